Context: an optimization exercise on an open-source flow, tuned for small area, a short achievable clock period and few clock cycles per item. The choices shown serve that exercise and are no tape-out recipe. At most, simulation tests tie the RTL to the original design; equivalence was not proved. The runs stand in the order in which they began. Some may have run side by side, so a run need not build on the results above it, and the first need not be the original design. The series may have gaps, and a smaller design here may also do less where the tests do not look. Only the layout flow was run in runs 4 to 17, 32 and 33; the RTL was not checked for function there. Power and IR drop assume default switching activity.

==> design/flow/design.v <==
`timescale 1ns / 1ps
module CORDIC #(
    parameter iterations = 16
    )(
    input clk,
    input rst,
    input input_ready,
    input [15:0] angle,  
    output reg output_ready,
    output reg signed [15:0] cosine_out,  
    output reg signed [15:0] sine_out
    );
    wire [15:0] SCALE_FACTOR_LUT [7:0];
    wire [15:0] ANGLE_LUT [15:0]; 
        localparam [1:0] START  = 2'b00,
                         CORDIC = 2'b01;
    reg [1:0] STATE;  
    reg signed [15:0] calc_angle;
    reg [15:0] angle_in;
    integer loop_num;
    assign ANGLE_LUT[0] = 16'd11520;  
    assign ANGLE_LUT[1] = 'd6801;  
    assign ANGLE_LUT[2] = 'd3593;   
    assign ANGLE_LUT[3] = 'd1824;   
    assign ANGLE_LUT[4] = 'd915;   
    assign ANGLE_LUT[5] = 'd458;    
    assign ANGLE_LUT[6] = 'd205;    
    assign ANGLE_LUT[7] = 'd115;    
    assign ANGLE_LUT[8] = 'd57;    
    assign ANGLE_LUT[9] = 'd29;     
    assign ANGLE_LUT[10] = 'd14;    
    assign ANGLE_LUT[11] = 'd7;    
    assign ANGLE_LUT[12] = 'd4;     
    assign ANGLE_LUT[13] = 'd2;     
    assign ANGLE_LUT[14] = 'd1;     
    assign ANGLE_LUT[15] = 'd1;
    assign SCALE_FACTOR_LUT[0] = 16'd23170;  
    assign SCALE_FACTOR_LUT[1] = 16'd20724;
    assign SCALE_FACTOR_LUT[2] = 16'd20105;
    assign SCALE_FACTOR_LUT[3] = 16'd19950;
    assign SCALE_FACTOR_LUT[4] = 16'd19911;
    assign SCALE_FACTOR_LUT[5] = 16'd19901;
    assign SCALE_FACTOR_LUT[6] = 16'd19899;
    assign SCALE_FACTOR_LUT[7] = 16'd19898;
    always @(posedge clk) begin
        if (rst) begin
            loop_num <= 'd0;
            output_ready <= 1'b0;
            STATE <= START;
        end else begin
            case (STATE)
                START: begin
                    if (input_ready) begin
                        if (iterations >= 'd8) begin
                            cosine_out <= SCALE_FACTOR_LUT[7];
                        end else begin
                            cosine_out <= SCALE_FACTOR_LUT[iterations - 1];
                        end
                        loop_num <= 'd0;
                        sine_out <= 'd0;
                        calc_angle <= 'd0;
                        output_ready <= 1'b0;
                        if (angle < 'd46080) begin
                            angle_in <= angle; 
                        end else begin
                            angle_in <= 'd46080;
                        end
                        STATE <= CORDIC;
                    end
                end
                CORDIC: begin
                    if ((loop_num >= iterations) || (loop_num >= 'd16)) begin
                        output_ready <= 1'b1;
                        STATE <= START;
                    end else begin
                        if ($signed({calc_angle[15], calc_angle}) <= $signed({1'b0, angle_in})) begin
                            cosine_out <= cosine_out - (sine_out >>> loop_num);
                            sine_out <= sine_out + (cosine_out >>> loop_num);
                            calc_angle <= calc_angle + ANGLE_LUT[loop_num];
                        end else begin
                            cosine_out <= cosine_out + (sine_out >>> loop_num);
                            sine_out <= sine_out - (cosine_out >>> loop_num);
                            calc_angle <= calc_angle - ANGLE_LUT[loop_num];
                        end
                    end
                    loop_num <= loop_num + 'd1;
                end
                default: begin
                    STATE <= START;
                end
            endcase
        end
    end
endmodule
==> design/flow/run.sh <==
#!/bin/bash
# synth_recipe.tcl (not shown) runs the flow's synth.tcl, then flattens the netlist and writes it again
# the make line also repeats each setting of config.mk as NAME=value (left out here)
make -C /OpenROAD-flow-scripts/flow DESIGN_CONFIG=/design/flow/config.mk WORK_HOME=/design/flow/orfs CLKGATE_MAP_FILE= SYNTH_SCRIPT=/design/flow/synth_recipe.tcl finish
==> design/flow/config.mk <==
export PLATFORM = sky130hd
export DESIGN_NAME = CORDIC
export DESIGN_NICKNAME = CORDIC
export VERILOG_FILES = /design/flow/design.v
export SDC_FILE = /design/flow/constraint.sdc
export NUM_CORES = 4
export LEC_CHECK = 0
export CAP_MARGIN = 20
export CORE_MARGIN = 2
export CORE_UTILIZATION = 40
export SLEW_MARGIN = 20
==> design/flow/constraint.sdc <==
create_clock -name core_clock -period 10.0 [get_ports {clk}]
set_input_delay 2.0000 -clock core_clock [delete_from_list [all_inputs] [get_ports {clk}]]
set_output_delay 2.0000 -clock core_clock [all_outputs]
set_load 0.01 [all_outputs]
==> flow_metrics.py, run 1 <==
metrics = {
    "route": {
        "drc": 0,
        "wl_per_cell_um": 18.7,
        "drt-pass1-iter-count": 5,
        "drt-total-wl_um": 27400,
        "drtIter0Drc": 766,
        "vias": 8561,
        "via_per_inst": 5.83,
        "ant_nets": 0,
    },
    "synthesis": {
        "syn-num-nets": 1227,
        "synth_seq_cells": 98,
        "avgSynthCellArea_um2": 8.48,
        "synthArstFlopShare_pct": 0,
        "muxShareOfSynthArea_pct": 8.86,
        "synth_edf_count": 64,
        "synth_cell_types": 82,
        "yosys_warnings": 1,
        "synth_top_family_by_area": "simple AND/OR/NAND/NOR gates",
        "syn_area_um2": 9610,
        "yosys.area_share.simple_pct": 21.8,
        "yosysSeqAreaShare_pct": 27.1,
        "synth-adder-area-share_pct": 10.0,
        "synthFlopType": "edfxtp_1",
        "synth-xor-area-share_pct": 7.38,
        "syn_inst": 1133,
        "synth_compound_area_share_pct": 20.0,
    },
    "min_path": {
        "holdPathEnd": "loop_num[0]",
        "whs_path_depth": 2,
        "hp-class": "flop to flop",
        "hp-start": "loop_num[0]",
    },
    "setup_path": {
        "cp-end-kind": "flop",
        "r2r_cells": 19,
        "path_class": "flop to flop",
        "cp_max_fo": 22,
        "worstPathRequired_ns": 10.14,
        "r2r-start": "loop_num[16]",
        "cp-start-kind": "flop",
        "ff2ff_setup_slack_ns": 4.24,
        "timing.rr.end": "sine_out[14]",
        "arrival_ns": 5.90,
    },
    "grt": {
        "grt_start_max_net_pins": 53,
        "grt_pass1_vias": 8110,
        "track_usage_pct": 21.6,
        "grt_pass1_wl_um": 44500,
        "grt_overflow": 0,
        "antenna_found_initial": 0,
    },
    "place": {
        "port_buffers": 51,
        "dp_hpwl_um": 19800,
        "gp_congestion": 0.976,
        "placed_area_um2": 10400,
    },
    "cells_and_area": {
        "fin_nets": 1239,
        "antenna_cells": 0,
        "final_layout_size_suffix_gt1_share_pct": 8.78,
        "final_cell_area_um2": 10700,
        "n_fill_cell": 2358,
        "area_growth_pct": 11.2,
    },
    "power": {
        "ir_drop_mv": 0.0764,
        "powerDensity_nw_per_um2": 142,
        "leakage_nw": 4.10,
    },
    "cts": {
        "clk_pin_slew_ns": 0.08,
        "cts_hold_buffers": 0,
        "clock_path_buffers": 2,
        "cts_made_buffers": 9,
        "htreeDepth": 3,
        "cts_resized": 0,
        "post-cts-setup-buffers": 0,
        "root_buffer": "clkbuf_16",
        "cts_tree": "done",
        "worstSkewPairLatency_ns": 0.37,
        "cts.sinks": 98,
    },
    "floorplan": {
        "core-area_um2": 23500,
        "rows": 56,
        "start_util_pct": 40.8,
        "io_pins": 52,
        "fp.dieH_um": 159,
        "die-area_um2": 25300,
        "die_w_um": 159,
    },
    "timing": {
        "tightest_slew_ns": 0.962,
        "skew_ns": 0.0143,
        "min_period_ns": 5.76,
        "rsz0062_at_grt": "false",
        "finalSetupViolations": 0,
        "fin_crit_sh_pct": 57.6,
        "fmax_mhz": 174,
        "setup_tns_ns": 0,
        "slew_headroom_pct": 35.6,
        "hold_viol": 0,
        "slew_violations": 0,
    },
    "job": {
        "cap_viol_max_count": 0,
    },
    "outcome": {
        "status": "complete, no violations",
    },
}
==> critical path: stages, from the launching register on <==
cell and delay (ns):
dfxtp_1 0.35, nor3_1 0.42, nand3_2 0.54, nor2_2 0.64, a21boi_0 0.36, o211a_1 0.38, ha_1 0.32, nor2_1 0.10
a21oi_1 0.08, fa_1 0.46, a21o_1 0.18, a21oi_1 0.22, o21bai_1 0.09, a21oi_1 0.22, o21bai_1 0.12, a41o_1 0.27
o41a_1 0.35, a31oi_1 0.21, xnor2_1 0.08, and2_1 0.15
==> power by group <==
group / internal, mW / total, mW / leakage [nW] / switching, mW
registers: 0.469 / 0.503 / 0.877 / 0.0339
logic: 0.286 / 0.645 / 3.08 / 0.359
clock network: 0.177 / 0.365 / 0.143 / 0.188
total: 0.932 / 1.51 / 4.10 / 0.581
==> registers in the layout, summed over array words and instances (netlist names) <==
signal / count
STATE: 1
angle_in: 16
calc_angle: 16
cosine_out: 16
loop_num: 32
output_ready: 1
sine_out: 16
==> routing by layer <==
layer	global-route usage [%]	vias up	wire (um)
met2	33.5	268	12200
li1	-	4190	-
met3	2.63	39	1450
met5	0	-	0
met4	7.15	0	616
met1	31.4	4064	13100
==> synth_stat cells, types with 3 or more instances <==
master | n | area (um^2)
a211o_1 | 3 | 26.3
a211oi_1 | 7 | 52.6
a21boi_0 | 3 | 22.5
a21o_1 | 14 | 105
a21oi_1 | 93 | 465
a221oi_1 | 3 | 26.3
a22oi_1 | 5 | 37.5
a31oi_1 | 16 | 100
a32oi_1 | 3 | 26.3
a41oi_1 | 4 | 35.0
and2_1 | 27 | 169
and3_1 | 14 | 87.6
buf_1 | 8 | 30.0
buf_2 | 17 | 85.1
clkbuf_1 | 39 | 146
dfxtp_1 | 34 | 681
edfxtp_1 | 64 | 1920
fa_1 | 3 | 60.1
ha_1 | 72 | 901
inv_1 | 48 | 180
mux2_2 | 14 | 158
mux2i_1 | 40 | 400
mux4_2 | 13 | 293
nand2_1 | 94 | 353
nand2b_1 | 12 | 75.1
nand3_1 | 48 | 240
nand4_1 | 11 | 68.8
nor2_1 | 107 | 402
nor2b_1 | 6 | 37.5
nor3_1 | 25 | 125
nor4_1 | 9 | 56.3
nor4_4 | 5 | 106
o211ai_1 | 21 | 158
o21a_1 | 11 | 82.6
o21ai_0 | 46 | 230
o21bai_1 | 10 | 75.1
o221ai_1 | 4 | 35.0
o22ai_1 | 4 | 25.0
o31ai_1 | 9 | 67.6
o32ai_1 | 3 | 26.3
or2_2 | 13 | 81.3
or3_1 | 17 | 106
xnor2_1 | 45 | 394
xor2_1 | 36 | 315
==> cells by family after synthesis <==
kind of cell | after synthesis
AO/OA/AOI/OAI | 291
XOR/XNOR | 81
adder cells (fa/ha/maj) | 75
buffers and inverters | 116
flip-flops | 98
multiplexers | 67
AND/OR/NAND/NOR | 405
==> metrics by stage <==
stage	std cells	power [mW]	hold WS (ns)	util, %	setup slack, ns
detailed placement	1453	1.15	0.476	44.1	4.34
global route	1469	1.62	0.533	45.4	3.76
CTS	1469	1.52	0.503	45.4	4.31
global placement	1453	1.15	0.461	44.1	4.40
finish	1469	1.51	0.496	45.4	4.24
floorplan	1133	0.986	0.475	-	4.77
==> worst max-delay path by stage <==
stage | from | endpoint | cells after the start
6_report | loop_num[16] | sine_out[14] | 19
5_1_grt | loop_num[16] | sine_out[14] | 19
4_1_cts | loop_num[11] | sine_out[14] | 19
3_5_place_dp | loop_num[16] | sine_out[14] | 19
3_3_place_gp | loop_num[2] | sine_out[14] | 19
2_1_floorplan | rst | calc_angle[0] | 3
==> placed cells by master, fill, tap and decap left out, drive strengths merged, types with 12 or more instances in the layout <==
cell type / instances
nor4: 16
nand2: 95
clkdlybuf4s50: 51
inv: 52
o211ai: 21
or2: 13
nand3: 49
xor2: 36
mux2i: 40
and3: 14
mux2: 14
o21ai: 47
xnor2: 45
dfxtp: 34
and2: 27
nor2: 108
a21oi: 94
nor3: 26
nand2b: 12
a31oi: 16
mux4: 13
ha: 72
edfxtp: 64
nand4: 12
buf: 16
a21o: 14
or3: 17
==> final cells by class <==
cell class,instances,area (um^2),share of cell area [%]
Clock buffer,9,225,2.11
Clock inverter,7,72.6,0.679
Inverter,50,188,1.76
Multi-Input combinational cell,919,6560,61.4
Sequential cell,98,2610,24.4
Tap cell,319,399,3.74
Timing Repair Buffer,67,631,5.90
Testbench counts, summed over its fixed seeds: cycles 43,200, items 2,400.
==> run 2: changes to the inputs <==
==> design/flow/design.v (replaced) <==
module CORDIC (
    input clk,
    input rst,
    input input_ready,
    input [15:0] angle,
    output reg output_ready,
    output reg signed [15:0] cosine_out,
    output reg signed [15:0] sine_out
);
    reg               busy;
    reg        [3:0]  cnt;    
    reg signed [13:0] r;      
    wire        big  = (angle >= 16'd25546);
    wire        d1   = (angle >= 16'd11520);
    wire [15:0] r2a  = angle - 16'd18321;    
    wire [15:0] r2b  = angle - 16'd4719;     
    wire [13:0] r2   = big ? 14'sd7225 : d1 ? r2a[13:0] : r2b[13:0];
    wire [12:0] t =
        (cnt == 4'd2) ? 13'd3593 :
        (cnt == 4'd3) ? 13'd1824 :
        (cnt == 4'd4) ? 13'd915 :
        (cnt == 4'd5) ? 13'd458 :
        (cnt == 4'd6) ? 13'd205 :
        (cnt == 4'd7) ? 13'd115 :
        (cnt == 4'd8) ? 13'd57 :
        (cnt == 4'd9) ? 13'd29 :
        (cnt == 4'd10) ? 13'd14 :
        (cnt == 4'd11) ? 13'd7 :
        (cnt == 4'd12) ? 13'd4 :
        (cnt == 4'd13) ? 13'd2 :
        (cnt == 4'd14) ? 13'd1 :
                        13'd1;
    wire               up = ~r[13];    
    wire signed [15:0] ss = sine_out >>> cnt;
    wire signed [15:0] cs = cosine_out >>> cnt;
    always @(posedge clk) begin
        if (rst) begin
            busy <= 1'b0;
            output_ready <= 1'b0;
        end else if (input_ready) begin
            busy <= 1'b1;
            output_ready <= 1'b0;
        end else if (busy && cnt == 4'd15) begin
            busy <= 1'b0;
            output_ready <= 1'b1;
        end
        if (input_ready) begin
            cnt <= 4'd2;
            cosine_out <= d1 ? 16'sd9949 : 16'sd29847;
            sine_out <= d1 ? 16'sd29847 : 16'sd9949;
            r <= r2;
        end else if (busy) begin
            cnt <= cnt + 4'd1;
            cosine_out <= up ? cosine_out - ss : cosine_out + ss;
            sine_out <= up ? sine_out + cs : sine_out - cs;
            r <= up ? r - $signed({1'b0, t}) : r + $signed({1'b0, t});
        end
    end
endmodule
==> run 2 against run 1 <==
  * Highest routed layer unchanged
  * Sequential cell count fell by 46
  * Clock skew fell by 0.0046 ns
  * Critical endpoint is now cosine_out[15]
  * Non-clock buffer count fell by 10
  * Clock-buffer cell count fell by 3
  * Die area fell by 29%
  * Still clean on timing, DRC and antenna
  * Core utilization rose by 0.30 points
  * Critical path type unchanged
  * Hold slack improved by 0.073 ns
==> flow_metrics.py, run 2 <==
metrics = {
    "timing": {
        "rsz0062_at_grt": "false",
        "fin_crit_sh_pct": 55.4,
        "slew_violations": 0,
        "tightest_slew_ns": 0.958,
        "min_period_ns": 5.54,
        "finalSetupViolations": 0,
        "skew_ns": 0.00966,
        "hold_viol": 0,
        "setup_tns_ns": 0,
        "slew_headroom_pct": 36.1,
        "fmax_mhz": 181,
    },
    "setup_path": {
        "cp-end-kind": "flop",
        "ff2ff_setup_slack_ns": 4.46,
        "cp_max_fo": 35,
        "path_class": "flop to flop",
        "r2r_cells": 15,
        "arrival_ns": 5.60,
        "cp-start-kind": "flop",
        "worstPathRequired_ns": 10.07,
    },
    "synthesis": {
        "synthFlopType": "edfxtp_1",
        "syn_inst": 752,
        "syn_area_um2": 6710,
        "yosys_warnings": 1,
        "synth.area.top_cells": "edfxtp_1 (21%), ha_1 (11%), mux4_2 (6.0%), xnor2_1 (6.0%), mux4_1 (5.9%)",
        "synth_top_area_cell": "edfxtp_1",
        "syn-num-nets": 835,
        "yosysSeqAreaShare_pct": 22.4,
        "synth_cell_types": 70,
        "synth_seq_cells": 52,
        "netlist_top_cells_count": "nor2_1 (78), a21oi_1 (67), nand2_1 (66), ha_1 (60)",
        "synthArstFlopShare_pct": 0,
        "avgSynthCellArea_um2": 8.92,
        "synth_edf_count": 46,
        "yosysTopAreaCellShare_pct": 20.6,
        "yosysMostFrequentCell": "nor2_1",
    },
    "floorplan": {
        "io_pins": 52,
        "core-area_um2": 16500,
        "start_util_pct": 40.8,
        "die_w_um": 134,
        "rows": 47,
        "die-area_um2": 17800,
        "fp.dieH_um": 134,
    },
    "cells_and_area": {
        "final_cell_area_um2": 7520,
        "layout_common_cells": "nor2_1 (78), a21oi_1 (67), nand2_1 (66)",
        "fin_cells": 1000,
        "final_layout_size_suffix_gt1_share_pct": 6.67,
        "antenna_cells": 0,
        "fin_nets": 862,
        "final_common_cell": "nor2_1",
        "area_growth_pct": 12.0,
        "reg_top3": "cosine_out x16, sine_out x16, r x14",
    },
    "route": {
        "drt-pass1-iter-count": 5,
        "vias": 5941,
        "drt-total-wl_um": 18300,
        "wl_per_cell_um": 18.3,
        "drc": 0,
        "drtIter0Drc": 470,
        "via_per_inst": 5.94,
        "ant_nets": 0,
    },
    "cts": {
        "cts_made_buffers": 5,
        "post-cts-setup-buffers": 0,
        "clock_path_buffers": 2,
        "worstSkewPairLatency_ns": 0.31,
        "cts.sinks": 52,
        "clk_pin_slew_ns": 0.08,
        "cts_tree": "done",
        "root_buffer": "clkbuf_16",
        "cts_hold_buffers": 0,
        "htreeDepth": 2,
        "cts_resized": 0,
    },
    "grt": {
        "grt_start_max_net_pins": 45,
        "grt_pass1_wl_um": 29900,
        "grt_pass1_vias": 5870,
        "track_usage_pct": 20.8,
        "antenna_found_initial": 0,
        "grt_overflow": 0,
    },
    "min_path": {
        "whs_path_depth": 2,
        "hp-class": "flop to flop",
    },
    "job": {
        "cap_viol_max_count": 0,
    },
    "place": {
        "place_inst": 992,
        "dp_hpwl_um": 13800,
        "gp_congestion": 0.932,
        "placed_area_um2": 7350,
        "port_buffers": 51,
    },
    "outcome": {
        "status": "complete, no violations",
    },
}
-- run 2: final cells by class --
type                    count  area, um^2
fillers                  1601        8950
multi-input cells         634        4910
flip-flops and latches     52        1500
repair buffers             57         556
well taps                 220         275
clock buffers               6         129
inverters                  29         109
clock inverters             2        35.0
-- run 2: path summary, 6_finish.rpt --
path                     start              to
hold reg to reg   output_ready    output_ready
hold / removal    output_ready    output_ready
setup reg to reg        cnt[0]  cosine_out[15]
setup / recovery        cnt[0]  cosine_out[15]
-- run 2: cells by family after synthesis --
logic type | after synthesis | synth area share, %
compound gates | 214 | 20.4
xor+xnor | 78 | 10.4
fa+ha+maj | 64 | 12.4
buf+inv | 66 | 4.42
flops | 52 | 22.4
mux | 46 | 14.0
simple gates | 232 | 16.1
-- run 2: metrics by stage --
| step | hold slack, ns | util [%] | setup slack (ns) |
|---|---|---|---|
| 2_1_floorplan | 0.558 | - | 5.26 |
| 3_3_place_gp | 0.533 | 44.7 | 4.62 |
| 3_5_place_dp | 0.547 | 44.7 | 4.42 |
| 4_1_cts | 0.563 | 45.7 | 4.46 |
| 5_1_grt | 0.617 | 45.7 | 4.01 |
| 6_report | 0.569 | 45.7 | 4.46 |
-- run 2: critical path, cell delays in order (launching register included) --
cell and delay [ns]:
dfxtp_2 0.96, mux4_2 0.62, mux2_2 0.30, a222oi_1 0.60
ha_1 0.35, nand2_1 0.08, o21ai_0 0.17, ha_1 0.35
a211o_1 0.30, a21oi_1 0.18, o21ai_0 0.20, a2111oi_0 0.43
a211oi_1 0.14, a31oi_1 0.24, nor2_1 0.05, mux2_1 0.29
-- run 2: layer usage --
layer	vias to the layer above	GRT usage, %	share of wire [%]
met2	184	34.4	46
met1	2847	27.7	46
met4	0	7.27	2.6
met5	-	0	0
met3	36	3.35	5.4
li1	2874	-	-
Testbench counts for the RTL of run 2, summed over its fixed seeds: cycles 36,000, items 2,400.
Power of run 2 is not shown: the default activity estimate is doubtful for this run.
==> run 3: changes to the inputs <==
==> design/flow/design.v (replaced) <==
module CORDIC (
    input clk,
    input rst,
    input input_ready,
    input [15:0] angle,
    output reg output_ready,
    output reg signed [15:0] cosine_out,
    output reg signed [15:0] sine_out
);
    reg               busy;
    reg        [3:0]  cnt;    
    reg               up;     
    reg signed [15:0] r;      
    wire [15:0] a_c = (angle >= 16'd25546) ? 16'd25546 : angle;
    reg signed [15:0] k;
    always @* begin
        k = 16'sd0;
        if (cnt == 4'd1) k = up ? -16'sd18321 : -16'sd4719;
        if (cnt == 4'd2) k = up ? -16'sd3593 : 16'sd3593;
        if (cnt == 4'd3) k = up ? -16'sd1824 : 16'sd1824;
        if (cnt == 4'd4) k = up ? -16'sd915 : 16'sd915;
        if (cnt == 4'd5) k = up ? -16'sd458 : 16'sd458;
        if (cnt == 4'd6) k = up ? -16'sd205 : 16'sd205;
        if (cnt == 4'd7) k = up ? -16'sd115 : 16'sd115;
        if (cnt == 4'd8) k = up ? -16'sd57 : 16'sd57;
        if (cnt == 4'd9) k = up ? -16'sd29 : 16'sd29;
        if (cnt == 4'd10) k = up ? -16'sd14 : 16'sd14;
        if (cnt == 4'd11) k = up ? -16'sd7 : 16'sd7;
        if (cnt == 4'd12) k = up ? -16'sd4 : 16'sd4;
        if (cnt == 4'd13) k = up ? -16'sd2 : 16'sd2;
        if (cnt == 4'd14 || cnt == 4'd15) k = up ? -16'sd1 : 16'sd1;
    end
    wire signed [15:0] r_n = r + k;
    wire signed [15:0] ss = sine_out >>> cnt;
    wire signed [15:0] cs = cosine_out >>> cnt;
    wire signed [15:0] c_n = cosine_out + (ss ^ {16{up}}) + {15'd0, up};
    wire signed [15:0] s_n = sine_out + (cs ^ {16{~up}}) + {15'd0, ~up};
    always @(posedge clk) begin
        if (rst) begin
            busy <= 1'b0;
            output_ready <= 1'b0;
        end else if (input_ready) begin
            busy <= 1'b1;
            output_ready <= 1'b0;
        end else if (busy && cnt == 4'd15) begin
            busy <= 1'b0;
            output_ready <= 1'b1;
        end
        if (input_ready) begin
            cnt <= 4'd1;
            cosine_out <= 16'sd19898;    
            sine_out <= 16'sd19898;
            r <= a_c;
            up <= (angle >= 16'd11520);
        end else if (busy) begin
            cnt <= cnt + 4'd1;
            cosine_out <= c_n;
            sine_out <= s_n;
            r <= r_n;
            up <= ~r_n[15];
        end
    end
endmodule
--- a/design/flow/config.mk
+++ b/design/flow/config.mk
@@ -6,4 +6,5 @@
 export NUM_CORES = 4
 export LEC_CHECK = 0
+export ABC_AREA = 1
 export CAP_MARGIN = 20
 export CORE_MARGIN = 2
==> run 3 against run 2 <==
  * Clock-buffer cell count is 1 lower
  * Final area is 5.5% lower
  * Clock skew is 0.0028 ns lower
  * First-iteration DRC count is 16% higher
  * Hold slack worse by 0.042 ns
  * Core utilization is 0.74 points higher
  * Synthesized area is 6.1% lower
  * Synthesized cell count is 35% higher
  * Sequential share of layout area is 2.1 points lower
  * Critical path depth is 7 higher
  * Sequential cell count is 3 higher
==> flow_metrics.py, run 3 <==
metrics = {
    "outcome": {
        "status": "complete, no violations",
    },
    "cts": {
        "cts_resized": 0,
        "clk_pin_slew_ns": 0.09,
        "cts.sinks": 55,
        "clock_path_buffers": 2,
        "cts_hold_buffers": 0,
        "root_buffer": "clkbuf_16",
        "cts_tree": "done",
        "cts_made_buffers": 5,
        "htreeDepth": 2,
        "post-cts-setup-buffers": 0,
        "worstSkewPairLatency_ns": 0.31,
    },
    "setup_path": {
        "worstPathRequired_ns": 10.08,
        "max_stage_delay_ns": 1.03,
        "critical_path_buf_inv_count": 1,
        "cp_max_fo": 34,
        "cp-end-kind": "flop",
        "cp-start-kind": "flop",
        "path_class": "flop to flop",
        "r2r_cells": 22,
        "path_cells": "inv_1, ha_1, o21ai_1, nor2_1, a211oi_1, nor3_1, o21ai_0, nand3_1, a21oi_1, a21oi_1, ha_1, nand3_1, nand2_1, a21boi_0, o21ai_0, a31oi_1, o21bai_1, nand2_1, nand2_1, nand2_1, nand3_1, nand2_1",
        "cpLargestDelayFamily": "compound AO/OA/AOI/OAI gates",
        "cp_common_cell": "nand2_1",
        "arrival_ns": 5.59,
        "crit_cells": 22,
        "crit_path_top_delay_cell": "dfxtp_1",
    },
    "power": {
        "leakage_nw": 3.35,
        "ir_drop_mv": 0.209,
        "p_total_mw": 2.46,
        "powerDensity_nw_per_um2": 346,
        "swShare_pct": 53.8,
        "p_sw_mw": 1.32,
        "pwr-share-clk_pct": 7.9,
        "combPwrFrac_pct": 75.3,
        "internal_power_mw": 1.14,
        "p_seq_share_pct": 16.8,
    },
    "cells_and_area": {
        "final_layout_size_suffix_gt1_share_pct": 4.21,
        "reg_top3": "cosine_out x16, r x16, sine_out x16",
        "fin_cells": 1256,
        "antenna_cells": 0,
        "fin_nets": 1114,
        "final_common_cell": "nand2_1",
        "area_growth_pct": 12.7,
        "fin_util_pct": 46.4,
        "final_cell_area_um2": 7110,
        "n_fill_cell": 1690,
        "layout_common_cells": "nand2_1 (261), a21oi_1 (100), o21ai_0 (92)",
    },
    "synthesis": {
        "synth_cell_types": 46,
        "synth.area.top_cells": "nand2_1 (16%), dfxtp_1 (12%), ha_1 (9.5%), edfxtp_1 (8.1%), a21oi_1 (7.9%)",
        "syn_area_um2": 6300,
        "syn_inst": 1015,
        "synthFlopType": "dfxtp_1",
        "yosysTopAreaCellShare_pct": 15.5,
        "synth_edf_count": 17,
        "synthArstFlopShare_pct": 0,
        "netlist_top_cells_count": "nand2_1 (261), a21oi_1 (100), o21ai_0 (92), nor2_1 (88), inv_1 (83)",
        "yosys_warnings": 1,
        "synth_seq_cells": 55,
        "syn-num-nets": 1085,
        "yosysSeqAreaShare_pct": 20.2,
        "yosysMostFrequentCell": "nand2_1",
        "avgSynthCellArea_um2": 6.21,
        "synth_top_area_cell": "nand2_1",
    },
    "place": {
        "dp_hpwl_um": 14600,
        "placed_area_um2": 6960,
        "port_buffers": 51,
        "gp_congestion": 0.964,
        "place_ws_ns": 4.61,
        "place_inst": 1248,
    },
    "grt": {
        "grt_start_max_net_pins": 36,
        "antenna_found_initial": 0,
        "grt_pass1_vias": 6258,
        "grt_overflow": 0,
        "grt_pass1_wl_um": 31700,
        "track_usage_pct": 23.7,
    },
    "floorplan": {
        "rows": 45,
        "start_util_pct": 41.2,
        "core-area_um2": 15300,
        "die_w_um": 130,
        "fp.dieH_um": 130,
        "io_pins": 52,
        "die-area_um2": 16800,
    },
    "timing": {
        "setup_ws_ns": 4.49,
        "skew_ns": 0.00681,
        "fin_crit_sh_pct": 55.1,
        "fmax_mhz": 181,
        "finalSetupViolations": 0,
        "slew_violations": 0,
        "setup_tns_ns": 0,
        "min_period_ns": 5.51,
        "tightest_slew_ns": 1.06,
        "slew_headroom_pct": 29.3,
        "rsz0062_at_grt": "false",
        "holdWs_ns": 0.526,
        "hold_viol": 0,
    },
    "route": {
        "drc": 0,
        "vias": 6900,
        "drt-total-wl_um": 19500,
        "drtIter0Drc": 547,
        "ant_nets": 0,
        "via_per_inst": 5.49,
        "drt-pass1-iter-count": 5,
        "wl_per_cell_um": 15.5,
    },
    "min_path": {
        "hp-class": "flop to flop",
        "whs_path_depth": 2,
    },
    "job": {
        "cap_viol_max_count": 0,
    },
}
[run 3: logic make-up after synthesis]
kind of cell / after synthesis / synth area share [%]
AO/OA/AOI/OAI: 265 / 23.6
XOR/XNOR: 40 / 5.56
adder cells (fa/ha/maj): 51 / 10.5
buffers and inverters: 125 / 8.04
flip-flops: 55 / 20.2
multiplexers: 2 / 0.318
AND/OR/NAND/NOR: 477 / 31.9
[run 3: tightest hold or removal path, cell delays in order (launching register included)]
cell and delay, ns:
dfxtp_1 0.32, a21oi_1 0.12, nor3_1 0.05
[run 3: area by class of cell]
type | count | area [um^2] | area share (%)
repair buffers | 58 | 563 | 7.92
clock inverters | 3 | 22.5 | 0.317
well taps | 211 | 264 | 3.72
clock buffers | 5 | 125 | 1.76
multi-input cells | 835 | 4530 | 63.7
inverters | 89 | 334 | 4.70
flip-flops and latches | 55 | 1270 | 17.9
[run 3: path summary, 6_finish.rpt]
| path | startpoint | endpoint | slack (ns) |
|---|---|---|---|
| max reg2reg | cnt[1] | r[13] | 4.49 |
| max | cnt[1] | r[13] | 4.49 |
| min | output_ready | output_ready | 0.53 |
| min reg2reg | output_ready | output_ready | 0.53 |
[run 3: power groups by stage]
stage | clock (mW) | combinational, mW | sequential [mW]
floorplan | 0 | 1.39 | 0.401
global placement | 0 | 1.82 | 0.416
detailed placement | 0 | 1.82 | 0.414
CTS | 0.199 | 1.83 | 0.411
global route | 0.207 | 2.12 | 0.422
finish | 0.194 | 1.85 | 0.412
[run 3: layer usage]
metal | global-route usage (%) | wire length [um]
met1 | 36.4 | 10200
met2 | 34.8 | 7940
met3 | 3.30 | 1060
met4 | 5.19 | 245
met5 | 0 | 0
Testbench counts for the RTL of run 3, summed over its fixed seeds: cycles 38,400, items 2,400.
==> run 4: changes to the inputs <==
--- a/design/flow/design.v
+++ b/design/flow/design.v
@@ -13,9 +13,12 @@
     reg signed [15:0] r;      
     wire [15:0] a_c = (angle >= 16'd25546) ? 16'd25546 : angle;
+    wire d1 = (angle >= 16'd11520);
+    wire d2 = d1 ? (angle >= 16'd18321) : (angle >= 16'd4719);
+    wire d1_held = ~cosine_out[14];
     reg signed [15:0] k;
     always @* begin
         k = 16'sd0;
-        if (cnt == 4'd1) k = up ? -16'sd18321 : -16'sd4719;
-        if (cnt == 4'd2) k = up ? -16'sd3593 : 16'sd3593;
+        if (cnt == 4'd2) k = d1_held ? (up ? -16'sd21914 : -16'sd14728)
+                                     : (up ? -16'sd8312 : -16'sd1126);
         if (cnt == 4'd3) k = up ? -16'sd1824 : 16'sd1824;
         if (cnt == 4'd4) k = up ? -16'sd915 : 16'sd915;
@@ -48,9 +51,9 @@
         end
         if (input_ready) begin
-            cnt <= 4'd1;
-            cosine_out <= 16'sd19898;    
-            sine_out <= 16'sd19898;
+            cnt <= 4'd2;
+            cosine_out <= d1 ? 16'sd9949 : 16'sd29847;    
+            sine_out <= d1 ? 16'sd29847 : 16'sd9949;
             r <= a_c;
-            up <= (angle >= 16'd11520);
+            up <= d2;
         end else if (busy) begin
             cnt <= cnt + 4'd1;
--- a/design/flow/config.mk
+++ b/design/flow/config.mk
@@ -10,3 +10,4 @@
 export CORE_MARGIN = 2
 export CORE_UTILIZATION = 40
+export SETUP_SLACK_MARGIN = 5
 export SLEW_MARGIN = 20
==> run 4 against run 3 <==
  * Synthesized area is 3.5% higher
  * Clock skew increased by 0.0073 ns
  * Die area grew 3.4%
  * Synthesized cell count fell by 3.5%
  * Final area increased by 3.6%
  * Core utilization shrank 0.20 points
  * First-iteration DRC count decreased by 19%
  * Routed wire length increased by 6.0%
  * Setup slack better by 1.1 ns
  * Critical path depth is 2 lower
==> flow_metrics.py, run 4 <==
metrics = {
    "grt": {
        "use_met1_pct": 35.3,
        "grt_pass1_wl_um": 33000,
        "grt_start_max_net_pins": 38,
        "grt_overflow": 0,
        "grt-busiest-layer": "met2",
        "antenna_found_initial": 1,
        "met2_usage_pct": 35.7,
        "track_usage_pct": 23.6,
        "use_met3_pct": 3.77,
        "grt_pass1_vias": 6297,
    },
    "place": {
        "gp_congestion": 0.949,
        "dp_hpwl_um": 15500,
        "port_buffers": 51,
        "placed_area_um2": 7200,
        "place_inst": 1220,
    },
    "synthesis": {
        "yosysSeqAreaShare_pct": 24.4,
        "synth_seq_cells": 55,
        "netlist_top_cells_count": "nand2_1 (270), nand3_1 (104), inv_1 (87), a21oi_1 (84), o21ai_0 (69)",
        "synthFlopType": "edfxtp_1",
        "yosysTopAreaCellShare_pct": 22.5,
        "synthArstFlopShare_pct": 0,
        "yosys_warnings": 1,
        "syn_area_um2": 6530,
        "synth_edf_count": 49,
        "synth_top_area_cell": "edfxtp_1",
        "synth.area.top_cells": "edfxtp_1 (23%), nand2_1 (16%), ha_1 (11%), nand3_1 (8.0%), a21oi_1 (6.4%)",
        "yosysMostFrequentCell": "nand2_1",
        "avgSynthCellArea_um2": 6.67,
        "syn_inst": 979,
        "synth_cell_types": 44,
        "syn-num-nets": 1056,
    },
    "setup_path": {
        "path_class": "flop to flop",
        "cpLargestDelayFamily": "compound AO/OA/AOI/OAI gates",
        "cp-start-kind": "flop",
        "worstPathRequired_ns": 10.04,
        "crit_path_top_delay_cell": "nor2_2",
        "cp-end-kind": "flop",
        "path_cells": "nor2_2, inv_1, nor2_1, inv_1, o21ai_0, a21oi_1, a21oi_1, o21ai_0, a21boi_0, ha_1, a21oi_1, o21ai_0, nand2_1, o2111ai_1, nand2_1, inv_1, o21ai_0, nand3_1, nand3_1, o21ai_0",
        "arrival_ns": 4.45,
        "critical_path_buf_inv_count": 3,
        "cp_max_fo": 15,
        "cp_common_cell": "o21ai_0",
        "max_stage_delay_ns": 0.60,
    },
    "floorplan": {
        "die_w_um": 132,
        "die-area_um2": 17400,
        "start_util_pct": 40.9,
        "rows": 46,
        "core-area_um2": 15900,
        "io_pins": 52,
        "fp.dieH_um": 132,
    },
    "cts": {
        "root_buffer": "clkbuf_16",
        "clock_path_buffers": 2,
        "cts.sinks": 55,
        "worstSkewPairLatency_ns": 0.32,
        "cts_hold_buffers": 0,
        "cts_tree": "done",
        "htreeDepth": 2,
        "clk_pin_slew_ns": 0.09,
        "cts_made_buffers": 5,
    },
    "timing": {
        "setup_tns_ns": 0,
        "rsz0062_at_grt": "false",
        "slew_violations": 0,
        "hold_viol": 0,
        "skew_ns": 0.0141,
        "fmax_mhz": 227,
        "holdWs_ns": 0.540,
        "fin_crit_sh_pct": 44.1,
        "min_period_ns": 4.41,
        "slew_headroom_pct": 46.7,
        "finalSetupViolations": 0,
        "tightest_slew_ns": 0.798,
    },
    "route": {
        "vias": 6768,
        "drc": 0,
        "drt-total-wl_um": 20600,
        "ant_nets": 0,
        "via_per_inst": 5.51,
        "wl_per_cell_um": 16.8,
        "drtIter0Drc": 443,
        "drt-pass1-iter-count": 6,
    },
    "job": {
        "cap_viol_max_count": 0,
    },
    "outcome": {
        "status": "complete, no violations",
    },
    "cells_and_area": {
        "fin_nets": 1089,
        "layout_common_cells": "nand2_1 (269), nand3_1 (104), inv_1 (86)",
        "final_layout_size_suffix_gt1_share_pct": 3.26,
        "fin_cells": 1229,
        "antenna_cells": 0,
        "area_growth_pct": 12.8,
        "final_cell_area_um2": 7360,
        "final_common_cell": "nand2_1",
        "reg_top3": "cosine_out x16, r x16, sine_out x16",
    },
    "min_path": {
        "hp-class": "flop to flop",
    },
}
run 4: kinds of logic after synthesis:
logic type               share of synthesized area, %
AND/OR/NAND/NOR                                  30.2
AO/OA/AOI/OAI                                    19.7
buffers and inverters                            7.55
adder cells (fa/ha/maj)                          11.5
flip-flops                                       24.4
XOR/XNOR                                         6.31
multiplexers                                    0.460
run 4: layout make-up:
cell class                      instances  area, um^2
Fill cell                            1729        8580
Multi-Input combinational cell        801        4440
Sequential cell                        55        1600
Timing Repair Buffer                   57         556
Inverter                               91         345
Tap cell                              216         270
Clock buffer                            5         125
Clock inverter                          3        23.8
Timing Repair inverter                  1        5.00
run 4: through the flow:
stage / util (%) / setup WS, ns
finish: 46.2 / 5.59
detailed placement: 45.2 / 4.87
CTS: 46.1 / 5.40
global route: 46.2 / 5.09
floorplan: - / 5.96
global placement: 45.2 / 4.93
run 4: per-layer routing:
metal	wire [um]	part of all wire (%)
met5	0	0
met3	1290	6.2
met2	8730	42
met1	10300	50
met4	278	1.3
run 4: worst paths after layout:
path / from / endpoint / slack [ns] / depth (start not counted)
setup / recovery: cnt[2] / r[14] / 5.59 / 20
hold reg to reg: output_ready / output_ready / 0.54 / 2
setup reg to reg: cnt[2] / r[14] / 5.59 / 20
hold / removal: output_ready / output_ready / 0.54 / 2
run 4: timing repair:
action                     4_1_cts  5_1_grt
gates cloned                     0        1
buffers inserted                 0        0
setup endpoints to repair        7        5
resized for setup                1        2
run 4: worst reg2reg max path: cells and delay by family, from the launching register on:
kind / cells / cell delay [ns]
AOI/OAI and AO/OA: 10 / 1.56
and+or+nand+nor: 6 / 1.26
adders and majority gates: 1 / 0.29
buffers and inverters: 3 / 0.51
DFF: 1 / 0.52
Power of run 4 is not shown: the default activity estimate is doubtful for this run.
==> run 5: changes to the inputs <==
==> design/flow/flow/run.sh (new file) <==
#!/bin/bash
set -euo pipefail
bash standard.sh SETUP_SLACK_MARGIN=6 finish > make_finish.log 2>&1
==> design/flow/standard.sh (new file) <==
#!/bin/bash
# synth_recipe.tcl (not shown) runs the flow's synth.tcl, then flattens the netlist and writes it again
# the make line also repeats each setting of config.mk as NAME=value (left out here)
make -C /OpenROAD-flow-scripts/flow DESIGN_CONFIG=/design/flow/config.mk WORK_HOME=/design/flow/orfs CLKGATE_MAP_FILE= SYNTH_SCRIPT=/design/flow/synth_recipe.tcl "${@:-finish}"
--- a/design/flow/config.mk
+++ b/design/flow/config.mk
@@ -10,4 +10,3 @@
 export CORE_MARGIN = 2
 export CORE_UTILIZATION = 40
-export SETUP_SLACK_MARGIN = 5
 export SLEW_MARGIN = 20
removed: design/flow/run.sh
==> run 5 against run 4 <==
  * Highest routed layer unchanged
  * Via count up 2.5%
  * Fmax up 15%
  * Setup slack better by 0.56 ns
  * Still clean
  * Clock skew down 0.0065 ns
  * Routed wire length up 3.1%
  * Hold slack worse by 0.0098 ns
  * Sequential share of layout area down 0.72 points
==> flow_metrics.py, run 5 <==
metrics = {
    "synthesis": {
        "syn_inst": 979,
        "synth_top_area_cell": "edfxtp_1",
        "yosys_warnings": 1,
        "syn-num-nets": 1056,
        "synth_compound_area_share_pct": 19.7,
        "synth-xor-area-share_pct": 6.31,
        "yosys.area_share.simple_pct": 30.2,
        "synth_cell_types": 44,
        "syn_area_um2": 6530,
        "synth_top_family_by_area": "simple AND/OR/NAND/NOR gates",
        "yosysMostFrequentCell": "nand2_1",
        "yosysTopAreaCellShare_pct": 22.5,
        "netlist_top_cells_count": "nand2_1 (270), nand3_1 (104), inv_1 (87), a21oi_1 (84), o21ai_0 (69)",
        "avgSynthCellArea_um2": 6.67,
        "synth-adder-area-share_pct": 11.5,
        "muxShareOfSynthArea_pct": 0.460,
        "synthArstFlopShare_pct": 0,
        "synth.area.top_cells": "edfxtp_1 (23%), nand2_1 (16%), ha_1 (11%), nand3_1 (8.0%), a21oi_1 (6.4%)",
        "synth_seq_cells": 55,
        "yosysSeqAreaShare_pct": 24.4,
        "synthFlopType": "edfxtp_1",
        "synth_edf_count": 49,
    },
    "route": {
        "ant_nets": 0,
        "wl_per_cell_um": 17.1,
        "vias": 6938,
        "drt-pass1-iter-count": 5,
        "drt-total-wl_um": 21300,
        "drtIter0Drc": 546,
        "drc": 0,
        "via_per_inst": 5.56,
    },
    "cells_and_area": {
        "reg_top3": "cosine_out x16, r x16, sine_out x16",
        "fin_nets": 1107,
        "final_layout_size_suffix_gt1_share_pct": 6.21,
        "layout_common_cells": "nand2_1 (266), nand3_1 (104), inv_1 (85)",
        "n_fill_cell": 1667,
        "fin_util_pct": 48.0,
        "area_growth_pct": 17.4,
        "final_common_cell": "nand2_1",
        "fin_cells": 1247,
        "antenna_cells": 0,
    },
    "job": {
        "cap_viol_max_count": 0,
    },
    "timing": {
        "min_period_ns": 3.85,
        "skew_ns": 0.00764,
        "slew_headroom_pct": 59.5,
        "tightest_slew_ns": 0.604,
        "setup_tns_ns": 0,
        "fmax_mhz": 260,
        "slew_violations": 0,
        "hold_viol": 0,
        "fin_crit_sh_pct": 38.5,
        "rsz0062_at_grt": "true",
        "finalSetupViolations": 0,
        "holdWs_ns": 0.530,
    },
    "setup_path": {
        "path_class": "primary input to flop",
        "crit_end": "r[15]",
        "r2r_cells": 20,
        "cp-end-kind": "flop",
        "arrival_ns": 3.83,
        "cp_max_fo": 37,
        "crit_start": "input_ready",
        "timing.rr.end": "r[14]",
        "ff2ff_setup_slack_ns": 6.29,
        "r2r-start": "cnt[0]",
        "worstPathRequired_ns": 9.98,
        "cp-start-kind": "primary input",
    },
    "grt": {
        "antenna_found_initial": 1,
        "grt_overflow": 0,
        "grt_start_max_net_pins": 38,
        "grt_pass1_vias": 6244,
        "track_usage_pct": 23.6,
        "grt_pass1_wl_um": 33200,
    },
    "cts": {
        "cts_made_buffers": 5,
        "root_buffer": "clkbuf_16",
        "cts.sinks": 55,
        "clock_path_buffers": 2,
        "clk_pin_slew_ns": 0.08,
        "worstSkewPairLatency_ns": 0.32,
        "cts_hold_buffers": 0,
        "htreeDepth": 2,
        "cts_tree": "done",
    },
    "floorplan": {
        "start_util_pct": 40.9,
        "die-area_um2": 17400,
        "io_pins": 52,
        "core-area_um2": 15900,
        "rows": 46,
        "die_w_um": 132,
        "fp.dieH_um": 132,
    },
    "place": {
        "dp_hpwl_um": 15600,
        "port_buffers": 51,
        "gp_congestion": 0.945,
        "place_inst": 1220,
    },
    "outcome": {
        "status": "complete, no violations",
    },
    "min_path": {
        "hp-class": "flop to flop",
    },
}
run 5: what timing repair did:
action | in CTS | in global routing
setup endpoints to repair | 90 | 15
cloned | 1 | 3
gates resized for setup | 9 | 39
buffers inserted | 1 | 14
pin swaps | 0 | 2
run 5: metrics by stage:
stage,setup WS (ns),instance area [um^2]
2_1_floorplan,6.16,6530
3_3_place_gp,4.91,7200
3_5_place_dp,4.85,7200
4_1_cts,5.99,7390
5_1_grt,5.95,7660
6_report,6.15,7660
run 5: worst min-delay path by stage:
stage | slack [ns] | from | cells after the start | to
after global routing | 0.58 | output_ready | 2 | output_ready
after detailed placement | 0.52 | output_ready | 2 | output_ready
after CTS | 0.54 | output_ready | 2 | output_ready
after floorplan | 0.49 | busy | 1 | cnt[1]
final | 0.53 | output_ready | 2 | output_ready
after global placement | 0.52 | output_ready | 2 | output_ready
run 5: cell families after synthesis:
| kind of cell | count (synthesis) |
|---|---|
| flops | 55 |
| simple gates | 471 |
| fa+ha+maj | 58 |
| xor+xnor | 47 |
| compound gates | 222 |
| buf+inv | 123 |
| mux | 3 |
run 5: area by class of cell:
| cell class | instances | area [um^2] | share of cell area [%] |
|---|---|---|---|
| clock buffers | 5 | 125 | 1.63 |
| clock inverters | 3 | 17.5 | 0.229 |
| inverters | 91 | 362 | 4.72 |
| multi-input cells | 801 | 4510 | 58.9 |
| flip-flops and latches | 55 | 1600 | 20.9 |
| well taps | 216 | 270 | 3.53 |
| repair buffers | 74 | 759 | 9.92 |
| repair inverters | 2 | 10.0 | 0.131 |
run 5: critical path, stage by stage:
cell and delay, ns:
clkdlybuf4s50_1 0.45, buf_4 0.36, inv_4 0.30, nand2_8 0.28, buf_4 0.38
run 5: metal layers:
layer  share of wire [%]  global-route usage [%]  wire (um)  up-vias
met3                 6.8                    3.96       1440       17
met2                  42                    35.3       8980      219
met1                  50                    35.7      10600     3227
met5                   0                       0          0        -
met4                 1.3                    4.95        284        0
li1                    -                       -          -     3475
Power of run 5 is not shown: the default activity estimate is doubtful for this run.
==> run 6: changes to the inputs <==
==> design/flow/flow/run.sh (replaced) <==
#!/bin/bash
set -euo pipefail
bash standard.sh SETUP_SLACK_MARGIN=7 finish > make_finish.log 2>&1
==> run 6 against run 5 <==
  * Core utilization grew 21 points
  * Global-route usage grew 5.8 points
  * Sequential cell count is the same
  * Clock skew grew 0.0056 ns
  * Final area grew 43%
  * Still clean on timing, DRC and antenna
  * Critical endpoint is now up
  * Critical path type is now flop to flop
  * Routed wire length grew 35%
  * Die area is the same
==> flow_metrics.py, run 6 <==
metrics = {
    "outcome": {
        "status": "complete, no violations",
    },
    "synthesis": {
        "synth-adder-area-share_pct": 11.5,
        "synth_top_family_by_area": "simple AND/OR/NAND/NOR gates",
        "syn_area_um2": 6530,
        "synth_edf_count": 49,
        "netlist_top_cells_count": "nand2_1 (270), nand3_1 (104), inv_1 (87), a21oi_1 (84), o21ai_0 (69)",
        "syn_inst": 979,
        "yosysMostFrequentCell": "nand2_1",
        "avgSynthCellArea_um2": 6.67,
        "yosys.area_share.simple_pct": 30.2,
        "yosys_warnings": 1,
        "synthArstFlopShare_pct": 0,
        "yosysTopAreaCellShare_pct": 22.5,
        "synthFlopType": "edfxtp_1",
        "synth_compound_area_share_pct": 19.7,
        "synth_top_area_cell": "edfxtp_1",
        "syn-num-nets": 1056,
        "yosysSeqAreaShare_pct": 24.4,
        "synth_cell_types": 44,
        "synth-xor-area-share_pct": 6.31,
        "synth_seq_cells": 55,
        "synth.area.top_cells": "edfxtp_1 (23%), nand2_1 (16%), ha_1 (11%), nand3_1 (8.0%), a21oi_1 (6.4%)",
        "muxShareOfSynthArea_pct": 0.460,
    },
    "cells_and_area": {
        "final_cell_area_um2": 11000,
        "reg_top3": "cosine_out x16, r x16, sine_out x16",
        "antenna_cells": 0,
        "n_fill_cell": 1211,
        "multi_input_area_um2": 6160,
        "area_growth_pct": 68.1,
        "final_layout_size_suffix_gt1_share_pct": 44.6,
        "regArea_um2": 1610,
        "layout_common_cells": "nand2_1 (199), buf_4 (140), nand3_1 (79)",
        "final_common_cell": "nand2_1",
        "fin_nets": 1286,
    },
    "cts": {
        "htreeDepth": 2,
        "cts_made_buffers": 5,
        "clk_pin_slew_ns": 0.08,
        "cts_hold_buffers": 0,
        "cts.sinks": 55,
        "clock_path_buffers": 2,
        "worstSkewPairLatency_ns": 0.32,
        "cts_tree": "done",
        "root_buffer": "clkbuf_16",
    },
    "setup_path": {
        "cp-end-kind": "flop",
        "cp_max_fo": 5,
        "worstPathRequired_ns": 10.08,
        "ff2ff_setup_slack_ns": 6.55,
        "cp-start-kind": "flop",
        "path_class": "flop to flop",
        "arrival_ns": 3.52,
    },
    "min_path": {
        "hp-class": "flop to flop",
    },
    "route": {
        "drt-pass1-iter-count": 6,
        "wl_met2_um": 12900,
        "drt-total-wl_um": 28800,
        "wl_per_cell_um": 20.2,
        "drc": 0,
        "route.met3.wl_um": 2810,
        "drtIter0Drc": 873,
        "ant_nets": 0,
        "met1_length_um": 11700,
        "via_per_inst": 5.94,
        "vias": 8475,
        "maxUsedRoutingLayer": "met4",
    },
    "job": {
        "cap_viol_max_count": 0,
    },
    "place": {
        "dp_hpwl_um": 15700,
        "port_buffers": 51,
        "placed_area_um2": 7400,
        "gp_congestion": 1.00,
        "place_ws_ns": 5.64,
    },
    "timing": {
        "rsz0062_at_grt": "true",
        "fin_crit_sh_pct": 34.5,
        "setup_tns_ns": 0,
        "min_period_ns": 3.45,
        "finalSetupViolations": 0,
        "slew_headroom_pct": 66.6,
        "slew_violations": 0,
        "hold_viol": 0,
        "setup_ws_ns": 6.55,
        "tightest_slew_ns": 0.496,
        "fmax_mhz": 290,
        "skew_ns": 0.0132,
    },
    "floorplan": {
        "die_w_um": 132,
        "io_pins": 52,
        "die-area_um2": 17400,
        "core-area_um2": 15900,
        "fp.dieH_um": 132,
        "start_util_pct": 40.9,
        "rows": 46,
    },
    "grt": {
        "antenna_found_initial": 0,
        "grt_overflow": 0,
        "grt_start_max_net_pins": 30,
        "grt_pass1_vias": 7601,
        "track_usage_pct": 29.4,
        "grt_pass1_wl_um": 40700,
    },
}
[run 6: cell count changes in the layout (fill, tap and decap cells not counted), sizes merged]
cell / before / now
bufinv: 0 / 1
dlygate4sd2: 0 / 3
nand2: 273 / 276
clkinv: 2 / 3
buf: 21 / 209
bufbuf: 0 / 3
clkinvlp: 3 / 2
clkdlybuf4s15: 0 / 20
clkdlybuf4s50: 51 / 2
clkbuf: 7 / 17
[run 6: path summary, 6_finish.rpt]
kind / start / end / cells after the start
min: output_ready / output_ready / 2
max reg2reg: cnt[0] / up / 21
min reg2reg: output_ready / output_ready / 2
max: cnt[0] / up / 21
[run 6: critical path, cell delays in order (launching register included)]
cell	delay, ns
dfxtp_4	0.37
buf_4	0.16
ha_4	0.19
inv_6	0.09
nand2_8	0.06
o21ai_4	0.14
nand3b_1	0.18
buf_4	0.21
nand2_4	0.08
nand2_4	0.10
inv_2	0.08
nand2_2	0.06
a41oi_2	0.23
ha_4	0.25
nand2_1	0.07
nor2_1	0.05
inv_1	0.12
a21oi_2	0.07
a2111oi_4	0.31
nand3_1	0.18
nand3_1	0.11
nand3_1	0.07
[run 6: cell type report]
type | count | area share (%)
Timing Repair inverter | 4 | 0.479
Clock inverter | 2 | 0.114
Multi-Input combinational cell | 804 | 56.1
Sequential cell | 55 | 14.6
Inverter | 91 | 4.15
Clock buffer | 6 | 1.17
Tap cell | 216 | 2.46
Timing Repair Buffer | 248 | 20.8
[run 6: layer usage]
metal  global-route usage, %  up-vias
li1                        -     3849
met1                    40.2     3969
met2                    44.3      536
met3                    7.15      121
met4                    12.4        0
met5                       0        -
[run 6: cell families (layout without fill, tap and decap cells)]
kind of cell             Yosys count  in the layout
XOR/XNOR                          47             47
buffers and inverters            123            351
multiplexers                       3              3
AO/OA/AOI/OAI                    222            222
AND/OR/NAND/NOR                  471            474
adder cells (fa/ha/maj)           58             58
flip-flops                        55             55
[run 6: repair_timing]
item	in CTS	in global routing
resized for setup	370	232
endpoints found under the setup margin	133	77
pin swaps	116	83
setup buffers	139	50
gates cloned	11	1
[run 6: stage by stage]
step,hold slack (ns),util [%],cells
after floorplan,0.489,-,979
after global placement,0.497,46.4,1217
after detailed placement,0.498,46.4,1217
after CTS,0.510,61.0,1375
after global routing,0.546,68.8,1426
final,0.512,68.8,1426
Power of run 6 is not shown: the default activity estimate is doubtful for this run.
==> run 7: changes to the inputs <==
==> design/flow/design.v (replaced) <==
module CORDIC (
    input clk,
    input rst,
    input input_ready,
    input [15:0] angle,
    output reg output_ready,
    output reg signed [15:0] cosine_out,
    output reg signed [15:0] sine_out
);
    reg               busy;
    reg        [3:0]  cnt;    
    reg               d1;     
    reg               up;     
    reg signed [16:0] r;      
    wire in_d1 = (angle >= 16'd11520);
    wire in_d2 = in_d1 ? (angle >= 16'd18321) : (angle >= 16'd4719);
    reg signed [16:0] k;
    always @* begin
        k = 17'sd0;
        if (cnt == 4'd2) k = d1 ? (up ? -17'sd21914 : -17'sd14728)
                                : (up ? -17'sd8312 : -17'sd1126);
        if (cnt == 4'd3) k = up ? -17'sd1824 : 17'sd1824;
        if (cnt == 4'd4) k = up ? -17'sd915 : 17'sd915;
        if (cnt == 4'd5) k = up ? -17'sd458 : 17'sd458;
        if (cnt == 4'd6) k = up ? -17'sd205 : 17'sd205;
        if (cnt == 4'd7) k = up ? -17'sd115 : 17'sd115;
        if (cnt == 4'd8) k = up ? -17'sd57 : 17'sd57;
        if (cnt == 4'd9) k = up ? -17'sd29 : 17'sd29;
        if (cnt == 4'd10) k = up ? -17'sd14 : 17'sd14;
        if (cnt == 4'd11) k = up ? -17'sd7 : 17'sd7;
        if (cnt == 4'd12) k = up ? -17'sd4 : 17'sd4;
        if (cnt == 4'd13) k = up ? -17'sd2 : 17'sd2;
        if (cnt == 4'd14 || cnt == 4'd15) k = up ? -17'sd1 : 17'sd1;
    end
    wire signed [16:0] r_n = r + k;
    wire signed [15:0] c3 = d1 ? (up ? 16'sd2488 : 16'sd17410)
                               : (up ? 16'sd27360 : 16'sd32334);
    wire signed [15:0] s3 = d1 ? (up ? 16'sd32334 : 16'sd27360)
                               : (up ? 16'sd17410 : 16'sd2488);
    wire signed [15:0] ss = sine_out >>> cnt;
    wire signed [15:0] cs = cosine_out >>> cnt;
    wire signed [15:0] c_n = cosine_out + (ss ^ {16{up}}) + {15'd0, up};
    wire signed [15:0] s_n = sine_out + (cs ^ {16{~up}}) + {15'd0, ~up};
    always @(posedge clk) begin
        if (rst) begin
            busy <= 1'b0;
            output_ready <= 1'b0;
        end else if (busy) begin
            if (cnt == 4'd15) begin
                busy <= 1'b0;
                output_ready <= 1'b1;
            end
        end else if (input_ready) begin
            busy <= 1'b1;
            output_ready <= 1'b0;
        end
        if (busy) begin
            cnt <= cnt + 4'd1;
            r <= r_n;
            up <= ~r_n[16];
            cosine_out <= (cnt == 4'd2) ? c3 : c_n;
            sine_out <= (cnt == 4'd2) ? s3 : s_n;
        end else begin
            cnt <= 4'd2;
            r <= {1'b0, angle};
            d1 <= in_d1;
            up <= in_d2;
        end
    end
endmodule
==> design/flow/flow/run.sh (replaced) <==
#!/bin/bash
# Standard layout with extra make settings for timing repair.
set -euo pipefail
bash standard.sh SETUP_SLACK_MARGIN=6 finish > make_finish.log 2>&1
==> run 7 against run 6 <==
  * Die area grew 1.6%
  * Register-to-register slack lost 0.24 ns
  * Synthesized area grew 1.7%
  * Setup slack lost 0.24 ns
  * Sequential share of layout area grew 4.3 points
  * Final area shrank 29%
  * First-iteration DRC count shrank 39%
  * Critical path depth is the same
  * Fmax shrank 6.6%
  * Highest routed layer unchanged
  * Routed wire length shrank 27%
  * Critical endpoint is now r[9]
  * Global-route usage shrank 5.3 points
  * Still clean on timing, DRC and antenna
  * Synthesized cell count grew 2.7%
==> flow_metrics.py, run 7 <==
metrics = {
    "outcome": {
        "status": "complete, no violations",
    },
    "cts": {
        "worstSkewPairLatency_ns": 0.35,
        "cts_tree": "done",
        "clk_pin_slew_ns": 0.06,
        "root_buffer": "clkbuf_16",
        "cts_made_buffers": 9,
        "cts_hold_buffers": 0,
        "clock_path_buffers": 2,
        "cts.sinks": 57,
        "htreeDepth": 3,
    },
    "timing": {
        "fin_crit_sh_pct": 36.9,
        "fmax_mhz": 271,
        "skew_ns": 0.00925,
        "holdWs_ns": 0.500,
        "slew_headroom_pct": 47.3,
        "min_period_ns": 3.69,
        "setup_tns_ns": 0,
        "hold_viol": 0,
        "slew_violations": 0,
        "finalSetupViolations": 0,
        "tightest_slew_ns": 0.785,
        "rsz0062_at_grt": "true",
    },
    "route": {
        "drtIter0Drc": 536,
        "drt-pass1-iter-count": 7,
        "drt-total-wl_um": 20900,
        "vias": 6871,
        "via_per_inst": 5.40,
        "wl_per_cell_um": 16.4,
        "drc": 0,
        "ant_nets": 0,
    },
    "cells_and_area": {
        "fin_nets": 1123,
        "antenna_cells": 0,
        "layout_common_cells": "nand2_1 (270), nand3_1 (90), o21ai_0 (88)",
        "largest_register": "r",
        "final_layout_size_suffix_gt1_share_pct": 8.84,
        "largest_reg_flops": 17,
        "regArea_um2": 1480,
        "fin_util_pct": 47.5,
        "final_common_cell": "nand2_1",
        "area_growth_pct": 17.5,
        "multi_input_area_um2": 4670,
        "final_cell_area_um2": 7800,
        "n_fill_cell": 1701,
        "reg_top3": "r x17, cosine_out x16, sine_out x16",
    },
    "floorplan": {
        "fp.dieH_um": 133,
        "core-area_um2": 16400,
        "die_w_um": 133,
        "io_pins": 52,
        "rows": 47,
        "die-area_um2": 17600,
        "start_util_pct": 40.4,
    },
    "synthesis": {
        "yosysTopAreaCellShare_pct": 15.3,
        "syn_inst": 1005,
        "synth_cell_types": 52,
        "syn-num-nets": 1081,
        "synth.area.top_cells": "nand2_1 (15%), edfxtp_1 (15%), ha_1 (10%), dfxtp_1 (7.2%), nand3_1 (6.8%)",
        "synth_edf_count": 33,
        "yosysMostFrequentCell": "nand2_1",
        "yosysSeqAreaShare_pct": 22.2,
        "yosys_warnings": 1,
        "synth_seq_cells": 57,
        "synthFlopType": "edfxtp_1",
        "avgSynthCellArea_um2": 6.60,
        "synth_top_area_cell": "nand2_1",
        "synthArstFlopShare_pct": 0,
        "syn_area_um2": 6640,
        "netlist_top_cells_count": "nand2_1 (271), nand3_1 (90), o21ai_0 (90), inv_1 (82), a21oi_1 (70)",
    },
    "setup_path": {
        "path_class": "flop to flop",
        "crit_path_top_delay_cell": "dfxtp_2",
        "cp-end-kind": "flop",
        "cp_max_fo": 28,
        "path_cells": "buf_12, clkinv_8, ha_2, inv_4, nor2_4, buf_12, buf_4, o211ai_1, a31oi_1, o31ai_1, nand2_1, ha_1, a21oi_1, inv_1, a31oi_1, o21ai_0, a21o_1, nand2_1, nand3_1, nand3_1, o21ai_0",
        "arrival_ns": 3.90,
        "critical_path_buf_inv_count": 6,
        "worstPathRequired_ns": 10.21,
        "cpLargestDelayFamily": "compound AO/OA/AOI/OAI gates",
        "cp-start-kind": "flop",
        "max_stage_delay_ns": 0.40,
    },
    "grt": {
        "antenna_found_initial": 0,
        "grt_pass1_wl_um": 33600,
        "grt_start_max_net_pins": 50,
        "grt_overflow": 0,
        "grt_pass1_vias": 6471,
        "track_usage_pct": 24.1,
    },
    "power": {
        "leakage_nw": 3.65,
        "p_total_mw": 2.07,
        "powerDensity_nw_per_um2": 266,
        "ir_drop_mv": 0.110,
    },
    "place": {
        "placed_area_um2": 7280,
        "port_buffers": 51,
        "dp_hpwl_um": 15500,
        "gp_congestion": 0.949,
    },
    "job": {
        "cap_viol_max_count": 0,
    },
    "min_path": {
        "hp-class": "flop to flop",
    },
}
==> run 7: cell types whose count changed after synthesis, sizes merged, moves of 4 or more <==
cell and delta:
or2 +5, nor3 -9, o21ai +24, nand3 -12, inv +6, dfxtp +18
edfxtp -16, o21a -5, a21oi -14, nand2 +11, nor2 +4
==> run 7: final cells by class <==
class	instances	share of cell area, %
Multi-Input combinational cell	817	59.8
Sequential cell	57	19.0
Timing Repair Buffer	62	8.47
Inverter	99	5.34
Tap cell	220	3.53
Clock buffer	10	3.21
Clock inverter	6	0.498
Timing Repair inverter	1	0.112
==> run 7: kinds of logic after synthesis <==
| logic type | share of synthesized area [%] |
|---|---|
| AND/OR/NAND/NOR | 31.5 |
| buffers and inverters | 8.33 |
| multiplexers | 0.603 |
| adder cells (fa/ha/maj) | 11.1 |
| flip-flops | 22.2 |
| AO/OA/AOI/OAI | 19.6 |
| XOR/XNOR | 6.73 |
==> run 7: where the power goes <==
group	internal, mW	switching, mW	total (mW)
clock	0.183	0.131	0.313
sequential	0.327	0.0562	0.384
combinational	0.540	0.837	1.38
==> run 7: path summary, 6_finish.rpt <==
check             slack, ns         start            to  cells after the start
setup / recovery       6.31        cnt[0]          r[9]                     21
hold / removal         0.50  output_ready  output_ready                      2
setup reg to reg       6.31        cnt[0]          r[9]                     21
hold reg to reg        0.50  output_ready  output_ready                      2
==> run 7: per-layer routing <==
metal | GRT usage [%] | share of wire, % | vias to the layer above
li1 | - | - | 3510
met1 | 30.4 | 45 | 3143
met2 | 41.0 | 48 | 179
met3 | 3.41 | 4.5 | 39
met4 | 10.3 | 3.0 | 0
met5 | 0 | 0 | -
==> run 7: through the flow <==
| step | std cells | worst slack [ns] |
|---|---|---|
| after CTS | 1267 | 5.98 |
| after global routing | 1272 | 5.91 |
| after global placement | 1247 | 5.36 |
| after detailed placement | 1247 | 5.19 |
| after floorplan | 1005 | 6.56 |
| final | 1272 | 6.31 |
==> run 7: repair_timing <==
action                                  CTS  global route
resized for setup                        10            33
cloned                                    1             2
pin swaps                                 2             3
setup buffers                             3             3
endpoints found under the setup margin   13            12
==> run 7: worst register-to-register path: stages (launching register included) <==
cell,delay (ns)
dfxtp_2,0.40
buf_12,0.19
clkinv_8,0.13
ha_2,0.26
inv_4,0.11
nor2_4,0.06
buf_12,0.14
buf_4,0.16
o211ai_1,0.12
a31oi_1,0.14
o31ai_1,0.21
nand2_1,0.10
ha_1,0.36
a21oi_1,0.21
inv_1,0.06
a31oi_1,0.22
o21ai_0,0.17
a21o_1,0.19
nand2_1,0.07
nand3_1,0.08
nand3_1,0.08
o21ai_0,0.08
==> run 8: changes to the inputs <==
==> design/flow/flow/run.sh (replaced) <==
#!/bin/bash
# Standard layout with extra make settings for timing repair.
set -euo pipefail
bash standard.sh SETUP_SLACK_MARGIN=6 'BUFFER_PORTS_ARGS=-buffer_cell sky130_fd_sc_hd__buf_2' finish > make_finish.log 2>&1
==> run 8 against run 7 <==
  * First-iteration DRC count rose by 21%
  * Combinational power shrank 3%
  * Cell count barely moved
  * Synthesized cell count stayed put
  * Routed wire length fell by 1.0%
  * Non-clock buffer count decreased by 1
  * Core utilization fell by 1.7 points
  * Critical path type unchanged
==> flow_metrics.py, run 8 <==
metrics = {
    "cells_and_area": {
        "largest_reg_flops": 17,
        "area_growth_pct": 13.4,
        "largest_register": "r",
        "antenna_cells": 0,
        "reg_top3": "r x17, cosine_out x16, sine_out x16",
        "regArea_um2": 1480,
        "final_common_cell": "nand2_1",
        "layout_common_cells": "nand2_1 (270), nand3_1 (90), o21ai_0 (88)",
        "multi_input_area_um2": 4640,
        "n_fill_cell": 1725,
        "fin_nets": 1122,
        "final_layout_size_suffix_gt1_share_pct": 13.2,
        "fin_cells": 1271,
    },
    "power": {
        "internal_power_mw": 1.05,
        "pwr-share-clk_pct": 16.9,
        "swShare_pct": 49.3,
        "ir_drop_mv": 0.101,
        "combPwrFrac_pct": 64.6,
        "p_total_mw": 2.07,
        "p_sw_mw": 1.02,
        "powerDensity_nw_per_um2": 276,
        "p_seq_share_pct": 18.5,
        "leakage_nw": 3.66,
    },
    "min_path": {
        "hp-class": "flop to flop",
        "hp-start": "output_ready",
        "whs_path_depth": 2,
        "holdPathEnd": "output_ready",
    },
    "setup_path": {
        "cp_max_fo": 28,
        "ff2ff_setup_slack_ns": 6.25,
        "path_class": "flop to flop",
        "cp-end-kind": "flop",
        "timing.rr.end": "r[12]",
        "r2r-start": "cnt[0]",
        "r2r_cells": 27,
        "cp-start-kind": "flop",
        "worstPathRequired_ns": 10.20,
        "arrival_ns": 3.95,
    },
    "floorplan": {
        "die-area_um2": 17600,
        "fp.dieH_um": 133,
        "rows": 47,
        "io_pins": 52,
        "die_w_um": 133,
        "start_util_pct": 40.4,
        "core-area_um2": 16400,
    },
    "grt": {
        "antenna_found_initial": 0,
        "grt_overflow": 0,
        "use_met3_pct": 3.03,
        "track_usage_pct": 23.4,
        "grt-busiest-layer": "met2",
        "grt_pass1_wl_um": 32600,
        "met2_usage_pct": 38.8,
        "use_met1_pct": 30.6,
        "grt_pass1_vias": 6319,
        "grt_start_max_net_pins": 50,
    },
    "synthesis": {
        "synth_cell_types": 52,
        "syn_area_um2": 6640,
        "avgSynthCellArea_um2": 6.60,
        "yosysSeqAreaShare_pct": 22.2,
        "syn-num-nets": 1081,
        "synthFlopType": "edfxtp_1",
        "synth_seq_cells": 57,
        "synth_top_area_cell": "nand2_1",
        "yosys_warnings": 1,
        "syn_inst": 1005,
        "synthArstFlopShare_pct": 0,
        "netlist_top_cells_count": "nand2_1 (271), nand3_1 (90), o21ai_0 (90), inv_1 (82), a21oi_1 (70)",
        "yosysMostFrequentCell": "nand2_1",
        "synth.area.top_cells": "nand2_1 (15%), edfxtp_1 (15%), ha_1 (10%), dfxtp_1 (7.2%), nand3_1 (6.8%)",
        "yosysTopAreaCellShare_pct": 15.3,
        "synth_edf_count": 33,
    },
    "timing": {
        "hold_viol": 0,
        "setup_tns_ns": 0,
        "rsz0062_at_grt": "true",
        "slew_violations": 0,
        "finalSetupViolations": 0,
        "slew_headroom_pct": 49.6,
        "fmax_mhz": 267,
        "skew_ns": 0.00832,
        "fin_crit_sh_pct": 37.5,
        "tightest_slew_ns": 0.751,
        "min_period_ns": 3.75,
    },
    "route": {
        "drt-total-wl_um": 20700,
        "drc": 0,
        "vias": 6826,
        "ant_nets": 0,
        "drt-pass1-iter-count": 6,
        "wl_per_cell_um": 16.3,
        "via_per_inst": 5.37,
        "drtIter0Drc": 650,
    },
    "cts": {
        "worstSkewPairLatency_ns": 0.34,
        "clock_path_buffers": 2,
        "root_buffer": "clkbuf_16",
        "cts_tree": "done",
        "cts_made_buffers": 9,
        "cts_hold_buffers": 0,
        "cts.sinks": 57,
        "htreeDepth": 3,
        "clk_pin_slew_ns": 0.06,
    },
    "job": {
        "cap_viol_max_count": 0,
    },
    "place": {
        "gp_congestion": 0.912,
        "place_inst": 1247,
        "dp_hpwl_um": 15400,
        "port_buffers": 51,
    },
    "outcome": {
        "status": "complete, no violations",
    },
}
run 8: cell counts after synthesis:
No cell type changed its count.
run 8: power groups by stage:
| stage | clock, mW | sequential, mW | combinational [mW] |
|---|---|---|---|
| 4_1_cts | 0.354 | 0.385 | 1.31 |
| 3_3_place_gp | 0 | 0.389 | 1.29 |
| 5_1_grt | 0.363 | 0.391 | 1.51 |
| 2_1_floorplan | 0 | 0.385 | 0.983 |
| 6_report | 0.349 | 0.384 | 1.34 |
| 3_5_place_dp | 0 | 0.389 | 1.29 |
run 8: cell type report:
class / count / area share [%]
timing repair inverter: 1 / 0.116
sequential: 57 / 19.7
clock inverter: 5 / 0.765
timing repair buffer: 61 / 4.99
clock buffer: 11 / 3.66
tap: 220 / 3.66
inverter: 99 / 5.54
multi-input combinational: 817 / 61.6
run 8: kinds of logic (layout without fill, tap and decap cells):
group	after synthesis	after routing	share of synthesized area, %
multiplexers	4	4	0.603
flip-flops	57	57	22.2
AND/OR/NAND/NOR	476	477	31.5
XOR/XNOR	51	51	6.73
AO/OA/AOI/OAI	228	228	19.6
buffers and inverters	132	177	8.33
adder cells (fa/ha/maj)	57	57	11.1
run 8: critical path, stage by stage, from the launching register on:
cell      delay, ns
dfxtp_2        0.36
buf_12         0.17
clkinv_8       0.12
ha_1           0.20
inv_2          0.10
nor2_4         0.28
nand2_2        0.15
nor2_1         0.11
o21ai_1        0.11
a21boi_1       0.15
o22ai_1        0.08
nand2_1        0.06
o21ai_1        0.11
fa_1           0.42
inv_1          0.10
nand3_1        0.07
nand2_1        0.11
nand3_1        0.07
nand3b_1       0.17
nand2_1        0.07
nand2_1        0.13
a21oi_2        0.08
inv_1          0.06
nand2_1        0.06
nand2_1        0.06
nand2_1        0.05
nand3_1        0.06
o21ai_0        0.08
run 8: how the worst max path moves through the flow:
stage	start	to	slack [ns]
global route	cnt[0]	r[12]	5.92
global placement	cnt[3]	r[12]	5.46
CTS	up	r[12]	6.01
floorplan	up	r[12]	6.56
detailed placement	cnt[3]	r[12]	5.31
finish	cnt[0]	r[12]	6.25
run 8: timing repair:
action,4_1_cts,5_1_grt
resized for setup,10,24
setup endpoints to repair,13,12
gates cloned,1,2
buffers inserted,4,1
pin swaps,2,2
run 8: per-stage QoR:
step           hold WS [ns]  cell area, um^2  setup slack, ns  utilization (%)
4_1_cts               0.503             7420             6.01             45.2
3_5_place_dp          0.496             7030             5.31             42.8
6_report              0.496             7520             6.25             45.9
5_1_grt               0.522             7520             5.92             45.9
2_1_floorplan         0.511             6640             6.56                -
3_3_place_gp          0.502             7030             5.46             42.8
run 8: routing by layer:
metal / vias to the layer above / wire length, um
met5: - / 0
met1: 3083 / 9430
met3: 40 / 1000
met2: 195 / 9580
met4: 0 / 699
li1: 3508 / -
==> run 9: changes to the inputs <==
==> design/flow/design.v (replaced) <==
module CORDIC (
    input clk,
    input rst,
    input input_ready,
    input [15:0] angle,
    output reg output_ready,
    output reg signed [15:0] cosine_out,
    output reg signed [15:0] sine_out
);
    reg               busy;
    reg        [3:0]  m;      
    reg               d1;     
    reg               up;     
    reg signed [16:0] r;      
    wire in_d1 = (angle >= 16'd11520);
    wire in_d2 = in_d1 ? (angle >= 16'd18321) : (angle >= 16'd4719);
    reg signed [16:0] k;
    always @* begin
        k = 17'sd0;
        if (m == 4'd15) k = d1 ? (up ? -17'sd21914 : -17'sd14728)
                               : (up ? -17'sd8312 : -17'sd1126);
        if (m == 4'd0) k = up ? -17'sd1824 : 17'sd1824;
        if (m == 4'd1) k = up ? -17'sd915 : 17'sd915;
        if (m == 4'd2) k = up ? -17'sd458 : 17'sd458;
        if (m == 4'd3) k = up ? -17'sd205 : 17'sd205;
        if (m == 4'd4) k = up ? -17'sd115 : 17'sd115;
        if (m == 4'd5) k = up ? -17'sd57 : 17'sd57;
        if (m == 4'd6) k = up ? -17'sd29 : 17'sd29;
        if (m == 4'd7) k = up ? -17'sd14 : 17'sd14;
        if (m == 4'd8) k = up ? -17'sd7 : 17'sd7;
        if (m == 4'd9) k = up ? -17'sd4 : 17'sd4;
        if (m == 4'd10) k = up ? -17'sd2 : 17'sd2;
        if (m == 4'd11) k = up ? -17'sd1 : 17'sd1;
        if (m == 4'd12) k = up ? -17'sd1 : 17'sd1;
    end
    wire signed [16:0] r_n = r + k;
    wire signed [15:0] c3 = d1 ? (up ? 16'sd2488 : 16'sd17410)
                               : (up ? 16'sd27360 : 16'sd32334);
    wire signed [15:0] s3 = d1 ? (up ? 16'sd32334 : 16'sd27360)
                               : (up ? 16'sd17410 : 16'sd2488);
    wire signed [15:0] ss = busy ? (sine_out >>> 3) >>> m : 16'sd0;
    wire signed [15:0] cs = busy ? (cosine_out >>> 3) >>> m : 16'sd0;
    wire first = busy && (m == 4'd15);
    wire signed [15:0] c_n = cosine_out + (ss ^ {16{up}}) + {15'd0, up};
    wire signed [15:0] s_n = sine_out + (cs ^ {16{~up}}) + {15'd0, ~up};
    always @(posedge clk) begin
        if (rst) begin
            busy <= 1'b0;
            output_ready <= 1'b0;
        end else if (busy) begin
            if (m == 4'd12) begin
                busy <= 1'b0;
                output_ready <= 1'b1;
            end
        end else if (input_ready) begin
            busy <= 1'b1;
            output_ready <= 1'b0;
        end
        cosine_out <= first ? c3 : c_n;
        sine_out <= first ? s3 : s_n;
        if (busy) begin
            m <= m + 4'd1;
            r <= r_n;
            up <= ~r_n[16];
        end else begin
            m <= 4'd15;
            r <= {1'b0, angle};
            d1 <= in_d1;
            up <= in_d2;
        end
    end
endmodule
==> run 9 against run 8 <==
  * Still clean
  * Cell count down 3.1%
  * Core utilization increased by 1.3 points
  * Sequential power rose by 17%
  * Fmax grew 1.0%
==> flow_metrics.py, run 9 <==
metrics = {
    "timing": {
        "fin_crit_sh_pct": 37.1,
        "setup_tns_ns": 0,
        "hold_viol": 0,
        "finalSetupViolations": 0,
        "skew_ns": 0.00746,
        "slew_headroom_pct": 50.6,
        "min_period_ns": 3.71,
        "rsz0062_at_grt": "false",
        "setup_ws_ns": 6.29,
        "fmax_mhz": 270,
        "slew_violations": 0,
        "tightest_slew_ns": 0.736,
        "holdWs_ns": 0.468,
    },
    "floorplan": {
        "die-area_um2": 16400,
        "start_util_pct": 40.7,
        "die_w_um": 128,
        "fp.dieH_um": 128,
        "rows": 45,
        "core-area_um2": 15100,
        "io_pins": 52,
    },
    "cells_and_area": {
        "final_common_cell": "nand2_1",
        "final_layout_size_suffix_gt1_share_pct": 15.0,
        "antenna_cells": 0,
        "largest_reg_flops": 17,
        "n_fill_cell": 1583,
        "fin_util_pct": 47.2,
        "area_growth_pct": 16.1,
        "layout_common_cells": "nand2_1 (269), inv_1 (86), nand3_1 (81)",
        "fin_nets": 1115,
        "final_cell_area_um2": 7150,
        "fin_cells": 1231,
        "reg_top3": "r x17, cosine_out x16, sine_out x16",
        "largest_register": "r",
    },
    "grt": {
        "antenna_found_initial": 0,
        "grt_pass1_vias": 6148,
        "grt_pass1_wl_um": 30500,
        "grt_overflow": 0,
        "track_usage_pct": 23.3,
        "grt_start_max_net_pins": 41,
    },
    "synthesis": {
        "synth_top_family_by_area": "simple AND/OR/NAND/NOR gates",
        "synth_seq_cells": 57,
        "yosys.area_share.simple_pct": 33.1,
        "syn-num-nets": 1056,
        "synth-xor-area-share_pct": 5.55,
        "avgSynthCellArea_um2": 6.28,
        "netlist_top_cells_count": "nand2_1 (270), inv_1 (91), nand3_1 (81), a21oi_1 (77), o21ai_0 (77)",
        "yosysSeqAreaShare_pct": 18.7,
        "muxShareOfSynthArea_pct": 0.650,
        "yosysTopAreaCellShare_pct": 18.2,
        "synthArstFlopShare_pct": 0,
        "synth_compound_area_share_pct": 20.9,
        "yosysMostFrequentCell": "nand2_1",
        "syn_area_um2": 6160,
        "yosys_warnings": 1,
        "synthFlopType": "dfxtp_1",
        "syn_inst": 980,
        "synth_top_area_cell": "dfxtp_1",
        "synth_edf_count": 1,
        "synth.area.top_cells": "dfxtp_1 (18%), nand2_1 (16%), ha_1 (11%), nand3_1 (6.6%), a21oi_1 (6.3%)",
        "synth-adder-area-share_pct": 11.9,
        "synth_cell_types": 57,
    },
    "place": {
        "place_ws_ns": 5.36,
        "port_buffers": 51,
        "gp_congestion": 0.916,
        "placed_area_um2": 6550,
        "dp_hpwl_um": 14200,
        "place_inst": 1196,
    },
    "setup_path": {
        "r2r-start": "m[0]",
        "critical_path_buf_inv_count": 8,
        "max_stage_delay_ns": 0.38,
        "crit_path_top_delay_cell": "fa_1",
        "cp_max_fo": 14,
        "path_class": "flop to flop",
        "cp_common_cell": "nand2_1",
        "ff2ff_setup_slack_ns": 6.29,
        "timing.rr.end": "up",
        "cp-end-kind": "flop",
        "cp-start-kind": "flop",
        "cpLargestDelayFamily": "simple AND/OR/NAND/NOR gates",
        "r2r_cells": 27,
        "worstPathRequired_ns": 10.22,
        "arrival_ns": 3.93,
    },
    "outcome": {
        "status": "complete, no violations",
    },
    "route": {
        "via_per_inst": 5.46,
        "wl_per_cell_um": 15.5,
        "vias": 6720,
        "drc": 0,
        "drt-pass1-iter-count": 7,
        "drtIter0Drc": 552,
        "drt-total-wl_um": 19100,
        "ant_nets": 0,
    },
    "power": {
        "leakage_nw": 3.49,
        "powerDensity_nw_per_um2": 340,
        "p_total_mw": 2.43,
        "ir_drop_mv": 0.131,
    },
    "min_path": {
        "holdPathEnd": "sine_out[0]",
        "hp-class": "flop to flop",
        "whs_path_depth": 2,
        "hp-start": "sine_out[0]",
    },
    "cts": {
        "cts_hold_buffers": 0,
        "clk_pin_slew_ns": 0.05,
        "clock_path_buffers": 2,
        "cts_made_buffers": 9,
        "cts.sinks": 57,
        "root_buffer": "clkbuf_16",
        "worstSkewPairLatency_ns": 0.34,
        "cts_tree": "done",
        "htreeDepth": 3,
    },
    "job": {
        "cap_viol_max_count": 0,
    },
}
run 9: changes by cell type after synthesis, sizes merged, moves of 6 or more:
cell	change
xor2	-10
nand3	-8
dfxtp	+32
a21oi	+8
nand2	-6
o21ai	-13
edfxtp	-32
run 9: worst register-to-register path, delay by kind of cell (launching register included):
kind | cells | cell delay (ns)
AND/OR/NAND/NOR | 12 | 1.11
buffers and inverters | 8 | 0.81
AO/OA/AOI/OAI | 5 | 0.75
flip-flops | 1 | 0.35
adder cells (fa/ha/maj) | 2 | 0.56
run 9: cells by family after synthesis:
logic type,count (synthesis)
multiplexers,4
flip-flops,57
AND/OR/NAND/NOR,463
buffers and inverters,135
XOR/XNOR,39
AO/OA/AOI/OAI,225
adder cells (fa/ha/maj),57
run 9: timing repair:
item,in CTS,in global routing
cloned,1,1
endpoints found under the setup margin,12,9
resized for setup,11,34
buffers inserted,3,15
pin swaps,0,6
run 9: layout make-up:
| class | count | area, um^2 | share of cell area (%) |
|---|---|---|---|
| inverters | 105 | 429 | 6.00 |
| flip-flops and latches | 57 | 1160 | 16.2 |
| clock inverters | 5 | 32.5 | 0.455 |
| multi-input cells | 788 | 4540 | 63.5 |
| clock buffers | 10 | 239 | 3.34 |
| repair inverters | 1 | 5.00 | 0.0700 |
| well taps | 188 | 235 | 3.29 |
| repair buffers | 77 | 509 | 7.12 |
run 9: worst max-delay path by stage:
stage	from	to	slack, ns	depth (start not counted)
floorplan	up	r[14]	6.28	25
finish	m[0]	up	6.29	27
CTS	m[0]	r[13]	6.05	20
global placement	m[1]	r[13]	5.47	19
global route	m[1]	up	5.98	26
detailed placement	m[1]	r[13]	5.36	19
run 9: layer usage:
layer / up-vias / track usage, % / routed length, um
met1: 3037 / 32.2 / 9090
met5: - / 0 / 0
met4: 0 / 6.40 / 241
met2: 239 / 36.8 / 8490
li1: 3426 / - / -
met3: 18 / 5.13 / 1300
run 9: where the power goes:
group | switching (mW) | internal (mW)
clock network | 0.117 | 0.172
logic | 1.02 | 0.666
registers | 0.115 | 0.336
total | 1.25 | 1.17
==> run 10: changes to the inputs <==
--- a/design/flow/config.mk
+++ b/design/flow/config.mk
@@ -10,3 +10,4 @@
 export CORE_MARGIN = 2
 export CORE_UTILIZATION = 40
+export CTS_BUF_LIST = sky130_fd_sc_hd__clkbuf_2 sky130_fd_sc_hd__clkbuf_4 sky130_fd_sc_hd__clkbuf_8
 export SLEW_MARGIN = 20
==> run 10 against run 9 <==
  * Synthesized area unchanged
  * Routed wire length decreased by 0.54%
  * Fmax decreased by 0.42%
  * Largest power group unchanged
==> flow_metrics.py, run 10 <==
metrics = {
    "timing": {
        "slew_headroom_pct": 51.4,
        "setup_tns_ns": 0,
        "min_period_ns": 3.72,
        "slew_violations": 0,
        "rsz0062_at_grt": "false",
        "fmax_mhz": 269,
        "hold_viol": 0,
        "fin_crit_sh_pct": 37.2,
        "holdWs_ns": 0.471,
        "setup_ws_ns": 6.28,
        "finalSetupViolations": 0,
        "tightest_slew_ns": 0.724,
        "skew_ns": 0.0142,
    },
    "floorplan": {
        "io_pins": 52,
        "die-area_um2": 16400,
        "die_w_um": 128,
        "start_util_pct": 40.7,
        "rows": 45,
        "core-area_um2": 15100,
        "fp.dieH_um": 128,
    },
    "min_path": {
        "whs_path_depth": 2,
        "hp-class": "flop to flop",
    },
    "cells_and_area": {
        "reg_top3": "r x17, cosine_out x16, sine_out x16",
        "fin_nets": 1112,
        "multi_input_area_um2": 4540,
        "final_common_cell": "nand2_1",
        "regArea_um2": 1160,
        "largest_reg_flops": 17,
        "largest_register": "r",
        "area_growth_pct": 14.1,
        "fin_cells": 1228,
        "layout_common_cells": "nand2_1 (268), inv_1 (86), nand3_1 (81)",
        "final_layout_size_suffix_gt1_share_pct": 14.7,
        "final_cell_area_um2": 7020,
        "antenna_cells": 0,
        "n_fill_cell": 1592,
    },
    "setup_path": {
        "cp_max_fo": 16,
        "crit_start": "m[0]",
        "ff2ff_setup_slack_ns": 6.28,
        "r2r_cells": 27,
        "cp-start-kind": "flop",
        "timing.rr.end": "up",
        "crit_end": "up",
        "worstPathRequired_ns": 10.25,
        "r2r-start": "m[0]",
        "cp_common_cell": "nand2_1",
        "crit_cells": 27,
        "critical_path_buf_inv_count": 8,
        "arrival_ns": 3.97,
        "max_stage_delay_ns": 0.38,
        "path_class": "flop to flop",
        "cp-end-kind": "flop",
        "crit_path_top_delay_cell": "fa_1",
        "cpLargestDelayFamily": "simple AND/OR/NAND/NOR gates",
    },
    "cts": {
        "cts_made_buffers": 9,
        "root_buffer": "clkbuf_8",
        "cts_tree": "done",
        "cts.sinks": 57,
        "clock_path_buffers": 2,
        "worstSkewPairLatency_ns": 0.37,
        "cts_hold_buffers": 0,
        "htreeDepth": 3,
        "clk_pin_slew_ns": 0.07,
    },
    "synthesis": {
        "yosysTopAreaCellShare_pct": 18.2,
        "synth_cell_types": 57,
        "syn-num-nets": 1056,
        "yosysSeqAreaShare_pct": 18.7,
        "avgSynthCellArea_um2": 6.28,
        "netlist_top_cells_count": "nand2_1 (270), inv_1 (91), nand3_1 (81), a21oi_1 (77), o21ai_0 (77)",
        "synthFlopType": "dfxtp_1",
        "yosys_warnings": 1,
        "syn_area_um2": 6160,
        "syn_inst": 980,
        "synth.area.top_cells": "dfxtp_1 (18%), nand2_1 (16%), ha_1 (11%), nand3_1 (6.6%), a21oi_1 (6.3%)",
        "synth_top_area_cell": "dfxtp_1",
        "synth_edf_count": 1,
        "synthArstFlopShare_pct": 0,
        "yosysMostFrequentCell": "nand2_1",
        "synth_seq_cells": 57,
    },
    "route": {
        "wl_per_cell_um": 15.5,
        "drc": 0,
        "vias": 6747,
        "via_per_inst": 5.49,
        "drt-pass1-iter-count": 5,
        "drtIter0Drc": 531,
        "drt-total-wl_um": 19000,
        "ant_nets": 0,
    },
    "grt": {
        "grt_pass1_wl_um": 30600,
        "grt_pass1_vias": 6124,
        "track_usage_pct": 23.4,
        "antenna_found_initial": 0,
        "grt_start_max_net_pins": 41,
        "grt_overflow": 0,
    },
    "place": {
        "gp_congestion": 0.916,
        "dp_hpwl_um": 14200,
        "place_ws_ns": 5.36,
        "place_inst": 1196,
        "placed_area_um2": 6550,
        "port_buffers": 51,
    },
    "power": {
        "ir_drop_mv": 0.131,
        "powerDensity_nw_per_um2": 333,
        "leakage_nw": 3.43,
    },
    "job": {
        "cap_viol_max_count": 0,
    },
    "outcome": {
        "status": "complete, no violations",
    },
}
==> run 10: cell counts after synthesis <==
No cell type changed its count.
==> run 10: timing repair <==
action / CTS / global route
setup endpoints to repair: 12 / 9
pin swaps: 0 / 6
resized for setup: 11 / 34
setup buffers: 3 / 12
cloned: 1 / 1
==> run 10: worst min-delay path by stage <==
stage                        startpoint       endpoint  slack (ns)
after floorplan           cosine_out[0]  cosine_out[0]        0.49
after global placement      sine_out[0]    sine_out[0]        0.46
after CTS                   sine_out[0]    sine_out[0]        0.48
after global routing      cosine_out[0]  cosine_out[0]        0.51
final                       sine_out[0]    sine_out[0]        0.47
after detailed placement    sine_out[0]    sine_out[0]        0.47
==> run 10: cells by family after synthesis <==
logic type | after synthesis | synth area share [%]
XOR/XNOR | 39 | 5.55
buffers and inverters | 135 | 9.14
AO/OA/AOI/OAI | 225 | 20.9
AND/OR/NAND/NOR | 463 | 33.1
flip-flops | 57 | 18.7
multiplexers | 4 | 0.650
adder cells (fa/ha/maj) | 57 | 11.9
==> run 10: layout make-up <==
class | count | share of cell area, %
Clock inverter | 5 | 0.463
Clock buffer | 10 | 1.96
Multi-Input combinational cell | 788 | 64.7
Timing Repair inverter | 1 | 0.0713
Tap cell | 188 | 3.35
Timing Repair Buffer | 74 | 6.93
Sequential cell | 57 | 16.5
Inverter | 105 | 6.04
==> run 10: layer usage <==
layer | up-vias | share of wire (%) | wire length, um | GRT usage (%)
li1 | 3418 | - | - | -
met1 | 3064 | 49 | 9240 | 33.2
met2 | 239 | 44 | 8440 | 36.9
met3 | 26 | 5.2 | 991 | 2.80
met4 | 0 | 1.8 | 338 | 7.69
met5 | - | 0 | 0 | 0
==> run 10: through the flow <==
stage | power (mW) | utilization [%]
floorplan | 1.68 | -
global placement | 2.06 | 43.2
detailed placement | 2.06 | 43.2
CTS | 2.29 | 44.7
global route | 2.60 | 46.4
finish | 2.34 | 46.4
==> run 10: power breakdown <==
part / leakage, nW / switching, mW / internal, mW
clock: 0.0802 / 0.107 / 0.0942
sequential: 0.480 / 0.111 / 0.336
combinational: 2.87 / 1.02 / 0.664
total: 3.43 / 1.24 / 1.09
==> run 10: worst reg2reg max path: stages, from the launching register on <==
cell and delay (ns):
dfxtp_2 0.35, buf_12 0.16, clkinvlp_4 0.14, ha_4 0.18, inv_1 0.09, nor2_4 0.14
inv_2 0.08, nand2_1 0.09, o21ai_0 0.10, nand2_1 0.07, nand3_1 0.06, nand2_1 0.07
o211ai_1 0.11, a31oi_2 0.22, inv_1 0.08, fa_1 0.38, inv_1 0.09, nand3_1 0.09
nand2_2 0.10, a21oi_1 0.11, o21ai_2 0.21, buf_4 0.14, nand2_1 0.05, and2_1 0.18
inv_1 0.05, nand3_1 0.10, nand3_1 0.10, nand2_1 0.05
==> run 11: changes to the inputs <==
--- a/design/flow/config.mk
+++ b/design/flow/config.mk
@@ -9,5 +9,5 @@
 export CAP_MARGIN = 20
 export CORE_MARGIN = 2
-export CORE_UTILIZATION = 40
+export CORE_UTILIZATION = 65
 export CTS_BUF_LIST = sky130_fd_sc_hd__clkbuf_2 sky130_fd_sc_hd__clkbuf_4 sky130_fd_sc_hd__clkbuf_8
 export SLEW_MARGIN = 20
==> run 11 against run 10 <==
  * Sequential cell count is the same
  * Synthesized area is the same
  * Synthesized cell count is the same
  * Core utilization grew 28 points
==> flow_metrics.py, run 11 <==
metrics = {
    "route": {
        "drtIter0Drc": 500,
        "wl_per_cell_um": 16.2,
        "vias": 6895,
        "drc": 0,
        "via_per_inst": 6.04,
        "drt-total-wl_um": 18500,
        "drt-pass1-iter-count": 5,
        "ant_nets": 0,
    },
    "place": {
        "port_buffers": 51,
        "place_inst": 1116,
        "place_ws_ns": 5.16,
        "gp_congestion": 0.963,
        "dp_hpwl_um": 13100,
    },
    "timing": {
        "rsz0062_at_grt": "false",
        "hold_viol": 0,
        "slew_violations": 0,
        "setup_ws_ns": 6.18,
        "slew_headroom_pct": 55.2,
        "setup_tns_ns": 0,
        "tightest_slew_ns": 0.668,
        "fmax_mhz": 262,
        "fin_crit_sh_pct": 38.2,
        "skew_ns": 0.0119,
        "finalSetupViolations": 0,
        "min_period_ns": 3.82,
    },
    "synthesis": {
        "synthArstFlopShare_pct": 0,
        "syn-num-nets": 1056,
        "synth_cell_types": 57,
        "yosysSeqAreaShare_pct": 18.7,
        "yosysTopAreaCellShare_pct": 18.2,
        "synth.area.top_cells": "dfxtp_1 (18%), nand2_1 (16%), ha_1 (11%), nand3_1 (6.6%), a21oi_1 (6.3%)",
        "avgSynthCellArea_um2": 6.28,
        "synthFlopType": "dfxtp_1",
        "yosysMostFrequentCell": "nand2_1",
        "synth_edf_count": 1,
        "synth_top_area_cell": "dfxtp_1",
        "netlist_top_cells_count": "nand2_1 (270), inv_1 (91), nand3_1 (81), a21oi_1 (77), o21ai_0 (77)",
        "syn_inst": 980,
        "syn_area_um2": 6160,
        "synth_seq_cells": 57,
        "yosys_warnings": 1,
    },
    "power": {
        "powerDensity_nw_per_um2": 345,
        "leakage_nw": 3.40,
        "ir_drop_mv": 0.168,
        "p_total_mw": 2.36,
    },
    "min_path": {
        "hp-class": "flop to flop",
        "whs_path_depth": 2,
    },
    "cells_and_area": {
        "final_layout_size_suffix_gt1_share_pct": 13.5,
        "fin_cells": 1142,
        "layout_common_cells": "nand2_1 (269), inv_1 (89), nand3_1 (81)",
        "largest_register": "r",
        "reg_top3": "r x17, cosine_out x16, sine_out x16",
        "largest_reg_flops": 17,
        "final_common_cell": "nand2_1",
        "fin_nets": 1102,
        "antenna_cells": 0,
        "area_growth_pct": 11.3,
        "fin_util_pct": 74.5,
        "n_fill_cell": 804,
    },
    "grt": {
        "use_met1_pct": 42.4,
        "track_usage_pct": 34.7,
        "grt_pass1_vias": 6128,
        "grt_overflow": 0,
        "grt-busiest-layer": "met2",
        "grt_pass1_wl_um": 28400,
        "grt_start_max_net_pins": 40,
        "antenna_found_initial": 0,
        "met2_usage_pct": 60.4,
        "use_met3_pct": 3.52,
    },
    "setup_path": {
        "arrival_ns": 4.05,
        "cp_common_cell": "nand2_1",
        "r2r_cells": 25,
        "worstPathRequired_ns": 10.23,
        "path_class": "flop to flop",
        "cp-end-kind": "flop",
        "cp_max_fo": 18,
        "crit_path_top_delay_cell": "dfxtp_4",
        "max_stage_delay_ns": 0.39,
        "cp-start-kind": "flop",
    },
    "outcome": {
        "status": "complete, no violations",
    },
    "floorplan": {
        "die-area_um2": 10300,
        "die_w_um": 101,
        "fp.dieH_um": 101,
        "start_util_pct": 67.0,
        "core-area_um2": 9200,
        "rows": 35,
        "io_pins": 52,
    },
    "cts": {
        "cts_made_buffers": 9,
        "clock_path_buffers": 2,
        "cts_hold_buffers": 0,
        "worstSkewPairLatency_ns": 0.36,
        "root_buffer": "clkbuf_8",
        "cts.sinks": 57,
        "cts_tree": "done",
        "htreeDepth": 3,
        "clk_pin_slew_ns": 0.07,
    },
    "job": {
        "cap_viol_max_count": 0,
    },
}
==> run 11: cell types whose count changed in the layout (fill, tap and decap cells not counted), sizes merged <==
cell	previous run	this run
buf	73	62
clkinvlp	6	5
clkinv	5	6
clkbuf	11	13
==> run 11: worst paths after layout <==
check	startpoint	end	slack [ns]
worst max register to register	up	r[14]	6.18
worst min-delay path	output_ready	output_ready	0.48
worst min register to register	output_ready	output_ready	0.48
worst max-delay path	up	r[14]	6.18
==> run 11: final cells by class <==
| type | instances | area, um^2 | area share [%] |
|---|---|---|---|
| clock buffers | 11 | 151 | 2.21 |
| clock inverters | 5 | 30.0 | 0.438 |
| inverters | 105 | 424 | 6.19 |
| multi-input cells | 788 | 4490 | 65.6 |
| flip-flops and latches | 57 | 1170 | 17.0 |
| well taps | 111 | 139 | 2.03 |
| repair buffers | 64 | 440 | 6.43 |
| repair inverters | 1 | 5.00 | 0.0731 |
==> run 11: cell families (layout without fill, tap and decap cells) <==
family | count (synthesis) | count (layout) | synth area share [%]
adders and majority gates | 57 | 57 | 11.9
AOI/OAI and AO/OA | 225 | 225 | 20.9
buffers and inverters | 135 | 186 | 9.14
xor gates and xnor gates | 39 | 39 | 5.55
muxes | 4 | 4 | 0.650
and+or+nand+nor | 463 | 463 | 33.1
DFF | 57 | 57 | 18.7
==> run 11: timing repair <==
action                     4_1_cts  5_1_grt
setup buffers                    1        5
gates resized for setup         11       26
setup endpoints to repair       20        9
pin swaps                        1        3
cloned                           1        2
==> run 11: where the power goes <==
group | internal, mW | total [mW] | switching (mW) | leakage, nW
logic | 0.661 | 1.69 | 1.03 | 2.83
registers | 0.336 | 0.459 | 0.123 | 0.480
clock network | 0.102 | 0.212 | 0.110 | 0.0911
==> run 11: per-layer routing <==
layer | part of all wire (%) | wire length (um)
met1 | 41 | 7500
met2 | 47 | 8620
met3 | 7.6 | 1400
met4 | 5.2 | 970
met5 | 0 | 0
==> run 11: stage by stage <==
step | hold WS (ns) | cell area (um^2)
after global routing | 0.511 | 6850
after detailed placement | 0.472 | 6430
after global placement | 0.464 | 6430
after floorplan | 0.495 | 6160
final | 0.484 | 6850
after CTS | 0.488 | 6650
==> run 11: worst max-delay path: cells and delay by family, from the launching register on <==
family,cells,cell delay (ns)
buf+inv,5,0.65
fa+ha+maj,2,0.72
compound gates,8,1.08
simple gates,10,0.82
flops,1,0.39
==> run 12: changes to the inputs <==
--- a/design/flow/design.v
+++ b/design/flow/design.v
@@ -13,4 +13,31 @@
     reg               up;     
     reg signed [16:0] r;      
+    function [16:0] bk_add;
+        input [16:0] a, b;
+        input        cin;
+        input integer w;
+        reg [16:0] g, p, G, P, c;
+        integer i, d;
+        begin
+            g = a & b;
+            p = a ^ b;
+            G = g;
+            P = p;
+            for (d = 1; d < 17; d = d * 2)
+                for (i = 2 * d - 1; i < 17; i = i + 2 * d) begin
+                    G[i] = G[i] | (P[i] & G[i - d]);
+                    P[i] = P[i] & P[i - d];
+                end
+            for (d = 8; d >= 1; d = d / 2)
+                for (i = 3 * d - 1; i < 17; i = i + 2 * d) begin
+                    G[i] = G[i] | (P[i] & G[i - d]);
+                    P[i] = P[i] & P[i - d];
+                end
+            c[0] = cin;
+            for (i = 1; i < 17; i = i + 1)
+                c[i] = G[i - 1] | (P[i - 1] & cin);
+            bk_add = p ^ c;
+        end
+    endfunction
     wire in_d1 = (angle >= 16'd11520);
     wire in_d2 = in_d1 ? (angle >= 16'd18321) : (angle >= 16'd4719);
@@ -34,5 +61,5 @@
         if (m == 4'd12) k = up ? -17'sd1 : 17'sd1;
     end
-    wire signed [16:0] r_n = r + k;
+    wire signed [16:0] r_n = bk_add(r, k, 1'b0, 17);
     wire signed [15:0] c3 = d1 ? (up ? 16'sd2488 : 16'sd17410)
                                : (up ? 16'sd27360 : 16'sd32334);
@@ -42,6 +69,8 @@
     wire signed [15:0] cs = busy ? (cosine_out >>> 3) >>> m : 16'sd0;
     wire first = busy && (m == 4'd15);
-    wire signed [15:0] c_n = cosine_out + (ss ^ {16{up}}) + {15'd0, up};
-    wire signed [15:0] s_n = sine_out + (cs ^ {16{~up}}) + {15'd0, ~up};
+    wire [16:0] c_w = bk_add({1'b0, cosine_out}, {1'b0, ss ^ {16{up}}}, up, 16);
+    wire signed [15:0] c_n = c_w[15:0];
+    wire [16:0] s_w = bk_add({1'b0, sine_out}, {1'b0, cs ^ {16{~up}}}, ~up, 16);
+    wire signed [15:0] s_n = s_w[15:0];
     always @(posedge clk) begin
         if (rst) begin
--- a/design/flow/config.mk
+++ b/design/flow/config.mk
@@ -6,8 +6,8 @@
 export NUM_CORES = 4
 export LEC_CHECK = 0
-export ABC_AREA = 1
+export ABC_AREA = 0
 export CAP_MARGIN = 20
 export CORE_MARGIN = 2
-export CORE_UTILIZATION = 65
+export CORE_UTILIZATION = 40
 export CTS_BUF_LIST = sky130_fd_sc_hd__clkbuf_2 sky130_fd_sc_hd__clkbuf_4 sky130_fd_sc_hd__clkbuf_8
 export SLEW_MARGIN = 20
==> run 12 against run 11 <==
  * Still clean
  * Register-to-register slack worse by 0.16 ns
  * Sequential share of layout area down 0.57 points
  * Core utilization decreased by 26 points
  * Non-clock buffer count rose by 26
  * Hold slack worse by 0.0022 ns
  * Critical path type unchanged
  * Final area up 3.0%
  * Sequential cell count is the same
  * Via count is 15% lower
  * Critical endpoint is now sine_out[14]
  * Synthesized cell count fell by 24%
  * Clock-buffer cell count up 2
  * Fmax shrank 4.1%
  * Routed wire length down 2.5%
==> flow_metrics.py, run 12 <==
metrics = {
    "synthesis": {
        "synth.area.top_cells": "dfxtp_1 (19%), ha_1 (12%), xnor2_1 (7.2%), o21ai_0 (5.5%), a21oi_1 (5.2%)",
        "synthFlopType": "dfxtp_1",
        "yosysSeqAreaShare_pct": 19.6,
        "synth_edf_count": 1,
        "avgSynthCellArea_um2": 7.93,
        "synth_cell_types": 67,
        "synth_top_area_cell": "dfxtp_1",
        "yosysMostFrequentCell": "nand2_1",
        "syn_inst": 740,
        "yosysTopAreaCellShare_pct": 19.1,
        "yosys_warnings": 1,
        "synthArstFlopShare_pct": 0,
        "synth_seq_cells": 57,
        "syn-num-nets": 822,
        "netlist_top_cells_count": "nand2_1 (70), o21ai_0 (65), nor2_1 (64), a21oi_1 (61), dfxtp_1 (56)",
        "syn_area_um2": 5870,
    },
    "setup_path": {
        "r2r-start": "m[1]",
        "worstPathRequired_ns": 10.27,
        "path_class": "flop to flop",
        "ff2ff_setup_slack_ns": 6.01,
        "timing.rr.end": "sine_out[14]",
        "r2r_cells": 15,
        "arrival_ns": 4.26,
        "cp-end-kind": "flop",
        "cp-start-kind": "flop",
        "cp_max_fo": 7,
    },
    "cts": {
        "cts_hold_buffers": 0,
        "clock_path_buffers": 2,
        "cts_made_buffers": 9,
        "root_buffer": "clkbuf_8",
        "worstSkewPairLatency_ns": 0.38,
        "clk_pin_slew_ns": 0.08,
        "cts.sinks": 57,
        "cts_tree": "done",
        "htreeDepth": 3,
    },
    "grt": {
        "grt_start_max_net_pins": 70,
        "grt_pass1_vias": 5616,
        "track_usage_pct": 22.5,
        "antenna_found_initial": 0,
        "grt_overflow": 0,
        "grt_pass1_wl_um": 28400,
    },
    "route": {
        "via_per_inst": 5.95,
        "drt-pass1-iter-count": 6,
        "drtIter0Drc": 501,
        "wl_per_cell_um": 18.3,
        "drt-total-wl_um": 18000,
        "drc": 0,
        "ant_nets": 0,
        "vias": 5866,
    },
    "cells_and_area": {
        "layout_common_cells": "nand2_1 (67), o21ai_0 (62), nor2_1 (60)",
        "largest_register": "r",
        "largest_reg_flops": 17,
        "area_growth_pct": 20.3,
        "fin_nets": 879,
        "reg_top3": "r x17, cosine_out x16, sine_out x16",
        "final_layout_size_suffix_gt1_share_pct": 24.2,
        "multi_input_area_um2": 4680,
        "n_fill_cell": 1409,
        "regArea_um2": 1160,
        "antenna_cells": 0,
        "final_common_cell": "nand2_1",
    },
    "job": {
        "cap_viol_max_count": 0,
    },
    "min_path": {
        "holdPathEnd": "output_ready",
        "hp-class": "flop to flop",
        "whs_path_depth": 2,
        "hp-start": "output_ready",
    },
    "floorplan": {
        "fp.dieH_um": 125,
        "start_util_pct": 40.7,
        "core-area_um2": 14400,
        "die_w_um": 125,
        "io_pins": 52,
        "die-area_um2": 15700,
        "rows": 44,
    },
    "place": {
        "gp_congestion": 0.882,
        "dp_hpwl_um": 12800,
        "port_buffers": 51,
    },
    "timing": {
        "hold_viol": 0,
        "fmax_mhz": 251,
        "slew_violations": 0,
        "fin_crit_sh_pct": 39.9,
        "rsz0062_at_grt": "true",
        "tightest_slew_ns": 0.587,
        "min_period_ns": 3.99,
        "setup_tns_ns": 0,
        "skew_ns": 0.0104,
        "slew_headroom_pct": 60.8,
        "finalSetupViolations": 0,
    },
    "outcome": {
        "status": "complete, no violations",
    },
}
-- run 12: what timing repair did --
action	in CTS	in global routing
gates cloned	1	0
setup buffers	9	21
endpoints found under the setup margin	28	12
gates resized for setup	14	39
pin swaps	2	19
-- run 12: area by class of cell --
type	count	share of cell area (%)
Clock buffer	13	2.27
Clock inverter	3	0.567
Timing Repair Buffer	90	9.41
Sequential cell	57	16.5
Multi-Input combinational cell	613	66.4
Tap cell	184	3.26
Inverter	26	1.67
-- run 12: cell families after synthesis --
family                     count (synthesis)  share of synthesized area, %
AOI/OAI and AO/OA                        232                          25.2
xor gates and xnor gates                  54                          8.06
adders and majority gates                 63                          14.5
buffers and inverters                     70                          4.69
DFF                                       57                          19.6
muxes                                     48                          11.1
and+or+nand+nor                          216                          16.9
-- run 12: worst max path at each step --
stage                              end  cells past startpoint  startpoint  slack (ns)
after global placement           r[15]                     19          up        5.15
after global routing             r[15]                     17        m[2]        5.85
final                     sine_out[14]                     15        m[1]        6.01
after floorplan                  r[15]                     22        m[1]        6.01
after CTS                        r[13]                     19          up        6.00
after detailed placement         r[14]                     18          up        5.16
-- run 12: critical path, stage by stage, from the launching register on --
cell	delay, ns
dfxtp_4	0.41
buf_4	0.12
mux2_2	0.34
mux2i_1	0.32
o211ai_1	0.13
o211ai_1	0.12
buf_4	0.17
xnor2_2	0.07
ha_1	0.32
nor2b_4	0.14
o31a_1	0.35
o41a_4	0.49
a311oi_4	0.30
nor3_2	0.09
or3_1	0.31
a31o_1	0.20
-- run 12: routing by layer --
layer	part of all wire [%]	wire [um]	global-route usage (%)
met5	0	0	0
met4	2.3	411	8.30
met2	50	9090	39.4
met1	42	7560	27.5
met3	5.3	963	4.07
-- run 12: metrics by stage --
| stage | instances | setup slack (ns) | instance area [um^2] | utilization [%] | hold slack, ns |
|---|---|---|---|---|---|
| global placement | 939 | 5.15 | 6350 | 44.1 | 0.464 |
| finish | 986 | 6.01 | 7060 | 48.9 | 0.481 |
| detailed placement | 939 | 5.16 | 6350 | 44.1 | 0.477 |
| floorplan | 740 | 6.01 | 6040 | - | 0.492 |
| CTS | 965 | 6.00 | 6740 | 46.7 | 0.487 |
| global route | 986 | 5.85 | 7060 | 48.9 | 0.507 |
Power of run 12 is not shown: the default activity estimate is doubtful for this run.
==> run 13: changes to the inputs <==
--- a/design/flow/config.mk
+++ b/design/flow/config.mk
@@ -6,5 +6,5 @@
 export NUM_CORES = 4
 export LEC_CHECK = 0
-export ABC_AREA = 0
+export ABC_AREA = 1
 export CAP_MARGIN = 20
 export CORE_MARGIN = 2
==> run 13 against run 12 <==
  * Still clean
  * Sequential share of layout area up 0.60 points
  * Fmax up 5.7%
  * Critical path depth up 6
  * Routed wire length up 0.77%
  * Cell count up 20%
  * Final area down 3.1%
  * Die area up 2.1%
  * Global-route usage up 0.34 points
  * First-iteration DRC count up 17%
  * Critical path type unchanged
  * Largest cell class unchanged
  * Highest routed layer unchanged
==> flow_metrics.py, run 13 <==
metrics = {
    "cells_and_area": {
        "largest_register": "r",
        "reg_top3": "r x17, cosine_out x16, sine_out x16",
        "area_growth_pct": 14.0,
        "layout_common_cells": "nand2_1 (278), inv_1 (96), nand3_1 (79)",
        "largest_reg_flops": 17,
        "antenna_cells": 0,
        "final_common_cell": "nand2_1",
        "fin_nets": 1074,
        "final_cell_area_um2": 6840,
        "final_layout_size_suffix_gt1_share_pct": 14.3,
    },
    "cts": {
        "cts_hold_buffers": 0,
        "cts_made_buffers": 9,
        "clock_path_buffers": 2,
        "cts_tree": "done",
        "clk_pin_slew_ns": 0.07,
        "htreeDepth": 3,
        "root_buffer": "clkbuf_8",
        "worstSkewPairLatency_ns": 0.37,
        "cts.sinks": 57,
    },
    "setup_path": {
        "cp_common_cell": "nand2_1",
        "path_class": "flop to flop",
        "r2r-start": "m[0]",
        "path_cells": "buf_12, inv_4, ha_2, nand3_2, nand2_2, nor2_4, nand3_4, nor3_4, nand2_1, nand2_1, and3_1, o31ai_1, ha_1, nand2_1, nor3_2, a21oi_2, nor3_1, nor2_1, fa_1, xor2_1, o21ai_0",
        "cp_max_fo": 15,
        "worstPathRequired_ns": 10.24,
        "cp-start-kind": "flop",
        "ff2ff_setup_slack_ns": 6.23,
        "cp-end-kind": "flop",
        "max_stage_delay_ns": 0.40,
        "r2r_cells": 21,
        "timing.rr.end": "r[15]",
        "arrival_ns": 4.02,
        "crit_path_top_delay_cell": "dfxtp_4",
    },
    "floorplan": {
        "fp.dieH_um": 126,
        "die_w_um": 126,
        "die-area_um2": 16000,
        "start_util_pct": 41.1,
        "io_pins": 52,
        "rows": 44,
        "core-area_um2": 14600,
    },
    "route": {
        "drt-pass1-iter-count": 5,
        "wl_per_cell_um": 15.4,
        "vias": 6252,
        "drtIter0Drc": 586,
        "drt-total-wl_um": 18200,
        "drc": 0,
        "via_per_inst": 5.29,
        "ant_nets": 0,
    },
    "power": {
        "p_sw_mw": 1.09,
        "swShare_pct": 50.5,
        "powerDensity_nw_per_um2": 315,
        "p_seq_share_pct": 20.9,
        "ir_drop_mv": 0.109,
        "pwr-share-clk_pct": 11.5,
        "combPwrFrac_pct": 67.6,
        "internal_power_mw": 1.07,
        "leakage_nw": 3.56,
    },
    "grt": {
        "grt_start_max_net_pins": 47,
        "track_usage_pct": 22.8,
        "grt_pass1_wl_um": 29300,
        "grt_overflow": 0,
        "antenna_found_initial": 0,
        "grt_pass1_vias": 5820,
    },
    "timing": {
        "finalSetupViolations": 0,
        "slew_headroom_pct": 45.2,
        "fin_crit_sh_pct": 37.7,
        "slew_violations": 0,
        "hold_viol": 0,
        "holdWs_ns": 0.491,
        "skew_ns": 0.0108,
        "tightest_slew_ns": 0.821,
        "setup_tns_ns": 0,
        "min_period_ns": 3.77,
        "fmax_mhz": 265,
        "rsz0062_at_grt": "true",
    },
    "place": {
        "placed_area_um2": 6340,
        "dp_hpwl_um": 13200,
        "gp_congestion": 0.924,
        "port_buffers": 51,
    },
    "synthesis": {
        "synthFlopType": "dfxtp_1",
        "yosysTopAreaCellShare_pct": 18.7,
        "synth_edf_count": 1,
        "synthArstFlopShare_pct": 0,
        "yosys_warnings": 1,
        "netlist_top_cells_count": "nand2_1 (282), inv_1 (99), nand3_1 (80), o21ai_0 (80), dfxtp_1 (56)",
        "yosysSeqAreaShare_pct": 19.2,
        "synth.area.top_cells": "dfxtp_1 (19%), nand2_1 (18%), ha_1 (11%), nand3_1 (6.7%), o21ai_0 (6.7%)",
        "yosysMostFrequentCell": "nand2_1",
        "syn_area_um2": 6000,
        "synth_cell_types": 51,
        "synth_top_area_cell": "dfxtp_1",
        "syn_inst": 947,
        "syn-num-nets": 1029,
        "synth_seq_cells": 57,
        "avgSynthCellArea_um2": 6.33,
    },
    "min_path": {
        "hp-class": "flop to flop",
        "holdPathEnd": "output_ready",
        "whs_path_depth": 2,
        "hp-start": "output_ready",
    },
    "job": {
        "cap_viol_max_count": 0,
    },
    "outcome": {
        "status": "complete, no violations",
    },
}
-- run 13: cell types whose count changed after synthesis, sizes merged, moves of 17 or more --
| cell | before | now |
|---|---|---|
| a21oi | 61 | 41 |
| clkbuf | 29 | 12 |
| inv | 24 | 109 |
| nand2 | 70 | 288 |
| xor2 | 6 | 27 |
| xnor2 | 48 | 8 |
| mux2 | 18 | 0 |
| nand3 | 11 | 82 |
| o21ai | 66 | 86 |
-- run 13: cell families (layout without fill, tap and decap cells) --
group,count (synthesis),count (layout),share of synthesized area (%)
simple gates,463,463,33.5
compound gates,174,174,16.7
buf+inv,146,196,9.89
fa+ha+maj,63,63,14.1
flops,57,57,19.2
xor+xnor,35,35,5.11
mux,9,9,1.50
-- run 13: layer usage --
metal / part of all wire (%) / routed length, um / up-vias / global-route usage [%]
li1: - / - / 3220 / -
met1: 45 / 8140 / 2789 / 29.7
met2: 47 / 8500 / 204 / 38.3
met3: 5.7 / 1040 / 39 / 4.01
met4: 2.6 / 476 / 0 / 7.63
met5: 0 / 0 / - / 0
-- run 13: timing repair --
action,in CTS,in global routing
cloned,1,3
pin swaps,1,2
setup endpoints to repair,14,8
gates resized for setup,20,28
buffers inserted,5,5
-- run 13: worst max-delay path by stage --
stage | endpoint | start | slack, ns
after detailed placement | r[14] | m[1] | 5.21
after CTS | r[15] | m[3] | 6.02
final | r[15] | m[0] | 6.23
after global placement | r[14] | m[1] | 5.36
after floorplan | r[10] | up | 6.18
after global routing | r[15] | m[0] | 5.93
-- run 13: per-stage QoR --
stage / total power [mW] / worst slack (ns) / cells / utilization [%]
global route: 2.41 / 5.93 / 1181 / 46.9
finish: 2.16 / 6.23 / 1181 / 46.9
CTS: 2.13 / 6.02 / 1173 / 45.6
floorplan: 1.52 / 6.18 / 947 / -
detailed placement: 1.86 / 5.21 / 1151 / 43.5
global placement: 1.85 / 5.36 / 1151 / 43.5
-- run 13: cell type report --
| cell class | count | area (um^2) |
|---|---|---|
| Inverter | 110 | 443 |
| Clock buffer | 14 | 180 |
| Timing Repair inverter | 1 | 5.00 |
| Clock inverter | 2 | 35.0 |
| Sequential cell | 57 | 1170 |
| Fill cell | 1547 | 7750 |
| Tap cell | 184 | 230 |
| Timing Repair Buffer | 69 | 468 |
| Multi-Input combinational cell | 744 | 4310 |
-- run 13: power by group through the flow --
stage               combinational, mW  sequential (mW)  clock, mW
floorplan                        1.08            0.442          0
global placement                 1.39            0.455          0
detailed placement               1.40            0.457          0
CTS                              1.43            0.452      0.254
global route                     1.69            0.464      0.263
finish                           1.46            0.451      0.247
-- run 13: critical path: cells and delay by family, from the launching register on --
kind | cells | cell delay (ns)
buf+inv | 2 | 0.23
simple gates | 12 | 1.64
compound gates | 3 | 0.26
flops | 1 | 0.40
xor+xnor | 1 | 0.14
fa+ha+maj | 3 | 0.97
==> run 14: changes to the inputs <==
--- a/design/flow/design.v
+++ b/design/flow/design.v
@@ -13,4 +13,5 @@
     reg               up;     
     reg signed [16:0] r;      
+    reg               first;  
     function [16:0] bk_add;
         input [16:0] a, b;
@@ -42,24 +43,29 @@
     wire in_d1 = (angle >= 16'd11520);
     wire in_d2 = in_d1 ? (angle >= 16'd18321) : (angle >= 16'd4719);
-    reg signed [16:0] k;
+    wire [3:0] m_next = busy ? m + 4'd1 : 4'd0;
+    reg [10:0] t_next;
     always @* begin
-        k = 17'sd0;
-        if (m == 4'd15) k = d1 ? (up ? -17'sd21914 : -17'sd14728)
+        case (m_next)
+            4'd0: t_next = 11'd1824;
+            4'd1: t_next = 11'd915;
+            4'd2: t_next = 11'd458;
+            4'd3: t_next = 11'd205;
+            4'd4: t_next = 11'd115;
+            4'd5: t_next = 11'd57;
+            4'd6: t_next = 11'd29;
+            4'd7: t_next = 11'd14;
+            4'd8: t_next = 11'd7;
+            4'd9: t_next = 11'd4;
+            4'd10: t_next = 11'd2;
+            4'd11: t_next = 11'd1;
+            4'd12: t_next = 11'd1;
+            default: t_next = 11'd1;
+        endcase
+    end
+    reg [10:0] t;
+    wire signed [16:0] k0 = d1 ? (up ? -17'sd21914 : -17'sd14728)
                                : (up ? -17'sd8312 : -17'sd1126);
-        if (m == 4'd0) k = up ? -17'sd1824 : 17'sd1824;
-        if (m == 4'd1) k = up ? -17'sd915 : 17'sd915;
-        if (m == 4'd2) k = up ? -17'sd458 : 17'sd458;
-        if (m == 4'd3) k = up ? -17'sd205 : 17'sd205;
-        if (m == 4'd4) k = up ? -17'sd115 : 17'sd115;
-        if (m == 4'd5) k = up ? -17'sd57 : 17'sd57;
-        if (m == 4'd6) k = up ? -17'sd29 : 17'sd29;
-        if (m == 4'd7) k = up ? -17'sd14 : 17'sd14;
-        if (m == 4'd8) k = up ? -17'sd7 : 17'sd7;
-        if (m == 4'd9) k = up ? -17'sd4 : 17'sd4;
-        if (m == 4'd10) k = up ? -17'sd2 : 17'sd2;
-        if (m == 4'd11) k = up ? -17'sd1 : 17'sd1;
-        if (m == 4'd12) k = up ? -17'sd1 : 17'sd1;
-    end
-    wire signed [16:0] r_n = bk_add(r, k, 1'b0, 17);
+    wire [16:0] k = first ? k0 : ({17{up}} ^ {6'd0, t});
+    wire signed [16:0] r_n = bk_add(r, k, up & ~first, 17);
     wire signed [15:0] c3 = d1 ? (up ? 16'sd2488 : 16'sd17410)
                                : (up ? 16'sd27360 : 16'sd32334);
@@ -68,5 +74,4 @@
     wire signed [15:0] ss = busy ? (sine_out >>> 3) >>> m : 16'sd0;
     wire signed [15:0] cs = busy ? (cosine_out >>> 3) >>> m : 16'sd0;
-    wire first = busy && (m == 4'd15);
     wire [16:0] c_w = bk_add({1'b0, cosine_out}, {1'b0, ss ^ {16{up}}}, up, 16);
     wire signed [15:0] c_n = c_w[15:0];
@@ -88,4 +93,6 @@
         cosine_out <= first ? c3 : c_n;
         sine_out <= first ? s3 : s_n;
+        first <= ~busy;
+        t <= t_next;
         if (busy) begin
             m <= m + 4'd1;
==> run 14 against run 13 <==
  * Sequential power up 6.9%
  * Setup slack better by 0.23 ns
  * First-iteration DRC count shrank 30%
  * Die area fell by 0.59%
  * Final area is 4.4% lower
  * Clock-buffer cell count fell by 4
  * Register-to-register slack gained 0.23 ns
  * Cell count fell by 1.8%
  * Sequential share of layout area up 4.2 points
  * Sequential cell count increased by 12
  * Routed wire length down 7.7%
  * Combinational power down 21%
==> flow_metrics.py, run 14 <==
metrics = {
    "setup_path": {
        "critical_path_buf_inv_count": 2,
        "arrival_ns": 3.82,
        "cpLargestDelayFamily": "simple AND/OR/NAND/NOR gates",
        "timing.rr.end": "sine_out[11]",
        "worstPathRequired_ns": 10.28,
        "ff2ff_setup_slack_ns": 6.45,
        "crit_end": "sine_out[11]",
        "crit_start": "m[3]",
        "cp-end-kind": "flop",
        "cp-start-kind": "flop",
        "r2r_cells": 20,
        "cp_common_cell": "nand2_1",
        "r2r-start": "m[3]",
        "path_cells": "clkinvlp_4, o211ai_1, o211ai_1, xor2_1, ha_1, nand2_1, nand2_1, inv_1, nand2_2, nand2_1, nand2_1, nand2_1, nand2_2, nand2_1, nand2_1, nand2_1, nand2_1, nand2_1, nand3_1, nand2_1",
        "path_class": "flop to flop",
        "crit_cells": 20,
        "cp_max_fo": 20,
        "crit_path_top_delay_cell": "dfxtp_1",
        "max_stage_delay_ns": 0.81,
    },
    "synthesis": {
        "synth.area.top_cells": "dfxtp_1 (23%), nand2_1 (19%), ha_1 (12%), nand3_1 (6.6%), inv_1 (6.0%)",
        "yosysTopAreaCellShare_pct": 22.8,
        "synth_edf_count": 1,
        "synth_compound_area_share_pct": 14.5,
        "synth-adder-area-share_pct": 12.3,
        "syn_inst": 939,
        "yosys.area_share.simple_pct": 33.4,
        "synth_top_area_cell": "dfxtp_1",
        "synth_cell_types": 41,
        "synth_top_family_by_area": "simple AND/OR/NAND/NOR gates",
        "muxShareOfSynthArea_pct": 0,
        "yosysMostFrequentCell": "nand2_1",
        "syn-num-nets": 1016,
        "synth-xor-area-share_pct": 6.32,
        "syn_area_um2": 5960,
        "netlist_top_cells_count": "nand2_1 (300), inv_1 (96), nand3_1 (79), dfxtp_1 (68), o21ai_0 (64)",
        "yosys_warnings": 1,
        "yosysSeqAreaShare_pct": 23.3,
        "synthArstFlopShare_pct": 0,
        "synthFlopType": "dfxtp_1",
        "avgSynthCellArea_um2": 6.35,
        "synth_seq_cells": 69,
    },
    "cells_and_area": {
        "area_growth_pct": 9.72,
        "layout_common_cells": "nand2_1 (300), inv_1 (95), nand3_1 (79)",
        "final_layout_size_suffix_gt1_share_pct": 9.84,
        "fin_util_pct": 45.0,
        "final_common_cell": "nand2_1",
        "largest_register": "r",
        "largest_reg_flops": 17,
        "fin_nets": 1048,
        "antenna_cells": 0,
        "reg_top3": "r x17, cosine_out x16, sine_out x16",
    },
    "place": {
        "port_buffers": 51,
        "dp_hpwl_um": 12500,
        "gp_congestion": 0.894,
        "place_ws_ns": 6.38,
    },
    "grt": {
        "grt_pass1_vias": 5321,
        "antenna_found_initial": 0,
        "grt_overflow": 0,
        "grt_start_max_net_pins": 48,
        "grt_pass1_wl_um": 27300,
        "track_usage_pct": 21.5,
    },
    "power": {
        "powerDensity_nw_per_um2": 297,
        "ir_drop_mv": 0.103,
        "leakage_nw": 3.38,
    },
    "route": {
        "via_per_inst": 5.08,
        "vias": 5894,
        "wl_per_cell_um": 14.5,
        "drc": 0,
        "drt-total-wl_um": 16800,
        "ant_nets": 0,
        "drt-pass1-iter-count": 6,
        "drtIter0Drc": 408,
    },
    "cts": {
        "root_buffer": "clkbuf_8",
        "clk_pin_slew_ns": 0.09,
        "cts_made_buffers": 9,
        "clock_path_buffers": 2,
        "worstSkewPairLatency_ns": 0.39,
        "cts_hold_buffers": 0,
        "cts.sinks": 69,
        "htreeDepth": 3,
        "cts_tree": "done",
    },
    "outcome": {
        "status": "complete, no violations",
    },
    "timing": {
        "slew_headroom_pct": 38.8,
        "finalSetupViolations": 0,
        "fmax_mhz": 282,
        "min_period_ns": 3.55,
        "hold_viol": 0,
        "rsz0062_at_grt": "false",
        "setup_ws_ns": 6.45,
        "tightest_slew_ns": 0.917,
        "fin_crit_sh_pct": 35.5,
        "setup_tns_ns": 0,
        "slew_violations": 0,
        "skew_ns": 0.0164,
    },
    "floorplan": {
        "start_util_pct": 41.0,
        "io_pins": 52,
        "die_w_um": 126,
        "die-area_um2": 15900,
        "core-area_um2": 14500,
        "rows": 44,
        "fp.dieH_um": 126,
    },
    "job": {
        "cap_viol_max_count": 0,
    },
    "min_path": {
        "hp-class": "flop to flop",
    },
}
## run 14: cell count changes in the layout (fill, tap and decap cells not counted), moves of 7 or more
cell | previous run | this run
dfxtp_1 | 51 | 66
a21oi_1 | 38 | 52
fa_1 | 8 | 1
buf_4 | 13 | 5
mux2i_1 | 9 | 0
o21ai_0 | 77 | 64
nor2_1 | 50 | 57
nand2_1 | 278 | 300
## run 14: cells by family (layout without fill, tap and decap cells)
group,count (synthesis),count (layout)
AOI/OAI and AO/OA,158,158
DFF,69,69
adders and majority gates,58,58
xor gates and xnor gates,43,43
and+or+nand+nor,474,474
buffers and inverters,137,174
## run 14: layer usage
| metal | part of all wire, % | track usage [%] |
|---|---|---|
| met5 | 0 | 0 |
| met4 | 2.3 | 6.79 |
| met3 | 5.6 | 4.63 |
| met2 | 45 | 34.2 |
| met1 | 47 | 29.2 |
## run 14: through the flow
step / hold slack (ns) / power (mW) / cells / instance area [um^2]
2_1_floorplan: 0.481 / 1.35 / 939 / 5960
3_3_place_gp: 0.453 / 1.64 / 1143 / 6270
3_5_place_dp: 0.454 / 1.64 / 1143 / 6270
4_1_cts: 0.466 / 1.95 / 1159 / 6520
5_1_grt: 0.478 / 2.16 / 1160 / 6540
6_report: 0.461 / 1.94 / 1160 / 6540
## run 14: worst min-delay path, delay by kind of cell, from the launching register on
kind | cells | cell delay [ns]
simple gates | 1 | 0.06
flops | 1 | 0.31
compound gates | 1 | 0.05
## run 14: report_power, final
group | switching [mW] | internal [mW]
sequential | 0.115 | 0.366
combinational | 0.708 | 0.454
clock | 0.126 | 0.175
## run 14: how the worst min path moves through the flow
stage	from	endpoint	slack [ns]	depth (start not counted)
after floorplan	output_ready	output_ready	0.48	2
after global placement	output_ready	output_ready	0.45	2
after detailed placement	output_ready	output_ready	0.45	2
after CTS	output_ready	output_ready	0.47	2
after global routing	output_ready	output_ready	0.48	2
final	output_ready	output_ready	0.46	2
## run 14: area by class of cell
| class | count | area, um^2 |
|---|---|---|
| Fill cell | 1619 | 7990 |
| Sequential cell | 69 | 1390 |
| Tap cell | 184 | 230 |
| Multi-Input combinational cell | 733 | 3970 |
| Clock buffer | 10 | 138 |
| Inverter | 101 | 394 |
| Clock inverter | 6 | 116 |
| Timing Repair inverter | 1 | 7.51 |
| Timing Repair Buffer | 56 | 293 |
## run 14: what timing repair did
item                       in CTS  in global routing
setup endpoints to repair       0                  9
gates resized for setup         0                  5
hold endpoints to repair        0                  0
setup buffers                   0                  0
==> run 15: changes to the inputs <==
==> design/flow/flow/run.sh (replaced) <==
#!/bin/bash
# Standard layout with extra make settings for timing repair.
set -euo pipefail
bash standard.sh SETUP_SLACK_MARGIN=6.5 'BUFFER_PORTS_ARGS=-buffer_cell sky130_fd_sc_hd__buf_2' finish > make_finish.log 2>&1
==> run 15 against run 14 <==
  * Still clean
  * Register-to-register slack better by 0.39 ns
  * Core utilization grew 0.20 points
  * First-iteration DRC count grew 4.2%
  * Critical endpoint unchanged
  * Largest cell class unchanged
  * Highest routed layer unchanged
==> flow_metrics.py, run 15 <==
metrics = {
    "synthesis": {
        "netlist_top_cells_count": "nand2_1 (300), inv_1 (96), nand3_1 (79), dfxtp_1 (68), o21ai_0 (64)",
        "synthFlopType": "dfxtp_1",
        "synthArstFlopShare_pct": 0,
        "avgSynthCellArea_um2": 6.35,
        "synth.area.top_cells": "dfxtp_1 (23%), nand2_1 (19%), ha_1 (12%), nand3_1 (6.6%), inv_1 (6.0%)",
        "synth_top_family_by_area": "simple AND/OR/NAND/NOR gates",
        "synth-xor-area-share_pct": 6.32,
        "synth_edf_count": 1,
        "synth_compound_area_share_pct": 14.5,
        "synth_seq_cells": 69,
        "syn_area_um2": 5960,
        "yosysMostFrequentCell": "nand2_1",
        "synth_top_area_cell": "dfxtp_1",
        "yosysTopAreaCellShare_pct": 22.8,
        "muxShareOfSynthArea_pct": 0,
        "yosys.area_share.simple_pct": 33.4,
        "syn_inst": 939,
        "yosysSeqAreaShare_pct": 23.3,
        "synth-adder-area-share_pct": 12.3,
        "syn-num-nets": 1016,
        "yosys_warnings": 1,
        "synth_cell_types": 41,
    },
    "grt": {
        "track_usage_pct": 21.6,
        "grt_pass1_vias": 5330,
        "grt_overflow": 0,
        "grt_start_max_net_pins": 48,
        "antenna_found_initial": 0,
        "grt_pass1_wl_um": 27300,
    },
    "timing": {
        "finalSetupViolations": 0,
        "hold_viol": 0,
        "skew_ns": 0.0164,
        "slew_headroom_pct": 63.3,
        "tightest_slew_ns": 0.550,
        "min_period_ns": 3.15,
        "fmax_mhz": 317,
        "setup_tns_ns": 0,
        "rsz0062_at_grt": "false",
        "setup_ws_ns": 6.85,
        "slew_violations": 0,
        "fin_crit_sh_pct": 31.5,
    },
    "cts": {
        "root_buffer": "clkbuf_8",
        "cts_made_buffers": 9,
        "cts_hold_buffers": 0,
        "cts.sinks": 69,
        "htreeDepth": 3,
        "clock_path_buffers": 2,
        "cts_tree": "done",
        "clk_pin_slew_ns": 0.08,
        "worstSkewPairLatency_ns": 0.39,
    },
    "cells_and_area": {
        "fin_util_pct": 45.2,
        "fin_nets": 1049,
        "final_common_cell": "nand2_1",
        "final_layout_size_suffix_gt1_share_pct": 10.3,
        "area_growth_pct": 10.2,
        "largest_register": "r",
        "largest_reg_flops": 17,
        "reg_top3": "r x17, cosine_out x16, sine_out x16",
        "n_fill_cell": 1610,
        "antenna_cells": 0,
        "layout_common_cells": "nand2_1 (300), inv_1 (94), nand3_1 (79)",
    },
    "floorplan": {
        "core-area_um2": 14500,
        "die-area_um2": 15900,
        "die_w_um": 126,
        "start_util_pct": 41.0,
        "fp.dieH_um": 126,
        "io_pins": 52,
        "rows": 44,
    },
    "place": {
        "gp_congestion": 0.894,
        "port_buffers": 51,
        "dp_hpwl_um": 12500,
        "place_ws_ns": 6.38,
    },
    "setup_path": {
        "cp-start-kind": "flop",
        "max_stage_delay_ns": 0.34,
        "worstPathRequired_ns": 10.27,
        "cp_common_cell": "nand2_1",
        "cpLargestDelayFamily": "simple AND/OR/NAND/NOR gates",
        "cp-end-kind": "flop",
        "path_cells": "buf_8, inv_4, nand2_1, nand2_1, o21ai_1, o21ai_1, o211ai_1, xor2_1, ha_1, nand2_1, nand2_1, inv_1, nand2_2, nand2_1, nand2_1, nand2_1, nand2_2, nand2_1, nand2_1, nand2_1, nand3_1, nand3_1, nand2_1",
        "cp_max_fo": 35,
        "ff2ff_setup_slack_ns": 6.85,
        "crit_path_top_delay_cell": "dfxtp_1",
        "arrival_ns": 3.43,
        "critical_path_buf_inv_count": 3,
        "path_class": "flop to flop",
    },
    "route": {
        "drc": 0,
        "drt-pass1-iter-count": 6,
        "ant_nets": 0,
        "via_per_inst": 5.12,
        "vias": 5949,
        "wl_per_cell_um": 14.4,
        "drt-total-wl_um": 16700,
        "drtIter0Drc": 425,
    },
    "power": {
        "leakage_nw": 3.39,
        "powerDensity_nw_per_um2": 296,
        "pwr-share-clk_pct": 15.4,
        "p_sw_mw": 0.949,
        "ir_drop_mv": 0.103,
        "p_total_mw": 1.95,
        "internal_power_mw": 0.997,
        "combPwrFrac_pct": 59.8,
        "swShare_pct": 48.8,
        "p_seq_share_pct": 24.8,
    },
    "outcome": {
        "status": "complete, no violations",
    },
    "min_path": {
        "hp-class": "flop to flop",
    },
    "job": {
        "cap_viol_max_count": 0,
    },
}
==> run 15: cell counts after synthesis <==
Identical to the previous run, type by type.
==> run 15: power groups by stage <==
| stage | sequential (mW) | clock (mW) | combinational, mW |
|---|---|---|---|
| after global routing | 0.495 | 0.320 | 1.35 |
| after detailed placement | 0.489 | 0 | 1.15 |
| after CTS | 0.483 | 0.309 | 1.16 |
| after floorplan | 0.460 | 0 | 0.895 |
| final | 0.482 | 0.301 | 1.16 |
| after global placement | 0.489 | 0 | 1.15 |
==> run 15: cell type report <==
| class | instances | area [um^2] | area share [%] |
|---|---|---|---|
| Clock inverter | 6 | 116 | 1.77 |
| Clock buffer | 10 | 138 | 2.10 |
| Timing Repair inverter | 1 | 7.51 | 0.114 |
| Timing Repair Buffer | 57 | 308 | 4.69 |
| Inverter | 101 | 395 | 6.02 |
| Tap cell | 184 | 230 | 3.50 |
| Multi-Input combinational cell | 733 | 3980 | 60.5 |
| Sequential cell | 69 | 1400 | 21.3 |
==> run 15: cells by family (layout without fill, tap and decap cells) <==
logic type	Yosys count	after routing
adders and majority gates	58	58
xor gates and xnor gates	43	43
and+or+nand+nor	474	474
DFF	69	69
buffers and inverters	137	175
AOI/OAI and AO/OA	158	158
==> run 15: what timing repair did <==
action	CTS	global route
setup endpoints to repair	10	24
buffers inserted	0	1
pin swaps	0	1
resized for setup	5	8
cloned	1	0
==> run 15: worst min-delay path: cells and delay by family, from the launching register on <==
kind / cells / cell delay (ns)
compound gates: 1 / 0.05
simple gates: 1 / 0.06
flops: 1 / 0.31
==> run 15: per-stage QoR <==
step	area, um^2	hold slack [ns]	cells
after floorplan	5960	0.481	939
after global placement	6270	0.453	1143
after detailed placement	6270	0.454	1143
after CTS	6540	0.466	1160
after global routing	6570	0.478	1161
final	6570	0.461	1161
==> run 15: routing by layer <==
metal  track usage (%)  wire (um)  vias to the layer above  part of all wire (%)
met2              34.4       7510                      147                    45
met1              29.0       7990                     2650                    48
met4              6.79        361                        0                   2.2
li1                  -          -                     3129                     -
met3              4.97        843                       23                   5.0
met5                 0          0                        -                     0
==> run 15: path summary, 6_finish.rpt <==
| check | end | start | cells after the start |
|---|---|---|---|
| worst max register to register | sine_out[11] | m[0] | 23 |
| worst min-delay path | output_ready | output_ready | 2 |
| worst min register to register | output_ready | output_ready | 2 |
| worst max-delay path | sine_out[11] | m[0] | 23 |
==> run 16: changes to the inputs <==
==> design/flow/flow/run.sh (replaced) <==
#!/bin/bash
# Standard layout with extra make settings for timing repair.
set -euo pipefail
bash standard.sh SETUP_SLACK_MARGIN=7.5 'BUFFER_PORTS_ARGS=-buffer_cell sky130_fd_sc_hd__buf_2' finish > make_finish.log 2>&1
==> run 16 against run 15 <==
  * Core utilization increased by 13 points
  * Clock skew shrank 0.0092 ns
  * Die area is the same
  * Non-clock buffer count is 109 higher
  * Synthesized area unchanged
  * Largest power group unchanged
==> flow_metrics.py, run 16 <==
metrics = {
    "cells_and_area": {
        "largest_register": "r",
        "final_layout_size_suffix_gt1_share_pct": 35.2,
        "reg_top3": "r x17, cosine_out x16, sine_out x16",
        "layout_common_cells": "nand2_1 (239), buf_4 (98), inv_1 (82)",
        "area_growth_pct": 41.1,
        "largest_reg_flops": 17,
        "multi_input_area_um2": 4530,
        "antenna_cells": 0,
        "fin_nets": 1161,
        "regArea_um2": 1500,
        "final_common_cell": "nand2_1",
        "n_fill_cell": 1377,
        "final_cell_area_um2": 8410,
    },
    "grt": {
        "grt_start_max_net_pins": 48,
        "use_met3_pct": 4.84,
        "use_met1_pct": 32.9,
        "met2_usage_pct": 41.0,
        "track_usage_pct": 25.2,
        "grt_pass1_wl_um": 31800,
        "antenna_found_initial": 0,
        "grt-busiest-layer": "met2",
        "grt_pass1_vias": 6209,
        "grt_overflow": 0,
    },
    "setup_path": {
        "crit_start": "m[0]",
        "cp-end-kind": "flop",
        "worstPathRequired_ns": 10.25,
        "r2r_cells": 22,
        "cp-start-kind": "flop",
        "timing.rr.end": "cosine_out[11]",
        "ff2ff_setup_slack_ns": 7.02,
        "cp_max_fo": 4,
        "arrival_ns": 3.23,
        "path_class": "flop to flop",
        "r2r-start": "m[0]",
    },
    "job": {
        "cap_viol_max_count": 0,
    },
    "power": {
        "p_seq_share_pct": 18.0,
        "combPwrFrac_pct": 71.7,
        "pwr-share-clk_pct": 10.3,
        "leakage_nw": 4.18,
        "powerDensity_nw_per_um2": 311,
        "internal_power_mw": 1.40,
        "p_sw_mw": 1.21,
        "p_total_mw": 2.61,
        "swShare_pct": 46.3,
        "ir_drop_mv": 0.161,
    },
    "synthesis": {
        "synth_top_area_cell": "dfxtp_1",
        "syn_inst": 939,
        "synth.area.top_cells": "dfxtp_1 (23%), nand2_1 (19%), ha_1 (12%), nand3_1 (6.6%), inv_1 (6.0%)",
        "syn-num-nets": 1016,
        "synth_edf_count": 1,
        "yosysTopAreaCellShare_pct": 22.8,
        "avgSynthCellArea_um2": 6.35,
        "synth_cell_types": 41,
        "synthFlopType": "dfxtp_1",
        "synthArstFlopShare_pct": 0,
        "yosys_warnings": 1,
        "syn_area_um2": 5960,
        "yosysMostFrequentCell": "nand2_1",
        "synth_seq_cells": 69,
        "yosysSeqAreaShare_pct": 23.3,
        "netlist_top_cells_count": "nand2_1 (300), inv_1 (96), nand3_1 (79), dfxtp_1 (68), o21ai_0 (64)",
    },
    "route": {
        "vias": 6681,
        "ant_nets": 0,
        "drt-total-wl_um": 20600,
        "via_per_inst": 5.25,
        "drt-pass1-iter-count": 5,
        "drc": 0,
        "drtIter0Drc": 491,
        "wl_per_cell_um": 16.2,
    },
    "cts": {
        "cts_made_buffers": 9,
        "root_buffer": "clkbuf_8",
        "clock_path_buffers": 2,
        "cts.sinks": 69,
        "clk_pin_slew_ns": 0.08,
        "worstSkewPairLatency_ns": 0.38,
        "htreeDepth": 3,
        "cts_tree": "done",
    },
    "floorplan": {
        "core-area_um2": 14500,
        "die_w_um": 126,
        "fp.dieH_um": 126,
        "die-area_um2": 15900,
        "io_pins": 52,
        "start_util_pct": 41.0,
        "rows": 44,
    },
    "timing": {
        "tightest_slew_ns": 0.746,
        "hold_viol": 0,
        "min_period_ns": 2.98,
        "slew_headroom_pct": 50.0,
        "rsz0062_at_grt": "true",
        "skew_ns": 0.00722,
        "fin_crit_sh_pct": 29.8,
        "fmax_mhz": 336,
        "setup_ws_ns": 7.02,
        "setup_tns_ns": 0,
        "slew_violations": 0,
        "finalSetupViolations": 0,
        "holdWs_ns": 0.471,
    },
    "place": {
        "gp_congestion": 0.896,
        "placed_area_um2": 6300,
        "dp_hpwl_um": 12500,
        "place_ws_ns": 6.50,
        "port_buffers": 51,
    },
    "min_path": {
        "holdPathEnd": "output_ready",
        "hp-class": "flop to flop",
        "hp-start": "output_ready",
        "whs_path_depth": 2,
    },
    "outcome": {
        "status": "complete, no violations",
    },
}
[run 16: cell counts after synthesis]
No cell type changed its count.
[run 16: area by class of cell]
cell class / count / share of cell area [%]
multi-input combinational: 733 / 53.8
sequential: 69 / 17.8
timing repair buffer: 166 / 17.8
inverter: 101 / 4.92
tap: 184 / 2.74
clock buffer: 10 / 1.56
clock inverter: 6 / 1.04
timing repair inverter: 4 / 0.312
[run 16: cells by family after synthesis]
| kind of cell | count (synthesis) | share of synthesized area [%] |
|---|---|---|
| buffers and inverters | 137 | 10.1 |
| XOR/XNOR | 43 | 6.32 |
| AND/OR/NAND/NOR | 474 | 33.4 |
| AO/OA/AOI/OAI | 158 | 14.5 |
| flip-flops | 69 | 23.3 |
| adder cells (fa/ha/maj) | 58 | 12.3 |
[run 16: per-layer routing]
metal	vias to the layer above	share of wire, %
met3	44	6.5
met2	231	47
met5	-	0
met1	3045	43
met4	0	3.4
li1	3361	-
[run 16: stage by stage]
| stage | instances | utilization, % |
|---|---|---|
| 2_1_floorplan | 939 | - |
| 3_3_place_gp | 1142 | 43.3 |
| 3_5_place_dp | 1142 | 43.3 |
| 4_1_cts | 1255 | 55.0 |
| 5_1_grt | 1273 | 57.9 |
| 6_report | 1273 | 57.9 |
[run 16: worst max-delay path, stage by stage, from the launching register on]
cell	delay, ns
dfxtp_4	0.37
buf_8	0.14
buf_6	0.13
buf_4	0.13
nand2_4	0.06
nand2_4	0.08
o21ai_4	0.17
o21ai_2	0.08
o211ai_1	0.22
xor2_1	0.19
ha_1	0.30
nand2_2	0.10
nand2_1	0.05
nand2_1	0.06
nand2_1	0.07
nand2_2	0.09
nand3_4	0.09
nand2_1	0.11
nand2_1	0.10
nand2_1	0.08
nand3b_1	0.08
nand3_1	0.08
o21ai_1	0.05
[run 16: how the worst max path moves through the flow]
stage	endpoint	slack (ns)
6_report	cosine_out[11]	7.02
5_1_grt	sine_out[15]	6.84
4_1_cts	sine_out[13]	7.11
3_3_place_gp	sine_out[11]	6.52
2_1_floorplan	up	7.20
3_5_place_dp	cosine_out[11]	6.50
[run 16: power by group through the flow]
stage / clock [mW] / sequential [mW] / combinational (mW)
finish: 0.269 / 0.471 / 1.87
global route: 0.289 / 0.479 / 2.06
CTS: 0.275 / 0.469 / 1.63
detailed placement: 0 / 0.480 / 1.16
global placement: 0 / 0.481 / 1.16
floorplan: 0 / 0.460 / 0.907
[run 16: repair_timing]
item / in CTS / in global routing
setup buffers: 90 / 18
endpoints found under the setup margin: 81 / 75
gates resized for setup: 228 / 85
hold buffers: 0 / 0
gates cloned: 7 / 0
pin swaps: 61 / 64
==> run 17: changes to the inputs <==
==> design/flow/flow/run.sh (replaced) <==
#!/bin/bash
# Standard layout with extra make settings for timing repair.
set -euo pipefail
bash standard.sh SETUP_SLACK_MARGIN=7 'BUFFER_PORTS_ARGS=-buffer_cell sky130_fd_sc_hd__buf_2' finish > make_finish.log 2>&1
==> run 17 against run 16 <==
  * Still clean on timing, DRC and antenna
  * Synthesized area stayed put
  * Clock-buffer cell count stayed put
  * Sequential share of layout area is 2.0 points higher
  * Total power is 17% lower
  * Critical path type is now flop to output port
  * Critical endpoint is now cosine_out[7]
  * Largest cell class unchanged
==> flow_metrics.py, run 17 <==
metrics = {
    "outcome": {
        "status": "complete, no violations",
    },
    "cts": {
        "htreeDepth": 3,
        "clock_path_buffers": 2,
        "worstSkewPairLatency_ns": 0.39,
        "cts_hold_buffers": 0,
        "root_buffer": "clkbuf_8",
        "cts.sinks": 69,
        "clk_pin_slew_ns": 0.08,
        "cts_tree": "done",
        "cts_made_buffers": 9,
    },
    "timing": {
        "fin_crit_sh_pct": 29.9,
        "tightest_slew_ns": 0.620,
        "min_period_ns": 2.99,
        "hold_viol": 0,
        "setup_tns_ns": 0,
        "slew_headroom_pct": 58.4,
        "skew_ns": 0.0191,
        "slew_violations": 0,
        "finalSetupViolations": 0,
        "fmax_mhz": 334,
        "rsz0062_at_grt": "true",
        "setup_ws_ns": 7.01,
    },
    "power": {
        "powerDensity_nw_per_um2": 301,
        "ir_drop_mv": 0.103,
        "leakage_nw": 3.67,
    },
    "synthesis": {
        "synth_seq_cells": 69,
        "synth_edf_count": 1,
        "syn_area_um2": 5960,
        "yosys_warnings": 1,
        "synthFlopType": "dfxtp_1",
        "synth_top_area_cell": "dfxtp_1",
        "synth_cell_types": 41,
        "netlist_top_cells_count": "nand2_1 (300), inv_1 (96), nand3_1 (79), dfxtp_1 (68), o21ai_0 (64)",
        "synthArstFlopShare_pct": 0,
        "synth.area.top_cells": "dfxtp_1 (23%), nand2_1 (19%), ha_1 (12%), nand3_1 (6.6%), inv_1 (6.0%)",
        "yosysSeqAreaShare_pct": 23.3,
        "yosysMostFrequentCell": "nand2_1",
        "syn_inst": 939,
        "syn-num-nets": 1016,
        "avgSynthCellArea_um2": 6.35,
        "yosysTopAreaCellShare_pct": 22.8,
    },
    "cells_and_area": {
        "reg_top3": "r x17, cosine_out x16, sine_out x16",
        "layout_common_cells": "nand2_1 (263), inv_1 (91), nand3_1 (72)",
        "largest_reg_flops": 17,
        "final_common_cell": "nand2_1",
        "area_growth_pct": 21.8,
        "fin_nets": 1085,
        "antenna_cells": 0,
        "largest_register": "r",
        "final_layout_size_suffix_gt1_share_pct": 22.8,
        "fin_util_pct": 49.9,
    },
    "min_path": {
        "whs_path_depth": 2,
        "hp-class": "flop to flop",
    },
    "place": {
        "place_ws_ns": 6.38,
        "gp_congestion": 0.894,
        "dp_hpwl_um": 12500,
        "port_buffers": 51,
    },
    "route": {
        "vias": 6229,
        "drtIter0Drc": 466,
        "drt-pass1-iter-count": 8,
        "via_per_inst": 5.20,
        "wl_per_cell_um": 15.2,
        "drc": 0,
        "drt-total-wl_um": 18100,
        "ant_nets": 0,
    },
    "setup_path": {
        "critical_path_buf_inv_count": 1,
        "arrival_ns": 0.99,
        "cp-end-kind": "output port",
        "r2r-start": "m[0]",
        "timing.rr.end": "cosine_out[15]",
        "max_stage_delay_ns": 0.45,
        "cp-start-kind": "flop",
        "crit_end": "cosine_out[7]",
        "cpLargestDelayFamily": "flip-flops",
        "path_cells": "buf_2",
        "crit_start": "cosine_out[7]",
        "r2r_cells": 24,
        "crit_cells": 1,
        "ff2ff_setup_slack_ns": 7.11,
        "worstPathRequired_ns": 8.00,
        "path_class": "flop to output port",
        "crit_path_top_delay_cell": "dfxtp_1",
        "cp_max_fo": 4,
    },
    "floorplan": {
        "die-area_um2": 15900,
        "start_util_pct": 41.0,
        "die_w_um": 126,
        "rows": 44,
        "io_pins": 52,
        "fp.dieH_um": 126,
        "core-area_um2": 14500,
    },
    "grt": {
        "grt_pass1_wl_um": 27800,
        "grt_pass1_vias": 5366,
        "grt_start_max_net_pins": 48,
        "grt_overflow": 0,
        "track_usage_pct": 22.0,
        "antenna_found_initial": 0,
    },
    "job": {
        "cap_viol_max_count": 0,
    },
}
[run 17: worst reg2reg max path, cell delays in order, from the launching register on]
cell and delay [ns]:
dfxtp_4 0.39, buf_12 0.14, buf_16 0.13, nand2_4 0.05, o21ai_2 0.05, nand2_1 0.07, o21ai_1 0.07, o211ai_1 0.23
o211ai_1 0.14, xor2_1 0.18, ha_1 0.38, nand2_2 0.12, nand2_1 0.05, nand2_1 0.05, nand2_1 0.07, nand2_2 0.08
nand2_1 0.05, nand2_1 0.07, nand2_2 0.08, nand2_2 0.09, nand2_2 0.06, nand2_2 0.08, nand3_2 0.06, nand2_1 0.06
nor2_1 0.05
[run 17: cells by family (layout without fill, tap and decap cells)]
family | Yosys count | in the layout | share of synthesized area [%]
buffers and inverters | 137 | 211 | 10.1
DFF | 69 | 69 | 23.3
AOI/OAI and AO/OA | 158 | 158 | 14.5
and+or+nand+nor | 474 | 474 | 33.4
adders and majority gates | 58 | 58 | 12.3
xor gates and xnor gates | 43 | 43 | 6.32
[run 17: metrics by stage]
stage	instance area, um^2	hold WS [ns]	total power, mW	instances
after global placement	6270	0.453	1.64	1143
after floorplan	5960	0.481	1.35	939
after global routing	7260	0.478	2.40	1197
after CTS	6660	0.466	1.97	1164
final	7260	0.461	2.18	1197
after detailed placement	6270	0.454	1.64	1143
[run 17: worst min-delay path by stage]
stage | startpoint | end
final | output_ready | output_ready
after CTS | output_ready | output_ready
after global placement | output_ready | output_ready
after global routing | output_ready | output_ready
after detailed placement | output_ready | output_ready
after floorplan | output_ready | output_ready
[run 17: routing by layer]
metal	wire [um]	part of all wire [%]	vias to the layer above	GRT usage (%)
li1	-	-	3209	-
met1	8200	45	2801	29.6
met2	8490	47	203	35.2
met3	1210	6.7	16	4.80
met4	233	1.3	0	6.79
met5	0	0	-	0
[run 17: area by class of cell]
cell class                 count  area [um^2]
multi-input combinational    733         4230
timing repair inverter         2         12.5
inverter                     101          413
clock inverter                 6          116
sequential                    69         1440
fill                        1547         7280
clock buffer                  10          138
timing repair buffer          92          676
tap                          184          230
[run 17: where the power goes]
group | switching, mW | internal [mW] | total [mW]
combinational | 0.818 | 0.569 | 1.39
sequential | 0.116 | 0.378 | 0.494
clock | 0.127 | 0.175 | 0.301
[run 17: timing repair]
| action | CTS | global route |
|---|---|---|
| endpoints found under the setup margin | 58 | 37 |
| buffers inserted | 2 | 30 |
| endpoints found under the hold margin | 0 | 0 |
| pin swaps | 1 | 26 |
| gates cloned | 3 | 3 |
| gates resized for setup | 36 | 103 |
==> run 18: changes to the inputs <==
--- a/design/flow/design.v
+++ b/design/flow/design.v
@@ -91,7 +91,7 @@
             output_ready <= 1'b0;
         end
+        first <= ~rst && ~busy && input_ready;
         cosine_out <= first ? c3 : c_n;
         sine_out <= first ? s3 : s_n;
-        first <= ~busy;
         t <= t_next;
         if (busy) begin
==> design/flow/flow/run.sh (replaced) <==
#!/bin/bash
# Standard layout with extra make settings for timing repair.
set -euo pipefail
bash standard.sh SETUP_SLACK_MARGIN=6.5 'BUFFER_PORTS_ARGS=-buffer_cell sky130_fd_sc_hd__buf_2' finish > make_finish.log 2>&1
==> run 18 against run 17 <==
  * Still clean
  * Clock-buffer cell count did not move
  * Combinational power is 14% higher
  * Clock power fell by 26%
  * Sequential power increased by 6.1%
  * Routed wire length shrank 7.7%
  * Sequential cell count did not move
==> flow_metrics.py, run 18 <==
metrics = {
    "outcome": {
        "status": "complete, no violations",
    },
    "floorplan": {
        "rows": 44,
        "io_pins": 52,
        "fp.dieH_um": 126,
        "die_w_um": 126,
        "core-area_um2": 14500,
        "die-area_um2": 15800,
        "start_util_pct": 40.8,
    },
    "synthesis": {
        "yosys.area_share.simple_pct": 32.7,
        "syn-num-nets": 1007,
        "yosysSeqAreaShare_pct": 23.5,
        "synth.area.top_cells": "dfxtp_1 (23%), nand2_1 (19%), ha_1 (12%), inv_1 (6.1%), nand3_1 (6.0%)",
        "avgSynthCellArea_um2": 6.36,
        "yosysTopAreaCellShare_pct": 23.0,
        "syn_inst": 930,
        "synth_cell_types": 39,
        "synth_edf_count": 1,
        "synth-adder-area-share_pct": 12.4,
        "synth_seq_cells": 69,
        "yosys_warnings": 1,
        "synthFlopType": "dfxtp_1",
        "yosysMostFrequentCell": "nand2_1",
        "synth_top_family_by_area": "simple AND/OR/NAND/NOR gates",
        "synth-xor-area-share_pct": 6.52,
        "synth_compound_area_share_pct": 15.3,
        "syn_area_um2": 5910,
        "muxShareOfSynthArea_pct": 0.169,
        "netlist_top_cells_count": "nand2_1 (292), inv_1 (96), nand3_1 (71), dfxtp_1 (68), o21ai_0 (59)",
        "synthArstFlopShare_pct": 0,
        "synth_top_area_cell": "dfxtp_1",
    },
    "cells_and_area": {
        "final_layout_size_suffix_gt1_share_pct": 11.7,
        "area_growth_pct": 11.1,
        "largest_reg_flops": 17,
        "fin_nets": 1049,
        "layout_common_cells": "nand2_1 (292), inv_1 (93), nand3_1 (71)",
        "reg_top3": "r x17, cosine_out x16, sine_out x16",
        "n_fill_cell": 1571,
        "regArea_um2": 1400,
        "final_common_cell": "nand2_1",
        "largest_register": "r",
        "multi_input_area_um2": 3970,
        "antenna_cells": 0,
    },
    "timing": {
        "fin_crit_sh_pct": 32.1,
        "tightest_slew_ns": 0.743,
        "setup_tns_ns": 0,
        "finalSetupViolations": 0,
        "skew_ns": 0.0128,
        "slew_violations": 0,
        "min_period_ns": 3.21,
        "hold_viol": 0,
        "holdWs_ns": 0.476,
        "rsz0062_at_grt": "false",
        "fmax_mhz": 312,
        "slew_headroom_pct": 50.2,
    },
    "grt": {
        "grt_pass1_vias": 5284,
        "antenna_found_initial": 0,
        "grt_pass1_wl_um": 26500,
        "grt_start_max_net_pins": 44,
        "grt_overflow": 0,
        "track_usage_pct": 21.2,
    },
    "power": {
        "combPwrFrac_pct": 67.8,
        "ir_drop_mv": 0.179,
        "p_sw_mw": 1.19,
        "p_seq_share_pct": 22.5,
        "swShare_pct": 51.2,
        "pwr-share-clk_pct": 9.6,
        "internal_power_mw": 1.13,
        "leakage_nw": 3.40,
        "powerDensity_nw_per_um2": 354,
    },
    "route": {
        "ant_nets": 0,
        "drt-pass1-iter-count": 5,
        "wl_per_cell_um": 14.4,
        "drc": 0,
        "drt-total-wl_um": 16700,
        "drtIter0Drc": 397,
        "via_per_inst": 5.10,
        "vias": 5923,
    },
    "setup_path": {
        "cp_common_cell": "nand2_1",
        "worstPathRequired_ns": 10.29,
        "cp_max_fo": 26,
        "path_class": "flop to flop",
        "arrival_ns": 3.50,
        "max_stage_delay_ns": 0.42,
        "path_cells": "buf_4, clkinvlp_4, nor2_1, inv_1, o21ai_0, a21oi_1, ha_1, nand2_1, inv_1, a21oi_1, nand3_2, nand2_1, nand2_2, nand2_1, nand2_1, nand2_1, nand2_1, nand3_1, nand2_1",
        "cp-end-kind": "flop",
        "crit_path_top_delay_cell": "clkinvlp_4",
        "cp-start-kind": "flop",
    },
    "cts": {
        "clk_pin_slew_ns": 0.09,
        "cts.sinks": 69,
        "root_buffer": "clkbuf_8",
        "clock_path_buffers": 2,
        "cts_tree": "done",
        "worstSkewPairLatency_ns": 0.38,
        "cts_made_buffers": 9,
        "htreeDepth": 3,
    },
    "job": {
        "cap_viol_max_count": 0,
    },
    "place": {
        "dp_hpwl_um": 12300,
        "port_buffers": 51,
        "gp_congestion": 0.856,
    },
    "min_path": {
        "hp-class": "flop to flop",
    },
}
## run 18: changes by cell type after synthesis, moves of 3 or more
cell | before | now
o21ai_0 | 64 | 59
o21ai_1 | 13 | 16
buf_2 | 7 | 19
nand2_1 | 300 | 292
o21ai_2 | 0 | 3
buf_6 | 8 | 0
a21oi_1 | 52 | 55
nand3_1 | 79 | 71
buf_1 | 8 | 4
## run 18: worst paths after layout
check	start	endpoint	slack (ns)	cells past startpoint
setup / recovery	first	r[15]	6.79	19
hold / removal	output_ready	output_ready	0.48	2
setup reg to reg	first	r[15]	6.79	19
hold reg to reg	output_ready	output_ready	0.48	2
## run 18: power groups by stage
stage	sequential, mW	combinational [mW]	clock, mW
floorplan	0.509	1.22	0
global placement	0.534	1.54	0
detailed placement	0.533	1.55	0
CTS	0.528	1.56	0.231
global route	0.540	1.83	0.241
finish	0.524	1.58	0.224
## run 18: kinds of logic (layout without fill, tap and decap cells)
logic type      Yosys count  count (layout)
buf+inv                 137             184
compound gates          163             163
mux                       1               1
xor+xnor                 44              44
simple gates            458             458
flops                    69              69
fa+ha+maj                58              58
## run 18: critical path: cells and delay by family, from the launching register on
family                   cells  cell delay [ns]
adder cells (fa/ha/maj)      1             0.32
AO/OA/AOI/OAI                3             0.40
flip-flops                   1             0.31
buffers and inverters        4             0.99
AND/OR/NAND/NOR             11             1.07
## run 18: timing repair
action / in CTS / in global routing
pin swaps: 0 / 1
setup buffers: 0 / 11
resized for setup: 7 / 12
hold buffers: 0 / 0
cloned: 1 / 1
endpoints found under the setup margin: 25 / 28
endpoints found under the hold margin: 0 / 0
## run 18: area by class of cell
cell class                      instances  share of cell area [%]
Clock buffer                           10                    2.10
Clock inverter                          6                   0.724
Inverter                              101                    6.08
Multi-Input combinational cell        724                    60.5
Sequential cell                        69                    21.4
Tap cell                              184                    3.51
Timing Repair Buffer                   65                    5.54
Timing Repair inverter                  2                   0.191
## run 18: stage by stage
step	total power, mW	area [um^2]	setup slack [ns]	instances	utilization [%]
6_report	2.33	6570	6.79	1161	45.4
5_1_grt	2.62	6570	6.51	1161	45.4
4_1_cts	2.32	6450	6.52	1149	44.6
3_5_place_dp	2.09	6240	6.20	1132	43.1
3_3_place_gp	2.08	6240	6.21	1132	43.1
2_1_floorplan	1.73	5910	7.18	930	-
## run 18: per-layer routing
layer	wire length (um)	track usage (%)	part of all wire [%]	up-vias
met3	870	5.26	5.2	17
met2	7730	35.4	46	142
met1	7800	27.0	47	2628
met5	0	0	0	-
met4	343	6.08	2.0	0
li1	-	-	-	3136
Testbench counts for the RTL of run 18, summed over its fixed seeds: cycles 36,000, items 2,400.
==> run 19: changes to the inputs <==
--- a/design/flow/design.v
+++ b/design/flow/design.v
@@ -12,5 +12,6 @@
     reg               d1;     
     reg               up;     
-    reg signed [16:0] r;      
+    reg signed [12:0] r;      
+    reg               big;    
     reg               first;  
     function [16:0] bk_add;
@@ -64,8 +65,9 @@
     end
     reg [10:0] t;
-    wire signed [16:0] k0 = d1 ? (up ? -17'sd21914 : -17'sd14728)
-                               : (up ? -17'sd8312 : -17'sd1126);
-    wire [16:0] k = first ? k0 : ({17{up}} ^ {6'd0, t});
-    wire signed [16:0] r_n = bk_add(r, k, up & ~first, 17);
+    wire signed [12:0] k0 = d1 ? (up ? -13'sd21914 : -13'sd14728)
+                               : (up ? -13'sd8312 : -13'sd1126);
+    wire [12:0] k = first ? k0 : ({13{up}} ^ {2'd0, t});
+    wire [16:0] r_w = bk_add({4'd0, r}, {4'd0, k}, up & ~first, 13);
+    wire signed [12:0] r_n = r_w[12:0];
     wire signed [15:0] c3 = d1 ? (up ? 16'sd2488 : 16'sd17410)
                                : (up ? 16'sd27360 : 16'sd32334);
@@ -98,8 +100,9 @@
             m <= m + 4'd1;
             r <= r_n;
-            up <= ~r_n[16];
+            up <= ~r_n[12] | big;
         end else begin
             m <= 4'd15;
-            r <= {1'b0, angle};
+            r <= angle[12:0];
+            big <= (angle >= 16'd25546);
             d1 <= in_d1;
             up <= in_d2;
==> run 19 against run 18 <==
  * Still clean on timing, DRC and antenna
  * Synthesized area decreased by 2.2%
  * First-iteration DRC count decreased by 14%
  * Critical path depth decreased by 1
  * Sequential power decreased by 6.3%
==> flow_metrics.py, run 19 <==
metrics = {
    "power": {
        "leakage_nw": 3.34,
        "p_seq_share_pct": 24.6,
        "combPwrFrac_pct": 63.8,
        "p_total_mw": 1.99,
        "p_sw_mw": 0.990,
        "pwr-share-clk_pct": 11.6,
        "powerDensity_nw_per_um2": 313,
        "swShare_pct": 49.7,
        "internal_power_mw": 1.00,
        "ir_drop_mv": 0.104,
    },
    "route": {
        "maxUsedRoutingLayer": "met4",
        "route.met3.wl_um": 764,
        "met1_length_um": 7960,
        "wl_met2_um": 6870,
        "drt-total-wl_um": 15900,
        "drtIter0Drc": 342,
        "vias": 5585,
        "drt-pass1-iter-count": 6,
        "via_per_inst": 5.06,
        "wl_per_cell_um": 14.4,
        "ant_nets": 0,
        "drc": 0,
    },
    "floorplan": {
        "die_w_um": 124,
        "fp.dieH_um": 124,
        "core-area_um2": 14000,
        "die-area_um2": 15400,
        "io_pins": 52,
        "start_util_pct": 41.3,
        "rows": 43,
    },
    "cts": {
        "cts_made_buffers": 9,
        "cts_tree": "done",
        "clock_path_buffers": 2,
        "clk_pin_slew_ns": 0.08,
        "cts.sinks": 66,
        "root_buffer": "clkbuf_8",
        "worstSkewPairLatency_ns": 0.37,
        "htreeDepth": 3,
        "cts_hold_buffers": 0,
    },
    "cells_and_area": {
        "reg_top3": "cosine_out x16, sine_out x16, r x13",
        "fin_cells": 1104,
        "antenna_cells": 0,
        "fin_util_pct": 45.5,
        "fin_nets": 992,
        "layout_common_cells": "nand2_1 (262), inv_1 (91), o21ai_0 (67)",
        "multi_input_area_um2": 3850,
        "regArea_um2": 1350,
        "n_fill_cell": 1537,
        "final_layout_size_suffix_gt1_share_pct": 14.5,
        "area_growth_pct": 9.98,
        "final_common_cell": "nand2_1",
    },
    "synthesis": {
        "syn-num-nets": 953,
        "syn_area_um2": 5780,
        "synthFlopType": "dfxtp_1",
        "synthArstFlopShare_pct": 0,
        "yosys_warnings": 4,
        "syn_inst": 880,
        "synth_seq_cells": 66,
        "yosysTopAreaCellShare_pct": 22.2,
        "yosysMostFrequentCell": "nand2_1",
        "netlist_top_cells_count": "nand2_1 (262), inv_1 (92), o21ai_0 (67), dfxtp_1 (64), ha_1 (53)",
        "synth_cell_types": 49,
        "yosysSeqAreaShare_pct": 23.2,
        "avgSynthCellArea_um2": 6.57,
        "synth_edf_count": 2,
        "synth_top_area_cell": "dfxtp_1",
        "synth.area.top_cells": "dfxtp_1 (22%), nand2_1 (17%), ha_1 (11%), inv_1 (6.0%), o21ai_0 (5.8%)",
    },
    "setup_path": {
        "r2r-start": "up",
        "cp_max_fo": 32,
        "worstPathRequired_ns": 10.27,
        "ff2ff_setup_slack_ns": 6.82,
        "crit_start": "up",
        "timing.rr.end": "r[11]",
        "path_class": "flop to flop",
        "r2r_cells": 18,
        "arrival_ns": 3.45,
        "cp-end-kind": "flop",
        "cp-start-kind": "flop",
    },
    "min_path": {
        "hp-class": "flop to flop",
        "whs_path_depth": 2,
        "holdPathEnd": "output_ready",
        "hp-start": "output_ready",
    },
    "grt": {
        "grt_start_max_net_pins": 35,
        "antenna_found_initial": 0,
        "grt_pass1_wl_um": 26000,
        "track_usage_pct": 20.8,
        "grt_overflow": 0,
        "grt_pass1_vias": 5229,
    },
    "place": {
        "place_inst": 1080,
        "dp_hpwl_um": 11800,
        "port_buffers": 51,
        "gp_congestion": 0.869,
    },
    "timing": {
        "fin_crit_sh_pct": 31.8,
        "slew_violations": 0,
        "tightest_slew_ns": 0.668,
        "setup_tns_ns": 0,
        "skew_ns": 0.0138,
        "holdWs_ns": 0.464,
        "rsz0062_at_grt": "false",
        "slew_headroom_pct": 55.2,
        "finalSetupViolations": 0,
        "hold_viol": 0,
        "fmax_mhz": 314,
        "min_period_ns": 3.18,
    },
    "job": {
        "cap_viol_max_count": 0,
    },
    "outcome": {
        "status": "complete, no violations",
    },
}
[run 19: cell types whose count changed in the layout (fill, tap and decap cells not counted), moves of 5 or more]
cell and delta:
a21oi_1 -7, buf_4 -6, nand2_1 -30, nand3_1 -21, nand4_1 -5, nor2_1 -6
nor2_2 +5, o211ai_1 -12, o21ai_0 +8, o21ai_1 -7, o21ai_2 +8, o21bai_1 +5
[run 19: worst max-delay path by stage]
stage | endpoint | cells after the start
finish | r[11] | 18
global placement | cosine_out[15] | 22
floorplan | r[11] | 20
global route | r[11] | 19
CTS | cosine_out[11] | 20
detailed placement | cosine_out[11] | 20
[run 19: per-layer routing]
metal  up-vias  global-route usage, %
li1       2928                      -
met2       163                   33.2
met5         -                      0
met1      2473                   28.7
met3        21                   3.27
met4         0                   7.01
[run 19: worst max-delay path: stages (launching register included)]
cell	delay (ns)
dfxtp_1	0.33
buf_6	0.31
inv_6	0.20
ha_1	0.32
or2_2	0.40
o21ai_0	0.14
ha_1	0.31
nand2_1	0.08
nand2_1	0.08
nand2_1	0.06
nand2_1	0.09
nand2_1	0.11
nand3_1	0.15
nand2_1	0.12
nand2_1	0.05
nand2_1	0.09
nand3_1	0.08
nand3_1	0.09
nand2_1	0.05
[run 19: power by group through the flow]
stage | Clock, mW | Combinational (mW) | Sequential [mW]
2_1_floorplan | 0 | 0.971 | 0.481
3_3_place_gp | 0 | 1.25 | 0.496
5_1_grt | 0.252 | 1.47 | 0.507
6_report | 0.231 | 1.27 | 0.491
3_5_place_dp | 0 | 1.26 | 0.495
4_1_cts | 0.241 | 1.27 | 0.490
[run 19: area by class of cell]
type | instances | share of cell area (%)
Clock buffer | 9 | 1.95
Clock inverter | 7 | 1.08
Inverter | 101 | 6.18
Multi-Input combinational cell | 680 | 60.6
Sequential cell | 66 | 21.3
Tap cell | 180 | 3.54
Timing Repair Buffer | 60 | 5.33
Timing Repair inverter | 1 | 0.0787
[run 19: kinds of logic after synthesis]
logic type      Yosys count  share of synthesized area (%)
flops                    66                           23.2
buf+inv                 134                           10.2
xor+xnor                 46                           6.97
fa+ha+maj                54                           11.8
compound gates          169                           17.0
mux                       2                          0.346
simple gates            409                           30.5
[run 19: what timing repair did]
item	in CTS	in global routing
gates resized for setup	3	6
endpoints found under the setup margin	23	31
pin swaps	0	1
cloned	0	1
setup buffers	0	7
[run 19: per-stage QoR]
step / cell area, um^2 / worst slack (ns)
floorplan: 5780 / 7.17
global route: 6360 / 6.50
detailed placement: 6080 / 6.16
global placement: 6080 / 6.27
finish: 6360 / 6.82
CTS: 6270 / 6.56
Testbench counts for the RTL of run 19, summed over its fixed seeds: cycles 36,000, items 2,400.
==> run 20: changes to the inputs <==
--- a/design/flow/design.v
+++ b/design/flow/design.v
@@ -42,4 +42,16 @@
         end
     endfunction
+    function signed [15:0] sh;
+        input signed [15:0] x;
+        input [3:0] m;
+        reg signed [15:0] y;
+        begin
+            y = x >>> 3;
+            y = m[3] ? y >>> 8 : y;
+            y = m[2] ? y >>> 4 : y;
+            y = m[1] ? y >>> 2 : y;
+            sh = m[0] ? y >>> 1 : y;
+        end
+    endfunction
     wire in_d1 = (angle >= 16'd11520);
     wire in_d2 = in_d1 ? (angle >= 16'd18321) : (angle >= 16'd4719);
@@ -74,6 +86,6 @@
     wire signed [15:0] s3 = d1 ? (up ? 16'sd32334 : 16'sd27360)
                                : (up ? 16'sd17410 : 16'sd2488);
-    wire signed [15:0] ss = busy ? (sine_out >>> 3) >>> m : 16'sd0;
-    wire signed [15:0] cs = busy ? (cosine_out >>> 3) >>> m : 16'sd0;
+    wire signed [15:0] ss = busy ? sh(sine_out, m) : 16'sd0;
+    wire signed [15:0] cs = busy ? sh(cosine_out, m) : 16'sd0;
     wire [16:0] c_w = bk_add({1'b0, cosine_out}, {1'b0, ss ^ {16{up}}}, up, 16);
     wire signed [15:0] c_n = c_w[15:0];
==> run 20 against run 19 <==
  * Clock-buffer cell count grew 3
  * Fmax shrank 0.45%
  * Sequential cell count stayed put
  * Sequential power down 2%
  * Synthesized cell count increased by 1.0%
  * Critical path depth is 6 higher
  * Sequential share of layout area is 0.30 points higher
  * Die area shrank 2.7%
  * Highest routed layer unchanged
  * Setup slack worse by 0.014 ns
  * Clock skew grew 0.0024 ns
  * Critical endpoint is now sine_out[11]
  * Hold slack gained 0.0028 ns
==> flow_metrics.py, run 20 <==
metrics = {
    "cells_and_area": {
        "area_growth_pct": 11.9,
        "reg_top3": "cosine_out x16, sine_out x16, r x13",
        "final_common_cell": "nand2_1",
        "final_layout_size_suffix_gt1_share_pct": 11.9,
        "antenna_cells": 0,
        "fin_nets": 1004,
        "layout_common_cells": "nand2_1 (291), inv_1 (92), o21ai_0 (62)",
        "fin_cells": 1116,
        "n_fill_cell": 1502,
    },
    "cts": {
        "cts.sinks": 66,
        "cts_hold_buffers": 0,
        "root_buffer": "clkbuf_8",
        "clk_pin_slew_ns": 0.08,
        "cts_made_buffers": 9,
        "worstSkewPairLatency_ns": 0.38,
        "cts_tree": "done",
        "clock_path_buffers": 2,
        "htreeDepth": 3,
    },
    "synthesis": {
        "synth_seq_cells": 66,
        "syn_inst": 889,
        "yosysTopAreaCellShare_pct": 22.8,
        "synth_edf_count": 2,
        "synth.area.top_cells": "dfxtp_1 (23%), nand2_1 (20%), ha_1 (12%), inv_1 (6.3%), o21ai_0 (5.5%)",
        "yosys_warnings": 4,
        "yosysSeqAreaShare_pct": 23.9,
        "yosysMostFrequentCell": "nand2_1",
        "synthArstFlopShare_pct": 0,
        "syn_area_um2": 5620,
        "netlist_top_cells_count": "nand2_1 (292), inv_1 (95), dfxtp_1 (64), o21ai_0 (62), nand3_1 (56)",
        "synth_top_area_cell": "dfxtp_1",
        "synthFlopType": "dfxtp_1",
        "syn-num-nets": 962,
        "avgSynthCellArea_um2": 6.32,
        "synth_cell_types": 44,
    },
    "grt": {
        "grt_overflow": 0,
        "grt_pass1_wl_um": 25300,
        "use_met3_pct": 3.07,
        "met2_usage_pct": 36.3,
        "antenna_found_initial": 0,
        "grt_pass1_vias": 5206,
        "track_usage_pct": 21.8,
        "grt_start_max_net_pins": 33,
        "grt-busiest-layer": "met2",
        "use_met1_pct": 27.0,
    },
    "timing": {
        "finalSetupViolations": 0,
        "fin_crit_sh_pct": 32.0,
        "hold_viol": 0,
        "rsz0062_at_grt": "true",
        "setup_tns_ns": 0,
        "holdWs_ns": 0.467,
        "slew_violations": 0,
        "min_period_ns": 3.20,
        "fmax_mhz": 313,
        "slew_headroom_pct": 68.2,
        "setup_ws_ns": 6.80,
        "tightest_slew_ns": 0.476,
        "skew_ns": 0.0162,
    },
    "setup_path": {
        "cp-start-kind": "flop",
        "crit_path_top_delay_cell": "dfxtp_1",
        "cp_common_cell": "nand2_1",
        "max_stage_delay_ns": 0.56,
        "worstPathRequired_ns": 10.27,
        "cp-end-kind": "flop",
        "cp_max_fo": 7,
        "path_class": "flop to flop",
        "arrival_ns": 3.47,
        "path_cells": "nand2_2, inv_2, a21oi_1, nand2_1, o21ai_1, nand2_1, o21ai_2, or2_2, nand2_1, nand2_1, nand2_1, inv_1, ha_1, nand2_1, nor2_1, nand2_1, nand3_1, inv_1, o21bai_2, nand2_1, nand2_1, nand2_1, nand3_1, nand2_1",
        "r2r_cells": 24,
    },
    "place": {
        "place_inst": 1091,
        "dp_hpwl_um": 11500,
        "place_ws_ns": 5.67,
        "port_buffers": 51,
        "gp_congestion": 0.927,
    },
    "power": {
        "p_total_mw": 1.95,
        "powerDensity_nw_per_um2": 311,
        "leakage_nw": 3.34,
        "pwr-share-clk_pct": 12.7,
        "swShare_pct": 48.6,
        "combPwrFrac_pct": 62.8,
        "p_sw_mw": 0.950,
        "ir_drop_mv": 0.0840,
        "p_seq_share_pct": 24.5,
        "internal_power_mw": 1.00,
    },
    "route": {
        "drtIter0Drc": 301,
        "via_per_inst": 5.07,
        "drt-pass1-iter-count": 5,
        "vias": 5660,
        "drt-total-wl_um": 15500,
        "ant_nets": 0,
        "wl_per_cell_um": 13.9,
        "drc": 0,
    },
    "floorplan": {
        "io_pins": 52,
        "core-area_um2": 13800,
        "start_util_pct": 40.6,
        "fp.dieH_um": 123,
        "die_w_um": 123,
        "rows": 43,
        "die-area_um2": 15000,
    },
    "job": {
        "cap_viol_max_count": 0,
    },
    "outcome": {
        "status": "complete, no violations",
    },
    "min_path": {
        "hp-class": "flop to flop",
        "whs_path_depth": 2,
    },
}
run 20: worst max-delay path: cells and delay by family, from the launching register on:
| family | cells | cell delay [ns] |
|---|---|---|
| AND/OR/NAND/NOR | 16 | 1.65 |
| buffers and inverters | 3 | 0.22 |
| AO/OA/AOI/OAI | 4 | 0.35 |
| flip-flops | 1 | 0.56 |
| adder cells (fa/ha/maj) | 1 | 0.31 |
run 20: final cells by class:
class                           count  area (um^2)  area share (%)
Timing Repair inverter              2         12.5           0.199
Tap cell                          180          225            3.58
Timing Repair Buffer               60          329            5.23
Clock buffer                       12          159            2.53
Clock inverter                      4         50.0           0.796
Multi-Input combinational cell    691         3760            59.7
Inverter                          101          400            6.37
Sequential cell                    66         1360            21.5
run 20: stage by stage:
stage          util, %  area [um^2]
2_1_floorplan        -         5620
3_3_place_gp      43.1         5960
3_5_place_dp      43.1         5960
4_1_cts           44.9         6210
5_1_grt           45.5         6290
6_report          45.5         6290
run 20: logic make-up after synthesis:
group	count (synthesis)	synth area share, %
flip-flops	66	23.9
buffers and inverters	132	9.55
XOR/XNOR	43	6.70
AO/OA/AOI/OAI	159	15.9
adder cells (fa/ha/maj)	54	12.2
AND/OR/NAND/NOR	435	31.8
run 20: repair_timing:
item	CTS	global route
setup buffers	1	6
pin swaps	0	1
gates resized for setup	9	15
endpoints found under the setup margin	31	28
gates cloned	2	0
run 20: power groups by stage:
stage / Combinational, mW / Sequential, mW / Clock (mW)
6_report: 1.23 / 0.479 / 0.248
5_1_grt: 1.42 / 0.494 / 0.265
4_1_cts: 1.23 / 0.480 / 0.255
3_5_place_dp: 1.22 / 0.484 / 0
3_3_place_gp: 1.21 / 0.485 / 0
2_1_floorplan: 0.937 / 0.477 / 0
run 20: path summary, 6_finish.rpt:
check                 startpoint      endpoint  slack, ns
setup / recovery  cosine_out[15]  sine_out[11]       6.80
hold / removal      output_ready  output_ready       0.47
setup reg to reg  cosine_out[15]  sine_out[11]       6.80
hold reg to reg     output_ready  output_ready       0.47
run 20: metal layers:
layer  up-vias  share of wire [%]
met5         -                  0
met4         0                4.0
met3        33                4.2
met2       136                 46
met1      2524                 45
li1       2967                  -
Testbench counts for the RTL of run 20, summed over its fixed seeds: cycles 36,000, items 2,400.
==> run 21: changes to the inputs <==
--- a/design/flow/config.mk
+++ b/design/flow/config.mk
@@ -11,3 +11,4 @@
 export CORE_UTILIZATION = 40
 export CTS_BUF_LIST = sky130_fd_sc_hd__clkbuf_2 sky130_fd_sc_hd__clkbuf_4 sky130_fd_sc_hd__clkbuf_8
+export PLACE_DENSITY = 0.75
 export SLEW_MARGIN = 20
==> run 21 against run 20 <==
  * Non-clock buffer count is 3 higher
  * Largest cell class unchanged
  * Synthesized cell count unchanged
  * Highest routed layer unchanged
  * Largest power group unchanged
  * Still clean
  * Critical path type unchanged
  * Combinational power about the same
  * Hold slack got worse by 0.0094 ns
  * Clock-buffer cell count down 2
  * Total power fell by 0.90%
==> flow_metrics.py, run 21 <==
metrics = {
    "setup_path": {
        "cp_max_fo": 32,
        "r2r_cells": 18,
        "max_stage_delay_ns": 0.37,
        "path_class": "flop to flop",
        "cp_common_cell": "nand2_1",
        "r2r-start": "up",
        "arrival_ns": 3.51,
        "critical_path_buf_inv_count": 2,
        "crit_cells": 18,
        "cpLargestDelayFamily": "simple AND/OR/NAND/NOR gates",
        "timing.rr.end": "r[11]",
        "cp-start-kind": "flop",
        "path_cells": "buf_6, inv_4, ha_1, or2_2, o21ai_0, ha_1, nand2_1, nand2_1, nand2_1, nand2_1, nand2_1, nand3_1, nand2_1, nand2_1, nand2_1, nand3_1, nand3_1, nand2_1",
        "ff2ff_setup_slack_ns": 6.77,
        "worstPathRequired_ns": 10.28,
        "cp-end-kind": "flop",
        "crit_path_top_delay_cell": "or2_2",
    },
    "route": {
        "via_per_inst": 5.14,
        "drt-total-wl_um": 14800,
        "drc": 0,
        "vias": 5751,
        "drt-pass1-iter-count": 5,
        "drtIter0Drc": 426,
        "wl_per_cell_um": 13.2,
        "ant_nets": 0,
    },
    "timing": {
        "skew_ns": 0.0162,
        "setup_tns_ns": 0,
        "slew_violations": 0,
        "rsz0062_at_grt": "false",
        "hold_viol": 0,
        "slew_headroom_pct": 60.5,
        "finalSetupViolations": 0,
        "holdWs_ns": 0.457,
        "min_period_ns": 3.23,
        "setup_ws_ns": 6.77,
        "tightest_slew_ns": 0.591,
        "fin_crit_sh_pct": 32.3,
        "fmax_mhz": 309,
    },
    "grt": {
        "grt_start_max_net_pins": 33,
        "grt_overflow": 0,
        "use_met3_pct": 3.30,
        "grt_pass1_wl_um": 23700,
        "grt-busiest-layer": "met2",
        "met2_usage_pct": 34.3,
        "antenna_found_initial": 0,
        "track_usage_pct": 20.0,
        "grt_pass1_vias": 5060,
        "use_met1_pct": 25.2,
    },
    "synthesis": {
        "yosysTopAreaCellShare_pct": 22.8,
        "syn-num-nets": 962,
        "avgSynthCellArea_um2": 6.32,
        "yosysSeqAreaShare_pct": 23.9,
        "yosysMostFrequentCell": "nand2_1",
        "synth.area.top_cells": "dfxtp_1 (23%), nand2_1 (20%), ha_1 (12%), inv_1 (6.3%), o21ai_0 (5.5%)",
        "synth_edf_count": 2,
        "synth_top_area_cell": "dfxtp_1",
        "synthFlopType": "dfxtp_1",
        "synth_seq_cells": 66,
        "netlist_top_cells_count": "nand2_1 (292), inv_1 (95), dfxtp_1 (64), o21ai_0 (62), nand3_1 (56)",
        "synth_cell_types": 44,
        "syn_area_um2": 5620,
        "syn_inst": 889,
        "synthArstFlopShare_pct": 0,
        "yosys_warnings": 4,
    },
    "cells_and_area": {
        "reg_top3": "cosine_out x16, sine_out x16, r x13",
        "fin_util_pct": 45.5,
        "antenna_cells": 0,
        "final_cell_area_um2": 6290,
        "fin_nets": 1007,
        "final_common_cell": "nand2_1",
        "area_growth_pct": 11.8,
        "final_layout_size_suffix_gt1_share_pct": 12.2,
        "layout_common_cells": "nand2_1 (292), inv_1 (91), o21ai_0 (62)",
    },
    "power": {
        "swShare_pct": 49.7,
        "p_seq_share_pct": 24.9,
        "leakage_nw": 3.35,
        "combPwrFrac_pct": 63.6,
        "pwr-share-clk_pct": 11.5,
        "internal_power_mw": 0.973,
        "ir_drop_mv": 0.0884,
        "p_sw_mw": 0.964,
        "powerDensity_nw_per_um2": 308,
    },
    "min_path": {
        "whs_path_depth": 2,
        "hp-class": "flop to flop",
        "hp-start": "output_ready",
        "holdPathEnd": "output_ready",
    },
    "cts": {
        "cts_tree": "done",
        "cts_hold_buffers": 0,
        "htreeDepth": 3,
        "root_buffer": "clkbuf_8",
        "cts.sinks": 66,
        "clk_pin_slew_ns": 0.08,
        "worstSkewPairLatency_ns": 0.39,
        "clock_path_buffers": 2,
        "cts_made_buffers": 9,
    },
    "floorplan": {
        "die_w_um": 123,
        "rows": 43,
        "core-area_um2": 13800,
        "io_pins": 52,
        "start_util_pct": 40.6,
        "die-area_um2": 15000,
        "fp.dieH_um": 123,
    },
    "place": {
        "port_buffers": 51,
        "dp_hpwl_um": 11000,
        "place_ws_ns": 5.65,
        "placed_area_um2": 5960,
        "gp_congestion": 0.922,
    },
    "job": {
        "cap_viol_max_count": 0,
    },
    "outcome": {
        "status": "complete, no violations",
    },
}
run 21: cell counts after synthesis:
Identical to the previous run, type by type.
run 21: worst min-delay path: stages, from the launching register on:
cell and delay, ns:
dfxtp_1 0.31, nand2_1 0.06, a21oi_1 0.05
run 21: layout make-up:
| cell class | count | area (um^2) |
|---|---|---|
| repair inverters | 2 | 12.5 |
| clock inverters | 6 | 51.3 |
| fillers | 1411 | 7540 |
| repair buffers | 63 | 349 |
| inverters | 101 | 399 |
| clock buffers | 10 | 138 |
| multi-input cells | 691 | 3750 |
| flip-flops and latches | 66 | 1360 |
| well taps | 180 | 225 |
run 21: how the worst max path moves through the flow:
stage                         start              to  slack (ns)
after detailed placement       busy  cosine_out[15]        5.65
after global placement         busy  cosine_out[11]        5.88
after global routing           m[1]    sine_out[15]        6.52
after floorplan           angle[14]              up        7.17
after CTS                      m[2]  cosine_out[15]        6.49
final                            up           r[11]        6.77
run 21: metal layers:
metal  wire (um)  up-vias
met3         775       18
met4         246        0
li1            -     2975
met5           0        -
met2        7040      144
met1        6690     2614
run 21: power groups by stage:
stage	clock network (mW)	logic, mW	registers (mW)
2_1_floorplan	0	0.937	0.477
3_3_place_gp	0	1.19	0.485
3_5_place_dp	0	1.21	0.484
4_1_cts	0.225	1.22	0.479
5_1_grt	0.235	1.41	0.494
6_report	0.222	1.23	0.483
run 21: metrics by stage:
stage                     cells  power (mW)
after global placement     1091        1.67
after CTS                  1110        1.93
after detailed placement   1091        1.70
final                      1119        1.94
after floorplan             889        1.41
after global routing       1119        2.14
run 21: timing repair:
item	in CTS	in global routing
setup buffers	1	9
setup endpoints to repair	30	33
gates cloned	2	0
resized for setup	7	15
pin swaps	0	1
run 21: cells by family (layout without fill, tap and decap cells):
kind of cell / after synthesis / after routing / synth area share, %
xor+xnor: 43 / 43 / 6.70
fa+ha+maj: 54 / 54 / 12.2
simple gates: 435 / 435 / 31.8
compound gates: 159 / 159 / 15.9
flops: 66 / 66 / 23.9
buf+inv: 132 / 182 / 9.55
==> run 22: changes to the inputs <==
==> design/flow/flow/run.sh (replaced) <==
#!/bin/bash
# Standard layout with extra make settings for timing repair and the clock tree.
set -euo pipefail
bash standard.sh SETUP_SLACK_MARGIN=6.5 'BUFFER_PORTS_ARGS=-buffer_cell sky130_fd_sc_hd__buf_2' 'CTS_ARGS=-sink_clustering_enable -repair_clock_nets -dont_use_dummy_load -buf_list {sky130_fd_sc_hd__clkbuf_2 sky130_fd_sc_hd__clkbuf_4 sky130_fd_sc_hd__clkbuf_8}' finish > make_finish.log 2>&1
--- a/design/flow/config.mk
+++ b/design/flow/config.mk
@@ -10,5 +10,3 @@
 export CORE_MARGIN = 2
 export CORE_UTILIZATION = 40
-export CTS_BUF_LIST = sky130_fd_sc_hd__clkbuf_2 sky130_fd_sc_hd__clkbuf_4 sky130_fd_sc_hd__clkbuf_8
-export PLACE_DENSITY = 0.75
 export SLEW_MARGIN = 20
==> run 22 against run 21 <==
  * Critical endpoint is now sine_out[11]
  * Core utilization is 0.43 points lower
  * Critical path type unchanged
  * Die area unchanged
  * Global-route usage is 1.7 points higher
  * Sequential share of layout area increased by 0.19 points
  * Combinational power hardly changed
  * Clock power down 18%
==> flow_metrics.py, run 22 <==
metrics = {
    "power": {
        "ir_drop_mv": 0.0781,
        "leakage_nw": 3.32,
        "powerDensity_nw_per_um2": 304,
        "swShare_pct": 49.5,
        "pwr-share-clk_pct": 9.7,
        "internal_power_mw": 0.955,
        "p_sw_mw": 0.937,
        "p_total_mw": 1.89,
        "combPwrFrac_pct": 65.0,
        "p_seq_share_pct": 25.3,
    },
    "synthesis": {
        "yosys_warnings": 4,
        "synth.area.top_cells": "dfxtp_1 (23%), nand2_1 (20%), ha_1 (12%), inv_1 (6.3%), o21ai_0 (5.5%)",
        "syn_inst": 889,
        "synth_top_area_cell": "dfxtp_1",
        "synthFlopType": "dfxtp_1",
        "synth_edf_count": 2,
        "synthArstFlopShare_pct": 0,
        "syn-num-nets": 962,
        "syn_area_um2": 5620,
        "yosysTopAreaCellShare_pct": 22.8,
        "netlist_top_cells_count": "nand2_1 (292), inv_1 (95), dfxtp_1 (64), o21ai_0 (62), nand3_1 (56)",
        "yosysMostFrequentCell": "nand2_1",
        "avgSynthCellArea_um2": 6.32,
        "synth_cell_types": 44,
        "synth_seq_cells": 66,
        "yosysSeqAreaShare_pct": 23.9,
    },
    "cells_and_area": {
        "layout_common_cells": "nand2_1 (291), inv_1 (92), o21ai_0 (62)",
        "final_common_cell": "nand2_1",
        "reg_top3": "cosine_out x16, sine_out x16, r x13",
        "final_layout_size_suffix_gt1_share_pct": 11.5,
        "antenna_cells": 0,
        "fin_nets": 1007,
        "area_growth_pct": 10.8,
        "fin_cells": 1112,
        "n_fill_cell": 1506,
    },
    "floorplan": {
        "die-area_um2": 15000,
        "rows": 43,
        "core-area_um2": 13800,
        "io_pins": 52,
        "fp.dieH_um": 123,
        "start_util_pct": 40.6,
        "die_w_um": 123,
    },
    "timing": {
        "min_period_ns": 3.18,
        "slew_violations": 0,
        "slew_headroom_pct": 69.8,
        "finalSetupViolations": 0,
        "setup_ws_ns": 6.82,
        "hold_viol": 0,
        "setup_tns_ns": 0,
        "tightest_slew_ns": 0.452,
        "rsz0062_at_grt": "true",
        "fmax_mhz": 314,
        "fin_crit_sh_pct": 31.8,
        "skew_ns": 0.0208,
    },
    "min_path": {
        "hp-class": "flop to flop",
        "hp-start": "output_ready",
        "holdPathEnd": "output_ready",
        "whs_path_depth": 2,
    },
    "cts": {
        "root_buffer": "clkbuf_8",
        "worstSkewPairLatency_ns": 0.37,
        "cts_made_buffers": 9,
        "htreeDepth": 3,
        "clk_pin_slew_ns": 0.07,
        "clock_path_buffers": 2,
        "cts.sinks": 66,
        "cts_tree": "done",
    },
    "grt": {
        "grt_overflow": 0,
        "track_usage_pct": 21.8,
        "antenna_found_initial": 0,
        "grt_pass1_vias": 5204,
        "grt_pass1_wl_um": 25400,
        "grt_start_max_net_pins": 33,
    },
    "setup_path": {
        "cp-start-kind": "flop",
        "r2r-start": "cosine_out[15]",
        "cp_max_fo": 7,
        "timing.rr.end": "sine_out[11]",
        "cp-end-kind": "flop",
        "worstPathRequired_ns": 10.26,
        "r2r_cells": 24,
        "path_class": "flop to flop",
        "arrival_ns": 3.45,
        "ff2ff_setup_slack_ns": 6.82,
    },
    "job": {
        "cap_viol_max_count": 0,
    },
    "route": {
        "wl_per_cell_um": 14.0,
        "drtIter0Drc": 384,
        "drc": 0,
        "via_per_inst": 5.08,
        "ant_nets": 0,
        "drt-pass1-iter-count": 5,
        "drt-total-wl_um": 15600,
        "vias": 5653,
    },
    "place": {
        "port_buffers": 51,
        "place_inst": 1091,
        "place_ws_ns": 5.67,
        "gp_congestion": 0.927,
        "dp_hpwl_um": 11500,
    },
    "outcome": {
        "status": "complete, no violations",
    },
}
## run 22: cell counts after synthesis
No cell type changed its count.
## run 22: how the worst max path moves through the flow
stage | start | endpoint | slack, ns | cells after the start
floorplan | angle[14] | up | 7.17 | 9
global placement | busy | cosine_out[11] | 5.84 | 15
detailed placement | busy | sine_out[14] | 5.67 | 19
CTS | busy | cosine_out[11] | 6.54 | 15
global route | cosine_out[15] | sine_out[11] | 6.47 | 22
finish | cosine_out[15] | sine_out[11] | 6.82 | 24
## run 22: cell type report
cell class	count	area [um^2]	share of cell area [%]
Clock buffer	9	124	1.99
Tap cell	180	225	3.62
Sequential cell	66	1360	21.8
Timing Repair inverter	2	12.5	0.201
Multi-Input combinational cell	691	3760	60.3
Inverter	101	400	6.43
Timing Repair Buffer	63	352	5.65
## run 22: repair_timing
item                                    4_1_cts  5_1_grt
pin swaps                                     0        1
endpoints found under the setup margin       32       26
hold buffers                                  0        0
gates resized for setup                      10       14
buffers inserted                              1        9
cloned                                        2        0
## run 22: power groups by stage
| stage | clock, mW | sequential, mW | combinational [mW] |
|---|---|---|---|
| CTS | 0.188 | 0.480 | 1.22 |
| floorplan | 0 | 0.477 | 0.937 |
| global route | 0.199 | 0.494 | 1.42 |
| global placement | 0 | 0.485 | 1.21 |
| finish | 0.183 | 0.479 | 1.23 |
| detailed placement | 0 | 0.484 | 1.22 |
## run 22: stage by stage
stage / area [um^2] / util [%] / hold slack (ns)
global placement: 5960 / 43.1 / 0.454
CTS: 6120 / 44.3 / 0.470
global route: 6230 / 45.0 / 0.501
detailed placement: 5960 / 43.1 / 0.458
finish: 6230 / 45.0 / 0.465
floorplan: 5620 / - / 0.433
## run 22: per-layer routing
| layer | global-route usage [%] | vias to the layer above | share of wire [%] |
|---|---|---|---|
| li1 | - | 2961 | - |
| met1 | 27.4 | 2528 | 46 |
| met2 | 36.1 | 127 | 46 |
| met3 | 3.02 | 37 | 4.3 |
| met4 | 11.5 | 0 | 4.1 |
| met5 | 0 | - | 0 |
## run 22: cell families after synthesis
kind of cell,share of synthesized area (%)
AO/OA/AOI/OAI,15.9
adder cells (fa/ha/maj),12.2
AND/OR/NAND/NOR,31.8
buffers and inverters,9.55
flip-flops,23.9
XOR/XNOR,6.70
## run 22: worst max-delay path: stages, from the launching register on
cell      delay (ns)
dfxtp_1         0.55
nand2_2         0.16
inv_2           0.11
a21oi_1         0.07
nand2_1         0.09
o21ai_1         0.09
nand2_1         0.09
o21ai_2         0.07
or2_2           0.29
nand2_1         0.06
nand2_1         0.04
nand2_1         0.06
inv_1           0.04
ha_1            0.31
nand2_1         0.08
nor2_1          0.20
nand2_1         0.10
nand3_1         0.13
inv_1           0.07
o21bai_2        0.12
nand2_1         0.10
nand2_1         0.07
nand2_1         0.05
nand3_1         0.06
nand2_1         0.05
==> run 23: changes to the inputs <==
==> design/flow/flow/run.sh (replaced) <==
#!/bin/bash
# Standard layout with extra make settings for timing repair and the clock tree.
set -euo pipefail
bash standard.sh SETUP_SLACK_MARGIN=6.5 'BUFFER_PORTS_ARGS=-buffer_cell sky130_fd_sc_hd__buf_2' 'CTS_ARGS=-repair_clock_nets -dont_use_dummy_load -root_buf sky130_fd_sc_hd__clkbuf_16 -buf_list sky130_fd_sc_hd__clkbuf_16 -sink_clustering_enable -sink_clustering_size 100 -sink_clustering_max_diameter 500' finish > make_finish.log 2>&1
==> run 23 against run 22 <==
  * Clock skew down 0.0086 ns
  * Routed wire length decreased by 0.40%
  * Sequential power about the same
  * Hold slack lost 0.0025 ns
  * Clock-buffer cell count unchanged
  * Critical path type unchanged
  * Register-to-register slack better by 0.02 ns
  * Cell count down 0.27%
  * Non-clock buffer count is 3 lower
  * Clock power is 47% higher
  * Total power increased by 4.6%
==> flow_metrics.py, run 23 <==
metrics = {
    "grt": {
        "grt_pass1_vias": 5205,
        "track_usage_pct": 21.8,
        "grt_start_max_net_pins": 33,
        "grt_pass1_wl_um": 25400,
        "grt_overflow": 0,
        "antenna_found_initial": 0,
    },
    "place": {
        "dp_hpwl_um": 11500,
        "gp_congestion": 0.927,
        "port_buffers": 51,
    },
    "cts": {
        "worstSkewPairLatency_ns": 0.35,
        "clock_path_buffers": 2,
        "cts_hold_buffers": 0,
        "clk_pin_slew_ns": 0.05,
        "htreeDepth": 3,
        "cts_made_buffers": 9,
        "cts.sinks": 66,
        "cts_tree": "done",
        "root_buffer": "clkbuf_16",
    },
    "cells_and_area": {
        "fin_nets": 1004,
        "regArea_um2": 1360,
        "final_layout_size_suffix_gt1_share_pct": 11.3,
        "area_growth_pct": 12.2,
        "multi_input_area_um2": 3760,
        "reg_top3": "cosine_out x16, sine_out x16, r x13",
        "layout_common_cells": "nand2_1 (291), inv_1 (92), o21ai_0 (62)",
        "antenna_cells": 0,
        "n_fill_cell": 1493,
        "final_common_cell": "nand2_1",
    },
    "synthesis": {
        "synthArstFlopShare_pct": 0,
        "synth_seq_cells": 66,
        "synth_cell_types": 44,
        "syn-num-nets": 962,
        "syn_area_um2": 5620,
        "synth_top_area_cell": "dfxtp_1",
        "yosysSeqAreaShare_pct": 23.9,
        "avgSynthCellArea_um2": 6.32,
        "yosys_warnings": 4,
        "netlist_top_cells_count": "nand2_1 (292), inv_1 (95), dfxtp_1 (64), o21ai_0 (62), nand3_1 (56)",
        "yosysTopAreaCellShare_pct": 22.8,
        "synthFlopType": "dfxtp_1",
        "yosysMostFrequentCell": "nand2_1",
        "synth_edf_count": 2,
        "synth.area.top_cells": "dfxtp_1 (23%), nand2_1 (20%), ha_1 (12%), inv_1 (6.3%), o21ai_0 (5.5%)",
        "syn_inst": 889,
    },
    "timing": {
        "rsz0062_at_grt": "false",
        "min_period_ns": 3.16,
        "hold_viol": 0,
        "tightest_slew_ns": 0.463,
        "fmax_mhz": 317,
        "skew_ns": 0.0122,
        "slew_headroom_pct": 69.1,
        "holdWs_ns": 0.462,
        "finalSetupViolations": 0,
        "slew_violations": 0,
        "fin_crit_sh_pct": 31.6,
        "setup_tns_ns": 0,
    },
    "power": {
        "leakage_nw": 3.35,
        "powerDensity_nw_per_um2": 314,
        "ir_drop_mv": 0.0850,
    },
    "setup_path": {
        "cp-end-kind": "flop",
        "r2r-start": "up",
        "ff2ff_setup_slack_ns": 6.84,
        "path_class": "flop to flop",
        "r2r_cells": 18,
        "timing.rr.end": "r[11]",
        "cp_max_fo": 32,
        "arrival_ns": 3.39,
        "cp-start-kind": "flop",
        "worstPathRequired_ns": 10.23,
    },
    "route": {
        "wl_per_cell_um": 14.0,
        "drt-pass1-iter-count": 5,
        "drt-total-wl_um": 15500,
        "drc": 0,
        "drtIter0Drc": 287,
        "via_per_inst": 5.09,
        "vias": 5649,
        "ant_nets": 0,
    },
    "floorplan": {
        "io_pins": 52,
        "die_w_um": 123,
        "start_util_pct": 40.6,
        "core-area_um2": 13800,
        "die-area_um2": 15000,
        "rows": 43,
        "fp.dieH_um": 123,
    },
    "min_path": {
        "whs_path_depth": 2,
        "holdPathEnd": "output_ready",
        "hp-start": "output_ready",
        "hp-class": "flop to flop",
    },
    "job": {
        "cap_viol_max_count": 0,
    },
    "outcome": {
        "status": "complete, no violations",
    },
}
run 23: cell counts after synthesis:
No cell type changed its count.
run 23: logic make-up after synthesis:
logic type,Yosys count,synth area share (%)
flip-flops,66,23.9
AND/OR/NAND/NOR,435,31.8
buffers and inverters,132,9.55
XOR/XNOR,43,6.70
AO/OA/AOI/OAI,159,15.9
adder cells (fa/ha/maj),54,12.2
run 23: repair_timing:
action	CTS	global route
gates resized for setup	9	16
setup endpoints to repair	31	28
cloned	2	0
pin swaps	0	1
setup buffers	1	6
run 23: worst max path at each step:
stage	start	end	slack [ns]
6_report	up	r[11]	6.84
5_1_grt	m[3]	sine_out[11]	6.56
4_1_cts	m[3]	cosine_out[11]	6.51
3_5_place_dp	busy	sine_out[14]	5.67
3_3_place_gp	busy	cosine_out[11]	5.84
2_1_floorplan	angle[14]	up	7.17
run 23: worst max-delay path, stage by stage, from the launching register on:
cell      delay, ns
dfxtp_1        0.30
clkbuf_8       0.25
inv_6          0.28
ha_1           0.29
or2_2          0.41
o21ai_0        0.14
ha_1           0.30
nand2_1        0.08
nand2_1        0.06
nand2_1        0.06
nand2_1        0.09
nand2_1        0.10
nand3_1        0.17
nand2_1        0.12
nand2_1        0.05
nand2_1        0.10
nand3_1        0.08
nand3_1        0.10
nand2_1        0.05
run 23: metal layers:
layer	GRT usage (%)	wire (um)
met2	36.9	7280
met3	3.16	639
met5	0	0
met4	10.6	555
met1	27.1	7040
run 23: where the power goes:
part | switching (mW) | internal, mW
Sequential | 0.106 | 0.375
Clock | 0.112 | 0.157
Combinational | 0.729 | 0.500
Total | 0.946 | 1.03
run 23: area by class of cell:
cell class	count	area share (%)
Clock buffer	9	3.57
Tap cell	180	3.57
Timing Repair inverter	2	0.198
Timing Repair Buffer	60	5.22
Multi-Input combinational cell	691	59.6
Sequential cell	66	21.5
Inverter	101	6.35
run 23: per-stage QoR:
| stage | power [mW] | util [%] | cell area [um^2] | cells | setup WS [ns] |
|---|---|---|---|---|---|
| after floorplan | 1.41 | - | 5620 | 889 | 7.17 |
| after global placement | 1.69 | 43.1 | 5960 | 1091 | 5.84 |
| after detailed placement | 1.70 | 43.1 | 5960 | 1091 | 5.67 |
| after CTS | 1.98 | 45.0 | 6220 | 1103 | 6.51 |
| after global routing | 2.20 | 45.6 | 6310 | 1109 | 6.56 |
| final | 1.98 | 45.6 | 6310 | 1109 | 6.84 |
==> run 24: changes to the inputs <==
==> design/flow/design.v (replaced) <==
module CORDIC (
    input clk,
    input rst,
    input input_ready,
    input [15:0] angle,
    output reg output_ready,
    output reg signed [15:0] cosine_out,
    output reg signed [15:0] sine_out
);
    reg               busy;
    reg               first;  
    reg        [3:0]  m;      
    reg               up;     
    reg signed [12:0] r;      
    reg        [10:0] t;      
    reg               d1, d2;   
    reg               f1, f0;   
    function [16:0] bk_add;
        input [16:0] a, b;
        input        cin;
        reg [16:0] g, p, G, P, c;
        integer i, d;
        begin
            g = a & b;
            p = a ^ b;
            G = g;
            P = p;
            for (d = 1; d < 17; d = d * 2)
                for (i = 2 * d - 1; i < 17; i = i + 2 * d) begin
                    G[i] = G[i] | (P[i] & G[i - d]);
                    P[i] = P[i] & P[i - d];
                end
            for (d = 8; d >= 1; d = d / 2)
                for (i = 3 * d - 1; i < 17; i = i + 2 * d) begin
                    G[i] = G[i] | (P[i] & G[i - d]);
                    P[i] = P[i] & P[i - d];
                end
            c[0] = cin;
            for (i = 1; i < 17; i = i + 1)
                c[i] = G[i - 1] | (P[i - 1] & cin);
            bk_add = p ^ c;
        end
    endfunction
    function signed [15:0] sh;
        input signed [15:0] x;
        input [3:0] m;
        reg signed [15:0] y;
        begin
            y = x >>> 4;
            y = m[3] ? y >>> 8 : y;
            y = m[2] ? y >>> 4 : y;
            y = m[1] ? y >>> 2 : y;
            sh = m[0] ? y >>> 1 : y;
        end
    endfunction
    wire in_d1 = (angle >= 16'd11520);
    wire in_d2 = in_d1 ? (angle >= 16'd18321) : (angle >= 16'd4719);
    wire in_f1 = in_d1 ? (angle >= 16'd21914) : (angle >= 16'd8312);
    wire in_f0 = in_d1 ? (angle >= 16'd14728) : (angle >= 16'd1126);
    wire d3 = d2 ? f1 : f0;
    wire [3:0] m_next = busy ? m + 4'd1 : 4'd0;
    reg [10:0] t_next;
    always @* begin
        case (m_next)
            4'd0: t_next = 11'd915;
            4'd1: t_next = 11'd458;
            4'd2: t_next = 11'd205;
            4'd3: t_next = 11'd115;
            4'd4: t_next = 11'd57;
            4'd5: t_next = 11'd29;
            4'd6: t_next = 11'd14;
            4'd7: t_next = 11'd7;
            4'd8: t_next = 11'd4;
            4'd9: t_next = 11'd2;
            default: t_next = 11'd1;
        endcase
    end
    reg [12:0] z4;    
    always @* begin
        case ({d1, d2, d3})
            3'b111: z4 = 13'd7354;
            3'b110: z4 = 13'd3706;
            3'b101: z4 = 13'd168;
            3'b100: z4 = 13'd4712;
            3'b011: z4 = 13'd1944;
            3'b010: z4 = 13'sd6488;
            3'b001: z4 = 13'sd2950;
            default: z4 = 13'd7494;    
        endcase
    end
    wire [12:0] k = first ? ~z4 : ({13{up}} ^ {2'd0, t});
    wire [16:0] r_w = bk_add({4'd0, r}, {4'd0, k}, up | first);
    wire signed [12:0] r_n = r_w[12:0];
    reg signed [15:0] c4, s4;
    always @* begin
        case ({d1, d2, d3})
            3'b111: begin c4 = -16'sd1553; s4 = 16'sd32645; end
            3'b110: begin c4 = 16'sd6529;  s4 = 16'sd32023; end
            3'b101: begin c4 = 16'sd13990; s4 = 16'sd29536; end
            3'b100: begin c4 = 16'sd20830; s4 = 16'sd25184; end
            3'b011: begin c4 = 16'sd25184; s4 = 16'sd20830; end
            3'b010: begin c4 = 16'sd29536; s4 = 16'sd13990; end
            3'b001: begin c4 = 16'sd32023; s4 = 16'sd6529;  end
            default: begin c4 = 16'sd32645; s4 = -16'sd1553; end
        endcase
    end
    wire signed [15:0] ss = busy ? sh(sine_out, m) : 16'sd0;
    wire signed [15:0] cs = busy ? sh(cosine_out, m) : 16'sd0;
    wire [16:0] c_w = bk_add({1'b0, cosine_out}, {1'b0, ss ^ {16{up}}}, up);
    wire [16:0] s_w = bk_add({1'b0, sine_out}, {1'b0, cs ^ {16{~up}}}, ~up);
    always @(posedge clk) begin
        if (rst) begin
            busy <= 1'b0;
            output_ready <= 1'b0;
        end else if (busy) begin
            if (m == 4'd11) begin
                busy <= 1'b0;
                output_ready <= 1'b1;
            end
        end else if (input_ready) begin
            busy <= 1'b1;
            output_ready <= 1'b0;
        end
        first <= ~rst && ~busy && input_ready;
        cosine_out <= first ? c4 : c_w[15:0];
        sine_out <= first ? s4 : s_w[15:0];
        t <= t_next;
        up <= ~r_n[12];
        d1 <= in_d1;
        d2 <= in_d2;
        f1 <= in_f1;
        f0 <= in_f0;
        if (busy) begin
            m <= m + 4'd1;
            r <= r_n;
        end else begin
            m <= 4'd15;
            r <= (angle >= 16'd25546) ? 13'd1162 : angle[12:0];
        end
    end
endmodule
==> design/flow/flow/run.sh (replaced) <==
#!/bin/bash
# Standard layout with extra make settings for timing repair and the clock tree.
set -euo pipefail
bash standard.sh SETUP_SLACK_MARGIN=6.5 'BUFFER_PORTS_ARGS=-buffer_cell sky130_fd_sc_hd__buf_2' 'CTS_ARGS=-sink_clustering_enable -repair_clock_nets -dont_use_dummy_load -buf_list {sky130_fd_sc_hd__clkbuf_2 sky130_fd_sc_hd__clkbuf_4 sky130_fd_sc_hd__clkbuf_8}' finish > make_finish.log 2>&1
==> run 24 against run 23 <==
  * Critical path depth decreased by 3
  * Cell count rose by 4.3%
  * Clock skew up 0.0055 ns
  * Register-to-register slack got worse by 0.07 ns
  * Fmax decreased by 2.1%
  * Via count rose by 7.9%
  * Clock-buffer cell count is the same
  * Sequential share of layout area decreased by 0.87 points
  * Die area rose by 6.8%
==> flow_metrics.py, run 24 <==
metrics = {
    "timing": {
        "min_period_ns": 3.23,
        "slew_violations": 0,
        "slew_headroom_pct": 60.8,
        "fmax_mhz": 310,
        "fin_crit_sh_pct": 32.3,
        "tightest_slew_ns": 0.585,
        "hold_viol": 0,
        "skew_ns": 0.0177,
        "finalSetupViolations": 0,
        "setup_tns_ns": 0,
        "rsz0062_at_grt": "false",
    },
    "grt": {
        "grt_pass1_vias": 5606,
        "track_usage_pct": 22.7,
        "grt_start_max_net_pins": 37,
        "grt_pass1_wl_um": 28800,
        "antenna_found_initial": 0,
        "grt_overflow": 0,
    },
    "setup_path": {
        "worstPathRequired_ns": 10.25,
        "path_class": "flop to flop",
        "r2r_cells": 15,
        "cp-start-kind": "flop",
        "arrival_ns": 3.47,
        "cp_max_fo": 36,
        "cp-end-kind": "flop",
    },
    "floorplan": {
        "die_w_um": 127,
        "die-area_um2": 16000,
        "rows": 44,
        "fp.dieH_um": 127,
        "start_util_pct": 41.2,
        "io_pins": 52,
        "core-area_um2": 14600,
    },
    "route": {
        "ant_nets": 0,
        "drt-total-wl_um": 18100,
        "drtIter0Drc": 471,
        "wl_per_cell_um": 15.6,
        "via_per_inst": 5.27,
        "drt-pass1-iter-count": 5,
        "drc": 0,
        "vias": 6096,
    },
    "place": {
        "port_buffers": 51,
        "gp_congestion": 0.896,
        "placed_area_um2": 6330,
        "dp_hpwl_um": 13700,
        "place_inst": 1140,
    },
    "job": {
        "cap_viol_max_count": 0,
    },
    "cells_and_area": {
        "multi_input_area_um2": 4020,
        "layout_common_cells": "nand2_1 (255), inv_1 (113), nand3_1 (75)",
        "area_growth_pct": 8.97,
        "final_common_cell": "nand2_1",
        "regArea_um2": 1350,
        "fin_cells": 1157,
        "final_layout_size_suffix_gt1_share_pct": 12.9,
        "fin_nets": 1049,
        "n_fill_cell": 1550,
        "final_cell_area_um2": 6550,
        "antenna_cells": 0,
        "reg_top3": "cosine_out x16, sine_out x16, r x13",
    },
    "synthesis": {
        "yosysSeqAreaShare_pct": 22.3,
        "yosysMostFrequentCell": "nand2_1",
        "synth_edf_count": 0,
        "avgSynthCellArea_um2": 6.45,
        "synth_cell_types": 54,
        "netlist_top_cells_count": "nand2_1 (256), inv_1 (115), nand3_1 (75), dfxtp_1 (67), nor2_1 (66)",
        "synth_top_area_cell": "dfxtp_1",
        "syn_area_um2": 6010,
        "yosys_warnings": 1,
        "synth.area.top_cells": "dfxtp_1 (22%), nand2_1 (16%), ha_1 (11%), inv_1 (7.2%), nand3_1 (6.2%)",
        "synth_seq_cells": 67,
        "syn_inst": 933,
        "synthArstFlopShare_pct": 0,
        "synthFlopType": "dfxtp_1",
        "yosysTopAreaCellShare_pct": 22.3,
        "syn-num-nets": 1007,
    },
    "cts": {
        "worstSkewPairLatency_ns": 0.37,
        "clock_path_buffers": 2,
        "cts_hold_buffers": 0,
        "htreeDepth": 3,
        "root_buffer": "clkbuf_8",
        "cts_tree": "done",
        "cts.sinks": 67,
        "cts_made_buffers": 9,
        "clk_pin_slew_ns": 0.08,
    },
    "min_path": {
        "whs_path_depth": 2,
        "hp-class": "flop to flop",
    },
    "outcome": {
        "status": "complete, no violations",
    },
}
run 24: routing by layer:
metal | routed length (um) | up-vias | global-route usage, %
met5 | 0 | - | 0
met4 | 516 | 0 | 8.27
met3 | 1010 | 36 | 4.72
met2 | 8460 | 173 | 37.3
met1 | 8090 | 2754 | 29.5
li1 | - | 3133 | -
run 24: worst max-delay path, cell delays in order, from the launching register on:
cell,delay [ns]
dfxtp_1,0.31
buf_4,0.38
inv_1,0.33
or2_2,0.47
nand2_1,0.10
inv_1,0.04
ha_1,0.32
a21oi_1,0.09
o21ai_0,0.25
nand2_1,0.15
nand3_1,0.16
nand2_1,0.10
nand2_1,0.07
nand2_1,0.09
a21oi_1,0.16
a21oi_1,0.06
run 24: final timing paths:
path	start	end	slack, ns
setup / recovery	first	r[10]	6.77
hold / removal	output_ready	output_ready	0.50
setup reg to reg	first	r[10]	6.77
hold reg to reg	output_ready	output_ready	0.50
run 24: layout make-up:
class	instances	share of cell area, %
clock buffer	9	1.89
timing repair inverter	1	0.115
tap	184	3.51
inverter	123	7.28
multi-input combinational	712	61.3
sequential	67	20.6
timing repair buffer	61	5.23
run 24: what timing repair did:
action                                  in CTS  in global routing
endpoints found under the setup margin      26                 27
resized for setup                            6                  6
setup buffers                                2                  5
cloned                                       0                  1
pin swaps                                    0                  1
run 24: cells by family (layout without fill, tap and decap cells):
group	Yosys count	after routing	share of synthesized area, %
AND/OR/NAND/NOR	442	442	31.5
AO/OA/AOI/OAI	172	172	17.2
buffers and inverters	154	194	11.0
flip-flops	67	67	22.3
adder cells (fa/ha/maj)	55	55	11.6
XOR/XNOR	41	41	6.10
multiplexers	2	2	0.333
run 24: stage by stage:
| step | hold WS, ns | worst slack [ns] | utilization, % |
|---|---|---|---|
| final | 0.496 | 6.77 | 44.9 |
| after floorplan | 0.511 | 7.03 | - |
| after global routing | 0.524 | 6.51 | 44.9 |
| after detailed placement | 0.489 | 5.77 | 43.4 |
| after global placement | 0.493 | 5.85 | 43.4 |
| after CTS | 0.499 | 6.57 | 44.5 |
Testbench counts for the RTL of run 24, summed over its fixed seeds: cycles 33,600, items 2,400.
Power of run 24 is not shown: the default activity estimate is doubtful for this run.
==> run 25: changes to the inputs <==
==> design/flow/flow/run.sh (replaced) <==
#!/bin/bash
# Standard layout with extra make settings for timing repair and the clock tree.
set -euo pipefail
bash standard.sh SETUP_SLACK_MARGIN=7 'BUFFER_PORTS_ARGS=-buffer_cell sky130_fd_sc_hd__buf_2' 'CTS_ARGS=-sink_clustering_enable -repair_clock_nets -dont_use_dummy_load -buf_list {sky130_fd_sc_hd__clkbuf_2 sky130_fd_sc_hd__clkbuf_4 sky130_fd_sc_hd__clkbuf_8}' finish > make_finish.log 2>&1
==> run 25 against run 24 <==
  * Synthesized area unchanged
  * Die area unchanged
  * Critical path depth fell by 14
  * Fmax increased by 8.3%
  * Sequential share of layout area down 1.2 points
  * Critical path type is now flop to output port
  * Critical endpoint is now sine_out[11]
==> flow_metrics.py, run 25 <==
metrics = {
    "setup_path": {
        "r2r-start": "m[3]",
        "crit_path_top_delay_cell": "dfxtp_1",
        "cp_max_fo": 4,
        "critical_path_buf_inv_count": 1,
        "worstPathRequired_ns": 8.00,
        "cp-start-kind": "flop",
        "arrival_ns": 0.98,
        "crit_start": "sine_out[11]",
        "timing.rr.end": "sine_out[11]",
        "cp-end-kind": "output port",
        "path_cells": "buf_2",
        "crit_cells": 1,
        "crit_end": "sine_out[11]",
        "cpLargestDelayFamily": "flip-flops",
        "max_stage_delay_ns": 0.43,
        "ff2ff_setup_slack_ns": 7.08,
        "path_class": "flop to output port",
        "r2r_cells": 21,
    },
    "timing": {
        "fin_crit_sh_pct": 29.8,
        "min_period_ns": 2.98,
        "skew_ns": 0.0204,
        "slew_violations": 0,
        "hold_viol": 0,
        "rsz0062_at_grt": "true",
        "finalSetupViolations": 0,
        "fmax_mhz": 336,
        "setup_tns_ns": 0,
        "tightest_slew_ns": 0.605,
        "slew_headroom_pct": 59.3,
    },
    "synthesis": {
        "yosys.area_share.simple_pct": 31.5,
        "synthArstFlopShare_pct": 0,
        "synth_seq_cells": 67,
        "synth_edf_count": 0,
        "yosysSeqAreaShare_pct": 22.3,
        "synth_top_area_cell": "dfxtp_1",
        "synth_top_family_by_area": "simple AND/OR/NAND/NOR gates",
        "yosysTopAreaCellShare_pct": 22.3,
        "syn-num-nets": 1007,
        "syn_area_um2": 6010,
        "muxShareOfSynthArea_pct": 0.333,
        "synth-adder-area-share_pct": 11.6,
        "synth.area.top_cells": "dfxtp_1 (22%), nand2_1 (16%), ha_1 (11%), inv_1 (7.2%), nand3_1 (6.2%)",
        "avgSynthCellArea_um2": 6.45,
        "synth_cell_types": 54,
        "synth_compound_area_share_pct": 17.2,
        "synth-xor-area-share_pct": 6.10,
        "netlist_top_cells_count": "nand2_1 (256), inv_1 (115), nand3_1 (75), dfxtp_1 (67), nor2_1 (66)",
        "yosysMostFrequentCell": "nand2_1",
        "synthFlopType": "dfxtp_1",
        "yosys_warnings": 1,
        "syn_inst": 933,
    },
    "route": {
        "drtIter0Drc": 470,
        "drt-pass1-iter-count": 7,
        "drc": 0,
        "via_per_inst": 5.31,
        "ant_nets": 0,
        "wl_per_cell_um": 16.0,
        "drt-total-wl_um": 18900,
        "vias": 6272,
    },
    "min_path": {
        "hp-class": "flop to flop",
    },
    "floorplan": {
        "core-area_um2": 14600,
        "rows": 44,
        "start_util_pct": 41.2,
        "io_pins": 52,
        "die_w_um": 127,
        "die-area_um2": 16000,
        "fp.dieH_um": 127,
    },
    "cts": {
        "clock_path_buffers": 2,
        "cts_made_buffers": 9,
        "htreeDepth": 3,
        "clk_pin_slew_ns": 0.07,
        "cts_tree": "done",
        "root_buffer": "clkbuf_8",
        "worstSkewPairLatency_ns": 0.38,
        "cts.sinks": 67,
    },
    "cells_and_area": {
        "area_growth_pct": 17.7,
        "layout_common_cells": "nand2_1 (245), inv_1 (109), nand3_1 (70)",
        "reg_top3": "cosine_out x16, sine_out x16, r x13",
        "antenna_cells": 0,
        "fin_nets": 1073,
        "final_common_cell": "nand2_1",
        "n_fill_cell": 1506,
        "final_layout_size_suffix_gt1_share_pct": 21.5,
    },
    "place": {
        "gp_congestion": 0.896,
        "dp_hpwl_um": 13700,
        "port_buffers": 51,
    },
    "outcome": {
        "status": "complete, no violations",
    },
    "grt": {
        "grt_pass1_vias": 5689,
        "grt_start_max_net_pins": 37,
        "grt_overflow": 0,
        "track_usage_pct": 23.4,
        "grt_pass1_wl_um": 29500,
        "antenna_found_initial": 0,
    },
    "job": {
        "cap_viol_max_count": 0,
    },
}
run 25: cell counts after synthesis:
Identical to the previous run, type by type.
run 25: kinds of logic after synthesis:
kind of cell / after synthesis
xor+xnor: 41
fa+ha+maj: 55
buf+inv: 154
compound gates: 172
flops: 67
simple gates: 442
mux: 2
run 25: worst min-delay path by stage:
stage / startpoint / end / cells past startpoint
2_1_floorplan: output_ready / output_ready / 2
3_3_place_gp: output_ready / output_ready / 2
3_5_place_dp: output_ready / output_ready / 2
4_1_cts: output_ready / output_ready / 2
5_1_grt: output_ready / output_ready / 2
6_report: output_ready / output_ready / 2
run 25: repair_timing:
item	4_1_cts	5_1_grt
pin swaps	2	13
endpoints found under the setup margin	50	39
hold buffers	0	0
buffers inserted	16	14
resized for setup	26	77
cloned	1	1
run 25: through the flow:
step | hold slack (ns) | instances | worst slack, ns | util, % | area (um^2)
6_report | 0.496 | 1181 | 7.02 | 48.5 | 7080
5_1_grt | 0.523 | 1181 | 6.83 | 48.5 | 7080
4_1_cts | 0.499 | 1166 | 7.00 | 45.7 | 6660
3_5_place_dp | 0.489 | 1140 | 5.77 | 43.4 | 6330
3_3_place_gp | 0.493 | 1140 | 5.85 | 43.4 | 6330
2_1_floorplan | 0.511 | 933 | 7.03 | - | 6010
run 25: layout make-up:
type | instances | area, um^2 | area share [%]
Clock buffer | 9 | 124 | 1.75
Inverter | 123 | 489 | 6.91
Multi-Input combinational cell | 712 | 4280 | 60.5
Sequential cell | 67 | 1380 | 19.4
Tap cell | 184 | 230 | 3.25
Timing Repair Buffer | 85 | 571 | 8.06
Timing Repair inverter | 1 | 7.51 | 0.106
run 25: layer usage:
layer	GRT usage, %	wire length [um]	up-vias
li1	-	-	3188
met1	30.2	8450	2863
met2	38.4	8880	178
met3	4.89	977	43
met4	8.60	600	0
met5	0	0	-
Power of run 25 is not shown: the default activity estimate is doubtful for this run.
==> run 26: changes to the inputs <==
==> design/flow/flow/run.sh (replaced) <==
#!/bin/bash
# Standard layout with extra make settings for timing repair and the clock tree.
set -euo pipefail
bash standard.sh SETUP_SLACK_MARGIN=6.75 'BUFFER_PORTS_ARGS=-buffer_cell sky130_fd_sc_hd__buf_2' 'CTS_ARGS=-sink_clustering_enable -repair_clock_nets -dont_use_dummy_load -buf_list {sky130_fd_sc_hd__clkbuf_2 sky130_fd_sc_hd__clkbuf_4 sky130_fd_sc_hd__clkbuf_8}' finish > make_finish.log 2>&1
==> run 26 against run 25 <==
  * Clock-buffer cell count is the same
  * First-iteration DRC count shrank 8.3%
  * Critical path depth grew 14
  * Highest routed layer unchanged
==> flow_metrics.py, run 26 <==
metrics = {
    "route": {
        "via_per_inst": 5.24,
        "wl_per_cell_um": 15.8,
        "drtIter0Drc": 431,
        "drt-pass1-iter-count": 5,
        "ant_nets": 0,
        "drt-total-wl_um": 18500,
        "drc": 0,
        "vias": 6140,
    },
    "setup_path": {
        "r2r-start": "first",
        "arrival_ns": 3.29,
        "cpLargestDelayFamily": "simple AND/OR/NAND/NOR gates",
        "r2r_cells": 15,
        "crit_path_top_delay_cell": "or2_2",
        "cp-start-kind": "flop",
        "critical_path_buf_inv_count": 3,
        "cp_max_fo": 36,
        "cp-end-kind": "flop",
        "path_cells": "buf_6, clkinvlp_4, or2_2, nand2_1, inv_1, ha_1, a21oi_1, o21ai_0, nand2_1, nand3_1, nand2_1, nand2_1, nand2_1, a21oi_1, a21oi_1",
        "max_stage_delay_ns": 0.43,
        "worstPathRequired_ns": 10.25,
        "ff2ff_setup_slack_ns": 6.96,
        "path_class": "flop to flop",
        "timing.rr.end": "r[10]",
        "cp_common_cell": "nand2_1",
    },
    "cts": {
        "cts_made_buffers": 9,
        "cts_tree": "done",
        "root_buffer": "clkbuf_8",
        "htreeDepth": 3,
        "cts_hold_buffers": 0,
        "clock_path_buffers": 2,
        "clk_pin_slew_ns": 0.07,
        "cts.sinks": 67,
        "worstSkewPairLatency_ns": 0.37,
    },
    "synthesis": {
        "yosysTopAreaCellShare_pct": 22.3,
        "synth_edf_count": 0,
        "yosysMostFrequentCell": "nand2_1",
        "syn-num-nets": 1007,
        "avgSynthCellArea_um2": 6.45,
        "synthFlopType": "dfxtp_1",
        "yosys_warnings": 1,
        "synthArstFlopShare_pct": 0,
        "synth_cell_types": 54,
        "synth.area.top_cells": "dfxtp_1 (22%), nand2_1 (16%), ha_1 (11%), inv_1 (7.2%), nand3_1 (6.2%)",
        "syn_area_um2": 6010,
        "synth_top_area_cell": "dfxtp_1",
        "netlist_top_cells_count": "nand2_1 (256), inv_1 (115), nand3_1 (75), dfxtp_1 (67), nor2_1 (66)",
        "syn_inst": 933,
        "synth_seq_cells": 67,
        "yosysSeqAreaShare_pct": 22.3,
    },
    "timing": {
        "fin_crit_sh_pct": 30.4,
        "slew_violations": 0,
        "hold_viol": 0,
        "rsz0062_at_grt": "true",
        "slew_headroom_pct": 60.5,
        "finalSetupViolations": 0,
        "skew_ns": 0.0201,
        "fmax_mhz": 329,
        "setup_tns_ns": 0,
        "min_period_ns": 3.04,
        "holdWs_ns": 0.497,
        "tightest_slew_ns": 0.587,
    },
    "floorplan": {
        "die-area_um2": 16000,
        "io_pins": 52,
        "start_util_pct": 41.2,
        "core-area_um2": 14600,
        "rows": 44,
        "die_w_um": 127,
        "fp.dieH_um": 127,
    },
    "place": {
        "gp_congestion": 0.896,
        "place_inst": 1140,
        "port_buffers": 51,
        "dp_hpwl_um": 13700,
    },
    "grt": {
        "grt_pass1_wl_um": 29000,
        "grt_start_max_net_pins": 37,
        "track_usage_pct": 23.0,
        "grt_pass1_vias": 5624,
        "grt_overflow": 0,
        "antenna_found_initial": 0,
    },
    "min_path": {
        "hp-start": "output_ready",
        "holdPathEnd": "output_ready",
        "hp-class": "flop to flop",
        "whs_path_depth": 2,
    },
    "cells_and_area": {
        "fin_nets": 1064,
        "final_common_cell": "nand2_1",
        "reg_top3": "cosine_out x16, sine_out x16, r x13",
        "fin_cells": 1172,
        "layout_common_cells": "nand2_1 (255), inv_1 (111), nand3_1 (75)",
        "final_layout_size_suffix_gt1_share_pct": 15.3,
        "antenna_cells": 0,
        "area_growth_pct": 12.3,
    },
    "outcome": {
        "status": "complete, no violations",
    },
    "job": {
        "cap_viol_max_count": 0,
    },
}
==> run 26: cell counts after synthesis <==
No cell type changed its count.
==> run 26: cell type report <==
type                            instances  area [um^2]
Inverter                              123          484
Timing Repair inverter                  1         7.51
Clock buffer                            9          124
Sequential cell                        67         1360
Tap cell                              184          230
Timing Repair Buffer                   76          475
Multi-Input combinational cell        712         4070
Fill cell                            1533         7840
==> run 26: routing by layer <==
| layer | part of all wire [%] | up-vias | global-route usage, % |
|---|---|---|---|
| met4 | 3.0 | 0 | 8.21 |
| li1 | - | 3164 | - |
| met1 | 45 | 2763 | 29.6 |
| met5 | 0 | - | 0 |
| met3 | 5.9 | 38 | 4.89 |
| met2 | 47 | 175 | 37.9 |
==> run 26: worst max-delay path by stage <==
stage | start | to | slack [ns] | cells past startpoint
after floorplan | angle[4] | r[3] | 7.03 | 8
after global placement | busy | cosine_out[9] | 5.85 | 15
after detailed placement | busy | sine_out[11] | 5.77 | 18
after CTS | first | r[10] | 6.78 | 15
after global routing | m[3] | cosine_out[15] | 6.71 | 24
final | first | r[10] | 6.96 | 15
==> run 26: cells by family (layout without fill, tap and decap cells) <==
kind of cell,count (synthesis),in the layout,synth area share [%]
and+or+nand+nor,442,442,31.5
AOI/OAI and AO/OA,172,172,17.2
buffers and inverters,154,209,11.0
DFF,67,67,22.3
adders and majority gates,55,55,11.6
xor gates and xnor gates,41,41,6.10
muxes,2,2,0.333
==> run 26: worst min-delay path: cells and delay by family, from the launching register on <==
family           cells  cell delay [ns]
AO/OA/AOI/OAI        1             0.05
AND/OR/NAND/NOR      1             0.09
flip-flops           1             0.31
==> run 26: stage by stage <==
stage | area [um^2] | setup WS, ns | util [%]
2_1_floorplan | 6010 | 7.03 | -
3_3_place_gp | 6330 | 5.85 | 43.4
3_5_place_dp | 6330 | 5.77 | 43.4
4_1_cts | 6540 | 6.78 | 44.8
5_1_grt | 6750 | 6.71 | 46.3
6_report | 6750 | 6.96 | 46.3
==> run 26: repair_timing <==
item                                    in CTS  in global routing
hold endpoints to repair                     0                  0
pin swaps                                    1                  2
setup buffers                                6                 16
cloned                                       1                  0
endpoints found under the setup margin      32                 30
gates resized for setup                     11                 19
Power of run 26 is not shown: the default activity estimate is doubtful for this run.
==> run 27: changes to the inputs <==
==> design/flow/design.v: back to that of run 20 <==
==> run 27 against run 26 <==
  * Highest routed layer unchanged
  * Synthesized area fell by 6.5%
  * Hold slack got worse by 0.030 ns
  * Critical path type unchanged
  * Clock-buffer cell count is the same
  * Largest cell class unchanged
==> flow_metrics.py, run 27 <==
metrics = {
    "place": {
        "dp_hpwl_um": 11500,
        "gp_congestion": 0.927,
        "port_buffers": 51,
        "place_inst": 1091,
    },
    "setup_path": {
        "arrival_ns": 3.25,
        "r2r_cells": 24,
        "cp-end-kind": "flop",
        "path_class": "flop to flop",
        "worstPathRequired_ns": 10.27,
        "cp-start-kind": "flop",
        "cp_max_fo": 6,
    },
    "power": {
        "p_sw_mw": 0.947,
        "p_total_mw": 1.92,
        "pwr-share-clk_pct": 9.5,
        "p_seq_share_pct": 25.2,
        "powerDensity_nw_per_um2": 302,
        "ir_drop_mv": 0.0781,
        "internal_power_mw": 0.971,
        "combPwrFrac_pct": 65.3,
        "swShare_pct": 49.4,
        "leakage_nw": 3.37,
    },
    "floorplan": {
        "fp.dieH_um": 123,
        "start_util_pct": 40.6,
        "die-area_um2": 15000,
        "rows": 43,
        "core-area_um2": 13800,
        "io_pins": 52,
        "die_w_um": 123,
    },
    "route": {
        "ant_nets": 0,
        "drtIter0Drc": 419,
        "drc": 0,
        "vias": 5741,
        "via_per_inst": 5.13,
        "wl_per_cell_um": 14.4,
        "drt-total-wl_um": 16100,
        "drt-pass1-iter-count": 5,
    },
    "grt": {
        "grt_overflow": 0,
        "grt_start_max_net_pins": 33,
        "grt_pass1_wl_um": 25400,
        "grt_pass1_vias": 5213,
        "antenna_found_initial": 0,
        "track_usage_pct": 21.8,
    },
    "cells_and_area": {
        "final_common_cell": "nand2_1",
        "antenna_cells": 0,
        "final_layout_size_suffix_gt1_share_pct": 13.0,
        "fin_cells": 1120,
        "layout_common_cells": "nand2_1 (290), inv_1 (91), o21ai_0 (59)",
        "fin_nets": 1015,
        "reg_top3": "cosine_out x16, sine_out x16, r x13",
        "area_growth_pct": 13.1,
    },
    "synthesis": {
        "synthArstFlopShare_pct": 0,
        "netlist_top_cells_count": "nand2_1 (292), inv_1 (95), dfxtp_1 (64), o21ai_0 (62), nand3_1 (56)",
        "syn_inst": 889,
        "yosysSeqAreaShare_pct": 23.9,
        "yosys_warnings": 4,
        "synthFlopType": "dfxtp_1",
        "synth_seq_cells": 66,
        "avgSynthCellArea_um2": 6.32,
        "synth_cell_types": 44,
        "synth_edf_count": 2,
        "syn_area_um2": 5620,
        "synth_top_area_cell": "dfxtp_1",
        "yosysTopAreaCellShare_pct": 22.8,
        "yosysMostFrequentCell": "nand2_1",
        "syn-num-nets": 962,
        "synth.area.top_cells": "dfxtp_1 (23%), nand2_1 (20%), ha_1 (12%), inv_1 (6.3%), o21ai_0 (5.5%)",
    },
    "cts": {
        "cts_tree": "done",
        "cts_hold_buffers": 0,
        "cts.sinks": 66,
        "htreeDepth": 3,
        "root_buffer": "clkbuf_8",
        "worstSkewPairLatency_ns": 0.38,
        "clock_path_buffers": 2,
        "cts_made_buffers": 9,
        "clk_pin_slew_ns": 0.08,
    },
    "outcome": {
        "status": "complete, no violations",
    },
    "min_path": {
        "whs_path_depth": 2,
        "hp-class": "flop to flop",
    },
    "timing": {
        "min_period_ns": 2.98,
        "finalSetupViolations": 0,
        "tightest_slew_ns": 0.354,
        "fmax_mhz": 335,
        "slew_headroom_pct": 76.2,
        "setup_tns_ns": 0,
        "skew_ns": 0.0210,
        "hold_viol": 0,
        "fin_crit_sh_pct": 29.8,
        "slew_violations": 0,
        "rsz0062_at_grt": "true",
    },
    "job": {
        "cap_viol_max_count": 0,
    },
}
==> run 27: cell families (layout without fill, tap and decap cells) <==
family	count (synthesis)	in the layout	synth area share, %
AOI/OAI and AO/OA	159	159	15.9
xor gates and xnor gates	43	43	6.70
adders and majority gates	54	54	12.2
buffers and inverters	132	183	9.55
DFF	66	66	23.9
and+or+nand+nor	435	435	31.8
==> run 27: final cells by class <==
class	instances	area [um^2]
Tap cell	180	225
Timing Repair inverter	2	12.5
Multi-Input combinational cell	691	3770
Clock buffer	9	124
Sequential cell	66	1370
Inverter	101	417
Timing Repair Buffer	71	437
Fill cell	1491	7470
==> run 27: per-layer routing <==
layer	vias to the layer above	part of all wire (%)	track usage [%]
met2	137	46	36.3
met1	2582	46	27.3
met5	-	0	0
li1	2985	-	-
met4	0	4.0	11.4
met3	37	4.0	3.02
==> run 27: power groups by stage <==
stage	Clock, mW	Sequential, mW	Combinational, mW
4_1_cts	0.188	0.480	1.23
3_5_place_dp	0	0.484	1.22
6_report	0.183	0.483	1.25
2_1_floorplan	0	0.477	0.937
3_3_place_gp	0	0.485	1.21
5_1_grt	0.199	0.498	1.45
==> run 27: worst paths after layout <==
kind / endpoint / startpoint / slack, ns
setup / recovery: sine_out[15] / m[3] / 7.02
hold / removal: output_ready / output_ready / 0.47
setup reg to reg: sine_out[15] / m[3] / 7.02
hold reg to reg: output_ready / output_ready / 0.47
==> run 27: critical path: stages, from the launching register on <==
cell and delay [ns]:
dfxtp_4 0.44, nand2_2 0.12, inv_2 0.11, a21oi_1 0.07, nand2_1 0.08, o21ai_1 0.09
nand2_1 0.09, o21ai_2 0.07, or2_2 0.29, nand2_1 0.06, nand2_1 0.04, nand2_1 0.06
inv_1 0.04, ha_1 0.31, nand2_1 0.09, nor2_2 0.16, nand3_1 0.11, nand2_1 0.07
nor2_1 0.04, nand2_2 0.09, nand2_1 0.10, nand2_1 0.08, nand2_1 0.08, a21oi_1 0.13
nor2_1 0.05
==> run 27: metrics by stage <==
stage          util (%)  setup slack, ns  hold WS, ns  instance area (um^2)
2_1_floorplan         -             7.17        0.433                  5620
3_3_place_gp       43.1             5.84        0.454                  5960
3_5_place_dp       43.1             5.67        0.458                  5960
4_1_cts            44.6             6.77        0.470                  6160
5_1_grt            46.0             6.71        0.514                  6350
6_report           46.0             7.02        0.467                  6350
==> run 27: timing repair <==
action | CTS | global route
setup buffers | 3 | 14
hold endpoints to repair | 0 | 0
gates cloned | 2 | 1
endpoints found under the setup margin | 38 | 28
gates resized for setup | 16 | 29
pin swaps | 0 | 2
Testbench counts for the RTL of run 27, summed over its fixed seeds: cycles 36,000, items 2,400.
==> run 28: changes to the inputs <==
==> design/flow/flow/run.sh (replaced) <==
#!/bin/bash
# Standard layout with extra make settings for timing repair and the clock tree.
set -euo pipefail
bash standard.sh SETUP_SLACK_MARGIN=7 'BUFFER_PORTS_ARGS=-buffer_cell sky130_fd_sc_hd__buf_2' 'CTS_ARGS=-sink_clustering_enable -repair_clock_nets -dont_use_dummy_load -buf_list {sky130_fd_sc_hd__clkbuf_2 sky130_fd_sc_hd__clkbuf_4 sky130_fd_sc_hd__clkbuf_8}' finish > make_finish.log 2>&1
==> run 28 against run 27 <==
  * Setup slack worse by 0.036 ns
  * Clock-buffer cell count did not move
  * Total power grew 16%
  * Clock power is essentially flat
  * Combinational power is 23% higher
  * First-iteration DRC count is 10% lower
  * Clock skew down 0.0012 ns
  * Routed wire length grew 6.3%
==> flow_metrics.py, run 28 <==
metrics = {
    "cts": {
        "clock_path_buffers": 2,
        "htreeDepth": 3,
        "cts.sinks": 66,
        "worstSkewPairLatency_ns": 0.38,
        "root_buffer": "clkbuf_8",
        "cts_tree": "done",
        "cts_hold_buffers": 0,
        "cts_made_buffers": 9,
        "clk_pin_slew_ns": 0.07,
    },
    "place": {
        "dp_hpwl_um": 11500,
        "gp_congestion": 0.927,
        "port_buffers": 51,
    },
    "power": {
        "ir_drop_mv": 0.0865,
        "internal_power_mw": 1.12,
        "powerDensity_nw_per_um2": 313,
        "swShare_pct": 49.8,
        "pwr-share-clk_pct": 8.3,
        "combPwrFrac_pct": 69.2,
        "leakage_nw": 3.60,
        "p_total_mw": 2.22,
        "p_sw_mw": 1.11,
        "p_seq_share_pct": 22.5,
    },
    "cells_and_area": {
        "final_layout_size_suffix_gt1_share_pct": 24.9,
        "layout_common_cells": "nand2_1 (251), inv_1 (89), dfxtp_1 (56)",
        "fin_nets": 1039,
        "area_growth_pct": 26.3,
        "antenna_cells": 0,
        "regArea_um2": 1370,
        "reg_top3": "cosine_out x16, sine_out x16, r x13",
        "n_fill_cell": 1408,
        "final_common_cell": "nand2_1",
        "multi_input_area_um2": 4280,
    },
    "timing": {
        "hold_viol": 0,
        "slew_violations": 0,
        "fin_crit_sh_pct": 30.2,
        "slew_headroom_pct": 77.1,
        "rsz0062_at_grt": "true",
        "fmax_mhz": 331,
        "min_period_ns": 3.02,
        "skew_ns": 0.0198,
        "tightest_slew_ns": 0.342,
        "finalSetupViolations": 0,
        "setup_tns_ns": 0,
    },
    "synthesis": {
        "synth.area.top_cells": "dfxtp_1 (23%), nand2_1 (20%), ha_1 (12%), inv_1 (6.3%), o21ai_0 (5.5%)",
        "synth_top_area_cell": "dfxtp_1",
        "yosys_warnings": 4,
        "netlist_top_cells_count": "nand2_1 (292), inv_1 (95), dfxtp_1 (64), o21ai_0 (62), nand3_1 (56)",
        "yosysTopAreaCellShare_pct": 22.8,
        "synthArstFlopShare_pct": 0,
        "avgSynthCellArea_um2": 6.32,
        "syn_area_um2": 5620,
        "yosysMostFrequentCell": "nand2_1",
        "synth_cell_types": 44,
        "yosysSeqAreaShare_pct": 23.9,
        "synth_seq_cells": 66,
        "syn_inst": 889,
        "syn-num-nets": 962,
        "synthFlopType": "dfxtp_1",
        "synth_edf_count": 2,
    },
    "route": {
        "vias": 5949,
        "wl_per_cell_um": 15.0,
        "drt-pass1-iter-count": 5,
        "drtIter0Drc": 376,
        "via_per_inst": 5.20,
        "drc": 0,
        "drt-total-wl_um": 17100,
        "ant_nets": 0,
    },
    "job": {
        "cap_viol_max_count": 0,
    },
    "grt": {
        "track_usage_pct": 22.2,
        "grt_pass1_vias": 5238,
        "antenna_found_initial": 0,
        "grt_start_max_net_pins": 32,
        "grt_pass1_wl_um": 25800,
        "grt_overflow": 0,
    },
    "setup_path": {
        "cp_max_fo": 3,
        "cpLargestDelayFamily": "flip-flops",
        "worstPathRequired_ns": 8.00,
        "arrival_ns": 1.02,
        "cp-start-kind": "flop",
        "critical_path_buf_inv_count": 1,
        "crit_path_top_delay_cell": "dfxtp_1",
        "cp-end-kind": "output port",
        "path_cells": "buf_2",
        "ff2ff_setup_slack_ns": 7.07,
        "path_class": "flop to output port",
        "max_stage_delay_ns": 0.47,
    },
    "min_path": {
        "hp-class": "flop to flop",
    },
    "floorplan": {
        "io_pins": 52,
        "die-area_um2": 15000,
        "die_w_um": 123,
        "core-area_um2": 13800,
        "fp.dieH_um": 123,
        "start_util_pct": 40.6,
        "rows": 43,
    },
    "outcome": {
        "status": "complete, no violations",
    },
}
run 28: stage by stage:
step / area (um^2) / hold slack [ns] / worst slack [ns] / util (%) / instances
CTS: 6310 / 0.470 / 7.01 / 45.7 / 1114
global route: 7100 / 0.497 / 6.84 / 51.3 / 1144
finish: 7100 / 0.466 / 6.98 / 51.3 / 1144
global placement: 5960 / 0.454 / 5.84 / 43.1 / 1091
detailed placement: 5960 / 0.458 / 5.67 / 43.1 / 1091
floorplan: 5620 / 0.433 / 7.17 / - / 889
run 28: what timing repair did:
| item | in CTS | in global routing |
|---|---|---|
| endpoints found under the setup margin | 52 | 30 |
| pin swaps | 1 | 42 |
| gates resized for setup | 35 | 147 |
| gates cloned | 3 | 2 |
| endpoints found under the hold margin | 0 | 0 |
| buffers inserted | 11 | 28 |
run 28: cells by family (layout without fill, tap and decap cells):
logic type | Yosys count | after routing | share of synthesized area, %
AOI/OAI and AO/OA | 159 | 159 | 15.9
xor gates and xnor gates | 43 | 43 | 6.70
adders and majority gates | 54 | 54 | 12.2
DFF | 66 | 66 | 23.9
and+or+nand+nor | 435 | 435 | 31.8
buffers and inverters | 132 | 207 | 9.55
run 28: path summary, 6_finish.rpt:
| path | start | endpoint | depth (start not counted) |
|---|---|---|---|
| worst max-delay path | sine_out[7] | sine_out[7] | 1 |
| worst min-delay path | output_ready | output_ready | 2 |
| worst max register to register | m[3] | cosine_out[15] | 21 |
| worst min register to register | output_ready | output_ready | 2 |
run 28: power groups by stage:
stage	Combinational [mW]	Sequential (mW)	Clock (mW)
6_report	1.54	0.500	0.183
5_1_grt	1.73	0.515	0.199
4_1_cts	1.24	0.485	0.188
3_5_place_dp	1.22	0.484	0
3_3_place_gp	1.21	0.485	0
2_1_floorplan	0.937	0.477	0
run 28: metal layers:
metal	GRT usage, %	routed length, um	up-vias
met1	27.7	7520	2719
met3	3.39	714	43
met2	36.8	8180	151
met5	0	0	-
li1	-	-	3036
met4	12.0	710	0
run 28: final cells by class:
cell class                 instances  share of cell area [%]
clock buffer                       9                    1.74
inverter                         101                    6.19
multi-input combinational        691                    60.2
sequential                        66                    19.3
tap                              180                    3.17
timing repair buffer              93                    8.97
timing repair inverter             4                   0.423
==> run 29: changes to the inputs <==
==> design/flow/design.v (replaced) <==
module CORDIC (
    input clk,
    input rst,
    input input_ready,
    input [15:0] angle,
    output reg output_ready,
    output reg signed [15:0] cosine_out,
    output reg signed [15:0] sine_out
);
    reg               busy;
    reg               first;  
    reg        [3:0]  m;      
    reg               up;     
    reg signed [11:0] r;      
    reg        [10:0] t;      
    reg               d1, d2;   
    reg               f1, f0;   
    function [16:0] bk_add;
        input [16:0] a, b;
        input        cin;
        reg [16:0] g, p, G, P, c;
        integer i, d;
        begin
            g = a & b;
            p = a ^ b;
            G = g;
            P = p;
            for (d = 1; d < 17; d = d * 2)
                for (i = 2 * d - 1; i < 17; i = i + 2 * d) begin
                    G[i] = G[i] | (P[i] & G[i - d]);
                    P[i] = P[i] & P[i - d];
                end
            for (d = 8; d >= 1; d = d / 2)
                for (i = 3 * d - 1; i < 17; i = i + 2 * d) begin
                    G[i] = G[i] | (P[i] & G[i - d]);
                    P[i] = P[i] & P[i - d];
                end
            c[0] = cin;
            for (i = 1; i < 17; i = i + 1)
                c[i] = G[i - 1] | (P[i - 1] & cin);
            bk_add = p ^ c;
        end
    endfunction
    function signed [15:0] sh;
        input signed [15:0] x;
        input [3:0] m;
        reg signed [15:0] y;
        begin
            y = x >>> 4;
            y = m[3] ? y >>> 8 : y;
            y = m[2] ? y >>> 4 : y;
            y = m[1] ? y >>> 2 : y;
            sh = m[0] ? y >>> 1 : y;
        end
    endfunction
    wire in_d1 = (angle >= 16'd11520);
    wire in_d2 = in_d1 ? (angle >= 16'd18321) : (angle >= 16'd4719);
    wire in_f1 = in_d1 ? (angle >= 16'd21914) : (angle >= 16'd8312);
    wire in_f0 = in_d1 ? (angle >= 16'd14728) : (angle >= 16'd1126);
    wire d3 = d2 ? f1 : f0;
    wire [3:0] m_next = busy ? m + 4'd1 : 4'd0;
    reg [10:0] t_next;
    always @* begin
        case (m_next)
            4'd0: t_next = 11'd915;
            4'd1: t_next = 11'd458;
            4'd2: t_next = 11'd205;
            4'd3: t_next = 11'd115;
            4'd4: t_next = 11'd57;
            4'd5: t_next = 11'd29;
            4'd6: t_next = 11'd14;
            4'd7: t_next = 11'd7;
            4'd8: t_next = 11'd4;
            4'd9: t_next = 11'd2;
            default: t_next = 11'd1;
        endcase
    end
    reg [11:0] z4;    
    always @* begin
        case ({d1, d2, d3})
            3'b111: z4 = 12'd3258;
            3'b110: z4 = 12'd3706;
            3'b101: z4 = 12'd168;
            3'b100: z4 = 12'd616;
            3'b011: z4 = 12'd1944;
            3'b010: z4 = 12'd2392;
            3'b001: z4 = 12'd2950;
            default: z4 = 12'd3398;    
        endcase
    end
    wire [11:0] k = first ? ~z4 : ({12{up}} ^ {1'd0, t});
    wire [16:0] r_w = bk_add({5'd0, r}, {5'd0, k}, up | first);
    wire signed [11:0] r_n = r_w[11:0];
    reg signed [15:0] c4, s4;
    always @* begin
        case ({d1, d2, d3})
            3'b111: begin c4 = -16'sd1553; s4 = 16'sd32645; end
            3'b110: begin c4 = 16'sd6529;  s4 = 16'sd32023; end
            3'b101: begin c4 = 16'sd13990; s4 = 16'sd29536; end
            3'b100: begin c4 = 16'sd20830; s4 = 16'sd25184; end
            3'b011: begin c4 = 16'sd25184; s4 = 16'sd20830; end
            3'b010: begin c4 = 16'sd29536; s4 = 16'sd13990; end
            3'b001: begin c4 = 16'sd32023; s4 = 16'sd6529;  end
            default: begin c4 = 16'sd32645; s4 = -16'sd1553; end
        endcase
    end
    wire signed [15:0] ss = busy ? sh(sine_out, m) : 16'sd0;
    wire signed [15:0] cs = busy ? sh(cosine_out, m) : 16'sd0;
    wire [16:0] c_w = bk_add({1'b0, cosine_out}, {1'b0, ss ^ {16{up}}}, up);
    wire [16:0] s_w = bk_add({1'b0, sine_out}, {1'b0, cs ^ {16{~up}}}, ~up);
    always @(posedge clk) begin
        if (rst) begin
            busy <= 1'b0;
            output_ready <= 1'b0;
        end else if (busy) begin
            if (m == 4'd11) begin
                busy <= 1'b0;
                output_ready <= 1'b1;
            end
        end else if (input_ready) begin
            busy <= 1'b1;
            output_ready <= 1'b0;
        end
        first <= ~rst && ~busy && input_ready;
        cosine_out <= first ? c4 : c_w[15:0];
        sine_out <= first ? s4 : s_w[15:0];
        t <= t_next;
        up <= ~r_n[11];
        d1 <= in_d1;
        d2 <= in_d2;
        f1 <= in_f1;
        f0 <= in_f0;
        if (busy) begin
            m <= m + 4'd1;
            r <= r_n;
        end else begin
            m <= 4'd15;
            r <= (angle >= 16'd25546) ? 12'd1162 : angle[11:0];
        end
    end
endmodule
==> design/flow/flow/run.sh (replaced) <==
#!/bin/bash
# Standard layout with extra make settings for timing repair and the clock tree.
set -euo pipefail
bash standard.sh SETUP_SLACK_MARGIN=6.5 'BUFFER_PORTS_ARGS=-buffer_cell sky130_fd_sc_hd__buf_2' 'CTS_ARGS=-sink_clustering_enable -repair_clock_nets -dont_use_dummy_load -buf_list {sky130_fd_sc_hd__clkbuf_2 sky130_fd_sc_hd__clkbuf_4 sky130_fd_sc_hd__clkbuf_8}' finish > make_finish.log 2>&1
==> run 29 against run 28 <==
  * Synthesized cell count grew 3.0%
  * Sequential cell count did not move
  * Register-to-register slack lost 0.29 ns
  * Clock skew fell by 0.0044 ns
  * Cell count barely moved
  * Non-clock buffer count is 29 lower
  * Fmax is 6.4% lower
  * Hold slack better by 0.038 ns
  * Sequential share of layout area grew 1.7 points
  * Critical path type is now flop to flop
  * Core utilization shrank 6.9 points
  * Clock-buffer cell count did not move
==> flow_metrics.py, run 29 <==
metrics = {
    "outcome": {
        "status": "complete, no violations",
    },
    "grt": {
        "antenna_found_initial": 0,
        "grt_pass1_vias": 5443,
        "grt_overflow": 0,
        "track_usage_pct": 22.6,
        "grt_start_max_net_pins": 43,
        "grt_pass1_wl_um": 28200,
    },
    "route": {
        "route.met3.wl_um": 886,
        "via_per_inst": 5.22,
        "drc": 0,
        "ant_nets": 0,
        "met1_length_um": 7940,
        "drt-pass1-iter-count": 5,
        "drt-total-wl_um": 17200,
        "wl_per_cell_um": 15.0,
        "vias": 5982,
        "wl_met2_um": 7820,
        "maxUsedRoutingLayer": "met4",
        "drtIter0Drc": 511,
    },
    "synthesis": {
        "synth_seq_cells": 66,
        "synth_cell_types": 48,
        "avgSynthCellArea_um2": 6.34,
        "synthFlopType": "dfxtp_1",
        "syn_inst": 916,
        "yosys_warnings": 1,
        "synth_top_area_cell": "dfxtp_1",
        "yosysTopAreaCellShare_pct": 22.8,
        "synthArstFlopShare_pct": 0,
        "synth_edf_count": 0,
        "yosysMostFrequentCell": "nand2_1",
        "syn-num-nets": 989,
        "syn_area_um2": 5800,
        "synth.area.top_cells": "dfxtp_1 (23%), nand2_1 (16%), ha_1 (11%), inv_1 (7.1%), o21ai_0 (5.9%)",
        "netlist_top_cells_count": "nand2_1 (251), inv_1 (110), nor2_1 (79), o21ai_0 (68), dfxtp_1 (66)",
        "yosysSeqAreaShare_pct": 22.8,
    },
    "timing": {
        "tightest_slew_ns": 0.546,
        "slew_headroom_pct": 63.2,
        "skew_ns": 0.0154,
        "finalSetupViolations": 0,
        "rsz0062_at_grt": "true",
        "hold_viol": 0,
        "slew_violations": 0,
        "min_period_ns": 3.22,
        "fin_crit_sh_pct": 32.2,
        "setup_tns_ns": 0,
        "fmax_mhz": 310,
    },
    "cts": {
        "root_buffer": "clkbuf_8",
        "clk_pin_slew_ns": 0.07,
        "htreeDepth": 3,
        "cts_hold_buffers": 0,
        "cts.sinks": 66,
        "cts_tree": "done",
        "cts_made_buffers": 9,
        "worstSkewPairLatency_ns": 0.36,
        "clock_path_buffers": 2,
    },
    "setup_path": {
        "critical_path_buf_inv_count": 3,
        "max_stage_delay_ns": 0.40,
        "path_class": "flop to flop",
        "r2r_cells": 21,
        "worstPathRequired_ns": 10.24,
        "r2r-start": "m[3]",
        "arrival_ns": 3.47,
        "cp-start-kind": "flop",
        "crit_path_top_delay_cell": "dfxtp_4",
        "cp-end-kind": "flop",
        "cp_common_cell": "nand2_1",
        "cpLargestDelayFamily": "simple AND/OR/NAND/NOR gates",
        "path_cells": "buf_4, inv_4, nand2_1, nand3_1, o21ai_1, o21ai_0, nand2_1, o21ai_1, xor2_1, ha_1, nand2_1, inv_1, nand2_1, nand2_1, nand2_1, nand3_1, a21oi_1, or2_1, nand3_1, nand3_1, nand2_1",
        "ff2ff_setup_slack_ns": 6.78,
        "timing.rr.end": "sine_out[11]",
        "cp_max_fo": 16,
    },
    "floorplan": {
        "start_util_pct": 40.4,
        "die_w_um": 124,
        "die-area_um2": 15500,
        "core-area_um2": 14400,
        "io_pins": 52,
        "rows": 44,
        "fp.dieH_um": 124,
    },
    "min_path": {
        "hp-class": "flop to flop",
        "hp-start": "output_ready",
        "holdPathEnd": "output_ready",
        "whs_path_depth": 2,
    },
    "place": {
        "dp_hpwl_um": 13400,
        "port_buffers": 51,
        "gp_congestion": 0.957,
        "place_inst": 1128,
    },
    "cells_and_area": {
        "layout_common_cells": "nand2_1 (250), inv_1 (108), nor2_1 (78)",
        "final_layout_size_suffix_gt1_share_pct": 10.8,
        "reg_top3": "cosine_out x16, sine_out x16, r x12",
        "fin_cells": 1145,
        "area_growth_pct": 9.96,
        "fin_util_pct": 44.4,
        "final_common_cell": "nand2_1",
        "fin_nets": 1036,
        "antenna_cells": 0,
    },
    "job": {
        "cap_viol_max_count": 0,
    },
}
## run 29: cell types whose count changed after synthesis, moves of 5 or more
cell	change
nand2_1	-41
nor2_1	+24
inv_1	+15
nor3_1	+7
o22ai_1	+7
o21ai_0	+6
a211oi_1	+5
clkbuf_1	-5
## run 29: cell type report
type / count / area [um^2]
Fill cell: 1550 / 7990
Multi-Input combinational cell: 705 / 3880
Sequential cell: 66 / 1340
Inverter: 116 / 449
Timing Repair Buffer: 64 / 353
Tap cell: 184 / 230
Clock buffer: 9 / 124
Timing Repair inverter: 1 / 5.00
## run 29: repair_timing
action | 4_1_cts | 5_1_grt
gates resized for setup | 5 | 13
gates cloned | 0 | 1
buffers inserted | 2 | 5
endpoints found under the setup margin | 24 | 30
pin swaps | 0 | 1
## run 29: routing by layer
| metal | vias up | global-route usage, % |
|---|---|---|
| li1 | 3107 | - |
| met1 | 2657 | 30.4 |
| met2 | 186 | 36.0 |
| met3 | 32 | 3.87 |
| met4 | 0 | 9.05 |
| met5 | - | 0 |
## run 29: how the worst max path moves through the flow
stage	start	end	slack, ns	cells after the start
finish	m[3]	sine_out[11]	6.78	21
global route	cosine_out[15]	sine_out[11]	6.46	21
global placement	busy	sine_out[11]	6.00	17
detailed placement	busy	cosine_out[15]	5.89	20
floorplan	angle[3]	r[0]	6.97	9
CTS	busy	cosine_out[15]	6.55	21
## run 29: per-stage QoR
stage	worst slack (ns)	hold slack (ns)	area, um^2
6_report	6.78	0.503	6380
3_5_place_dp	5.89	0.499	6160
5_1_grt	6.46	0.539	6380
4_1_cts	6.55	0.509	6320
3_3_place_gp	6.00	0.502	6160
2_1_floorplan	6.97	0.497	5800
## run 29: kinds of logic (layout without fill, tap and decap cells)
logic type               after synthesis  after routing  synth area share [%]
AND/OR/NAND/NOR                      425            425                  30.5
AO/OA/AOI/OAI                        183            183                  18.0
buffers and inverters                145            190                  10.5
flip-flops                            66             66                  22.8
adder cells (fa/ha/maj)               54             54                  11.8
XOR/XNOR                              42             42                  6.34
multiplexers                           1              1                 0.172
## run 29: worst reg2reg max path, stage by stage (launching register included)
cell and delay (ns):
dfxtp_4 0.40, buf_4 0.16, inv_4 0.14, nand2_1 0.07
nand3_1 0.08, o21ai_1 0.10, o21ai_0 0.30, nand2_1 0.09
o21ai_1 0.13, xor2_1 0.24, ha_1 0.31, nand2_1 0.10
inv_1 0.04, nand2_1 0.05, nand2_1 0.09, nand2_1 0.10
nand3_1 0.14, a21oi_1 0.19, or2_1 0.16, nand3_1 0.08
nand3_1 0.08, nand2_1 0.05
Testbench counts for the RTL of run 29, summed over its fixed seeds: cycles 33,600, items 2,400.
Power of run 29 is not shown: the default activity estimate is doubtful for this run.
==> run 30: changes to the inputs <==
==> design/flow/flow/run.sh (replaced) <==
#!/bin/bash
# Standard layout with extra make settings for timing repair and the clock tree.
set -euo pipefail
bash standard.sh SETUP_SLACK_MARGIN=6.75 'BUFFER_PORTS_ARGS=-buffer_cell sky130_fd_sc_hd__buf_2' 'CTS_ARGS=-sink_clustering_enable -repair_clock_nets -dont_use_dummy_load -buf_list {sky130_fd_sc_hd__clkbuf_2 sky130_fd_sc_hd__clkbuf_4 sky130_fd_sc_hd__clkbuf_8}' finish > make_finish.log 2>&1
==> run 30 against run 29 <==
  * Still clean
  * Routed wire length rose by 2.9%
  * Sequential cell count did not move
  * Critical path depth rose by 2
  * Global-route usage barely moved
  * Core utilization rose by 0.75 points
  * Non-clock buffer count rose by 4
  * Cell count rose by 0.52%
  * Largest cell class unchanged
==> flow_metrics.py, run 30 <==
metrics = {
    "timing": {
        "tightest_slew_ns": 0.540,
        "fmax_mhz": 324,
        "hold_viol": 0,
        "finalSetupViolations": 0,
        "slew_violations": 0,
        "setup_tns_ns": 0,
        "holdWs_ns": 0.506,
        "rsz0062_at_grt": "true",
        "slew_headroom_pct": 63.6,
        "skew_ns": 0.0172,
        "min_period_ns": 3.08,
        "fin_crit_sh_pct": 30.8,
    },
    "setup_path": {
        "arrival_ns": 3.33,
        "crit_path_top_delay_cell": "dfxtp_4",
        "cp-start-kind": "flop",
        "cp-end-kind": "flop",
        "cp_common_cell": "nand2_1",
        "cp_max_fo": 7,
        "worstPathRequired_ns": 10.25,
        "path_class": "flop to flop",
        "max_stage_delay_ns": 0.44,
        "path_cells": "buf_4, nand2_1, nand3_1, o21ai_1, o21ai_0, nand2_1, o21ai_1, xor2_1, ha_1, nand2_2, inv_1, nand2_1, nand2_1, nand2_1, nand2_1, nand2_1, nand2_1, nand2_1, nand2_1, nand2_1, nand3_1, nand3_1, nand2_1",
    },
    "cells_and_area": {
        "antenna_cells": 0,
        "regArea_um2": 1340,
        "fin_nets": 1042,
        "multi_input_area_um2": 3940,
        "layout_common_cells": "nand2_1 (248), inv_1 (108), nor2_1 (77)",
        "final_layout_size_suffix_gt1_share_pct": 12.5,
        "reg_top3": "cosine_out x16, sine_out x16, r x12",
        "area_growth_pct": 11.8,
        "final_common_cell": "nand2_1",
        "n_fill_cell": 1535,
    },
    "cts": {
        "cts.sinks": 66,
        "cts_tree": "done",
        "clk_pin_slew_ns": 0.07,
        "worstSkewPairLatency_ns": 0.36,
        "htreeDepth": 3,
        "clock_path_buffers": 2,
        "cts_made_buffers": 9,
        "root_buffer": "clkbuf_8",
        "cts_hold_buffers": 0,
    },
    "synthesis": {
        "avgSynthCellArea_um2": 6.34,
        "yosysSeqAreaShare_pct": 22.8,
        "synth_seq_cells": 66,
        "syn-num-nets": 989,
        "yosys_warnings": 1,
        "yosysMostFrequentCell": "nand2_1",
        "yosysTopAreaCellShare_pct": 22.8,
        "netlist_top_cells_count": "nand2_1 (251), inv_1 (110), nor2_1 (79), o21ai_0 (68), dfxtp_1 (66)",
        "synth.area.top_cells": "dfxtp_1 (23%), nand2_1 (16%), ha_1 (11%), inv_1 (7.1%), o21ai_0 (5.9%)",
        "synth_edf_count": 0,
        "synth_cell_types": 48,
        "synthFlopType": "dfxtp_1",
        "synthArstFlopShare_pct": 0,
        "syn_inst": 916,
        "synth_top_area_cell": "dfxtp_1",
        "syn_area_um2": 5800,
    },
    "route": {
        "drtIter0Drc": 510,
        "route.met3.wl_um": 946,
        "wl_per_cell_um": 15.4,
        "drc": 0,
        "ant_nets": 0,
        "vias": 6087,
        "via_per_inst": 5.29,
        "wl_met2_um": 7990,
        "met1_length_um": 8150,
        "maxUsedRoutingLayer": "met4",
        "drt-pass1-iter-count": 9,
        "drt-total-wl_um": 17700,
    },
    "job": {
        "cap_viol_max_count": 0,
    },
    "grt": {
        "grt_pass1_vias": 5441,
        "antenna_found_initial": 0,
        "grt_start_max_net_pins": 43,
        "grt_pass1_wl_um": 28200,
        "track_usage_pct": 22.6,
        "grt_overflow": 0,
    },
    "floorplan": {
        "rows": 44,
        "die_w_um": 124,
        "start_util_pct": 40.4,
        "die-area_um2": 15500,
        "fp.dieH_um": 124,
        "io_pins": 52,
        "core-area_um2": 14400,
    },
    "place": {
        "port_buffers": 51,
        "dp_hpwl_um": 13400,
        "gp_congestion": 0.957,
    },
    "min_path": {
        "hp-class": "flop to flop",
    },
    "outcome": {
        "status": "complete, no violations",
    },
}
## run 30: worst paths after layout
check	startpoint	end	slack, ns	depth (start not counted)
worst max-delay path	m[3]	sine_out[15]	6.92	23
worst min-delay path	output_ready	output_ready	0.51	2
worst max register to register	m[3]	sine_out[15]	6.92	23
worst min register to register	output_ready	output_ready	0.51	2
## run 30: timing repair
action	in CTS	in global routing
buffers inserted	3	8
gates resized for setup	8	37
pin swaps	1	2
endpoints found under the setup margin	30	35
cloned	0	3
## run 30: cells by family (layout without fill, tap and decap cells)
kind of cell               count (synthesis)  after routing  synth area share (%)
and+or+nand+nor                          425            426                  30.5
muxes                                      1              1                 0.172
adders and majority gates                 54             54                  11.8
AOI/OAI and AO/OA                        183            183                  18.0
buffers and inverters                    145            195                  10.5
DFF                                       66             66                  22.8
xor gates and xnor gates                  42             42                  6.34
## run 30: cell type report
| cell class | count | area share [%] |
|---|---|---|
| multi-input cells | 706 | 60.7 |
| flip-flops and latches | 66 | 20.7 |
| inverters | 116 | 7.06 |
| repair buffers | 68 | 5.90 |
| well taps | 184 | 3.55 |
| clock buffers | 9 | 1.91 |
| repair inverters | 2 | 0.231 |
## run 30: layer usage
| metal | vias up | GRT usage, % |
|---|---|---|
| met2 | 206 | 36.1 |
| li1 | 3111 | - |
| met5 | - | 0 |
| met1 | 2734 | 30.5 |
| met3 | 36 | 3.65 |
| met4 | 0 | 8.92 |
## run 30: stage by stage
step / area [um^2] / instances / util [%] / setup WS (ns)
6_report: 6490 / 1151 / 45.2 / 6.92
3_5_place_dp: 6160 / 1128 / 42.9 / 5.89
3_3_place_gp: 6160 / 1128 / 42.9 / 6.00
4_1_cts: 6330 / 1140 / 44.1 / 6.71
2_1_floorplan: 5800 / 916 / - / 6.97
5_1_grt: 6490 / 1151 / 45.2 / 6.58
## run 30: worst max-delay path, delay by kind of cell, from the launching register on
family / cells / cell delay (ns)
AO/OA/AOI/OAI: 3 / 0.53
XOR/XNOR: 1 / 0.24
adder cells (fa/ha/maj): 1 / 0.31
buffers and inverters: 2 / 0.21
AND/OR/NAND/NOR: 16 / 1.24
flip-flops: 1 / 0.44
Power of run 30 is not shown: the default activity estimate is doubtful for this run.
==> run 31: changes to the inputs <==
==> design/flow/flow/run.sh (replaced) <==
#!/bin/bash
# Standard layout with extra make settings for timing repair and the clock tree.
set -euo pipefail
bash standard.sh SETUP_SLACK_MARGIN=7 'BUFFER_PORTS_ARGS=-buffer_cell sky130_fd_sc_hd__buf_2' 'CTS_ARGS=-sink_clustering_enable -repair_clock_nets -dont_use_dummy_load -buf_list {sky130_fd_sc_hd__clkbuf_2 sky130_fd_sc_hd__clkbuf_4 sky130_fd_sc_hd__clkbuf_8}' finish > make_finish.log 2>&1
==> run 31 against run 30 <==
  * Clock-buffer cell count unchanged
  * Hold slack improved by 0.0018 ns
  * Cell count increased by 2.4%
  * Sequential cell count unchanged
  * Setup slack improved by 0.050 ns
  * Critical path depth decreased by 21
  * Non-clock buffer count increased by 28
  * Register-to-register slack improved by 0.14 ns
  * Sequential share of layout area decreased by 1.7 points
  * Via count increased by 2.4%
  * Final area increased by 9.9%
  * Highest routed layer unchanged
==> flow_metrics.py, run 31 <==
metrics = {
    "route": {
        "ant_nets": 0,
        "wl_per_cell_um": 15.9,
        "vias": 6231,
        "drt-total-wl_um": 18700,
        "drtIter0Drc": 536,
        "via_per_inst": 5.28,
        "drc": 0,
        "drt-pass1-iter-count": 5,
    },
    "setup_path": {
        "worstPathRequired_ns": 8.00,
        "cp-start-kind": "flop",
        "ff2ff_setup_slack_ns": 7.06,
        "max_stage_delay_ns": 0.43,
        "path_class": "flop to output port",
        "path_cells": "buf_4, buf_2",
        "cp_max_fo": 5,
        "crit_path_top_delay_cell": "dfxtp_4",
        "cp-end-kind": "output port",
        "arrival_ns": 1.03,
    },
    "synthesis": {
        "syn-num-nets": 989,
        "synth_edf_count": 0,
        "yosysSeqAreaShare_pct": 22.8,
        "yosysTopAreaCellShare_pct": 22.8,
        "syn_area_um2": 5800,
        "synth_cell_types": 48,
        "synth-adder-area-share_pct": 11.8,
        "synth_compound_area_share_pct": 18.0,
        "synth-xor-area-share_pct": 6.34,
        "yosys.area_share.simple_pct": 30.5,
        "muxShareOfSynthArea_pct": 0.172,
        "syn_inst": 916,
        "synth_top_area_cell": "dfxtp_1",
        "yosys_warnings": 1,
        "synth_seq_cells": 66,
        "yosysMostFrequentCell": "nand2_1",
        "synth_top_family_by_area": "simple AND/OR/NAND/NOR gates",
        "avgSynthCellArea_um2": 6.34,
        "netlist_top_cells_count": "nand2_1 (251), inv_1 (110), nor2_1 (79), o21ai_0 (68), dfxtp_1 (66)",
        "synthFlopType": "dfxtp_1",
        "synthArstFlopShare_pct": 0,
        "synth.area.top_cells": "dfxtp_1 (23%), nand2_1 (16%), ha_1 (11%), inv_1 (7.1%), o21ai_0 (5.9%)",
    },
    "cts": {
        "clock_path_buffers": 2,
        "cts_made_buffers": 9,
        "root_buffer": "clkbuf_8",
        "htreeDepth": 3,
        "clk_pin_slew_ns": 0.07,
        "cts.sinks": 66,
        "cts_tree": "done",
        "worstSkewPairLatency_ns": 0.35,
    },
    "timing": {
        "skew_ns": 0.0205,
        "tightest_slew_ns": 0.473,
        "slew_headroom_pct": 68.2,
        "setup_tns_ns": 0,
        "finalSetupViolations": 0,
        "setup_ws_ns": 6.97,
        "rsz0062_at_grt": "true",
        "fin_crit_sh_pct": 30.3,
        "slew_violations": 0,
        "hold_viol": 0,
        "min_period_ns": 3.03,
        "fmax_mhz": 330,
    },
    "grt": {
        "grt_start_max_net_pins": 42,
        "track_usage_pct": 22.7,
        "grt_pass1_wl_um": 28400,
        "antenna_found_initial": 0,
        "grt_overflow": 0,
        "grt_pass1_vias": 5460,
    },
    "cells_and_area": {
        "antenna_cells": 0,
        "fin_nets": 1070,
        "fin_cells": 1179,
        "layout_common_cells": "nand2_1 (225), inv_1 (105), nor2_1 (63)",
        "final_common_cell": "nand2_1",
        "final_layout_size_suffix_gt1_share_pct": 22.9,
        "n_fill_cell": 1459,
        "reg_top3": "cosine_out x16, sine_out x16, r x12",
        "area_growth_pct": 22.8,
        "final_cell_area_um2": 7130,
    },
    "job": {
        "cap_viol_max_count": 0,
    },
    "place": {
        "placed_area_um2": 6160,
        "place_ws_ns": 5.86,
        "gp_congestion": 0.945,
        "dp_hpwl_um": 13400,
        "port_buffers": 51,
        "place_inst": 1128,
    },
    "floorplan": {
        "die-area_um2": 15500,
        "rows": 44,
        "die_w_um": 124,
        "start_util_pct": 40.4,
        "fp.dieH_um": 124,
        "core-area_um2": 14400,
        "io_pins": 52,
    },
    "min_path": {
        "hp-class": "flop to flop",
    },
    "outcome": {
        "status": "complete, no violations",
    },
}
run 31: cell types whose count changed in the layout (fill, tap and decap cells not counted), sizes merged:
cell,change
buf,+26
nor2,-1
clkinvlp,+2
inv,-1
clkbuf,+2
run 31: cells by family (layout without fill, tap and decap cells):
family | Yosys count | count (layout)
multiplexers | 1 | 1
AND/OR/NAND/NOR | 425 | 425
AO/OA/AOI/OAI | 183 | 183
flip-flops | 66 | 66
XOR/XNOR | 42 | 42
buffers and inverters | 145 | 224
adder cells (fa/ha/maj) | 54 | 54
run 31: worst paths after layout:
kind	startpoint	endpoint	cells after the start
max	sine_out[15]	sine_out[15]	2
min	output_ready	output_ready	2
max reg2reg	m[3]	sine_out[11]	22
min reg2reg	output_ready	output_ready	2
run 31: routing by layer:
metal	share of wire [%]	track usage (%)	routed length, um
met2	47	37.8	8870
met5	0	0	0
met3	6.5	4.12	1220
met4	2.2	5.88	418
met1	44	30.2	8200
run 31: through the flow:
step	util, %	hold WS [ns]
finish	49.6	0.507
global route	49.6	0.556
global placement	42.9	0.509
floorplan	-	0.497
detailed placement	42.9	0.506
CTS	44.6	0.516
run 31: layout make-up:
cell class	count	area [um^2]	area share, %
inverters	116	468	6.56
well taps	184	230	3.23
repair inverters	3	22.5	0.316
repair buffers	96	628	8.81
flip-flops and latches	66	1350	18.9
clock buffers	9	124	1.74
multi-input cells	705	4310	60.4
run 31: worst max-delay path, delay by kind of cell, from the launching register on:
kind	cells	cell delay, ns
flip-flops	1	0.43
buffers and inverters	2	0.24
run 31: timing repair:
action,CTS,global route
hold buffers,0,0
setup buffers,7,32
setup endpoints to repair,45,38
pin swaps,2,42
resized for setup,27,126
hold endpoints to repair,0,0
cloned,1,2
Power of run 31 is not shown: the default activity estimate is doubtful for this run.
==> run 32: changes to the inputs <==
==> design/flow/design.v (replaced) <==
module CORDIC (
    input clk,
    input rst,
    input input_ready,
    input [15:0] angle,
    output reg output_ready,
    output reg signed [15:0] cosine_out,
    output reg signed [15:0] sine_out
);
    reg               busy;
    reg               first;  
    reg        [3:0]  m;      
    reg               up;     
    reg signed [10:0] r;      
    reg        [8:0]  t;      
    reg               d1, d2;   
    reg               f1, f0;   
    reg        [3:0]  g;      
    function [16:0] bk_add;
        input [16:0] a, b;
        input        cin;
        reg [16:0] g, p, G, P, c;
        integer i, d;
        begin
            g = a & b;
            p = a ^ b;
            G = g;
            P = p;
            for (d = 1; d < 17; d = d * 2)
                for (i = 2 * d - 1; i < 17; i = i + 2 * d) begin
                    G[i] = G[i] | (P[i] & G[i - d]);
                    P[i] = P[i] & P[i - d];
                end
            for (d = 8; d >= 1; d = d / 2)
                for (i = 3 * d - 1; i < 17; i = i + 2 * d) begin
                    G[i] = G[i] | (P[i] & G[i - d]);
                    P[i] = P[i] & P[i - d];
                end
            c[0] = cin;
            for (i = 1; i < 17; i = i + 1)
                c[i] = G[i - 1] | (P[i - 1] & cin);
            bk_add = p ^ c;
        end
    endfunction
    function signed [15:0] sh;
        input signed [15:0] x;
        input [3:0] m;
        reg signed [15:0] y;
        begin
            y = x >>> 5;
            y = m[3] ? y >>> 8 : y;
            y = m[2] ? y >>> 4 : y;
            y = m[1] ? y >>> 2 : y;
            sh = m[0] ? y >>> 1 : y;
        end
    endfunction
    wire in_d1 = (angle >= 16'd11520);
    wire in_d2 = in_d1 ? (angle >= 16'd18321) : (angle >= 16'd4719);
    wire in_f1 = in_d1 ? (angle >= 16'd21914) : (angle >= 16'd8312);
    wire in_f0 = in_d1 ? (angle >= 16'd14728) : (angle >= 16'd1126);
    wire [3:0] in_g;
    assign in_g[3] = in_d1 ? (angle >= 16'd23738) : (angle >= 16'd10136);
    assign in_g[2] = in_d1 ? (angle >= 16'd20090) : (angle >= 16'd6488);
    assign in_g[1] = in_d1 ? (angle >= 16'd16552) : (angle >= 16'd2950);
    assign in_g[0] = in_d1 ? (angle >= 16'd12904) : 1'b1;
    wire d3 = d2 ? f1 : f0;
    wire d4 = g[{d2, d3}];
    wire [3:0] m_next = busy ? m + 4'd1 : 4'd0;
    reg [8:0] t_next;
    always @* begin
        case (m_next)
            4'd0: t_next = 9'd458;
            4'd1: t_next = 9'd205;
            4'd2: t_next = 9'd115;
            4'd3: t_next = 9'd57;
            4'd4: t_next = 9'd29;
            4'd5: t_next = 9'd14;
            4'd6: t_next = 9'd7;
            4'd7: t_next = 9'd4;
            4'd8: t_next = 9'd2;
            default: t_next = 9'd1;
        endcase
    end
    reg signed [15:0] c5, s5;
    reg [10:0] z5;
    always @* begin
        case ({d1, d2, d3, d4})
            4'b1111: begin c5 = -16'sd3593; s5 = 16'sd32547; z5 = 11'd77; end    
            4'b1110: begin c5 = 16'sd487; s5 = 16'sd32743; z5 = 11'd295; end    
            4'b1101: begin c5 = 16'sd4528; s5 = 16'sd32431; z5 = 11'd525; end    
            4'b1100: begin c5 = 16'sd8530; s5 = 16'sd31615; z5 = 11'd743; end    
            4'b1011: begin c5 = 16'sd12144; s5 = 16'sd30410; z5 = 11'd1083; end    
            4'b1010: begin c5 = 16'sd15836; s5 = 16'sd28662; z5 = 11'd1301; end    
            4'b1001: begin c5 = 16'sd19256; s5 = 16'sd26485; z5 = 11'd1531; end    
            4'b1000: begin c5 = 16'sd22404; s5 = 16'sd23883; z5 = 11'd1749; end    
            4'b0111: begin c5 = 16'sd23883; s5 = 16'sd22404; z5 = 11'd811; end    
            4'b0110: begin c5 = 16'sd26485; s5 = 16'sd19256; z5 = 11'd1029; end    
            4'b0101: begin c5 = 16'sd28662; s5 = 16'sd15836; z5 = 11'd1259; end    
            4'b0100: begin c5 = 16'sd30410; s5 = 16'sd12144; z5 = 11'd1477; end    
            4'b0011: begin c5 = 16'sd31615; s5 = 16'sd8530; z5 = 11'd1817; end    
            4'b0010: begin c5 = 16'sd32431; s5 = 16'sd4528; z5 = 11'd2035; end    
            4'b0001: begin c5 = 16'sd32743; s5 = 16'sd487; z5 = 11'd217; end    
            default: begin c5 = 16'sd32547; s5 = -16'sd3593; z5 = 11'd435; end    
        endcase
    end
    wire [10:0] k = first ? ~z5 : ({11{up}} ^ {2'd0, t});
    wire [16:0] r_w = bk_add({6'd0, r}, {6'd0, k}, up | first);
    wire signed [10:0] r_n = r_w[10:0];
    wire signed [15:0] ss = busy ? sh(sine_out, m) : 16'sd0;
    wire signed [15:0] cs = busy ? sh(cosine_out, m) : 16'sd0;
    wire [16:0] c_w = bk_add({1'b0, cosine_out}, {1'b0, ss ^ {16{up}}}, up);
    wire [16:0] s_w = bk_add({1'b0, sine_out}, {1'b0, cs ^ {16{~up}}}, ~up);
    always @(posedge clk) begin
        if (rst) begin
            busy <= 1'b0;
            output_ready <= 1'b0;
        end else if (busy) begin
            if (m == 4'd10) begin
                busy <= 1'b0;
                output_ready <= 1'b1;
            end
        end else if (input_ready) begin
            busy <= 1'b1;
            output_ready <= 1'b0;
        end
        first <= ~rst && ~busy && input_ready;
        cosine_out <= first ? c5 : c_w[15:0];
        sine_out <= first ? s5 : s_w[15:0];
        t <= t_next;
        up <= ~r_n[10];
        d1 <= in_d1;
        d2 <= in_d2;
        f1 <= in_f1;
        f0 <= in_f0;
        g <= in_g;
        if (busy) begin
            m <= m + 4'd1;
            r <= r_n;
        end else begin
            m <= 4'd15;
            r <= (angle >= 16'd25546) ? 11'd1077 : angle[10:0];
        end
    end
endmodule
==> design/flow/flow/run.sh (replaced) <==
#!/bin/bash
# Standard layout with extra make settings for timing repair and the clock tree.
set -euo pipefail
bash standard.sh SETUP_SLACK_MARGIN=6.75 'BUFFER_PORTS_ARGS=-buffer_cell sky130_fd_sc_hd__buf_2' 'CTS_ARGS=-sink_clustering_enable -repair_clock_nets -dont_use_dummy_load -buf_list {sky130_fd_sc_hd__clkbuf_2 sky130_fd_sc_hd__clkbuf_4 sky130_fd_sc_hd__clkbuf_8}' finish > make_finish.log 2>&1
==> run 32 against run 31 <==
  * Fmax is 6.2% lower
  * Critical path depth up 4
  * Core utilization decreased by 1.3 points
  * Die area increased by 6.1%
  * Via count grew 7.5%
  * Routed wire length grew 7.4%
  * Clock-buffer cell count stayed put
  * Highest routed layer unchanged
==> flow_metrics.py, run 32 <==
metrics = {
    "route": {
        "wl_per_cell_um": 16.1,
        "drt-pass1-iter-count": 5,
        "vias": 6701,
        "via_per_inst": 5.37,
        "drc": 0,
        "drt-total-wl_um": 20100,
        "drtIter0Drc": 439,
        "ant_nets": 0,
    },
    "min_path": {
        "hp-class": "flop to flop",
    },
    "cells_and_area": {
        "antenna_cells": 0,
        "area_growth_pct": 18.7,
        "layout_common_cells": "nand2_1 (240), inv_1 (126), nor2_1 (82)",
        "final_layout_size_suffix_gt1_share_pct": 17.9,
        "multi_input_area_um2": 4490,
        "reg_top3": "cosine_out x16, sine_out x16, r x11",
        "regArea_um2": 1390,
        "final_common_cell": "nand2_1",
        "fin_nets": 1137,
        "n_fill_cell": 1602,
    },
    "place": {
        "port_buffers": 51,
        "gp_congestion": 0.967,
        "dp_hpwl_um": 15000,
    },
    "synthesis": {
        "synth_edf_count": 0,
        "avgSynthCellArea_um2": 6.21,
        "synth.area.top_cells": "dfxtp_1 (22%), nand2_1 (16%), ha_1 (11%), inv_1 (8.0%), nor2_1 (6.0%)",
        "syn-num-nets": 1068,
        "yosysSeqAreaShare_pct": 22.1,
        "yosys_warnings": 1,
        "yosysTopAreaCellShare_pct": 22.1,
        "yosysMostFrequentCell": "nand2_1",
        "synth_top_area_cell": "dfxtp_1",
        "syn_inst": 994,
        "synth_cell_types": 47,
        "synthArstFlopShare_pct": 0,
        "synthFlopType": "dfxtp_1",
        "syn_area_um2": 6170,
        "synth_seq_cells": 68,
        "netlist_top_cells_count": "nand2_1 (256), inv_1 (131), nor2_1 (98), o21ai_0 (73), dfxtp_1 (68)",
    },
    "timing": {
        "min_period_ns": 3.23,
        "hold_viol": 0,
        "fin_crit_sh_pct": 32.3,
        "tightest_slew_ns": 0.549,
        "rsz0062_at_grt": "true",
        "setup_tns_ns": 0,
        "finalSetupViolations": 0,
        "skew_ns": 0.0239,
        "fmax_mhz": 310,
        "slew_headroom_pct": 63.4,
        "slew_violations": 0,
    },
    "grt": {
        "grt_overflow": 0,
        "antenna_found_initial": 0,
        "track_usage_pct": 23.8,
        "grt_start_max_net_pins": 35,
        "grt_pass1_wl_um": 30600,
        "grt_pass1_vias": 5955,
    },
    "setup_path": {
        "crit_cells": 6,
        "crit_start": "angle[7]",
        "ff2ff_setup_slack_ns": 6.89,
        "crit_path_top_delay_cell": "o41ai_1",
        "timing.rr.end": "cosine_out[11]",
        "r2r-start": "m[3]",
        "r2r_cells": 24,
        "cp-start-kind": "primary input",
        "cp_max_fo": 9,
        "max_stage_delay_ns": 0.45,
        "cpLargestDelayFamily": "compound AO/OA/AOI/OAI gates",
        "arrival_ns": 3.50,
        "path_cells": "buf_2, clkinv_1, or2_2, o41ai_1, nand3_1, o2111ai_1",
        "cp-end-kind": "flop",
        "path_class": "primary input to flop",
        "critical_path_buf_inv_count": 2,
        "crit_end": "g[1]",
        "worstPathRequired_ns": 10.26,
    },
    "cts": {
        "cts.sinks": 68,
        "worstSkewPairLatency_ns": 0.37,
        "cts_made_buffers": 9,
        "htreeDepth": 3,
        "clk_pin_slew_ns": 0.07,
        "root_buffer": "clkbuf_8",
        "cts_hold_buffers": 0,
        "clock_path_buffers": 2,
        "cts_tree": "done",
    },
    "floorplan": {
        "die-area_um2": 16400,
        "start_util_pct": 40.8,
        "fp.dieH_um": 128,
        "io_pins": 52,
        "core-area_um2": 15100,
        "rows": 45,
        "die_w_um": 128,
    },
    "outcome": {
        "status": "complete, no violations",
    },
    "job": {
        "cap_viol_max_count": 0,
    },
}
-- run 32: changes by cell type after synthesis, sizes merged, moves of 5 or more --
cell,previous run,this run
clkbuf,8,18
a211oi,7,2
nor2,86,102
o211ai,2,12
o21ai,84,78
buf,21,13
inv,114,135
-- run 32: stage by stage --
step	hold WS, ns	std cells	cell area, um^2	util [%]	worst slack, ns
6_report	0.495	1249	7320	48.4	6.77
5_1_grt	0.514	1249	7320	48.4	6.69
4_1_cts	0.496	1230	6860	45.3	6.74
3_5_place_dp	0.486	1205	6550	43.3	5.70
3_3_place_gp	0.490	1205	6550	43.3	5.61
2_1_floorplan	0.511	994	6170	-	6.87
-- run 32: cell families (layout without fill, tap and decap cells) --
logic type | after synthesis | in the layout | share of synthesized area, %
simple gates | 455 | 455 | 30.5
compound gates | 206 | 206 | 19.7
buf+inv | 169 | 236 | 10.6
flops | 68 | 68 | 22.1
fa+ha+maj | 55 | 55 | 11.3
xor+xnor | 40 | 40 | 5.68
mux | 1 | 1 | 0.162
-- run 32: metal layers --
metal  global-route usage (%)  vias up  share of wire (%)
met1                     32.2     3014                 46
met4                     8.60        0                2.8
li1                         -     3429                  -
met5                        0        -                  0
met2                     38.3      213                 46
met3                     3.67       45                5.3
-- run 32: how the worst min path moves through the flow --
stage | from | end | cells after the start
2_1_floorplan | output_ready | output_ready | 2
5_1_grt | output_ready | output_ready | 2
6_report | output_ready | output_ready | 2
4_1_cts | output_ready | output_ready | 2
3_3_place_gp | output_ready | output_ready | 2
3_5_place_dp | output_ready | output_ready | 2
-- run 32: tightest hold or removal path: stages (launching register included) --
cell and delay, ns:
dfxtp_1 0.31, nor2_1 0.10, a211oi_1 0.05
-- run 32: final cells by class --
class                           instances  area share (%)
Clock buffer                            9            1.69
Tap cell                              188            3.21
Sequential cell                        68            18.9
Multi-Input combinational cell        757            61.3
Inverter                              138            7.45
Timing Repair inverter                  2           0.171
Timing Repair Buffer                   87            7.23
-- run 32: what timing repair did --
action,CTS,global route
resized for setup,25,90
endpoints found under the setup margin,38,33
pin swaps,5,24
cloned,1,1
buffers inserted,15,18
Power of run 32 is not shown: the default activity estimate is doubtful for this run.
==> run 33: changes to the inputs <==
==> design/flow/flow/run.sh (replaced) <==
#!/bin/bash
# Standard layout with extra make settings for timing repair and the clock tree.
set -euo pipefail
bash standard.sh SETUP_SLACK_MARGIN=6.5 'BUFFER_PORTS_ARGS=-buffer_cell sky130_fd_sc_hd__buf_2' 'CTS_ARGS=-sink_clustering_enable -repair_clock_nets -dont_use_dummy_load -buf_list {sky130_fd_sc_hd__clkbuf_2 sky130_fd_sc_hd__clkbuf_4 sky130_fd_sc_hd__clkbuf_8}' finish > make_finish.log 2>&1
==> run 33 against run 32 <==
  * Hold slack is essentially flat
  * Synthesized area is the same
  * Register-to-register slack lost 0.15 ns
  * Still clean
  * Highest routed layer unchanged
  * Synthesized cell count is the same
  * Die area is the same
==> flow_metrics.py, run 33 <==
metrics = {
    "cells_and_area": {
        "layout_common_cells": "nand2_1 (250), inv_1 (127), nor2_1 (93)",
        "n_fill_cell": 1628,
        "fin_util_pct": 45.9,
        "final_common_cell": "nand2_1",
        "area_growth_pct": 12.7,
        "final_layout_size_suffix_gt1_share_pct": 12.2,
        "reg_top3": "cosine_out x16, sine_out x16, r x11",
        "antenna_cells": 0,
        "fin_nets": 1122,
        "multi_input_area_um2": 4260,
        "regArea_um2": 1380,
    },
    "setup_path": {
        "r2r-start": "d2",
        "arrival_ns": 3.49,
        "crit_start": "d2",
        "path_class": "flop to flop",
        "ff2ff_setup_slack_ns": 6.74,
        "cp-end-kind": "flop",
        "cp_max_fo": 13,
        "worstPathRequired_ns": 10.24,
        "cp-start-kind": "flop",
    },
    "grt": {
        "use_met3_pct": 3.88,
        "use_met1_pct": 32.0,
        "grt_start_max_net_pins": 35,
        "grt_overflow": 0,
        "grt_pass1_vias": 5882,
        "antenna_found_initial": 0,
        "track_usage_pct": 23.6,
        "met2_usage_pct": 38.0,
        "grt-busiest-layer": "met2",
        "grt_pass1_wl_um": 30400,
    },
    "synthesis": {
        "synth_seq_cells": 68,
        "yosys_warnings": 1,
        "muxShareOfSynthArea_pct": 0.162,
        "syn_inst": 994,
        "yosysTopAreaCellShare_pct": 22.1,
        "synth_compound_area_share_pct": 19.7,
        "syn-num-nets": 1068,
        "synth_top_area_cell": "dfxtp_1",
        "synth_top_family_by_area": "simple AND/OR/NAND/NOR gates",
        "synth_cell_types": 47,
        "synth-xor-area-share_pct": 5.68,
        "syn_area_um2": 6170,
        "synth.area.top_cells": "dfxtp_1 (22%), nand2_1 (16%), ha_1 (11%), inv_1 (8.0%), nor2_1 (6.0%)",
        "synthFlopType": "dfxtp_1",
        "avgSynthCellArea_um2": 6.21,
        "synthArstFlopShare_pct": 0,
        "synth_edf_count": 0,
        "netlist_top_cells_count": "nand2_1 (256), inv_1 (131), nor2_1 (98), o21ai_0 (73), dfxtp_1 (68)",
        "yosys.area_share.simple_pct": 30.5,
        "synth-adder-area-share_pct": 11.3,
        "yosysSeqAreaShare_pct": 22.1,
        "yosysMostFrequentCell": "nand2_1",
    },
    "place": {
        "dp_hpwl_um": 15000,
        "place_ws_ns": 5.70,
        "port_buffers": 51,
        "gp_congestion": 0.967,
    },
    "route": {
        "via_per_inst": 5.32,
        "ant_nets": 0,
        "drtIter0Drc": 462,
        "drt-total-wl_um": 19400,
        "vias": 6560,
        "wl_per_cell_um": 15.7,
        "drc": 0,
        "drt-pass1-iter-count": 5,
    },
    "timing": {
        "setup_ws_ns": 6.74,
        "tightest_slew_ns": 0.593,
        "skew_ns": 0.0224,
        "slew_headroom_pct": 60.3,
        "setup_tns_ns": 0,
        "rsz0062_at_grt": "false",
        "slew_violations": 0,
        "fin_crit_sh_pct": 32.6,
        "hold_viol": 0,
        "finalSetupViolations": 0,
        "min_period_ns": 3.26,
        "fmax_mhz": 307,
        "holdWs_ns": 0.496,
    },
    "cts": {
        "cts_hold_buffers": 0,
        "cts.sinks": 68,
        "root_buffer": "clkbuf_8",
        "cts_made_buffers": 9,
        "clock_path_buffers": 2,
        "clk_pin_slew_ns": 0.07,
        "htreeDepth": 3,
        "cts_tree": "done",
        "worstSkewPairLatency_ns": 0.37,
    },
    "outcome": {
        "status": "complete, no violations",
    },
    "power": {
        "ir_drop_mv": 0.191,
        "powerDensity_nw_per_um2": 348,
        "leakage_nw": 3.56,
    },
    "floorplan": {
        "core-area_um2": 15100,
        "start_util_pct": 40.8,
        "die-area_um2": 16400,
        "die_w_um": 128,
        "io_pins": 52,
        "fp.dieH_um": 128,
        "rows": 45,
    },
    "min_path": {
        "hp-start": "output_ready",
        "hp-class": "flop to flop",
    },
    "job": {
        "cap_viol_max_count": 0,
    },
}
run 33: cell counts after synthesis:
No cell type changed its count.
run 33: metal layers:
layer | wire length, um | vias up
met1 | 9070 | 2923
met4 | 569 | 0
met3 | 1040 | 39
li1 | - | 3396
met5 | 0 | -
met2 | 8680 | 202
run 33: timing repair:
item / CTS / global route
setup buffers: 4 / 15
gates cloned: 1 / 0
endpoints found under the setup margin: 34 / 28
resized for setup: 11 / 32
pin swaps: 1 / 5
run 33: logic make-up (layout without fill, tap and decap cells):
group | Yosys count | in the layout
buffers and inverters | 169 | 221
XOR/XNOR | 40 | 40
AO/OA/AOI/OAI | 206 | 206
flip-flops | 68 | 68
AND/OR/NAND/NOR | 455 | 455
adder cells (fa/ha/maj) | 55 | 55
multiplexers | 1 | 1
run 33: critical path, cell delays in order, from the launching register on:
cell,delay (ns)
dfxtp_4,0.37
inv_6,0.11
nand2_2,0.12
nand2_4,0.12
nand2_1,0.05
o21ai_1,0.12
nand2_2,0.11
nand2_4,0.10
ha_1,0.14
inv_1,0.04
nand2_1,0.12
o21ai_0,0.11
a21oi_2,0.20
nor2_2,0.07
ha_1,0.32
a21oi_2,0.17
o21ai_2,0.09
nand2_1,0.08
nand2_1,0.11
nand2_1,0.08
nand2_1,0.08
a21oi_1,0.17
xor2_1,0.16
o21ai_0,0.08
run 33: layout make-up:
class	count	area share, %
multi-input cells	757	61.2
well taps	188	3.38
repair inverters	1	0.0719
clock buffers	9	1.78
flip-flops and latches	68	19.8
repair buffers	73	6.04
inverters	138	7.73
run 33: power breakdown:
part	leakage (nW)	internal [mW]	switching, mW
clock	0.0647	0.0802	0.0988
sequential	0.571	0.392	0.107
combinational	2.92	0.698	1.05
total	3.56	1.17	1.25
run 33: final timing paths:
kind | endpoint | depth (start not counted)
setup / recovery | r[7] | 23
hold / removal | output_ready | 2
setup reg to reg | r[7] | 23
hold reg to reg | output_ready | 2
run 33: through the flow:
| step | total power [mW] | instances | instance area (um^2) |
|---|---|---|---|
| after global routing | 2.70 | 1234 | 6960 |
| after floorplan | 1.79 | 994 | 6170 |
| after CTS | 2.38 | 1219 | 6730 |
| after detailed placement | 2.19 | 1205 | 6550 |
| after global placement | 2.18 | 1205 | 6550 |
| final | 2.42 | 1234 | 6960 |
==> run 34: changes to the inputs <==
==> design/flow/design.v: back to that of run 29 <==
==> design/flow/run.sh (new file) <==
#!/bin/bash
# synth_recipe.tcl (not shown) runs the flow's synth.tcl, then flattens the netlist and writes it again
# the make line also repeats each setting of config.mk as NAME=value (left out here)
make -C /OpenROAD-flow-scripts/flow DESIGN_CONFIG=/design/flow/config.mk WORK_HOME=/design/flow/orfs CLKGATE_MAP_FILE= SYNTH_SCRIPT=/design/flow/synth_recipe.tcl finish
--- a/design/flow/config.mk
+++ b/design/flow/config.mk
@@ -10,3 +10,5 @@
 export CORE_MARGIN = 2
 export CORE_UTILIZATION = 40
+export CTS_BUF_LIST = sky130_fd_sc_hd__clkbuf_2 sky130_fd_sc_hd__clkbuf_4 sky130_fd_sc_hd__clkbuf_8
+export SETUP_SLACK_MARGIN = 5
 export SLEW_MARGIN = 20
removed: design/flow/flow/run.sh
removed: design/flow/standard.sh
==> run 34 against run 33 <==
  * Fmax is 21% lower
  * Global-route usage is 0.88 points lower
  * Largest cell class unchanged
  * Highest routed layer unchanged
  * Hold slack better by 0.013 ns
==> flow_metrics.py, run 34 <==
metrics = {
    "synthesis": {
        "synthArstFlopShare_pct": 0,
        "synthFlopType": "dfxtp_1",
        "syn_area_um2": 5800,
        "synth_top_area_cell": "dfxtp_1",
        "syn_inst": 916,
        "syn-num-nets": 989,
        "yosysTopAreaCellShare_pct": 22.8,
        "synth_cell_types": 48,
        "yosys_warnings": 1,
        "yosysSeqAreaShare_pct": 22.8,
        "synth_seq_cells": 66,
        "avgSynthCellArea_um2": 6.34,
        "yosysMostFrequentCell": "nand2_1",
        "netlist_top_cells_count": "nand2_1 (251), inv_1 (110), nor2_1 (79), o21ai_0 (68), dfxtp_1 (66)",
        "synth.area.top_cells": "dfxtp_1 (23%), nand2_1 (16%), ha_1 (11%), inv_1 (7.1%), o21ai_0 (5.9%)",
        "synth_edf_count": 0,
    },
    "setup_path": {
        "path_class": "flop to flop",
        "ff2ff_setup_slack_ns": 5.87,
        "cp_max_fo": 20,
        "worstPathRequired_ns": 10.27,
        "cp-start-kind": "flop",
        "cp-end-kind": "flop",
        "arrival_ns": 4.41,
    },
    "floorplan": {
        "io_pins": 52,
        "die_w_um": 124,
        "core-area_um2": 14400,
        "rows": 44,
        "die-area_um2": 15500,
        "start_util_pct": 40.4,
        "fp.dieH_um": 124,
    },
    "cells_and_area": {
        "final_common_cell": "nand2_1",
        "final_layout_size_suffix_gt1_share_pct": 4.07,
        "area_growth_pct": 13.7,
        "layout_common_cells": "nand2_1 (251), inv_1 (110), nor2_1 (79)",
        "fin_cells": 1142,
        "regArea_um2": 1320,
        "reg_top3": "cosine_out x16, sine_out x16, r x12",
        "fin_nets": 1028,
        "antenna_cells": 0,
        "fin_util_pct": 45.9,
        "n_fill_cell": 1500,
        "multi_input_area_um2": 3870,
    },
    "timing": {
        "skew_ns": 0.00925,
        "fin_crit_sh_pct": 41.3,
        "hold_viol": 0,
        "tightest_slew_ns": 0.855,
        "slew_violations": 0,
        "holdWs_ns": 0.509,
        "min_period_ns": 4.13,
        "finalSetupViolations": 0,
        "setup_tns_ns": 0,
        "slew_headroom_pct": 42.9,
        "rsz0062_at_grt": "false",
        "fmax_mhz": 242,
    },
    "outcome": {
        "status": "complete, no violations",
    },
    "cts": {
        "cts.sinks": 66,
        "cts_hold_buffers": 0,
        "root_buffer": "clkbuf_8",
        "worstSkewPairLatency_ns": 0.38,
        "clock_path_buffers": 2,
        "clk_pin_slew_ns": 0.08,
        "cts_tree": "done",
        "cts_made_buffers": 9,
        "cts_resized": 0,
        "post-cts-setup-buffers": 0,
        "htreeDepth": 3,
    },
    "min_path": {
        "hp-class": "flop to flop",
    },
    "grt": {
        "track_usage_pct": 22.7,
        "grt_pass1_wl_um": 28000,
        "grt_start_max_net_pins": 42,
        "antenna_found_initial": 0,
        "grt_pass1_vias": 5315,
        "grt_overflow": 0,
    },
    "route": {
        "drc": 0,
        "drtIter0Drc": 574,
        "drt-total-wl_um": 17400,
        "ant_nets": 0,
        "wl_per_cell_um": 15.2,
        "drt-pass1-iter-count": 5,
        "via_per_inst": 5.16,
        "vias": 5898,
    },
    "place": {
        "place_inst": 1128,
        "port_buffers": 51,
        "gp_congestion": 0.979,
        "dp_hpwl_um": 13400,
    },
    "job": {
        "cap_viol_max_count": 0,
    },
}
run 34: cell count changes after synthesis, sizes merged, moves of 5 or more:
cell,previous run,this run
a211oi,2,7
inv,135,114
o211ai,12,2
buf,13,21
o21ai,78,84
nor2,102,86
clkbuf,18,8
run 34: layer usage:
metal  track usage [%]  part of all wire, %  up-vias
li1                  -                    -     3074
met1              31.1                   47     2638
met2              36.4                   46      161
met3              3.61                  4.6       25
met4              8.13                  2.2        0
met5                 0                    0        -
run 34: stage by stage:
| stage | setup slack, ns | instance area (um^2) |
|---|---|---|
| floorplan | 6.97 | 5800 |
| global placement | 5.99 | 6420 |
| detailed placement | 5.86 | 6420 |
| CTS | 5.85 | 6600 |
| global route | 5.33 | 6600 |
| finish | 5.87 | 6600 |
run 34: final timing paths:
| path | from | to | cells after the start |
|---|---|---|---|
| hold reg to reg | output_ready | output_ready | 2 |
| hold / removal | output_ready | output_ready | 2 |
| setup / recovery | busy | sine_out[11] | 14 |
| setup reg to reg | busy | sine_out[11] | 14 |
run 34: worst max-delay path, stage by stage, from the launching register on:
cell and delay (ns):
dfxtp_1 0.81, inv_2 0.30, nor2_2 0.56, inv_1 0.43
o22ai_1 0.33, xor2_1 0.23, ha_1 0.31, a21o_1 0.19
nor2_1 0.14, nand3_1 0.17, a21oi_1 0.20, or2_1 0.16
nand3_1 0.07, nand3_1 0.08, nand2_1 0.05
run 34: cell type report:
type / count / share of cell area (%)
Clock buffer: 12 / 2.50
Sequential cell: 66 / 20.0
Inverter: 116 / 6.64
Timing Repair Buffer: 57 / 8.42
Clock inverter: 2 / 0.190
Tap cell: 184 / 3.49
Multi-Input combinational cell: 705 / 58.7
run 34: logic make-up (layout without fill, tap and decap cells):
| family | count (synthesis) | after routing | share of synthesized area [%] |
|---|---|---|---|
| adder cells (fa/ha/maj) | 54 | 54 | 11.8 |
| buffers and inverters | 145 | 187 | 10.5 |
| multiplexers | 1 | 1 | 0.172 |
| AO/OA/AOI/OAI | 183 | 183 | 18.0 |
| flip-flops | 66 | 66 | 22.8 |
| XOR/XNOR | 42 | 42 | 6.34 |
| AND/OR/NAND/NOR | 425 | 425 | 30.5 |
Testbench counts for the RTL of run 34, summed over its fixed seeds: cycles 33,600, items 2,400.
Power of run 34 is not shown: the default activity estimate is doubtful for this run.
==> run 35: changes to the inputs <==
==> design/flow/flow/run.sh (new file) <==
#!/bin/bash
# Standard layout with extra make settings for timing repair and the clock tree.
set -euo pipefail
bash standard.sh SETUP_SLACK_MARGIN=6.75 'BUFFER_PORTS_ARGS=-buffer_cell sky130_fd_sc_hd__buf_2' 'CTS_ARGS=-sink_clustering_enable -repair_clock_nets -dont_use_dummy_load -buf_list {sky130_fd_sc_hd__clkbuf_4}' finish > make_finish.log 2>&1
==> design/flow/standard.sh (new file) <==
#!/bin/bash
# synth_recipe.tcl (not shown) runs the flow's synth.tcl, then flattens the netlist and writes it again
# the make line also repeats each setting of config.mk as NAME=value (left out here)
make -C /OpenROAD-flow-scripts/flow DESIGN_CONFIG=/design/flow/config.mk WORK_HOME=/design/flow/orfs CLKGATE_MAP_FILE= SYNTH_SCRIPT=/design/flow/synth_recipe.tcl "${@:-finish}"
--- a/design/flow/config.mk
+++ b/design/flow/config.mk
@@ -10,5 +10,3 @@
 export CORE_MARGIN = 2
 export CORE_UTILIZATION = 40
-export CTS_BUF_LIST = sky130_fd_sc_hd__clkbuf_2 sky130_fd_sc_hd__clkbuf_4 sky130_fd_sc_hd__clkbuf_8
-export SETUP_SLACK_MARGIN = 5
 export SLEW_MARGIN = 20
removed: design/flow/run.sh
==> run 35 against run 34 <==
  * Still clean
  * Cell count up 1.1%
  * Synthesized cell count unchanged
  * Setup slack better by 1.0 ns
  * Via count up 3.3%
  * Sequential share of layout area up 0.54 points
  * Critical path depth down 13
  * First-iteration DRC count down 17%
  * Hold slack about the same
  * Global-route usage down 0.13 points
  * Register-to-register slack better by 1.1 ns
  * Die area unchanged
  * Critical path type is now flop to output port
  * Critical endpoint is now cosine_out[11]
==> flow_metrics.py, run 35 <==
metrics = {
    "outcome": {
        "status": "complete, no violations",
    },
    "setup_path": {
        "worstPathRequired_ns": 8.00,
        "r2r_cells": 19,
        "cp-start-kind": "flop",
        "critical_path_buf_inv_count": 1,
        "arrival_ns": 1.09,
        "timing.rr.end": "cosine_out[15]",
        "path_class": "flop to output port",
        "path_cells": "buf_2",
        "ff2ff_setup_slack_ns": 6.97,
        "r2r-start": "m[1]",
        "crit_path_top_delay_cell": "dfxtp_1",
        "max_stage_delay_ns": 0.48,
        "cp_max_fo": 4,
        "cpLargestDelayFamily": "flip-flops",
        "cp-end-kind": "output port",
    },
    "synthesis": {
        "avgSynthCellArea_um2": 6.34,
        "synthFlopType": "dfxtp_1",
        "synth_seq_cells": 66,
        "netlist_top_cells_count": "nand2_1 (251), inv_1 (110), nor2_1 (79), o21ai_0 (68), dfxtp_1 (66)",
        "synthArstFlopShare_pct": 0,
        "synth.area.top_cells": "dfxtp_1 (23%), nand2_1 (16%), ha_1 (11%), inv_1 (7.1%), o21ai_0 (5.9%)",
        "yosys_warnings": 1,
        "syn-num-nets": 989,
        "synth_cell_types": 48,
        "syn_area_um2": 5800,
        "synth_edf_count": 0,
        "synth_top_area_cell": "dfxtp_1",
        "syn_inst": 916,
        "yosysSeqAreaShare_pct": 22.8,
        "yosysMostFrequentCell": "nand2_1",
        "yosysTopAreaCellShare_pct": 22.8,
    },
    "min_path": {
        "whs_path_depth": 2,
        "holdPathEnd": "output_ready",
        "hp-class": "flop to flop",
        "hp-start": "output_ready",
    },
    "route": {
        "drt-total-wl_um": 17900,
        "drt-pass1-iter-count": 5,
        "drc": 0,
        "via_per_inst": 5.27,
        "wl_per_cell_um": 15.5,
        "ant_nets": 0,
        "drtIter0Drc": 475,
        "vias": 6092,
    },
    "timing": {
        "rsz0062_at_grt": "true",
        "finalSetupViolations": 0,
        "fmax_mhz": 323,
        "tightest_slew_ns": 0.538,
        "min_period_ns": 3.09,
        "setup_tns_ns": 0,
        "slew_violations": 0,
        "hold_viol": 0,
        "slew_headroom_pct": 63.7,
        "fin_crit_sh_pct": 30.9,
        "skew_ns": 0.0346,
    },
    "grt": {
        "grt_start_max_net_pins": 43,
        "grt_overflow": 0,
        "track_usage_pct": 22.6,
        "grt_pass1_wl_um": 28200,
        "antenna_found_initial": 0,
        "grt_pass1_vias": 5433,
    },
    "cells_and_area": {
        "layout_common_cells": "nand2_1 (244), inv_1 (108), nor2_1 (74)",
        "fin_util_pct": 45.4,
        "area_growth_pct": 12.4,
        "final_common_cell": "nand2_1",
        "reg_top3": "cosine_out x16, sine_out x16, r x12",
        "final_layout_size_suffix_gt1_share_pct": 14.2,
        "fin_nets": 1046,
        "antenna_cells": 0,
    },
    "cts": {
        "cts.sinks": 66,
        "cts_hold_buffers": 0,
        "root_buffer": "clkbuf_4",
        "cts_tree": "done",
        "worstSkewPairLatency_ns": 0.45,
        "htreeDepth": 3,
        "clk_pin_slew_ns": 0.10,
        "clock_path_buffers": 2,
        "cts_made_buffers": 9,
    },
    "place": {
        "dp_hpwl_um": 13400,
        "port_buffers": 51,
        "gp_congestion": 0.957,
    },
    "floorplan": {
        "start_util_pct": 40.4,
        "die-area_um2": 15500,
        "rows": 44,
        "core-area_um2": 14400,
        "die_w_um": 124,
        "fp.dieH_um": 124,
        "io_pins": 52,
    },
    "job": {
        "cap_viol_max_count": 0,
    },
}
-- run 35: cell counts after synthesis --
No cell type changed its count.
-- run 35: layer usage --
layer  part of all wire (%)  vias up  global-route usage [%]  routed length (um)
met5                      0        -                       0                   0
met4                    3.1        0                    7.34                 561
met3                    6.0       36                    4.51                1080
met2                     45      222                    36.0                8120
met1                     45     2712                    30.7                8150
li1                       -     3122                       -                   -
-- run 35: final cells by class --
| type | count | area [um^2] |
|---|---|---|
| fill | 1532 | 7840 |
| tap | 184 | 230 |
| sequential | 66 | 1340 |
| inverter | 116 | 458 |
| multi-input combinational | 706 | 4000 |
| clock buffer | 9 | 67.6 |
| timing repair buffer | 72 | 410 |
| timing repair inverter | 2 | 15.0 |
-- run 35: how the worst max path moves through the flow --
stage	to	slack, ns	startpoint	depth (start not counted)
final	cosine_out[11]	6.91	cosine_out[11]	1
after global routing	sine_out[15]	6.71	busy	20
after CTS	sine_out[11]	6.74	m[2]	19
after detailed placement	cosine_out[15]	5.89	busy	20
after global placement	sine_out[11]	6.00	busy	17
after floorplan	r[0]	6.97	angle[3]	9
-- run 35: kinds of logic (layout without fill, tap and decap cells) --
family	after synthesis	in the layout	share of synthesized area [%]
and+or+nand+nor	425	426	30.5
AOI/OAI and AO/OA	183	183	18.0
buffers and inverters	145	199	10.5
DFF	66	66	22.8
adders and majority gates	54	54	11.8
xor gates and xnor gates	42	42	6.34
muxes	1	1	0.172
-- run 35: worst min-delay path, cell delays in order, from the launching register on --
cell	delay, ns
dfxtp_1	0.33
nor2_1	0.10
a211oi_1	0.05
-- run 35: timing repair --
item / 4_1_cts / 5_1_grt
gates cloned: 0 / 3
endpoints found under the setup margin: 32 / 33
pin swaps: 1 / 4
resized for setup: 9 / 50
hold endpoints to repair: 0 / 0
buffers inserted: 4 / 11
-- run 35: metrics by stage --
stage / area [um^2] / hold WS (ns) / cells / setup slack [ns]
after detailed placement: 6160 / 0.499 / 1128 / 5.89
after CTS: 6280 / 0.515 / 1141 / 6.74
after global routing: 6530 / 0.545 / 1155 / 6.71
after floorplan: 5800 / 0.497 / 916 / 6.97
final: 6530 / 0.509 / 1155 / 6.91
after global placement: 6160 / 0.502 / 1128 / 6.00
Power of run 35 is not shown: the default activity estimate is doubtful for this run.
==> run 36: changes to the inputs <==
==> design/flow/flow/run.sh (replaced) <==
#!/bin/bash
# Standard layout with extra make settings for timing repair and the clock tree.
set -euo pipefail
bash standard.sh SETUP_SLACK_MARGIN=6.9 'BUFFER_PORTS_ARGS=-buffer_cell sky130_fd_sc_hd__buf_2' 'CTS_ARGS=-sink_clustering_enable -repair_clock_nets -dont_use_dummy_load -buf_list {sky130_fd_sc_hd__clkbuf_4}' finish > make_finish.log 2>&1
==> run 36 against run 35 <==
  * Cell count up 0.43%
  * Non-clock buffer count up 5
  * Via count up 1.2%
  * Largest cell class unchanged
  * Critical path depth up 1
  * Setup slack worse by 0.026 ns
  * Clock skew down 0.0026 ns
  * Synthesized area unchanged
  * Global-route usage up 0.15 points
  * Final area up 3.4%
  * Synthesized cell count unchanged
  * First-iteration DRC count down 1.7%
==> flow_metrics.py, run 36 <==
metrics = {
    "outcome": {
        "status": "complete, no violations",
    },
    "synthesis": {
        "yosys.area_share.simple_pct": 30.5,
        "synth_edf_count": 0,
        "synth-adder-area-share_pct": 11.8,
        "yosysMostFrequentCell": "nand2_1",
        "synth.area.top_cells": "dfxtp_1 (23%), nand2_1 (16%), ha_1 (11%), inv_1 (7.1%), o21ai_0 (5.9%)",
        "synth_compound_area_share_pct": 18.0,
        "yosysTopAreaCellShare_pct": 22.8,
        "syn_area_um2": 5800,
        "synth_top_area_cell": "dfxtp_1",
        "synth_seq_cells": 66,
        "synth_top_family_by_area": "simple AND/OR/NAND/NOR gates",
        "yosys_warnings": 1,
        "synth_cell_types": 48,
        "synthArstFlopShare_pct": 0,
        "syn_inst": 916,
        "syn-num-nets": 989,
        "yosysSeqAreaShare_pct": 22.8,
        "synth-xor-area-share_pct": 6.34,
        "netlist_top_cells_count": "nand2_1 (251), inv_1 (110), nor2_1 (79), o21ai_0 (68), dfxtp_1 (66)",
        "synthFlopType": "dfxtp_1",
        "avgSynthCellArea_um2": 6.34,
        "muxShareOfSynthArea_pct": 0.172,
    },
    "route": {
        "drt-pass1-iter-count": 6,
        "wl_per_cell_um": 15.6,
        "via_per_inst": 5.31,
        "ant_nets": 0,
        "drc": 0,
        "vias": 6165,
        "drt-total-wl_um": 18100,
        "drtIter0Drc": 467,
    },
    "timing": {
        "fin_crit_sh_pct": 31.2,
        "rsz0062_at_grt": "true",
        "slew_violations": 0,
        "tightest_slew_ns": 0.547,
        "fmax_mhz": 321,
        "slew_headroom_pct": 63.1,
        "skew_ns": 0.0320,
        "hold_viol": 0,
        "holdWs_ns": 0.507,
        "setup_tns_ns": 0,
        "min_period_ns": 3.12,
        "finalSetupViolations": 0,
    },
    "setup_path": {
        "path_class": "flop to output port",
        "cp-start-kind": "flop",
        "worstPathRequired_ns": 8.00,
        "ff2ff_setup_slack_ns": 7.07,
        "crit_start": "cosine_out[15]",
        "critical_path_buf_inv_count": 2,
        "cp_max_fo": 5,
        "r2r_cells": 22,
        "crit_path_top_delay_cell": "dfxtp_4",
        "timing.rr.end": "sine_out[15]",
        "max_stage_delay_ns": 0.37,
        "r2r-start": "m[2]",
        "cpLargestDelayFamily": "flip-flops",
        "path_cells": "buf_4, buf_2",
        "arrival_ns": 1.12,
        "cp-end-kind": "output port",
    },
    "job": {
        "cap_viol_max_count": 0,
    },
    "floorplan": {
        "die_w_um": 124,
        "rows": 44,
        "io_pins": 52,
        "die-area_um2": 15500,
        "fp.dieH_um": 124,
        "core-area_um2": 14400,
        "start_util_pct": 40.4,
    },
    "grt": {
        "antenna_found_initial": 0,
        "grt_pass1_vias": 5488,
        "track_usage_pct": 22.8,
        "grt_start_max_net_pins": 43,
        "grt_overflow": 0,
        "grt_pass1_wl_um": 28400,
    },
    "place": {
        "gp_congestion": 0.957,
        "port_buffers": 51,
        "dp_hpwl_um": 13400,
        "placed_area_um2": 6160,
    },
    "cells_and_area": {
        "final_cell_area_um2": 6750,
        "fin_nets": 1051,
        "area_growth_pct": 16.2,
        "final_common_cell": "nand2_1",
        "n_fill_cell": 1493,
        "reg_top3": "cosine_out x16, sine_out x16, r x12",
        "antenna_cells": 0,
        "layout_common_cells": "nand2_1 (237), inv_1 (108), nor2_1 (72)",
        "final_layout_size_suffix_gt1_share_pct": 17.7,
    },
    "cts": {
        "cts.sinks": 66,
        "htreeDepth": 3,
        "cts_tree": "done",
        "root_buffer": "clkbuf_4",
        "clk_pin_slew_ns": 0.11,
        "clock_path_buffers": 2,
        "cts_made_buffers": 9,
        "cts_hold_buffers": 0,
        "worstSkewPairLatency_ns": 0.45,
    },
    "min_path": {
        "hp-start": "output_ready",
        "holdPathEnd": "output_ready",
        "whs_path_depth": 2,
        "hp-class": "flop to flop",
    },
}
## run 36: cell counts after synthesis
Identical to the previous run, type by type.
## run 36: layout make-up
| type | count | area [um^2] | share of cell area, % |
|---|---|---|---|
| Inverter | 116 | 462 | 6.84 |
| Multi-Input combinational cell | 706 | 4140 | 61.4 |
| Tap cell | 184 | 230 | 3.41 |
| Clock buffer | 9 | 67.6 | 1.00 |
| Sequential cell | 66 | 1350 | 20.1 |
| Timing Repair Buffer | 77 | 478 | 7.09 |
| Timing Repair inverter | 2 | 15.0 | 0.223 |
## run 36: metrics by stage
step / utilization (%) / setup WS, ns / instances
after floorplan: - / 6.97 / 916
after global placement: 42.9 / 6.00 / 1128
after detailed placement: 42.9 / 5.89 / 1128
after CTS: 44.0 / 6.90 / 1144
after global routing: 46.9 / 6.78 / 1160
final: 46.9 / 6.88 / 1160
## run 36: how the worst max path moves through the flow
stage	to	slack, ns	cells past startpoint
6_report	cosine_out[15]	6.88	2
2_1_floorplan	r[0]	6.97	9
3_3_place_gp	sine_out[11]	6.00	17
4_1_cts	sine_out[13]	6.90	1
3_5_place_dp	cosine_out[15]	5.89	20
5_1_grt	sine_out[11]	6.78	21
## run 36: kinds of logic (layout without fill, tap and decap cells)
logic type	Yosys count	count (layout)
DFF	66	66
adders and majority gates	54	54
AOI/OAI and AO/OA	183	183
muxes	1	1
xor gates and xnor gates	42	42
buffers and inverters	145	204
and+or+nand+nor	425	426
## run 36: metal layers
| layer | vias up | global-route usage (%) | part of all wire (%) |
|---|---|---|---|
| met5 | - | 0 | 0 |
| met4 | 0 | 7.67 | 3.7 |
| met3 | 48 | 4.90 | 6.1 |
| met2 | 224 | 36.3 | 45 |
| met1 | 2758 | 30.6 | 45 |
| li1 | 3135 | - | - |
## run 36: worst reg2reg max path, stage by stage, from the launching register on
cell,delay [ns]
dfxtp_4,0.48
inv_8,0.11
nor2_1,0.11
nor2_1,0.04
o21ai_1,0.13
nand3_1,0.18
nand3_1,0.12
nand2_1,0.08
xor2_1,0.16
ha_1,0.36
nand3_2,0.13
nor2_4,0.17
nand3_1,0.09
nand2_1,0.06
nor2_1,0.04
nand2_1,0.09
nand2_1,0.08
nand2_1,0.10
nand2_2,0.07
nand2_1,0.06
nand2_1,0.04
nand3_1,0.07
nand2_1,0.05
## run 36: what timing repair did
action / 4_1_cts / 5_1_grt
cloned: 1 / 2
resized for setup: 18 / 91
endpoints found under the setup margin: 41 / 40
pin swaps: 1 / 15
buffers inserted: 6 / 14
Power of run 36 is not shown: the default activity estimate is doubtful for this run.
==> run 37: changes to the inputs <==
==> design/flow/flow/run.sh (replaced) <==
#!/bin/bash
# Standard layout with extra make settings for timing repair and the clock tree.
set -euo pipefail
bash standard.sh SETUP_SLACK_MARGIN=6.6 'BUFFER_PORTS_ARGS=-buffer_cell sky130_fd_sc_hd__buf_2' 'CTS_ARGS=-sink_clustering_enable -repair_clock_nets -dont_use_dummy_load -buf_list {sky130_fd_sc_hd__clkbuf_4}' finish > make_finish.log 2>&1
==> run 37 against run 36 <==
  * Still clean on timing, DRC and antenna
  * Non-clock buffer count shrank 12
  * Fmax is essentially flat
  * First-iteration DRC count grew 7.5%
  * Global-route usage shrank 0.13 points
  * Final area shrank 5.9%
  * Highest routed layer unchanged
==> flow_metrics.py, run 37 <==
metrics = {
    "outcome": {
        "status": "complete, no violations",
    },
    "floorplan": {
        "start_util_pct": 40.4,
        "io_pins": 52,
        "rows": 44,
        "core-area_um2": 14400,
        "die-area_um2": 15500,
        "die_w_um": 124,
        "fp.dieH_um": 124,
    },
    "cells_and_area": {
        "final_layout_size_suffix_gt1_share_pct": 11.0,
        "final_cell_area_um2": 6350,
        "fin_nets": 1037,
        "final_common_cell": "nand2_1",
        "layout_common_cells": "nand2_1 (250), inv_1 (108), nor2_1 (78)",
        "reg_top3": "cosine_out x16, sine_out x16, r x12",
        "area_growth_pct": 9.36,
    },
    "route": {
        "drt-pass1-iter-count": 6,
        "drt-total-wl_um": 17400,
        "wl_per_cell_um": 15.2,
        "via_per_inst": 5.27,
        "drc": 0,
        "ant_nets": 0,
        "vias": 6039,
        "drtIter0Drc": 502,
    },
    "synthesis": {
        "synth_edf_count": 0,
        "synth.area.top_cells": "dfxtp_1 (23%), nand2_1 (16%), ha_1 (11%), inv_1 (7.1%), o21ai_0 (5.9%)",
        "synthFlopType": "dfxtp_1",
        "netlist_top_cells_count": "nand2_1 (251), inv_1 (110), nor2_1 (79), o21ai_0 (68), dfxtp_1 (66)",
        "syn_area_um2": 5800,
        "syn_inst": 916,
        "syn-num-nets": 989,
        "yosys_warnings": 1,
        "synthArstFlopShare_pct": 0,
        "yosysTopAreaCellShare_pct": 22.8,
        "yosysSeqAreaShare_pct": 22.8,
        "synth_top_area_cell": "dfxtp_1",
        "avgSynthCellArea_um2": 6.34,
        "synth_cell_types": 48,
        "synth_seq_cells": 66,
        "yosysMostFrequentCell": "nand2_1",
    },
    "setup_path": {
        "worstPathRequired_ns": 10.33,
        "cp-start-kind": "flop",
        "cp_common_cell": "nand2_1",
        "crit_path_top_delay_cell": "dfxtp_4",
        "cp_max_fo": 14,
        "cp-end-kind": "flop",
        "path_class": "flop to flop",
        "path_cells": "nor2_1, nor2_1, inv_1, nand2_1, o21ai_0, o22ai_1, xor2_1, ha_1, nand2_1, nor2_1, nand3_1, nand2_1, nor2_1, nand2_1, nand2_1, nand2_1, nand2_1, nand2_1, nand2_1, nand3_1, nand2_1",
        "arrival_ns": 3.45,
        "r2r_cells": 21,
        "max_stage_delay_ns": 0.43,
    },
    "job": {
        "cap_viol_max_count": 0,
    },
    "min_path": {
        "hp-class": "flop to flop",
        "whs_path_depth": 2,
    },
    "cts": {
        "clock_path_buffers": 2,
        "htreeDepth": 3,
        "root_buffer": "clkbuf_4",
        "cts.sinks": 66,
        "cts_tree": "done",
        "worstSkewPairLatency_ns": 0.45,
        "clk_pin_slew_ns": 0.11,
        "cts_made_buffers": 9,
    },
    "timing": {
        "setup_tns_ns": 0,
        "slew_violations": 0,
        "min_period_ns": 3.12,
        "tightest_slew_ns": 0.547,
        "hold_viol": 0,
        "slew_headroom_pct": 63.2,
        "rsz0062_at_grt": "true",
        "fin_crit_sh_pct": 31.2,
        "fmax_mhz": 321,
        "skew_ns": 0.0350,
        "finalSetupViolations": 0,
    },
    "place": {
        "dp_hpwl_um": 13400,
        "placed_area_um2": 6160,
        "gp_congestion": 0.957,
        "port_buffers": 51,
    },
    "grt": {
        "grt_pass1_vias": 5441,
        "antenna_found_initial": 1,
        "grt_pass1_wl_um": 28200,
        "grt_overflow": 0,
        "track_usage_pct": 22.6,
        "grt_start_max_net_pins": 43,
    },
}
## run 37: cell types whose count changed in the layout (fill, tap and decap cells not counted), moves of 7 or more
cell	change
nand2_1	+13
nand3_2	-7
nand2_2	-9
buf_4	-9
dfxtp_1	+8
o21ai_0	+7
nand3_1	+7
o21ai_2	-9
## run 37: layout make-up
cell class / instances / area, um^2
Tap cell: 184 / 230
Timing Repair Buffer: 65 / 360
Antenna cell: 1 / 2.50
Inverter: 116 / 452
Fill cell: 1545 / 8020
Timing Repair inverter: 1 / 7.51
Clock buffer: 9 / 67.6
Sequential cell: 66 / 1340
Multi-Input combinational cell: 705 / 3890
## run 37: per-layer routing
| metal | GRT usage [%] | up-vias | wire [um] |
|---|---|---|---|
| met5 | 0 | - | 0 |
| met4 | 7.34 | 0 | 495 |
| met3 | 4.51 | 31 | 1110 |
| met2 | 36.1 | 216 | 7890 |
| met1 | 30.8 | 2686 | 7910 |
| li1 | - | 3106 | - |
## run 37: timing repair
| action | 4_1_cts | 5_1_grt |
|---|---|---|
| setup buffers | 4 | 4 |
| resized for setup | 5 | 18 |
| pin swaps | 1 | 0 |
| cloned | 0 | 1 |
| hold buffers | 0 | 0 |
| endpoints found under the setup margin | 25 | 31 |
## run 37: cell families (layout without fill, tap and decap cells)
kind of cell / count (synthesis) / after routing / share of synthesized area (%)
other: 0 / 1 / 0
buffers and inverters: 145 / 191 / 10.5
muxes: 1 / 1 / 0.172
AOI/OAI and AO/OA: 183 / 183 / 18.0
and+or+nand+nor: 425 / 425 / 30.5
xor gates and xnor gates: 42 / 42 / 6.34
adders and majority gates: 54 / 54 / 11.8
DFF: 66 / 66 / 22.8
## run 37: through the flow
stage / instances / setup WS, ns / hold WS (ns) / utilization (%)
finish: 1147 / 6.88 / 0.508 / 44.2
global route: 1147 / 6.50 / 0.545 / 44.2
CTS: 1141 / 6.64 / 0.515 / 43.7
detailed placement: 1128 / 5.89 / 0.499 / 42.9
global placement: 1128 / 6.00 / 0.502 / 42.9
floorplan: 916 / 6.97 / 0.497 / -
## run 37: worst paths after layout
kind | start | endpoint | slack, ns
setup / recovery | m[2] | sine_out[15] | 6.88
hold / removal | output_ready | output_ready | 0.51
setup reg to reg | m[2] | sine_out[15] | 6.88
hold reg to reg | output_ready | output_ready | 0.51
## run 37: worst max-delay path, delay by kind of cell (launching register included)
family	cells	cell delay, ns
flops	1	0.43
fa+ha+maj	1	0.36
simple gates	16	1.48
buf+inv	1	0.08
compound gates	2	0.47
xor+xnor	1	0.17
Power of run 37 is not shown: the default activity estimate is doubtful for this run.

## port drivers added, routing unchanged
The flow's constraints put no driver on any port. The routed layouts listed below were extracted and timed again, unchanged, in two steps.
Step 1, drivers: a clkbuf_16 drives clk and a buf_2 each remaining input, both assumed.
Step 2 also shifts input and output timing later by t, the mid clock arrival at the registers, as if the neighbouring blocks saw the same clock.
a / b / c = no drivers / after step 1 / after step 2; a / b = the first two.
run	t (ns)	setup slack, ns	worst setup path at the end
run 1	0.414	4.243 / 4.243 / 4.243	register to register
run 2	0.343	4.462 / 4.462 / 4.420	input to register
run 3	0.354	4.485 / 4.485 / 4.485	register to register
run 4	0.356	5.590 / 5.590 / 5.274	input to register
run 5	0.355	6.153 / 6.173 / 5.818	input to register
run 6	0.354	6.554 / 6.554 / 6.408	input to register
run 7	0.391	6.311 / 6.311 / 6.311	register to register
run 8	0.381	6.255 / 6.255 / 6.255	register to register
run 9	0.381	6.292 / 6.292 / 6.292	register to register
run 10	0.400	6.277 / 6.277 / 6.277	register to register
run 11	0.391	6.176 / 6.176 / 6.176	register to register
run 12	0.408	6.011 / 6.011 / 6.011	register to register
run 13	0.407	6.227 / 6.227 / 6.227	register to register
run 14	0.416	6.454 / 6.454 / 6.454	register to register
run 15	0.417	6.846 / 6.846 / 6.821	input to register
run 16	0.413	7.024 / 7.024 / 6.950	input to register
run 17	0.419	7.006 / 6.968 / 6.806	input to register
run 18	0.413	6.792 / 6.792 / 6.792	register to register
run 19	0.397	6.817 / 6.817 / 6.817	register to register
run 20	0.409	6.803 / 6.803 / 6.727	input to register
run 21	0.413	6.765 / 6.765 / 6.765	register to register
run 22	0.400	6.819 / 6.819 / 6.722	input to register
run 23	0.380	6.843 / 6.843 / 6.725	input to register
run 24	0.399	6.774 / 6.774 / 6.604	input to register
run 25	0.407	7.020 / 6.983 / 6.726	input to register
run 26	0.402	6.960 / 6.937 / 6.609	input to register
run 27	0.401	7.016 / 7.009 / 6.717	input to register
run 28	0.402	6.980 / 6.944 / 6.808	input to register
run 29	0.390	6.775 / 6.775 / 6.481	input to register
run 30	0.389	6.918 / 6.918 / 6.577	input to register
run 31	0.379	6.968 / 6.937 / 6.710	input to register
run 32	0.395	6.770 / 6.782 / 6.387	input to register
run 33	0.395	6.744 / 6.744 / 6.446	input to register
run 34	0.407	5.866 / 5.866 / 5.866	register to register
run 35	0.461	6.907 / 6.877 / 6.596	input to register
run 36	0.467	6.881 / 6.849 / 6.594	input to register
run 37	0.463	6.880 / 6.867 / 6.480	input to register
After both steps setup and hold are still met in every run listed. The setup slack of run 37, which loses most, moves by -0.013 ns with the drivers and by -0.400 ns with both steps.
